This is an optimization exercise on Yosys and OpenROAD, whose aim is small area, not a production implementation. Function was checked by simulation only, so behaviour that the tests miss may differ from the original. The runs stand in the order in which they began. Some may have run side by side, so a run need not build on the results above it, and the first need not be the original design. Some runs may be left out. An edit can pass the tests and still lose a function that they never use. No activity file was given, so power comes from the tool's default toggle rates.

==> flow/constraint.sdc <==
create_clock -name core_clock -period 16.0 [get_ports {clk_i}]
set_input_delay 3.2000 -clock core_clock [delete_from_list [all_inputs] [get_ports {clk_i}]]
set_output_delay 3.2000 -clock core_clock [all_outputs]
set_load 0.01 [all_outputs]
==> flow/config.mk <==
export PLATFORM = sky130hd
export DESIGN_NAME = mchanipa
export DESIGN_NICKNAME = mchanipa
export VERILOG_FILES = /design/flow/design.v
export SDC_FILE = /design/flow/constraint.sdc
export NUM_CORES = 8
export LEC_CHECK = 0
export CAP_MARGIN = 20
export CORE_MARGIN = 2
export CORE_UTILIZATION = 40
export SLEW_MARGIN = 20
==> flow/run.sh <==
#!/bin/bash
# synth_recipe.tcl (not shown) runs the flow's synth.tcl, then flattens the netlist and writes it again
# the make line also repeats each setting of config.mk as NAME=value (left out here)
make -C /OpenROAD-flow-scripts/flow DESIGN_CONFIG=/design/flow/config.mk WORK_HOME=/design/flow/orfs CLKGATE_MAP_FILE= SYNTH_SCRIPT=/design/flow/synth_recipe.tcl finish
==> flow/design.v <==
module cluster_clock_gating
  (
   input  logic clk_i,
   input  logic en_i,
   input  logic test_en_i,
   output logic clk_o
   );
   assign clk_o = clk_i;
endmodule
module mchan_arb_primitive_ipa
#(
    parameter DATA_WIDTH = 32,
    parameter ID_WIDTH   = 4
)
(
    input  logic                   RR_FLAG,
    input  logic                   req0_i,
    input  logic                   req1_i,      
    output logic                   gnt0_o,
    output logic                   gnt1_o,
    input  logic [DATA_WIDTH-1:0]  data0_i,
    input  logic [DATA_WIDTH-1:0]  data1_i,
    input  logic [ID_WIDTH-1:0]    id0_i,
    input  logic [ID_WIDTH-1:0]    id1_i,
    output logic                   req_o,
    input  logic                   gnt_i,
    output logic [DATA_WIDTH-1:0]  data_o,
    output logic [ID_WIDTH-1:0]    id_o
);
   logic                   sel;
   assign req_o  = req0_i | req1_i;
   assign sel    = ~req0_i | ( RR_FLAG & req1_i);  
   assign gnt0_o = (( req0_i & ~req1_i) | ( req0_i & ~RR_FLAG)) & gnt_i;
   assign gnt1_o = ((~req0_i &  req1_i) | ( req1_i &  RR_FLAG)) & gnt_i;
   assign data_o = sel   ? data1_i : data0_i;
   assign id_o   = sel   ? id1_i   : id0_i;
endmodule
module mchan_arbiter_ipa
#(
    parameter DATA_WIDTH = 32,
    parameter N_MASTER   = 2,
    parameter LOG_MASTER = $clog2(N_MASTER)
)
(
    input  logic                                clk,
    input  logic                                rst_n,
    input  logic [N_MASTER-1:0]                 req_i,
    output logic [N_MASTER-1:0]                 gnt_o,
    input  logic [N_MASTER-1:0][DATA_WIDTH-1:0] data_i,
    output  logic                               req_o,
    input   logic                               gnt_i,
    output  logic [DATA_WIDTH-1:0]              data_o,
    output  logic [LOG_MASTER-1:0]              id_o
);
   localparam N_WIRE =  N_MASTER - 2;
   logic [LOG_MASTER-1:0]                       RR_FLAG;
   typedef logic [LOG_MASTER-1:0]               temp_ID_type;
   genvar                       j,k;
   generate
      if(N_MASTER == 1)
        begin
           assign req_o    = req_i[0];
           assign gnt_o[0] = gnt_i;
           assign data_o   = data_i[0];
           assign id_o     = '0;
        end
      else
        begin
           if(N_MASTER == 2)
             begin : INCR  
                mchan_arb_primitive_ipa #( .DATA_WIDTH(DATA_WIDTH) , .ID_WIDTH(LOG_MASTER) ) MCHAN_ARB_FAN_IN_REQ
                  (
                   .RR_FLAG  ( RR_FLAG   ),
                   .req0_i   ( req_i[0]  ),
                   .req1_i   ( req_i[1]  ),
                   .gnt0_o   ( gnt_o[0]  ),
                   .gnt1_o   ( gnt_o[1]  ),
                   .data0_i  ( data_i[0] ),
                   .data1_i  ( data_i[1] ),
                   .id0_i    ( 1'b0      ),
                   .id1_i    ( 1'b1      ),
                   .req_o    ( req_o     ),
                   .gnt_i    ( gnt_i     ),
                   .data_o   ( data_o    ),
                   .id_o     ( id_o      )
                   );
             end  
           else  
             begin : BINARY_TREE
                logic [DATA_WIDTH-1:0]          data_LEVEL[N_WIRE-1:0];
                logic [LOG_MASTER-1:0]          id_LEVEL[N_WIRE-1:0];
                logic                           req_LEVEL[N_WIRE-1:0];
                logic                           gnt_LEVEL[N_WIRE-1:0];
                for(j=0; j < LOG_MASTER; j++)  
                  begin : STAGE
                     for(k=0; k<2**j; k=k+1)  
                       begin : INCR_VERT
                          if (j == 0 )   
                            begin : LAST_NODE
                               mchan_arb_primitive_ipa #( .DATA_WIDTH(DATA_WIDTH), .ID_WIDTH(LOG_MASTER) ) MCHAN_ARB_FAN_IN_REQ
                                 (
                                  .RR_FLAG ( RR_FLAG[LOG_MASTER-j-1]),
                                  .req0_i  ( req_LEVEL[2*k]         ),
                                  .req1_i  ( req_LEVEL[2*k+1]       ),
                                  .gnt0_o  ( gnt_LEVEL[2*k]         ),
                                  .gnt1_o  ( gnt_LEVEL[2*k+1]       ),
                                  .data0_i ( data_LEVEL[2*k]        ),
                                  .data1_i ( data_LEVEL[2*k+1]      ),
                                  .id0_i   ( id_LEVEL[2*k]          ),
                                  .id1_i   ( id_LEVEL[2*k+1]        ),
                                  .req_o   ( req_o                  ),
                                  .gnt_i   ( gnt_i                  ),
                                  .data_o  ( data_o                 ),
                                  .id_o    ( id_o                   )
                                  );
                            end 
                          else if ( j < LOG_MASTER - 1)  
                            begin : MIDDLE_NODES  
                               mchan_arb_primitive_ipa #( .DATA_WIDTH(DATA_WIDTH) , .ID_WIDTH(LOG_MASTER) ) MCHAN_ARB_FAN_IN_REQ
                                 (
                                  .RR_FLAG(RR_FLAG[LOG_MASTER-j-1]),
                                  .data0_i  (  data_LEVEL[((2**j)*2-2) + 2*k]     ),
                                  .data1_i  (  data_LEVEL[((2**j)*2-2) + 2*k +1]  ),
                                  .req0_i   (  req_LEVEL[((2**j)*2-2) + 2*k]      ),
                                  .req1_i   (  req_LEVEL[((2**j)*2-2) + 2*k+1]    ),
                                  .gnt0_o   (  gnt_LEVEL[((2**j)*2-2) + 2*k]      ),
                                  .gnt1_o   (  gnt_LEVEL[((2**j)*2-2) + 2*k+1]    ),
                                  .id0_i    (  id_LEVEL[((2**j)*2-2) + 2*k]       ),
                                  .id1_i    (  id_LEVEL[((2**j)*2-2) + 2*k+1]     ),
                                  .data_o  (   data_LEVEL[((2**(j-1))*2-2) + k]   ),
                                  .req_o   (   req_LEVEL[((2**(j-1))*2-2) + k]    ),
                                  .gnt_i   (   gnt_LEVEL[((2**(j-1))*2-2) + k]    ),
                                  .id_o    (   id_LEVEL[((2**(j-1))*2-2) + k]     )
                                  );
                            end   
                          else  
                            begin : LEAF_NODES   
                               mchan_arb_primitive_ipa #( .DATA_WIDTH(DATA_WIDTH), .ID_WIDTH(LOG_MASTER) ) MCHAN_ARB_FAN_IN_REQ
                                 (
                                  .RR_FLAG ( RR_FLAG[LOG_MASTER-j-1]           ),
                                  .req0_i  ( req_i[2*k]                        ),
                                  .req1_i  ( req_i[2*k+1]                      ),
                                  .gnt0_o  ( gnt_o[2*k]                        ),
                                  .gnt1_o  ( gnt_o[2*k+1]                      ),
                                  .data0_i ( data_i[2*k]                       ),
                                  .data1_i ( data_i[2*k+1]                     ),
                                  .id0_i   ( temp_ID_type'(2*k)                ),  
                                  .id1_i   ( temp_ID_type'(2*k+1)              ),  
                                  .data_o  ( data_LEVEL[((2**(j-1))*2-2) + k]  ),
                                  .req_o   ( req_LEVEL[((2**(j-1))*2-2) + k]   ),
                                  .gnt_i   ( gnt_LEVEL[((2**(j-1))*2-2) + k]   ),
                                  .id_o    (  id_LEVEL[((2**(j-1))*2-2) + k]   )
                                  );
                            end  
                       end
                  end
             end  
        end
   endgenerate
   mchan_rr_flag_req_ipa #( .WIDTH(LOG_MASTER) )  RR_REQ_ipa
     (
      .clk(clk),
      .rst_n(rst_n),
      .RR_FLAG_req_o(RR_FLAG),
      .req_i(req_o),
      .gnt_i(gnt_i)
      );
endmodule
module mchan_fifo_ipa 
#(
    parameter           DATA_WIDTH = 0,
    parameter           DATA_DEPTH = 8
)
(
    input  logic                    clk_i,
    input  logic                    rst_ni,
    input  logic [DATA_WIDTH-1:0]   push_dat_i,
    input  logic                    push_req_i,
    output logic                    push_gnt_o,
    output logic [DATA_WIDTH-1:0]   pop_dat_o,
    output logic                    pop_gnt_o,
    input  logic                    pop_req_i
);
          localparam                ADDR_DEPTH = $clog2(DATA_DEPTH);
          enum   logic [1:0]  { EMPTY, FULL, MIDDLE } CS, NS;
          logic [ADDR_DEPTH-1:0]        Pop_Pointer_CS,  Pop_Pointer_NS;
          logic [ADDR_DEPTH-1:0]        Push_Pointer_CS, Push_Pointer_NS;
          logic [DATA_WIDTH-1:0]        FIFO_REGISTERS[DATA_DEPTH-1:0];
          integer               i;
          initial
            begin : parameter_check
              integer param_err_flg;
              param_err_flg = 0;
              if (DATA_WIDTH < 1)
            begin
              param_err_flg = 1;
              $display("ERROR: %m :\n  Invalid value (%d) for parameter DATA_WIDTH (legal range: greater than 1)", DATA_WIDTH );
            end
              if (DATA_DEPTH < 1)
            begin
              param_err_flg = 1;
              $display("ERROR: %m :\n  Invalid value (%d) for parameter DATA_DEPTH (legal range: greater than 1)", DATA_DEPTH );
            end           
            end
          always_ff @(posedge clk_i, negedge rst_ni)
            begin
              if(rst_ni == 1'b0)
            begin
              CS              <= EMPTY;
              Pop_Pointer_CS  <= {ADDR_DEPTH {1'b0}};
              Push_Pointer_CS <= {ADDR_DEPTH {1'b0}};
            end
              else
            begin
              CS              <= NS;
              Pop_Pointer_CS  <= Pop_Pointer_NS;
              Push_Pointer_CS <= Push_Pointer_NS;
            end
            end
            always_comb
              begin
            case(CS)
            EMPTY:
              begin
                push_gnt_o = 1'b1;
                pop_gnt_o = 1'b0;
                case(push_req_i)
                1'b0 : 
                  begin 
                NS      = EMPTY;
                Push_Pointer_NS = Push_Pointer_CS;
                Pop_Pointer_NS  = Pop_Pointer_CS;
                  end
                1'b1: 
                  begin 
                NS      = MIDDLE;
                Push_Pointer_NS = Push_Pointer_CS + 1'b1;
                Pop_Pointer_NS  = Pop_Pointer_CS;
                  end
                endcase
              end
            MIDDLE:
              begin
                push_gnt_o = 1'b1;
                pop_gnt_o = 1'b1;
                case({push_req_i,pop_req_i})
                2'b01:
                begin 
                    if((Pop_Pointer_CS == Push_Pointer_CS -1 ) || ((Pop_Pointer_CS == DATA_DEPTH-1) && (Push_Pointer_CS == 0) ))
                        NS      = EMPTY;
                    else
                        NS      = MIDDLE;
                    Push_Pointer_NS = Push_Pointer_CS;
                    if(Pop_Pointer_CS == DATA_DEPTH-1)
                        Pop_Pointer_NS  = 0;
                    else
                        Pop_Pointer_NS  = Pop_Pointer_CS + 1'b1;
                end
                2'b00 : 
                begin 
                    NS      = MIDDLE;
                    Push_Pointer_NS = Push_Pointer_CS;
                    Pop_Pointer_NS  = Pop_Pointer_CS;
                end
                2'b11: 
                begin                   
                    NS      = MIDDLE;
                    if(Push_Pointer_CS == DATA_DEPTH-1)
                        Push_Pointer_NS = 0;
                    else
                        Push_Pointer_NS = Push_Pointer_CS + 1'b1;
                    if(Pop_Pointer_CS == DATA_DEPTH-1)
                        Pop_Pointer_NS  = 0;
                    else
                        Pop_Pointer_NS  = Pop_Pointer_CS  + 1'b1;
                end
                2'b10:
                begin                 
                    if(( Push_Pointer_CS == Pop_Pointer_CS - 1) || ( (Push_Pointer_CS == DATA_DEPTH-1) && (Pop_Pointer_CS == 0) ))
                        NS      = FULL;
                    else
                        NS    = MIDDLE;
                    if(Push_Pointer_CS == DATA_DEPTH - 1)
                        Push_Pointer_NS = 0;
                    else
                        Push_Pointer_NS = Push_Pointer_CS + 1'b1;
                    Pop_Pointer_NS  = Pop_Pointer_CS;
                end
                endcase             
              end
            FULL:
              begin
                push_gnt_o = 1'b0;
                pop_gnt_o = 1'b1;
                case(pop_req_i)
                1'b1: 
                  begin 
                NS      = MIDDLE;
                Push_Pointer_NS = Push_Pointer_CS;
                if(Pop_Pointer_CS == DATA_DEPTH-1)
                    Pop_Pointer_NS  = 0;
                else
                    Pop_Pointer_NS  = Pop_Pointer_CS  + 1'b1;
                  end
                1'b0:
                begin 
                    NS      = FULL;
                    Push_Pointer_NS = Push_Pointer_CS;
                    Pop_Pointer_NS  = Pop_Pointer_CS;
                end
                endcase     
              end  
              default :
                begin
                    push_gnt_o = 1'b0;
                    pop_gnt_o = 1'b0;
                    NS = EMPTY;
                    Pop_Pointer_NS = 0;
                    Push_Pointer_NS = 0;
                end
              endcase
              end
          always_ff @(posedge clk_i, negedge rst_ni)
            begin
              if(rst_ni == 1'b0)
            begin
              for (i=0; i< DATA_DEPTH; i++)
                FIFO_REGISTERS[i] <= {DATA_WIDTH {1'b0}};
            end
              else
            if((push_gnt_o == 1'b1) && (push_req_i == 1'b1))
                FIFO_REGISTERS[Push_Pointer_CS] <= push_dat_i;
            else ;
            end
          assign pop_dat_o = FIFO_REGISTERS[Pop_Pointer_CS];
endmodule
module mchan_rr_flag_req_ipa
  #(
	parameter WIDTH = 3
   )
   (
	input  logic 			clk,
	input  logic 			rst_n,
	output logic [WIDTH-1:0] 	RR_FLAG_req_o,
	input  logic			req_i,
	input  logic			gnt_i
  );
	always_ff @(posedge clk, negedge rst_n)
	begin : RR_Flag_Req_SEQ
		if(rst_n == 1'b0)
		   RR_FLAG_req_o <= '0;
		else
		  if( req_i & gnt_i)
		      RR_FLAG_req_o <= RR_FLAG_req_o + 1'b1;
	end
endmodule
module address_decoder_ipa
  #(
    parameter TCDM_ADD_WIDTH      = 12,
    parameter EXT_ADD_WIDTH       = 29,
    parameter NB_TRANSFERS        = 4,
    parameter TWD_COUNT_WIDTH     = 16,
    parameter TWD_STRIDE_WIDTH    = 16,
    parameter TWD_QUEUE_DEPTH     = 4,
    parameter TWD_QUEUE_ADD_WIDTH = $clog2(TWD_QUEUE_DEPTH),
    parameter TRANS_SID_WIDTH     = $clog2(NB_TRANSFERS),
    parameter MCHAN_OPC_WIDTH     = 1,
    parameter MCHAN_LEN_WIDTH     = 15
    )
   (
    input  logic                           clk_i,
    input  logic                           rst_ni,
    input  logic                           ctrl_targ_req_i,
    input  logic                           ctrl_targ_type_i,
    input  logic [3:0]                     ctrl_targ_be_i,
    input  logic [31:0]                    ctrl_targ_add_i,
    input  logic [31:0]                    ctrl_targ_data_i,
    input  logic [4:0]                     ctrl_targ_id_i, 
    output logic                           ctrl_targ_gnt_o,
    output logic                           ctrl_targ_r_valid_o,
    output logic [31:0]                    ctrl_targ_r_data_o,
    output logic [4:0]                     ctrl_targ_r_id_o,
    input  logic                           cmd_gnt_i,
    output logic                           cmd_req_o,
    output logic [MCHAN_LEN_WIDTH-1:0]     cmd_len_o,
    output logic [MCHAN_OPC_WIDTH-1:0]     cmd_opc_o,
    output logic                           cmd_inc_o,
    output logic                           cmd_twd_o,
    output logic                           cmd_ele_o,
    output logic                           cmd_ile_o,
    output logic                           cmd_ble_o,
    output logic [TWD_QUEUE_ADD_WIDTH-1:0] cmd_twd_add_o,
    output logic [TRANS_SID_WIDTH-1:0]     cmd_sid_o,
    input  logic                           tcdm_gnt_i,
    output logic                           tcdm_req_o,
    output logic [TCDM_ADD_WIDTH-1:0]      tcdm_add_o,
    input  logic                           ext_gnt_i,
    output logic                           ext_req_o,
    output logic [EXT_ADD_WIDTH-1:0]       ext_add_o,
    output logic                           twd_trans_o,
    output logic                           twd_alloc_req_o,
    input  logic                           twd_alloc_gnt_i,
    input  logic [TWD_QUEUE_ADD_WIDTH-1:0] twd_alloc_add_i,
    output logic                           twd_queue_req_o,
    output logic [TWD_QUEUE_ADD_WIDTH-1:0] twd_queue_add_o,
    output logic [TWD_COUNT_WIDTH-1:0]     twd_queue_count_o,
    output logic [TWD_STRIDE_WIDTH-1:0]    twd_queue_stride_o,
    output logic [TRANS_SID_WIDTH-1:0]     twd_queue_sid_o,
    output logic                           trans_alloc_req_o,
    input  logic                           trans_alloc_gnt_i,
    input  logic [TRANS_SID_WIDTH-1:0]     trans_alloc_ret_i,
    output logic [NB_TRANSFERS-1:0]        trans_alloc_clr_o,
    input  logic [NB_TRANSFERS-1:0]        trans_alloc_status_i,
    input  logic [NB_TRANSFERS-1:0]        trans_status_i,
    output logic                           busy_o
    );
   enum 				     logic [3:0]  { IDLE, STATUS_GRANTED, RET_ID_GRANTED, CLR_ID_GRANTED, CMD, CMD_GRANTED, TCDM, TCDM_GRANTED, EXT, EXT_GRANTED, TWD, TWD_GRANTED, BUSY } CS, NS;
   logic 				   s_twd_trans;
   logic [TWD_QUEUE_ADD_WIDTH-1:0] 	   s_twd_add;
   logic [TRANS_SID_WIDTH-1:0] 		   s_trans_sid;
   logic [4:0] 				   s_core_id;
   always_ff @(posedge clk_i, negedge rst_ni)
     begin
	if(rst_ni == 1'b0)
	  begin
	     CS              <= IDLE;
	     s_core_id       <= '0;
	  end
	else
	  begin
	     CS              <= NS;
	     s_core_id       <= ctrl_targ_id_i;
	  end
     end
   always_comb
     begin
	ctrl_targ_r_valid_o = 1'b0;
	ctrl_targ_r_data_o  = '0;
	ctrl_targ_gnt_o     = 1'b0;
	trans_alloc_req_o   = 1'b0;
	trans_alloc_clr_o   = 1'b0;
	cmd_req_o           = 1'b0;
	tcdm_req_o          = 1'b0;
	ext_req_o           = 1'b0;
	twd_alloc_req_o     = 1'b0;
	twd_queue_req_o     = 1'b0;
	busy_o              = 1'b1;
	ctrl_targ_r_id_o    = '0;
	case(CS)
	  IDLE:
	    begin
	       busy_o = 1'b0;
	       if ( ctrl_targ_req_i == 1'b1 )
		 begin
		    busy_o = 1'b1;
		    case(ctrl_targ_add_i[3:0])
		      8'h00:
			begin
			   if ( ctrl_targ_type_i == 1'b1 )  
			     begin
				trans_alloc_req_o = 1'b1;
				if ( trans_alloc_gnt_i == 1'b1 )  
				  begin
				     ctrl_targ_gnt_o = 1'b1;
				     NS = RET_ID_GRANTED;				     
				  end
				else  
				  begin
				     ctrl_targ_gnt_o = 1'b0;
				     NS = IDLE;
				  end
			     end
			   else  
			     begin
				if ( cmd_gnt_i == 1'b1 )  
				  begin
				     if ( cmd_twd_o == 1'b1 )
				       begin
					  twd_alloc_req_o = 1'b1;
					  if ( twd_alloc_gnt_i == 1'b1 )  
					    begin
					       ctrl_targ_gnt_o = 1'b1;
					       cmd_req_o       = 1'b1;
					       NS              = CMD_GRANTED;
					    end
					  else  
					    begin
					       ctrl_targ_gnt_o = 1'b0;
					       cmd_req_o       = 1'b0;
					       NS              = IDLE;
					    end
				       end
				     else  
				       begin
					  NS              = CMD_GRANTED;
					  ctrl_targ_gnt_o = 1'b1;
					  cmd_req_o       = 1'b1;
				       end
				  end
				else  
				  begin
				     ctrl_targ_gnt_o = 1'b0;
				     cmd_req_o       = 1'b0;
				     NS              = IDLE;
				  end 
			     end
			end
		      8'h04:
			begin
			   if ( ctrl_targ_type_i == 1'b1 )  
			     begin
				ctrl_targ_gnt_o = 1'b1;
				NS              = STATUS_GRANTED;
			     end
			   else  
			     begin
				ctrl_targ_gnt_o   = 1'b1;
				trans_alloc_clr_o = ctrl_targ_data_i[NB_TRANSFERS-1:0];
				NS                = CLR_ID_GRANTED;
			     end
			end
		      default:
			begin
			   NS = IDLE;
			end
		    endcase
		 end
	       else
		 begin
		    NS = IDLE;
		 end
	    end
	  STATUS_GRANTED:
	    begin
	       ctrl_targ_r_id_o = s_core_id;
	       ctrl_targ_r_data_o[NB_TRANSFERS-1:0]     = trans_status_i;
	       ctrl_targ_r_data_o[16+NB_TRANSFERS-1:16] = trans_alloc_status_i;
	       ctrl_targ_r_valid_o                      = 1'b1;
	       ctrl_targ_gnt_o                          = 1'b0;
	       NS                                       = IDLE;
	    end
	  CLR_ID_GRANTED:
	    begin
	       ctrl_targ_r_id_o = s_core_id;
	       ctrl_targ_r_valid_o = 1'b1;
	       ctrl_targ_gnt_o     = 1'b0;
	       NS                  = IDLE;
	    end
	  RET_ID_GRANTED:
	    begin
	       ctrl_targ_r_id_o = s_core_id;
	       ctrl_targ_r_data_o  = s_trans_sid;
	       ctrl_targ_r_valid_o = 1'b1;
	       if ( ctrl_targ_req_i == 1'b1 && cmd_gnt_i == 1'b1 )  
		 begin
		    if( ctrl_targ_type_i == 1'b0 && ctrl_targ_add_i[3:2] == 8'h00 )
		      begin
			 if ( cmd_twd_o == 1'b1 )
			   begin
			      twd_alloc_req_o = 1'b1;
			      if ( twd_alloc_gnt_i == 1'b1 )  
				begin
				   ctrl_targ_gnt_o = 1'b1;
				   NS              = CMD_GRANTED;
				   cmd_req_o       = 1'b1;
				end
			      else
				begin
				   NS              = CMD;
				   cmd_req_o       = 1'b0;
				end
			   end
			 else
			   begin
			      NS              = CMD_GRANTED;
			      ctrl_targ_gnt_o = 1'b1;
			      cmd_req_o       = 1'b1;
			   end
		      end
		    else  
		      begin
			 NS = IDLE;   
		      end
		 end
	       else
		 begin
		    NS = CMD;
		 end
	    end
	  CMD:
	    begin
	       if ( ctrl_targ_req_i == 1'b1 && cmd_gnt_i == 1'b1 )  
		 begin
		    if( ctrl_targ_type_i == 1'b0 && ctrl_targ_add_i[3:2] == 8'h00 )
		      begin
			 if ( cmd_twd_o == 1'b1 )
			   begin
			      twd_alloc_req_o = 1'b1;
			      if ( twd_alloc_gnt_i == 1'b1 )  
				begin
				   ctrl_targ_gnt_o = 1'b1;
				   NS              = CMD_GRANTED;
				   cmd_req_o       = 1'b1;
				end
			      else
				begin
				   NS              = CMD;
				end
			   end
			 else  
			   begin
			      cmd_req_o       = 1'b1;
			      ctrl_targ_gnt_o = 1'b1;
			      NS              = CMD_GRANTED;
			   end
		      end
		    else  
		      begin
			 NS = IDLE;   
		      end
		 end
	       else
		 begin
		    NS              = CMD;
		 end
	    end
	  CMD_GRANTED:
	    begin
	       ctrl_targ_r_valid_o = 1'b1;
	       ctrl_targ_r_id_o = s_core_id;
	       if ( ctrl_targ_req_i == 1'b1 & tcdm_gnt_i == 1'b1 )  
		 begin
		    if( ctrl_targ_type_i == 1'b0 && ctrl_targ_add_i[3:2] == 8'h00 )
		      begin
			 NS              = TCDM_GRANTED;
			 ctrl_targ_gnt_o = 1'b1;
			 tcdm_req_o      = 1'b1;
		      end
		    else  
		      begin
			 NS = IDLE;  
		      end
		 end
	       else
		 begin
		    NS = TCDM;
		 end
	    end
	  TCDM:
	    begin
	       if ( ctrl_targ_req_i == 1'b1 & tcdm_gnt_i == 1'b1 )  
		 begin
		    if( ctrl_targ_type_i == 1'b0 && ctrl_targ_add_i[3:2] == 8'h00 )
		      begin
			 NS              = TCDM_GRANTED;
			 ctrl_targ_gnt_o = 1'b1;
			 tcdm_req_o      = 1'b1;
		      end
		    else  
		      begin
			 NS = IDLE;  
		      end
		 end
	       else
		 begin
		    NS              = TCDM;
		 end
	    end
	  TCDM_GRANTED:
	    begin
	       ctrl_targ_r_valid_o = 1'b1;
	       ctrl_targ_r_id_o = s_core_id;
	       if ( ctrl_targ_req_i == 1'b1 & ext_gnt_i == 1'b1 )  
		 begin
		    if( ctrl_targ_type_i == 1'b0 && ctrl_targ_add_i[3:2] == 8'h00 )
		      begin
			 NS              = EXT_GRANTED;
			 ctrl_targ_gnt_o = 1'b1;
			 ext_req_o       = 1'b1;
		      end
		    else  
		      begin
			 NS = IDLE;  
		      end
		 end
	       else
		 begin
		    NS = EXT;
		 end
	    end
	  EXT:
	    begin
	       if ( ctrl_targ_req_i == 1'b1 & ext_gnt_i == 1'b1 )  
		 begin
		    if( ctrl_targ_type_i == 1'b0 && ctrl_targ_add_i[3:2] == 8'h00 )
		      begin
			 NS              = EXT_GRANTED;
			 ctrl_targ_gnt_o = 1'b1;
			 ext_req_o       = 1'b1;
		      end
		    else  
		      begin
			 NS = IDLE;  
		      end
		 end
	       else
		 begin
		    NS = EXT;
		 end
	    end
	  EXT_GRANTED:
	    begin
	       ctrl_targ_r_valid_o = 1'b1;
	       ctrl_targ_r_id_o = s_core_id;
	       if ( ctrl_targ_req_i == 1'b1 )
		 begin
		    if( ctrl_targ_type_i == 1'b0 && ctrl_targ_add_i[3:2] == 8'h00 )
		      begin
			 if ( s_twd_trans == 1'b1 )  
			   begin
			      twd_queue_req_o = 1'b1;
			      ctrl_targ_gnt_o = 1'b1;
			      NS              = TWD_GRANTED;
			   end
			 else  
			   begin
			      NS              = BUSY;  
			   end
		      end
		    else
		      begin
			 NS = BUSY;  
		      end
		 end
	       else  
		 begin
		    if ( s_twd_trans == 1'b1 )  
		      begin
			 NS = TWD;
		      end
		    else
		      begin
			 NS = BUSY;
		      end
		 end
	    end
	  TWD:
	    begin
	       if ( ctrl_targ_req_i == 1'b1 )  
		 begin
		    if( ctrl_targ_type_i == 1'b0 && ctrl_targ_add_i[3:2] == 8'h00 )
		      begin
			 NS              = TWD_GRANTED;
			 ctrl_targ_gnt_o = 1'b1;
			 twd_queue_req_o = 1'b1;
		      end
		    else
		      begin  
			 NS = IDLE;  
		      end
		 end
	       else
		 begin
		    NS              = TWD;
		 end
	    end
	  TWD_GRANTED:
	    begin
	       ctrl_targ_r_valid_o = 1'b1;
	       NS                  = BUSY;
	    end
	  BUSY:
	    begin
	       NS                  = IDLE;
	    end
	  default:
	    begin
	       NS                  = IDLE;
	    end
	endcase
     end
   always_ff @(posedge clk_i, negedge rst_ni)
     begin
	if(rst_ni == 1'b0)
	  begin
	     s_trans_sid <= 1'b0;
	  end
	else
	  begin
	     if(trans_alloc_req_o == 1'b1 && trans_alloc_gnt_i == 1'b1)
	       begin
		  s_trans_sid <= trans_alloc_ret_i;
	       end
	  end
     end
   always_ff @(posedge clk_i, negedge rst_ni)
     begin
	if(rst_ni == 1'b0)
	  begin
	     s_twd_add <= 1'b0;
	  end
	else
	  begin
	     if(twd_alloc_req_o == 1'b1 && twd_alloc_gnt_i == 1'b1)
	       begin
		  s_twd_add <= twd_alloc_add_i;
	       end
	  end
     end
   always_ff @(posedge clk_i, negedge rst_ni)
     begin
	if(rst_ni == 1'b0)
	  begin
	     s_twd_trans <= 1'b0;
	  end
	else
	  begin
	     if (cmd_req_o == 1'b1 && cmd_gnt_i == 1'b1 && ctrl_targ_data_i[MCHAN_LEN_WIDTH+3] == 1'b1)
	       begin
		  s_twd_trans <= 1'b1;
	       end
	     else
	       begin
		  if (twd_queue_req_o == 1'b1)
		    begin
		       s_twd_trans <= 1'b0;
		    end
	       end
	  end
     end
   assign cmd_len_o          = ctrl_targ_data_i[MCHAN_LEN_WIDTH:0]-1;                  
   assign cmd_opc_o          = ctrl_targ_data_i[MCHAN_LEN_WIDTH+1:MCHAN_LEN_WIDTH+1];  
   assign cmd_inc_o          = ctrl_targ_data_i[MCHAN_LEN_WIDTH+2:MCHAN_LEN_WIDTH+2];  
   assign cmd_twd_o          = ctrl_targ_data_i[MCHAN_LEN_WIDTH+3:MCHAN_LEN_WIDTH+3];  
   assign cmd_ele_o          = ctrl_targ_data_i[MCHAN_LEN_WIDTH+4:MCHAN_LEN_WIDTH+4];  
   assign cmd_ile_o          = ctrl_targ_data_i[MCHAN_LEN_WIDTH+5:MCHAN_LEN_WIDTH+5];  
   assign cmd_ble_o          = ctrl_targ_data_i[MCHAN_LEN_WIDTH+6:MCHAN_LEN_WIDTH+6];  
   assign cmd_sid_o          = s_trans_sid;
   assign cmd_twd_add_o      = twd_alloc_add_i;
   assign tcdm_add_o         = ctrl_targ_data_i[TCDM_ADD_WIDTH-1:0];
   assign ext_add_o          = ctrl_targ_data_i[EXT_ADD_WIDTH-1:0];
   assign twd_queue_count_o  = ctrl_targ_data_i[TWD_COUNT_WIDTH-1:0]-1;
   assign twd_queue_stride_o = ctrl_targ_data_i[15+TWD_STRIDE_WIDTH:16]-1;
   assign twd_queue_add_o    = s_twd_add;
   assign twd_queue_sid_o    = s_trans_sid;
   assign twd_trans_o        = s_twd_trans;
endmodule
module cmd_counter_ipa
  #(
    parameter MCHAN_LEN_WIDTH    = 16,
    parameter TWD_COUNT_WIDTH    = 16,
    parameter TWD_STRIDE_WIDTH   = 16,
    parameter EXT_ADD_WIDTH      = 29,
    parameter MCHAN_BURST_LENGTH = 64
    )
   (
    input  logic                        clk_i,
    input  logic                        rst_ni,
    input  logic                        cmd_req_i,
    input  logic [MCHAN_LEN_WIDTH-1:0]  cmd_len_i,
    input  logic                        cmd_twd_i,
    input  logic [TWD_COUNT_WIDTH-1:0]  cmd_count_i,
    input  logic [TWD_STRIDE_WIDTH-1:0] cmd_stride_i,
    input  logic [EXT_ADD_WIDTH-1:0]    ext_add_i,
    output logic                        cmd_req_o,
    output logic [MCHAN_LEN_WIDTH-1:0]  cmd_nb_o
    );
   enum 				  logic [1:0]  { TRANS_IDLE, TRANS_RUN } CS, NS;
   logic [MCHAN_LEN_WIDTH-1:0] 		s_mchan_rem_len, s_mchan_cur_len, s_mchan_first_len, s_mchan_init_rem_len, s_mchan_init_rem_len_plus;
   logic                                s_trans_complete,s_ext_add_burst_crossed,s_ext_add_burst_aligned,s_end_add_burst_aligned ;
   logic [TWD_COUNT_WIDTH-1:0] 		s_cmd_count;
   logic [TWD_STRIDE_WIDTH-1:0] 	s_cmd_stride;
   logic                                s_cmd_twd;
   logic [EXT_ADD_WIDTH-1:0] 		s_mchan_ext_add;
   always_ff @ (posedge clk_i, negedge rst_ni)
     begin
	if (rst_ni == 1'b0)
	  begin
	     s_cmd_count  <= 0;
	     s_cmd_stride <= 0;
	     s_cmd_twd    <= 0;
	  end
	else
	  begin
	     if ( cmd_req_i == 1'b1 )  
	       begin
		  s_cmd_count  <= cmd_count_i;
		  s_cmd_stride <= cmd_stride_i;
		  s_cmd_twd    <= cmd_twd_i;
	       end
	  end
     end
   always_ff @ (posedge clk_i, negedge rst_ni)
     begin
	if (rst_ni == 1'b0)
	  begin
	     s_mchan_cur_len <= '0;   
	     s_mchan_rem_len <= '0;   
	  end
	else
	  begin
	     if ( cmd_req_i == 1 )  
	       begin
		  if ( ( cmd_len_i <= cmd_count_i ) || ( cmd_twd_i == 0 ) )
		    begin
		       s_mchan_cur_len <= cmd_len_i;
		       s_mchan_rem_len <= 0;
		    end
		  else
		    begin
		       s_mchan_cur_len <= cmd_count_i;
		       s_mchan_rem_len <= cmd_len_i;
		    end
	       end
	     else
	       begin
		  if ( (s_mchan_rem_len <= s_cmd_count) )
		    begin
		       s_mchan_cur_len  <= s_mchan_rem_len;
		       s_mchan_rem_len  <= 0;
		    end
		  else
		    begin
		       s_mchan_cur_len  <= s_cmd_count;
		       s_mchan_rem_len  <= s_mchan_rem_len - (s_cmd_count+1);
		    end
	       end
	  end
     end
   always_comb
     begin
	if ( ( s_mchan_rem_len <= s_cmd_count ) )
	  begin
	     s_trans_complete = 1;
	  end
	else
	  begin
	     s_trans_complete = 0;
	  end
     end
   always_ff @ (posedge clk_i, negedge rst_ni)
     begin
	if (rst_ni == 1'b0)
	  begin
	     s_mchan_ext_add <= '0;
	  end
	else
	  begin
	     if ( cmd_req_i == 1'b1 )  
	       begin
		  s_mchan_ext_add <= ext_add_i;
	       end
	     else
	       begin
		  if ( cmd_req_o == 1 )
		    begin
		       s_mchan_ext_add <= s_mchan_ext_add + (s_cmd_stride + 1);
		    end
	       end
	  end
     end
   always_ff @(posedge clk_i, negedge rst_ni)
     begin
	if(rst_ni == 1'b0)
	  CS <= TRANS_IDLE;
	else
	  CS <= NS;
     end
   always_comb
     begin
	cmd_req_o = 0;
	case(CS)
	  TRANS_IDLE:
	    begin
	       cmd_req_o = 0;
	       if ( cmd_req_i == 1'b1 )
		 NS = TRANS_RUN;
	       else
		 NS = TRANS_IDLE;
	    end
	  TRANS_RUN:
	    begin
	       cmd_req_o = 1;
	       if ( s_trans_complete == 1'b1 || s_cmd_twd == 1'b0 )
		 begin
		    NS = TRANS_IDLE;
		 end
	       else
		 begin
		    NS =  TRANS_RUN;
		 end
	    end
	  default:
	    begin
	       NS = TRANS_IDLE;
	    end
	endcase
     end
   always_comb
     begin
	if ( s_mchan_ext_add[EXT_ADD_WIDTH-1:$clog2(MCHAN_BURST_LENGTH)] != ( ( ( s_mchan_ext_add + ( s_mchan_cur_len + 1 ) ) -1 ) >>  $clog2(MCHAN_BURST_LENGTH) ) )
	  s_ext_add_burst_crossed = 1'b1;
	else
	  s_ext_add_burst_crossed = 1'b0;
     end
   always_comb
     begin
	if ( s_ext_add_burst_crossed == 1'b0  )
	  s_mchan_first_len = s_mchan_cur_len;  
	else
	  s_mchan_first_len = MCHAN_BURST_LENGTH - 1 - s_mchan_ext_add[$clog2(MCHAN_BURST_LENGTH)-1:0];  
     end
   assign s_mchan_init_rem_len      = s_mchan_cur_len - (s_mchan_first_len + 1);
   assign s_mchan_init_rem_len_plus = s_mchan_init_rem_len + 1;
   always_comb
     begin
	if ( s_mchan_init_rem_len_plus[$clog2(MCHAN_BURST_LENGTH)-1:0] == 0 )
	  s_end_add_burst_aligned = 1'b1;
	else
	  s_end_add_burst_aligned = 1'b0;
     end
   always_comb
     begin
	if ( s_ext_add_burst_crossed == 1'b0 )
	  cmd_nb_o = 1;
	else
	  if ( s_end_add_burst_aligned == 1'b1 )
	    cmd_nb_o = ( s_mchan_init_rem_len_plus >> $clog2(MCHAN_BURST_LENGTH) ) + 1;
	  else
	    cmd_nb_o = ( s_mchan_init_rem_len_plus >> $clog2(MCHAN_BURST_LENGTH) ) + 2;
     end
endmodule
module core_if_ipa
  #(
    parameter CORE_ID                = 0,
    parameter NB_CORES               = 2,
    parameter NB_TRANSFERS           = 4,
    parameter TWD_QUEUE_DEPTH        = 4,
    parameter TRANS_ARBITER_WIDTH    = 2,
    parameter CORE_TRANS_QUEUE_DEPTH = 2,
    parameter TCDM_ADD_WIDTH         = 12,
    parameter EXT_ADD_WIDTH          = 29,
    parameter MCHAN_SID_WIDTH        = 2,
    parameter MCHAN_BURST_LENGTH     = 64,
    parameter TWD_COUNT_WIDTH        = 16,
    parameter TWD_STRIDE_WIDTH       = 16,
    parameter TWD_QUEUE_WIDTH        = TWD_STRIDE_WIDTH+TWD_COUNT_WIDTH,
    parameter TWD_QUEUE_ADD_WIDTH    = $clog2(TWD_QUEUE_DEPTH),
    parameter MCHAN_OPC_WIDTH        = 1,
    parameter MCHAN_LEN_WIDTH        = 15,
    parameter TRANS_SID_WIDTH        = $clog2(NB_TRANSFERS),
    parameter CORE_SID_WIDTH         = $clog2(NB_CORES)
    )
   (
    input  logic                                      clk_i,
    input  logic                                      rst_ni,
    input  logic                                      test_mode_i,
    input  logic                                      ctrl_targ_req_i,
    input  logic                                      ctrl_targ_type_i,
    input  logic [3:0]                                ctrl_targ_be_i,
    input  logic [31:0]                               ctrl_targ_add_i,
    input  logic [31:0]                               ctrl_targ_data_i,
    input  logic [4:0]                                ctrl_targ_id_i,
    output logic                                      ctrl_targ_gnt_o,
    output logic                                      ctrl_targ_r_valid_o,
    output logic [31:0]                               ctrl_targ_r_data_o,
    output logic [4:0]                                ctrl_targ_r_id_o,
    output logic                                      trans_alloc_req_o,
    input  logic                                      trans_alloc_gnt_i,
    input  logic [TRANS_SID_WIDTH-1:0]                trans_alloc_ret_i,
    output logic [NB_TRANSFERS-1:0]                   trans_alloc_clr_o,
    input  logic [NB_TRANSFERS-1:0]                   trans_alloc_status_i,
    output logic                                      cmd_req_o,
    input  logic                                      cmd_gnt_i,
    output logic [MCHAN_LEN_WIDTH-1:0] 		      cmd_len_o,
    output logic [MCHAN_OPC_WIDTH-1:0] 		      cmd_opc_o,
    output logic 				      cmd_inc_o,
    output logic 				      cmd_twd_o,
    output logic 				      cmd_ele_o,
    output logic 				      cmd_ile_o,
    output logic 				      cmd_ble_o,
    output logic [TWD_QUEUE_ADD_WIDTH-1:0] 	      cmd_twd_add_o,
    output logic [TRANS_SID_WIDTH-1:0] 		      cmd_sid_o,
    output logic [TCDM_ADD_WIDTH-1:0] 		      tcdm_add_o,
    output logic [EXT_ADD_WIDTH-1:0] 		      ext_add_o,
    output logic                                      twd_alloc_req_o,
    input  logic                                      twd_alloc_gnt_i,
    input  logic [TWD_QUEUE_ADD_WIDTH-1:0]            twd_alloc_add_i,
    output logic              	                      twd_queue_req_o,
    output logic [TWD_QUEUE_ADD_WIDTH-1:0]            twd_queue_add_o,
    output logic [TWD_QUEUE_WIDTH-1:0]                twd_queue_dat_o,
    output logic [TRANS_SID_WIDTH-1:0]                twd_queue_sid_o,
    input  logic [NB_TRANSFERS-1:0]                   trans_status_i,
    output logic                                      busy_o
    );
   localparam COMMAND_FIFO_WIDTH = TWD_QUEUE_ADD_WIDTH + MCHAN_LEN_WIDTH + TRANS_SID_WIDTH + 6;  
   logic [TWD_COUNT_WIDTH-1:0] 			      s_twd_queue_count; 
   logic [TWD_STRIDE_WIDTH-1:0] 		      s_twd_queue_stride;
   logic 					      s_cmd_req,s_cmd_req_fifo;
   logic 					      s_cmd_gnt,s_cmd_gnt_fifo;
   logic [MCHAN_LEN_WIDTH-1:0] 			      s_cmd_len;
   logic [MCHAN_OPC_WIDTH-1:0] 			      s_cmd_opc;
   logic 					      s_cmd_inc;
   logic 					      s_cmd_twd;
   logic 					      s_cmd_ele;
   logic 					      s_cmd_ile;
   logic 					      s_cmd_ble;
   logic [TWD_QUEUE_ADD_WIDTH-1:0] 		      s_cmd_twd_add;
   logic [TRANS_SID_WIDTH-1:0] 			      s_cmd_sid;
   logic [TCDM_ADD_WIDTH-1:0] 			      s_tcdm_add;
   logic 					      s_tcdm_req,s_tcdm_req_fifo;
   logic 					      s_tcdm_gnt,s_tcdm_gnt_fifo;
   logic [EXT_ADD_WIDTH-1:0] 			      s_ext_add;
   logic 					      s_ext_req,s_ext_req_fifo;
   logic 					      s_ext_gnt,s_ext_gnt_fifo;
   logic 					      s_twd_trans;
   logic                                              s_decoder_busy;
   logic 					      s_clk_enable;
   logic 					      s_clk_gated;
   genvar 					      i;
   address_decoder_ipa
     #(
       .TCDM_ADD_WIDTH(TCDM_ADD_WIDTH),
       .EXT_ADD_WIDTH(EXT_ADD_WIDTH),
       .NB_TRANSFERS(NB_TRANSFERS),
       .TWD_COUNT_WIDTH(TWD_COUNT_WIDTH),
       .TWD_STRIDE_WIDTH(TWD_STRIDE_WIDTH),
       .TWD_QUEUE_DEPTH(TWD_QUEUE_DEPTH)
       )
   address_decoder_i
     (
      .clk_i(clk_i),
      .rst_ni(rst_ni),
      .ctrl_targ_req_i(ctrl_targ_req_i),
      .ctrl_targ_type_i(ctrl_targ_type_i),
      .ctrl_targ_be_i(ctrl_targ_be_i),
      .ctrl_targ_add_i(ctrl_targ_add_i),
      .ctrl_targ_data_i(ctrl_targ_data_i),
      .ctrl_targ_id_i(ctrl_targ_id_i),
      .ctrl_targ_gnt_o(ctrl_targ_gnt_o),
      .ctrl_targ_r_valid_o(ctrl_targ_r_valid_o),
      .ctrl_targ_r_data_o(ctrl_targ_r_data_o),
      .ctrl_targ_r_id_o(ctrl_targ_r_id_o),
      .cmd_gnt_i(s_cmd_gnt),
      .cmd_req_o(s_cmd_req),
      .cmd_len_o(s_cmd_len),
      .cmd_opc_o(s_cmd_opc),
      .cmd_inc_o(s_cmd_inc),
      .cmd_twd_o(s_cmd_twd),
      .cmd_ele_o(s_cmd_ele),
      .cmd_ile_o(s_cmd_ile),
      .cmd_ble_o(s_cmd_ble),
      .cmd_twd_add_o(s_cmd_twd_add),
      .cmd_sid_o(s_cmd_sid),
      .tcdm_gnt_i(s_tcdm_gnt),
      .tcdm_req_o(s_tcdm_req),
      .tcdm_add_o(s_tcdm_add),
      .ext_gnt_i(s_ext_gnt),
      .ext_req_o(s_ext_req),
      .ext_add_o(s_ext_add),
      .twd_trans_o(s_twd_trans),
      .twd_alloc_req_o(twd_alloc_req_o),
      .twd_alloc_gnt_i(twd_alloc_gnt_i),
      .twd_alloc_add_i(twd_alloc_add_i),
      .twd_queue_req_o(twd_queue_req_o),
      .twd_queue_add_o(twd_queue_add_o),
      .twd_queue_count_o(s_twd_queue_count),
      .twd_queue_stride_o(s_twd_queue_stride),
      .twd_queue_sid_o(twd_queue_sid_o),
      .trans_alloc_req_o(trans_alloc_req_o),
      .trans_alloc_gnt_i(trans_alloc_gnt_i),
      .trans_alloc_ret_i(trans_alloc_ret_i),
      .trans_alloc_clr_o(trans_alloc_clr_o),
      .trans_alloc_status_i(trans_alloc_status_i),
      .trans_status_i(trans_status_i),
      .busy_o(s_decoder_busy)
      );
   mchan_fifo_ipa
     #(
       .DATA_WIDTH(COMMAND_FIFO_WIDTH),
       .DATA_DEPTH(CORE_TRANS_QUEUE_DEPTH)
       )
   command_fifo_i
     (
      .clk_i(s_clk_gated),
      .rst_ni(rst_ni),
      .push_dat_i({s_cmd_sid,s_cmd_ble,s_cmd_ile,s_cmd_ele,s_cmd_twd,s_cmd_twd_add,s_cmd_inc,s_cmd_opc,s_cmd_len}),
      .push_req_i(s_cmd_req),
      .push_gnt_o(s_cmd_gnt),
      .pop_dat_o({cmd_sid_o,cmd_ble_o,cmd_ile_o,cmd_ele_o,cmd_twd_o,cmd_twd_add_o,cmd_inc_o,cmd_opc_o,cmd_len_o}),
      .pop_req_i(s_cmd_gnt_fifo),
      .pop_gnt_o(s_cmd_req_fifo)
      );
   mchan_fifo_ipa
     #(
       .DATA_WIDTH(TCDM_ADD_WIDTH),
       .DATA_DEPTH(CORE_TRANS_QUEUE_DEPTH)
       )
   tcdm_addr_fifo_ipa_i
     (
      .clk_i(s_clk_gated),
      .rst_ni(rst_ni),
      .push_dat_i(s_tcdm_add),
      .push_req_i(s_tcdm_req),
      .push_gnt_o(s_tcdm_gnt),
      .pop_dat_o(tcdm_add_o),
      .pop_req_i(s_tcdm_gnt_fifo),
      .pop_gnt_o(s_tcdm_req_fifo)
      );
   mchan_fifo_ipa
     #(
       .DATA_WIDTH(EXT_ADD_WIDTH),
       .DATA_DEPTH(CORE_TRANS_QUEUE_DEPTH)
       )
   ext_addr_fifo_ipa_i
     (
      .clk_i(s_clk_gated),
      .rst_ni(rst_ni),
      .push_dat_i(s_ext_add),
      .push_req_i(s_ext_req),
      .push_gnt_o(s_ext_gnt),
      .pop_dat_o(ext_add_o),
      .pop_req_i(s_ext_gnt_fifo),
      .pop_gnt_o(s_ext_req_fifo)
      );
   cluster_clock_gating mchan_ctrl_ckgate
     (
      .clk_i      ( clk_i        ),
      .en_i       ( s_clk_enable ),
      .test_en_i  ( test_mode_i  ),
      .clk_o      ( s_clk_gated  )
      );
   assign busy_o           = s_decoder_busy;
   assign s_clk_enable     = (| trans_alloc_status_i) | s_decoder_busy;
   assign cmd_req_o        = s_ext_req_fifo && s_tcdm_req_fifo && s_cmd_req_fifo && ( ! ( s_twd_trans == 1 && twd_queue_req_o == 0 ) ) ;
   assign s_ext_gnt_fifo   = cmd_gnt_i;
   assign s_tcdm_gnt_fifo  = cmd_gnt_i;
   assign s_cmd_gnt_fifo   = cmd_gnt_i;
   assign twd_queue_dat_o  = {s_twd_queue_stride,s_twd_queue_count};
endmodule
module synch_unit_ipa
  #(
    parameter NB_CORES           = 1,
    parameter TRANS_SID          = 1,
    parameter TRANS_SID_WIDTH    = 1,
    parameter TRANS_CID_WIDTH    = 1,
    parameter CORE_SID_WIDTH     = 1,
    parameter EXT_ADD_WIDTH      = 29,
    parameter MCHAN_BURST_LENGTH = 64,
    parameter TWD_COUNT_WIDTH    = 16,
    parameter TWD_STRIDE_WIDTH   = 16,
    parameter TWD_QUEUE_WIDTH    = TWD_COUNT_WIDTH+TWD_STRIDE_WIDTH,
    parameter MCHAN_LEN_WIDTH    = 15
    )
   (
    input  logic                                      clk_i,
    input  logic                                      rst_ni,
    input  logic                                      cmd_req_i,
    input  logic                                      cmd_gnt_i,
    input  logic [TRANS_SID_WIDTH-1:0]                cmd_sid_i,
    input  logic [MCHAN_LEN_WIDTH-1:0]                cmd_len_i,
    input  logic                                      cmd_twd_i,
    input  logic [NB_CORES-1:0]	                      twd_req_i,
    input  logic [NB_CORES-1:0][TWD_QUEUE_WIDTH-1:0]  twd_dat_i,
    input  logic [NB_CORES-1:0][TRANS_SID_WIDTH-1:0]  twd_sid_i,
    input  logic [EXT_ADD_WIDTH-1:0]                  ext_add_i,
    input  logic                                      ext_tx_synch_req_i,
    input  logic [TRANS_SID_WIDTH-1:0]                ext_tx_synch_sid_i,
    input  logic                                      ext_rx_synch_req_i,
    input  logic [TRANS_SID_WIDTH-1:0]                ext_rx_synch_sid_i,
    input  logic                                      tcdm_tx_synch_req_i,
    input  logic [TRANS_SID_WIDTH-1:0]                tcdm_tx_synch_sid_i,
    input  logic                                      tcdm_rx_synch_req_i,
    input  logic [TRANS_SID_WIDTH-1:0]                tcdm_rx_synch_sid_i,
    output logic                                      trans_status_o,
    output logic                                      term_sig_o
    );
   logic [TWD_COUNT_WIDTH-1:0] 			      s_twd_count;
   logic [TWD_STRIDE_WIDTH-1:0] 		      s_twd_stride;
   logic [MCHAN_LEN_WIDTH-1:0] 			      s_cmd_nb, s_tcdm_cmd_nb, s_ext_cmd_nb;
   logic 					      s_cmd_req, s_tcdm_tx_synch_req, s_tcdm_rx_synch_req, s_ext_tx_synch_req, s_ext_rx_synch_req;
   logic 					      s_pending_transfer,s_pending_transfer_reg;
   logic 					      s_trans_status, s_trans_status_reg;
   logic [13:0] 				      s_trans_cells_nb;
   integer 					      s_loop1;
   always_comb
     begin
	s_twd_count  = 0;
	s_twd_stride = 0;
	for ( s_loop1 = 0; s_loop1 < NB_CORES; s_loop1++ )
	  begin
	     if ( ( twd_req_i[s_loop1] == 1'b1  ) && ( twd_sid_i[s_loop1] ==  TRANS_SID ) )
	       begin
		  s_twd_count  = twd_dat_i[s_loop1][TWD_COUNT_WIDTH-1:0];
		  s_twd_stride = twd_dat_i[s_loop1][TWD_STRIDE_WIDTH+TWD_COUNT_WIDTH-1:TWD_COUNT_WIDTH];
	       end
	  end
     end
   cmd_counter_ipa
     #(
       .MCHAN_LEN_WIDTH(MCHAN_LEN_WIDTH),
       .TWD_COUNT_WIDTH(TWD_COUNT_WIDTH),
       .TWD_STRIDE_WIDTH(TWD_STRIDE_WIDTH),
       .EXT_ADD_WIDTH(EXT_ADD_WIDTH),
       .MCHAN_BURST_LENGTH(MCHAN_BURST_LENGTH)
       )
   cmd_counter_ipa_i
     (
      .clk_i(clk_i),
      .rst_ni(rst_ni),
      .cmd_req_i(cmd_req_i && cmd_gnt_i && (cmd_sid_i == TRANS_SID) ),
      .cmd_len_i(cmd_len_i),
      .cmd_twd_i(cmd_twd_i),
      .cmd_count_i(s_twd_count),
      .cmd_stride_i(s_twd_stride),
      .ext_add_i(ext_add_i),
      .cmd_req_o(s_cmd_req),
      .cmd_nb_o(s_cmd_nb)
      );
   assign s_tcdm_tx_synch_req = ( ( tcdm_tx_synch_req_i == 1'b1 ) && ( tcdm_tx_synch_sid_i == TRANS_SID ) );
   assign s_tcdm_rx_synch_req = ( ( tcdm_rx_synch_req_i == 1'b1 ) && ( tcdm_rx_synch_sid_i == TRANS_SID ) );
   assign s_ext_tx_synch_req  = ( ( ext_tx_synch_req_i  == 1'b1 ) && ( ext_tx_synch_sid_i  == TRANS_SID ) );
   assign s_ext_rx_synch_req  = ( ( ext_rx_synch_req_i  == 1'b1 ) && ( ext_rx_synch_sid_i  == TRANS_SID ) );
   always_ff @ (posedge clk_i, negedge rst_ni)
     begin
	if (rst_ni == 1'b0)
	  begin
	     s_tcdm_cmd_nb <= 10'b0;
	  end
	else
	  begin
	     case({s_cmd_req,s_tcdm_tx_synch_req,s_tcdm_rx_synch_req})
	       3'b000 :
		 begin
		    s_tcdm_cmd_nb <= s_tcdm_cmd_nb;
		 end
	       3'b001 :
		 begin
		    s_tcdm_cmd_nb <= s_tcdm_cmd_nb - 1;
		 end
	       3'b010 :
		 begin
		    s_tcdm_cmd_nb <= s_tcdm_cmd_nb - 1;
		 end
	       3'b011 :
		 begin
		    s_tcdm_cmd_nb <= s_tcdm_cmd_nb - 2;
		 end
	       3'b100 :
		 begin
		    s_tcdm_cmd_nb <= s_tcdm_cmd_nb + s_cmd_nb;
		 end
	       3'b101 :
		 begin
		    s_tcdm_cmd_nb <= s_tcdm_cmd_nb + s_cmd_nb - 1;
		 end
	       3'b110 :
		 begin
		    s_tcdm_cmd_nb <= s_tcdm_cmd_nb + s_cmd_nb - 1;
		 end
	       3'b111 :
		 begin
		    s_tcdm_cmd_nb <= s_tcdm_cmd_nb + s_cmd_nb - 2;
		 end
	     endcase
	  end
     end
   always_ff @ (posedge clk_i, negedge rst_ni)
     begin
	if (rst_ni == 1'b0)
	  begin
	     s_ext_cmd_nb <= 10'b0;
	  end
	else
	  begin
	     case({s_cmd_req,s_ext_tx_synch_req,s_ext_rx_synch_req})
	       3'b000 :
		 begin
		    s_ext_cmd_nb <= s_ext_cmd_nb;
		 end
	       3'b001 :
		 begin
		    s_ext_cmd_nb <= s_ext_cmd_nb - 1;
		 end
	       3'b010 :
		 begin
		    s_ext_cmd_nb <= s_ext_cmd_nb - 1;
		 end
	       3'b011 :
		 begin
		    s_ext_cmd_nb <= s_ext_cmd_nb - 2;
		 end
	       3'b100 :
		 begin
		    s_ext_cmd_nb <= s_ext_cmd_nb + s_cmd_nb;
		 end
	       3'b101 :
		 begin
		    s_ext_cmd_nb <= s_ext_cmd_nb + s_cmd_nb - 1;
		 end
	       3'b110 :
		 begin
		    s_ext_cmd_nb <= s_ext_cmd_nb + s_cmd_nb - 1;
		 end
	       3'b111 :
		 begin
		    s_ext_cmd_nb <= s_ext_cmd_nb + s_cmd_nb - 2;
		 end
	     endcase
	  end
     end
   always_comb
     begin
	if ( s_ext_cmd_nb > s_tcdm_cmd_nb )
	  s_trans_cells_nb = {s_ext_cmd_nb,4'b0};
	else
	  s_trans_cells_nb = {s_tcdm_cmd_nb,4'b0};
     end
   always_comb 
     begin
	if ( s_trans_cells_nb == 14'b0 )
	  s_pending_transfer = 1'b0;
	else
	  s_pending_transfer = 1'b1;
     end
   always_ff @ (posedge clk_i, negedge rst_ni)
     begin
	if (rst_ni == 1'b0)
	  s_pending_transfer_reg <= 1'b0;
	else
	  s_pending_transfer_reg <= s_pending_transfer;
     end
   always_comb
     begin
	if ( ( s_pending_transfer == 1'b0 ) && ( s_pending_transfer_reg == 1'b1 ) )
	  term_sig_o = 1'b1;
	else
	  term_sig_o = 1'b0;
     end
   always_comb
     begin
	if ( ( s_ext_cmd_nb == 0 ) && ( s_tcdm_cmd_nb == 0 ) )
	  s_trans_status = 1'b0;
	else
	  s_trans_status = 1'b1;
     end
   always_ff @ (posedge clk_i, negedge rst_ni)
     begin
	if (rst_ni == 1'b0)
	  s_trans_status_reg <= 1'b0;
	else
	  s_trans_status_reg <= s_trans_status;
     end
   always_comb
     begin
	if ( s_trans_status == 1'b1 || s_trans_status_reg == 1'b1 )
	  trans_status_o = 1'b1;
	else
	  trans_status_o = 1'b0;
     end
endmodule
module trans_allocator_ipa
  #(
    parameter NB_CORES           = 1,
    parameter NB_TRANSFERS       = 1,
    parameter TRANS_SID_WIDTH    = 1,
    parameter TRANS_CID_WIDTH    = 1
    )
   (
    input  logic                                     clk_i,
    input  logic                                     rst_ni,
    input  logic [NB_CORES-1:0]                      trans_req_i,
    output logic [NB_CORES-1:0]                      trans_gnt_o,
    output logic [NB_CORES-1:0][TRANS_SID_WIDTH-1:0] trans_sid_o,
    input  logic [NB_CORES-1:0][NB_TRANSFERS-1:0]    trans_sid_i,
    output logic [NB_CORES-1:0][NB_TRANSFERS-1:0]    trans_status_o,
    input  logic                                     cmd_req_i,
    input  logic                                     cmd_gnt_i,
    input  logic [TRANS_SID_WIDTH-1:0]               cmd_sid_i,
    input  logic [TRANS_CID_WIDTH-1:0]               cmd_cid_i,
    input  logic                                     cmd_ele_i,
    input  logic                                     cmd_ile_i,
    input  logic                                     cmd_ble_i,
    input  logic [NB_TRANSFERS-1:0]                  term_sig_i,
    output logic [NB_CORES-1:0]                      term_evt_o,
    output logic [NB_CORES-1:0]                      term_int_o
    );
   logic 					     s_trans_req;
   logic 					     s_trans_gnt;
   logic [TRANS_CID_WIDTH-1:0]			     s_trans_cid;
   logic [NB_TRANSFERS-1:0] 			     s_busy;
   logic [TRANS_SID_WIDTH-1:0] 			     s_trans_sid;
   logic [NB_TRANSFERS-1:0] 			     s_clear_sid;
   logic [NB_TRANSFERS-1:0][TRANS_CID_WIDTH-1:0]     s_cid,s_cid_buf;
   logic [NB_TRANSFERS-1:0] 			     s_ele,s_ele_buf;
   logic [NB_TRANSFERS-1:0] 			     s_ile,s_ile_buf;
   logic [NB_TRANSFERS-1:0] 			     s_ble,s_ble_buf;
   logic [TRANS_SID_WIDTH-1:0] 			     s_term_id_buf;
   logic [NB_TRANSFERS-1:0] 			     s_term_sig_buf;
   logic [NB_TRANSFERS-1:0] 			     s_term_sig_ser;
   logic [NB_TRANSFERS-1:0][NB_CORES-1:0] 	     s_term_int;
   logic [NB_TRANSFERS-1:0][NB_CORES-1:0] 	     s_term_evt;
   integer 					     s_loop1,s_loop2,s_loop3,s_loop4,s_loop5,s_loop6,s_loop7,s_loop8,s_loop9,s_loop10,s_loop11,s_loop12;
   genvar 					     i,j;
   mchan_arbiter_ipa
     #(
       .DATA_WIDTH(0),
       .N_MASTER(NB_CORES),
       .LOG_MASTER(TRANS_CID_WIDTH)
       )
   trans_manager_arbiter_ipa_i
     (
      .clk     ( clk_i       ),
      .rst_n   ( rst_ni      ),
      .data_i  ( '0          ),
      .req_i   ( trans_req_i ),
      .gnt_o   ( trans_gnt_o ),
      .req_o   ( s_trans_req ),
      .gnt_i   ( s_trans_gnt ),
      .id_o    ( s_trans_cid ),
      .data_o  (             )
      );
   always_comb
     begin
	s_trans_sid = '0;
        for (s_loop1 = NB_TRANSFERS-1 ; s_loop1 >= 0  ; s_loop1 = s_loop1 - 1)
          begin
	     if (s_busy[s_loop1] == 1'b0)
	       s_trans_sid = s_loop1;
          end
     end
   always_comb
     begin
	for (s_loop2 = 0 ; s_loop2 < NB_CORES  ; s_loop2++ )
	  begin
	     if ( &s_busy != 1'b1 )  
	       begin
		  trans_sid_o[s_loop2] = s_trans_sid;  
		  s_trans_gnt          = 1'b1;
	       end
	     else
	       begin
		  trans_sid_o[s_loop2] = '0;  
		  s_trans_gnt          = 1'b0;
	       end
	  end
     end
   always_comb
     begin
	for (s_loop11 = 0 ; s_loop11 < NB_TRANSFERS ; s_loop11++ )
	  begin
	     s_clear_sid[s_loop11] = 0;
	     for (s_loop12 = 0 ; s_loop12 < NB_CORES ; s_loop12++ )
	       begin
		  s_clear_sid[s_loop11] = s_clear_sid[s_loop11] | trans_sid_i[s_loop12][s_loop11];
	       end
	  end
     end
   generate
      for (i=0; i<NB_TRANSFERS; i++)
	always @(posedge clk_i or negedge rst_ni)
	  begin
             if (rst_ni == 1'b0)
               begin
		  s_busy[i] <= 1'b0;
	       end
	     else
	       begin
		  if ( s_clear_sid[i] == 1'b1 )
		    s_busy[i] <= 1'b0;
		  else
		    if ( ( s_trans_req == 1'b1 ) && ( s_trans_gnt == 1'b1 ) && ( trans_sid_o[s_trans_cid] == i ) )
		      s_busy[i] <= 1'b1;
	       end
	  end
   endgenerate
   always @(posedge clk_i or negedge rst_ni)
     begin
        if (rst_ni == 1'b0)
          begin
	     for (s_loop3 = 0 ; s_loop3 <NB_TRANSFERS ; s_loop3 = s_loop3 + 1)
	       begin
		  s_cid[s_loop3] <= 0;
		  s_ele[s_loop3] <= 0;
		  s_ile[s_loop3] <= 0;
		  s_ble[s_loop3] <= 0;
	       end
	  end
	else
	  begin
	     if ( ( cmd_req_i == 1'b1 ) && ( cmd_gnt_i == 1'b1 ) )
	       begin
		  s_cid[cmd_sid_i] <= cmd_cid_i;
		  s_ele[cmd_sid_i] <= cmd_ele_i;
		  s_ile[cmd_sid_i] <= cmd_ile_i;
		  s_ble[cmd_sid_i] <= cmd_ble_i;
	       end
	  end
     end
   generate
      for ( i=0; i < NB_TRANSFERS; i++ )
	begin
	   always @(posedge clk_i or negedge rst_ni)
	     begin
		if (rst_ni == 1'b0)
		  begin
		     s_term_sig_buf[i] <= 1'b0;
		     s_cid_buf[i]      <= '0;
		     s_ele_buf[i]      <= 1'b0;
		     s_ile_buf[i]      <= 1'b0;
		     s_ble_buf[i]      <= 1'b0;
		  end
		else
		  begin
		     if (term_sig_i[i] == 1'b1)  
		       begin
			  s_term_sig_buf[i] <= 1'b1;
			  s_cid_buf[i]      <= s_cid[i];
			  s_ele_buf[i]      <= s_ele[i];
			  s_ile_buf[i]      <= s_ile[i];
			  s_ble_buf[i]      <= s_ble[i];
		       end
		     else
		       begin
			  if (s_term_sig_ser[i] == 1'b1)  
			    begin
			       s_term_sig_buf[i] <= 1'b0;
			       s_cid_buf[i]      <= '0;
			       s_ele_buf[i]      <= 1'b0;
			       s_ile_buf[i]      <= 1'b0;
			       s_ble_buf[i]      <= 1'b0;
			    end
		       end
		  end
	     end
	end
   endgenerate
   always_comb
     begin
	s_term_sig_ser = '0;
	s_term_id_buf  = '0;
	for ( s_loop5=0; s_loop5 < NB_TRANSFERS; s_loop5++ )
	  begin
	     if ( s_term_sig_buf[s_loop5] == 1'b1 )
	       begin
		  s_term_id_buf = s_loop5;
	       end
	  end
	for ( s_loop6=0; s_loop6 < NB_TRANSFERS; s_loop6++ )
	  begin
	     if ( s_term_id_buf == s_loop6 )
	       begin
		  s_term_sig_ser[s_loop6] = 1'b1;
	       end
	  end
     end
   always_comb
     begin
	s_term_int = '0;
	s_term_evt = '0;
	term_int_o = '0;
	term_evt_o = '0;
	for ( s_loop7=0; s_loop7 < NB_TRANSFERS; s_loop7++ )
	  begin
	     for ( s_loop8=0; s_loop8 < NB_CORES; s_loop8++ )
	       begin
		  if ( s_term_sig_ser[s_loop7] == 1'b1 )  
		    begin
		       if ( ( s_ble_buf[s_loop7] == 1'b1 )  )  
			 begin
			    if ( s_ile_buf[s_loop7] == 1'b1 )  
			      begin
				 s_term_int[s_loop7][s_loop8] = 1'b1;
			      end
			    if ( s_ele_buf[s_loop7] == 1'b1 )  
			      begin
				 s_term_evt[s_loop7][s_loop8] = 1'b1;
			      end
			 end
		       else  
			 begin
			    if ( ( s_ile_buf[s_loop7] == 1'b1 ) && ( s_cid_buf[s_loop7] == s_loop8 ) )  
			      begin
				 s_term_int[s_loop7][s_loop8] = 1'b1;
			      end
			    if ( ( s_ele_buf[s_loop7] == 1'b1 )  && ( s_cid_buf[s_loop7] == s_loop8 ) )  
			      begin
				 s_term_evt[s_loop7][s_loop8] = 1'b1;
			      end
			 end
		    end
	       end
	  end
	for ( s_loop9=0; s_loop9 < NB_CORES; s_loop9++ )
	  begin
	     for ( s_loop10=0; s_loop10 < NB_TRANSFERS; s_loop10++ )
	       begin
		  if ( s_term_int[s_loop10][s_loop9] == 1'b1 )
		    term_int_o[s_loop9] = 1'b1;
		  if ( s_term_evt[s_loop10][s_loop9] == 1'b1 )
		    term_evt_o[s_loop9] = 1'b1;
	       end
	  end
     end
   generate
      for (i = 0; i<NB_CORES; i++)
	begin
	   for (j = 0; j<NB_TRANSFERS; j++)
	     begin
		assign trans_status_o[i][j] = s_busy[j];
	     end
	end
   endgenerate
endmodule
module trans_queue_ipa
  #(
    parameter TRANS_QUEUE_WIDTH     = 10,
    parameter TRANS_QUEUE_DEPTH     = 2,
    parameter TCDM_ADD_WIDTH        = 16,
    parameter EXT_ADD_WIDTH         = 16,
    parameter MCHAN_LEN_WIDTH       = 16,
    parameter LOG_TRANS_QUEUE_DEPTH = $clog2(TRANS_QUEUE_DEPTH)
    )
   (
    input  logic                         clk_i,
    input  logic                         rst_ni,
    input  logic                         req_i,
    output logic                         gnt_o,
    input  logic [TRANS_QUEUE_WIDTH-1:0] dat_i,
    output logic                         tx_req_o,
    input  logic                         tx_gnt_i,
    output logic [TRANS_QUEUE_WIDTH-1:0] tx_dat_o,
    output logic                         rx_req_o,
    input  logic                         rx_gnt_i,
    output logic [TRANS_QUEUE_WIDTH-1:0] rx_dat_o
    );
   logic [LOG_TRANS_QUEUE_DEPTH-1:0]                        s_pointer_in;      
   logic [LOG_TRANS_QUEUE_DEPTH-1:0]                        s_pointer_in_tx;   
   logic [LOG_TRANS_QUEUE_DEPTH-1:0]                        s_pointer_in_rx;   
   logic [LOG_TRANS_QUEUE_DEPTH-1:0]                        s_pointer_out_tx;  
   logic [LOG_TRANS_QUEUE_DEPTH-1:0]                        s_pointer_out_rx;  
   logic [TRANS_QUEUE_DEPTH-1:0][LOG_TRANS_QUEUE_DEPTH-1:0] s_table_tx;        
   logic [TRANS_QUEUE_DEPTH-1:0][LOG_TRANS_QUEUE_DEPTH-1:0] s_table_rx;        
   logic [TRANS_QUEUE_DEPTH-1:0]                            s_busy;            
   logic [LOG_TRANS_QUEUE_DEPTH:0]                          s_elements;        
   logic [LOG_TRANS_QUEUE_DEPTH:0]                          s_tx_elements;     
   logic [LOG_TRANS_QUEUE_DEPTH:0]                          s_rx_elements;     
   logic [TRANS_QUEUE_DEPTH-1:0][TRANS_QUEUE_WIDTH-1:0]     s_buffer;
   logic                                                    s_full;
   logic                                                    s_push;
   logic                                                    s_pop_tx;
   logic                                                    s_pop_rx;
   integer                                                  s_loop1,s_loop2,s_loop3;
   assign s_full = (s_elements == TRANS_QUEUE_DEPTH);
   assign s_push   = req_i && !s_full;
   assign s_pop_tx = tx_gnt_i && tx_req_o;
   assign s_pop_rx = rx_gnt_i && rx_req_o;
   always @(posedge clk_i or negedge rst_ni)
     begin
        if (rst_ni == 1'b0)
          begin
             s_elements    <= 0;
             s_tx_elements <= 0;
             s_rx_elements <= 0;
          end
        else
          begin
             case ({s_push,s_pop_tx,s_pop_rx})
               3'b000:
                 begin
                    s_elements    <= s_elements;
                    s_tx_elements <= s_tx_elements;
                    s_rx_elements <= s_rx_elements;
                 end
               3'b001:
                 begin
                    s_elements    <= s_elements - 1;
                    s_tx_elements <= s_tx_elements;
                    s_rx_elements <= s_rx_elements - 1;
                 end
               3'b010:
                 begin
                    s_elements    <= s_elements - 1;
                    s_tx_elements <= s_tx_elements - 1;
                    s_rx_elements <= s_rx_elements;
                 end
               3'b011:
                 begin
                    s_elements    <= s_elements - 2;
                    s_tx_elements <= s_tx_elements - 1;
                    s_rx_elements <= s_rx_elements - 1;
                 end
               3'b100:
                 begin
                    s_elements <= s_elements + 1;
                    if (dat_i[MCHAN_LEN_WIDTH + TCDM_ADD_WIDTH + EXT_ADD_WIDTH] == 1'b0)  
                      begin
                         s_tx_elements <= s_tx_elements + 1;
                         s_rx_elements <= s_rx_elements;
                      end
                    else  
                      begin
                         s_tx_elements <= s_tx_elements;
                         s_rx_elements <= s_rx_elements + 1;
                      end
                 end
               3'b101:
                 begin
                    s_elements <= s_elements;
                    if (dat_i[MCHAN_LEN_WIDTH + TCDM_ADD_WIDTH + EXT_ADD_WIDTH] == 1'b0)  
                      begin
                         s_tx_elements <= s_tx_elements + 1;
                         s_rx_elements <= s_rx_elements - 1;
                      end
                    else  
                      begin
                         s_tx_elements <= s_tx_elements;
                         s_rx_elements <= s_rx_elements;
                      end
                 end
               3'b110:
                 begin
                    s_elements <= s_elements;
                    if (dat_i[MCHAN_LEN_WIDTH + TCDM_ADD_WIDTH + EXT_ADD_WIDTH] == 1'b0)  
                      begin
                         s_tx_elements <= s_tx_elements;
                         s_rx_elements <= s_rx_elements;
                      end
                    else  
                      begin
                         s_tx_elements <= s_tx_elements - 1;
                         s_rx_elements <= s_rx_elements + 1;
                      end
                 end
               3'b111:
                 begin
                    s_elements <= s_elements - 1;
                    if (dat_i[MCHAN_LEN_WIDTH + TCDM_ADD_WIDTH + EXT_ADD_WIDTH] == 1'b0)  
                      begin
                         s_tx_elements <= s_tx_elements;
                         s_rx_elements <= s_rx_elements - 1;
                      end
                    else  
                      begin
                         s_tx_elements <= s_tx_elements - 1;
                         s_rx_elements <= s_rx_elements;
                      end
                 end
             endcase
          end
     end
   always_comb
     begin
	s_pointer_in = 0;
        for (s_loop1 = TRANS_QUEUE_DEPTH - 1 ; s_loop1 >= 0  ; s_loop1 = s_loop1 - 1)
          begin
             if (s_busy[s_loop1] == 1'b0)
               s_pointer_in = s_loop1;
          end
     end
   always @(posedge clk_i or negedge rst_ni)
     begin
        if (rst_ni == 1'b0)
          begin
             for (s_loop2 = 0 ; s_loop2 < TRANS_QUEUE_DEPTH ; s_loop2 = s_loop2 + 1)
               s_buffer[s_loop2] <= 0;
          end
        else
        begin
           if (req_i && !s_full)
             s_buffer[s_pointer_in] <= dat_i;
        end
     end
   always @(posedge clk_i or negedge rst_ni)
     begin
        if (rst_ni == 1'b0)
          begin
             s_pointer_in_rx  <= 0;
             s_pointer_in_tx  <= 0;
             s_pointer_out_rx <= 0;
             s_pointer_out_tx <= 0;
             s_busy           <= 0;
             for (s_loop3 = 0 ; s_loop3 < TRANS_QUEUE_DEPTH ; s_loop3 = s_loop3 + 1)
               begin
                  s_table_tx[s_loop3] <= 0;
                  s_table_rx[s_loop3] <= 0;
               end
          end
        else
          begin
             if (req_i && !s_full)
               begin
                  if (dat_i[MCHAN_LEN_WIDTH + TCDM_ADD_WIDTH + EXT_ADD_WIDTH] == 1'b0)  
                    begin
                       s_table_tx[s_pointer_in_tx] <= s_pointer_in;
                       s_busy[s_pointer_in] <= 1;
                       if (s_pointer_in_tx == $unsigned(TRANS_QUEUE_DEPTH - 1))
		         s_pointer_in_tx <= 0;
		       else
                         s_pointer_in_tx <= s_pointer_in_tx + 1;
                    end
                  else  
                    begin
                       s_table_rx[s_pointer_in_rx] <= s_pointer_in;
                       s_busy[s_pointer_in] <= 1;
                       if (s_pointer_in_rx == $unsigned(TRANS_QUEUE_DEPTH - 1))
		         s_pointer_in_rx <= 0;
		       else
                         s_pointer_in_rx <= s_pointer_in_rx + 1;
                    end
               end
             if (tx_gnt_i && tx_req_o)
               begin
                  s_busy[s_table_tx[s_pointer_out_tx]] <= 0;
		  if (s_pointer_out_tx == $unsigned(TRANS_QUEUE_DEPTH-1))
		    s_pointer_out_tx <= 0;
		  else
		    s_pointer_out_tx <= s_pointer_out_tx + 1;
               end
             if (rx_gnt_i && rx_req_o)
               begin
                  s_busy[s_table_rx[s_pointer_out_rx]] <= 0;
		  if (s_pointer_out_rx == $unsigned(TRANS_QUEUE_DEPTH-1))
		    s_pointer_out_rx <= 0;
		  else
		    s_pointer_out_rx <= s_pointer_out_rx + 1;
               end
          end
     end
   assign tx_dat_o  = s_buffer[s_table_tx[s_pointer_out_tx]];
   assign rx_dat_o  = s_buffer[s_table_rx[s_pointer_out_rx]];
   assign tx_req_o = (s_tx_elements != 0);
   assign rx_req_o = (s_rx_elements != 0);
   assign gnt_o = ~s_full;
endmodule
module trans_arbiter_wrap_ipa
  #(
    parameter DATA_WIDTH          = 32,
    parameter NB_CORES            = 2,
    parameter MCHAN_LEN_WIDTH     = 5,
    parameter TCDM_ADD_WIDTH      = 16,
    parameter EXT_ADD_WIDTH       = 32,
    parameter MCHAN_OPC_WIDTH     = 1,
    parameter TWD_QUEUE_ADD_WIDTH = 1,
    parameter TRANS_SID_WIDTH     = 1,
    parameter TRANS_CID_WIDTH     = $clog2(NB_CORES)
    )
   (
    input  logic                                         clk_i,
    input  logic                                         rst_ni,
    input  logic [NB_CORES-1:0]                          req_i,
    output logic [NB_CORES-1:0]                          gnt_o,
    input  logic [NB_CORES-1:0][EXT_ADD_WIDTH-1:0]       ext_add_i,
    input  logic [NB_CORES-1:0][TCDM_ADD_WIDTH-1:0]      tcdm_add_i,
    input  logic [NB_CORES-1:0][MCHAN_LEN_WIDTH-1:0]     len_i,
    input  logic [NB_CORES-1:0][MCHAN_OPC_WIDTH-1:0]     opc_i,
    input  logic [NB_CORES-1:0]                          inc_i,
    input  logic [NB_CORES-1:0]                          twd_i,
    input  logic [NB_CORES-1:0]                          ele_i,
    input  logic [NB_CORES-1:0]                          ile_i,
    input  logic [NB_CORES-1:0]                          ble_i,
    input  logic [NB_CORES-1:0][TWD_QUEUE_ADD_WIDTH-1:0] twd_add_i,
    input  logic [NB_CORES-1:0][TRANS_SID_WIDTH-1:0]     sid_i,
    output logic                                         req_o,
    input  logic                                         gnt_i,
    output logic  [EXT_ADD_WIDTH-1:0]                    ext_add_o,
    output logic  [TCDM_ADD_WIDTH-1:0]                   tcdm_add_o,
    output logic  [MCHAN_LEN_WIDTH-1:0]                  len_o,
    output logic  [MCHAN_OPC_WIDTH-1:0]                  opc_o,
    output logic                                         inc_o,
    output logic                                         twd_o,
    output logic                                         ele_o,
    output logic                                         ile_o,
    output logic                                         ble_o,
    output logic  [TWD_QUEUE_ADD_WIDTH-1:0]              twd_add_o,
    output logic  [TRANS_SID_WIDTH-1:0]                  sid_o,
    output logic  [TRANS_CID_WIDTH-1:0]                  cid_o
    );
   logic [NB_CORES-1:0][DATA_WIDTH-1:0] 		 s_dat;
   genvar 						 i;
   generate
      for (i =0; i<NB_CORES; i++)
	begin
	   assign s_dat[i] = {sid_i[i],twd_add_i[i],ble_i[i],ile_i[i],ele_i[i],twd_i[i],inc_i[i],opc_i[i],len_i[i],tcdm_add_i[i],ext_add_i[i]};
	end
   endgenerate
   mchan_arbiter_ipa
     #(
       .DATA_WIDTH(DATA_WIDTH),
       .N_MASTER(NB_CORES),
       .LOG_MASTER(TRANS_CID_WIDTH)
       )
   arbiter_ipa_i
     (
      .clk     ( clk_i  ),
      .rst_n   ( rst_ni ),
      .data_i  ( s_dat  ),
      .req_i   ( req_i  ),
      .gnt_o   ( gnt_o  ),
      .req_o   ( req_o  ),
      .gnt_i   ( gnt_i  ),
      .id_o    ( cid_o  ),
      .data_o  ( {sid_o,twd_add_o,ble_o,ile_o,ele_o,twd_o,inc_o,opc_o,len_o,tcdm_add_o,ext_add_o} )
      );
endmodule
module trans_unpack_ipa
  #(
    parameter TRANS_SID_WIDTH    = 1,
    parameter TCDM_ADD_WIDTH     = 12,
    parameter EXT_ADD_WIDTH      = 29,
    parameter MCHAN_BURST_LENGTH = 64,
    parameter MCHAN_OPC_WIDTH = 1,
    parameter MCHAN_LEN_WIDTH = 15,
    parameter TCDM_OPC_WIDTH  = 1,
    parameter EXT_OPC_WIDTH   = 1
    )
   (
    input  logic                       clk_i,
    input  logic                       rst_ni,
    input  logic [TRANS_SID_WIDTH-1:0] mchan_sid_i,
    input  logic [MCHAN_OPC_WIDTH-1:0] mchan_opc_i,
    input  logic [MCHAN_LEN_WIDTH-1:0] mchan_len_i,
    input  logic [TCDM_ADD_WIDTH-1:0]  mchan_tcdm_add_i,
    input  logic [EXT_ADD_WIDTH-1:0]   mchan_ext_add_i,
    input  logic                       mchan_inc_i,
    input  logic                       mchan_req_i,
    output logic                       mchan_gnt_o,
    output logic [TRANS_SID_WIDTH-1:0] tcdm_sid_o,
    output logic [TCDM_ADD_WIDTH-1:0]  tcdm_add_o,
    output logic [TCDM_OPC_WIDTH-1:0]  tcdm_opc_o,
    output logic [MCHAN_LEN_WIDTH-1:0] tcdm_len_o,
    output logic                       tcdm_req_o,
    input  logic                       tcdm_gnt_i,
    output logic [TRANS_SID_WIDTH-1:0] ext_sid_o,
    output logic [EXT_ADD_WIDTH-1:0]   ext_add_o,
    output logic [EXT_OPC_WIDTH-1:0]   ext_opc_o,
    output logic [MCHAN_LEN_WIDTH-1:0] ext_len_o,
    output logic                       ext_bst_o,
    output logic                       ext_req_o,
    input  logic                       ext_gnt_i,
    output logic [2:0]                 trans_tx_ext_add_o,
    output logic [2:0]                 trans_tx_tcdm_add_o,
    output logic [MCHAN_LEN_WIDTH-1:0] trans_tx_len_o,
    output logic                       trans_tx_req_o,
    input  logic                       trans_tx_gnt_i
    );
   logic [TRANS_SID_WIDTH-1:0] 	       s_mchan_sid_reg;
   logic [MCHAN_OPC_WIDTH-1:0] 	       s_mchan_opc_reg;
   logic [EXT_OPC_WIDTH-1:0] 	       s_mchan_opc;
   logic [MCHAN_LEN_WIDTH-1:0] 	       s_mchan_len, s_mchan_len_reg,s_mchan_init_rem_len,s_mchan_init_rem_len_plus;
   logic [TCDM_ADD_WIDTH-1:0] 	       s_mchan_tcdm_add;
   logic [EXT_ADD_WIDTH-1:0] 	       s_mchan_ext_add;
   logic                               s_mchan_inc;
   logic 			       s_mchan_req;
   logic 			       s_mchan_gnt;
   logic 			       s_ext_add_burst_crossed, s_ext_add_burst_aligned, s_end_add_burst_aligned;
   logic [MCHAN_LEN_WIDTH-1:0]         s_mchan_rem_len, 
				       s_mchan_first_len, 
				       s_mchan_cur_len, 
				       s_mchan_cur_len_inc;
   logic [MCHAN_LEN_WIDTH-1:0]	       s_mchan_cmd_nb,
				       s_mchan_cmd_nb_reg,
				       s_mchan_cmd_count;
   logic 			       s_trans_complete;
   enum 			         logic [1:0]  { TRANS_IDLE, TRANS_RUN } CS, NS;
   always_comb
     begin
	if ( mchan_ext_add_i[EXT_ADD_WIDTH-1:$clog2(MCHAN_BURST_LENGTH)] != ( ( ( mchan_ext_add_i + ( mchan_len_i + 1 ) ) -1 ) >>  $clog2(MCHAN_BURST_LENGTH) ) )
	  s_ext_add_burst_crossed = 1'b1;
	else
	  s_ext_add_burst_crossed = 1'b0;
     end
   always_comb
     begin
	if ( s_ext_add_burst_crossed == 1'b0  )
	  s_mchan_first_len = mchan_len_i;  
	else
	  s_mchan_first_len = MCHAN_BURST_LENGTH - 1 - mchan_ext_add_i[$clog2(MCHAN_BURST_LENGTH)-1:0];  
     end
   assign s_mchan_init_rem_len      = mchan_len_i - (s_mchan_first_len + 1);
   assign s_mchan_init_rem_len_plus = s_mchan_init_rem_len + 1;
   always_comb
     begin
	if ( s_mchan_init_rem_len_plus[$clog2(MCHAN_BURST_LENGTH)-1:0] == 0 )
	  s_end_add_burst_aligned = 1'b1;
	else
	  s_end_add_burst_aligned = 1'b0;
     end
   always_comb
     begin
	if ( s_ext_add_burst_crossed == 1'b0 )
	  s_mchan_cmd_nb = 0;
	else
	  if ( s_end_add_burst_aligned == 1'b1 )
	    s_mchan_cmd_nb = s_mchan_init_rem_len_plus >> $clog2(MCHAN_BURST_LENGTH);
	  else
	    s_mchan_cmd_nb = ( s_mchan_init_rem_len_plus >> $clog2(MCHAN_BURST_LENGTH) ) + 1;
     end
   always_ff @ (posedge clk_i, negedge rst_ni)
     begin
	if (rst_ni == 1'b0)
	  begin
	     s_mchan_cmd_nb_reg    <= 0;
	     s_mchan_opc_reg       <= 0;
	     s_mchan_sid_reg       <= 0;
	     s_mchan_inc           <= 0;
	  end
	else
	  begin
	     if ( mchan_req_i == 1'b1 && mchan_gnt_o == 1'b1 )  
	       begin
		  s_mchan_cmd_nb_reg    <= s_mchan_cmd_nb;     
		  s_mchan_opc_reg       <= mchan_opc_i;        
		  s_mchan_sid_reg       <= mchan_sid_i;        
		  s_mchan_inc           <= mchan_inc_i;       
	       end
	  end
     end
   always_ff @ (posedge clk_i, negedge rst_ni)
     begin
	if (rst_ni == 1'b0)
	  begin
	     s_mchan_cur_len <= '0;   
	     s_mchan_rem_len <= '0;    
	  end
	else
	  begin
	     if ( mchan_req_i == 1 && mchan_gnt_o == 1 )  
	       begin
		  s_mchan_rem_len <= mchan_len_i;
		  s_mchan_cur_len <= s_mchan_first_len;
	       end
	     else
	       begin
		  if ( s_mchan_req == 1'b1 && s_mchan_gnt == 1'b1 )
		    begin
		       s_mchan_rem_len <= s_mchan_rem_len - ( s_mchan_cur_len + 1 );
		       if ( s_mchan_rem_len >= MCHAN_BURST_LENGTH-1 )
			 s_mchan_cur_len <= MCHAN_BURST_LENGTH-1;
		       else
			 s_mchan_cur_len <= s_mchan_rem_len;
		    end
		  else
		    begin
		       s_mchan_cur_len <= s_mchan_cur_len;
		       s_mchan_rem_len <= s_mchan_rem_len;
		    end
	       end
	  end
     end
   always_ff @ (posedge clk_i, negedge rst_ni)
     begin
	if (rst_ni == 1'b0)
	  begin
	     s_mchan_tcdm_add <= '0;
	  end
	else
	  begin
	     if ( mchan_req_i == 1'b1 && mchan_gnt_o == 1'b1 )
	       begin
		  s_mchan_tcdm_add <= mchan_tcdm_add_i;
	       end
	     else
	       begin
		  if ( s_mchan_req == 1'b1 && s_mchan_gnt == 1'b1 )
		    begin
		       s_mchan_tcdm_add <= s_mchan_tcdm_add + ( s_mchan_cur_len + 1 );
		    end
		  else
		    begin
		       s_mchan_tcdm_add <= s_mchan_tcdm_add;
		    end
	       end
	  end
     end
   always_ff @ (posedge clk_i, negedge rst_ni)
     begin
	if (rst_ni == 1'b0)
	  begin
	     s_mchan_ext_add <= 0;
	  end
	else
	  begin
	     if ( mchan_req_i == 1'b1 && mchan_gnt_o == 1'b1)
	       begin
		  s_mchan_ext_add <= mchan_ext_add_i;
	       end
	     else
	       begin
		  if ( s_mchan_req == 1'b1 && s_mchan_gnt == 1'b1  && s_mchan_inc == 1'b1 )
		    begin
		       s_mchan_ext_add <= s_mchan_ext_add + ( s_mchan_cur_len + 1 );
		    end
		  else
		    begin
		       s_mchan_ext_add <= s_mchan_ext_add;
		    end
	       end
	  end
     end
   always_ff @ (posedge clk_i, negedge rst_ni)
     begin
	if(rst_ni == 1'b0)
	  s_mchan_cmd_count <= 9'b0;
	else
	  if ( mchan_req_i == 1'b1 && mchan_gnt_o == 1'b1 )
	    s_mchan_cmd_count <= 9'b0;
	  else
	    if ( s_mchan_req == 1'b1 && s_mchan_gnt == 1'b1 )
	      s_mchan_cmd_count <= s_mchan_cmd_count + 1;
	    else
	      s_mchan_cmd_count <= s_mchan_cmd_count;
     end
   always_comb
     begin
	if ( s_mchan_cmd_count == s_mchan_cmd_nb_reg )
	  s_trans_complete = 1'b1;
	else
	  s_trans_complete = 1'b0;
     end
   always_ff @(posedge clk_i, negedge rst_ni)
     begin
	if(rst_ni == 1'b0)
	  CS <= TRANS_IDLE;
	else
	  CS <= NS;
     end
   always_comb
     begin
	mchan_gnt_o = 1;
	s_mchan_req = 0;
	s_mchan_opc = 0;
	s_mchan_len = 0;
	tcdm_sid_o  = 0;
	ext_sid_o   = 0;
	tcdm_add_o  = 0;
	ext_add_o   = 0;
	ext_bst_o   = 0;
	case(CS)
	  TRANS_IDLE:
	    begin
	       mchan_gnt_o = s_mchan_gnt;
	       if ( mchan_req_i == 1'b1 && s_mchan_gnt == 1'b1 )
		 begin
		    NS          = TRANS_RUN;
		 end
	       else
		 begin
		    NS          = TRANS_IDLE;
		 end
	    end
	  TRANS_RUN:
	    begin
	       mchan_gnt_o = 1'b0;
	       s_mchan_opc = s_mchan_opc_reg;
	       s_mchan_len = s_mchan_cur_len;
	       tcdm_sid_o  = s_mchan_sid_reg;
	       ext_sid_o   = s_mchan_sid_reg;
	       tcdm_add_o  = s_mchan_tcdm_add;
	       ext_add_o   = s_mchan_ext_add;
	       ext_bst_o   = s_mchan_inc;
	       if ( s_mchan_gnt == 1'b1 )
		 begin
		    s_mchan_req = 1'b1;
		    begin
		       if ( s_trans_complete == 1'b1 )
			 begin
			    s_mchan_len = s_mchan_rem_len;
			    NS = TRANS_IDLE;
			 end
		       else
			 begin
			    NS = TRANS_RUN;
			 end
		    end
		 end
	       else
		 begin
		    NS = TRANS_RUN;
		 end
	    end
	  default:
	    NS = TRANS_IDLE;
	endcase
     end
   assign ext_req_o = s_mchan_req;
   always_comb
     begin
	if ( s_mchan_req == 1'b1 && s_mchan_opc[0] == 1'b0)  
	  tcdm_req_o = 1'b1;
	else
	  tcdm_req_o = 1'b0;
     end
   always_comb
     begin
	if ( ( tcdm_gnt_i == 1'b1 && s_mchan_opc[0] == 1'b0 && ext_gnt_i == 1'b1 && trans_tx_gnt_i == 1'b1 ) ||  
	     ( s_mchan_opc[0] == 1'b1 && ext_gnt_i == 1'b1 ) )                                                   
	  s_mchan_gnt    = 1'b1;
	else
	  s_mchan_gnt    = 1'b0;
     end
   always_comb
     begin
	case(s_mchan_opc[0])
	  0:
	    begin
	       tcdm_opc_o[0] = 1'b1;  
	       ext_opc_o[0]  = 1'b0;  
	    end
	  1:
	    begin
	       tcdm_opc_o[0] = 1'b0;  
	       ext_opc_o[0]  = 1'b1;  
	    end
	  default:
	    begin
	       tcdm_opc_o[0] = 1'b0;
	       ext_opc_o[0]  = 1'b0;
	    end
	endcase
	tcdm_len_o = s_mchan_len;
	ext_len_o  = s_mchan_len;
     end
   assign trans_tx_ext_add_o  = ext_add_o[2:0];
   assign trans_tx_tcdm_add_o = tcdm_add_o[2:0];
   assign trans_tx_len_o = s_mchan_len;
   assign trans_tx_req_o = ext_req_o && tcdm_req_o;
endmodule
module twd_trans_queue_ipa
  #(
    parameter NB_CORES            = 4,
    parameter TWD_QUEUE_WIDTH     = 2,
    parameter TWD_QUEUE_DEPTH     = 4,
    parameter TWD_QUEUE_ADD_WIDTH = $clog2(TWD_QUEUE_DEPTH)
    )
   (
    input  logic                                         clk_i,
    input  logic                                         rst_ni,
    input  logic [NB_CORES-1:0]                          alloc_req_i,
    output logic [NB_CORES-1:0]                          alloc_gnt_o,
    output logic [NB_CORES-1:0][TWD_QUEUE_ADD_WIDTH-1:0] alloc_add_o,
    input  logic [NB_CORES-1:0]                          wr_req_i,
    input  logic [NB_CORES-1:0][TWD_QUEUE_ADD_WIDTH-1:0] wr_add_i,
    input  logic [NB_CORES-1:0][TWD_QUEUE_WIDTH-1:0]     wr_dat_i,
    input  logic                                         tx_rd_req_i,
    input  logic [TWD_QUEUE_ADD_WIDTH-1:0]               tx_rd_add_i,
    output logic [TWD_QUEUE_WIDTH-1:0]                   tx_rd_dat_o,
    input  logic                                         rx_rd_req_i,
    input  logic [TWD_QUEUE_ADD_WIDTH-1:0]               rx_rd_add_i,
    output logic [TWD_QUEUE_WIDTH-1:0]                   rx_rd_dat_o
    );
   logic [TWD_QUEUE_ADD_WIDTH-1:0]                  s_pointer;  
   logic [TWD_QUEUE_DEPTH-1:0][TWD_QUEUE_WIDTH-1:0] s_buffer;   
   logic [TWD_QUEUE_DEPTH-1:0]                      s_busy;     
   logic 					    s_full;
   logic                                            s_alloc_req, s_alloc_gnt;
   integer                                          s_loop1,s_loop2,s_loop3;
   genvar 					    i;
   mchan_arbiter_ipa
     #(
       .DATA_WIDTH(1),
       .N_MASTER(NB_CORES)
       )
   twd_queue_arbiter_ipa_i
     (
      .clk(clk_i),
      .rst_n(rst_ni),
      .data_i('0),
      .req_i(alloc_req_i),
      .gnt_o(alloc_gnt_o),
      .req_o(s_alloc_req),
      .gnt_i(s_alloc_gnt),
      .id_o(),
      .data_o()
      );
   always_comb
     begin
	s_pointer = 0;
        for (s_loop1 = TWD_QUEUE_DEPTH - 1 ; s_loop1 >= 0  ; s_loop1 = s_loop1 - 1)
          begin
             if (s_busy[s_loop1] == 1'b0)
               s_pointer = s_loop1;
          end
     end
   always @(posedge clk_i or negedge rst_ni)
     begin
        if (rst_ni == 1'b0)
          begin
             for (s_loop2 = 0 ; s_loop2 < TWD_QUEUE_DEPTH ; s_loop2 = s_loop2 + 1)
               begin
                  s_buffer[s_loop2] <= 0;
               end
          end
        else
          begin
	     for (s_loop3 = 0 ; s_loop3 < NB_CORES ; s_loop3 = s_loop3 + 1)
               begin
                  if (wr_req_i[s_loop3] == 1)
		    begin
		       s_buffer[wr_add_i[s_loop3]] <= wr_dat_i[s_loop3];
		    end
               end
          end
     end
   always @(posedge clk_i or negedge rst_ni)
     begin
        if (rst_ni == 1'b0)
          begin
             s_busy <= 0;
          end
        else
          begin
             if (s_alloc_req && s_alloc_gnt)
               begin
                  s_busy[s_pointer] <= 1;
               end
             if (tx_rd_req_i)
               begin
                  s_busy[tx_rd_add_i] <= 0;
               end
             if (rx_rd_req_i)
               begin
                  s_busy[rx_rd_add_i] <= 0;
               end
          end
     end
   generate
      for (i=0; i<NB_CORES; i++)
	begin
	   assign alloc_add_o[i] =  s_pointer;
	end
   endgenerate
   assign tx_rd_dat_o = s_buffer[tx_rd_add_i];
   assign rx_rd_dat_o = s_buffer[rx_rd_add_i];
   assign s_full      = &s_busy;
   assign s_alloc_gnt = ~s_full;
endmodule
module twd_trans_splitter_ipa
  #(
    parameter TRANS_SID_WIDTH    = 1,
    parameter TCDM_ADD_WIDTH     = 12,
    parameter EXT_ADD_WIDTH      = 29,
    parameter MCHAN_BURST_LENGTH = 64,
    parameter TWD_COUNT_WIDTH    = 16,
    parameter TWD_STRIDE_WIDTH   = 16,
    parameter MCHAN_OPC_WIDTH = 1,
    parameter MCHAN_LEN_WIDTH = 15,
    parameter TCDM_OPC_WIDTH  = 1,
    parameter EXT_OPC_WIDTH   = 1
    )
   (
    input  logic                          clk_i,
    input  logic                          rst_ni,
    input  logic                          mchan_req_i,
    output logic                          mchan_gnt_o,
    input  logic [TRANS_SID_WIDTH-1:0]    mchan_sid_i,
    input  logic [MCHAN_OPC_WIDTH-1:0]    mchan_opc_i,
    input  logic [MCHAN_LEN_WIDTH-1:0]    mchan_len_i,
    input  logic                          mchan_inc_i,
    input  logic                          mchan_twd_i,
    input  logic [TWD_COUNT_WIDTH-1:0]    mchan_count_i,
    input  logic [TWD_STRIDE_WIDTH-1:0]   mchan_stride_i,
    input  logic [TCDM_ADD_WIDTH-1:0]     mchan_tcdm_add_i,
    input  logic [EXT_ADD_WIDTH-1:0]      mchan_ext_add_i,
    output logic                          mchan_req_o,
    input  logic                          mchan_gnt_i,
    output logic [TRANS_SID_WIDTH-1:0]    mchan_sid_o,
    output logic [MCHAN_OPC_WIDTH-1:0]    mchan_opc_o,
    output logic [MCHAN_LEN_WIDTH-1:0]    mchan_len_o,
    output logic                          mchan_inc_o,
    output logic [TCDM_ADD_WIDTH-1:0]     mchan_tcdm_add_o,
    output logic [EXT_ADD_WIDTH-1:0]      mchan_ext_add_o
    );
   logic [TRANS_SID_WIDTH-1:0] 		  s_mchan_sid;
   logic [MCHAN_OPC_WIDTH-1:0] 		  s_mchan_opc;
   logic [MCHAN_LEN_WIDTH-1:0] 		  s_mchan_len;
   logic                                  s_mchan_inc;
   logic                                  s_mchan_twd;
   logic [TWD_COUNT_WIDTH-1:0] 		  s_mchan_count,s_mchan_count_inc;
   logic [TWD_STRIDE_WIDTH-1:0] 	  s_mchan_stride,s_mchan_stride_inc;
   logic [TCDM_ADD_WIDTH-1:0] 		  s_mchan_tcdm_add;
   logic [EXT_ADD_WIDTH-1:0] 		  s_mchan_ext_add;
   logic [MCHAN_LEN_WIDTH-1:0] 		  s_mchan_rem_len;
   logic [MCHAN_LEN_WIDTH-1:0] 		  s_mchan_cur_len;
   logic 				  s_trans_complete;
   enum 				    logic [1:0]  { TRANS_IDLE, TRANS_RUN, TRANS_TWD } CS, NS;
   always_ff @ (posedge clk_i, negedge rst_ni)
     begin
	if (rst_ni == 1'b0)
	  begin
	     s_mchan_count  <= 0;
	     s_mchan_stride <= 0;
	     s_mchan_opc    <= 0;
	     s_mchan_sid    <= 0;
	     s_mchan_inc    <= 0;
	     s_mchan_len    <= 0;
	     s_mchan_twd    <= 0;
	  end
	else
	  begin
	     if ( mchan_req_i == 1'b1 && mchan_gnt_o == 1'b1 )  
	       begin
		  s_mchan_opc    <= mchan_opc_i;     
		  s_mchan_sid    <= mchan_sid_i;     
		  s_mchan_inc    <= mchan_inc_i;     
		  s_mchan_len    <= mchan_len_i;     
		  s_mchan_count  <= mchan_count_i;   
		  s_mchan_stride <= mchan_stride_i;  
		  s_mchan_twd    <= mchan_twd_i;
	       end
	  end
     end
   always_ff @ (posedge clk_i, negedge rst_ni)
     begin
	if (rst_ni == 1'b0)
	  begin
	     s_mchan_cur_len  <= 0;   
	     s_mchan_rem_len  <= 0;   
	  end
	else
	  begin
	     if ( mchan_req_i == 1 && mchan_gnt_o == 1 )
	       begin
		  if ( mchan_len_i <=  mchan_count_i )
		    begin
		       s_mchan_rem_len  <= mchan_len_i;
		       s_mchan_cur_len  <= mchan_len_i;
		    end
		  else
		    begin
		       s_mchan_rem_len  <= mchan_len_i;
		       s_mchan_cur_len  <= mchan_count_i;
		    end
	       end
	     else
	       begin
		  if ( mchan_req_o == 1'b1 && mchan_gnt_i == 1'b1 )
		    begin
		       if ( (s_mchan_rem_len <= s_mchan_count) )
			 begin
			    s_mchan_cur_len  <= s_mchan_rem_len;
			    s_mchan_rem_len  <= s_mchan_rem_len;
			 end
		       else
			 begin
			    s_mchan_cur_len <= s_mchan_count;
			    s_mchan_rem_len <= s_mchan_rem_len - s_mchan_count_inc;
			 end
		    end
		  else
		    begin
		       s_mchan_cur_len  <= s_mchan_cur_len;
		       s_mchan_rem_len  <= s_mchan_rem_len;
		    end
	       end
	  end
     end
   always_comb
     begin
	if ( ( s_mchan_rem_len <= s_mchan_count ) )
	  begin
	     s_trans_complete = 1;
	  end
	else
	  begin
	     s_trans_complete = 0;
	  end
     end
   always_ff @ (posedge clk_i, negedge rst_ni)
     begin
	if (rst_ni == 1'b0)
	  begin
	     s_mchan_tcdm_add <= '0;
	  end
	else
	  begin
	     if ( mchan_req_i == 1'b1 && mchan_gnt_o == 1'b1 )  
	       begin
		  s_mchan_tcdm_add <= mchan_tcdm_add_i;
	       end
	     else
	       begin
		  if ( mchan_req_o == 1'b1 && mchan_gnt_i == 1'b1 )  
		    begin
		       s_mchan_tcdm_add <= s_mchan_tcdm_add + s_mchan_cur_len + 1;
		    end
		  else
		    begin
		       s_mchan_tcdm_add <= s_mchan_tcdm_add;
		    end
	       end
	  end
     end
   always_ff @ (posedge clk_i, negedge rst_ni)
     begin
	if (rst_ni == 1'b0)
	  begin
	     s_mchan_ext_add <= '0;
	  end
	else
	  begin
	     if ( mchan_req_i == 1'b1 && mchan_gnt_o == 1'b1 )  
	       begin
		  s_mchan_ext_add <= mchan_ext_add_i;
	       end
	     else
	       begin
		  if ( mchan_req_o == 1'b1 && mchan_gnt_i == 1'b1 )  
		    begin
		       s_mchan_ext_add <= s_mchan_ext_add + s_mchan_stride_inc;
		    end
		  else
		    begin
		       s_mchan_ext_add <= s_mchan_ext_add;
		    end
	       end
	  end
     end
   always_ff @(posedge clk_i, negedge rst_ni)
     begin
	if(rst_ni == 1'b0)
	  CS <= TRANS_IDLE;
	else
	  CS <= NS;
     end
   always_comb
     begin
	mchan_gnt_o      = 1;
	mchan_req_o      = 0;
	mchan_opc_o      = 0;
	mchan_len_o      = 0;
	mchan_sid_o      = 0;
	mchan_inc_o      = 0;
	mchan_tcdm_add_o = 0;
	mchan_ext_add_o  = 0;
	case(CS)
	  TRANS_IDLE:
	    begin
	       if ( mchan_req_i == 1'b1 && mchan_gnt_i == 1'b1 )
		 begin
		    NS = TRANS_RUN;
		 end
	       else
		 begin
		    NS = TRANS_IDLE;
		    mchan_gnt_o      = 0;
		 end
	    end
	  TRANS_RUN:
	    begin
	       mchan_gnt_o      = 0;
	       mchan_opc_o      = s_mchan_opc;
	       mchan_len_o      = s_mchan_cur_len;
	       mchan_sid_o      = s_mchan_sid;
	       mchan_inc_o      = s_mchan_inc;
	       mchan_tcdm_add_o = s_mchan_tcdm_add;
	       mchan_ext_add_o  = s_mchan_ext_add;
	       if ( mchan_gnt_i == 1'b1 )
		 begin
		    mchan_req_o = 1'b1;
		    if ( s_trans_complete == 1'b1 || s_mchan_twd == 1'b0 )
		      begin
			 mchan_len_o = s_mchan_rem_len;
			 NS          = TRANS_IDLE;
		      end
		    else
		      begin
			 NS = TRANS_RUN;
		      end
		 end
	       else
		 begin
		    NS = TRANS_RUN;
		 end
	    end
	  default:
	    NS = TRANS_IDLE;
	endcase
     end
   assign s_mchan_count_inc  = s_mchan_count + 1;
   assign s_mchan_stride_inc = s_mchan_stride + 1;
endmodule
module ctrl_unit_ipa
  #(
    parameter NB_CORES                 = 4,
    parameter NB_TRANSFERS             = 4,
    parameter TWD_COUNT_WIDTH          = 16,
    parameter TWD_STRIDE_WIDTH         = 16,
    parameter TWD_QUEUE_DEPTH          = 4,
    parameter CORE_TRANS_QUEUE_DEPTH   = 2,
    parameter GLOBAL_TRANS_QUEUE_DEPTH = 8,
    parameter TCDM_ADD_WIDTH           = 16,
    parameter EXT_ADD_WIDTH            = 32,
    parameter MCHAN_BURST_LENGTH       = 64,
    parameter TRANS_CID_WIDTH          = $clog2(NB_CORES),
    parameter TRANS_SID_WIDTH          = $clog2(NB_TRANSFERS),
    parameter TWD_QUEUE_ADD_WIDTH      = $clog2(TWD_QUEUE_DEPTH),
    parameter TWD_QUEUE_WIDTH          = TWD_COUNT_WIDTH+TWD_STRIDE_WIDTH,
    parameter MCHAN_OPC_WIDTH          = 1,
    parameter MCHAN_LEN_WIDTH          = 15,
    parameter TCDM_OPC_WIDTH           = 1,
    parameter EXT_OPC_WIDTH            = 1
    )
   (
    input  logic                        clk_i,
    input  logic                        rst_ni,
    input  logic                        test_mode_i,
    output logic                        clk_gated_o,
    input  logic [NB_CORES-1:0]         ctrl_targ_req_i,
    input  logic [NB_CORES-1:0]         ctrl_targ_type_i,
    input  logic [NB_CORES-1:0][3:0]    ctrl_targ_be_i,
    input  logic [NB_CORES-1:0][31:0]   ctrl_targ_add_i,
    input  logic [NB_CORES-1:0][31:0]   ctrl_targ_data_i,
    input  logic [NB_CORES-1:0][4:0]    ctrl_targ_id_i,
    output logic [NB_CORES-1:0]         ctrl_targ_gnt_o,
    output logic [NB_CORES-1:0]         ctrl_targ_r_valid_o,
    output logic [NB_CORES-1:0][31:0]   ctrl_targ_r_data_o,
    output logic [NB_CORES-1:0][4:0]    ctrl_targ_r_id_o,
    output logic [TRANS_SID_WIDTH-1:0]  tcdm_tx_sid_o,
    output logic [TCDM_ADD_WIDTH-1:0]   tcdm_tx_add_o,
    output logic [TCDM_OPC_WIDTH-1:0]   tcdm_tx_opc_o,
    output logic [MCHAN_LEN_WIDTH-1:0]  tcdm_tx_len_o,
    output logic                        tcdm_tx_req_o,
    input  logic                        tcdm_tx_gnt_i,
    output logic [TRANS_SID_WIDTH-1:0]  ext_tx_sid_o,
    output logic [EXT_ADD_WIDTH-1:0]    ext_tx_add_o,
    output logic [EXT_OPC_WIDTH-1:0]    ext_tx_opc_o,
    output logic [MCHAN_LEN_WIDTH-1:0]  ext_tx_len_o,
    output logic                        ext_tx_bst_o,
    output logic                        ext_tx_req_o,
    input  logic                        ext_tx_gnt_i,
    output logic [TRANS_SID_WIDTH-1:0]  ext_rx_sid_o,
    output logic [EXT_ADD_WIDTH-1:0]    ext_rx_add_o,
    output logic [TCDM_ADD_WIDTH-1:0]   ext_rx_tcdm_add_o,
    output logic [EXT_OPC_WIDTH-1:0]    ext_rx_opc_o,
    output logic [MCHAN_LEN_WIDTH-1:0]  ext_rx_len_o,
    output logic                        ext_rx_bst_o,
    output logic                        ext_rx_req_o,
    input  logic                        ext_rx_gnt_i,
    output logic [2:0]                  trans_tx_ext_add_o,
    output logic [2:0]                  trans_tx_tcdm_add_o,
    output logic [MCHAN_LEN_WIDTH-1:0]  trans_tx_len_o,
    output logic                        trans_tx_req_o,
    input  logic                        trans_tx_gnt_i,
    input  logic                        tcdm_tx_synch_req_i,
    input  logic [TRANS_SID_WIDTH-1:0]  tcdm_tx_synch_sid_i,
    input  logic                        tcdm_rx_synch_req_i,
    input  logic [TRANS_SID_WIDTH-1:0]  tcdm_rx_synch_sid_i,
    input  logic                        ext_tx_synch_req_i,
    input  logic [TRANS_SID_WIDTH-1:0]  ext_tx_synch_sid_i,
    input  logic                        ext_rx_synch_req_i,
    input  logic [TRANS_SID_WIDTH-1:0]  ext_rx_synch_sid_i,
    output logic [NB_CORES-1:0]         term_evt_o,
    output logic [NB_CORES-1:0]         term_int_o,
    output logic                        busy_o
    );
   localparam TRANS_ARBITER_WIDTH    = MCHAN_OPC_WIDTH + MCHAN_LEN_WIDTH + TCDM_ADD_WIDTH + EXT_ADD_WIDTH + TRANS_SID_WIDTH + TWD_QUEUE_ADD_WIDTH + 5;  
   localparam TRANS_QUEUE_WIDTH      = MCHAN_OPC_WIDTH + MCHAN_LEN_WIDTH + TCDM_ADD_WIDTH + EXT_ADD_WIDTH + TRANS_SID_WIDTH + TWD_QUEUE_ADD_WIDTH + 2;  
   localparam EXT_RX_CMD_QUEUE_WIDTH = MCHAN_OPC_WIDTH + MCHAN_LEN_WIDTH + TCDM_ADD_WIDTH + EXT_ADD_WIDTH + TRANS_SID_WIDTH + 1;  
   localparam EXT_TX_CMD_QUEUE_WIDTH = MCHAN_OPC_WIDTH + MCHAN_LEN_WIDTH + TCDM_ADD_WIDTH + EXT_ADD_WIDTH + TRANS_SID_WIDTH + 1;  
   logic [NB_CORES-1:0]			           s_trans_alloc_req;
   logic [NB_CORES-1:0] 		           s_trans_alloc_gnt;
   logic [NB_CORES-1:0][TRANS_SID_WIDTH-1:0] 	   s_trans_alloc_ret;
   logic [NB_CORES-1:0][NB_TRANSFERS-1:0] 	   s_trans_alloc_clr;
   logic [NB_CORES-1:0][NB_TRANSFERS-1:0]          s_trans_alloc_status;
   logic [NB_CORES-1:0]                            s_core_req;
   logic [NB_CORES-1:0]                            s_core_gnt;
   logic [NB_CORES-1:0][MCHAN_LEN_WIDTH-1:0] 	   s_core_len;
   logic [NB_CORES-1:0][MCHAN_OPC_WIDTH-1:0] 	   s_core_opc;
   logic [NB_CORES-1:0] 			   s_core_inc;
   logic [NB_CORES-1:0] 			   s_core_twd;
   logic [NB_CORES-1:0] 			   s_core_ele;
   logic [NB_CORES-1:0] 			   s_core_ile;
   logic [NB_CORES-1:0] 			   s_core_ble;
   logic [NB_CORES-1:0][TWD_QUEUE_ADD_WIDTH-1:0]   s_core_twd_add;
   logic [NB_CORES-1:0][TRANS_SID_WIDTH-1:0] 	   s_core_sid;
   logic [NB_CORES-1:0][TCDM_ADD_WIDTH-1:0] 	   s_core_tcdm_add;
   logic [NB_CORES-1:0][EXT_ADD_WIDTH-1:0] 	   s_core_ext_add;
   logic [NB_CORES-1:0]                            s_cores_busy;
   logic [NB_CORES-1:0] 			   s_twd_alloc_req;
   logic [NB_CORES-1:0] 			   s_twd_alloc_gnt;
   logic [NB_CORES-1:0][TWD_QUEUE_ADD_WIDTH-1:0]   s_twd_alloc_add;
   logic [NB_CORES-1:0]				   s_twd_queue_req;
   logic [NB_CORES-1:0][TWD_QUEUE_ADD_WIDTH-1:0]   s_twd_queue_add;
   logic [NB_CORES-1:0][TWD_QUEUE_WIDTH-1:0]       s_twd_queue_dat;
   logic [NB_CORES-1:0][TRANS_SID_WIDTH-1:0]       s_twd_queue_sid;
   logic [MCHAN_LEN_WIDTH-1:0] 			   s_arb_len;
   logic [MCHAN_OPC_WIDTH-1:0] 			   s_arb_opc;
   logic 					   s_arb_inc;
   logic 					   s_arb_twd;
   logic 					   s_arb_ele;
   logic 					   s_arb_ile;
   logic 					   s_arb_ble;
   logic [TWD_QUEUE_ADD_WIDTH-1:0] 		   s_arb_twd_add;
   logic [TRANS_SID_WIDTH-1:0] 			   s_arb_sid;
   logic [TCDM_ADD_WIDTH-1:0] 			   s_arb_tcdm_add;
   logic [EXT_ADD_WIDTH-1:0] 			   s_arb_ext_add;
   logic [TRANS_CID_WIDTH-1:0]                     s_arb_cid;
   logic                                           s_arb_req;
   logic                                           s_arb_gnt;
   logic [MCHAN_OPC_WIDTH-1:0]                     s_tx_opc,s_rx_opc;
   logic [MCHAN_LEN_WIDTH-1:0]                     s_tx_len,s_rx_len;
   logic [TRANS_SID_WIDTH-1:0]                     s_tx_sid,s_rx_sid;
   logic [TCDM_ADD_WIDTH-1:0]                      s_tx_tcdm_add,s_rx_tcdm_add;
   logic [EXT_ADD_WIDTH-1:0]                       s_tx_ext_add,s_rx_ext_add;
   logic                                           s_tx_twd,s_rx_twd;
   logic [TWD_COUNT_WIDTH-1:0]			   s_tx_count,s_rx_count;
   logic [TWD_STRIDE_WIDTH-1:0]			   s_tx_stride,s_rx_stride;
   logic [TWD_QUEUE_ADD_WIDTH-1:0]                 s_tx_twd_add,s_rx_twd_add;
   logic                                           s_tx_inc,s_rx_inc;
   logic                                           s_tx_req,s_rx_req;
   logic                                           s_tx_gnt,s_rx_gnt;
   logic 					   s_tx_split_req,s_rx_split_req;
   logic 					   s_tx_split_gnt,s_rx_split_gnt;
   logic [TRANS_SID_WIDTH-1:0] 			   s_tx_split_sid,s_rx_split_sid;
   logic 					   s_tx_split_opc,s_rx_split_opc;
   logic [MCHAN_LEN_WIDTH-1:0] 			   s_tx_split_len,s_rx_split_len;
   logic 					   s_tx_split_inc,s_rx_split_inc;
   logic [TCDM_ADD_WIDTH-1:0] 			   s_tx_split_tcdm_add,s_rx_split_tcdm_add;
   logic [EXT_ADD_WIDTH-1:0] 			   s_tx_split_ext_add,s_rx_split_ext_add;
   logic 					   s_tx_queue_req,s_rx_queue_req;
   logic 					   s_tx_queue_gnt,s_rx_queue_gnt;
   logic [TRANS_SID_WIDTH-1:0] 			   s_tx_queue_sid,s_rx_queue_sid;
   logic 					   s_tx_queue_opc,s_rx_queue_opc;
   logic [MCHAN_LEN_WIDTH-1:0] 			   s_tx_queue_len,s_rx_queue_len;
   logic 					   s_tx_queue_inc,s_rx_queue_inc;
   logic [TCDM_ADD_WIDTH-1:0] 			   s_tx_queue_tcdm_add,s_rx_queue_tcdm_add;
   logic [EXT_ADD_WIDTH-1:0] 			   s_tx_queue_ext_add,s_rx_queue_ext_add;
   logic [NB_TRANSFERS-1:0] 			   s_trans_status;
   logic [NB_TRANSFERS-1:0] 			   s_term_sig;
   genvar                                          i;
   generate
      for (i=0; i<NB_CORES; i++)
        begin : core_if_bind
           core_if_ipa
             #(
               .CORE_ID                ( i                      ),
               .NB_CORES               ( NB_CORES               ),
	       .NB_TRANSFERS           ( NB_TRANSFERS           ),
	       .TWD_QUEUE_DEPTH        ( TWD_QUEUE_DEPTH        ),
               .TRANS_ARBITER_WIDTH    ( TRANS_ARBITER_WIDTH    ),
               .CORE_TRANS_QUEUE_DEPTH ( CORE_TRANS_QUEUE_DEPTH ),
               .TCDM_ADD_WIDTH         ( TCDM_ADD_WIDTH         ),
               .EXT_ADD_WIDTH          ( EXT_ADD_WIDTH          ),
               .TRANS_SID_WIDTH        ( TRANS_SID_WIDTH        ),
               .MCHAN_BURST_LENGTH     ( MCHAN_BURST_LENGTH     ),
	       .TWD_COUNT_WIDTH        ( TWD_COUNT_WIDTH        ),
	       .TWD_STRIDE_WIDTH       ( TWD_STRIDE_WIDTH       ),
	       .TWD_QUEUE_WIDTH        ( TWD_QUEUE_WIDTH        )
               )
           core_if_ipa_i
             (
              .clk_i                ( clk_i                   ),
              .rst_ni               ( rst_ni                  ),
	      .test_mode_i          ( test_mode_i             ),
              .ctrl_targ_req_i      ( ctrl_targ_req_i[i]      ),
              .ctrl_targ_add_i      ( ctrl_targ_add_i[i]      ),
              .ctrl_targ_type_i     ( ctrl_targ_type_i[i]     ),
              .ctrl_targ_be_i       ( ctrl_targ_be_i[i]       ),
              .ctrl_targ_data_i     ( ctrl_targ_data_i[i]     ),
	      .ctrl_targ_id_i       ( ctrl_targ_id_i[i]       ),
              .ctrl_targ_gnt_o      ( ctrl_targ_gnt_o[i]      ),
              .ctrl_targ_r_valid_o  ( ctrl_targ_r_valid_o[i]  ),
              .ctrl_targ_r_data_o   ( ctrl_targ_r_data_o[i]   ),
	      .ctrl_targ_r_id_o     ( ctrl_targ_r_id_o[i]     ),
	      .trans_alloc_req_o    ( s_trans_alloc_req[i]    ),
	      .trans_alloc_gnt_i    ( s_trans_alloc_gnt[i]    ),
	      .trans_alloc_ret_i    ( s_trans_alloc_ret[i]    ),
              .trans_alloc_clr_o    ( s_trans_alloc_clr[i]    ),
	      .trans_alloc_status_i ( s_trans_alloc_status[i] ),
              .cmd_req_o            ( s_core_req[i]           ),
              .cmd_gnt_i            ( s_core_gnt[i]           ),
	      .cmd_len_o            ( s_core_len[i]           ),
	      .cmd_opc_o            ( s_core_opc[i]           ),
	      .cmd_inc_o            ( s_core_inc[i]           ),
	      .cmd_twd_o            ( s_core_twd[i]           ),
	      .cmd_ele_o            ( s_core_ele[i]           ),
	      .cmd_ile_o            ( s_core_ile[i]           ),
	      .cmd_ble_o            ( s_core_ble[i]           ),
	      .cmd_twd_add_o        ( s_core_twd_add[i]       ),
	      .cmd_sid_o            ( s_core_sid[i]           ),
	      .tcdm_add_o           ( s_core_tcdm_add[i]      ),
	      .ext_add_o            ( s_core_ext_add[i]       ),
	      .twd_alloc_req_o      ( s_twd_alloc_req[i]      ),
	      .twd_alloc_gnt_i      ( s_twd_alloc_gnt[i]      ),
	      .twd_alloc_add_i      ( s_twd_alloc_add[i]      ),
	      .twd_queue_req_o      ( s_twd_queue_req[i]      ),
	      .twd_queue_add_o      ( s_twd_queue_add[i]      ),
	      .twd_queue_dat_o      ( s_twd_queue_dat[i]      ),
	      .twd_queue_sid_o      ( s_twd_queue_sid[i]      ),
	      .trans_status_i       ( s_trans_status          ),
              .busy_o               ( s_cores_busy[i]         )
              );
        end
   endgenerate
   trans_allocator_ipa
     #(
       .NB_CORES(NB_CORES),
       .NB_TRANSFERS(NB_TRANSFERS),
       .TRANS_SID_WIDTH(TRANS_SID_WIDTH),
       .TRANS_CID_WIDTH(TRANS_CID_WIDTH)
       )
   trans_allocator_ipa_i
     (
      .clk_i          ( clk_gated_o          ),
      .rst_ni         ( rst_ni               ),
      .trans_req_i    ( s_trans_alloc_req    ),
      .trans_gnt_o    ( s_trans_alloc_gnt    ),
      .trans_sid_o    ( s_trans_alloc_ret    ),
      .trans_sid_i    ( s_trans_alloc_clr    ),
      .trans_status_o ( s_trans_alloc_status ),
      .cmd_req_i      ( s_arb_req            ),
      .cmd_gnt_i      ( s_arb_gnt            ),
      .cmd_cid_i      ( s_arb_cid            ),
      .cmd_sid_i      ( s_arb_sid            ),
      .cmd_ele_i      ( s_arb_ele            ),
      .cmd_ile_i      ( s_arb_ile            ),
      .cmd_ble_i      ( s_arb_ble            ),
      .term_sig_i     ( s_term_sig           ),
      .term_evt_o     ( term_evt_o           ),
      .term_int_o     ( term_int_o           )
      );
   generate
      for (i=0; i<NB_TRANSFERS; i++)
        begin : synch_unit_bind
	   synch_unit_ipa
	     #(
	       .NB_CORES(NB_CORES),
	       .TRANS_SID(i),
	       .TRANS_SID_WIDTH(TRANS_SID_WIDTH),
	       .TRANS_CID_WIDTH(TRANS_CID_WIDTH),
	       .EXT_ADD_WIDTH(EXT_ADD_WIDTH),
	       .MCHAN_BURST_LENGTH(MCHAN_BURST_LENGTH),
	       .TWD_COUNT_WIDTH(TWD_COUNT_WIDTH),
	       .TWD_STRIDE_WIDTH(TWD_STRIDE_WIDTH),
	       .TWD_QUEUE_WIDTH(TWD_QUEUE_WIDTH)
	       )
	   synch_unit_ipa_i
	     (
	      .clk_i(clk_gated_o),
	      .rst_ni(rst_ni),
	      .cmd_req_i(s_arb_req),
	      .cmd_gnt_i(s_arb_gnt),
	      .cmd_sid_i(s_arb_sid),
	      .cmd_len_i(s_arb_len),
	      .cmd_twd_i(s_arb_twd),
	      .ext_add_i(s_arb_ext_add),
	      .twd_req_i(s_twd_queue_req),
	      .twd_dat_i(s_twd_queue_dat),
	      .twd_sid_i(s_twd_queue_sid),
	      .tcdm_tx_synch_req_i(tcdm_tx_synch_req_i),
	      .tcdm_tx_synch_sid_i(tcdm_tx_synch_sid_i),
	      .tcdm_rx_synch_req_i(tcdm_rx_synch_req_i),
	      .tcdm_rx_synch_sid_i(tcdm_rx_synch_sid_i),
	      .ext_tx_synch_req_i(ext_tx_synch_req_i),
	      .ext_tx_synch_sid_i(ext_tx_synch_sid_i),
	      .ext_rx_synch_req_i(ext_rx_synch_req_i),
	      .ext_rx_synch_sid_i(ext_rx_synch_sid_i),
	      .trans_status_o(s_trans_status[i]),
	      .term_sig_o(s_term_sig[i])
	      );
	end
   endgenerate
   trans_arbiter_wrap_ipa
     #(
       .DATA_WIDTH          ( TRANS_ARBITER_WIDTH ),
       .NB_CORES            ( NB_CORES            ),
       .MCHAN_LEN_WIDTH     ( MCHAN_LEN_WIDTH     ),
       .TCDM_ADD_WIDTH      ( TCDM_ADD_WIDTH      ),
       .EXT_ADD_WIDTH       ( EXT_ADD_WIDTH       ),
       .MCHAN_OPC_WIDTH     ( MCHAN_OPC_WIDTH     ),
       .TWD_QUEUE_ADD_WIDTH ( TWD_QUEUE_ADD_WIDTH ),
       .TRANS_SID_WIDTH     ( TRANS_SID_WIDTH      ),
       .TRANS_CID_WIDTH     ( TRANS_CID_WIDTH       )
       )
   trans_arbiter_ipa_i
     (
      .clk_i      ( clk_gated_o     ),
      .rst_ni     ( rst_ni          ),
      .req_i      ( s_core_req      ),
      .gnt_o      ( s_core_gnt      ),
      .len_i      ( s_core_len      ),
      .opc_i      ( s_core_opc      ),
      .inc_i      ( s_core_inc      ),
      .twd_i      ( s_core_twd      ),
      .ele_i      ( s_core_ele      ),
      .ile_i      ( s_core_ile      ),
      .ble_i      ( s_core_ble      ),
      .twd_add_i  ( s_core_twd_add  ),
      .sid_i      ( s_core_sid      ),
      .tcdm_add_i ( s_core_tcdm_add ),
      .ext_add_i  ( s_core_ext_add  ),
      .req_o      ( s_arb_req       ),
      .gnt_i      ( s_arb_gnt       ),
      .len_o      ( s_arb_len       ),
      .opc_o      ( s_arb_opc       ),
      .inc_o      ( s_arb_inc       ),
      .twd_o      ( s_arb_twd       ),
      .ele_o      ( s_arb_ele       ),
      .ile_o      ( s_arb_ile       ),
      .ble_o      ( s_arb_ble       ),
      .twd_add_o  ( s_arb_twd_add   ),
      .sid_o      ( s_arb_sid       ),
      .tcdm_add_o ( s_arb_tcdm_add  ),
      .ext_add_o  ( s_arb_ext_add   ),
      .cid_o      ( s_arb_cid       )
      );
   trans_queue_ipa
     #(
       .TRANS_QUEUE_WIDTH  ( TRANS_QUEUE_WIDTH          ),
       .TRANS_QUEUE_DEPTH  ( GLOBAL_TRANS_QUEUE_DEPTH   ),
       .TCDM_ADD_WIDTH     ( TCDM_ADD_WIDTH             ),
       .EXT_ADD_WIDTH      ( EXT_ADD_WIDTH              ),
       .MCHAN_LEN_WIDTH    ( MCHAN_LEN_WIDTH            )
       )
   trans_queue_ipa_i
     (
      .clk_i     ( clk_gated_o                                              ),
      .rst_ni    ( rst_ni                                                   ),
      .req_i     ( s_arb_req                                                ),
      .gnt_o     ( s_arb_gnt                                                ),
      .dat_i     ( {s_arb_sid,s_arb_twd,s_arb_twd_add,s_arb_inc,s_arb_opc,s_arb_len,s_arb_tcdm_add,s_arb_ext_add} ),
      .tx_req_o  ( s_tx_req                                                 ),
      .tx_gnt_i  ( s_tx_gnt                                                 ),
      .tx_dat_o  ( {s_tx_sid,s_tx_twd,s_tx_twd_add,s_tx_inc,s_tx_opc,s_tx_len,s_tx_tcdm_add,s_tx_ext_add} ),
      .rx_req_o  ( s_rx_req                                                 ),
      .rx_gnt_i  ( s_rx_gnt                                                 ),
      .rx_dat_o  ( {s_rx_sid,s_rx_twd,s_rx_twd_add,s_rx_inc,s_rx_opc,s_rx_len,s_rx_tcdm_add,s_rx_ext_add} )
      );
   twd_trans_queue_ipa
     #(
       .NB_CORES(NB_CORES),
       .TWD_QUEUE_WIDTH(TWD_QUEUE_WIDTH),
       .TWD_QUEUE_DEPTH(TWD_QUEUE_DEPTH)
       )
   twd_trans_queue_ipa_i
     (
      .clk_i(clk_gated_o),
      .rst_ni(rst_ni),
      .alloc_req_i(s_twd_alloc_req),
      .alloc_gnt_o(s_twd_alloc_gnt),
      .alloc_add_o(s_twd_alloc_add),
      .wr_req_i(s_twd_queue_req),
      .wr_add_i(s_twd_queue_add),
      .wr_dat_i(s_twd_queue_dat),
      .tx_rd_req_i(s_tx_req & s_tx_gnt & s_tx_twd),
      .tx_rd_add_i(s_tx_twd_add),
      .tx_rd_dat_o({s_tx_stride,s_tx_count}),
      .rx_rd_req_i(s_rx_req & s_rx_gnt & s_rx_twd),
      .rx_rd_add_i(s_rx_twd_add),
      .rx_rd_dat_o({s_rx_stride,s_rx_count})
      );
   twd_trans_splitter_ipa
     #(
       .TRANS_SID_WIDTH    ( TRANS_SID_WIDTH    ),
       .TCDM_ADD_WIDTH     ( TCDM_ADD_WIDTH     ),
       .EXT_ADD_WIDTH      ( EXT_ADD_WIDTH      ),
       .MCHAN_BURST_LENGTH ( MCHAN_BURST_LENGTH ),
       .TWD_COUNT_WIDTH    ( TWD_COUNT_WIDTH    )
       )
   tx_twd_trans_splitter_ipa_i
     (
      .clk_i(clk_gated_o),
      .rst_ni(rst_ni),
      .mchan_req_i         ( s_tx_req             ),
      .mchan_gnt_o         ( s_tx_gnt             ),
      .mchan_sid_i         ( s_tx_sid             ),
      .mchan_opc_i         ( s_tx_opc             ),
      .mchan_len_i         ( s_tx_len             ),
      .mchan_inc_i         ( s_tx_inc             ),
      .mchan_twd_i         ( s_tx_twd             ),
      .mchan_count_i       ( s_tx_count           ),
      .mchan_stride_i      ( s_tx_stride          ),
      .mchan_tcdm_add_i    ( s_tx_tcdm_add        ),
      .mchan_ext_add_i     ( s_tx_ext_add         ),
      .mchan_req_o         ( s_tx_split_req       ),
      .mchan_gnt_i         ( s_tx_split_gnt       ),
      .mchan_sid_o         ( s_tx_split_sid       ),
      .mchan_opc_o         ( s_tx_split_opc       ),
      .mchan_len_o         ( s_tx_split_len       ),
      .mchan_inc_o         ( s_tx_split_inc       ),
      .mchan_tcdm_add_o    ( s_tx_split_tcdm_add  ),
      .mchan_ext_add_o     ( s_tx_split_ext_add   )
      );
   twd_trans_splitter_ipa
     #(
       .TRANS_SID_WIDTH    ( TRANS_SID_WIDTH    ),
       .TCDM_ADD_WIDTH     ( TCDM_ADD_WIDTH     ),
       .EXT_ADD_WIDTH      ( EXT_ADD_WIDTH      ),
       .MCHAN_BURST_LENGTH ( MCHAN_BURST_LENGTH ),
       .TWD_COUNT_WIDTH    ( TWD_COUNT_WIDTH    )
       )
   rx_twd_trans_splitter_ipa_i
     (
      .clk_i(clk_gated_o),
      .rst_ni(rst_ni),
      .mchan_req_i         ( s_rx_req             ),
      .mchan_gnt_o         ( s_rx_gnt             ),
      .mchan_sid_i         ( s_rx_sid             ),
      .mchan_opc_i         ( s_rx_opc             ),
      .mchan_len_i         ( s_rx_len             ),
      .mchan_inc_i         ( s_rx_inc             ),
      .mchan_twd_i         ( s_rx_twd             ),
      .mchan_count_i       ( s_rx_count           ),
      .mchan_stride_i      ( s_rx_stride          ),
      .mchan_tcdm_add_i    ( s_rx_tcdm_add        ),
      .mchan_ext_add_i     ( s_rx_ext_add         ),
      .mchan_req_o         ( s_rx_split_req       ),
      .mchan_gnt_i         ( s_rx_split_gnt       ),
      .mchan_sid_o         ( s_rx_split_sid       ),
      .mchan_opc_o         ( s_rx_split_opc       ),
      .mchan_len_o         ( s_rx_split_len       ),
      .mchan_inc_o         ( s_rx_split_inc       ),
      .mchan_tcdm_add_o    ( s_rx_split_tcdm_add  ),
      .mchan_ext_add_o     ( s_rx_split_ext_add   )
      );
   mchan_fifo_ipa
     #(
       .DATA_WIDTH(EXT_TX_CMD_QUEUE_WIDTH),
       .DATA_DEPTH(2)
       )
   tx_trans_queue_ipa_i
     (
      .clk_i(clk_gated_o),
      .rst_ni(rst_ni),
      .push_dat_i({s_tx_split_sid,s_tx_split_inc,s_tx_split_opc,s_tx_split_len,s_tx_split_tcdm_add,s_tx_split_ext_add}),
      .push_req_i(s_tx_split_req),
      .push_gnt_o(s_tx_split_gnt),
      .pop_dat_o({s_tx_queue_sid,s_tx_queue_inc,s_tx_queue_opc,s_tx_queue_len,s_tx_queue_tcdm_add,s_tx_queue_ext_add}),
      .pop_req_i(s_tx_queue_gnt),
      .pop_gnt_o(s_tx_queue_req)
      );
   mchan_fifo_ipa
     #(
       .DATA_WIDTH(EXT_RX_CMD_QUEUE_WIDTH),
       .DATA_DEPTH(2)
       )
   rx_trans_queue_ipa_i
     (
      .clk_i(clk_gated_o),
      .rst_ni(rst_ni),
      .push_dat_i({s_rx_split_sid,s_rx_split_inc,s_rx_split_opc,s_rx_split_len,s_rx_split_tcdm_add,s_rx_split_ext_add}),
      .push_req_i(s_rx_split_req),
      .push_gnt_o(s_rx_split_gnt),
      .pop_dat_o({s_rx_queue_sid,s_rx_queue_inc,s_rx_queue_opc,s_rx_queue_len,s_rx_queue_tcdm_add,s_rx_queue_ext_add}),
      .pop_req_i(s_rx_queue_gnt),
      .pop_gnt_o(s_rx_queue_req)
      );
   trans_unpack_ipa
    #(
      .TRANS_SID_WIDTH    ( TRANS_SID_WIDTH    ),
      .TCDM_ADD_WIDTH     ( TCDM_ADD_WIDTH     ),
      .EXT_ADD_WIDTH      ( EXT_ADD_WIDTH      ),
      .MCHAN_BURST_LENGTH ( MCHAN_BURST_LENGTH )
    )
    tx_trans_unpack_ipa_i
      (
       .clk_i               ( clk_gated_o          ),
       .rst_ni              ( rst_ni               ),
       .mchan_sid_i         ( s_tx_queue_sid       ),
       .mchan_opc_i         ( s_tx_queue_opc       ),
       .mchan_len_i         ( s_tx_queue_len       ),
       .mchan_inc_i         ( s_tx_queue_inc       ),
       .mchan_tcdm_add_i    ( s_tx_queue_tcdm_add  ),
       .mchan_ext_add_i     ( s_tx_queue_ext_add   ),
       .mchan_req_i         ( s_tx_queue_req       ),
       .mchan_gnt_o         ( s_tx_queue_gnt       ),
       .tcdm_sid_o          ( tcdm_tx_sid_o        ),
       .tcdm_opc_o          ( tcdm_tx_opc_o        ),
       .tcdm_len_o          ( tcdm_tx_len_o        ),
       .tcdm_add_o          ( tcdm_tx_add_o        ),
       .tcdm_req_o          ( tcdm_tx_req_o        ),
       .tcdm_gnt_i          ( tcdm_tx_gnt_i        ),
       .ext_sid_o           ( ext_tx_sid_o         ),
       .ext_opc_o           ( ext_tx_opc_o         ),
       .ext_len_o           ( ext_tx_len_o         ),
       .ext_bst_o           ( ext_tx_bst_o         ),
       .ext_add_o           ( ext_tx_add_o         ),
       .ext_req_o           ( ext_tx_req_o         ),
       .ext_gnt_i           ( ext_tx_gnt_i         ),
       .trans_tx_ext_add_o  ( trans_tx_ext_add_o   ),
       .trans_tx_tcdm_add_o ( trans_tx_tcdm_add_o  ),
       .trans_tx_len_o      ( trans_tx_len_o       ),
       .trans_tx_req_o      ( trans_tx_req_o       ),
       .trans_tx_gnt_i      ( trans_tx_gnt_i       )
       );
   trans_unpack_ipa
     #(
       .TRANS_SID_WIDTH     ( TRANS_SID_WIDTH     ),
       .TCDM_ADD_WIDTH      ( TCDM_ADD_WIDTH      ),
       .EXT_ADD_WIDTH       ( EXT_ADD_WIDTH       ),
       .MCHAN_BURST_LENGTH  ( MCHAN_BURST_LENGTH  )
       )
   rx_trans_unpack_ipa_i
     (
      .clk_i                ( clk_gated_o         ),
      .rst_ni               ( rst_ni              ),
      .mchan_sid_i          ( s_rx_queue_sid      ),
      .mchan_opc_i          ( s_rx_queue_opc      ),
      .mchan_len_i          ( s_rx_queue_len      ),
      .mchan_inc_i          ( s_rx_queue_inc      ),
      .mchan_tcdm_add_i     ( s_rx_queue_tcdm_add ),
      .mchan_ext_add_i      ( s_rx_queue_ext_add  ),
      .mchan_req_i          ( s_rx_queue_req      ),
      .mchan_gnt_o          ( s_rx_queue_gnt      ),
      .tcdm_sid_o           (                     ),
      .tcdm_opc_o           (                     ),
      .tcdm_len_o           (                     ),
      .tcdm_add_o           ( ext_rx_tcdm_add_o   ),
      .tcdm_req_o           (                     ),
      .tcdm_gnt_i           ( 1'b1                ),
      .ext_sid_o            ( ext_rx_sid_o        ),
      .ext_opc_o            ( ext_rx_opc_o        ),
      .ext_len_o            ( ext_rx_len_o        ),
      .ext_add_o            ( ext_rx_add_o        ),
      .ext_bst_o            ( ext_rx_bst_o        ),
      .ext_req_o            ( ext_rx_req_o        ),
      .ext_gnt_i            ( ext_rx_gnt_i        ),
      .trans_tx_ext_add_o   (                     ),
      .trans_tx_tcdm_add_o  (                     ),
      .trans_tx_len_o       (                     ),
      .trans_tx_req_o       (                     ),
      .trans_tx_gnt_i       ( 1'b1                )
      );
   assign busy_o = ( | s_cores_busy ) | ( | s_trans_alloc_status );
   cluster_clock_gating mchan_ckgate
     (
      .clk_i      ( clk_i        ),
      .en_i       ( busy_o       ),
      .test_en_i  ( test_mode_i  ),
      .clk_o      ( clk_gated_o  )
      );
endmodule
module ext_ar_buffer_ipa
  #(
    parameter ID_WIDTH = 4,
    parameter ADDR_WIDTH = 32,
    parameter USER_WIDTH = 6
    )
   (
    input logic                   clk_i,
    input logic                   rst_ni,
    input  logic                  slave_valid_i,
    input  logic [ADDR_WIDTH-1:0] slave_addr_i,
    input  logic [2:0]            slave_prot_i,
    input  logic [3:0]            slave_region_i,
    input  logic [7:0]            slave_len_i,
    input  logic [2:0]            slave_size_i,
    input  logic [1:0]            slave_burst_i,
    input  logic                  slave_lock_i,
    input  logic [3:0]            slave_cache_i,
    input  logic [3:0]            slave_qos_i,
    input  logic [ID_WIDTH-1:0]   slave_id_i,
    input  logic [USER_WIDTH-1:0] slave_user_i,
    output logic                  slave_ready_o,
    output logic                  master_valid_o,
    output logic [ADDR_WIDTH-1:0] master_addr_o,
    output logic [2:0]            master_prot_o,
    output logic [3:0]            master_region_o,
    output logic [7:0]            master_len_o,
    output logic [2:0]            master_size_o,
    output logic [1:0]            master_burst_o,
    output logic                  master_lock_o,
    output logic [3:0]            master_cache_o,
    output logic [3:0]            master_qos_o,
    output logic [ID_WIDTH-1:0]   master_id_o,
    output logic [USER_WIDTH-1:0] master_user_o,
    input  logic                  master_ready_i
    );
   logic [29+ADDR_WIDTH+USER_WIDTH+ID_WIDTH-1:0] s_data_in;
   logic [29+ADDR_WIDTH+USER_WIDTH+ID_WIDTH-1:0] s_data_out;
   assign s_data_in =      {slave_cache_i,   slave_prot_i,    slave_lock_i,   slave_burst_i,   slave_size_i,    slave_len_i,    slave_qos_i,    slave_region_i,    slave_addr_i,   slave_user_i,    slave_id_i} ;
   assign                  {master_cache_o, master_prot_o, master_lock_o, master_burst_o, master_size_o, master_len_o, master_qos_o,  master_region_o, master_addr_o, master_user_o, master_id_o} =  s_data_out;
   ext_buffer_ipa
     #(
       .DATA_WIDTH(29+ADDR_WIDTH+USER_WIDTH+ID_WIDTH)
       )
   buffer_ipa_i
     (
      .clk_i(clk_i),
      .rst_ni(rst_ni),
      .valid_o(master_valid_o),
      .data_o(s_data_out),
      .ready_i(master_ready_i),
      .valid_i(slave_valid_i),
      .data_i(s_data_in),
      .ready_o(slave_ready_o)
      );
endmodule
module ext_aw_buffer_ipa
  #(
    parameter ID_WIDTH = 4,
    parameter ADDR_WIDTH = 32,
    parameter USER_WIDTH = 6
    )
   (
    input logic                   clk_i,
    input logic                   rst_ni,
    input  logic                  slave_valid_i,
    input  logic [ADDR_WIDTH-1:0] slave_addr_i,
    input  logic [2:0]            slave_prot_i,
    input  logic [3:0]            slave_region_i,
    input  logic [7:0]            slave_len_i,
    input  logic [2:0]            slave_size_i,
    input  logic [1:0]            slave_burst_i,
    input  logic                  slave_lock_i,
    input  logic [3:0]            slave_cache_i,
    input  logic [3:0]            slave_qos_i,
    input  logic [ID_WIDTH-1:0]   slave_id_i,
    input  logic [USER_WIDTH-1:0] slave_user_i,
    output logic                  slave_ready_o,
    output logic                  master_valid_o,
    output logic [ADDR_WIDTH-1:0] master_addr_o,
    output logic [2:0]            master_prot_o,
    output logic [3:0]            master_region_o,
    output logic [7:0]            master_len_o,
    output logic [2:0]            master_size_o,
    output logic [1:0]            master_burst_o,
    output logic                  master_lock_o,
    output logic [3:0]            master_cache_o,
    output logic [3:0]            master_qos_o,
    output logic [ID_WIDTH-1:0]   master_id_o,
    output logic [USER_WIDTH-1:0] master_user_o,
    input  logic                  master_ready_i
    );
   logic [29+ADDR_WIDTH+USER_WIDTH+ID_WIDTH-1:0] s_data_in;
   logic [29+ADDR_WIDTH+USER_WIDTH+ID_WIDTH-1:0] s_data_out;
   assign s_data_in = {slave_cache_i,  slave_prot_i,  slave_lock_i,  slave_burst_i,  slave_size_i,  slave_len_i,  slave_qos_i,  slave_region_i,  slave_addr_i,  slave_user_i,  slave_id_i};
   assign             {master_cache_o, master_prot_o, master_lock_o, master_burst_o, master_size_o, master_len_o, master_qos_o, master_region_o, master_addr_o, master_user_o, master_id_o} = s_data_out;
   ext_buffer_ipa
     #(
       .DATA_WIDTH(29+ADDR_WIDTH+USER_WIDTH+ID_WIDTH)
       )
   buffer_ipa_i
     (
      .clk_i(clk_i),
      .rst_ni(rst_ni),
      .valid_o(master_valid_o),
      .data_o(s_data_out),
      .ready_i(master_ready_i),
      .valid_i(slave_valid_i),
      .data_i(s_data_in),
      .ready_o(slave_ready_o)
      );
endmodule
module ext_b_buffer_ipa
  #(
    parameter ID_WIDTH = 4,
    parameter USER_WIDTH = 6
    )
  (
   input logic                   clk_i,
   input logic                   rst_ni,
   input logic                   slave_valid_i,
   input logic  [1:0]            slave_resp_i,
   input logic  [ID_WIDTH-1:0]   slave_id_i,
   input logic  [USER_WIDTH-1:0] slave_user_i,
   output logic                  slave_ready_o,
   output logic                  master_valid_o,
   output logic [1:0]            master_resp_o,
   output logic [ID_WIDTH-1:0]   master_id_o,
   output logic [USER_WIDTH-1:0] master_user_o,
   input  logic                  master_ready_i
   );
   logic [2+USER_WIDTH+ID_WIDTH-1:0] s_data_in;
   logic [2+USER_WIDTH+ID_WIDTH-1:0] s_data_out;
   assign s_data_in = {slave_id_i,  slave_user_i,  slave_resp_i};
   assign             {master_id_o, master_user_o, master_resp_o} = s_data_out; 
   ext_buffer_ipa
     #(
       .DATA_WIDTH(2+USER_WIDTH+ID_WIDTH)
       )
   buffer_ipa_i
     (
      .clk_i(clk_i),
      .rst_ni(rst_ni),
      .valid_o(master_valid_o),
      .data_o(s_data_out),
      .ready_i(master_ready_i),
      .valid_i(slave_valid_i),
      .data_i(s_data_in),
      .ready_o(slave_ready_o)
      );
endmodule
module ext_buffer_ipa
  #(
    parameter DATA_WIDTH = 32,
    parameter BUFFER_DEPTH = 2,
    parameter LOG_BUFFER_DEPTH = $clog2(BUFFER_DEPTH)
    )
   (
    input  logic	            clk_i,
    input  logic                    rst_ni,
    output logic [DATA_WIDTH-1 : 0] data_o,
    output logic                    valid_o,
    input  logic                    ready_i,
    input  logic                    valid_i,
    input  logic [DATA_WIDTH-1 : 0] data_i,
    output logic                    ready_o
    );
   logic [LOG_BUFFER_DEPTH-1:0]     pointer_in;   
   logic [LOG_BUFFER_DEPTH-1:0]     pointer_out;  
   logic [LOG_BUFFER_DEPTH:0] 	    elements;     
   logic [DATA_WIDTH-1:0] 	    buffer [BUFFER_DEPTH - 1 : 0];
   wire 			    full;
   integer 			    loop1;
   assign full = (elements == BUFFER_DEPTH);
   always @(posedge clk_i or negedge rst_ni)
     begin: elements_sequential
        if (rst_ni == 1'b0)
          elements <= 0;
        else
          begin
             if (ready_i && valid_o && (!valid_i || full))
               elements <= elements - 1;
             else if ((!valid_o || !ready_i) && valid_i && !full)
               elements <= elements + 1;
          end
     end
   always @(posedge clk_i or negedge rst_ni)
     begin: buffers_sequential
        if (rst_ni == 1'b0)
          begin
             for (loop1 = 0 ; loop1 < BUFFER_DEPTH ; loop1 = loop1 + 1)
               buffer[loop1] <= 0;
          end
        else
        begin
           if (valid_i && !full)
             buffer[pointer_in] <= data_i;
        end
     end
   always @(posedge clk_i or negedge rst_ni)
     begin: sequential
        if (rst_ni == 1'b0)
          begin
             pointer_out <= 0;
             pointer_in  <= 0;
          end
        else
          begin
             if (valid_i && !full)
               begin
		  if (pointer_in == $unsigned(BUFFER_DEPTH - 1))
		    pointer_in <= 0;
		  else
		    pointer_in <= pointer_in + 1;
               end
             if (ready_i && valid_o)
               begin
		  if (pointer_out == $unsigned(BUFFER_DEPTH - 1))
		    pointer_out <= 0;
		  else
		    pointer_out <= pointer_out + 1;
               end
          end
     end
   assign data_o  = buffer[pointer_out];
   assign valid_o = (elements != 0);
   assign ready_o = ~full;
endmodule
module ext_opc_buf_ipa
  #(
    parameter TRANS_SID_WIDTH = 2,
    parameter TCDM_ADD_WIDTH  = 12,
    parameter TCDM_OPC_WIDTH  = 12,
    parameter EXT_TID_WIDTH   = 4,
    parameter MCHAN_LEN_WIDTH = 15
    )
   (
    input  logic                       clk_i,
    input  logic		       rst_ni,
    input  logic                       tid_valid_i,
    input  logic [EXT_TID_WIDTH-1:0]   tid_i,
    input  logic [TCDM_OPC_WIDTH-1:0]  opc_i,
    input  logic [MCHAN_LEN_WIDTH-1:0] len_i,
    input  logic [TCDM_ADD_WIDTH-1:0]  r_add_i,
    input  logic [2:0]                 add_i,
    input  logic [TRANS_SID_WIDTH-1:0] sid_i,
    input  logic [EXT_TID_WIDTH-1:0]   r_tid_i,
    output logic [TCDM_OPC_WIDTH-1:0]  tcdm_opc_o,
    output logic [MCHAN_LEN_WIDTH-1:0] tcdm_len_o,
    output logic [TCDM_ADD_WIDTH-1:0]  tcdm_add_o,
    output logic [TRANS_SID_WIDTH-1:0] tcdm_sid_o,
    output logic [2:0]                 trans_rx_ext_add_o,
    output logic [2:0]                 trans_rx_tcdm_add_o,
    output logic [MCHAN_LEN_WIDTH-1:0] trans_rx_len_o,
    output logic [TRANS_SID_WIDTH-1:0] synch_sid_o
    );
   localparam OPC_BUF_WIDTH = TCDM_OPC_WIDTH+MCHAN_LEN_WIDTH+3+TCDM_ADD_WIDTH+TRANS_SID_WIDTH;
   localparam OPC_BUF_DEPTH = 2**EXT_TID_WIDTH;
   logic [OPC_BUF_WIDTH-1:0] 	       mem[OPC_BUF_DEPTH-1:0];
   logic [TCDM_OPC_WIDTH-1:0] 	       s_opc;
   integer 			       i;
   always_ff @ (posedge clk_i, negedge rst_ni)
     begin
        if(rst_ni == 1'b0)
          begin
	     for(i=0;i<OPC_BUF_DEPTH;i++)
	       mem[i] <= '0;
          end
        else
          begin
	     if(tid_valid_i == 1'b1)
	       mem[tid_i] <= {opc_i,len_i,add_i,r_add_i,sid_i};
          end
     end
   always_comb
     begin
	{s_opc,tcdm_len_o,trans_rx_ext_add_o,tcdm_add_o,tcdm_sid_o} = mem[r_tid_i];
     end
   always_comb
     begin
	tcdm_opc_o = s_opc;
	if ( s_opc[0] == 1'b1 )
	  tcdm_opc_o[0] = 1'b0;
	else
	  if ( s_opc[0] == 1'b0 )
	    tcdm_opc_o[0] = 1'b1;
	  else
	    tcdm_opc_o[0] = 1'b0;
     end
   assign trans_rx_tcdm_add_o = tcdm_add_o[2:0];
   assign trans_rx_len_o      = tcdm_len_o;
   assign synch_sid_o         = tcdm_sid_o;
endmodule
module ext_r_buffer_ipa
  #(
    parameter ID_WIDTH = 4,
    parameter DATA_WIDTH = 64,
    parameter USER_WIDTH = 6,
    parameter STRB_WIDTH = DATA_WIDTH/8    
    )
  (
   input logic                   clk_i,
   input logic                   rst_ni,
   input logic                   slave_valid_i,
   input logic  [DATA_WIDTH-1:0] slave_data_i,
   input logic  [1:0]            slave_resp_i,
   input logic  [USER_WIDTH-1:0] slave_user_i,
   input logic  [ID_WIDTH-1:0]   slave_id_i,
   input logic                   slave_last_i,
   output logic                  slave_ready_o,
   output logic                  master_valid_o,
   output logic [DATA_WIDTH-1:0] master_data_o,
   output logic [1:0]            master_resp_o,
   output logic [USER_WIDTH-1:0] master_user_o,
   output logic [ID_WIDTH-1:0]   master_id_o,
   output logic                  master_last_o,
   input  logic                  master_ready_i
   );
   logic [2+DATA_WIDTH+USER_WIDTH+ID_WIDTH:0] s_data_in;
   logic [2+DATA_WIDTH+USER_WIDTH+ID_WIDTH:0] s_data_out;
   assign s_data_in =  {slave_id_i,  slave_user_i,  slave_data_i,  slave_resp_i,  slave_last_i};
   assign              {master_id_o, master_user_o, master_data_o, master_resp_o, master_last_o} = s_data_out;
   ext_buffer_ipa
     #(
       .DATA_WIDTH(3+DATA_WIDTH+USER_WIDTH+ID_WIDTH)
       )
   buffer_ipa_i
     (
      .clk_i(clk_i),
      .rst_ni(rst_ni),
      .valid_o(master_valid_o),
      .data_o(s_data_out),
      .ready_i(master_ready_i),
      .valid_i(slave_valid_i),
      .data_i(s_data_in),
      .ready_o(slave_ready_o)
      );
endmodule
module ext_rx_if_ipa
  #(
    parameter AXI_ADDR_WIDTH  = 32,
    parameter AXI_DATA_WIDTH  = 64,
    parameter AXI_USER_WIDTH  = 6,
    parameter AXI_ID_WIDTH    = 4,
    parameter AXI_STRB_WIDTH  = AXI_DATA_WIDTH/8,
    parameter EXT_ADD_WIDTH   = 29,
    parameter EXT_OPC_WIDTH   = 12,
    parameter EXT_TID_WIDTH   = 4,
    parameter MCHAN_LEN_WIDTH = 15
    )
   (
    input  logic                      clk_i,
    input  logic                      rst_ni,
    input  logic [EXT_ADD_WIDTH-1:0]  cmd_add_i,
    input  logic [EXT_OPC_WIDTH-1:0]  cmd_opc_i,
    input  logic [MCHAN_LEN_WIDTH-1:0]cmd_len_i,
    input  logic [EXT_TID_WIDTH-1:0]  cmd_tid_i,
    input  logic                      cmd_bst_i,
    input  logic                      cmd_req_i,
    output logic                      cmd_gnt_o,
    output logic                      tcdm_req_o,
    input  logic                      tcdm_gnt_i,
    output logic                      trans_rx_req_o,
    input  logic                      trans_rx_gnt_i,
    input  logic                      valid_tid_i,
    output logic                      release_tid_o,
    output logic [EXT_TID_WIDTH-1:0]  res_tid_o,
    output logic                      synch_req_o,
    output logic [63:0]               rx_data_dat_o,
    output logic                      rx_data_req_o,
    input  logic                      rx_data_gnt_i,
    output logic                      axi_master_ar_valid_o,
    output logic [AXI_ADDR_WIDTH-1:0] axi_master_ar_addr_o,
    output logic [2:0]                axi_master_ar_prot_o,
    output logic [3:0]                axi_master_ar_region_o,
    output logic [7:0]                axi_master_ar_len_o,
    output logic [2:0]                axi_master_ar_size_o,
    output logic [1:0]                axi_master_ar_burst_o,
    output logic                      axi_master_ar_lock_o,
    output logic [3:0]                axi_master_ar_cache_o,
    output logic [3:0]                axi_master_ar_qos_o,
    output logic [AXI_ID_WIDTH-1:0]   axi_master_ar_id_o,
    output logic [AXI_USER_WIDTH-1:0] axi_master_ar_user_o,
    input  logic                      axi_master_ar_ready_i,
    input  logic                      axi_master_r_valid_i,
    input  logic [AXI_DATA_WIDTH-1:0] axi_master_r_data_i,
    input  logic [1:0]                axi_master_r_resp_i,
    input  logic                      axi_master_r_last_i,
    input  logic [AXI_ID_WIDTH-1:0]   axi_master_r_id_i,
    input  logic [AXI_USER_WIDTH-1:0] axi_master_r_user_i,
    output logic                      axi_master_r_ready_o
    );
   enum 			        logic [1:0]  { TRANS_IDLE, TRANS_STALLED, TRANS_RUN } CS, NS;
   logic [AXI_ID_WIDTH+4-1:0]	      s_axi_master_ar_id;
   logic [7:0] 			      s_beats_nb,s_beats_nb_align;
   assign s_beats_nb = cmd_len_i >> 3;
   always_comb
     begin
        if ( cmd_add_i[2:0] + cmd_len_i[2:0] < 8 )
          s_beats_nb_align = s_beats_nb;
        else
          s_beats_nb_align = s_beats_nb + 1;
     end
   always_comb
     begin
	if ( cmd_req_i             == 1'b1 &&  
	     axi_master_ar_ready_i == 1'b1 &&  
	     valid_tid_i           == 1'b1 )   
	  begin
	     cmd_gnt_o             = 1'b1;  
	     axi_master_ar_valid_o = 1'b1;  
	  end
	else
	  begin
	     cmd_gnt_o             = 1'b0;
	     axi_master_ar_valid_o = 1'b0;
	  end
     end
   always_ff @(posedge clk_i, negedge rst_ni)
     begin
	if(rst_ni == 1'b0)
	  CS <= TRANS_IDLE;
	else
	  CS <= NS;
     end
   always_comb
     begin
	tcdm_req_o     = 1'b0;
	trans_rx_req_o = 1'b0;
	case(CS)
	  TRANS_IDLE:
	    begin
	       if ( trans_rx_gnt_i       == 1'b1 &&
		    tcdm_gnt_i           == 1'b1 &&
		    rx_data_gnt_i        == 1'b1 &&
		    axi_master_r_valid_i == 1'b1 &&  
		    axi_master_r_last_i  == 1'b0 )   
		 begin
		    tcdm_req_o     = 1'b1;
		    trans_rx_req_o = 1'b1;
		    NS             = TRANS_RUN;
		 end
	       else
		 if ( trans_rx_gnt_i       == 1'b1 &&
		      tcdm_gnt_i           == 1'b1 &&
		      rx_data_gnt_i        == 1'b1 &&
		      axi_master_r_valid_i == 1'b1 &&  
		      axi_master_r_last_i  == 1'b1 )   
		   begin
		      tcdm_req_o     = 1'b1;
		      trans_rx_req_o = 1'b1;
		      NS             = TRANS_IDLE;
		   end
		 else
		   begin
		      NS = TRANS_IDLE;
		   end
	    end
	  TRANS_RUN:
	    begin
	       if ( rx_data_gnt_i        == 1'b1 &&  
		    axi_master_r_last_i  == 1'b1 &&
		    axi_master_r_valid_i == 1'b1 )  
		 NS = TRANS_IDLE;
	       else
		 NS = TRANS_RUN;
	    end
	  default:
	    NS = TRANS_IDLE;
	endcase
     end
   always_comb
     begin
	if ( axi_master_r_valid_i == 1'b1 &&
	     rx_data_gnt_i        == 1'b1 )
	  begin
	     if ( axi_master_r_last_i == 1'b1 )
	       begin
		  axi_master_r_ready_o = 1'b1;
		  rx_data_req_o        = 1'b1;
		  release_tid_o        = 1'b1;
		  synch_req_o          = 1'b1;
	       end
	     else
	       begin
		  axi_master_r_ready_o = 1'b1;
		  rx_data_req_o        = 1'b1;
		  release_tid_o        = 1'b0;
		  synch_req_o          = 1'b0;
	       end
	  end
	else
	  begin
	     axi_master_r_ready_o = 1'b0;
	     rx_data_req_o        = 1'b0;
	     release_tid_o        = 1'b0;
	     synch_req_o          = 1'b0;
	  end
     end
   assign axi_master_ar_addr_o   = cmd_add_i;
   assign axi_master_ar_prot_o   = '0;
   assign axi_master_ar_region_o = '0;
   assign axi_master_ar_len_o    = s_beats_nb_align;
   assign axi_master_ar_size_o   = 3'd3;
   assign axi_master_ar_burst_o  = cmd_bst_i;
   assign axi_master_ar_lock_o   = '0;
   assign axi_master_ar_cache_o  = '0;
   assign axi_master_ar_qos_o    = '0;
   assign axi_master_ar_user_o   = '0;
   assign s_axi_master_ar_id     = {4'b0000,cmd_tid_i};
   assign axi_master_ar_id_o     = s_axi_master_ar_id[AXI_ID_WIDTH-1:0];
   assign rx_data_dat_o          = axi_master_r_data_i;
   assign res_tid_o              = axi_master_r_id_i[EXT_TID_WIDTH-1:0];
endmodule
module ext_tid_gen_ipa
  #(
    parameter EXT_TID_WIDTH = 4
    )
   (
    input   logic                       clk_i,
    input   logic	                rst_ni,
    output  logic	                valid_tid_o,
    output  logic [EXT_TID_WIDTH-1:0]	tid_o,
    input   logic	                incr_i,
    input   logic [EXT_TID_WIDTH-1:0]	tid_i,
    input   logic                       release_tid_i
    );
   localparam NB_OUTSND_TRANS = 2**EXT_TID_WIDTH;
   integer 				i;
   logic [15:0] 			tid_table, s_tid;
   always_ff @(posedge clk_i, negedge rst_ni)
     begin
	if(rst_ni == 1'b0)
	  begin
	     for(i=0; i<NB_OUTSND_TRANS; i++)
	       begin
		  tid_table[i] <= 1'b0;
	       end
	     for(i=NB_OUTSND_TRANS; i< 16; i++)
	       begin
		  tid_table[i] <= 1'b1;
	       end
	  end
	else
	  begin
	     if(release_tid_i)
	       tid_table[tid_i] <= 1'b0;
	     else;
	     casex(tid_table)
	       16'bxxxx_xxxx_xxxx_xxx0 :
		 begin
		    if(incr_i)
		      begin
			 tid_table[0] <= 1'b1;
		      end
		 end
	       16'bxxxx_xxxx_xxxx_xx01 :
		 begin
		    if(incr_i)
		      begin
			 tid_table[1]<= 1'b1;
		      end
		 end
	       16'bxxxx_xxxx_xxxx_x011 :
		 begin
		    if(incr_i)
		      begin
			 tid_table[2]<= 1'b1;
		      end
		 end
	       16'bxxxx_xxxx_xxxx_0111 :
		 begin
		    if(incr_i)
		      begin
			 tid_table[3] <= 1'b1;
		      end
		 end
	       16'bxxxx_xxxx_xxx0_1111 :
		 begin
		    if(incr_i)
		      begin
			 tid_table[4] <= 1'b1;
		      end
		 end
	       16'bxxxx_xxxx_xx01_1111 :
		 begin
		    if(incr_i)
		      begin
			 tid_table[5] <= 1'b1;
		      end
		 end
	       16'bxxxx_xxxx_x011_1111 :
		 begin
		    if(incr_i)
		      begin
			 tid_table[6] <= 1'b1;
		      end
		 end
	       16'bxxxx_xxxx_0111_1111 :
		 begin
		    if(incr_i)
		      begin
			 tid_table[7] <= 1'b1;
		      end
		 end
	       16'bxxxx_xxx0_1111_1111 : 
		 begin
		    if(incr_i)
		      begin
			 tid_table[8] <= 1'b1;
		      end
		 end
	       16'bxxxx_xx01_1111_1111 : 
		 begin
		    if(incr_i)
		      begin
			 tid_table[9] <= 1'b1;
		      end
		 end
	       16'bxxxx_x011_1111_1111 :
		 begin
		    if(incr_i)
		      begin
			 tid_table[10] <= 1'b1;
		      end
		 end
	       16'bxxxx_0111_1111_1111 :
		 begin
		    if(incr_i)
		      begin
			 tid_table[11] <= 1'b1;
		      end
		 end
	       16'bxxx0_1111_1111_1111 :
		 begin
		    if(incr_i)
		      begin
			 tid_table[12] <= 1'b1;
		      end
		 end
	       16'bxx01_1111_1111_1111 : 
		 begin
		    if(incr_i)
		      begin
			 tid_table[13] <= 1'b1;
		      end
		 end
	       16'bx011_1111_1111_1111 : 
		 begin
		    if(incr_i)
		      begin
			 tid_table[14] <= 1'b1;
		      end
		 end	  
	       16'b0111_1111_1111_1111 : 
		 begin
		    if(incr_i)
		      begin
			 tid_table[15] <= 1'b1;
		      end
		 end
	       default:
		 begin
		 end
	     endcase
	  end
     end
   always_comb
     begin
	casex(tid_table)
	  16'bxxxx_xxxx_xxxx_xxx0 : 
	    begin
	       s_tid            = 0;
	       valid_tid_o      = 1'b1;
	    end
	  16'bxxxx_xxxx_xxxx_xx01 : 
	    begin
	       s_tid            = 1;
	       valid_tid_o      = 1'b1;
	    end	  
	  16'bxxxx_xxxx_xxxx_x011 : 
	    begin
	       s_tid            = 2;
	       valid_tid_o      = 1'b1;
	    end	  
	  16'bxxxx_xxxx_xxxx_0111 : 
	    begin
	       s_tid            = 3;
	       valid_tid_o      = 1'b1;
	    end
	  16'bxxxx_xxxx_xxx0_1111 : 
	    begin
	       s_tid            = 4;
	       valid_tid_o      = 1'b1;
	    end
	  16'bxxxx_xxxx_xx01_1111 : 
	    begin
	       s_tid            = 5;
	       valid_tid_o      = 1'b1;
	    end	  
	  16'bxxxx_xxxx_x011_1111 : 
	    begin
	       s_tid            = 6;
	       valid_tid_o      = 1'b1;
	    end
	  16'bxxxx_xxxx_0111_1111 : 
	    begin
	       s_tid            = 7;
	       valid_tid_o      = 1'b1;
	    end
	  16'bxxxx_xxx0_1111_1111 : 
	    begin
	       s_tid            = 8;
	       valid_tid_o      = 1'b1;
	    end
	  16'bxxxx_xx01_1111_1111 : 
	    begin
	       s_tid            = 9;
	       valid_tid_o      = 1'b1;
	    end
	  16'bxxxx_x011_1111_1111 :
	    begin
	       s_tid            = 10;
	       valid_tid_o      = 1'b1;
	    end
	  16'bxxxx_0111_1111_1111 :
	    begin
	       s_tid            = 11;
	       valid_tid_o      = 1'b1;
	    end
	  16'bxxx0_1111_1111_1111 :
	    begin
	       s_tid            = 12;
	       valid_tid_o      = 1'b1;
	    end
	  16'bxx01_1111_1111_1111 :
	    begin
	       s_tid            = 13;
	       valid_tid_o      = 1'b1;
	    end
	  16'bx011_1111_1111_1111 :
	    begin
	       s_tid            = 14;
	       valid_tid_o      = 1'b1;
	    end
	  16'b0111_1111_1111_1111 :
	    begin
	       s_tid            = 15;
	       valid_tid_o      = 1'b1;
	    end
	  default :
	    begin
	       s_tid            = 4'bxxxx;
	       valid_tid_o      = 1'b0;
	    end
	endcase
     end
   assign tid_o = s_tid[EXT_TID_WIDTH:0];
endmodule
module ext_tx_if_ipa
  #(
    parameter AXI_ADDR_WIDTH  = 32,
    parameter AXI_DATA_WIDTH  = 64,
    parameter AXI_USER_WIDTH  = 6,
    parameter AXI_ID_WIDTH    = 4,
    parameter AXI_STRB_WIDTH  = AXI_DATA_WIDTH/8,
    parameter EXT_ADD_WIDTH   = 29,
    parameter EXT_OPC_WIDTH   = 12,
    parameter EXT_TID_WIDTH   = 4,
    parameter MCHAN_LEN_WIDTH = 15
    )
   (
    input  logic                      clk_i,
    input  logic                      rst_ni,
    input  logic [EXT_ADD_WIDTH-1:0]   cmd_add_i,
    input  logic [EXT_OPC_WIDTH-1:0]   cmd_opc_i,
    input  logic [MCHAN_LEN_WIDTH-1:0] cmd_len_i,
    input  logic [EXT_TID_WIDTH-1:0]   cmd_tid_i,
    input  logic                       cmd_bst_i,
    input  logic                       cmd_req_i,
    output logic                       cmd_gnt_o,
    input  logic                       valid_tid_i,
    output logic                       release_tid_o,
    output logic [EXT_TID_WIDTH-1:0]   res_tid_o,
    output logic                       synch_req_o,
    input  logic [63:0]                tx_data_dat_i,
    input  logic [7:0]                 tx_data_strb_i,
    output logic                       tx_data_req_o,
    input  logic                       tx_data_gnt_i,
    output logic                       axi_master_aw_valid_o,
    output logic [AXI_ADDR_WIDTH-1:0]  axi_master_aw_addr_o,
    output logic [2:0]                 axi_master_aw_prot_o,
    output logic [3:0]                 axi_master_aw_region_o,
    output logic [7:0]                 axi_master_aw_len_o,
    output logic [2:0]                 axi_master_aw_size_o,
    output logic [1:0]                 axi_master_aw_burst_o,
    output logic                       axi_master_aw_lock_o,
    output logic [3:0]                 axi_master_aw_cache_o,
    output logic [3:0]                 axi_master_aw_qos_o,
    output logic [AXI_ID_WIDTH-1:0]    axi_master_aw_id_o,
    output logic [AXI_USER_WIDTH-1:0]  axi_master_aw_user_o,
    input  logic                       axi_master_aw_ready_i,
    output logic                       axi_master_w_valid_o,
    output logic [AXI_DATA_WIDTH-1:0]  axi_master_w_data_o,
    output logic [AXI_STRB_WIDTH-1:0]  axi_master_w_strb_o,
    output logic [AXI_USER_WIDTH-1:0]  axi_master_w_user_o,
    output logic                       axi_master_w_last_o,
    input  logic                       axi_master_w_ready_i,
    input  logic                       axi_master_b_valid_i,
    input  logic [1:0]                 axi_master_b_resp_i,
    input  logic [AXI_ID_WIDTH-1:0]    axi_master_b_id_i,
    input  logic [AXI_USER_WIDTH-1:0]  axi_master_b_user_i,
    output logic                       axi_master_b_ready_o
    );
   enum 			        logic [1:0]  { TRANS_IDLE, TRANS_ACK, TRANS_RUN } CS, NS;
   logic [7:0] 			      s_beats_nb,
                                      s_beats_nb_align,
				      s_beats_nb_reg,
				      s_beats_count;
   logic 			      s_trans_complete,
				      s_start_count;
   logic [AXI_ID_WIDTH+4-1:0] 	      s_axi_master_aw_id;
   assign s_beats_nb = cmd_len_i >> 3;
   always_comb
     begin
        if ( cmd_add_i[2:0] + cmd_len_i[2:0] < 8 )
          s_beats_nb_align = s_beats_nb;
        else
          s_beats_nb_align = s_beats_nb + 1;
     end
   always_ff @ (posedge clk_i, negedge rst_ni)
     begin
	if (rst_ni == 1'b0)
	  begin
	     s_beats_nb_reg <= '0;
	  end
	else
	  begin
	     if ( cmd_req_i == 1'b1 &&
		  cmd_gnt_o == 1'b1 &&
		  valid_tid_i == 1'b1 )
	       begin
		  s_beats_nb_reg <= s_beats_nb_align;
	       end
	  end
     end
   always_ff @ (posedge clk_i, negedge rst_ni)
     begin
	if(rst_ni == 1'b0)
	  s_beats_count <= 8'b0;
	else
	  if ( s_start_count == 1'b1 )
	    s_beats_count <= 8'b0;
	  else
	    if ( tx_data_req_o        == 1'b1 &&
                 tx_data_gnt_i        == 1'b1 &&
                 axi_master_w_ready_i == 1'b1 &&
                 axi_master_w_valid_o == 1'b1 )
	      s_beats_count <= s_beats_count+1;
	    else
	      s_beats_count <= s_beats_count;
     end
   always_comb
     begin
	if ( s_beats_count == s_beats_nb_reg-1 )
	  s_trans_complete = 1'b1;
	else
	  s_trans_complete = 1'b0;
     end
   always_ff @(posedge clk_i, negedge rst_ni)
     begin
	if(rst_ni == 1'b0)
	  begin
	     CS <= TRANS_IDLE;
	  end
	else
	  begin
	     CS <= NS;
	  end
     end
   always_comb
     begin
	tx_data_req_o         = 1'b0;
        cmd_gnt_o             = 1'b0;
	axi_master_aw_valid_o = 1'b0;
	axi_master_w_valid_o  = 1'b0;
	axi_master_w_last_o   = 1'b0;
	s_start_count         = 1'b0;
	NS                    = TRANS_IDLE;
	case(CS)
	  TRANS_IDLE:
	    begin
	       if ( cmd_req_i             == 1'b1 &&  
		    axi_master_aw_ready_i == 1'b1 &&  
		    valid_tid_i           == 1'b1 )   
		 begin
		    cmd_gnt_o             = 1'b1;  
		    axi_master_aw_valid_o = 1'b1;  
		    if ( tx_data_gnt_i         == 1'b1 &&  
			 axi_master_w_ready_i  == 1'b1 )   
		      begin
			 tx_data_req_o         = 1'b1;  
			 axi_master_w_valid_o  = 1'b1;  
			 if ( s_beats_nb_align == 8'd0 )  
			   begin
			      axi_master_w_last_o = 1'b1;
			      NS                  = TRANS_IDLE;
			   end
			 else
			   begin  
			      s_start_count = 1'b1;
			      NS = TRANS_RUN;
			   end
		      end
		    else
		      begin  
			 s_start_count = 1'b0;
			 NS = TRANS_ACK;
		      end
		 end
	       else
		 begin
		    NS = TRANS_IDLE;
		 end
	    end
	  TRANS_ACK:
	    begin
	       if ( tx_data_gnt_i        == 1'b1 &&   
		    axi_master_w_ready_i == 1'b1 )    
		 begin
		    tx_data_req_o         = 1'b1;  
		    axi_master_w_valid_o  = 1'b1;  
		    if ( s_beats_nb_reg == 8'd0 )  
		      begin
			 axi_master_w_last_o = 1'b1;
			 NS                  = TRANS_IDLE;
		      end
		    else
		      begin  
			 s_start_count = 1'b1;
			 NS = TRANS_RUN;
		      end
		 end
	       else
		 begin
		    NS = TRANS_ACK;
		 end
	    end
	  TRANS_RUN:
	    begin
	       if ( tx_data_gnt_i        == 1'b1 &&   
		    axi_master_w_ready_i == 1'b1 )    
		 begin
		    tx_data_req_o         = 1'b1;  
		    axi_master_w_valid_o  = 1'b1;  
		    if ( s_trans_complete      == 1'b1 &&  
			 axi_master_w_ready_i  == 1'b1 )   
		      begin
			 axi_master_w_last_o = 1'b1;
			 NS = TRANS_IDLE;
		      end
		    else
		      begin
			 NS = TRANS_RUN;
		      end
		 end
	       else
		 begin
		    NS = TRANS_RUN;
		 end
	    end
	  default:
	    begin
	       NS = TRANS_IDLE;
	    end
	endcase
     end
   assign axi_master_aw_addr_o   = cmd_add_i;
   assign axi_master_aw_prot_o   = '0;
   assign axi_master_aw_region_o = '0;
   assign axi_master_aw_len_o    = s_beats_nb_align;
   assign axi_master_aw_size_o   = 3'd3;
   assign axi_master_aw_burst_o  = cmd_bst_i;
   assign axi_master_aw_lock_o   = '0;
   assign axi_master_aw_cache_o  = '0;
   assign axi_master_aw_qos_o    = '0;
   assign axi_master_aw_user_o   = '0;
   assign s_axi_master_aw_id     = {4'b0000,cmd_tid_i};
   assign axi_master_aw_id_o     = s_axi_master_aw_id[AXI_ID_WIDTH-1:0];
   assign axi_master_w_data_o    = tx_data_dat_i;
   assign axi_master_w_strb_o    = tx_data_strb_i;
   assign axi_master_w_user_o    = '0;
   assign axi_master_b_ready_o   = 1'b1;
   assign release_tid_o = axi_master_b_valid_i;
   assign res_tid_o     = axi_master_b_id_i[EXT_TID_WIDTH-1:0];
   assign synch_req_o   = release_tid_o;
endmodule
module ext_w_buffer_ipa
  #(
    parameter DATA_WIDTH = 64,
    parameter USER_WIDTH = 6,
    parameter STRB_WIDTH = DATA_WIDTH/8    
    )
   (
    input logic                   clk_i,
    input logic                   rst_ni,
    input logic                   slave_valid_i,
    input logic  [DATA_WIDTH-1:0] slave_data_i,
    input logic  [STRB_WIDTH-1:0] slave_strb_i,
    input logic  [USER_WIDTH-1:0] slave_user_i,
    input logic                   slave_last_i,
    output logic                  slave_ready_o,
    output logic                  master_valid_o,
    output logic [DATA_WIDTH-1:0] master_data_o,
    output logic [STRB_WIDTH-1:0] master_strb_o,
    output logic [USER_WIDTH-1:0] master_user_o,
    output logic                  master_last_o,
    input  logic                  master_ready_i
    );
   logic [DATA_WIDTH+STRB_WIDTH+USER_WIDTH:0] s_data_in;
   logic [DATA_WIDTH+STRB_WIDTH+USER_WIDTH:0] s_data_out;
   assign s_data_in = {slave_user_i,  slave_strb_i,  slave_data_i,  slave_last_i};
   assign             {master_user_o, master_strb_o, master_data_o, master_last_o} = s_data_out; 
   ext_buffer_ipa
     #(
       .DATA_WIDTH(1+DATA_WIDTH+STRB_WIDTH+USER_WIDTH)
       )
   buffer_ipa_i
     (
      .clk_i(clk_i),
      .rst_ni(rst_ni),
      .valid_o(master_valid_o),
      .data_o(s_data_out),
      .ready_i(master_ready_i),
      .valid_i(slave_valid_i),
      .data_i(s_data_in),
      .ready_o(slave_ready_o)
      );
endmodule
module ext_unit_ipa
  #(
    parameter AXI_ADDR_WIDTH  = 32,
    parameter AXI_DATA_WIDTH  = 64,
    parameter AXI_USER_WIDTH  = 6,
    parameter AXI_ID_WIDTH    = 4,
    parameter AXI_STRB_WIDTH  = AXI_DATA_WIDTH/8,
    parameter TRANS_SID_WIDTH = 1,
    parameter EXT_ADD_WIDTH   = 29,
    parameter EXT_OPC_WIDTH   = 12,
    parameter EXT_TID_WIDTH   = 4,
    parameter TCDM_ADD_WIDTH  = 12,
    parameter TCDM_OPC_WIDTH  = 12,
    parameter MCHAN_LEN_WIDTH = 15
    )
   (
    input  logic                        clk_i,
    input  logic                        rst_ni,
    output logic                        axi_master_aw_valid_o,
    output logic [AXI_ADDR_WIDTH-1:0]   axi_master_aw_addr_o,
    output logic [2:0]                  axi_master_aw_prot_o,
    output logic [3:0]                  axi_master_aw_region_o,
    output logic [7:0]                  axi_master_aw_len_o,
    output logic [2:0]                  axi_master_aw_size_o,
    output logic [1:0]                  axi_master_aw_burst_o,
    output logic                        axi_master_aw_lock_o,
    output logic [3:0]                  axi_master_aw_cache_o,
    output logic [3:0]                  axi_master_aw_qos_o,
    output logic [AXI_ID_WIDTH-1:0]     axi_master_aw_id_o,
    output logic [AXI_USER_WIDTH-1:0]   axi_master_aw_user_o,
    input  logic                        axi_master_aw_ready_i,
    output logic                        axi_master_ar_valid_o,
    output logic [AXI_ADDR_WIDTH-1:0]   axi_master_ar_addr_o,
    output logic [2:0]                  axi_master_ar_prot_o,
    output logic [3:0]                  axi_master_ar_region_o,
    output logic [7:0]                  axi_master_ar_len_o,
    output logic [2:0]                  axi_master_ar_size_o,
    output logic [1:0]                  axi_master_ar_burst_o,
    output logic                        axi_master_ar_lock_o,
    output logic [3:0]                  axi_master_ar_cache_o,
    output logic [3:0]                  axi_master_ar_qos_o,
    output logic [AXI_ID_WIDTH-1:0]     axi_master_ar_id_o,
    output logic [AXI_USER_WIDTH-1:0]   axi_master_ar_user_o,
    input  logic                        axi_master_ar_ready_i,
    output logic                        axi_master_w_valid_o,
    output logic [AXI_DATA_WIDTH-1:0]   axi_master_w_data_o,
    output logic [AXI_STRB_WIDTH-1:0]   axi_master_w_strb_o,
    output logic [AXI_USER_WIDTH-1:0]   axi_master_w_user_o,
    output logic                        axi_master_w_last_o,
    input  logic                        axi_master_w_ready_i,
    input  logic                        axi_master_r_valid_i,
    input  logic [AXI_DATA_WIDTH-1:0]   axi_master_r_data_i,
    input  logic [1:0]                  axi_master_r_resp_i,
    input  logic                        axi_master_r_last_i,
    input  logic [AXI_ID_WIDTH-1:0]     axi_master_r_id_i,
    input  logic [AXI_USER_WIDTH-1:0]   axi_master_r_user_i,
    output logic                        axi_master_r_ready_o,
    input  logic                        axi_master_b_valid_i,
    input  logic [1:0]                  axi_master_b_resp_i,
    input  logic [AXI_ID_WIDTH-1:0]     axi_master_b_id_i,
    input  logic [AXI_USER_WIDTH-1:0]   axi_master_b_user_i,
    output logic                        axi_master_b_ready_o,
    input  logic [TRANS_SID_WIDTH-1:0]  ext_rx_sid_i,
    input  logic [EXT_ADD_WIDTH-1:0]    ext_rx_add_i,
    input  logic [TCDM_ADD_WIDTH-1:0]   ext_rx_r_add_i,
    input  logic [TCDM_OPC_WIDTH-1:0]   ext_rx_opc_i,
    input  logic [MCHAN_LEN_WIDTH-1:0]  ext_rx_len_i,
    input  logic                        ext_rx_bst_i,
    input  logic                        ext_rx_req_i,
    output logic                        ext_rx_gnt_o,
    input  logic [TRANS_SID_WIDTH-1:0]  ext_tx_sid_i,
    input  logic [EXT_ADD_WIDTH-1:0]    ext_tx_add_i,
    input  logic [TCDM_OPC_WIDTH-1:0]   ext_tx_opc_i,
    input  logic [MCHAN_LEN_WIDTH-1:0]  ext_tx_len_i,
    input  logic                        ext_tx_bst_i,
    input  logic                        ext_tx_req_i,
    output logic                        ext_tx_gnt_o,
    output logic [TRANS_SID_WIDTH-1:0]  tcdm_rx_sid_o,
    output logic [TCDM_ADD_WIDTH-1:0]   tcdm_rx_add_o,
    output logic [TCDM_OPC_WIDTH-1:0]   tcdm_rx_opc_o,
    output logic [MCHAN_LEN_WIDTH-1:0]  tcdm_rx_len_o,
    output logic                        tcdm_rx_req_o,
    input  logic                        tcdm_rx_gnt_i,
    output logic [2:0]                  trans_rx_ext_add_o,
    output logic [2:0]                  trans_rx_tcdm_add_o,
    output logic [MCHAN_LEN_WIDTH-1:0]  trans_rx_len_o,
    output logic                        trans_rx_req_o,
    input  logic                        trans_rx_gnt_i,
    output logic                        tx_synch_req_o,
    output logic [TRANS_SID_WIDTH-1:0]  tx_synch_sid_o,
    output logic                        rx_synch_req_o,
    output logic [TRANS_SID_WIDTH-1:0]  rx_synch_sid_o,
    input  logic [63:0]                 tx_data_dat_i,
    input  logic [7:0]                  tx_data_strb_i,
    output logic                        tx_data_req_o,
    input  logic                        tx_data_gnt_i,
    output logic [63:0]                 rx_data_dat_o,
    output logic                        rx_data_req_o,
    input  logic                        rx_data_gnt_i
    );
   localparam EXT_TX_CMD_QUEUE_WIDTH = EXT_OPC_WIDTH + MCHAN_LEN_WIDTH + EXT_ADD_WIDTH + TRANS_SID_WIDTH +1;  
   localparam EXT_RX_CMD_QUEUE_WIDTH = EXT_OPC_WIDTH + MCHAN_LEN_WIDTH + EXT_ADD_WIDTH + TCDM_ADD_WIDTH + TRANS_SID_WIDTH + 1;  
   logic 			       s_rx_req,s_tx_req;
   logic 			       s_rx_gnt,s_tx_gnt;
   logic                               s_rx_bst,s_tx_bst;
   logic [TRANS_SID_WIDTH-1:0] 	       s_rx_sid,s_tx_sid;
   logic [EXT_ADD_WIDTH-1:0] 	       s_rx_add,s_tx_add;
   logic [EXT_TID_WIDTH-1:0] 	       s_rx_tid,s_tx_tid;
   logic [TCDM_ADD_WIDTH-1:0] 	       s_rx_r_add;
   logic [EXT_OPC_WIDTH-1:0] 	       s_rx_opc,s_tx_opc;
   logic [MCHAN_LEN_WIDTH-1:0] 	       s_rx_len,s_tx_len;
   logic 			       s_rx_release_tid,s_tx_release_tid;
   logic 			       s_rx_valid_tid,s_tx_valid_tid;
   logic [EXT_TID_WIDTH-1:0] 	       s_rx_res_tid,s_tx_res_tid;
   logic 			       s_aw_valid;
   logic [AXI_ADDR_WIDTH-1:0] 	       s_aw_addr;
   logic [2:0] 			       s_aw_prot;
   logic [3:0] 			       s_aw_region;
   logic [7:0] 			       s_aw_len;
   logic [2:0] 			       s_aw_size;
   logic [1:0] 			       s_aw_burst;
   logic 			       s_aw_lock;
   logic [3:0] 			       s_aw_cache;
   logic [3:0] 			       s_aw_qos;
   logic [AXI_ID_WIDTH-1:0] 	       s_aw_id;
   logic [AXI_USER_WIDTH-1:0] 	       s_aw_user;
   logic 			       s_aw_ready;
   logic 			       s_ar_valid;
   logic [AXI_ADDR_WIDTH-1:0] 	       s_ar_addr;
   logic [2:0] 			       s_ar_prot;
   logic [3:0] 			       s_ar_region;
   logic [7:0] 			       s_ar_len;
   logic [2:0] 			       s_ar_size;
   logic [1:0] 			       s_ar_burst;
   logic 			       s_ar_lock;
   logic [3:0] 			       s_ar_cache;
   logic [3:0] 			       s_ar_qos;
   logic [AXI_ID_WIDTH-1:0] 	       s_ar_id;
   logic [AXI_USER_WIDTH-1:0] 	       s_ar_user;
   logic 			       s_ar_ready;
   logic 			       s_w_valid;
   logic [AXI_DATA_WIDTH-1:0] 	       s_w_data;
   logic [AXI_STRB_WIDTH-1:0] 	       s_w_strb;
   logic [AXI_USER_WIDTH-1:0] 	       s_w_user;
   logic 			       s_w_last;
   logic 			       s_w_ready;
   logic 			       s_r_valid;
   logic [AXI_DATA_WIDTH-1:0] 	       s_r_data;
   logic [1:0] 			       s_r_resp;
   logic 			       s_r_last;
   logic [AXI_ID_WIDTH-1:0] 	       s_r_id;
   logic [AXI_USER_WIDTH-1:0] 	       s_r_user;
   logic 			       s_r_ready;
   logic 			       s_b_valid;
   logic [1:0] 			       s_b_resp;
   logic [AXI_ID_WIDTH-1:0] 	       s_b_id;
   logic [AXI_USER_WIDTH-1:0] 	       s_b_user;
   logic 			       s_b_ready;
   mchan_fifo_ipa
     #(
       .DATA_WIDTH(EXT_TX_CMD_QUEUE_WIDTH),
       .DATA_DEPTH(2)
       )
   tx_cmd_queue_i
     (
      .clk_i(clk_i),
      .rst_ni(rst_ni),
      .push_dat_i({ext_tx_bst_i,ext_tx_opc_i,ext_tx_len_i,ext_tx_add_i,ext_tx_sid_i}),
      .push_req_i(ext_tx_req_i),
      .push_gnt_o(ext_tx_gnt_o),
      .pop_dat_o({s_tx_bst,s_tx_opc,s_tx_len,s_tx_add,s_tx_sid}),
      .pop_req_i(s_tx_gnt),
      .pop_gnt_o(s_tx_req)
      );
   mchan_fifo_ipa
     #(
       .DATA_WIDTH(EXT_RX_CMD_QUEUE_WIDTH),
       .DATA_DEPTH(2)
       )
   rx_cmd_queue_i
     (
      .clk_i(clk_i),
      .rst_ni(rst_ni),
      .push_dat_i({ext_rx_bst_i,ext_rx_opc_i,ext_rx_len_i,ext_rx_add_i,ext_rx_r_add_i,ext_rx_sid_i}),
      .push_req_i(ext_rx_req_i),
      .push_gnt_o(ext_rx_gnt_o),
      .pop_dat_o({s_rx_bst,s_rx_opc,s_rx_len,s_rx_add,s_rx_r_add,s_rx_sid}),
      .pop_req_i(s_rx_gnt),
      .pop_gnt_o(s_rx_req)
      );
   ext_tx_if_ipa
     #(
       .AXI_ADDR_WIDTH(AXI_ADDR_WIDTH),
       .AXI_DATA_WIDTH(AXI_DATA_WIDTH),
       .AXI_USER_WIDTH(AXI_USER_WIDTH),
       .AXI_ID_WIDTH(AXI_ID_WIDTH),
       .AXI_STRB_WIDTH(AXI_STRB_WIDTH),
       .EXT_ADD_WIDTH(EXT_ADD_WIDTH),
       .EXT_TID_WIDTH(EXT_TID_WIDTH),
       .EXT_OPC_WIDTH(EXT_OPC_WIDTH),
       .MCHAN_LEN_WIDTH(MCHAN_LEN_WIDTH)
       )
   ext_tx_if_ipa_i
     (
      .clk_i(clk_i),
      .rst_ni(rst_ni),
      .cmd_add_i(s_tx_add),
      .cmd_opc_i(s_tx_opc),
      .cmd_len_i(s_tx_len),
      .cmd_tid_i(s_tx_tid),
      .cmd_bst_i(s_tx_bst),
      .cmd_req_i(s_tx_req),
      .cmd_gnt_o(s_tx_gnt),
      .valid_tid_i(s_tx_valid_tid),
      .release_tid_o(s_tx_release_tid),
      .res_tid_o(s_tx_res_tid),
      .synch_req_o(tx_synch_req_o),
      .tx_data_dat_i(tx_data_dat_i),
      .tx_data_strb_i(tx_data_strb_i),
      .tx_data_req_o(tx_data_req_o),
      .tx_data_gnt_i(tx_data_gnt_i),
      .axi_master_aw_valid_o(s_aw_valid),
      .axi_master_aw_addr_o(s_aw_addr),
      .axi_master_aw_prot_o(s_aw_prot),
      .axi_master_aw_region_o(s_aw_region),
      .axi_master_aw_len_o(s_aw_len),
      .axi_master_aw_size_o(s_aw_size),
      .axi_master_aw_burst_o(s_aw_burst),
      .axi_master_aw_lock_o(s_aw_lock),
      .axi_master_aw_cache_o(s_aw_cache),
      .axi_master_aw_qos_o(s_aw_qos),
      .axi_master_aw_id_o(s_aw_id),
      .axi_master_aw_user_o(s_aw_user),
      .axi_master_aw_ready_i(s_aw_ready),
      .axi_master_w_valid_o(s_w_valid),
      .axi_master_w_data_o(s_w_data),
      .axi_master_w_strb_o(s_w_strb),
      .axi_master_w_user_o(s_w_user),
      .axi_master_w_last_o(s_w_last),
      .axi_master_w_ready_i(s_w_ready),
      .axi_master_b_valid_i(s_b_valid),
      .axi_master_b_resp_i(s_b_resp),
      .axi_master_b_id_i(s_b_id),
      .axi_master_b_user_i(s_b_user),
      .axi_master_b_ready_o(s_b_ready)
      );
   ext_rx_if_ipa
     #(
       .AXI_ADDR_WIDTH(AXI_ADDR_WIDTH),
       .AXI_DATA_WIDTH(AXI_DATA_WIDTH),
       .AXI_USER_WIDTH(AXI_USER_WIDTH),
       .AXI_ID_WIDTH(AXI_ID_WIDTH),
       .AXI_STRB_WIDTH(AXI_STRB_WIDTH),
       .EXT_ADD_WIDTH(EXT_ADD_WIDTH),
       .EXT_OPC_WIDTH(EXT_OPC_WIDTH),
       .EXT_TID_WIDTH(EXT_TID_WIDTH)
       )
   ext_rx_if_ipa_i
     (
      .clk_i(clk_i),
      .rst_ni(rst_ni),
      .cmd_add_i(s_rx_add),
      .cmd_opc_i(s_rx_opc),
      .cmd_len_i(s_rx_len),
      .cmd_tid_i(s_rx_tid),
      .cmd_bst_i(s_rx_bst),
      .cmd_req_i(s_rx_req),
      .cmd_gnt_o(s_rx_gnt),
      .tcdm_req_o(tcdm_rx_req_o),
      .tcdm_gnt_i(tcdm_rx_gnt_i),
      .trans_rx_req_o(trans_rx_req_o),
      .trans_rx_gnt_i(trans_rx_gnt_i),
      .valid_tid_i(s_rx_valid_tid),
      .release_tid_o(s_rx_release_tid),
      .res_tid_o(s_rx_res_tid),
      .synch_req_o(rx_synch_req_o),
      .rx_data_dat_o(rx_data_dat_o),
      .rx_data_req_o(rx_data_req_o),
      .rx_data_gnt_i(rx_data_gnt_i),
      .axi_master_ar_valid_o(s_ar_valid),
      .axi_master_ar_addr_o(s_ar_addr),
      .axi_master_ar_prot_o(s_ar_prot),
      .axi_master_ar_region_o(s_ar_region),
      .axi_master_ar_len_o(s_ar_len),
      .axi_master_ar_size_o(s_ar_size),
      .axi_master_ar_burst_o(s_ar_burst),
      .axi_master_ar_lock_o(s_ar_lock),
      .axi_master_ar_cache_o(s_ar_cache),
      .axi_master_ar_qos_o(s_ar_qos),
      .axi_master_ar_id_o(s_ar_id),
      .axi_master_ar_user_o(s_ar_user),
      .axi_master_ar_ready_i(s_ar_ready),
      .axi_master_r_valid_i(s_r_valid),
      .axi_master_r_data_i(s_r_data),
      .axi_master_r_resp_i(s_r_resp),
      .axi_master_r_last_i(s_r_last),
      .axi_master_r_id_i(s_r_id),
      .axi_master_r_user_i(s_r_user),
      .axi_master_r_ready_o(s_r_ready)
      );
   ext_tid_gen_ipa
     #(
       .EXT_TID_WIDTH(EXT_TID_WIDTH)
       )
   tx_tid_gen_ipa_i
     (
      .clk_i(clk_i),
      .rst_ni(rst_ni),
      .valid_tid_o(s_tx_valid_tid),
      .tid_o(s_tx_tid),
      .incr_i(s_tx_gnt && s_tx_req),
      .tid_i(s_tx_res_tid),
      .release_tid_i(s_tx_release_tid)
      );
   ext_tid_gen_ipa
     #(
       .EXT_TID_WIDTH(EXT_TID_WIDTH)
       )
   rx_tid_gen_ipa_i
     (
      .clk_i(clk_i),
      .rst_ni(rst_ni),
      .valid_tid_o(s_rx_valid_tid),
      .tid_o(s_rx_tid),
      .incr_i(s_rx_gnt && s_rx_req),
      .tid_i(s_rx_res_tid),
      .release_tid_i(s_rx_release_tid)
      );
   ext_opc_buf_ipa
     #(
       .TRANS_SID_WIDTH(TRANS_SID_WIDTH),
       .TCDM_ADD_WIDTH(TCDM_ADD_WIDTH),
       .TCDM_OPC_WIDTH(TCDM_OPC_WIDTH),
       .EXT_TID_WIDTH(EXT_TID_WIDTH),
       .MCHAN_LEN_WIDTH(MCHAN_LEN_WIDTH)
       )
   rx_opc_buf_ipa_i
     (
      .clk_i(clk_i),
      .rst_ni(rst_ni),
      .tid_valid_i(s_rx_gnt & s_rx_req & s_rx_valid_tid),
      .tid_i(s_rx_tid),
      .opc_i(s_rx_opc),
      .len_i(s_rx_len),
      .add_i(s_rx_add[2:0]),
      .r_add_i(s_rx_r_add),
      .sid_i(s_rx_sid),
      .r_tid_i(s_r_id[EXT_TID_WIDTH-1:0]),
      .tcdm_opc_o(tcdm_rx_opc_o),
      .tcdm_len_o(tcdm_rx_len_o),
      .tcdm_add_o(tcdm_rx_add_o),
      .tcdm_sid_o(tcdm_rx_sid_o),
      .trans_rx_ext_add_o(trans_rx_ext_add_o),
      .trans_rx_tcdm_add_o(trans_rx_tcdm_add_o),
      .trans_rx_len_o(trans_rx_len_o),
      .synch_sid_o(rx_synch_sid_o)
      );
   ext_opc_buf_ipa
     #(
       .TRANS_SID_WIDTH(TRANS_SID_WIDTH),
       .TCDM_ADD_WIDTH(TCDM_ADD_WIDTH),
       .TCDM_OPC_WIDTH(TCDM_OPC_WIDTH),
       .EXT_TID_WIDTH(EXT_TID_WIDTH),
       .MCHAN_LEN_WIDTH(MCHAN_LEN_WIDTH)
       )
   tx_opc_buf_ipa_i
     (
      .clk_i(clk_i),
      .rst_ni(rst_ni),
      .tid_valid_i(s_tx_gnt & s_tx_req & s_tx_valid_tid),
      .tid_i(s_tx_tid),
      .opc_i('0),
      .len_i('0),
      .add_i('0),
      .r_add_i('0),
      .sid_i(s_tx_sid),
      .r_tid_i(s_b_id[EXT_TID_WIDTH-1:0]),
      .tcdm_opc_o(),
      .tcdm_len_o(),
      .tcdm_add_o(),
      .tcdm_sid_o(),
      .trans_rx_ext_add_o(),
      .trans_rx_tcdm_add_o(),
      .trans_rx_len_o(),
      .synch_sid_o(tx_synch_sid_o)
      );
   ext_aw_buffer_ipa
     #(
       .ID_WIDTH(AXI_ID_WIDTH),
       .ADDR_WIDTH(AXI_ADDR_WIDTH),
       .USER_WIDTH(AXI_USER_WIDTH)
       )
   aw_buffer_ipa_i
     (
      .clk_i(clk_i),
      .rst_ni(rst_ni),
      .slave_valid_i(s_aw_valid),
      .slave_addr_i(s_aw_addr),
      .slave_prot_i(s_aw_prot),
      .slave_region_i(s_aw_region),
      .slave_len_i(s_aw_len),
      .slave_size_i(s_aw_size),
      .slave_burst_i(s_aw_burst),
      .slave_lock_i(s_aw_lock),
      .slave_cache_i(s_aw_cache),
      .slave_qos_i(s_aw_qos),
      .slave_id_i(s_aw_id),
      .slave_user_i(s_aw_user),
      .slave_ready_o(s_aw_ready),
      .master_valid_o(axi_master_aw_valid_o),
      .master_addr_o(axi_master_aw_addr_o),
      .master_prot_o(axi_master_aw_prot_o),
      .master_region_o(axi_master_aw_region_o),
      .master_len_o(axi_master_aw_len_o),
      .master_size_o(axi_master_aw_size_o),
      .master_burst_o(axi_master_aw_burst_o),
      .master_lock_o(axi_master_aw_lock_o),
      .master_cache_o(axi_master_aw_cache_o),
      .master_qos_o(axi_master_aw_qos_o),
      .master_id_o(axi_master_aw_id_o),
      .master_user_o(axi_master_aw_user_o),
      .master_ready_i(axi_master_aw_ready_i)
      );
   ext_ar_buffer_ipa
     #(
       .ID_WIDTH(AXI_ID_WIDTH),
       .ADDR_WIDTH(AXI_ADDR_WIDTH),
       .USER_WIDTH(AXI_USER_WIDTH)
       )
   ar_buffer_ipa_i
     (
      .clk_i(clk_i),
      .rst_ni(rst_ni),
      .slave_valid_i(s_ar_valid),
      .slave_addr_i(s_ar_addr),
      .slave_prot_i(s_ar_prot),
      .slave_region_i(s_ar_region),
      .slave_len_i(s_ar_len),
      .slave_size_i(s_ar_size),
      .slave_burst_i(s_ar_burst),
      .slave_lock_i(s_ar_lock),
      .slave_cache_i(s_ar_cache),
      .slave_qos_i(s_ar_qos),
      .slave_id_i(s_ar_id),
      .slave_user_i(s_ar_user),
      .slave_ready_o(s_ar_ready),
      .master_valid_o(axi_master_ar_valid_o),
      .master_addr_o(axi_master_ar_addr_o),
      .master_prot_o(axi_master_ar_prot_o),
      .master_region_o(axi_master_ar_region_o),
      .master_len_o(axi_master_ar_len_o),
      .master_size_o(axi_master_ar_size_o),
      .master_burst_o(axi_master_ar_burst_o),
      .master_lock_o(axi_master_ar_lock_o),
      .master_cache_o(axi_master_ar_cache_o),
      .master_qos_o(axi_master_ar_qos_o),
      .master_id_o(axi_master_ar_id_o),
      .master_user_o(axi_master_ar_user_o),
      .master_ready_i(axi_master_ar_ready_i)
      );
   ext_w_buffer_ipa
     #(
       .DATA_WIDTH(AXI_DATA_WIDTH),
       .USER_WIDTH(AXI_USER_WIDTH)
       )
   w_buffer_ipa_i
     (
      .clk_i(clk_i),
      .rst_ni(rst_ni),
      .slave_valid_i(s_w_valid),
      .slave_data_i(s_w_data),
      .slave_strb_i(s_w_strb),
      .slave_user_i(s_w_user),
      .slave_last_i(s_w_last),
      .slave_ready_o(s_w_ready),
      .master_valid_o(axi_master_w_valid_o),
      .master_data_o(axi_master_w_data_o),
      .master_strb_o(axi_master_w_strb_o),
      .master_user_o(axi_master_w_user_o),
      .master_last_o(axi_master_w_last_o),
      .master_ready_i(axi_master_w_ready_i)
      );
   ext_r_buffer_ipa
     #(
       .ID_WIDTH(AXI_ID_WIDTH),
       .DATA_WIDTH(AXI_DATA_WIDTH),
       .USER_WIDTH(AXI_USER_WIDTH)
       )
   r_buffer_ipa_i
     (
      .clk_i(clk_i),
      .rst_ni(rst_ni),
      .slave_valid_i(axi_master_r_valid_i),
      .slave_data_i(axi_master_r_data_i),
      .slave_resp_i(axi_master_r_resp_i),
      .slave_user_i(axi_master_r_user_i),
      .slave_id_i(axi_master_r_id_i),
      .slave_last_i(axi_master_r_last_i),
      .slave_ready_o(axi_master_r_ready_o),
      .master_valid_o(s_r_valid),
      .master_data_o(s_r_data),
      .master_resp_o(s_r_resp),
      .master_user_o(s_r_user),
      .master_id_o(s_r_id),
      .master_last_o(s_r_last),
      .master_ready_i(s_r_ready)
      );
   ext_b_buffer_ipa
     #(
       .ID_WIDTH(AXI_ID_WIDTH),
       .USER_WIDTH(AXI_USER_WIDTH)
       )
   b_buffer_ipa_i
     (
      .clk_i(clk_i),
      .rst_ni(rst_ni),
      .slave_valid_i(axi_master_b_valid_i),
      .slave_resp_i(axi_master_b_resp_i),
      .slave_id_i(axi_master_b_id_i),
      .slave_user_i(axi_master_b_user_i),
      .slave_ready_o(axi_master_b_ready_o),
      .master_valid_o(s_b_valid),
      .master_resp_o(s_b_resp),
      .master_id_o(s_b_id),
      .master_user_o(s_b_user),
      .master_ready_i(s_b_ready)
   );
endmodule
module tcdm_cmd_unpack_ipa
  #(
    parameter TRANS_SID_WIDTH = 2,
    parameter TCDM_ADD_WIDTH  = 12,
    parameter TCDM_OPC_WIDTH  = 12,
    parameter MCHAN_LEN_WIDTH = 15
    )
  (
   input  logic                            clk_i,
   input  logic                            rst_ni,
   input  logic [TCDM_OPC_WIDTH-1:0]       cmd_opc_i,
   input  logic [MCHAN_LEN_WIDTH-1:0]      cmd_len_i,
   input  logic [TCDM_ADD_WIDTH-1:0]       cmd_add_i,
   input  logic [TRANS_SID_WIDTH-1:0]      cmd_sid_i,
   input  logic                            cmd_req_i,
   output logic                            cmd_gnt_o,
   output logic [1:0][TCDM_OPC_WIDTH-1:0]  beat_opc_o,
   output logic [1:0][TCDM_ADD_WIDTH-1:0]  beat_add_o,
   output logic [1:0][TRANS_SID_WIDTH-1:0] beat_sid_o,
   output logic [1:0]                      beat_eop_o,
   output logic [1:0]                      beat_req_o,
   input  logic [1:0]                      beat_gnt_i
   );
   logic [TCDM_OPC_WIDTH-1:0] 		   s_cmd_opc_reg;
   logic [TRANS_SID_WIDTH-1:0] 		   s_cmd_sid_reg;
   logic [TCDM_ADD_WIDTH-1:0] 		   s_cmd_add_reg;
   logic 				   s_beat_req;
   logic 				   s_beat_eop;
   logic [TCDM_OPC_WIDTH-1:0] 		   s_beat_opc;
   logic [TCDM_ADD_WIDTH-1:0] 		   s_beat_add;
   logic [TRANS_SID_WIDTH-1:0] 		   s_beat_sid;
   logic [7:0] 				   s_beats_nb,
                                           s_beats_nb_align,
					   s_beats_nb_reg,
					   s_beats_count;
   logic 				   s_trans_complete;
   enum 				     logic [1:0]  { TRANS_IDLE, TRANS_RUN } CS, NS;
   assign s_beats_nb = cmd_len_i >> 3;
   always_comb
     begin
        if ( cmd_add_i[2:0] + cmd_len_i[2:0] < 8 )
          s_beats_nb_align = s_beats_nb;
        else
          s_beats_nb_align = s_beats_nb + 1;
     end
   always_ff @ (posedge clk_i, negedge rst_ni)
     begin
	if (rst_ni == 1'b0)
	  begin
	     s_beats_nb_reg <= '0;
	     s_cmd_opc_reg  <= '0;
	     s_cmd_sid_reg  <= '0;
	  end
	else
	  begin
	     if ( cmd_req_i == 1'b1 && cmd_gnt_o == 1'b1 )
	       begin
		  s_beats_nb_reg <= s_beats_nb_align;
		  s_cmd_opc_reg  <= cmd_opc_i;
		  s_cmd_sid_reg  <= cmd_sid_i;
	       end
	  end
     end
   always_ff @ (posedge clk_i, negedge rst_ni)
     begin
	if (rst_ni == 1'b0)
	  begin
	     s_cmd_add_reg <= '0;
	  end
	else
	  begin
	     if ( cmd_req_i == 1'b1 && cmd_gnt_o == 1'b1 )
	       begin
		  s_cmd_add_reg <= cmd_add_i + 8;
	       end
	     else
	       begin
		  if ( s_beat_req == 1'b1 && beat_gnt_i[0] == 1'b1 && beat_gnt_i[1] == 1'b1 )
		    begin
		       s_cmd_add_reg <= s_cmd_add_reg + 8;
		    end
		  else
		    begin
		       s_cmd_add_reg <= s_cmd_add_reg;
		    end
	       end
	  end
     end
   always_ff @ (posedge clk_i, negedge rst_ni)
     begin
	if(rst_ni == 1'b0)
	  s_beats_count <= '0;
	else
	  if ( s_beat_eop == 1'b1 )
	    s_beats_count <= '0;
	  else
	    if ( ( s_beat_req == 1'b1 ) && 
		 ( beat_gnt_i[0] == 1'b1 && beat_gnt_i[1] == 1'b1 ) )
	      s_beats_count <= s_beats_count+1;
	    else
	      s_beats_count <= s_beats_count;
     end
   always_comb
     begin
	if (s_beats_count == s_beats_nb_reg)
	  s_trans_complete = 1'b1;
	else
	  s_trans_complete = 1'b0;
     end
   always_ff @(posedge clk_i, negedge rst_ni)
     begin
	if(rst_ni == 1'b0)
	  CS <= TRANS_IDLE;
	else
	  CS <= NS;
     end
   always_comb
     begin
	cmd_gnt_o  = '1;
	s_beat_req = '0;
	s_beat_eop = '0;
	s_beat_opc = '0;
	s_beat_add = '0;
	s_beat_sid = '0;
	case(CS)
	  TRANS_IDLE:
	    begin
	       s_beat_opc = cmd_opc_i;
	       s_beat_add = cmd_add_i;
	       s_beat_sid = cmd_sid_i;
	       if ( ( cmd_req_i == 1'b1 ) &&
		    ( beat_gnt_i[0] == 1'b1 && beat_gnt_i[1] == 1'b1 ) )
		 begin
		    s_beat_req = 1'b1;
		    if ( s_beats_nb_align == 8'd0 )
		      begin
			 s_beat_eop = 1'b1;
			 NS         = TRANS_IDLE;
		      end
		    else
		      begin
			 NS = TRANS_RUN;
		      end
		 end
	       else
		 begin
		    NS         = TRANS_IDLE;
		    cmd_gnt_o  = 1'b0;
		 end
	    end
	  TRANS_RUN:
	    begin
	       cmd_gnt_o  = 1'b0;
	       s_beat_opc = s_cmd_opc_reg;
	       s_beat_add = s_cmd_add_reg;
	       s_beat_sid = s_cmd_sid_reg;
	       if ( beat_gnt_i[0] == 1'b1 && beat_gnt_i[1] )
		 begin
		    s_beat_req      = 1'b1;
		    if ( s_beats_nb_reg == 8'd1 )
		      begin
			 s_beat_eop     = 1'b1;
			 NS             = TRANS_IDLE;
		      end
		    else
		      if ( s_trans_complete == 1'b1 )
			begin
			   s_beat_eop     = 1'b1;
			   NS             = TRANS_IDLE;
			end
		      else
			begin
			   NS = TRANS_RUN;
			end
		 end
	       else
		 begin
		    NS = TRANS_RUN;
		 end
	    end
	  default:
	    NS  = TRANS_IDLE;
	endcase
     end
   assign beat_opc_o[0] = s_beat_opc;
   assign beat_opc_o[1] = s_beat_opc;
   assign beat_add_o[0] = {s_beat_add[TCDM_ADD_WIDTH-1:3],3'b000};
   assign beat_add_o[1] = {s_beat_add[TCDM_ADD_WIDTH-1:3],3'b000} + 4;
   assign beat_sid_o[0] = s_beat_sid;
   assign beat_sid_o[1] = s_beat_sid;
   assign beat_eop_o[0] = s_beat_eop;
   assign beat_eop_o[1] = s_beat_eop;
   assign beat_req_o[0] = s_beat_req;
   assign beat_req_o[1] = s_beat_req;
endmodule
module tcdm_rx_if_ipa
  #(
    parameter TRANS_SID_WIDTH = 2,
    parameter TCDM_ADD_WIDTH  = 12
    )
  (
   input  logic                        clk_i,
   input  logic                        rst_ni,
   input  logic                        beat_eop_i,
   input  logic [TRANS_SID_WIDTH-1:0]  beat_sid_i,
   input  logic [TCDM_ADD_WIDTH-1:0]   beat_add_i,
   input  logic                        beat_we_ni,
   input  logic                        beat_req_i,
   output logic                        beat_gnt_o,
   output logic                        synch_req_o,
   output logic [TRANS_SID_WIDTH-1:0]  synch_sid_o,
   input  logic [31:0]                 rx_data_dat_i,
   input  logic [3:0]                  rx_data_strb_i,
   output logic                        rx_data_req_o,
   input  logic                        rx_data_gnt_i,
   output logic                        tcdm_req_o,
   output logic [31:0]                 tcdm_add_o,
   output logic                        tcdm_we_o,
   output logic [31:0]                 tcdm_wdata_o,
   output logic [3:0]                  tcdm_be_o,
   input  logic                        tcdm_gnt_i,
   input  logic [31:0]                 tcdm_r_rdata_i,
   input  logic	                       tcdm_r_valid_i
   );
   always_comb
     begin
	rx_data_req_o    = '0;
	tcdm_req_o       = '0;
	beat_gnt_o       = '0;
	synch_req_o      = '0;
	synch_sid_o      = '0;
	begin
	   if ( beat_req_i == 1'b1 && beat_we_ni == 1'b0  && rx_data_gnt_i == 1'b1 )  
	     begin
		tcdm_req_o = 1'b1;
		if ( tcdm_gnt_i == 1'b1 )  
		  begin
		     synch_req_o   = beat_eop_i;
		     synch_sid_o   = beat_sid_i;
		     beat_gnt_o    = 1'b1;
		     rx_data_req_o = 1'b1;
		  end
	     end
	end
     end
   assign tcdm_add_o   = 32'd0 | beat_add_i;
   assign tcdm_be_o    = rx_data_strb_i;
   assign tcdm_we_o    = beat_we_ni;
   assign tcdm_wdata_o = rx_data_dat_i;
endmodule
module tcdm_synch_ipa
#(
      parameter TRANS_SID_WIDTH = 2
)
(
      input  logic                            clk_i,
      input  logic                            rst_ni,
      input  logic [1:0]                      synch_req_i,
      input  logic [1:0][TRANS_SID_WIDTH-1:0] synch_sid_i,
      output logic                            synch_req_o,
      output logic [TRANS_SID_WIDTH-1:0]      synch_sid_o
);
   logic [1:0]                               s_synch_req;
   logic                                     s_synch_gnt;
   logic [1:0][TRANS_SID_WIDTH-1:0]          s_synch_sid;
   genvar         i;
   generate
      for (i=0; i<2; i++)
      begin : synch
            mchan_fifo_ipa
            #(
               .DATA_WIDTH(TRANS_SID_WIDTH),
               .DATA_DEPTH(2)  
            )
            synch_ipa_i
            (
               .clk_i       ( clk_i           ),
               .rst_ni      ( rst_ni          ),
               .push_dat_i  ( synch_sid_i[i]  ),
               .push_req_i  ( synch_req_i[i]  ),
               .push_gnt_o  (                 ),
               .pop_dat_o   ( s_synch_sid[i]  ),
               .pop_req_i   ( s_synch_gnt     ),
               .pop_gnt_o   ( s_synch_req[i]  )
            );
      end
   endgenerate
   assign s_synch_gnt = s_synch_req[0] & s_synch_req[1];
   assign synch_req_o = s_synch_gnt;
   assign synch_sid_o = s_synch_sid[0];
endmodule
module tcdm_tx_if_ipa
#(
    parameter TRANS_SID_WIDTH = 2,
    parameter TCDM_ADD_WIDTH  = 12
)
(
    input  logic                       clk_i,
    input  logic                       rst_ni,
    input  logic                       beat_eop_i,
    input  logic [TRANS_SID_WIDTH-1:0] beat_sid_i,
    input  logic [TCDM_ADD_WIDTH-1:0]  beat_add_i,
    input  logic                       beat_we_ni,
    input  logic                       beat_req_i,
    output logic                       beat_gnt_o,
    output logic                       synch_req_o,
    output logic [TRANS_SID_WIDTH-1:0] synch_sid_o,
    output logic [31:0]                tx_data_dat_o,
    output logic                       tx_data_req_o,
    input  logic                       tx_data_gnt_i,
    output logic                       tcdm_req_o,
    output logic [31:0]                tcdm_add_o,
    output logic                       tcdm_we_o,
    output logic [31:0]                tcdm_wdata_o,
    output logic [3:0]                 tcdm_be_o,
    input  logic                       tcdm_gnt_i,
    input  logic [31:0]                tcdm_r_rdata_i,
    input  logic                       tcdm_r_valid_i
);
   logic [31:0]                        s_tcdm_r_rdata;
   logic [TRANS_SID_WIDTH-1:0]         s_beat_sid;
   logic                               s_beat_eop;
   logic                               s_push_req,s_pop_req;
   logic                               s_trans_stalled;
   logic                               s_sample_tx_data, s_forward_tx_data;
   enum                logic [1:0]  { TRANS_RUN, TRANS_STALLED } CS, NS;
   always_ff @ (posedge clk_i, negedge rst_ni)
   begin
         if (rst_ni == 1'b0)
         begin
               s_tcdm_r_rdata <= '0;
         end
         else
         begin
               if ( s_sample_tx_data == 1'b1 )
               begin
                  s_tcdm_r_rdata <= tcdm_r_rdata_i;
               end
         end
   end
   always_comb
   begin
         if ( s_forward_tx_data == 1'b1 )
         begin
            tx_data_dat_o  = s_tcdm_r_rdata;
         end
         else
         begin
            tx_data_dat_o  = tcdm_r_rdata_i;
         end
   end
   always_comb
   begin
      tcdm_req_o       = '0;
      beat_gnt_o       = '0;
      s_push_req       = '0;
      if ( beat_req_i == 1'b1 && beat_we_ni == 1'b1 && s_trans_stalled == 1'b0 )  
      begin
            tcdm_req_o = 1'b1;
             if ( tcdm_gnt_i == 1'b1 )  
             begin
                  beat_gnt_o  = 1'b1;
                  s_push_req  = 1'b1;
             end
      end
   end
   initial 
   begin
      $display("tcdm_tx_cmd_queue_i.DATA_WIDTH = %d", TRANS_SID_WIDTH+1 );
      $display("tcdm_tx_cmd_queue_i.DATA_DEPTH = %d", 2);
   end
    mchan_fifo_ipa
    #(
      .DATA_WIDTH    ( TRANS_SID_WIDTH+1         ),
      .DATA_DEPTH    ( 2                         )
    )
    tcdm_tx_cmd_queue_ipa_i
    (
        .clk_i       ( clk_i                    ),
        .rst_ni      ( rst_ni                   ),
        .push_dat_i  ( {beat_sid_i,beat_eop_i}  ),
        .push_req_i  ( s_push_req               ),
        .push_gnt_o  (                          ),
        .pop_dat_o   ( {s_beat_sid,s_beat_eop}  ),
        .pop_req_i   ( s_pop_req                ),
        .pop_gnt_o   (                          )
    );
   always_ff @(posedge clk_i, negedge  rst_ni)
     begin : UPDATE_STATE
  if(rst_ni == 1'b0)
    CS <= TRANS_RUN;
  else
    CS <= NS;
     end
   always_comb
     begin : COMPUTE_STATE
  tx_data_req_o     = '0;
  synch_req_o       = '0;
  synch_sid_o       = '0;
  s_pop_req         = '0;
  s_sample_tx_data  = '0;
  s_forward_tx_data = '0;
  s_trans_stalled   = '0;
  case(CS)
    TRANS_RUN:
      begin
         s_sample_tx_data  = 1'b1;
         if ( tcdm_r_valid_i == 1'b1 )
     begin
        if ( tx_data_gnt_i == 1'b1 )
          begin
       s_pop_req = 1'b1;
       tx_data_req_o = 1'b1;
       NS = TRANS_RUN;
       if ( s_beat_eop == 1'b1)
         begin
            synch_req_o = 1'b1;
            synch_sid_o = s_beat_sid;
         end
          end
        else
          begin
       s_trans_stalled = 1'b1;
       NS              = TRANS_STALLED;
          end
     end
         else
     begin
        NS = TRANS_RUN;
     end
      end
    TRANS_STALLED:
      begin
         s_forward_tx_data = 1'b1;
         s_trans_stalled   = 1'b1;
         if ( tx_data_gnt_i == 1'b1 )
     begin
        s_pop_req = 1'b1;
        tx_data_req_o = 1'b1;
        NS = TRANS_RUN;
        if ( s_beat_eop == 1'b1)
          begin
       synch_req_o = 1'b1;
       synch_sid_o = s_beat_sid;
          end
     end
         else
     begin
        NS = TRANS_STALLED;
     end
      end
    default:
      NS = TRANS_RUN;
  endcase
     end
   assign tcdm_add_o   = 32'd0 | beat_add_i;
   assign tcdm_be_o    = 4'b1111;
   assign tcdm_we_o    = beat_we_ni;
   assign tcdm_wdata_o = '0;
endmodule
module tcdm_unit_ipa
  #(
    parameter TRANS_SID_WIDTH = 1,
    parameter TCDM_ADD_WIDTH  = 12,
    parameter TCDM_OPC_WIDTH  = 12,
    parameter MCHAN_LEN_WIDTH  = 15
    )
   (
    input  logic                       clk_i,
    input  logic                       rst_ni,
    output logic [3:0]                 tcdm_req_o,
    output logic [3:0][31:0]           tcdm_add_o,
    output logic [3:0]                 tcdm_we_o,
    output logic [3:0][31:0]           tcdm_wdata_o,
    output logic [3:0][3:0]            tcdm_be_o,
    input  logic [3:0]                 tcdm_gnt_i,
    input  logic [3:0][31:0]           tcdm_r_rdata_i,
    input  logic [3:0]                 tcdm_r_valid_i,
    input  logic [TRANS_SID_WIDTH-1:0] tcdm_tx_sid_i,
    input  logic [TCDM_ADD_WIDTH-1:0]  tcdm_tx_add_i,
    input  logic [TCDM_OPC_WIDTH-1:0]  tcdm_tx_opc_i,
    input  logic [MCHAN_LEN_WIDTH-1:0] tcdm_tx_len_i,
    input  logic                       tcdm_tx_req_i,
    output logic                       tcdm_tx_gnt_o,
    input  logic [TRANS_SID_WIDTH-1:0] tcdm_rx_sid_i,
    input  logic [TCDM_ADD_WIDTH-1:0]  tcdm_rx_add_i,
    input  logic [TCDM_OPC_WIDTH-1:0]  tcdm_rx_opc_i,
    input  logic [MCHAN_LEN_WIDTH-1:0] tcdm_rx_len_i,
    input  logic                       tcdm_rx_req_i,
    output logic                       tcdm_rx_gnt_o,
    output logic                       tx_synch_req_o,
    output logic [TRANS_SID_WIDTH-1:0] tx_synch_sid_o,
    output logic                       rx_synch_req_o,
    output logic [TRANS_SID_WIDTH-1:0] rx_synch_sid_o,
    output logic [1:0][31:0]           tx_data_dat_o,
    output logic [1:0]                 tx_data_req_o,
    input  logic [1:0]                 tx_data_gnt_i,
    input  logic [1:0][31:0]           rx_data_dat_i,
    input  logic [1:0][3:0]            rx_data_strb_i,
    output logic [1:0]                 rx_data_req_o,
    input  logic [1:0]                 rx_data_gnt_i
    );
   localparam TCDM_CMD_QUEUE_WIDTH  = TCDM_OPC_WIDTH + MCHAN_LEN_WIDTH + TCDM_ADD_WIDTH + TRANS_SID_WIDTH;
   localparam TCDM_BEAT_QUEUE_WIDTH = TCDM_OPC_WIDTH + TCDM_ADD_WIDTH + TRANS_SID_WIDTH + 1;
   logic [TRANS_SID_WIDTH-1:0]        s_tcdm_rx_sid,s_tcdm_tx_sid;
   logic [TCDM_ADD_WIDTH-1:0]         s_tcdm_rx_add,s_tcdm_tx_add;
   logic [TCDM_OPC_WIDTH-1:0]         s_tcdm_rx_opc,s_tcdm_tx_opc;
   logic [MCHAN_LEN_WIDTH-1:0]        s_tcdm_rx_len,s_tcdm_tx_len;
   logic                              s_tcdm_rx_req,s_tcdm_tx_req;
   logic 			      s_tcdm_rx_gnt,s_tcdm_tx_gnt;
   logic [1:0][TCDM_ADD_WIDTH-1:0]    s_beat_tx_add,s_beat_rx_add,s_beat_tx_add_s,s_beat_rx_add_s;
   logic [1:0][TCDM_OPC_WIDTH-1:0]    s_beat_tx_opc,s_beat_rx_opc,s_beat_tx_opc_s,s_beat_rx_opc_s;
   logic [1:0][TRANS_SID_WIDTH-1:0]   s_beat_tx_sid,s_beat_rx_sid,s_beat_tx_sid_s,s_beat_rx_sid_s;
   logic [1:0] 			      s_beat_tx_req,s_beat_rx_req,s_beat_tx_req_s,s_beat_rx_req_s;
   logic [1:0] 			      s_beat_tx_gnt,s_beat_rx_gnt,s_beat_tx_gnt_s,s_beat_rx_gnt_s;
   logic [1:0] 			      s_beat_tx_eop,s_beat_rx_eop,s_beat_tx_eop_s,s_beat_rx_eop_s;
   logic [1:0] 			      s_tx_synch_req,s_rx_synch_req;
   logic [1:0][TRANS_SID_WIDTH-1:0]   s_tx_synch_sid,s_rx_synch_sid;
   genvar 			      i;
   mchan_fifo_ipa
     #(
       .DATA_WIDTH(TCDM_CMD_QUEUE_WIDTH),
       .DATA_DEPTH(2)
       )
   tcdm_tx_cmd_queue_ipa_i
     (
      .clk_i(clk_i),
      .rst_ni(rst_ni),
      .push_dat_i({tcdm_tx_opc_i,tcdm_tx_len_i,tcdm_tx_add_i,tcdm_tx_sid_i}),
      .push_req_i(tcdm_tx_req_i),
      .push_gnt_o(tcdm_tx_gnt_o),
      .pop_dat_o({s_tcdm_tx_opc,s_tcdm_tx_len,s_tcdm_tx_add,s_tcdm_tx_sid}),
      .pop_req_i(s_tcdm_tx_gnt),
      .pop_gnt_o(s_tcdm_tx_req)
      );
   mchan_fifo_ipa
     #(
       .DATA_WIDTH(TCDM_CMD_QUEUE_WIDTH),
       .DATA_DEPTH(2)
       )
   tcdm_rx_cmd_queue_ipa_i
     (
      .clk_i(clk_i),
      .rst_ni(rst_ni),
      .push_dat_i({tcdm_rx_opc_i,tcdm_rx_len_i,tcdm_rx_add_i,tcdm_rx_sid_i}),
      .push_req_i(tcdm_rx_req_i),
      .push_gnt_o(tcdm_rx_gnt_o),
      .pop_dat_o({s_tcdm_rx_opc,s_tcdm_rx_len,s_tcdm_rx_add,s_tcdm_rx_sid}),
      .pop_req_i(s_tcdm_rx_gnt),
      .pop_gnt_o(s_tcdm_rx_req)
      );
   tcdm_cmd_unpack_ipa
     #(
       .TRANS_SID_WIDTH(TRANS_SID_WIDTH),
       .TCDM_ADD_WIDTH(TCDM_ADD_WIDTH),
       .TCDM_OPC_WIDTH(TCDM_OPC_WIDTH)
       )
   tcdm_tx_cmd_unpack_ipa_i
     (
      .clk_i(clk_i),
      .rst_ni(rst_ni),
      .cmd_sid_i(s_tcdm_tx_sid),
      .cmd_opc_i(s_tcdm_tx_opc),
      .cmd_len_i(s_tcdm_tx_len),
      .cmd_add_i(s_tcdm_tx_add),
      .cmd_req_i(s_tcdm_tx_req),
      .cmd_gnt_o(s_tcdm_tx_gnt),
      .beat_sid_o(s_beat_tx_sid),
      .beat_add_o(s_beat_tx_add),
      .beat_opc_o(s_beat_tx_opc),
      .beat_eop_o(s_beat_tx_eop),
      .beat_req_o(s_beat_tx_req),
      .beat_gnt_i(s_beat_tx_gnt)
      );
   tcdm_cmd_unpack_ipa
     #(
       .TRANS_SID_WIDTH(TRANS_SID_WIDTH),
       .TCDM_ADD_WIDTH(TCDM_ADD_WIDTH),
       .TCDM_OPC_WIDTH(TCDM_OPC_WIDTH)
       )
   tcdm_rx_cmd_unpack_ipa_i
     (
      .clk_i(clk_i),
      .rst_ni(rst_ni),
      .cmd_sid_i(s_tcdm_rx_sid),
      .cmd_opc_i(s_tcdm_rx_opc),
      .cmd_len_i(s_tcdm_rx_len),
      .cmd_add_i(s_tcdm_rx_add),
      .cmd_req_i(s_tcdm_rx_req),
      .cmd_gnt_o(s_tcdm_rx_gnt),
      .beat_sid_o(s_beat_rx_sid),
      .beat_add_o(s_beat_rx_add),
      .beat_opc_o(s_beat_rx_opc),
      .beat_eop_o(s_beat_rx_eop),
      .beat_req_o(s_beat_rx_req),
      .beat_gnt_i(s_beat_rx_gnt)
      );
   generate
      for (i=0; i<2; i++)
        begin : beat_queue_tx
           mchan_fifo_ipa
             #(
               .DATA_WIDTH(TCDM_BEAT_QUEUE_WIDTH),
               .DATA_DEPTH(2)
               )
           tcdm_beat_queue_tx_ipa_i
             (
              .clk_i(clk_i),
              .rst_ni(rst_ni),
              .push_dat_i({s_beat_tx_sid[i],s_beat_tx_eop[i],s_beat_tx_opc[i],s_beat_tx_add[i]}),
              .push_req_i(s_beat_tx_req[i]),
              .push_gnt_o(s_beat_tx_gnt[i]),
              .pop_dat_o({s_beat_tx_sid_s[i],s_beat_tx_eop_s[i],s_beat_tx_opc_s[i],s_beat_tx_add_s[i]}),
              .pop_req_i(s_beat_tx_gnt_s[i]),
              .pop_gnt_o(s_beat_tx_req_s[i])
              );
        end
   endgenerate
   generate
      for (i=0; i<2; i++)
	begin : beat_queue_rx
	   mchan_fifo_ipa
	     #(
               .DATA_WIDTH(TCDM_BEAT_QUEUE_WIDTH),
               .DATA_DEPTH(2)
               )
	   tcdm_beat_queue_rx_ipa_i
	     (
              .clk_i(clk_i),
              .rst_ni(rst_ni),
              .push_dat_i({s_beat_rx_sid[i],s_beat_rx_eop[i],s_beat_rx_opc[i],s_beat_rx_add[i]}),
              .push_req_i(s_beat_rx_req[i]),
              .push_gnt_o(s_beat_rx_gnt[i]),
              .pop_dat_o({s_beat_rx_sid_s[i],s_beat_rx_eop_s[i],s_beat_rx_opc_s[i],s_beat_rx_add_s[i]}),
              .pop_req_i(s_beat_rx_gnt_s[i]),
              .pop_gnt_o(s_beat_rx_req_s[i])
              );
	end
   endgenerate
   generate
      for (i=0; i<2; i++)
	begin : tcdm_if_tx
	   tcdm_tx_if_ipa
	     #(
               .TRANS_SID_WIDTH(TRANS_SID_WIDTH),
               .TCDM_ADD_WIDTH(TCDM_ADD_WIDTH)
               )
	   tcdm_if_tx_ipa_i
	     (
              .clk_i(clk_i),
              .rst_ni(rst_ni),
              .beat_sid_i(s_beat_tx_sid_s[i]),
              .beat_eop_i(s_beat_tx_eop_s[i]),
              .beat_add_i(s_beat_tx_add_s[i]),
              .beat_we_ni(s_beat_tx_opc_s[i][0]),
              .beat_req_i(s_beat_tx_req_s[i]),
              .beat_gnt_o(s_beat_tx_gnt_s[i]),
              .synch_req_o(s_tx_synch_req[i]),
              .synch_sid_o(s_tx_synch_sid[i]),
              .tx_data_dat_o(tx_data_dat_o[i]),
              .tx_data_req_o(tx_data_req_o[i]),
              .tx_data_gnt_i(tx_data_gnt_i[i]),
              .tcdm_req_o(tcdm_req_o[i]),
              .tcdm_add_o(tcdm_add_o[i]),
              .tcdm_we_o(tcdm_we_o[i]),
              .tcdm_wdata_o(tcdm_wdata_o[i]),
              .tcdm_be_o(tcdm_be_o[i]),
              .tcdm_gnt_i(tcdm_gnt_i[i]),
              .tcdm_r_rdata_i(tcdm_r_rdata_i[i]),
              .tcdm_r_valid_i(tcdm_r_valid_i[i])
              );
	end
   endgenerate
   generate
      for (i=0; i<2; i++)
	begin : tcdm_if_rx
	   tcdm_rx_if_ipa
	     #(
               .TRANS_SID_WIDTH(TRANS_SID_WIDTH),
               .TCDM_ADD_WIDTH(TCDM_ADD_WIDTH)
               )
	   tcdm_if_rx_ipa_i
	     (
              .clk_i(clk_i),
              .rst_ni(rst_ni),
              .beat_sid_i(s_beat_rx_sid_s[i]),
              .beat_eop_i(s_beat_rx_eop_s[i]),
              .beat_add_i(s_beat_rx_add_s[i]),
              .beat_we_ni(s_beat_rx_opc_s[i][0]),
              .beat_req_i(s_beat_rx_req_s[i]),
              .beat_gnt_o(s_beat_rx_gnt_s[i]),
              .synch_req_o(s_rx_synch_req[i]),
              .synch_sid_o(s_rx_synch_sid[i]),
              .rx_data_dat_i(rx_data_dat_i[i]),
              .rx_data_strb_i(rx_data_strb_i[i]),
              .rx_data_req_o(rx_data_req_o[i]),
              .rx_data_gnt_i(rx_data_gnt_i[i]),
              .tcdm_req_o(tcdm_req_o[i+2]),
              .tcdm_add_o(tcdm_add_o[i+2]),
              .tcdm_we_o(tcdm_we_o[i+2]),
              .tcdm_wdata_o(tcdm_wdata_o[i+2]),
              .tcdm_be_o(tcdm_be_o[i+2]),
              .tcdm_gnt_i(tcdm_gnt_i[i+2]),
              .tcdm_r_rdata_i(tcdm_r_rdata_i[i+2]),
              .tcdm_r_valid_i(tcdm_r_valid_i[i+2])
              );
	end
   endgenerate
   tcdm_synch_ipa
     #(
       .TRANS_SID_WIDTH(TRANS_SID_WIDTH)
       )
   tcdm_synch_tx_ipa_i
     (
      .clk_i(clk_i),
      .rst_ni(rst_ni),
      .synch_req_i(s_tx_synch_req),
      .synch_sid_i(s_tx_synch_sid),
      .synch_req_o(tx_synch_req_o),
      .synch_sid_o(tx_synch_sid_o)
      );
   tcdm_synch_ipa
     #(
       .TRANS_SID_WIDTH(TRANS_SID_WIDTH)
       )
   tcdm_synch_rx_ipa_i
     (
      .clk_i(clk_i),
      .rst_ni(rst_ni),
      .synch_req_i(s_rx_synch_req),
      .synch_sid_i(s_rx_synch_sid),
      .synch_req_o(rx_synch_req_o),
      .synch_sid_o(rx_synch_sid_o)
      );
endmodule
module trans_aligner_ipa
  #(
    parameter MCHAN_LEN_WIDTH = 15
    )
   (
    input  logic                       clk_i,
    input  logic                       rst_ni,
    input  logic                       trans_req_i,
    output logic                       trans_gnt_o,
    input  logic [2:0]                 trans_pop_addr_i,
    input  logic [2:0]                 trans_push_addr_i,
    input  logic [MCHAN_LEN_WIDTH-1:0] trans_len_i,
    output logic [63:0]                data_pop_dat_o,
    output logic [7:0]                 data_pop_strb_o,
    input  logic                       data_pop_req_i,
    output logic                       data_pop_gnt_o,
    input  logic [63:0]                data_push_dat_i,
    input  logic                       data_push_req_i,
    output logic                       data_push_gnt_o
    );
   enum 			         logic [3:0]  { TRANS_IDLE, TRANS_FIRST, TRANS_SECOND, TRANS_THIRD, TRANS_RUN, PUSH_STALL, POP_STALL, TRANS_SSLAST, TRANS_SLAST, TRANS_LAST } CS, NS;
   logic [15:0][7:0] 		       s_align_buffer;
   logic [7:0][3:0] 		       s_even_align_matrix, s_odd_align_matrix, s_align_matrix;
   logic 			       s_push_data, s_pop_data, s_push_align, s_pop_align, s_push_aligned, s_pop_aligned, s_pop_addr_greater;
   logic [2:0] 			       s_pop_addr,s_push_addr;
   logic [7:0] 			       s_first_strb,s_last_strb_shift,s_last_strb_mask, s_last_strb, s_single_strb;
   logic [10:0]			       s_trans_len;
   logic [7:0]                         s_beats_nb, s_push_beats_nb, s_push_beats_count, s_pop_beats_nb, s_pop_beats_count;
   logic 			       s_start_count;
   integer 			       i;
   genvar 			       j;
   generate
      for (j=0;j<8;j++)
      begin :  _ALIGNMENT_BUFFER_
	always_ff @ (posedge clk_i, negedge rst_ni)
	  begin
	     if (rst_ni == 1'b0)
	       begin
		  s_align_buffer[j]   <= '0;
		  s_align_buffer[8+j] <= '0;
	       end
	     else
	       begin
		  if (s_push_data == 1'b1)
		    begin
		       if (s_push_align == 1'b0)
			 begin
			    s_align_buffer[j]   <= data_push_dat_i[(8*(j+1))-1:8*j];
			 end
		       else
			 begin
			    s_align_buffer[8+j] <= data_push_dat_i[(8*(j+1))-1:8*j];
			 end
		    end
	       end
	  end
      end
   endgenerate
   always_comb
     begin
	if ( s_pop_align == 1'b1 )
	  s_align_matrix = s_odd_align_matrix;
	else
	  s_align_matrix = s_even_align_matrix;
     end
   generate
      for (j=0; j<8; j++)
	begin
	   assign data_pop_dat_o[(8*(j+1))-1:8*j] = s_align_buffer[s_align_matrix[j]];
	end
   endgenerate
      always_ff @ (posedge clk_i, negedge rst_ni)
     begin
	if (rst_ni == 1'b0)
	  begin
	     s_pop_addr  <= '0;
	     s_push_addr <= '0;
	     s_trans_len <= '0;
	  end
	else
	  begin
	     if ( trans_req_i == 1'b1 && trans_gnt_o == 1'b1 )
	       begin
		  s_pop_addr  <= trans_pop_addr_i;
		  s_push_addr <= trans_push_addr_i;
		  s_trans_len <= trans_len_i;
	       end
	  end
     end
   generate
      for (j=0; j<8; j++)
	begin
	   assign s_even_align_matrix[j] = j + s_push_addr - s_pop_addr;
	   assign s_odd_align_matrix[j]  = 8 + j + s_push_addr - s_pop_addr;
	end
   endgenerate
   assign s_first_strb = 8'b11111111 << s_pop_addr;
   assign s_last_strb   = 8'b11111111 >> ( 3'd7 - s_trans_len[2:0] - s_pop_addr);
   assign s_single_strb = 8'b11111111 >> ( 3'd7 - s_trans_len[2:0] )  << s_pop_addr;
   assign s_beats_nb = s_trans_len >> 3;
   always_comb
     begin
        if ( ( s_push_addr + s_trans_len[2:0] ) < 8 )
          begin
             s_push_aligned  = 1'b1;
             s_push_beats_nb = s_beats_nb;
          end
        else
          begin
             s_push_aligned  = 1'b0;
             s_push_beats_nb = s_beats_nb + 1;
          end
     end
   always_comb
     begin
        if ( ( s_pop_addr + s_trans_len[2:0] ) < 8 )
          begin
             s_pop_aligned  = 1'b1;
             s_pop_beats_nb = s_beats_nb;
          end
        else
          begin
             s_pop_aligned  = 1'b0;
             s_pop_beats_nb = s_beats_nb + 1;
          end
     end
   always_comb
     begin
        if ( s_pop_addr > s_push_addr )
          begin
             s_pop_addr_greater = 1'b1;
          end
        else
          begin
             s_pop_addr_greater = 1'b0;
          end
     end
   always_ff @ (posedge clk_i, negedge rst_ni)
     begin
	if(rst_ni == 1'b0)
	  s_push_beats_count <= 4'b0;
	else
	  if ( s_start_count == 1'b1 )
	    s_push_beats_count <= 4'b0;
	  else
	    if ( s_push_data == 1'b1 )
	      s_push_beats_count <= s_push_beats_count+1;
	    else
	      s_push_beats_count <= s_push_beats_count;
     end
   always_ff @ (posedge clk_i, negedge rst_ni)
     begin
	if(rst_ni == 1'b0)
	  s_pop_beats_count <= 4'b0;
	else
	  if ( s_start_count == 1'b1 )
	    s_pop_beats_count <= 4'b0;
	  else
	    if ( s_pop_data == 1'b1 )
	      s_pop_beats_count <= s_pop_beats_count+1;
	    else
	      s_pop_beats_count <= s_pop_beats_count;
     end
   always_ff @(posedge clk_i, negedge rst_ni)
     begin
	if(rst_ni == 1'b0)
	  s_push_align <= 1'b0;  
	else
          if (s_start_count == 1'b1)
            s_push_align <= 1'b0;
          else
	    if (s_push_data == 1'b1)
	      s_push_align <= !s_push_align;
     end
   always_ff @(posedge clk_i, negedge rst_ni)
     begin
	if(rst_ni == 1'b0)
	  s_pop_align <= 1'b0;  
        else
          if (s_start_count == 1'b1)
            s_pop_align <= 1'b0;
	  else
	    if (s_pop_data == 1'b1)
	      s_pop_align <= !s_pop_align;
     end
   always_ff @(posedge clk_i, negedge rst_ni)
     begin
	if(rst_ni == 1'b0)
	  CS <= TRANS_IDLE;
	else
	  CS <= NS;
     end
   always_comb
     begin
	trans_gnt_o     = 1'b1;
        s_start_count   = 1'b0;
	data_push_gnt_o = 1'b0;
	data_pop_gnt_o  = 1'b0;
	s_push_data     = 1'b0;
        s_pop_data      = 1'b0;
	data_pop_strb_o = 8'b00000000;
	NS              = TRANS_IDLE;
	case(CS)
	  TRANS_IDLE:
	    begin
               data_push_gnt_o = 1'b0;
	       data_pop_gnt_o  = 1'b0;
	       if ( trans_req_i == 1'b1 )
		 begin
                    s_start_count   = 1'b1;
		    NS              = TRANS_FIRST;
		 end
	       else
		 begin
		    NS = TRANS_IDLE;
		 end
	    end
	  TRANS_FIRST:
	    begin
	       trans_gnt_o     = 1'b0;
               data_push_gnt_o = 1'b1;
               data_pop_gnt_o  = 1'b0;
               data_pop_strb_o = 8'b00000000;
	       if ( data_push_req_i == 1'b1 )
		 begin
		    s_push_data = 1'b1;
		    if ( s_push_beats_nb == 8'd0 )
		      begin
			 case({s_pop_addr_greater,s_push_aligned,s_pop_aligned})
                           3'b000: NS = TRANS_LAST;
                           3'b001: NS = TRANS_LAST;
                           3'b010: NS = TRANS_SLAST;
                           3'b011: NS = TRANS_LAST;
                           3'b100: NS = TRANS_SLAST;
                           3'b101: NS = TRANS_LAST;
                           3'b110: NS = TRANS_SLAST;
                           3'b111: NS = TRANS_LAST;
                         endcase
		      end
		    else
		      begin
			 case({s_pop_addr_greater,s_push_aligned,s_pop_aligned})
                           3'b000: NS = TRANS_SECOND;
                           3'b001: NS = TRANS_SECOND;
                           3'b010: NS = TRANS_THIRD;
                           3'b011: NS = TRANS_SECOND;
                           3'b100: NS = TRANS_THIRD;
                           3'b101: NS = TRANS_SECOND;
                           3'b110: NS = TRANS_THIRD;
                           3'b111: NS = TRANS_THIRD;
                         endcase
		      end
		 end
	       else
		 begin
		    NS = TRANS_FIRST;
		 end
	    end
          TRANS_SECOND:
	    begin
	       trans_gnt_o     = 1'b0;
               data_push_gnt_o = 1'b1;
               data_pop_gnt_o  = 1'b0;
               data_pop_strb_o = 8'b00000000;
	       if ( data_push_req_i == 1'b1 )
		 begin
		    s_push_data = 1'b1;
		    if ( s_push_beats_nb == 8'd1 )
		      begin
                         case({s_pop_addr_greater,s_push_aligned,s_pop_aligned})
                           3'b000: NS = TRANS_SLAST;
                           3'b001: NS = TRANS_LAST;
                           3'b010: NS = TRANS_SSLAST;
                           3'b011: NS = TRANS_SLAST;
                           3'b100: NS = TRANS_SSLAST;
                           3'b101: NS = TRANS_LAST;
                           3'b110: NS = TRANS_SSLAST;
                           3'b111: NS = TRANS_SSLAST;
                         endcase
		      end
		    else
		      begin
			 NS = TRANS_THIRD;
		      end
		 end
	       else
		 begin
		    NS = TRANS_SECOND;
		 end
	    end
          TRANS_THIRD:
	    begin
               trans_gnt_o     = 1'b0;
               data_pop_gnt_o  = 1'b1;
               data_push_gnt_o = 1'b1;
	       data_pop_strb_o = s_first_strb;
               case({data_push_req_i,data_pop_req_i})
                 2'b00:
                   begin
                      NS = TRANS_RUN;
                   end
                 2'b01:
                   begin
                      s_pop_data = 1'b1;
		      NS = PUSH_STALL;
                   end
                 2'b10:
                   begin
                      s_push_data    = 1'b1;
		      NS = POP_STALL;
                   end
                 2'b11:
                   begin
                      s_push_data    = 1'b1;
                      s_pop_data     = 1'b1;
		      if ( s_push_beats_count == s_push_beats_nb )
                        begin
                           case({s_pop_addr_greater,s_push_aligned,s_pop_aligned})
                             3'b000: NS = TRANS_SLAST;
                             3'b001: NS = TRANS_LAST;
                             3'b010: NS = TRANS_SLAST;
                             3'b011: NS = TRANS_SLAST;
                             3'b100: NS = TRANS_LAST;
                             3'b101: NS = TRANS_LAST;
                             3'b110: NS = TRANS_SLAST;
                             3'b111: NS = TRANS_LAST;
                           endcase
                        end
		      else
		        begin
			   NS = TRANS_RUN;
		        end
                   end
                 default:
                   NS = TRANS_IDLE;
               endcase
               if ( data_pop_req_i == 1'b0 )
                 begin
                    data_push_gnt_o = 1'b0;
                    s_push_data     = 1'b0;
                 end
	    end
	  TRANS_RUN:
	    begin
               trans_gnt_o     = 1'b0;
               data_pop_gnt_o  = 1'b1;
               data_push_gnt_o = 1'b1;
	       data_pop_strb_o = 8'b11111111;
               case({data_push_req_i,data_pop_req_i})
                 2'b00:
                   begin
                      NS = TRANS_RUN;
                   end
                 2'b01:
                   begin
                      s_pop_data = 1'b1;
		      NS = PUSH_STALL;
                   end
                 2'b10:
                   begin
                      s_push_data    = 1'b1;
		      NS = POP_STALL;
                   end
                 2'b11:
                   begin
                      s_push_data    = 1'b1;
                      s_pop_data     = 1'b1;
		      if ( s_push_beats_count == s_push_beats_nb )
                        begin
                           case({s_pop_addr_greater,s_push_aligned,s_pop_aligned})
                             3'b000: NS = TRANS_SLAST;
                             3'b001: NS = TRANS_LAST;
                             3'b010: NS = TRANS_SLAST;
                             3'b011: NS = TRANS_SLAST;
                             3'b100: NS = TRANS_LAST;
                             3'b101: NS = TRANS_LAST;
                             3'b110: NS = TRANS_SLAST;
                             3'b111: NS = TRANS_LAST;
                           endcase
                        end
		      else
		        begin
			   NS = TRANS_RUN;
		        end
                   end
                 default:
                   NS = TRANS_IDLE;
               endcase
               if ( data_pop_req_i == 1'b0 )
                 begin
                    data_push_gnt_o = 1'b0;
                    s_push_data     = 1'b0;
                 end
	    end
          PUSH_STALL:
            begin
               trans_gnt_o     = 1'b0;
               data_push_gnt_o = 1'b1;
               data_pop_gnt_o  = 1'b0;
               data_pop_strb_o = 8'b11111111;
               if( data_push_req_i == 1'b1 )
                 begin
                    s_push_data    = 1'b1;
                    if ( s_push_beats_count == s_push_beats_nb )
                      begin
                         case({s_pop_addr_greater,s_push_aligned,s_pop_aligned})
                             3'b000: NS = TRANS_SLAST;
                             3'b001: NS = TRANS_LAST;
                             3'b010: NS = TRANS_SLAST;
                             3'b011: NS = TRANS_SLAST;
                             3'b100: NS = TRANS_LAST;
                             3'b101: NS = TRANS_LAST;
                             3'b110: NS = TRANS_SLAST;
                             3'b111: NS = TRANS_LAST;
                           endcase
                      end
                    else
                      begin
                         NS = TRANS_RUN;
                      end
                 end
               else
                 begin
                    NS = PUSH_STALL;
                 end
            end
          POP_STALL:
            begin
               trans_gnt_o     = 1'b0;
               data_push_gnt_o = 1'b0;
               s_push_data     = 1'b0;
               data_pop_gnt_o  = 1'b1;
               data_pop_strb_o = 8'b11111111;
               if( data_pop_req_i == 1'b1 )
                 begin
                    s_pop_data      = 1'b1;
                    s_push_data     = 1'b1;
                    data_push_gnt_o = 1'b1;
                    if ( s_push_beats_count == s_push_beats_nb )
                      begin
                         case({s_pop_addr_greater,s_push_aligned,s_pop_aligned})
                           3'b000: NS = TRANS_SLAST;
                           3'b001: NS = TRANS_LAST;
                           3'b010: NS = TRANS_SLAST;
                           3'b011: NS = TRANS_SLAST;
                           3'b100: NS = TRANS_LAST;
                           3'b101: NS = TRANS_LAST;
                           3'b110: NS = TRANS_SLAST;
                           3'b111: NS = TRANS_LAST;
                         endcase
                      end
                    else
                      begin
                         NS = TRANS_RUN;
                      end
                 end
               else
                 begin
                    NS = POP_STALL;
                 end
            end
          TRANS_SSLAST:
	    begin
               trans_gnt_o     = 1'b0;
	       data_pop_gnt_o  = 1'b1;
               data_push_gnt_o = 1'b0;
               data_pop_strb_o = 8'b11111111;
	       if ( data_pop_req_i  == 1'b1 )
		 begin
                    s_pop_data = 1'b1;
                    NS         = TRANS_SLAST;
		 end
	       else
		 begin
		    NS = TRANS_SSLAST;
		 end
	    end
          TRANS_SLAST:
	    begin
               trans_gnt_o     = 1'b0;
	       data_pop_gnt_o  = 1'b1;
               data_push_gnt_o = 1'b0;
               if( s_pop_beats_nb == 8'd1 )  
                 data_pop_strb_o = s_first_strb;
               else
                 data_pop_strb_o = 8'b11111111;
	       if ( data_pop_req_i  == 1'b1 )
		 begin
                    s_pop_data = 1'b1;
                    NS         = TRANS_LAST;
		 end
	       else
		 begin
		    NS = TRANS_SLAST;
		 end
	    end
	  TRANS_LAST:
	    begin
	       trans_gnt_o     = 1'b0;
	       data_pop_gnt_o  = 1'b1;
               data_push_gnt_o = 1'b0;
	       if ( s_pop_beats_nb == 8'd0 )
		 begin
		    data_pop_strb_o = s_single_strb;
		 end
	       else
		 begin
		    data_pop_strb_o = s_last_strb;
		 end
	       if ( data_pop_req_i  == 1'b1 )
		 begin
		    trans_gnt_o = 1'b1;
                    s_pop_data  = 1'b1;
		    if ( trans_req_i == 1'b1 )
		      begin
			 s_start_count   = 1'b1;
			 NS              = TRANS_FIRST;
		      end
		    else
		      begin
			 NS              = TRANS_IDLE;
		      end
		 end
	       else
		 begin
		    NS         = TRANS_LAST;
		 end
	    end
	  default:
	    begin
	       NS = TRANS_IDLE;
	    end
	endcase
     end
endmodule
module trans_buffers_ipa
#(
    parameter TX_BUFFER_DEPTH = 2,
    parameter RX_BUFFER_DEPTH = 2
)
(
    input  logic             clk_i,
    input  logic             rst_ni,
    input  logic [1:0][31:0] tx_data_push_dat_i,
    input  logic [1:0]       tx_data_push_req_i,
    output logic [1:0]       tx_data_push_gnt_o,
    output logic [1:0][31:0] rx_data_pop_dat_o,
    output logic [1:0][3:0]  rx_data_pop_strb_o,
    input  logic [1:0]       rx_data_pop_req_i,
    output logic [1:0]       rx_data_pop_gnt_o,
    output logic [63:0]      tx_data_pop_dat_o,
    input  logic             tx_data_pop_req_i,
    output logic             tx_data_pop_gnt_o,
    input  logic [63:0]      rx_data_push_dat_i,
    input  logic [7:0]       rx_data_push_strb_i,
    input  logic             rx_data_push_req_i,
    output logic             rx_data_push_gnt_o
);
   logic [1:0][31:0]       s_tx_data_pop_dat;
   logic [1:0]             s_tx_data_pop_req;
   logic [1:0]             s_tx_data_pop_gnt;
   logic [1:0][31:0]       s_rx_data_push_dat;
   logic [1:0][3:0]        s_rx_data_push_strb;
   logic [1:0]             s_rx_data_push_req;
   logic [1:0]             s_rx_data_push_gnt;
   genvar          i;
   generate
      for (i=0; i<2; i++)
	begin : tx_buffer
           mchan_fifo_ipa
             #(
               .DATA_WIDTH(32),
               .DATA_DEPTH(TX_BUFFER_DEPTH)
               )
           tx_buffer_ipa_i
             (
              .clk_i(clk_i),
              .rst_ni(rst_ni),
              .push_dat_i(tx_data_push_dat_i[i]),
              .push_req_i(tx_data_push_req_i[i]),
              .push_gnt_o(tx_data_push_gnt_o[i]),
              .pop_dat_o(s_tx_data_pop_dat[i]),
              .pop_req_i(s_tx_data_pop_req[i]),
              .pop_gnt_o(s_tx_data_pop_gnt[i])
              );
	end
   endgenerate
   generate
      for (i=0; i<2; i++)
	begin : rx_buffer
           mchan_fifo_ipa
             #(
               .DATA_WIDTH(36),
               .DATA_DEPTH(RX_BUFFER_DEPTH)
               )
           rx_buffer_ipa_i
             (
              .clk_i(clk_i),
              .rst_ni(rst_ni),
              .push_dat_i({s_rx_data_push_strb[i],s_rx_data_push_dat[i]}),
              .push_req_i(s_rx_data_push_req[i]),
              .push_gnt_o(s_rx_data_push_gnt[i]),
              .pop_dat_o({rx_data_pop_strb_o[i],rx_data_pop_dat_o[i]}),
              .pop_req_i(rx_data_pop_req_i[i]),
              .pop_gnt_o(rx_data_pop_gnt_o[i])
              );
	end
   endgenerate
   assign tx_data_pop_gnt_o        = s_tx_data_pop_gnt[0] & s_tx_data_pop_gnt[1];
   assign rx_data_push_gnt_o       = s_rx_data_push_gnt[0] & s_rx_data_push_gnt[1];
   assign s_tx_data_pop_req[0]     = tx_data_pop_req_i & s_tx_data_pop_gnt[0] & s_tx_data_pop_gnt[1];
   assign s_tx_data_pop_req[1]     = tx_data_pop_req_i & s_tx_data_pop_gnt[0] & s_tx_data_pop_gnt[1];
   assign s_rx_data_push_req[0]    = rx_data_push_req_i & s_rx_data_push_gnt[0] & s_rx_data_push_gnt[1];
   assign s_rx_data_push_req[1]    = rx_data_push_req_i & s_rx_data_push_gnt[0] & s_rx_data_push_gnt[1];
   assign tx_data_pop_dat_o[31:0]  = s_tx_data_pop_dat[0];
   assign tx_data_pop_dat_o[63:32] = s_tx_data_pop_dat[1];
   assign s_rx_data_push_dat[0]    = rx_data_push_dat_i[31:0];
   assign s_rx_data_push_dat[1]    = rx_data_push_dat_i[63:32];
   assign s_rx_data_push_strb[0]   = rx_data_push_strb_i[3:0];
   assign s_rx_data_push_strb[1]   = rx_data_push_strb_i[7:4];
endmodule
module trans_unit_ipa
  #(
    parameter MCHAN_LEN_WIDTH = 15
    )
   (
    input  logic                       clk_i,
    input  logic                       rst_ni,
    input  logic                       tx_trans_req_i,
    output logic                       tx_trans_gnt_o,
    input  logic [2:0]                 tx_trans_ext_addr_i,
    input  logic [2:0]                 tx_trans_tcdm_addr_i,
    input  logic [MCHAN_LEN_WIDTH-1:0] tx_trans_len_i,
    input  logic                       rx_trans_req_i,
    output logic                       rx_trans_gnt_o,
    input  logic [2:0]                 rx_trans_tcdm_addr_i,
    input  logic [2:0]                 rx_trans_ext_addr_i,
    input  logic [MCHAN_LEN_WIDTH-1:0] rx_trans_len_i,
    input  logic [1:0][31:0]           tx_data_push_dat_i,
    input  logic [1:0]                 tx_data_push_req_i,
    output logic [1:0]                 tx_data_push_gnt_o,
    output logic [1:0][31:0]           rx_data_pop_dat_o,
    output logic [1:0][3:0]            rx_data_pop_strb_o,
    input  logic [1:0]                 rx_data_pop_req_i,
    output logic [1:0]                 rx_data_pop_gnt_o,
    output logic [63:0]                tx_data_pop_dat_o,
    output logic [7:0]                 tx_data_pop_strb_o,
    input  logic                       tx_data_pop_req_i,
    output logic                       tx_data_pop_gnt_o,
    input  logic [63:0]                rx_data_push_dat_i,
    input  logic                       rx_data_push_req_i,
    output logic                       rx_data_push_gnt_o
    );
   logic [63:0] 		       s_rx_data_ext_dat,s_rx_data_tcdm_dat,s_tx_data_ext_dat,s_tx_data_tcdm_dat;
   logic [7:0] 			       s_rx_data_tcdm_strb,s_tx_data_ext_strb;
   logic  			       s_rx_data_ext_req,s_rx_data_tcdm_req,s_tx_data_ext_req,s_tx_data_tcdm_req;
   logic  			       s_rx_data_ext_gnt,s_rx_data_tcdm_gnt,s_tx_data_ext_gnt,s_tx_data_tcdm_gnt;
   logic [MCHAN_LEN_WIDTH-1:0] 	       s_tx_trans_len,s_rx_trans_len;
   logic [2:0] 			       s_tx_trans_tcdm_addr,s_rx_trans_tcdm_addr;
   logic [2:0] 			       s_tx_trans_ext_addr,s_rx_trans_ext_addr;
   logic 			       s_tx_trans_req,s_rx_trans_req;
   logic 			       s_tx_trans_gnt,s_rx_trans_gnt;
   trans_buffers_ipa
     #(
       .RX_BUFFER_DEPTH(2),
       .TX_BUFFER_DEPTH(2)
       )
   trans_buffers_tcdm_ipa_i
     (
      .clk_i(clk_i),
      .rst_ni(rst_ni),
      .tx_data_push_dat_i(tx_data_push_dat_i),
      .tx_data_push_req_i(tx_data_push_req_i),
      .tx_data_push_gnt_o(tx_data_push_gnt_o),
      .rx_data_pop_dat_o(rx_data_pop_dat_o),
      .rx_data_pop_strb_o(rx_data_pop_strb_o),
      .rx_data_pop_req_i(rx_data_pop_req_i),
      .rx_data_pop_gnt_o(rx_data_pop_gnt_o),
      .tx_data_pop_dat_o(s_tx_data_tcdm_dat),
      .tx_data_pop_req_i(s_tx_data_tcdm_gnt),
      .tx_data_pop_gnt_o(s_tx_data_tcdm_req),
      .rx_data_push_dat_i(s_rx_data_tcdm_dat),
      .rx_data_push_strb_i(s_rx_data_tcdm_strb),
      .rx_data_push_req_i(s_rx_data_tcdm_gnt),
      .rx_data_push_gnt_o(s_rx_data_tcdm_req)
      );
   mchan_fifo_ipa
     #(
       .DATA_WIDTH(72),
       .DATA_DEPTH(2)
       )
   trans_buffer_ext_tx_ipa_i
     (
      .clk_i(clk_i),
      .rst_ni(rst_ni),
      .push_dat_i({s_tx_data_ext_strb,s_tx_data_ext_dat}),
      .push_req_i(s_tx_data_ext_gnt),
      .push_gnt_o(s_tx_data_ext_req),
      .pop_dat_o({tx_data_pop_strb_o,tx_data_pop_dat_o}),
      .pop_req_i(tx_data_pop_req_i),
      .pop_gnt_o(tx_data_pop_gnt_o)
      );
   mchan_fifo_ipa
     #(
       .DATA_WIDTH(64),
       .DATA_DEPTH(2)
       )
   trans_buffer_ext_rx_ipa_i
     (
      .clk_i(clk_i),
      .rst_ni(rst_ni),
      .push_dat_i(rx_data_push_dat_i),
      .push_req_i(rx_data_push_req_i),
      .push_gnt_o(rx_data_push_gnt_o),
      .pop_dat_o(s_rx_data_ext_dat),
      .pop_req_i(s_rx_data_ext_gnt),
      .pop_gnt_o(s_rx_data_ext_req)
      );
   mchan_fifo_ipa
     #(
       .DATA_WIDTH(MCHAN_LEN_WIDTH+6),
       .DATA_DEPTH(2)
       )
   trans_queue_tx_ipa_i
     (
      .clk_i(clk_i),
      .rst_ni(rst_ni),
      .push_dat_i({tx_trans_len_i,tx_trans_tcdm_addr_i,tx_trans_ext_addr_i}),
      .push_req_i(tx_trans_req_i),
      .push_gnt_o(tx_trans_gnt_o),
      .pop_dat_o({s_tx_trans_len,s_tx_trans_tcdm_addr,s_tx_trans_ext_addr}),
      .pop_req_i(s_tx_trans_gnt),
      .pop_gnt_o(s_tx_trans_req)
      );
   mchan_fifo_ipa
     #(
       .DATA_WIDTH(MCHAN_LEN_WIDTH+6),
       .DATA_DEPTH(2)
       )
   trans_queue_rx_ipa_i
     (
      .clk_i(clk_i),
      .rst_ni(rst_ni),
      .push_dat_i({rx_trans_len_i,rx_trans_tcdm_addr_i,rx_trans_ext_addr_i}),
      .push_req_i(rx_trans_req_i),
      .push_gnt_o(rx_trans_gnt_o),
      .pop_dat_o({s_rx_trans_len,s_rx_trans_tcdm_addr,s_rx_trans_ext_addr}),
      .pop_req_i(s_rx_trans_gnt),
      .pop_gnt_o(s_rx_trans_req)
      );
   trans_aligner_ipa
     #(
       .MCHAN_LEN_WIDTH(MCHAN_LEN_WIDTH)
       )
   trans_aligner_tx_ipa_i
     (
      .clk_i(clk_i),
      .rst_ni(rst_ni),
      .trans_req_i(s_tx_trans_req),
      .trans_gnt_o(s_tx_trans_gnt),
      .trans_pop_addr_i(s_tx_trans_ext_addr),
      .trans_push_addr_i(s_tx_trans_tcdm_addr),
      .trans_len_i(s_tx_trans_len),
      .data_pop_dat_o(s_tx_data_ext_dat),
      .data_pop_strb_o(s_tx_data_ext_strb),
      .data_pop_req_i(s_tx_data_ext_req),
      .data_pop_gnt_o(s_tx_data_ext_gnt),
      .data_push_dat_i(s_tx_data_tcdm_dat),
      .data_push_req_i(s_tx_data_tcdm_req),
      .data_push_gnt_o(s_tx_data_tcdm_gnt)
      );
   trans_aligner_ipa
     #(
       .MCHAN_LEN_WIDTH(MCHAN_LEN_WIDTH)
       )
   trans_aligner_rx_ipa_i
     (
      .clk_i(clk_i),
      .rst_ni(rst_ni),
      .trans_req_i(s_rx_trans_req),
      .trans_gnt_o(s_rx_trans_gnt),
      .trans_pop_addr_i(s_rx_trans_tcdm_addr),
      .trans_push_addr_i(s_rx_trans_ext_addr),
      .trans_len_i(s_rx_trans_len),
      .data_pop_dat_o(s_rx_data_tcdm_dat),
      .data_pop_strb_o(s_rx_data_tcdm_strb),
      .data_pop_req_i(s_rx_data_tcdm_req),
      .data_pop_gnt_o(s_rx_data_tcdm_gnt),
      .data_push_dat_i(s_rx_data_ext_dat),
      .data_push_req_i(s_rx_data_ext_req),
      .data_push_gnt_o(s_rx_data_ext_gnt)
      );
endmodule
module mchanipa
  #(
    parameter NB_CORES                 = 4,   
    parameter NB_TRANSFERS             = 8,   
    parameter CORE_TRANS_QUEUE_DEPTH   = 2,   
    parameter GLOBAL_TRANS_QUEUE_DEPTH = 2,   
    parameter TCDM_ADD_WIDTH           = 16,  
    parameter EXT_ADD_WIDTH            = 32,  
    parameter NB_OUTSND_TRANS          = 8,   
    parameter MCHAN_BURST_LENGTH       = 64,  
    parameter AXI_ADDR_WIDTH           = 32,
    parameter AXI_DATA_WIDTH           = 64,
    parameter AXI_USER_WIDTH           = 6,
    parameter AXI_ID_WIDTH             = 4,
    parameter AXI_STRB_WIDTH           = AXI_DATA_WIDTH/8
    )
   (
    input  logic                      clk_i,
    input  logic                      rst_ni,
    input logic                       test_mode_i,
    input  logic [NB_CORES-1:0]       ctrl_targ_req_i,
    input  logic [NB_CORES-1:0]       ctrl_targ_type_i,
    input  logic [NB_CORES-1:0][3:0]  ctrl_targ_be_i,
    input  logic [NB_CORES-1:0][31:0] ctrl_targ_add_i,
    input  logic [NB_CORES-1:0][31:0] ctrl_targ_data_i,
    input  logic [NB_CORES-1:0][4:0]  ctrl_targ_id_i,
    output logic [NB_CORES-1:0]       ctrl_targ_gnt_o,    
    output logic [NB_CORES-1:0]       ctrl_targ_r_valid_o,
    output logic [NB_CORES-1:0][31:0] ctrl_targ_r_data_o,
    output logic [NB_CORES-1:0][4:0]  ctrl_targ_r_id_o,
    output logic [3:0]                tcdm_init_req_o,
    output logic [3:0][31:0]          tcdm_init_add_o,
    output logic [3:0]                tcdm_init_type_o,
    output logic [3:0][3:0]           tcdm_init_be_o,
    output logic [3:0][31:0]          tcdm_init_data_o,
    input  logic [3:0]                tcdm_init_gnt_i,
    input  logic [3:0]                tcdm_init_r_valid_i,
    input  logic [3:0][31:0]          tcdm_init_r_data_i,
    output logic                      axi_master_aw_valid_o,
    output logic [AXI_ADDR_WIDTH-1:0] axi_master_aw_addr_o,
    output logic [2:0]                axi_master_aw_prot_o,
    output logic [3:0]                axi_master_aw_region_o,
    output logic [7:0]                axi_master_aw_len_o,
    output logic [2:0]                axi_master_aw_size_o,
    output logic [1:0]                axi_master_aw_burst_o,
    output logic                      axi_master_aw_lock_o,
    output logic [3:0]                axi_master_aw_cache_o,
    output logic [3:0]                axi_master_aw_qos_o,
    output logic [AXI_ID_WIDTH-1:0]   axi_master_aw_id_o,
    output logic [AXI_USER_WIDTH-1:0] axi_master_aw_user_o,
    input  logic                      axi_master_aw_ready_i,
    output logic                      axi_master_ar_valid_o,
    output logic [AXI_ADDR_WIDTH-1:0] axi_master_ar_addr_o,
    output logic [2:0]                axi_master_ar_prot_o,
    output logic [3:0]                axi_master_ar_region_o,
    output logic [7:0]                axi_master_ar_len_o,
    output logic [2:0]                axi_master_ar_size_o,
    output logic [1:0]                axi_master_ar_burst_o,
    output logic                      axi_master_ar_lock_o,
    output logic [3:0]                axi_master_ar_cache_o,
    output logic [3:0]                axi_master_ar_qos_o,
    output logic [AXI_ID_WIDTH-1:0]   axi_master_ar_id_o,
    output logic [AXI_USER_WIDTH-1:0] axi_master_ar_user_o,
    input  logic                      axi_master_ar_ready_i,
    output logic                      axi_master_w_valid_o,
    output logic [AXI_DATA_WIDTH-1:0] axi_master_w_data_o,
    output logic [AXI_STRB_WIDTH-1:0] axi_master_w_strb_o,
    output logic [AXI_USER_WIDTH-1:0] axi_master_w_user_o,
    output logic                      axi_master_w_last_o,
    input  logic                      axi_master_w_ready_i,
    input  logic                      axi_master_r_valid_i,
    input  logic [AXI_DATA_WIDTH-1:0] axi_master_r_data_i,
    input  logic [1:0]                axi_master_r_resp_i,
    input  logic                      axi_master_r_last_i,
    input  logic [AXI_ID_WIDTH-1:0]   axi_master_r_id_i,
    input  logic [AXI_USER_WIDTH-1:0] axi_master_r_user_i,
    output logic                      axi_master_r_ready_o,
    input  logic                      axi_master_b_valid_i,
    input  logic [1:0]                axi_master_b_resp_i,
    input  logic [AXI_ID_WIDTH-1:0]   axi_master_b_id_i,
    input  logic [AXI_USER_WIDTH-1:0] axi_master_b_user_i,
    output logic                      axi_master_b_ready_o,
    output logic [NB_CORES-1:0]       term_evt_o, 
    output logic [NB_CORES-1:0]       term_int_o,
    output logic                      busy_o
    );
   localparam TRANS_SID_WIDTH = $clog2(NB_TRANSFERS);
   localparam TCDM_OPC_WIDTH  = 1;
   localparam EXT_OPC_WIDTH   = 1;
   localparam MCHAN_LEN_WIDTH = 15;
   localparam EXT_TID_WIDTH   = $clog2(NB_OUTSND_TRANS);
   logic                              s_clk_gated;
   logic                              s_tcdm_tx_req, s_tcdm_rx_req, s_ext_tx_req, s_ext_rx_req;
   logic                              s_tcdm_tx_gnt, s_tcdm_rx_gnt, s_ext_tx_gnt, s_ext_rx_gnt;
   logic                              s_ext_tx_bst, s_ext_rx_bst;     
   logic [MCHAN_LEN_WIDTH-1:0]        s_tcdm_tx_len, s_tcdm_rx_len, s_ext_tx_len, s_ext_rx_len;
   logic [TCDM_OPC_WIDTH-1:0] 	      s_tcdm_tx_opc, s_tcdm_rx_opc;
   logic [TCDM_OPC_WIDTH-1:0]         s_ext_tx_opc, s_ext_rx_opc;
   logic [TCDM_ADD_WIDTH-1:0]         s_tcdm_tx_add, s_tcdm_rx_add;
   logic [EXT_ADD_WIDTH-1:0]          s_ext_tx_add, s_ext_rx_add;
   logic [TCDM_ADD_WIDTH-1:0]         s_ext_rx_tcdm_add;
   logic [TRANS_SID_WIDTH-1:0]        s_tcdm_tx_sid, s_tcdm_rx_sid, s_ext_tx_sid, s_ext_rx_sid;
   logic [1:0]                        s_tx_data_push_req, s_tx_data_push_gnt, s_rx_data_pop_req, s_rx_data_pop_gnt;
   logic [1:0][31:0]                  s_tx_data_push_dat, s_rx_data_pop_dat;
   logic                              s_rx_data_push_gnt, s_tx_data_pop_req, s_rx_data_push_req, s_tx_data_pop_gnt;
   logic [7:0]                        s_tx_data_pop_strb;
   logic [1:0][3:0]                   s_rx_data_pop_strb;
   logic [63:0]                       s_rx_data_push_dat, s_tx_data_pop_dat;
   logic [2:0]                        s_trans_tx_ext_add, s_trans_rx_ext_add;
   logic [2:0]                        s_trans_tx_tcdm_add, s_trans_rx_tcdm_add;
   logic [MCHAN_LEN_WIDTH-1:0]        s_trans_tx_len, s_trans_rx_len;
   logic                              s_trans_tx_req, s_trans_rx_req;
   logic                              s_trans_tx_gnt, s_trans_rx_gnt;
   logic                              s_tx_tcdm_synch_req, s_rx_tcdm_synch_req, s_tx_ext_synch_req, s_rx_ext_synch_req;
   logic [TRANS_SID_WIDTH-1:0]        s_tx_tcdm_synch_sid, s_rx_tcdm_synch_sid, s_tx_ext_synch_sid, s_rx_ext_synch_sid;
   ctrl_unit_ipa
     #(
       .NB_CORES(NB_CORES),
       .NB_TRANSFERS(NB_TRANSFERS),
       .CORE_TRANS_QUEUE_DEPTH(CORE_TRANS_QUEUE_DEPTH),
       .GLOBAL_TRANS_QUEUE_DEPTH(GLOBAL_TRANS_QUEUE_DEPTH),
       .TCDM_ADD_WIDTH(TCDM_ADD_WIDTH),
       .EXT_ADD_WIDTH(EXT_ADD_WIDTH),
       .TRANS_SID_WIDTH(TRANS_SID_WIDTH),
       .MCHAN_BURST_LENGTH(MCHAN_BURST_LENGTH)
       )
   ctrl_unit_ipa_i
     (
      .clk_i(clk_i),
      .rst_ni(rst_ni),
      .test_mode_i(test_mode_i),
      .clk_gated_o(s_clk_gated),
      .ctrl_targ_req_i(ctrl_targ_req_i),
      .ctrl_targ_add_i(ctrl_targ_add_i),
      .ctrl_targ_type_i(ctrl_targ_type_i),
      .ctrl_targ_be_i (ctrl_targ_be_i),
      .ctrl_targ_data_i(ctrl_targ_data_i),
      .ctrl_targ_id_i(ctrl_targ_id_i),
      .ctrl_targ_gnt_o(ctrl_targ_gnt_o),
      .ctrl_targ_r_valid_o(ctrl_targ_r_valid_o),
      .ctrl_targ_r_data_o(ctrl_targ_r_data_o),
      .ctrl_targ_r_id_o(ctrl_targ_r_id_o),
      .tcdm_tx_sid_o(s_tcdm_tx_sid),
      .tcdm_tx_add_o(s_tcdm_tx_add),
      .tcdm_tx_opc_o(s_tcdm_tx_opc),
      .tcdm_tx_len_o(s_tcdm_tx_len),
      .tcdm_tx_req_o(s_tcdm_tx_req),
      .tcdm_tx_gnt_i(s_tcdm_tx_gnt),
      .ext_tx_sid_o(s_ext_tx_sid),
      .ext_tx_add_o(s_ext_tx_add),
      .ext_tx_opc_o(s_ext_tx_opc),
      .ext_tx_len_o(s_ext_tx_len),
      .ext_tx_req_o(s_ext_tx_req),
      .ext_tx_bst_o(s_ext_tx_bst),
      .ext_tx_gnt_i(s_ext_tx_gnt),
      .ext_rx_sid_o(s_ext_rx_sid),
      .ext_rx_add_o(s_ext_rx_add),
      .ext_rx_tcdm_add_o(s_ext_rx_tcdm_add),
      .ext_rx_opc_o(s_ext_rx_opc),
      .ext_rx_len_o(s_ext_rx_len),
      .ext_rx_bst_o(s_ext_rx_bst),
      .ext_rx_req_o(s_ext_rx_req),
      .ext_rx_gnt_i(s_ext_rx_gnt),
      .trans_tx_ext_add_o(s_trans_tx_ext_add),
      .trans_tx_tcdm_add_o(s_trans_tx_tcdm_add),
      .trans_tx_len_o(s_trans_tx_len),
      .trans_tx_req_o(s_trans_tx_req),
      .trans_tx_gnt_i(s_trans_tx_gnt),
      .tcdm_tx_synch_req_i(s_tx_tcdm_synch_req),
      .tcdm_tx_synch_sid_i(s_tx_tcdm_synch_sid),
      .tcdm_rx_synch_req_i(s_rx_tcdm_synch_req),
      .tcdm_rx_synch_sid_i(s_rx_tcdm_synch_sid),
      .ext_tx_synch_req_i(s_tx_ext_synch_req),
      .ext_tx_synch_sid_i(s_tx_ext_synch_sid),
      .ext_rx_synch_req_i(s_rx_ext_synch_req),
      .ext_rx_synch_sid_i(s_rx_ext_synch_sid),
      .term_evt_o(term_evt_o),
      .term_int_o(term_int_o),
      .busy_o(busy_o)
      );
   ext_unit_ipa
     #(
       .AXI_ADDR_WIDTH(AXI_ADDR_WIDTH),
       .AXI_DATA_WIDTH(AXI_DATA_WIDTH),
       .AXI_USER_WIDTH(AXI_USER_WIDTH),
       .AXI_ID_WIDTH(AXI_ID_WIDTH),
       .AXI_STRB_WIDTH(AXI_STRB_WIDTH),
       .TRANS_SID_WIDTH(TRANS_SID_WIDTH),
       .EXT_ADD_WIDTH(EXT_ADD_WIDTH),
       .EXT_OPC_WIDTH(EXT_OPC_WIDTH),
       .EXT_TID_WIDTH(EXT_TID_WIDTH),
       .TCDM_ADD_WIDTH(TCDM_ADD_WIDTH),
       .TCDM_OPC_WIDTH(TCDM_OPC_WIDTH)
       )
   ext_unit_ipa_i
     (
      .clk_i(s_clk_gated),
      .rst_ni(rst_ni),
      .axi_master_aw_valid_o(axi_master_aw_valid_o),
      .axi_master_aw_addr_o(axi_master_aw_addr_o),
      .axi_master_aw_prot_o(axi_master_aw_prot_o),
      .axi_master_aw_region_o(axi_master_aw_region_o),
      .axi_master_aw_len_o(axi_master_aw_len_o),
      .axi_master_aw_size_o(axi_master_aw_size_o),
      .axi_master_aw_burst_o(axi_master_aw_burst_o),
      .axi_master_aw_lock_o(axi_master_aw_lock_o),
      .axi_master_aw_cache_o(axi_master_aw_cache_o),
      .axi_master_aw_qos_o(axi_master_aw_qos_o),
      .axi_master_aw_id_o(axi_master_aw_id_o),
      .axi_master_aw_user_o(axi_master_aw_user_o),
      .axi_master_aw_ready_i(axi_master_aw_ready_i),
      .axi_master_ar_valid_o(axi_master_ar_valid_o),
      .axi_master_ar_addr_o(axi_master_ar_addr_o),
      .axi_master_ar_prot_o(axi_master_ar_prot_o),
      .axi_master_ar_region_o(axi_master_ar_region_o),
      .axi_master_ar_len_o(axi_master_ar_len_o),
      .axi_master_ar_size_o(axi_master_ar_size_o),
      .axi_master_ar_burst_o(axi_master_ar_burst_o),
      .axi_master_ar_lock_o(axi_master_ar_lock_o),
      .axi_master_ar_cache_o(axi_master_ar_cache_o),
      .axi_master_ar_qos_o(axi_master_ar_qos_o),
      .axi_master_ar_id_o(axi_master_ar_id_o),
      .axi_master_ar_user_o(axi_master_ar_user_o),
      .axi_master_ar_ready_i(axi_master_ar_ready_i),
      .axi_master_w_valid_o(axi_master_w_valid_o),
      .axi_master_w_data_o(axi_master_w_data_o),
      .axi_master_w_strb_o(axi_master_w_strb_o),
      .axi_master_w_user_o(axi_master_w_user_o),
      .axi_master_w_last_o(axi_master_w_last_o),
      .axi_master_w_ready_i(axi_master_w_ready_i),
      .axi_master_r_valid_i(axi_master_r_valid_i),
      .axi_master_r_data_i(axi_master_r_data_i),
      .axi_master_r_resp_i(axi_master_r_resp_i),
      .axi_master_r_last_i(axi_master_r_last_i),
      .axi_master_r_id_i(axi_master_r_id_i),
      .axi_master_r_user_i(axi_master_r_user_i),
      .axi_master_r_ready_o(axi_master_r_ready_o),
      .axi_master_b_valid_i(axi_master_b_valid_i),
      .axi_master_b_resp_i(axi_master_b_resp_i),
      .axi_master_b_id_i(axi_master_b_id_i),
      .axi_master_b_user_i(axi_master_b_user_i),
      .axi_master_b_ready_o(axi_master_b_ready_o),
      .ext_rx_sid_i(s_ext_rx_sid),
      .ext_rx_add_i(s_ext_rx_add),
      .ext_rx_r_add_i(s_ext_rx_tcdm_add),
      .ext_rx_opc_i(s_ext_rx_opc),
      .ext_rx_len_i(s_ext_rx_len),
      .ext_rx_bst_i(s_ext_rx_bst),
      .ext_rx_req_i(s_ext_rx_req),
      .ext_rx_gnt_o(s_ext_rx_gnt),
      .ext_tx_sid_i(s_ext_tx_sid),
      .ext_tx_add_i(s_ext_tx_add),
      .ext_tx_opc_i(s_ext_tx_opc),
      .ext_tx_len_i(s_ext_tx_len),
      .ext_tx_bst_i(s_ext_tx_bst),
      .ext_tx_req_i(s_ext_tx_req),
      .ext_tx_gnt_o(s_ext_tx_gnt),
      .tcdm_rx_sid_o(s_tcdm_rx_sid),
      .tcdm_rx_add_o(s_tcdm_rx_add),
      .tcdm_rx_opc_o(s_tcdm_rx_opc),
      .tcdm_rx_len_o(s_tcdm_rx_len),
      .tcdm_rx_req_o(s_tcdm_rx_req),
      .tcdm_rx_gnt_i(s_tcdm_rx_gnt),
      .trans_rx_ext_add_o(s_trans_rx_ext_add),
      .trans_rx_tcdm_add_o(s_trans_rx_tcdm_add),
      .trans_rx_len_o(s_trans_rx_len),
      .trans_rx_req_o(s_trans_rx_req),
      .trans_rx_gnt_i(s_trans_rx_gnt),
      .tx_synch_req_o(s_tx_ext_synch_req),
      .tx_synch_sid_o(s_tx_ext_synch_sid),
      .rx_synch_req_o(s_rx_ext_synch_req),
      .rx_synch_sid_o(s_rx_ext_synch_sid),
      .tx_data_dat_i(s_tx_data_pop_dat),
      .tx_data_strb_i(s_tx_data_pop_strb),
      .tx_data_req_o(s_tx_data_pop_req),
      .tx_data_gnt_i(s_tx_data_pop_gnt),
      .rx_data_dat_o(s_rx_data_push_dat),
      .rx_data_req_o(s_rx_data_push_req),
      .rx_data_gnt_i(s_rx_data_push_gnt)
      );
   tcdm_unit_ipa
     #(
       .TRANS_SID_WIDTH(TRANS_SID_WIDTH),
       .TCDM_ADD_WIDTH(TCDM_ADD_WIDTH),
       .TCDM_OPC_WIDTH(TCDM_OPC_WIDTH)
       )
   tcdm_unit_ipa_i
     (
      .clk_i(s_clk_gated),
      .rst_ni(rst_ni),
      .tcdm_req_o(tcdm_init_req_o),
      .tcdm_add_o(tcdm_init_add_o),
      .tcdm_we_o(tcdm_init_type_o),
      .tcdm_be_o(tcdm_init_be_o),
      .tcdm_wdata_o(tcdm_init_data_o),
      .tcdm_gnt_i(tcdm_init_gnt_i),
      .tcdm_r_valid_i(tcdm_init_r_valid_i),
      .tcdm_r_rdata_i(tcdm_init_r_data_i),
      .tcdm_tx_sid_i(s_tcdm_tx_sid),
      .tcdm_tx_add_i(s_tcdm_tx_add),
      .tcdm_tx_opc_i(s_tcdm_tx_opc),
      .tcdm_tx_len_i(s_tcdm_tx_len),
      .tcdm_tx_req_i(s_tcdm_tx_req),
      .tcdm_tx_gnt_o(s_tcdm_tx_gnt),
      .tcdm_rx_sid_i(s_tcdm_rx_sid),
      .tcdm_rx_add_i(s_tcdm_rx_add),
      .tcdm_rx_opc_i(s_tcdm_rx_opc),
      .tcdm_rx_len_i(s_tcdm_rx_len),
      .tcdm_rx_req_i(s_tcdm_rx_req),
      .tcdm_rx_gnt_o(s_tcdm_rx_gnt),
      .tx_data_dat_o(s_tx_data_push_dat),
      .tx_data_req_o(s_tx_data_push_req),
      .tx_data_gnt_i(s_tx_data_push_gnt),
      .rx_data_dat_i(s_rx_data_pop_dat),
      .rx_data_strb_i(s_rx_data_pop_strb),
      .rx_data_req_o(s_rx_data_pop_req),
      .rx_data_gnt_i(s_rx_data_pop_gnt),
      .tx_synch_req_o(s_tx_tcdm_synch_req),
      .tx_synch_sid_o(s_tx_tcdm_synch_sid),
      .rx_synch_req_o(s_rx_tcdm_synch_req),
      .rx_synch_sid_o(s_rx_tcdm_synch_sid)
      );
   trans_unit_ipa
     #(
       .MCHAN_LEN_WIDTH(MCHAN_LEN_WIDTH)
       )
   trans_unit_ipa_i
     (
      .clk_i(s_clk_gated),
      .rst_ni(rst_ni),
      .tx_trans_ext_addr_i(s_trans_tx_ext_add),
      .tx_trans_tcdm_addr_i(s_trans_tx_tcdm_add),
      .tx_trans_len_i(s_trans_tx_len),
      .tx_trans_req_i(s_trans_tx_req),
      .tx_trans_gnt_o(s_trans_tx_gnt),
      .rx_trans_tcdm_addr_i(s_trans_rx_tcdm_add),
      .rx_trans_ext_addr_i(s_trans_rx_ext_add),
      .rx_trans_len_i(s_trans_rx_len),
      .rx_trans_req_i(s_trans_rx_req),
      .rx_trans_gnt_o(s_trans_rx_gnt),
      .tx_data_push_dat_i(s_tx_data_push_dat),
      .tx_data_push_req_i(s_tx_data_push_req),
      .tx_data_push_gnt_o(s_tx_data_push_gnt),
      .tx_data_pop_dat_o(s_tx_data_pop_dat),
      .tx_data_pop_strb_o(s_tx_data_pop_strb),
      .tx_data_pop_req_i(s_tx_data_pop_req),
      .tx_data_pop_gnt_o(s_tx_data_pop_gnt),
      .rx_data_push_dat_i(s_rx_data_push_dat),
      .rx_data_push_req_i(s_rx_data_push_req),
      .rx_data_push_gnt_o(s_rx_data_push_gnt),
      .rx_data_pop_dat_o(s_rx_data_pop_dat),
      .rx_data_pop_strb_o(s_rx_data_pop_strb),
      .rx_data_pop_req_i(s_rx_data_pop_req),
      .rx_data_pop_gnt_o(s_rx_data_pop_gnt)
      );
endmodule
==> key figures, run 1 <==
STA
  • Final critical-path required period: 13.70 ns
  • Final-report max-slew violation count: 0
  • Maximum operating frequency: 0.0730 GHz
  • Worst hold slack: 0.464 ns
  • Smallest setup slack after layout: 2.30 ns
  • Layout Skew: 0.0913 ns
  • Setup repair after global routing missed its margin: false
  • Number of failing hold endpoints at the final stage: 0
  • Setup TNS Final: 0 ns
  • Final period utilization: 85.6%
  • Finish-stage setup viols: 0
  • Actual transition at the worst max-transition pin: 1.44 ns
  • Slew Limit Headroom: 3.66%

Finish
  • Number of fillers in the final layout: 85.6k
  • Final standard cell count with taps included and fillers excluded: 52.2k
  • Footprint of the flip-flops and latches: 0.133 mm^2
  • Fraction of final layout cells sized beyond drive strength 1: 11.3%
  • Final nets: 42.2k
  • Signed area change from the synthesized netlist to the final layout: 12.0%
  • Multi-input gate area: 0.209 mm^2

Clock network
  • Clock buffer count from CTS: 625
  • Clock insertion delay at the later pin of the skew report: 1.20 ns
  • Maximum buffer depth of the clock tree: 4
  • Maximum level of the CTS H-tree: 6
  • Clock-pin slew on the worst setup and hold paths: 0.06 ns
  • Total of cells resized after clock tree synthesis: 0
  • Number of hold buffers added after CTS: 0
  • Post-CTS repair timing setup buffer count: 0
  • Sink Count: 5330
  • Root Buffer: sky130_fd_sc_hd__clkbuf_16
  • Clock tree from TritonCTS: built

Floorplanning
  • Die width: 949 um
  • I/O pin count: 1204
  • Placeable core area: 0.892 mm^2
  • Y dimension of the die: 949 um
  • Full die area: 0.901 mm^2
  • Cell row count: 347
  • Initial Utilization: 40.1%

Route
  • Routed wl met3: 118 mm
  • Post-Route WL: 1360 mm
  • Post-detailed-route via-to-cell ratio: 5.93
  • Top layer used by detailed routing: met5
  • Met1 Wirelength: 567 mm
  • Drc violations: 0
  • Starting DRT DRC Count: 30.8k
  • Number of vias in the routed layout: 309k
  • Detailed-routing iteration count for the pre-antenna-repair pass: 10
  • Routed WL per cell: 25.9 um
  • Detail Route met2 WL: 583 mm
  • Count of nets left with antenna violations after detail routing: 0

Setup path
  • Crit path buf inv count: 3
  • Category of cells accounting for the largest share of critical-path delay: simple AND/OR/NAND/NOR gates
  • CP max stage cell: sky130_fd_sc_hd__or4b_2
  • WS Path Type: register to register
  • Type of element launching the critical path: register
  • Required time reported for the critical path endpoint: 17.05 ns
  • Peak per-stage delay on the critical path: 0.80 ns
  • Worst-path maximum fanout: 11
  • Data arrival time at the worst-slack endpoint: 14.75 ns
  • Type of element capturing the critical path: register

Placed design
  • Setup slack at placement: 2.50 ns
  • Cells after DPL: 51.0k
  • HPWL reported at the end of detailed placement: 984 mm
  • GPL Wtd Cong: 1.02
  • Input/output buffers: 724

Power
  • Leakage component of the power: 176 nW
  • Power after layout: 0.0456 W
  • Largest voltage drop on the vdd net: 0.153 mV
  • Power per cell area: 114 mW/mm^2

Yosys
  • Share of Yosys cell area claimed by the top area cell type: 37.2%
  • Avg Cell Area, Syn: 8.94 um^2
  • Number of enable flip-flop cells after synthesis: 0
  • Register bit total from synthesis: 5330
  • Largest area contributor in the synthesized netlist: sky130_fd_sc_hd__dfrtp_1
  • Top post-synthesis cells by area: sky130_fd_sc_hd__dfrtp_1, sky130_fd_sc_hd__ha_1, sky130_fd_sc_hd__nand2_1, sky130_fd_sc_hd__mux2_2, sky130_fd_sc_hd__o21ai_0
  • Cells after synthesis: 40.0k
  • Top_reg_cell synth: sky130_fd_sc_hd__dfrtp_1
  • Synth warnings: 72
  • Async SR Flop Fraction: 100%
  • Yosys cell types: 135
  • Sequential share of the synthesized area: 37.3%
  • Post-synthesis cell area: 0.357 mm^2

Run status
  • Run status: finished clean

Global routing
  • Gr usage total: 28.9%
  • Aggregate global routing overflow: 0
  • Largest net degree at the start of global routing: 185
  • Via count of the first global-routing pass: 294k
  • Wire length of the first global-routing pass: 1980 mm
  • Initial antenna violation count: 157

Hold path
  • Type of the most critical hold path: register to register

Run
  • MaxCap Viol Count: 0
final cells by class:
cell class              instances  area share, %
well taps                   11900           3.71
diodes                        127         0.0794
flip-flops and latches       5330           33.3
repair buffers               1495           3.38
clock buffers                 884           4.53
inverters                    1889           1.77
clock inverters               250          0.964
multi-input cells           30400           52.2
Yosys cell counts, drive strengths merged (271+ instances only):
| library cell | count |
|---|---|
| inv | 1859 |
| mux2 | 1672 |
| clkbuf | 2029 |
| nor3 | 525 |
| and3 | 299 |
| xnor2 | 1715 |
| nand2 | 5379 |
| a22oi | 369 |
| o21bai | 346 |
| o21ai | 3406 |
| o211ai | 281 |
| nand4 | 380 |
| mux2i | 1358 |
| nor2b | 392 |
| a211oi | 458 |
| a31oi | 402 |
| dfrtp | 5314 |
| xor2 | 751 |
| mux4 | 433 |
| a21oi | 2510 |
| nand3 | 757 |
| nor2 | 2826 |
| buf | 595 |
| ha | 1868 |
| nand2b | 271 |
| a21o | 473 |
| o22ai | 639 |
through the flow:
step / util [%] / instance area, um^2
2_1_floorplan: - / 358000
3_3_place_gp: 42.3 / 377000
3_5_place_dp: 42.3 / 378000
4_1_cts: 44.8 / 400000
5_1_grt: 44.9 / 400000
6_report: 44.9 / 400000
kinds of logic (layout without fill, tap and decap cells):
kind of cell | count (synthesis) | after routing | synth area share (%)
other | 2 | 393 | 0.00210
XOR/XNOR | 2470 | 2470 | 6.09
multiplexers | 3463 | 3463 | 11.8
buffers and inverters | 4514 | 4518 | 5.08
AO/OA/AOI/OAI | 10300 | 10300 | 17.8
flip-flops | 5330 | 5330 | 37.3
AND/OR/NAND/NOR | 11900 | 11900 | 14.9
adder cells (fa/ha/maj) | 1965 | 1965 | 7.03
placed cells by master, fill, tap and decap left out, types with 1338 or more instances in the layout:
cell type                 Yosys  layout
sky130_fd_sc_hd__mux2_2    1670    1670
sky130_fd_sc_hd__nor2_1    2826    2797
sky130_fd_sc_hd__mux2i_1   1357    1338
sky130_fd_sc_hd__dfrtp_1   5314    5283
sky130_fd_sc_hd__nand2_1   5377    5335
sky130_fd_sc_hd__inv_1     1852    1839
sky130_fd_sc_hd__ha_1      1868    1866
sky130_fd_sc_hd__o21ai_0   3339    3315
sky130_fd_sc_hd__a21oi_1   2503    2475
sky130_fd_sc_hd__xnor2_1   1707    1671
report_power, final:
part / internal [W] / total, W / switching, W
clock: 0.00886 / 0.0153 / 0.00643
combinational: 0.00538 / 0.0138 / 0.00844
sequential: 0.0150 / 0.0164 / 0.00145
path summary, 6_finish.rpt:
path | start | end | cells past startpoint | slack, ns
max in group asynchronous | rst_ni | async pin | 4 | 10.76
setup / recovery | register | register | 47 | 2.30
hold reg to reg | register | register | 1 | 0.46
hold / removal | register | register | 1 | 0.46
min in group asynchronous | rst_ni | async pin | 1 | 1.98
setup reg to reg | register | register | 47 | 2.30
per-layer routing:
layer	vias to the layer above	global-route usage (%)
met1	153000	38.4
met5	-	0.693
li1	141000	-
met3	2750	6.80
met2	12600	43.5
met4	52	15.6
==> inputs of run 2 (changes only) <==
--- a/flow/design.v
+++ b/flow/design.v
@@ -865,170 +865,83 @@
     output logic                        cmd_req_o,
     output logic [MCHAN_LEN_WIDTH-1:0]  cmd_nb_o
     );
-   enum 				  logic [1:0]  { TRANS_IDLE, TRANS_RUN } CS, NS;
-   logic [MCHAN_LEN_WIDTH-1:0] 		s_mchan_rem_len, s_mchan_cur_len, s_mchan_first_len, s_mchan_init_rem_len, s_mchan_init_rem_len_plus;
-   logic                                s_trans_complete,s_ext_add_burst_crossed,s_ext_add_burst_aligned,s_end_add_burst_aligned ;
-   logic [TWD_COUNT_WIDTH-1:0] 		s_cmd_count;
-   logic [TWD_STRIDE_WIDTH-1:0] 	s_cmd_stride;
-   logic                                s_cmd_twd;
-   logic [EXT_ADD_WIDTH-1:0] 		s_mchan_ext_add;
+   localparam BW = $clog2(MCHAN_BURST_LENGTH);
+   logic [TWD_COUNT_WIDTH-1:0] s_cmd_count;
+   logic [BW-1:0]              s_cmd_stride;
+   logic                       s_cmd_twd;
+   logic [MCHAN_LEN_WIDTH-1:0] s_rem_len, s_cur_len;
+   logic [BW-1:0]              s_ext_add;
+   logic                       s_run;
+   logic                       s_complete;
+   logic [MCHAN_LEN_WIDTH:0]   s_end;
    always_ff @ (posedge clk_i, negedge rst_ni)
      begin
-	if (rst_ni == 1'b0)
-	  begin
-	     s_cmd_count  <= 0;
-	     s_cmd_stride <= 0;
-	     s_cmd_twd    <= 0;
-	  end
-	else
-	  begin
-	     if ( cmd_req_i == 1'b1 )  
-	       begin
-		  s_cmd_count  <= cmd_count_i;
-		  s_cmd_stride <= cmd_stride_i;
-		  s_cmd_twd    <= cmd_twd_i;
-	       end
-	  end
+        if (rst_ni == 1'b0)
+          begin
+             s_cmd_count  <= '0;
+             s_cmd_stride <= '0;
+             s_cmd_twd    <= 1'b0;
+          end
+        else if (cmd_req_i)
+          begin
+             s_cmd_count  <= cmd_count_i;
+             s_cmd_stride <= cmd_stride_i[BW-1:0];
+             s_cmd_twd    <= cmd_twd_i;
+          end
      end
+   assign s_complete = ({1'b0,s_rem_len} <= s_cmd_count);
    always_ff @ (posedge clk_i, negedge rst_ni)
      begin
-	if (rst_ni == 1'b0)
-	  begin
-	     s_mchan_cur_len <= '0;   
-	     s_mchan_rem_len <= '0;   
-	  end
-	else
-	  begin
-	     if ( cmd_req_i == 1 )  
-	       begin
-		  if ( ( cmd_len_i <= cmd_count_i ) || ( cmd_twd_i == 0 ) )
-		    begin
-		       s_mchan_cur_len <= cmd_len_i;
-		       s_mchan_rem_len <= 0;
-		    end
-		  else
-		    begin
-		       s_mchan_cur_len <= cmd_count_i;
-		       s_mchan_rem_len <= cmd_len_i;
-		    end
-	       end
-	     else
-	       begin
-		  if ( (s_mchan_rem_len <= s_cmd_count) )
-		    begin
-		       s_mchan_cur_len  <= s_mchan_rem_len;
-		       s_mchan_rem_len  <= 0;
-		    end
-		  else
-		    begin
-		       s_mchan_cur_len  <= s_cmd_count;
-		       s_mchan_rem_len  <= s_mchan_rem_len - (s_cmd_count+1);
-		    end
-	       end
-	  end
-     end
-   always_comb
-     begin
-	if ( ( s_mchan_rem_len <= s_cmd_count ) )
-	  begin
-	     s_trans_complete = 1;
-	  end
-	else
-	  begin
-	     s_trans_complete = 0;
-	  end
+        if (rst_ni == 1'b0)
+          begin
+             s_cur_len <= '0;
+             s_rem_len <= '0;
+          end
+        else if (cmd_req_i)
+          begin
+             if ( ( {1'b0,cmd_len_i} <= cmd_count_i ) || ( cmd_twd_i == 1'b0 ) )
+               begin
+                  s_cur_len <= cmd_len_i;
+                  s_rem_len <= '0;
+               end
+             else
+               begin
+                  s_cur_len <= cmd_count_i[MCHAN_LEN_WIDTH-1:0];
+                  s_rem_len <= cmd_len_i;
+               end
+          end
+        else if (s_complete)
+          begin
+             s_cur_len <= s_rem_len;
+             s_rem_len <= '0;
+          end
+        else
+          begin
+             s_cur_len <= s_cmd_count[MCHAN_LEN_WIDTH-1:0];
+             s_rem_len <= s_rem_len + ~s_cmd_count[MCHAN_LEN_WIDTH-1:0];
+          end
      end
    always_ff @ (posedge clk_i, negedge rst_ni)
      begin
-	if (rst_ni == 1'b0)
-	  begin
-	     s_mchan_ext_add <= '0;
-	  end
-	else
-	  begin
-	     if ( cmd_req_i == 1'b1 )  
-	       begin
-		  s_mchan_ext_add <= ext_add_i;
-	       end
-	     else
-	       begin
-		  if ( cmd_req_o == 1 )
-		    begin
-		       s_mchan_ext_add <= s_mchan_ext_add + (s_cmd_stride + 1);
-		    end
-	       end
-	  end
-     end
-   always_ff @(posedge clk_i, negedge rst_ni)
-     begin
-	if(rst_ni == 1'b0)
-	  CS <= TRANS_IDLE;
-	else
-	  CS <= NS;
-     end
-   always_comb
-     begin
-	cmd_req_o = 0;
-	case(CS)
-	  TRANS_IDLE:
-	    begin
-	       cmd_req_o = 0;
-	       if ( cmd_req_i == 1'b1 )
-		 NS = TRANS_RUN;
-	       else
-		 NS = TRANS_IDLE;
-	    end
-	  TRANS_RUN:
-	    begin
-	       cmd_req_o = 1;
-	       if ( s_trans_complete == 1'b1 || s_cmd_twd == 1'b0 )
-		 begin
-		    NS = TRANS_IDLE;
-		 end
-	       else
-		 begin
-		    NS =  TRANS_RUN;
-		 end
-	    end
-	  default:
-	    begin
-	       NS = TRANS_IDLE;
-	    end
-	endcase
-     end
-   always_comb
-     begin
-	if ( s_mchan_ext_add[EXT_ADD_WIDTH-1:$clog2(MCHAN_BURST_LENGTH)] != ( ( ( s_mchan_ext_add + ( s_mchan_cur_len + 1 ) ) -1 ) >>  $clog2(MCHAN_BURST_LENGTH) ) )
-	  s_ext_add_burst_crossed = 1'b1;
-	else
-	  s_ext_add_burst_crossed = 1'b0;
+        if (rst_ni == 1'b0)
+          s_ext_add <= '0;
+        else if (cmd_req_i)
+          s_ext_add <= ext_add_i[BW-1:0];
+        else if (s_run)
+          s_ext_add <= s_ext_add + s_cmd_stride + 1'b1;
      end
-   always_comb
-     begin
-	if ( s_ext_add_burst_crossed == 1'b0  )
-	  s_mchan_first_len = s_mchan_cur_len;  
-	else
-	  s_mchan_first_len = MCHAN_BURST_LENGTH - 1 - s_mchan_ext_add[$clog2(MCHAN_BURST_LENGTH)-1:0];  
-     end
-   assign s_mchan_init_rem_len      = s_mchan_cur_len - (s_mchan_first_len + 1);
-   assign s_mchan_init_rem_len_plus = s_mchan_init_rem_len + 1;
-   always_comb
-     begin
-	if ( s_mchan_init_rem_len_plus[$clog2(MCHAN_BURST_LENGTH)-1:0] == 0 )
-	  s_end_add_burst_aligned = 1'b1;
-	else
-	  s_end_add_burst_aligned = 1'b0;
-     end
-   always_comb
+   always_ff @ (posedge clk_i, negedge rst_ni)
      begin
-	if ( s_ext_add_burst_crossed == 1'b0 )
-	  cmd_nb_o = 1;
-	else
-	  if ( s_end_add_burst_aligned == 1'b1 )
-	    cmd_nb_o = ( s_mchan_init_rem_len_plus >> $clog2(MCHAN_BURST_LENGTH) ) + 1;
-	  else
-	    cmd_nb_o = ( s_mchan_init_rem_len_plus >> $clog2(MCHAN_BURST_LENGTH) ) + 2;
-     end
+        if (rst_ni == 1'b0)
+          s_run <= 1'b0;
+        else if (s_run)
+          s_run <= ~(s_complete | ~s_cmd_twd);
+        else
+          s_run <= cmd_req_i;
+     end
+   assign cmd_req_o = s_run;
+   assign s_end    = s_cur_len + s_ext_add;
+   assign cmd_nb_o = s_end[MCHAN_LEN_WIDTH:BW] + 1'b1;
 endmodule
 module core_if_ipa
   #(
@@ -1275,26 +1188,23 @@
     output logic                                      trans_status_o,
     output logic                                      term_sig_o
     );
-   logic [TWD_COUNT_WIDTH-1:0] 			      s_twd_count;
-   logic [TWD_STRIDE_WIDTH-1:0] 		      s_twd_stride;
-   logic [MCHAN_LEN_WIDTH-1:0] 			      s_cmd_nb, s_tcdm_cmd_nb, s_ext_cmd_nb;
-   logic 					      s_cmd_req, s_tcdm_tx_synch_req, s_tcdm_rx_synch_req, s_ext_tx_synch_req, s_ext_rx_synch_req;
-   logic 					      s_pending_transfer,s_pending_transfer_reg;
-   logic 					      s_trans_status, s_trans_status_reg;
-   logic [13:0] 				      s_trans_cells_nb;
-   integer 					      s_loop1;
-   always_comb
-     begin
-	s_twd_count  = 0;
-	s_twd_stride = 0;
-	for ( s_loop1 = 0; s_loop1 < NB_CORES; s_loop1++ )
-	  begin
-	     if ( ( twd_req_i[s_loop1] == 1'b1  ) && ( twd_sid_i[s_loop1] ==  TRANS_SID ) )
-	       begin
-		  s_twd_count  = twd_dat_i[s_loop1][TWD_COUNT_WIDTH-1:0];
-		  s_twd_stride = twd_dat_i[s_loop1][TWD_STRIDE_WIDTH+TWD_COUNT_WIDTH-1:TWD_COUNT_WIDTH];
-	       end
-	  end
+   logic [TWD_COUNT_WIDTH-1:0]  s_twd_count;
+   logic [TWD_STRIDE_WIDTH-1:0] s_twd_stride;
+   logic [MCHAN_LEN_WIDTH-1:0]  s_cmd_nb, s_tcdm_cmd_nb, s_ext_cmd_nb, s_inc;
+   logic                        s_cmd_req, s_tcdm_tx_synch_req, s_tcdm_rx_synch_req, s_ext_tx_synch_req, s_ext_rx_synch_req;
+   logic                        s_pending_transfer, s_pending_transfer_reg;
+   logic                        s_trans_status, s_trans_status_reg;
+   integer                      s_loop1;
+   always_comb
+     begin
+        s_twd_count  = 0;
+        s_twd_stride = 0;
+        for ( s_loop1 = 0; s_loop1 < NB_CORES; s_loop1++ )
+          if ( ( twd_req_i[s_loop1] == 1'b1 ) && ( twd_sid_i[s_loop1] == TRANS_SID ) )
+            begin
+               s_twd_count  = twd_dat_i[s_loop1][TWD_COUNT_WIDTH-1:0];
+               s_twd_stride = twd_dat_i[s_loop1][TWD_STRIDE_WIDTH+TWD_COUNT_WIDTH-1:TWD_COUNT_WIDTH];
+            end
      end
    cmd_counter_ipa
      #(
@@ -1317,147 +1227,41 @@
       .cmd_req_o(s_cmd_req),
       .cmd_nb_o(s_cmd_nb)
       );
-   assign s_tcdm_tx_synch_req = ( ( tcdm_tx_synch_req_i == 1'b1 ) && ( tcdm_tx_synch_sid_i == TRANS_SID ) );
-   assign s_tcdm_rx_synch_req = ( ( tcdm_rx_synch_req_i == 1'b1 ) && ( tcdm_rx_synch_sid_i == TRANS_SID ) );
-   assign s_ext_tx_synch_req  = ( ( ext_tx_synch_req_i  == 1'b1 ) && ( ext_tx_synch_sid_i  == TRANS_SID ) );
-   assign s_ext_rx_synch_req  = ( ( ext_rx_synch_req_i  == 1'b1 ) && ( ext_rx_synch_sid_i  == TRANS_SID ) );
+   assign s_tcdm_tx_synch_req = ( tcdm_tx_synch_req_i && ( tcdm_tx_synch_sid_i == TRANS_SID ) );
+   assign s_tcdm_rx_synch_req = ( tcdm_rx_synch_req_i && ( tcdm_rx_synch_sid_i == TRANS_SID ) );
+   assign s_ext_tx_synch_req  = ( ext_tx_synch_req_i  && ( ext_tx_synch_sid_i  == TRANS_SID ) );
+   assign s_ext_rx_synch_req  = ( ext_rx_synch_req_i  && ( ext_rx_synch_sid_i  == TRANS_SID ) );
+   assign s_inc = s_cmd_req ? s_cmd_nb : '0;
    always_ff @ (posedge clk_i, negedge rst_ni)
      begin
-	if (rst_ni == 1'b0)
-	  begin
-	     s_tcdm_cmd_nb <= 10'b0;
-	  end
-	else
-	  begin
-	     case({s_cmd_req,s_tcdm_tx_synch_req,s_tcdm_rx_synch_req})
-	       3'b000 :
-		 begin
-		    s_tcdm_cmd_nb <= s_tcdm_cmd_nb;
-		 end
-	       3'b001 :
-		 begin
-		    s_tcdm_cmd_nb <= s_tcdm_cmd_nb - 1;
-		 end
-	       3'b010 :
-		 begin
-		    s_tcdm_cmd_nb <= s_tcdm_cmd_nb - 1;
-		 end
-	       3'b011 :
-		 begin
-		    s_tcdm_cmd_nb <= s_tcdm_cmd_nb - 2;
-		 end
-	       3'b100 :
-		 begin
-		    s_tcdm_cmd_nb <= s_tcdm_cmd_nb + s_cmd_nb;
-		 end
-	       3'b101 :
-		 begin
-		    s_tcdm_cmd_nb <= s_tcdm_cmd_nb + s_cmd_nb - 1;
-		 end
-	       3'b110 :
-		 begin
-		    s_tcdm_cmd_nb <= s_tcdm_cmd_nb + s_cmd_nb - 1;
-		 end
-	       3'b111 :
-		 begin
-		    s_tcdm_cmd_nb <= s_tcdm_cmd_nb + s_cmd_nb - 2;
-		 end
-	     endcase
-	  end
+        if (rst_ni == 1'b0)
+          begin
+             s_tcdm_cmd_nb <= '0;
+             s_ext_cmd_nb  <= '0;
+          end
+        else
+          begin
+             s_tcdm_cmd_nb <= s_tcdm_cmd_nb + s_inc - s_tcdm_tx_synch_req - s_tcdm_rx_synch_req;
+             s_ext_cmd_nb  <= s_ext_cmd_nb  + s_inc - s_ext_tx_synch_req  - s_ext_rx_synch_req;
+          end
      end
+   assign s_pending_transfer = ( s_ext_cmd_nb > s_tcdm_cmd_nb ) ? ( | s_ext_cmd_nb[9:0] ) : ( | s_tcdm_cmd_nb[9:0] );
+   assign s_trans_status     = ( | s_ext_cmd_nb ) | ( | s_tcdm_cmd_nb );
    always_ff @ (posedge clk_i, negedge rst_ni)
      begin
-	if (rst_ni == 1'b0)
-	  begin
-	     s_ext_cmd_nb <= 10'b0;
-	  end
-	else
-	  begin
-	     case({s_cmd_req,s_ext_tx_synch_req,s_ext_rx_synch_req})
-	       3'b000 :
-		 begin
-		    s_ext_cmd_nb <= s_ext_cmd_nb;
-		 end
-	       3'b001 :
-		 begin
-		    s_ext_cmd_nb <= s_ext_cmd_nb - 1;
-		 end
-	       3'b010 :
-		 begin
-		    s_ext_cmd_nb <= s_ext_cmd_nb - 1;
-		 end
-	       3'b011 :
-		 begin
-		    s_ext_cmd_nb <= s_ext_cmd_nb - 2;
-		 end
-	       3'b100 :
-		 begin
-		    s_ext_cmd_nb <= s_ext_cmd_nb + s_cmd_nb;
-		 end
-	       3'b101 :
-		 begin
-		    s_ext_cmd_nb <= s_ext_cmd_nb + s_cmd_nb - 1;
-		 end
-	       3'b110 :
-		 begin
-		    s_ext_cmd_nb <= s_ext_cmd_nb + s_cmd_nb - 1;
-		 end
-	       3'b111 :
-		 begin
-		    s_ext_cmd_nb <= s_ext_cmd_nb + s_cmd_nb - 2;
-		 end
-	     endcase
-	  end
-     end
-   always_comb
-     begin
-	if ( s_ext_cmd_nb > s_tcdm_cmd_nb )
-	  s_trans_cells_nb = {s_ext_cmd_nb,4'b0};
-	else
-	  s_trans_cells_nb = {s_tcdm_cmd_nb,4'b0};
-     end
-   always_comb 
-     begin
-	if ( s_trans_cells_nb == 14'b0 )
-	  s_pending_transfer = 1'b0;
-	else
-	  s_pending_transfer = 1'b1;
-     end
-   always_ff @ (posedge clk_i, negedge rst_ni)
-     begin
-	if (rst_ni == 1'b0)
-	  s_pending_transfer_reg <= 1'b0;
-	else
-	  s_pending_transfer_reg <= s_pending_transfer;
-     end
-   always_comb
-     begin
-	if ( ( s_pending_transfer == 1'b0 ) && ( s_pending_transfer_reg == 1'b1 ) )
-	  term_sig_o = 1'b1;
-	else
-	  term_sig_o = 1'b0;
-     end
-   always_comb
-     begin
-	if ( ( s_ext_cmd_nb == 0 ) && ( s_tcdm_cmd_nb == 0 ) )
-	  s_trans_status = 1'b0;
-	else
-	  s_trans_status = 1'b1;
-     end
-   always_ff @ (posedge clk_i, negedge rst_ni)
-     begin
-	if (rst_ni == 1'b0)
-	  s_trans_status_reg <= 1'b0;
-	else
-	  s_trans_status_reg <= s_trans_status;
-     end
-   always_comb
-     begin
-	if ( s_trans_status == 1'b1 || s_trans_status_reg == 1'b1 )
-	  trans_status_o = 1'b1;
-	else
-	  trans_status_o = 1'b0;
+        if (rst_ni == 1'b0)
+          begin
+             s_pending_transfer_reg <= 1'b0;
+             s_trans_status_reg     <= 1'b0;
+          end
+        else
+          begin
+             s_pending_transfer_reg <= s_pending_transfer;
+             s_trans_status_reg     <= s_trans_status;
+          end
      end
+   assign term_sig_o     = ~s_pending_transfer & s_pending_transfer_reg;
+   assign trans_status_o = s_trans_status | s_trans_status_reg;
 endmodule
 module trans_allocator_ipa
   #(
--- a/flow/config.mk
+++ b/flow/config.mk
@@ -5,7 +5,8 @@
 export SDC_FILE = /design/flow/constraint.sdc
 export NUM_CORES = 8
 export LEC_CHECK = 0
+export ABC_AREA = 1
 export CAP_MARGIN = 20
 export CORE_MARGIN = 2
-export CORE_UTILIZATION = 40
+export CORE_UTILIZATION = 60
 export SLEW_MARGIN = 20
==> key figures, run 2 <==
Clock network
  • Maximum buffer depth of the clock tree: 4
  • Sink Count: 5050
  • Clock buffer count from CTS: 562
  • Total of cells resized after clock tree synthesis: 0
  • Clock insertion delay at the later pin of the skew report: 1.15 ns
  • Root Buffer: sky130_fd_sc_hd__clkbuf_16
  • Maximum level of the CTS H-tree: 6
  • Post-CTS repair timing setup buffer count: 0
  • Clock tree from TritonCTS: built
  • Clock-pin slew on the worst setup and hold paths: 0.06 ns
  • Number of hold buffers added after CTS: 0

Setup path
  • Crit path buf inv count: 3
  • Worst Reg-to-Reg Cells: 48
  • Crit path cell chain: clkdlybuf4s50_1 -> nand3_1 -> o41ai_1 -> inv_1 -> o2111ai_1 -> a21oi_1 -> nand2_1 -> nand3_1 -> clkdlybuf4s50_1
  • Stages on worst setup path: 9
  • Required time reported for the critical path endpoint: 12.80 ns
  • Category of cells accounting for the largest share of critical-path delay: compound AO/OA/AOI/OAI gates
  • CP max stage cell: sky130_fd_sc_hd__o2111ai_1
  • Type of element launching the critical path: input pin
  • Type of element capturing the critical path: output port
  • Worst-path maximum fanout: 8
  • WS Path Type: input pin to output port
  • Data arrival time at the worst-slack endpoint: 7.20 ns
  • Peak per-stage delay on the critical path: 0.95 ns

Yosys
  • Synth warnings: 72
  • Async SR Flop Fraction: 100%
  • Most common cell in the synthesized netlist: sky130_fd_sc_hd__nand2_1
  • Yosys cell types: 93
  • Main combinational cell family by area after synthesis: compound AO/OA/AOI/OAI gates
  • Register bit total from synthesis: 5050
  • Number of enable flip-flop cells after synthesis: 0
  • Proportion of synthesized area in mux cells: 1.71%
  • Share of Yosys cell area claimed by the top area cell type: 42.8%
  • Top post-synthesis cells by area: sky130_fd_sc_hd__dfrtp_1, sky130_fd_sc_hd__nand2_1, sky130_fd_sc_hd__o21ai_0, sky130_fd_sc_hd__ha_1, sky130_fd_sc_hd__inv_1
  • Sequential share of the synthesized area: 43.0%
  • Largest area contributor in the synthesized netlist: sky130_fd_sc_hd__dfrtp_1
  • Post-synthesis cell area: 0.294 mm^2
  • Top_reg_cell synth: sky130_fd_sc_hd__dfrtp_1
  • Adder-cell area share of the yosys netlist: 7.21%
  • Post-synthesis xor/xnor area fraction: 2.61%
  • Post-synthesis share of cell area spent on and, or, nand and nor gates: 17.3%
  • Commonest cells in the synthesized netlist: sky130_fd_sc_hd__nand2_1, sky130_fd_sc_hd__o21ai_0, sky130_fd_sc_hd__dfrtp_1
  • Share of the synthesized area in compound gates (AO/OA/AOI/OAI): 19.2%
  • Cells after synthesis: 37.2k
  • Avg Cell Area, Syn: 7.91 um^2

Floorplanning
  • Initial Utilization: 60.1%
  • Y dimension of the die: 704 um
  • I/O pin count: 1204
  • Cell row count: 257
  • Placeable core area: 0.489 mm^2
  • Full die area: 0.496 mm^2
  • Die width: 704 um

STA
  • Final period utilization: 65.0%
  • Number of failing hold endpoints at the final stage: 0
  • Worst hold slack: 0.450 ns
  • Actual transition at the worst max-transition pin: 1.29 ns
  • Final critical-path required period: 10.40 ns
  • Final-report max-slew violation count: 0
  • Maximum operating frequency: 0.0961 GHz
  • Setup TNS Final: 0 ns
  • Setup repair after global routing missed its margin: false
  • Finish-stage setup viols: 0
  • Layout Skew: 0.105 ns
  • Slew Limit Headroom: 13.5%

Run
  • MaxCap Viol Count: 0

Placed design
  • GPL Wtd Cong: 1.02
  • HPWL reported at the end of detailed placement: 729 mm
  • Input/output buffers: 724

Finish
  • Most common cell after layout, fill and taps aside: sky130_fd_sc_hd__nand2_1
  • Fraction of final layout cells sized beyond drive strength 1: 6.24%
  • Final nets: 39.4k
  • Signed area change from the synthesized netlist to the final layout: 10.9%
  • Top library cells by usage in the layout, fill and taps aside: sky130_fd_sc_hd__nand2_1, sky130_fd_sc_hd__o21ai_0, sky130_fd_sc_hd__dfrtp_1
  • Number of fillers in the final layout: 41.4k

Route
  • Post-detailed-route via-to-cell ratio: 5.99
  • Detailed-routing iteration count for the pre-antenna-repair pass: 10
  • Routed WL per cell: 23.1 um
  • Post-Route WL: 1020 mm
  • Count of nets left with antenna violations after detail routing: 0
  • Starting DRT DRC Count: 29.3k
  • Number of vias in the routed layout: 265k
  • Drc violations: 0

Global routing
  • Gr usage total: 40.2%
  • Wire length of the first global-routing pass: 1530 mm
  • Via count of the first global-routing pass: 250k
  • Largest net degree at the start of global routing: 176
  • Aggregate global routing overflow: 0
  • Initial antenna violation count: 59

Hold path
  • Worst hold path depth: 2
  • Type of the most critical hold path: register to register

Run status
  • Run status: finished clean
run 2: cell count changes in the layout (fill, tap and decap cells not counted), moves of 883 or more:
cell / delta
sky130_fd_sc_hd__nand2_1: +3545
sky130_fd_sc_hd__inv_1: +2696
sky130_fd_sc_hd__o21ai_0: +2158
sky130_fd_sc_hd__xnor2_1: -1453
sky130_fd_sc_hd__mux2i_1: -1289
sky130_fd_sc_hd__mux2_2: -1278
sky130_fd_sc_hd__a21oi_1: -995
sky130_fd_sc_hd__nor2_1: -883
run 2: cell families (layout without fill, tap and decap cells):
group,after synthesis,count (layout)
other cells,2,331
simple gates,12700,12700
fa+ha+maj,1635,1635
buf+inv,6673,6882
flops,5050,5050
compound gates,9843,9843
mux,447,447
xor+xnor,877,877
run 2: worst reg2reg max path: cells and delay by family (launching register included):
| kind | cells | cell delay (ns) |
|---|---|---|
| AND/OR/NAND/NOR | 26 | 3.85 |
| AO/OA/AOI/OAI | 7 | 2.12 |
| buffers and inverters | 9 | 1.49 |
| adder cells (fa/ha/maj) | 5 | 1.21 |
| XOR/XNOR | 1 | 0.13 |
| flip-flops | 1 | 0.38 |
run 2: metrics by stage:
step	cells	utilization [%]	setup WS (ns)	cell area (um^2)
final	44200	66.7	5.60	326000
after global routing	44200	66.7	5.38	326000
after CTS	44100	66.6	5.77	326000
after detailed placement	43100	62.6	4.93	306000
after global placement	43100	62.6	4.91	306000
after floorplan	37500	-	7.86	295000
run 2: layout make-up:
cell class / count / area, um^2 / area share [%]
Timing Repair Buffer: 1214 / 11300 / 3.46
Clock inverter: 204 / 3260 / 1.00
Inverter: 4663 / 17500 / 5.37
Tap cell: 6475 / 8100 / 2.48
Clock buffer: 801 / 16200 / 4.97
Antenna cell: 49 / 123 / 0.0376
Sequential cell: 5050 / 126000 / 38.8
Multi-Input combinational cell: 25700 / 143000 / 43.9
run 2: path summary, 6_finish.rpt:
path / from / endpoint / slack [ns]
min in group asynchronous: rst_ni / async pin / 2.04
hold / removal: register / register / 0.45
setup / recovery: ctrl_targ_data_i[18] / ctrl_targ_gnt_o[1] / 5.60
hold reg to reg: register / register / 0.45
max in group asynchronous: rst_ni / async pin / 10.36
setup reg to reg: register / register / 6.73
run 2: routing by layer:
layer  global-route usage (%)  share of wire [%]
met1                     51.4                 39
met2                     61.3                 44
met3                     9.29                9.1
met4                     26.6                8.2
met5                   0.0769              0.035
Power of run 2 is not shown: the default activity estimate is doubtful for this run.
==> run 3: too many edits to list; what changed since run 2 <==
flow/design.v: 6488 -> 5301 lines; modules unchanged: 15
  mchan_fifo_ipa: edited, 168 -> 66 lines
  address_decoder_ipa: edited, 491 -> 305 lines, shown in part
  core_if_ipa: edited, 208 -> 211 lines
  synch_unit_ipa: edited, 112 -> 103 lines
  trans_allocator_ipa: edited, 253 -> 145 lines, not shown
  trans_queue_ipa: edited, 221 -> 89 lines
  trans_unpack_ipa: edited, 323 -> 115 lines, not shown
  twd_trans_splitter_ipa: edited, 245 -> 101 lines
  ctrl_unit_ipa: edited, 551 -> 573 lines
  ext_buffer_ipa: edited, 77 -> 34 lines
  ext_tid_gen_ipa: edited, 245 -> 35 lines
  ext_tx_if_ipa: edited, 238 -> 238 lines
  ext_unit_ipa: edited, 528 -> 530 lines
  tcdm_cmd_unpack_ipa: edited, 195 -> 195 lines
  tcdm_synch_ipa: edited, 41 -> 42 lines
  tcdm_tx_if_ipa: edited, 169 -> 158 lines
  tcdm_unit_ipa: edited, 275 -> 270 lines
  tcdm_beat_queue_pair_ipa: new, 54 lines
  trans_aligner_ipa: edited, 535 -> 518 lines, not shown
  trans_buffers_ipa: edited, 86 -> 87 lines
  trans_unit_ipa: edited, 172 -> 175 lines
  removed: cmd_counter_ipa
==> module mchan_fifo_ipa as of run 3 <==
module mchan_fifo_ipa
#(
    parameter           DATA_WIDTH = 0,
    parameter           DATA_DEPTH = 2,
    parameter           RESET_DATA = 1
)
(
    input  logic                    clk_i,
    input  logic                    rst_ni,
    input  logic [DATA_WIDTH-1:0]   push_dat_i,
    input  logic                    push_req_i,
    output logic                    push_gnt_o,
    output logic [DATA_WIDTH-1:0]   pop_dat_o,
    output logic                    pop_gnt_o,
    input  logic                    pop_req_i
);
   logic                  s_wp, s_rp, s_full;
   logic                  s_push, s_pop;
   logic [DATA_WIDTH-1:0] s_reg0, s_reg1;
   assign push_gnt_o = ~s_full;
   assign pop_gnt_o  = s_full | (s_wp ^ s_rp);
   assign s_push     = push_req_i & ~s_full;
   assign s_pop      = pop_req_i & pop_gnt_o;
   always_ff @(posedge clk_i, negedge rst_ni)
     begin
        if (rst_ni == 1'b0)
          begin
             s_wp   <= 1'b0;
             s_rp   <= 1'b0;
             s_full <= 1'b0;
          end
        else
          begin
             s_wp   <= s_wp ^ s_push;
             s_rp   <= s_rp ^ s_pop;
             s_full <= s_full ? ~pop_req_i : ( (s_wp ^ s_rp) & push_req_i & ~pop_req_i );
          end
     end
   generate
      if (RESET_DATA)
        begin : rst_data
           always_ff @(posedge clk_i, negedge rst_ni)
             begin
                if (rst_ni == 1'b0)
                  begin
                     s_reg0 <= '0;
                     s_reg1 <= '0;
                  end
                else
                  begin
                     if (s_push & ~s_wp) s_reg0 <= push_dat_i;
                     if (s_push &  s_wp) s_reg1 <= push_dat_i;
                  end
             end
        end
      else
        begin : no_rst_data
           always_ff @(posedge clk_i)
             begin
                if (s_push & ~s_wp) s_reg0 <= push_dat_i;
                if (s_push &  s_wp) s_reg1 <= push_dat_i;
             end
        end
   endgenerate
   assign pop_dat_o = s_rp ? s_reg1 : s_reg0;
endmodule
==> module address_decoder_ipa, changes in run 3, first 41 of 562 lines <==
@@ -58,370 +58,182 @@
     input  logic [NB_TRANSFERS-1:0]        trans_status_i,
     output logic                           busy_o
     );
-   enum 				     logic [3:0]  { IDLE, STATUS_GRANTED, RET_ID_GRANTED, CLR_ID_GRANTED, CMD, CMD_GRANTED, TCDM, TCDM_GRANTED, EXT, EXT_GRANTED, TWD, TWD_GRANTED, BUSY } CS, NS;
-   logic 				   s_twd_trans;
-   logic [TWD_QUEUE_ADD_WIDTH-1:0] 	   s_twd_add;
-   logic [TRANS_SID_WIDTH-1:0] 		   s_trans_sid;
-   logic [4:0] 				   s_core_id;
+   localparam logic [3:0] IDLE           = 4'b0000,
+                          CMD            = 4'b0001,
+                          TCDM           = 4'b0010,
+                          EXT            = 4'b0011,
+                          TWD            = 4'b0100,
+                          BUSY           = 4'b0101,
+                          RET_ID_GRANTED = 4'b1001,
+                          CMD_GRANTED    = 4'b1010,
+                          TCDM_GRANTED   = 4'b1011,
+                          TWD_GRANTED    = 4'b1100,
+                          EXT_GRANTED    = 4'b1101,
+                          STATUS_GRANTED = 4'b1110,
+                          CLR_ID_GRANTED = 4'b1111;
+   logic [3:0]                     CS, NS;
+   logic                           s_twd_trans;
+   logic [TWD_QUEUE_ADD_WIDTH-1:0] s_twd_add;
+   logic [TRANS_SID_WIDTH-1:0]     s_trans_sid;
+   logic [4:0]                     s_core_id;
+   logic                           s_wr_cmd;      
+   logic                           s_wait_cmd, s_wait_tcdm, s_wait_ext;
    always_ff @(posedge clk_i, negedge rst_ni)
      begin
-	if(rst_ni == 1'b0)
-	  begin
-	     CS              <= IDLE;
-	     s_core_id       <= '0;
-	  end
-	else
-	  begin
-	     CS              <= NS;
-	     s_core_id       <= ctrl_targ_id_i;
-	  end
==> module core_if_ipa, changes in run 3 <==
@@ -145,6 +145,7 @@
       );
    mchan_fifo_ipa
      #(
+       .RESET_DATA(0),  
        .DATA_WIDTH(COMMAND_FIFO_WIDTH),
        .DATA_DEPTH(CORE_TRANS_QUEUE_DEPTH)
        )
@@ -161,6 +162,7 @@
       );
    mchan_fifo_ipa
      #(
+       .RESET_DATA(0),  
        .DATA_WIDTH(TCDM_ADD_WIDTH),
        .DATA_DEPTH(CORE_TRANS_QUEUE_DEPTH)
        )
@@ -177,6 +179,7 @@
       );
    mchan_fifo_ipa
      #(
+       .RESET_DATA(0),  
        .DATA_WIDTH(EXT_ADD_WIDTH),
        .DATA_DEPTH(CORE_TRANS_QUEUE_DEPTH)
        )
==> module synch_unit_ipa as of run 3 <==
module synch_unit_ipa
  #(
    parameter TRANS_SID          = 1,
    parameter TRANS_SID_WIDTH    = 1,
    parameter TWD_COUNT_WIDTH    = 16,
    parameter MCHAN_BURST_LENGTH = 64,
    parameter MCHAN_LEN_WIDTH    = 15,
    parameter BW                 = $clog2(MCHAN_BURST_LENGTH)
    )
   (
    input  logic                        clk_i,
    input  logic                        rst_ni,
    input  logic                        cmd_req_i,   
    input  logic [TWD_COUNT_WIDTH-1:0]  cmd_count_i,     
    input  logic [BW-1:0]               cmd_stride_i,
    input  logic [BW-1:0]               cmd_ext_add_i,
    input  logic [MCHAN_LEN_WIDTH-1:0]  cmd_rem_len_i,
    input  logic                        ext_tx_synch_req_i,
    input  logic [TRANS_SID_WIDTH-1:0]  ext_tx_synch_sid_i,
    input  logic                        ext_rx_synch_req_i,
    input  logic [TRANS_SID_WIDTH-1:0]  ext_rx_synch_sid_i,
    input  logic                        tcdm_tx_synch_req_i,
    input  logic [TRANS_SID_WIDTH-1:0]  tcdm_tx_synch_sid_i,
    input  logic                        tcdm_rx_synch_req_i,
    input  logic [TRANS_SID_WIDTH-1:0]  tcdm_rx_synch_sid_i,
    output logic                        trans_status_o,
    output logic                        term_sig_o
    );
   logic [TWD_COUNT_WIDTH-1:0] s_cmd_count;
   logic [BW-1:0]              s_cmd_stride;
   logic [MCHAN_LEN_WIDTH-1:0] s_rem_len;
   logic [BW-1:0]              s_ext_add;
   logic                       s_run;
   logic                       s_complete;
   logic [MCHAN_LEN_WIDTH:0]   s_end;
   logic [MCHAN_LEN_WIDTH-1:0] s_cmd_nb, s_tcdm_cmd_nb, s_ext_cmd_nb, s_inc;
   logic                       s_pending_transfer, s_pending_transfer_reg;
   logic                       s_trans_status, s_trans_status_reg;
   logic [BW:0]                s_ext_add_next;
   assign s_ext_add_next = {s_ext_add,1'b1} + {s_cmd_stride,1'b1};
   logic [MCHAN_LEN_WIDTH+1:0] s_rem_next;
   assign s_rem_next = {2'b00,s_rem_len} + {1'b1,~s_cmd_count};
   assign s_complete = s_rem_next[MCHAN_LEN_WIDTH+1];
   always_ff @ (posedge clk_i)
     begin
        if (cmd_req_i)
          begin
             s_cmd_count  <= cmd_count_i;
             s_cmd_stride <= cmd_stride_i;
             s_rem_len    <= cmd_rem_len_i;
             s_ext_add    <= cmd_ext_add_i;
          end
        else if (s_run)
          begin
             s_rem_len <= s_rem_next[MCHAN_LEN_WIDTH-1:0];
             s_ext_add <= s_ext_add_next[BW:1];
          end
     end
   always_ff @ (posedge clk_i, negedge rst_ni)
     begin
        if (rst_ni == 1'b0)
          s_run <= 1'b0;
        else if (s_run)
          s_run <= ~s_complete;
        else
          s_run <= cmd_req_i;
     end
   assign s_end    = s_cmd_count[MCHAN_LEN_WIDTH-1:0] + s_ext_add;
   assign s_cmd_nb = s_end[MCHAN_LEN_WIDTH:BW] + 1'b1;
   assign s_inc    = s_run ? s_cmd_nb : '0;
   always_ff @ (posedge clk_i, negedge rst_ni)
     begin
        if (rst_ni == 1'b0)
          begin
             s_tcdm_cmd_nb <= '0;
             s_ext_cmd_nb  <= '0;
          end
        else
          begin
             s_tcdm_cmd_nb <= s_tcdm_cmd_nb + s_inc - ( tcdm_tx_synch_req_i && ( tcdm_tx_synch_sid_i == TRANS_SID ) )
                                                    - ( tcdm_rx_synch_req_i && ( tcdm_rx_synch_sid_i == TRANS_SID ) );
             s_ext_cmd_nb  <= s_ext_cmd_nb  + s_inc - ( ext_tx_synch_req_i  && ( ext_tx_synch_sid_i  == TRANS_SID ) )
                                                    - ( ext_rx_synch_req_i  && ( ext_rx_synch_sid_i  == TRANS_SID ) );
          end
     end
   assign s_pending_transfer = ( s_ext_cmd_nb > s_tcdm_cmd_nb ) ? ( | s_ext_cmd_nb[9:0] ) : ( | s_tcdm_cmd_nb[9:0] );
   assign s_trans_status     = ( | s_ext_cmd_nb ) | ( | s_tcdm_cmd_nb );
   always_ff @ (posedge clk_i, negedge rst_ni)
     begin
        if (rst_ni == 1'b0)
          begin
             s_pending_transfer_reg <= 1'b0;
             s_trans_status_reg     <= 1'b0;
          end
        else
          begin
             s_pending_transfer_reg <= s_pending_transfer;
             s_trans_status_reg     <= s_trans_status;
          end
     end
   assign term_sig_o     = ~s_pending_transfer & s_pending_transfer_reg;
   assign trans_status_o = s_trans_status | s_trans_status_reg;
endmodule
==> module trans_queue_ipa as of run 3 <==
module trans_queue_ipa
  #(
    parameter TRANS_QUEUE_WIDTH     = 10,
    parameter TRANS_QUEUE_DEPTH     = 2,
    parameter TCDM_ADD_WIDTH        = 16,
    parameter EXT_ADD_WIDTH         = 16,
    parameter MCHAN_LEN_WIDTH       = 16,
    parameter LOG_TRANS_QUEUE_DEPTH = $clog2(TRANS_QUEUE_DEPTH)
    )
   (
    input  logic                         clk_i,
    input  logic                         rst_ni,
    input  logic                         req_i,
    output logic                         gnt_o,
    input  logic [TRANS_QUEUE_WIDTH-1:0] dat_i,
    output logic                         tx_req_o,
    input  logic                         tx_gnt_i,
    output logic [TRANS_QUEUE_WIDTH-1:0] tx_dat_o,
    output logic                         rx_req_o,
    input  logic                         rx_gnt_i,
    output logic [TRANS_QUEUE_WIDTH-1:0] rx_dat_o
    );
   localparam OPC_BIT = MCHAN_LEN_WIDTH + TCDM_ADD_WIDTH + EXT_ADD_WIDTH;
   logic                          s_pointer_in;      
   logic                          s_pointer_in_tx, s_pointer_in_rx;
   logic                          s_pointer_out_tx, s_pointer_out_rx;
   logic [1:0]                    s_table_tx, s_table_rx;
   logic [1:0]                    s_busy;
   logic [1:0]                    s_tx_elements, s_rx_elements;
   logic [1:0][TRANS_QUEUE_WIDTH-1:0] s_buffer;
   logic                          s_full, s_push, s_push_tx, s_push_rx, s_pop_tx, s_pop_rx;
   assign s_full    = ( s_tx_elements + s_rx_elements == 2'd2 );
   assign s_push    = req_i & ~s_full;
   assign s_push_tx = s_push & ~dat_i[OPC_BIT];
   assign s_push_rx = s_push &  dat_i[OPC_BIT];
   assign s_pop_tx  = tx_gnt_i & tx_req_o;
   assign s_pop_rx  = rx_gnt_i & rx_req_o;
   assign s_pointer_in = s_busy[0];
   always @(posedge clk_i or negedge rst_ni)
     begin
        if (rst_ni == 1'b0)
          begin
             s_tx_elements    <= '0;
             s_rx_elements    <= '0;
             s_pointer_in_rx  <= 1'b0;
             s_pointer_in_tx  <= 1'b0;
             s_pointer_out_rx <= 1'b0;
             s_pointer_out_tx <= 1'b0;
             s_busy           <= '0;
             s_table_tx       <= '0;
             s_table_rx       <= '0;
          end
        else
          begin
             s_tx_elements <= s_tx_elements + s_push_tx - s_pop_tx;
             s_rx_elements <= s_rx_elements + s_push_rx - s_pop_rx;
             if (s_push_tx)
               begin
                  s_table_tx[s_pointer_in_tx] <= s_pointer_in;
                  s_pointer_in_tx             <= ~s_pointer_in_tx;
               end
             if (s_push_rx)
               begin
                  s_table_rx[s_pointer_in_rx] <= s_pointer_in;
                  s_pointer_in_rx             <= ~s_pointer_in_rx;
               end
             if (s_push)
               s_busy[s_pointer_in] <= 1'b1;
             if (s_pop_tx)
               begin
                  s_busy[s_table_tx[s_pointer_out_tx]] <= 1'b0;
                  s_pointer_out_tx                     <= ~s_pointer_out_tx;
               end
             if (s_pop_rx)
               begin
                  s_busy[s_table_rx[s_pointer_out_rx]] <= 1'b0;
                  s_pointer_out_rx                     <= ~s_pointer_out_rx;
               end
          end
     end
   always @(posedge clk_i)
     if (s_push)
       s_buffer[s_pointer_in] <= dat_i;
   assign tx_dat_o = s_buffer[s_table_tx[s_pointer_out_tx]];
   assign rx_dat_o = s_buffer[s_table_rx[s_pointer_out_rx]];
   assign tx_req_o = ( s_tx_elements != 0 );
   assign rx_req_o = ( s_rx_elements != 0 );
   assign gnt_o = ~s_full;
endmodule
==> module twd_trans_splitter_ipa as of run 3 <==
module twd_trans_splitter_ipa
  #(
    parameter TRANS_SID_WIDTH    = 1,
    parameter TCDM_ADD_WIDTH     = 12,
    parameter EXT_ADD_WIDTH      = 29,
    parameter MCHAN_BURST_LENGTH = 64,
    parameter TWD_COUNT_WIDTH    = 16,
    parameter TWD_STRIDE_WIDTH   = 16,
    parameter MCHAN_OPC_WIDTH = 1,
    parameter MCHAN_LEN_WIDTH = 15,
    parameter TCDM_OPC_WIDTH  = 1,
    parameter EXT_OPC_WIDTH   = 1
    )
   (
    input  logic                          clk_i,
    input  logic                          rst_ni,
    input  logic                          mchan_req_i,
    output logic                          mchan_gnt_o,
    input  logic [TRANS_SID_WIDTH-1:0]    mchan_sid_i,
    input  logic [MCHAN_OPC_WIDTH-1:0]    mchan_opc_i,
    input  logic [MCHAN_LEN_WIDTH-1:0]    mchan_len_i,
    input  logic                          mchan_inc_i,
    input  logic                          mchan_twd_i,
    input  logic [TWD_COUNT_WIDTH-1:0]    mchan_count_i,
    input  logic [TWD_STRIDE_WIDTH-1:0]   mchan_stride_i,
    input  logic [TCDM_ADD_WIDTH-1:0]     mchan_tcdm_add_i,
    input  logic [EXT_ADD_WIDTH-1:0]      mchan_ext_add_i,
    output logic                          mchan_req_o,
    input  logic                          mchan_gnt_i,
    output logic [TRANS_SID_WIDTH-1:0]    mchan_sid_o,
    output logic [MCHAN_OPC_WIDTH-1:0]    mchan_opc_o,
    output logic [MCHAN_LEN_WIDTH-1:0]    mchan_len_o,
    output logic                          mchan_inc_o,
    output logic [TCDM_ADD_WIDTH-1:0]     mchan_tcdm_add_o,
    output logic [EXT_ADD_WIDTH-1:0]      mchan_ext_add_o
    );
   logic [TRANS_SID_WIDTH-1:0]  s_mchan_sid;
   logic [MCHAN_OPC_WIDTH-1:0]  s_mchan_opc;
   logic                        s_mchan_inc;
   logic                        s_mchan_twd;
   logic [TWD_COUNT_WIDTH-1:0]  s_mchan_count;
   logic [TWD_STRIDE_WIDTH-1:0] s_mchan_stride_inc;
   logic [TCDM_ADD_WIDTH-1:0]   s_mchan_tcdm_add;
   logic [EXT_ADD_WIDTH-1:0]    s_mchan_ext_add;
   logic [MCHAN_LEN_WIDTH-1:0]  s_mchan_rem_len;
   logic [MCHAN_LEN_WIDTH-1:0]  s_mchan_cur_len;
   logic                        s_trans_complete;
   logic                        s_run, s_start, s_next;
   assign s_start     = ~s_run & mchan_req_i & mchan_gnt_i;
   assign mchan_gnt_o = s_start;
   assign s_next      = s_run & mchan_gnt_i;
   assign mchan_req_o = s_next;
   logic [TCDM_ADD_WIDTH:0]    s_tcdm_add_next;
   assign s_tcdm_add_next = {s_mchan_tcdm_add,1'b1} + {s_mchan_cur_len,1'b1};
   logic [MCHAN_LEN_WIDTH+1:0] s_rem_next;
   assign s_rem_next       = {2'b00,s_mchan_rem_len} + {1'b1,~s_mchan_count};
   assign s_trans_complete = s_rem_next[MCHAN_LEN_WIDTH+1];
   always_ff @ (posedge clk_i)
     begin
        if ( s_start )
          begin
             s_mchan_opc        <= mchan_opc_i;
             s_mchan_sid        <= mchan_sid_i;
             s_mchan_inc        <= mchan_inc_i;
             s_mchan_count      <= mchan_count_i;
             s_mchan_stride_inc <= mchan_stride_i + 1'b1;
             s_mchan_twd        <= mchan_twd_i;
             s_mchan_rem_len    <= mchan_len_i;
             s_mchan_cur_len    <= ( {1'b0,mchan_len_i} <= mchan_count_i ) ? mchan_len_i : mchan_count_i[MCHAN_LEN_WIDTH-1:0];
             s_mchan_tcdm_add   <= mchan_tcdm_add_i;
             s_mchan_ext_add    <= mchan_ext_add_i;
          end
        else if ( s_next )
          begin
             if ( ~s_trans_complete )
               begin
                  s_mchan_cur_len <= s_mchan_count[MCHAN_LEN_WIDTH-1:0];
                  s_mchan_rem_len <= s_rem_next[MCHAN_LEN_WIDTH-1:0];
               end
             else
               s_mchan_cur_len <= s_mchan_rem_len;
             s_mchan_tcdm_add <= s_tcdm_add_next[TCDM_ADD_WIDTH:1];
             s_mchan_ext_add  <= s_mchan_ext_add + s_mchan_stride_inc;
          end
     end
   always_ff @(posedge clk_i, negedge rst_ni)
     begin
        if(rst_ni == 1'b0)
          s_run <= 1'b0;
        else if ( s_start )
          s_run <= 1'b1;
        else if ( s_next & ( s_trans_complete | ~s_mchan_twd ) )
          s_run <= 1'b0;
     end
   assign mchan_opc_o      = s_mchan_opc;
   assign mchan_sid_o      = s_mchan_sid;
   assign mchan_inc_o      = s_mchan_inc;
   assign mchan_tcdm_add_o = s_mchan_tcdm_add;
   assign mchan_ext_add_o  = s_mchan_ext_add;
   assign mchan_len_o      = ( s_trans_complete | ~s_mchan_twd ) ? s_mchan_rem_len : s_mchan_cur_len;
endmodule
==> module ctrl_unit_ipa, changes in run 3 <==
@@ -238,46 +238,66 @@
       .term_evt_o     ( term_evt_o           ),
       .term_int_o     ( term_int_o           )
       );
+   localparam BW = $clog2(MCHAN_BURST_LENGTH);
+   logic [TWD_COUNT_WIDTH-1:0]  s_synch_count;
+   logic [TWD_STRIDE_WIDTH-1:0] s_synch_stride;
+   logic [TWD_COUNT_WIDTH-1:0]  s_synch_cur_len;
+   logic [MCHAN_LEN_WIDTH-1:0]  s_synch_rem_len;
+   logic                        s_synch_req;
+   always_comb
+     begin
+        s_synch_count  = '0;
+        s_synch_stride = '0;
+        for (int c = 0; c < NB_CORES; c++)
+          if ( s_twd_queue_req[c] && ( s_twd_queue_sid[c] == s_arb_sid ) )
+            begin
+               s_synch_count  = s_twd_queue_dat[c][TWD_COUNT_WIDTH-1:0];
+               s_synch_stride = s_twd_queue_dat[c][TWD_STRIDE_WIDTH+TWD_COUNT_WIDTH-1:TWD_COUNT_WIDTH];
+            end
+        if ( ( {1'b0,s_arb_len} <= s_synch_count ) || ( s_arb_twd == 1'b0 ) )
+          begin
+             s_synch_cur_len = {1'b0,s_arb_len};   
+             s_synch_rem_len = '0;
+          end
+        else
+          begin
+             s_synch_cur_len = s_synch_count;
+             s_synch_rem_len = s_arb_len;
+          end
+     end
+   assign s_synch_req = s_arb_req & s_arb_gnt;
    generate
       for (i=0; i<NB_TRANSFERS; i++)
         begin : synch_unit_bind
-	   synch_unit_ipa
-	     #(
-	       .NB_CORES(NB_CORES),
-	       .TRANS_SID(i),
-	       .TRANS_SID_WIDTH(TRANS_SID_WIDTH),
-	       .TRANS_CID_WIDTH(TRANS_CID_WIDTH),
-	       .EXT_ADD_WIDTH(EXT_ADD_WIDTH),
-	       .MCHAN_BURST_LENGTH(MCHAN_BURST_LENGTH),
-	       .TWD_COUNT_WIDTH(TWD_COUNT_WIDTH),
-	       .TWD_STRIDE_WIDTH(TWD_STRIDE_WIDTH),
-	       .TWD_QUEUE_WIDTH(TWD_QUEUE_WIDTH)
-	       )
-	   synch_unit_ipa_i
-	     (
-	      .clk_i(clk_gated_o),
-	      .rst_ni(rst_ni),
-	      .cmd_req_i(s_arb_req),
-	      .cmd_gnt_i(s_arb_gnt),
-	      .cmd_sid_i(s_arb_sid),
-	      .cmd_len_i(s_arb_len),
-	      .cmd_twd_i(s_arb_twd),
-	      .ext_add_i(s_arb_ext_add),
-	      .twd_req_i(s_twd_queue_req),
-	      .twd_dat_i(s_twd_queue_dat),
-	      .twd_sid_i(s_twd_queue_sid),
-	      .tcdm_tx_synch_req_i(tcdm_tx_synch_req_i),
-	      .tcdm_tx_synch_sid_i(tcdm_tx_synch_sid_i),
-	      .tcdm_rx_synch_req_i(tcdm_rx_synch_req_i),
-	      .tcdm_rx_synch_sid_i(tcdm_rx_synch_sid_i),
-	      .ext_tx_synch_req_i(ext_tx_synch_req_i),
-	      .ext_tx_synch_sid_i(ext_tx_synch_sid_i),
-	      .ext_rx_synch_req_i(ext_rx_synch_req_i),
-	      .ext_rx_synch_sid_i(ext_rx_synch_sid_i),
-	      .trans_status_o(s_trans_status[i]),
-	      .term_sig_o(s_term_sig[i])
-	      );
-	end
+           synch_unit_ipa
+             #(
+               .TRANS_SID(i),
+               .TRANS_SID_WIDTH(TRANS_SID_WIDTH),
+               .TWD_COUNT_WIDTH(TWD_COUNT_WIDTH),
+               .MCHAN_BURST_LENGTH(MCHAN_BURST_LENGTH),
+               .MCHAN_LEN_WIDTH(MCHAN_LEN_WIDTH)
+               )
+           synch_unit_ipa_i
+             (
+              .clk_i(clk_gated_o),
+              .rst_ni(rst_ni),
+              .cmd_req_i(s_synch_req && (s_arb_sid == i)),
+              .cmd_count_i(s_synch_cur_len),
+              .cmd_stride_i(s_synch_stride[BW-1:0]),
+              .cmd_ext_add_i(s_arb_ext_add[BW-1:0]),
+              .cmd_rem_len_i(s_synch_rem_len),
+              .tcdm_tx_synch_req_i(tcdm_tx_synch_req_i),
+              .tcdm_tx_synch_sid_i(tcdm_tx_synch_sid_i),
+              .tcdm_rx_synch_req_i(tcdm_rx_synch_req_i),
+              .tcdm_rx_synch_sid_i(tcdm_rx_synch_sid_i),
+              .ext_tx_synch_req_i(ext_tx_synch_req_i),
+              .ext_tx_synch_sid_i(ext_tx_synch_sid_i),
+              .ext_rx_synch_req_i(ext_rx_synch_req_i),
+              .ext_rx_synch_sid_i(ext_rx_synch_sid_i),
+              .trans_status_o(s_trans_status[i]),
+              .term_sig_o(s_term_sig[i])
+              );
+        end
    endgenerate
    trans_arbiter_wrap_ipa
      #(
@@ -434,6 +454,7 @@
       );
    mchan_fifo_ipa
      #(
+       .RESET_DATA(0),  
        .DATA_WIDTH(EXT_TX_CMD_QUEUE_WIDTH),
        .DATA_DEPTH(2)
        )
@@ -450,6 +471,7 @@
       );
    mchan_fifo_ipa
      #(
+       .RESET_DATA(0),  
        .DATA_WIDTH(EXT_RX_CMD_QUEUE_WIDTH),
        .DATA_DEPTH(2)
        )
==> module ext_buffer_ipa as of run 3 <==
module ext_buffer_ipa
  #(
    parameter DATA_WIDTH = 32,
    parameter BUFFER_DEPTH = 2,
    parameter LOG_BUFFER_DEPTH = $clog2(BUFFER_DEPTH)
    )
   (
    input  logic                    clk_i,
    input  logic                    rst_ni,
    output logic [DATA_WIDTH-1 : 0] data_o,
    output logic                    valid_o,
    input  logic                    ready_i,
    input  logic                    valid_i,
    input  logic [DATA_WIDTH-1 : 0] data_i,
    output logic                    ready_o
    );
   mchan_fifo_ipa
     #(
       .DATA_WIDTH(DATA_WIDTH),
       .DATA_DEPTH(2),
       .RESET_DATA(0)
       )
   fifo_i
     (
      .clk_i(clk_i),
      .rst_ni(rst_ni),
      .push_dat_i(data_i),
      .push_req_i(valid_i),
      .push_gnt_o(ready_o),
      .pop_dat_o(data_o),
      .pop_gnt_o(valid_o),
      .pop_req_i(ready_i)
      );
endmodule
==> module ext_tid_gen_ipa as of run 3 <==
module ext_tid_gen_ipa
  #(
    parameter EXT_TID_WIDTH = 4
    )
   (
    input   logic                       clk_i,
    input   logic                       rst_ni,
    output  logic                       valid_tid_o,
    output  logic [EXT_TID_WIDTH-1:0]   tid_o,
    input   logic                       incr_i,
    input   logic [EXT_TID_WIDTH-1:0]   tid_i,
    input   logic                       release_tid_i
    );
   localparam NB_OUTSND_TRANS = 2**EXT_TID_WIDTH;
   logic [NB_OUTSND_TRANS-1:0] tid_table;
   always_comb
     begin
        tid_o = '0;
        for (int i = NB_OUTSND_TRANS-1; i >= 0; i--)
          if (tid_table[i] == 1'b0)
            tid_o = i;
     end
   assign valid_tid_o = ~(&tid_table);
   always_ff @(posedge clk_i, negedge rst_ni)
     begin
        if(rst_ni == 1'b0)
          tid_table <= '0;
        else
          for (int i = 0; i < NB_OUTSND_TRANS; i++)
            if ( incr_i && valid_tid_o && ( tid_o == i ) )
              tid_table[i] <= 1'b1;
            else if ( release_tid_i && ( tid_i == i ) )
              tid_table[i] <= 1'b0;
     end
endmodule
==> module ext_tx_if_ipa, changes in run 3 <==
@@ -56,8 +56,8 @@
    enum 			        logic [1:0]  { TRANS_IDLE, TRANS_ACK, TRANS_RUN } CS, NS;
    logic [7:0] 			      s_beats_nb,
                                       s_beats_nb_align,
-				      s_beats_nb_reg,
-				      s_beats_count;
+				      s_beats_nb_reg;
+   logic [2:0]                        s_beats_count;
    logic 			      s_trans_complete,
 				      s_start_count;
    logic [AXI_ID_WIDTH+4-1:0] 	      s_axi_master_aw_id;
@@ -88,10 +88,10 @@
    always_ff @ (posedge clk_i, negedge rst_ni)
      begin
 	if(rst_ni == 1'b0)
-	  s_beats_count <= 8'b0;
+	  s_beats_count <= '0;
 	else
 	  if ( s_start_count == 1'b1 )
-	    s_beats_count <= 8'b0;
+	    s_beats_count <= '0;
 	  else
 	    if ( tx_data_req_o        == 1'b1 &&
                  tx_data_gnt_i        == 1'b1 &&
@@ -103,7 +103,7 @@
      end
    always_comb
      begin
-	if ( s_beats_count == s_beats_nb_reg-1 )
+	if ( s_beats_count == 3'(s_beats_nb_reg-1) )
 	  s_trans_complete = 1'b1;
 	else
 	  s_trans_complete = 1'b0;
==> module ext_unit_ipa, changes in run 3 <==
@@ -158,6 +158,7 @@
    logic 			       s_b_ready;
    mchan_fifo_ipa
      #(
+       .RESET_DATA(0),  
        .DATA_WIDTH(EXT_TX_CMD_QUEUE_WIDTH),
        .DATA_DEPTH(2)
        )
@@ -174,6 +175,7 @@
       );
    mchan_fifo_ipa
      #(
+       .RESET_DATA(0),  
        .DATA_WIDTH(EXT_RX_CMD_QUEUE_WIDTH),
        .DATA_DEPTH(2)
        )
==> module tcdm_cmd_unpack_ipa, changes in run 3 <==
@@ -31,8 +31,8 @@
    logic [TRANS_SID_WIDTH-1:0] 		   s_beat_sid;
    logic [7:0] 				   s_beats_nb,
                                            s_beats_nb_align,
-					   s_beats_nb_reg,
-					   s_beats_count;
+					   s_beats_nb_reg;
+   logic [3:0]                             s_beats_count;
    logic 				   s_trans_complete;
    enum 				     logic [1:0]  { TRANS_IDLE, TRANS_RUN } CS, NS;
    assign s_beats_nb = cmd_len_i >> 3;
@@ -102,7 +102,7 @@
      end
    always_comb
      begin
-	if (s_beats_count == s_beats_nb_reg)
+	if ({4'b0,s_beats_count} == s_beats_nb_reg)
 	  s_trans_complete = 1'b1;
 	else
 	  s_trans_complete = 1'b0;
==> module tcdm_synch_ipa, changes in run 3 <==
@@ -19,6 +19,7 @@
       begin : synch
             mchan_fifo_ipa
             #(
+       .RESET_DATA(0),  
                .DATA_WIDTH(TRANS_SID_WIDTH),
                .DATA_DEPTH(2)  
             )
==> module tcdm_tx_if_ipa, changes in run 3 <==
@@ -33,20 +33,9 @@
    logic                               s_trans_stalled;
    logic                               s_sample_tx_data, s_forward_tx_data;
    enum                logic [1:0]  { TRANS_RUN, TRANS_STALLED } CS, NS;
-   always_ff @ (posedge clk_i, negedge rst_ni)
-   begin
-         if (rst_ni == 1'b0)
-         begin
-               s_tcdm_r_rdata <= '0;
-         end
-         else
-         begin
-               if ( s_sample_tx_data == 1'b1 )
-               begin
-                  s_tcdm_r_rdata <= tcdm_r_rdata_i;
-               end
-         end
-   end
+   always_ff @ (posedge clk_i)
+     if ( s_sample_tx_data == 1'b1 )
+       s_tcdm_r_rdata <= tcdm_r_rdata_i;
    always_comb
    begin
          if ( s_forward_tx_data == 1'b1 )
==> module tcdm_unit_ipa, changes in run 3 <==
@@ -56,9 +56,11 @@
    logic [1:0] 			      s_beat_tx_eop,s_beat_rx_eop,s_beat_tx_eop_s,s_beat_rx_eop_s;
    logic [1:0] 			      s_tx_synch_req,s_rx_synch_req;
    logic [1:0][TRANS_SID_WIDTH-1:0]   s_tx_synch_sid,s_rx_synch_sid;
+   logic [TRANS_SID_WIDTH+2+TCDM_ADD_WIDTH-4:0] s_beat_tx_pop_dat0, s_beat_tx_pop_dat1, s_beat_rx_pop_dat0, s_beat_rx_pop_dat1;
    genvar 			      i;
    mchan_fifo_ipa
      #(
+       .RESET_DATA(0),  
        .DATA_WIDTH(TCDM_CMD_QUEUE_WIDTH),
        .DATA_DEPTH(2)
        )
@@ -75,6 +77,7 @@
       );
    mchan_fifo_ipa
      #(
+       .RESET_DATA(0),  
        .DATA_WIDTH(TCDM_CMD_QUEUE_WIDTH),
        .DATA_DEPTH(2)
        )
@@ -135,48 +138,40 @@
       .beat_req_o(s_beat_rx_req),
       .beat_gnt_i(s_beat_rx_gnt)
       );
-   generate
-      for (i=0; i<2; i++)
-        begin : beat_queue_tx
-           mchan_fifo_ipa
-             #(
-               .DATA_WIDTH(TCDM_BEAT_QUEUE_WIDTH),
-               .DATA_DEPTH(2)
-               )
-           tcdm_beat_queue_tx_ipa_i
-             (
-              .clk_i(clk_i),
-              .rst_ni(rst_ni),
-              .push_dat_i({s_beat_tx_sid[i],s_beat_tx_eop[i],s_beat_tx_opc[i],s_beat_tx_add[i]}),
-              .push_req_i(s_beat_tx_req[i]),
-              .push_gnt_o(s_beat_tx_gnt[i]),
-              .pop_dat_o({s_beat_tx_sid_s[i],s_beat_tx_eop_s[i],s_beat_tx_opc_s[i],s_beat_tx_add_s[i]}),
-              .pop_req_i(s_beat_tx_gnt_s[i]),
-              .pop_gnt_o(s_beat_tx_req_s[i])
-              );
-        end
-   endgenerate
-   generate
-      for (i=0; i<2; i++)
-	begin : beat_queue_rx
-	   mchan_fifo_ipa
-	     #(
-               .DATA_WIDTH(TCDM_BEAT_QUEUE_WIDTH),
-               .DATA_DEPTH(2)
-               )
-	   tcdm_beat_queue_rx_ipa_i
-	     (
-              .clk_i(clk_i),
-              .rst_ni(rst_ni),
-              .push_dat_i({s_beat_rx_sid[i],s_beat_rx_eop[i],s_beat_rx_opc[i],s_beat_rx_add[i]}),
-              .push_req_i(s_beat_rx_req[i]),
-              .push_gnt_o(s_beat_rx_gnt[i]),
-              .pop_dat_o({s_beat_rx_sid_s[i],s_beat_rx_eop_s[i],s_beat_rx_opc_s[i],s_beat_rx_add_s[i]}),
-              .pop_req_i(s_beat_rx_gnt_s[i]),
-              .pop_gnt_o(s_beat_rx_req_s[i])
-              );
-	end
-   endgenerate
+   tcdm_beat_queue_pair_ipa
+     #(
+       .DATA_WIDTH(TRANS_SID_WIDTH+2+TCDM_ADD_WIDTH-3)
+       )
+   beat_queue_tx_ipa_i
+     (
+      .clk_i(clk_i),
+      .rst_ni(rst_ni),
+      .push_dat_i({s_beat_tx_sid[0],s_beat_tx_eop[0],s_beat_tx_opc[0],s_beat_tx_add[0][TCDM_ADD_WIDTH-1:3]}),
+      .push_req_i(s_beat_tx_req),
+      .push_gnt_o(s_beat_tx_gnt),
+      .pop_dat_o({s_beat_tx_pop_dat1,s_beat_tx_pop_dat0}),
+      .pop_req_i(s_beat_tx_gnt_s),
+      .pop_gnt_o(s_beat_tx_req_s)
+      );
+   assign {s_beat_tx_sid_s[0],s_beat_tx_eop_s[0],s_beat_tx_opc_s[0],s_beat_tx_add_s[0]} = {s_beat_tx_pop_dat0,3'b000};
+   assign {s_beat_tx_sid_s[1],s_beat_tx_eop_s[1],s_beat_tx_opc_s[1],s_beat_tx_add_s[1]} = {s_beat_tx_pop_dat1,3'b100};
+   tcdm_beat_queue_pair_ipa
+     #(
+       .DATA_WIDTH(TRANS_SID_WIDTH+2+TCDM_ADD_WIDTH-3)
+       )
+   beat_queue_rx_ipa_i
+     (
+      .clk_i(clk_i),
+      .rst_ni(rst_ni),
+      .push_dat_i({s_beat_rx_sid[0],s_beat_rx_eop[0],s_beat_rx_opc[0],s_beat_rx_add[0][TCDM_ADD_WIDTH-1:3]}),
+      .push_req_i(s_beat_rx_req),
+      .push_gnt_o(s_beat_rx_gnt),
+      .pop_dat_o({s_beat_rx_pop_dat1,s_beat_rx_pop_dat0}),
+      .pop_req_i(s_beat_rx_gnt_s),
+      .pop_gnt_o(s_beat_rx_req_s)
+      );
+   assign {s_beat_rx_sid_s[0],s_beat_rx_eop_s[0],s_beat_rx_opc_s[0],s_beat_rx_add_s[0]} = {s_beat_rx_pop_dat0,3'b000};
+   assign {s_beat_rx_sid_s[1],s_beat_rx_eop_s[1],s_beat_rx_opc_s[1],s_beat_rx_add_s[1]} = {s_beat_rx_pop_dat1,3'b100};
    generate
       for (i=0; i<2; i++)
 	begin : tcdm_if_tx
==> module tcdm_beat_queue_pair_ipa as of run 3 <==
module tcdm_beat_queue_pair_ipa
  #(
    parameter DATA_WIDTH = 1
    )
   (
    input  logic                       clk_i,
    input  logic                       rst_ni,
    input  logic [DATA_WIDTH-1:0]      push_dat_i,
    input  logic [1:0]                 push_req_i,
    output logic [1:0]                 push_gnt_o,
    output logic [1:0][DATA_WIDTH-1:0] pop_dat_o,
    input  logic [1:0]                 pop_req_i,
    output logic [1:0]                 pop_gnt_o
    );
   logic                  s_wp;
   logic [1:0]            s_rp, s_full, s_pop;
   logic                  s_push;
   logic [DATA_WIDTH-1:0] s_reg0, s_reg1;
   assign s_push = push_req_i[0] & ~s_full[0];
   always_ff @(posedge clk_i, negedge rst_ni)
     begin
        if (rst_ni == 1'b0)
          s_wp <= 1'b0;
        else
          s_wp <= s_wp ^ s_push;
     end
   generate
      for (genvar i = 0; i < 2; i++)
        begin : side
           assign push_gnt_o[i] = ~s_full[i];
           assign pop_gnt_o[i]  = s_full[i] | (s_wp ^ s_rp[i]);
           assign s_pop[i]      = pop_req_i[i] & pop_gnt_o[i];
           always_ff @(posedge clk_i, negedge rst_ni)
             begin
                if (rst_ni == 1'b0)
                  begin
                     s_rp[i]   <= 1'b0;
                     s_full[i] <= 1'b0;
                  end
                else
                  begin
                     s_rp[i]   <= s_rp[i] ^ s_pop[i];
                     s_full[i] <= s_full[i] ? ~pop_req_i[i] : ( (s_wp ^ s_rp[i]) & push_req_i[i] & ~pop_req_i[i] );
                  end
             end
           assign pop_dat_o[i] = s_rp[i] ? s_reg1 : s_reg0;
        end
   endgenerate
   always_ff @(posedge clk_i)
     begin
        if (s_push & ~s_wp) s_reg0 <= push_dat_i;
        if (s_push &  s_wp) s_reg1 <= push_dat_i;
     end
endmodule
==> module trans_buffers_ipa, changes in run 3 <==
@@ -55,6 +55,7 @@
 	begin : rx_buffer
            mchan_fifo_ipa
              #(
+       .RESET_DATA(0),  
                .DATA_WIDTH(36),
                .DATA_DEPTH(RX_BUFFER_DEPTH)
                )
==> module trans_unit_ipa, changes in run 3 <==
@@ -65,6 +65,7 @@
       );
    mchan_fifo_ipa
      #(
+       .RESET_DATA(0),  
        .DATA_WIDTH(72),
        .DATA_DEPTH(2)
        )
@@ -97,6 +98,7 @@
       );
    mchan_fifo_ipa
      #(
+       .RESET_DATA(0),  
        .DATA_WIDTH(MCHAN_LEN_WIDTH+6),
        .DATA_DEPTH(2)
        )
@@ -113,6 +115,7 @@
       );
    mchan_fifo_ipa
      #(
+       .RESET_DATA(0),  
        .DATA_WIDTH(MCHAN_LEN_WIDTH+6),
        .DATA_DEPTH(2)
        )
--- a/flow/config.mk
+++ b/flow/config.mk
@@ -5,8 +5,9 @@
 export SDC_FILE = /design/flow/constraint.sdc
 export NUM_CORES = 8
 export LEC_CHECK = 0
-export ABC_AREA = 1
 export CAP_MARGIN = 20
 export CORE_MARGIN = 2
-export CORE_UTILIZATION = 60
+export CORE_UTILIZATION = 65
+export CTS_CLUSTER_DIAMETER = 80
+export CTS_CLUSTER_SIZE = 25
 export SLEW_MARGIN = 20
==> key figures, run 3 <==
Yosys
  • Post-synthesis xor/xnor area fraction: 3.45%
  • Async SR Flop Fraction: 34.7%
  • Share of Yosys cell area claimed by the top area cell type: 38.3%
  • Post-synthesis share of cell area spent on and, or, nand and nor gates: 8.70%
  • Adder-cell area share of the yosys netlist: 6.57%
  • Number of enable flip-flop cells after synthesis: 2988
  • Commonest cells in the synthesized netlist: sky130_fd_sc_hd__edfxtp_1, sky130_fd_sc_hd__dfrtp_1, sky130_fd_sc_hd__nand2_1
  • Most common cell in the synthesized netlist: sky130_fd_sc_hd__edfxtp_1
  • Share of the synthesized area in compound gates (AO/OA/AOI/OAI): 10.6%
  • Top post-synthesis cells by area: sky130_fd_sc_hd__edfxtp_1, sky130_fd_sc_hd__dfrtp_1, sky130_fd_sc_hd__ha_1, sky130_fd_sc_hd__mux2i_1, sky130_fd_sc_hd__mux2_2
  • Proportion of synthesized area in mux cells: 10.3%
  • Sequential share of the synthesized area: 55.5%
  • Top_reg_cell synth: sky130_fd_sc_hd__edfxtp_1
  • Largest area contributor in the synthesized netlist: sky130_fd_sc_hd__edfxtp_1
  • Yosys cell types: 97
  • Register bit total from synthesis: 4604
  • Main combinational cell family by area after synthesis: compound AO/OA/AOI/OAI gates
  • Post-synthesis cell area: 0.234 mm^2
  • Synth warnings: 58
  • Cells after synthesis: 20.1k
  • Avg Cell Area, Syn: 11.6 um^2

Setup path
  • Type of element capturing the critical path: register
  • Type of element launching the critical path: input pin
  • Category of cells accounting for the largest share of critical-path delay: compound AO/OA/AOI/OAI gates
  • Crit path buf inv count: 4
  • CP max stage cell: sky130_fd_sc_hd__a311o_2
  • Required time reported for the critical path endpoint: 16.66 ns
  • Data arrival time at the worst-slack endpoint: 12.40 ns
  • WS Path Type: input pin to register
  • Worst-path maximum fanout: 147
  • Crit-path most repeated cell: sky130_fd_sc_hd__o21a_1
  • Peak per-stage delay on the critical path: 0.82 ns

Finish
  • Top library cells by usage in the layout, fill and taps aside: sky130_fd_sc_hd__edfxtp_1, sky130_fd_sc_hd__dfrtp_1, sky130_fd_sc_hd__nand2_1
  • Final nets: 22.2k
  • Signed area change from the synthesized netlist to the final layout: 8.08%
  • Most common cell after layout, fill and taps aside: sky130_fd_sc_hd__edfxtp_1
  • Fraction of final layout cells sized beyond drive strength 1: 8.48%

Route
  • Number of vias in the routed layout: 157k
  • Count of nets left with antenna violations after detail routing: 0
  • Post-detailed-route via-to-cell ratio: 6.18
  • Detailed-routing iteration count for the pre-antenna-repair pass: 7
  • Drc violations: 0
  • Starting DRT DRC Count: 16.0k
  • Post-Route WL: 619 mm
  • Routed WL per cell: 24.3 um

STA
  • Setup TNS Final: 0 ns
  • Layout Skew: 0.0735 ns
  • Actual transition at the worst max-transition pin: 1.26 ns
  • Setup repair after global routing missed its margin: false
  • Number of failing hold endpoints at the final stage: 0
  • Slew Limit Headroom: 16.2%
  • Maximum operating frequency: 0.0852 GHz
  • Final critical-path required period: 11.74 ns
  • Final-report max-slew violation count: 0
  • Finish-stage setup viols: 0
  • Final period utilization: 73.4%

Clock network
  • Total of cells resized after clock tree synthesis: 0
  • Clock buffer count from CTS: 227
  • Maximum level of the CTS H-tree: 4
  • Clock tree from TritonCTS: built
  • Maximum buffer depth of the clock tree: 4
  • Sink Count: 4604
  • Post-CTS repair timing setup buffer count: 0
  • Clock insertion delay at the later pin of the skew report: 1.02 ns
  • Number of hold buffers added after CTS: 0
  • Clock-pin slew on the worst setup and hold paths: 0.10 ns
  • Root Buffer: sky130_fd_sc_hd__clkbuf_16

Global routing
  • Initial antenna violation count: 44
  • Gr usage total: 33.4%
  • Via count of the first global-routing pass: 152k
  • Wire length of the first global-routing pass: 926 mm
  • Aggregate global routing overflow: 0
  • Largest net degree at the start of global routing: 184

Floorplanning
  • Initial Utilization: 65.2%
  • Cell row count: 220
  • Placeable core area: 0.359 mm^2
  • Y dimension of the die: 604 um
  • Die width: 604 um
  • Full die area: 0.365 mm^2
  • I/O pin count: 1204

Run
  • MaxCap Viol Count: 0

Hold path
  • Type of the most critical hold path: register to register

Placed design
  • HPWL reported at the end of detailed placement: 437 mm
  • GPL Wtd Cong: 0.964
  • Input/output buffers: 709

Run status
  • Run status: finished clean
## run 3: cell types whose count changed after synthesis, sizes merged, moves of 384 or more
cell / delta
clkbuf: -742
dfrtp: -3438
edfxtp: +2988
ha: -440
inv: -3177
mux2i: +1200
nand2: -7402
nand3: -391
nor2: -517
o21ai: -4665
xnor2: +384
## run 3: kinds of logic after synthesis
| logic type | Yosys count |
|---|---|
| DFF | 4604 |
| and+or+nand+nor | 4531 |
| AOI/OAI and AO/OA | 4097 |
| buffers and inverters | 2654 |
| muxes | 2143 |
| adders and majority gates | 1184 |
| xor gates and xnor gates | 923 |
| other | 2 |
## run 3: worst paths after layout
path / from / to / slack (ns) / depth (start not counted)
min: register / ctrl_unit_ipa_i.rx_trans_queue_ipa_i.s_reg1[63] / 0.46 / 0
min reg2reg: register / ctrl_unit_ipa_i.rx_trans_queue_ipa_i.s_reg1[63] / 0.46 / 0
max: ctrl_targ_req_i[0] / register / 4.26 / 26
min in group asynchronous: rst_ni / async pin / 2.11 / 1
max reg2reg: register / register / 5.97 / 25
max in group asynchronous: rst_ni / ctrl_unit_ipa_i.rx_trans_queue_ipa_i.s_rp / 10.64 / 5
## run 3: per-layer routing
metal	share of wire (%)	wire length [um]	track usage, %
met5	0.031	193	0
met4	5.0	30700	14.2
met3	8.6	53000	6.92
met1	40	247000	44.3
met2	47	288000	53.8
## run 3: metrics by stage
step / std cells / instance area [um^2] / hold slack (ns) / worst slack [ns] / utilization [%]
detailed placement: 25000 / 246000 / 0.434 / 3.45 / 68.4
floorplan: 20400 / 235000 / 0.421 / 6.74 / -
global placement: 25000 / 246000 / 0.429 / 3.54 / 68.4
global route: 25400 / 253000 / 0.487 / 3.91 / 70.5
CTS: 25400 / 253000 / 0.457 / 4.45 / 70.4
finish: 25400 / 253000 / 0.461 / 4.26 / 70.5
## run 3: area by class of cell
class / count / area (um^2)
tap: 4773 / 5970
fill: 26100 / 106000
timing repair buffer: 1003 / 9480
antenna: 20 / 50.0
sequential: 4604 / 130000
clock buffer: 346 / 6340
clock inverter: 70 / 866
inverter: 1437 / 5400
multi-input combinational: 13200 / 94900
Power of run 3 is not shown: the default activity estimate is doubtful for this run.
==> inputs of run 4 (changes only) <==
--- a/flow/config.mk
+++ b/flow/config.mk
@@ -7,7 +7,5 @@
 export LEC_CHECK = 0
 export CAP_MARGIN = 20
 export CORE_MARGIN = 2
-export CORE_UTILIZATION = 65
-export CTS_CLUSTER_DIAMETER = 80
-export CTS_CLUSTER_SIZE = 25
+export CORE_UTILIZATION = 60
 export SLEW_MARGIN = 20
==> key figures, run 4 <==
Floorplanning
  • Die width: 629 um
  • I/O pin count: 1204
  • Y dimension of the die: 629 um
  • Full die area: 0.395 mm^2
  • Placeable core area: 0.389 mm^2
  • Cell row count: 229
  • Initial Utilization: 60.2%

Clock network
  • Clock buffer count from CTS: 479
  • Clock insertion delay at the later pin of the skew report: 1.04 ns
  • Clock-pin slew on the worst setup and hold paths: 0.06 ns
  • Number of hold buffers added after CTS: 0
  • Root Buffer: sky130_fd_sc_hd__clkbuf_16
  • Total of cells resized after clock tree synthesis: 0
  • Maximum level of the CTS H-tree: 5
  • Sink Count: 4604
  • Clock tree from TritonCTS: built
  • Post-CTS repair timing setup buffer count: 0
  • Maximum buffer depth of the clock tree: 4

Global routing
  • Met2 Usage GRT: 51.0%
  • Via count of the first global-routing pass: 153k
  • Met3 Usage GRT: 6.49%
  • Met1 GRT Util: 42.1%
  • Largest net degree at the start of global routing: 157
  • Gr usage total: 31.5%
  • Wire length of the first global-routing pass: 949 mm
  • Aggregate global routing overflow: 0
  • Initial antenna violation count: 43
  • Busiest metal layer after global routing: met2

Yosys
  • Share of Yosys cell area claimed by the top area cell type: 38.3%
  • Post-synthesis cell area: 0.234 mm^2
  • Synth warnings: 58
  • Number of enable flip-flop cells after synthesis: 2988
  • Async SR Flop Fraction: 34.7%
  • Yosys cell types: 97
  • Top post-synthesis cells by area: sky130_fd_sc_hd__edfxtp_1, sky130_fd_sc_hd__dfrtp_1, sky130_fd_sc_hd__ha_1, sky130_fd_sc_hd__mux2i_1, sky130_fd_sc_hd__mux2_2
  • Cells after synthesis: 20.1k
  • Largest area contributor in the synthesized netlist: sky130_fd_sc_hd__edfxtp_1
  • Top_reg_cell synth: sky130_fd_sc_hd__edfxtp_1
  • Most common cell in the synthesized netlist: sky130_fd_sc_hd__edfxtp_1
  • Sequential share of the synthesized area: 55.5%
  • Avg Cell Area, Syn: 11.6 um^2
  • Commonest cells in the synthesized netlist: sky130_fd_sc_hd__edfxtp_1, sky130_fd_sc_hd__dfrtp_1, sky130_fd_sc_hd__nand2_1
  • Register bit total from synthesis: 4604

Route
  • Number of vias in the routed layout: 158k
  • Detailed-routing iteration count for the pre-antenna-repair pass: 9
  • Starting DRT DRC Count: 14.7k
  • Routed WL per cell: 24.0 um
  • Post-Route WL: 633 mm
  • Count of nets left with antenna violations after detail routing: 0
  • Drc violations: 0
  • Post-detailed-route via-to-cell ratio: 5.98

Finish
  • Top library cells by usage in the layout, fill and taps aside: sky130_fd_sc_hd__edfxtp_1, sky130_fd_sc_hd__dfrtp_1, sky130_fd_sc_hd__nand2_1
  • Fraction of final layout cells sized beyond drive strength 1: 10.2%
  • Final nets: 22.4k
  • Signed area change from the synthesized netlist to the final layout: 12.0%
  • Most common cell after layout, fill and taps aside: sky130_fd_sc_hd__edfxtp_1

Placed design
  • HPWL reported at the end of detailed placement: 441 mm
  • Input/output buffers: 709
  • GPL Wtd Cong: 0.936

STA
  • Layout Skew: 0.0646 ns
  • Final-report max-slew violation count: 0
  • Final critical-path required period: 11.71 ns
  • Actual transition at the worst max-transition pin: 1.35 ns
  • Setup TNS Final: 0 ns
  • Finish-stage setup viols: 0
  • Slew Limit Headroom: 9.90%
  • Setup repair after global routing missed its margin: false
  • Number of failing hold endpoints at the final stage: 0
  • Maximum operating frequency: 0.0854 GHz
  • Final period utilization: 73.2%

Setup path
  • Peak per-stage delay on the critical path: 0.85 ns
  • Data arrival time at the worst-slack endpoint: 12.39 ns
  • Type of element capturing the critical path: register
  • First element of the critical path: ctrl_targ_req_i[0]
  • Crit-path most repeated cell: sky130_fd_sc_hd__o21a_1
  • Required time reported for the critical path endpoint: 16.68 ns
  • WS Path Type: input pin to register
  • CP max stage cell: sky130_fd_sc_hd__mux2i_1
  • Type of element launching the critical path: input pin
  • Worst-path maximum fanout: 148

Run status
  • Run status: finished clean

Hold path
  • Type of the most critical hold path: register to register

Run
  • MaxCap Viol Count: 0
-- run 4: cell counts after synthesis --
No cell type changed its count.
-- run 4: worst paths after layout --
| kind | endpoint | slack, ns | cells past startpoint |
|---|---|---|---|
| worst max-delay path | register | 4.29 | 27 |
| worst min-delay path | ctrl_unit_ipa_i.rx_trans_queue_ipa_i.s_reg1[65] | 0.45 | 0 |
| worst max register to register | register | 6.23 | 26 |
| worst min register to register | ctrl_unit_ipa_i.rx_trans_queue_ipa_i.s_reg1[65] | 0.45 | 0 |
| max in group asynchronous | ctrl_unit_ipa_i.twd_trans_queue_ipa_i.s_buffer[23] | 10.70 | 4 |
| min in group asynchronous | async pin | 2.08 | 1 |
-- run 4: layout make-up --
class / instances / area (um^2)
timing repair buffer: 1021 / 9620
clock buffer: 648 / 13000
inverter: 1437 / 5400
clock inverter: 250 / 2790
fill: 29400 / 126000
tap: 5197 / 6500
sequential: 4604 / 130000
antenna: 32 / 80.1
multi-input combinational: 13200 / 94900
-- run 4: cells by family (layout without fill, tap and decap cells) --
| group | count (synthesis) | count (layout) | synth area share [%] |
|---|---|---|---|
| compound gates | 4097 | 4097 | 10.6 |
| fa+ha+maj | 1184 | 1184 | 6.57 |
| xor+xnor | 923 | 923 | 3.45 |
| simple gates | 4531 | 4531 | 8.70 |
| mux | 2143 | 2143 | 10.3 |
| buf+inv | 2654 | 3356 | 4.79 |
| other cells | 2 | 337 | 0.00321 |
| flops | 4604 | 4604 | 55.5 |
-- run 4: critical path, delay by kind of cell --
family                     cells  cell delay [ns]
muxes                          2             1.20
buffers and inverters          5             2.40
xor gates and xnor gates       1             0.21
and+or+nand+nor                5             2.01
AOI/OAI and AO/OA             13             2.98
adders and majority gates      1             0.27
-- run 4: stage by stage --
step	util, %	worst slack [ns]	hold WS (ns)	instances	instance area [um^2]
global route	67.5	3.98	0.462	26300	262000
detailed placement	63.4	3.46	0.432	25400	246000
global placement	63.3	3.47	0.423	25400	246000
floorplan	-	6.74	0.421	20400	235000
CTS	67.4	4.49	0.450	26300	262000
finish	67.5	4.29	0.446	26400	262000
-- run 4: metal layers --
metal  up-vias  part of all wire, %
li1      73300                    -
met2      5678                   47
met3      1330                  7.8
met5         -                0.075
met4        30                  4.2
met1     77400                   41
Power of run 4 is not shown: the default activity estimate is doubtful for this run.
==> inputs of run 5 (changes only) <==
--- a/flow/design.v
+++ b/flow/design.v
@@ -838,6 +838,11 @@
    assign s_end    = s_cmd_count[MCHAN_LEN_WIDTH-1:0] + s_ext_add;
    assign s_cmd_nb = s_end[MCHAN_LEN_WIDTH:BW] + 1'b1;
    assign s_inc    = s_run ? s_cmd_nb : '0;
+   logic [1:0] s_tcdm_dec, s_ext_dec;
+   assign s_tcdm_dec = ( tcdm_tx_synch_req_i && ( tcdm_tx_synch_sid_i == TRANS_SID ) )
+                     + ( tcdm_rx_synch_req_i && ( tcdm_rx_synch_sid_i == TRANS_SID ) );
+   assign s_ext_dec  = ( ext_tx_synch_req_i  && ( ext_tx_synch_sid_i  == TRANS_SID ) )
+                     + ( ext_rx_synch_req_i  && ( ext_rx_synch_sid_i  == TRANS_SID ) );
    always_ff @ (posedge clk_i, negedge rst_ni)
      begin
         if (rst_ni == 1'b0)
@@ -847,10 +852,8 @@
           end
         else
           begin
-             s_tcdm_cmd_nb <= s_tcdm_cmd_nb + s_inc - ( tcdm_tx_synch_req_i && ( tcdm_tx_synch_sid_i == TRANS_SID ) )
-                                                    - ( tcdm_rx_synch_req_i && ( tcdm_rx_synch_sid_i == TRANS_SID ) );
-             s_ext_cmd_nb  <= s_ext_cmd_nb  + s_inc - ( ext_tx_synch_req_i  && ( ext_tx_synch_sid_i  == TRANS_SID ) )
-                                                    - ( ext_rx_synch_req_i  && ( ext_rx_synch_sid_i  == TRANS_SID ) );
+             s_tcdm_cmd_nb <= s_tcdm_cmd_nb + ( s_inc - s_tcdm_dec );
+             s_ext_cmd_nb  <= s_ext_cmd_nb  + ( s_inc - s_ext_dec );
           end
      end
    assign s_pending_transfer = ( s_ext_cmd_nb > s_tcdm_cmd_nb ) ? ( | s_ext_cmd_nb[9:0] ) : ( | s_tcdm_cmd_nb[9:0] );
@@ -1097,8 +1100,10 @@
           end
      end
    always @(posedge clk_i)
-     if (s_push)
-       s_buffer[s_pointer_in] <= dat_i;
+     begin
+        if (s_push & ~s_pointer_in) s_buffer[0] <= dat_i;
+        if (s_push &  s_pointer_in) s_buffer[1] <= dat_i;
+     end
    assign tx_dat_o = s_buffer[s_table_tx[s_pointer_out_tx]];
    assign rx_dat_o = s_buffer[s_table_rx[s_pointer_out_rx]];
    assign tx_req_o = ( s_tx_elements != 0 );
@@ -4717,6 +4722,7 @@
 	begin : tx_buffer
            mchan_fifo_ipa
              #(
+       .RESET_DATA(0),  
                .DATA_WIDTH(32),
                .DATA_DEPTH(TX_BUFFER_DEPTH)
                )
@@ -4852,6 +4858,7 @@
       );
    mchan_fifo_ipa
      #(
+       .RESET_DATA(0),  
        .DATA_WIDTH(64),
        .DATA_DEPTH(2)
        )
==> flow/flow/run.sh (new file) <==
#!/bin/bash
# Layout flow: the standard ORFS flow (standard.sh, unchanged synthesis and
# steps) with two settings that ORFS reads from the environment:
#  - clock tree: larger sink clusters and no dummy loads (the clock slew limit
#    is still met);
#  - port buffers: the smallest buffer cell.
# Each tool's full output stays in orfs/logs; the make output goes to flow.log.
set -euo pipefail
export CTS_ARGS="-sink_clustering_enable -repair_clock_nets -sink_clustering_size 25 -sink_clustering_max_diameter 80 -dont_use_dummy_load"
export BUFFER_PORTS_ARGS="-buffer_cell sky130_fd_sc_hd__buf_1"
bash standard.sh > flow.log 2>&1
==> flow/standard.sh (new file) <==
#!/bin/bash
# synth_recipe.tcl (not shown) runs the flow's synth.tcl, then flattens the netlist and writes it again
# the make line also repeats each setting of config.mk as NAME=value (left out here)
make -C /OpenROAD-flow-scripts/flow DESIGN_CONFIG=/design/flow/config.mk WORK_HOME=/design/flow/orfs CLKGATE_MAP_FILE= SYNTH_SCRIPT=/design/flow/synth_recipe.tcl "${@:-finish}"
--- a/flow/config.mk
+++ b/flow/config.mk
@@ -7,5 +7,5 @@
 export LEC_CHECK = 0
 export CAP_MARGIN = 20
 export CORE_MARGIN = 2
-export CORE_UTILIZATION = 60
+export CORE_UTILIZATION = 65
 export SLEW_MARGIN = 20
removed: flow/run.sh
==> key figures, run 5 <==
Hold path
  • Type of the most critical hold path: register to register

Finish
  • Signed area change from the synthesized netlist to the final layout: 5.76%
  • Most common cell after layout, fill and taps aside: sky130_fd_sc_hd__edfxtp_1
  • Top library cells by usage in the layout, fill and taps aside: sky130_fd_sc_hd__edfxtp_1, sky130_fd_sc_hd__nand2_1, sky130_fd_sc_hd__dfrtp_1
  • Final nets: 21.2k
  • Fraction of final layout cells sized beyond drive strength 1: 9.40%
  • Number of fillers in the final layout: 26.2k

STA
  • Layout Skew: 0.0963 ns
  • Final-report max-slew violation count: 0
  • Slew Limit Headroom: 14.9%
  • Setup repair after global routing missed its margin: false
  • Number of failing hold endpoints at the final stage: 0
  • Final critical-path required period: 12.06 ns
  • Actual transition at the worst max-transition pin: 1.27 ns
  • Finish-stage setup viols: 0
  • Setup TNS Final: 0 ns
  • Maximum operating frequency: 0.0829 GHz
  • Final period utilization: 75.4%

Yosys
  • Top_reg_cell synth: sky130_fd_sc_hd__edfxtp_1
  • Number of enable flip-flop cells after synthesis: 3244
  • Largest area contributor in the synthesized netlist: sky130_fd_sc_hd__edfxtp_1
  • Synth warnings: 57
  • Post-synthesis xor/xnor area fraction: 3.94%
  • Adder-cell area share of the yosys netlist: 5.60%
  • Async SR Flop Fraction: 29.1%
  • Commonest cells in the synthesized netlist: sky130_fd_sc_hd__edfxtp_1, sky130_fd_sc_hd__nand2_1, sky130_fd_sc_hd__dfrtp_1
  • Proportion of synthesized area in mux cells: 10.4%
  • Share of Yosys cell area claimed by the top area cell type: 42.1%
  • Post-synthesis share of cell area spent on and, or, nand and nor gates: 8.75%
  • Cells after synthesis: 19.2k
  • Most common cell in the synthesized netlist: sky130_fd_sc_hd__edfxtp_1
  • Top post-synthesis cells by area: sky130_fd_sc_hd__edfxtp_1, sky130_fd_sc_hd__dfrtp_1, sky130_fd_sc_hd__ha_1, sky130_fd_sc_hd__mux2i_1, sky130_fd_sc_hd__mux2_2
  • Post-synthesis cell area: 0.232 mm^2
  • Share of the synthesized area in compound gates (AO/OA/AOI/OAI): 10.6%
  • Main combinational cell family by area after synthesis: compound AO/OA/AOI/OAI gates
  • Avg Cell Area, Syn: 12.0 um^2
  • Register bit total from synthesis: 4604
  • Sequential share of the synthesized area: 56.7%
  • Yosys cell types: 99

Floorplanning
  • Placeable core area: 0.355 mm^2
  • I/O pin count: 1204
  • Cell row count: 219
  • Initial Utilization: 65.2%
  • Die width: 601 um
  • Full die area: 0.361 mm^2
  • Y dimension of the die: 601 um

Setup path
  • Data arrival time at the worst-slack endpoint: 12.82 ns
  • Type of element launching the critical path: input pin
  • Peak per-stage delay on the critical path: 0.91 ns
  • Worst reg2reg setup slack: 5.67 ns
  • First element of the critical path: ctrl_targ_req_i[2]
  • Worst-path maximum fanout: 118
  • WS Path Type: input pin to register
  • Crit-path most repeated cell: sky130_fd_sc_hd__o21a_1
  • Worst Reg-to-Reg Cells: 25
  • CP max stage cell: sky130_fd_sc_hd__mux2i_2
  • Type of element capturing the critical path: register
  • Required time reported for the critical path endpoint: 16.76 ns

Global routing
  • Aggregate global routing overflow: 0
  • Largest net degree at the start of global routing: 187
  • Wire length of the first global-routing pass: 943 mm
  • Gr usage total: 34.9%
  • Initial antenna violation count: 66
  • Via count of the first global-routing pass: 146k

Route
  • Top layer used by detailed routing: met5
  • Drc violations: 0
  • Number of vias in the routed layout: 154k
  • Post-detailed-route via-to-cell ratio: 6.31
  • Post-Route WL: 641 mm
  • Starting DRT DRC Count: 16.7k
  • Routed WL per cell: 26.3 um
  • Met1 Wirelength: 254 mm
  • Routed wl met3: 52.1 mm
  • Detailed-routing iteration count for the pre-antenna-repair pass: 9
  • Detail Route met2 WL: 295 mm
  • Count of nets left with antenna violations after detail routing: 0

Placed design
  • HPWL reported at the end of detailed placement: 461 mm
  • Input/output buffers: 709
  • GPL Wtd Cong: 0.955

Clock network
  • Total of cells resized after clock tree synthesis: 0
  • Post-CTS repair timing setup buffer count: 0
  • Clock tree from TritonCTS: built
  • Maximum buffer depth of the clock tree: 4
  • Sink Count: 4604
  • Root Buffer: sky130_fd_sc_hd__clkbuf_16
  • Maximum level of the CTS H-tree: 4
  • Number of hold buffers added after CTS: 0
  • Clock insertion delay at the later pin of the skew report: 1.00 ns
  • Clock-pin slew on the worst setup and hold paths: 0.10 ns
  • Clock buffer count from CTS: 225

Run
  • MaxCap Viol Count: 0

Run status
  • Run status: finished clean
run 5: area by class of cell:
class / instances / area [um^2] / share of cell area (%)
multi-input combinational: 12800 / 92900 / 37.9
antenna: 40 / 100 / 0.0409
tap: 4751 / 5940 / 2.43
inverter: 965 / 3630 / 1.48
clock buffer: 225 / 5630 / 2.30
timing repair buffer: 1041 / 5280 / 2.16
sequential: 4604 / 131000 / 53.6
run 5: worst min path at each step:
stage / from / slack (ns) / cells past startpoint / endpoint
after detailed placement: register / 0.43 / 0 / ext_unit_ipa_i.rx_cmd_queue_i.s_reg1[66]
after global placement: register / 0.43 / 0 / ext_unit_ipa_i.rx_cmd_queue_i.s_reg0[66]
final: register / 0.44 / 0 / ctrl_unit_ipa_i.rx_trans_queue_ipa_i.s_reg1[67]
after floorplan: register / 0.42 / 0 / ctrl_unit_ipa_i.rx_trans_queue_ipa_i.s_reg0[63]
after global routing: register / 0.47 / 0 / ctrl_unit_ipa_i.rx_trans_queue_ipa_i.s_reg1[66]
after CTS: register / 0.46 / 0 / ctrl_unit_ipa_i.rx_trans_queue_ipa_i.s_reg0[64]
run 5: critical path: cells and delay by family:
kind	cells	cell delay (ns)
compound gates	15	4.56
buf+inv	4	1.90
simple gates	4	1.64
mux	1	0.91
fa+ha+maj	1	0.32
xor+xnor	1	0.24
run 5: cell families after synthesis:
kind of cell               after synthesis
xor gates and xnor gates              1035
other                                    2
DFF                                   4604
buffers and inverters                 2122
adders and majority gates              998
AOI/OAI and AO/OA                     3947
muxes                                 2123
and+or+nand+nor                       4409
run 5: layer usage:
layer	GRT usage, %	up-vias
li1	-	70500
met1	47.1	75900
met2	54.9	6361
met3	5.62	1355
met4	18.6	26
met5	0	-
run 5: through the flow:
step	hold slack, ns	util, %	setup WS (ns)	instance area, um^2	cells
finish	0.440	69.0	3.94	245000	24400
global route	0.466	69.0	3.58	245000	24400
CTS	0.457	68.9	4.28	245000	24400
detailed placement	0.430	67.3	3.32	239000	24200
global placement	0.426	67.3	3.36	239000	24200
floorplan	0.421	-	7.04	233000	19500
Power of run 5 is not shown: the default activity estimate is doubtful for this run.
==> inputs of run 6 (changes only) <==
==> flow/run.sh (new file) <==
#!/bin/bash
# synth_recipe.tcl (not shown) runs the flow's synth.tcl, then flattens the netlist and writes it again
# the make line also repeats each setting of config.mk as NAME=value (left out here)
make -C /OpenROAD-flow-scripts/flow DESIGN_CONFIG=/design/flow/config.mk WORK_HOME=/design/flow/orfs CLKGATE_MAP_FILE= SYNTH_SCRIPT=/design/flow/synth_recipe.tcl finish
--- a/flow/config.mk
+++ b/flow/config.mk
@@ -8,4 +8,6 @@
 export CAP_MARGIN = 20
 export CORE_MARGIN = 2
 export CORE_UTILIZATION = 65
+export CTS_CLUSTER_DIAMETER = 80
+export CTS_CLUSTER_SIZE = 25
 export SLEW_MARGIN = 20
removed: flow/flow/run.sh
removed: flow/standard.sh
==> key figures, run 6 <==
Yosys
  • Sequential share of the synthesized area: 56.7%
  • Commonest cells in the synthesized netlist: sky130_fd_sc_hd__edfxtp_1, sky130_fd_sc_hd__nand2_1, sky130_fd_sc_hd__dfrtp_1
  • Synth warnings: 57
  • Share of Yosys cell area claimed by the top area cell type: 42.1%
  • Most common cell in the synthesized netlist: sky130_fd_sc_hd__edfxtp_1
  • Largest area contributor in the synthesized netlist: sky130_fd_sc_hd__edfxtp_1
  • Register bit total from synthesis: 4604
  • Yosys cell types: 99
  • Cells after synthesis: 19.2k
  • Async SR Flop Fraction: 29.1%
  • Top post-synthesis cells by area: sky130_fd_sc_hd__edfxtp_1, sky130_fd_sc_hd__dfrtp_1, sky130_fd_sc_hd__ha_1, sky130_fd_sc_hd__mux2i_1, sky130_fd_sc_hd__mux2_2
  • Avg Cell Area, Syn: 12.0 um^2
  • Top_reg_cell synth: sky130_fd_sc_hd__edfxtp_1
  • Post-synthesis cell area: 0.232 mm^2
  • Number of enable flip-flop cells after synthesis: 3244

Global routing
  • Via count of the first global-routing pass: 147k
  • Largest net degree at the start of global routing: 168
  • Wire length of the first global-routing pass: 952 mm
  • Gr usage total: 35.2%
  • Initial antenna violation count: 47
  • Aggregate global routing overflow: 0

Clock network
  • Root Buffer: sky130_fd_sc_hd__clkbuf_16
  • Sink Count: 4604
  • Clock buffer count from CTS: 223
  • Clock tree from TritonCTS: built
  • Post-CTS repair timing setup buffer count: 0
  • Total of cells resized after clock tree synthesis: 0
  • Number of hold buffers added after CTS: 0
  • Clock insertion delay at the later pin of the skew report: 0.99 ns
  • Maximum level of the CTS H-tree: 4
  • Clock-pin slew on the worst setup and hold paths: 0.10 ns
  • Maximum buffer depth of the clock tree: 4

Finish
  • Most common cell after layout, fill and taps aside: sky130_fd_sc_hd__edfxtp_1
  • Multi-input gate area: 0.0930 mm^2
  • Number of fillers in the final layout: 25.5k
  • Signed area change from the synthesized netlist to the final layout: 8.26%
  • Final core utilization: 70.6%
  • Footprint of the flip-flops and latches: 0.131 mm^2
  • Top library cells by usage in the layout, fill and taps aside: sky130_fd_sc_hd__edfxtp_1, sky130_fd_sc_hd__nand2_1, sky130_fd_sc_hd__dfrtp_1
  • Final standard cell count with taps included and fillers excluded: 24.6k
  • Fraction of final layout cells sized beyond drive strength 1: 9.64%
  • Area of all placed cells without fillers: 0.251 mm^2
  • Final nets: 21.2k

Floorplanning
  • I/O pin count: 1204
  • Full die area: 0.361 mm^2
  • Initial Utilization: 65.2%
  • Placeable core area: 0.355 mm^2
  • Y dimension of the die: 601 um
  • Cell row count: 219
  • Die width: 601 um

Route
  • Post-detailed-route via-to-cell ratio: 6.29
  • Post-Route WL: 648 mm
  • Count of nets left with antenna violations after detail routing: 1
  • Routed WL per cell: 26.3 um
  • Number of vias in the routed layout: 155k
  • Detailed-routing iteration count for the pre-antenna-repair pass: 6
  • Starting DRT DRC Count: 17.0k
  • Drc violations: 0

Setup path
  • Crit path buf inv count: 3
  • Worst reg2reg setup slack: 6.34 ns
  • Required time reported for the critical path endpoint: 16.66 ns
  • Category of cells accounting for the largest share of critical-path delay: compound AO/OA/AOI/OAI gates
  • Worst-path maximum fanout: 84
  • Data arrival time at the worst-slack endpoint: 12.39 ns
  • WS Path Type: input pin to register
  • Crit-path most repeated cell: sky130_fd_sc_hd__o21a_1
  • Type of element capturing the critical path: register
  • CP max stage cell: sky130_fd_sc_hd__buf_4
  • Type of element launching the critical path: input pin
  • Stages on worst setup path: 25
  • First element of the critical path: ctrl_targ_req_i[2]
  • Peak per-stage delay on the critical path: 0.95 ns
  • Worst Reg-to-Reg Cells: 24

STA
  • Slew Limit Headroom: 15.8%
  • Final-report max-slew violation count: 0
  • Setup repair after global routing missed its margin: false
  • Maximum operating frequency: 0.0853 GHz
  • Final critical-path required period: 11.72 ns
  • Setup TNS Final: 0 ns
  • Number of failing hold endpoints at the final stage: 0
  • Layout Skew: 0.0526 ns
  • Final period utilization: 73.3%
  • Finish-stage setup viols: 0
  • Actual transition at the worst max-transition pin: 1.26 ns

Run status
  • Run status: finished with violations
  • Layout checks that failed: antenna violations

Hold path
  • Type of the most critical hold path: register to register

Run
  • MaxCap Viol Count: 0

Placed design
  • Input/output buffers: 709
  • Area after detailed placement: 0.243 mm^2
  • Cells after DPL: 24.1k
  • GPL Wtd Cong: 0.964
  • HPWL reported at the end of detailed placement: 463 mm
-- run 6: changes by cell type in the layout (fill, tap and decap cells not counted), sizes merged --
cell           before  now
inv               962  986
diode              40   48
clkdlybuf4s50       0  708
bufinv              0    3
clkinv              3   29
clkinvlp            0    5
clkbuf            226  351
buf              1040  323
-- run 6: worst min-delay path by stage --
stage	startpoint	end	slack, ns	cells after the start
5_1_grt	register	ext_unit_ipa_i.rx_cmd_queue_i.s_reg0[66]	0.47	0
6_report	register	ctrl_unit_ipa_i.rx_trans_queue_ipa_i.s_reg1[65]	0.44	0
3_5_place_dp	register	ext_unit_ipa_i.rx_cmd_queue_i.s_reg1[66]	0.44	0
4_1_cts	register	ctrl_unit_ipa_i.rx_trans_queue_ipa_i.s_reg0[65]	0.45	0
3_3_place_gp	register	ctrl_unit_ipa_i.rx_trans_queue_ipa_i.s_reg0[64]	0.42	0
2_1_floorplan	register	ctrl_unit_ipa_i.rx_trans_queue_ipa_i.s_reg0[63]	0.42	0
-- run 6: cell type report --
| class | instances | area share [%] |
|---|---|---|
| Multi-Input combinational cell | 12800 | 37.1 |
| Clock buffer | 351 | 2.53 |
| Timing Repair Buffer | 1031 | 3.85 |
| Clock inverter | 58 | 0.266 |
| Antenna cell | 48 | 0.0479 |
| Inverter | 965 | 1.45 |
| Sequential cell | 4604 | 52.4 |
| Tap cell | 4751 | 2.37 |
-- run 6: metrics by stage --
step	setup slack, ns	hold WS (ns)
finish	4.28	0.442
global route	3.92	0.466
CTS	4.47	0.453
detailed placement	3.44	0.437
global placement	3.49	0.425
floorplan	7.04	0.421
-- run 6: cell families (layout without fill, tap and decap cells) --
family,Yosys count,after routing,share of synthesized area (%)
other,2,337,0.00324
adder cells (fa/ha/maj),998,998,5.60
XOR/XNOR,1035,1035,3.94
multiplexers,2123,2123,10.4
flip-flops,4604,4604,56.7
buffers and inverters,2122,2405,3.99
AND/OR/NAND/NOR,4409,4409,8.75
AO/OA/AOI/OAI,3947,3947,10.6
-- run 6: metal layers --
layer	vias up	part of all wire, %	track usage [%]
met1	76100	40	47.4
li1	70600	-	-
met5	-	0.010	0
met2	6609	46	55.4
met3	1436	8.3	6.20
met4	10	6.1	18.1
Power of run 6 is not shown: the default activity estimate is doubtful for this run.

-- afterwards: timing with drivers on the ports --
No port has a modelled driver above. Below, the same layouts with a new extraction and two added sets of constraints. Step 1: set_driving_cell puts a clkbuf_16 on clk_i and a buf_2 on each other input, an assumption about the parent block. Step 2 times the ports against the registers' clock, not the clock port: input delays grow and output delays shrink by t, the midpoint of the rising clock arrivals with the driver on. a / b / c = ideal / step 1 / step 2; a / b = the first two.
run	shift t [ns]	setup WS [ns]	hold slack, ns	worst slew at a driven data input, ns	cell pins on the clock port's net
run 1	1.313	2.300 / 2.300 / 2.300	0.464 / 0.464 / 0.464	0.31	1
run 2	1.250	5.598 / 5.561 / 4.616	0.450 / 0.450 / 0.450	0.17	1
run 3	1.115	4.260 / 4.363 / 3.248	0.461 / 0.461 / 0.461	0.24	1
run 4	1.131	4.286 / 4.381 / 3.249	0.446 / 0.446 / 0.446	0.23	1
run 5	1.082	3.936 / 4.034 / 2.952	0.440 / 0.440 / 0.440	0.21	1
run 6	1.083	4.275 / 4.370 / 3.287	0.442 / 0.442 / 0.442	0.16	1
For run 4, which loses most, drivers alone change the setup slack by +0.095 ns; drivers and shift together by -1.037 ns.
